This design comes from an exercise in tuning for small area, a short achievable clock period and few clock cycles on the open sky130 flow, not from production work. Where RTL was checked, it was by simulation tests only, not by an equivalence proof against the original. Order is by start time. A run may have started before the one above it ended, and the first run may already hold edits. Not every run is shown, and edits may drop behaviour that the tests do not exercise. The RTL of runs 5 to 11, 13, 20, 21, 23, 24, 32, 33, 38 to 40, 45 and 46 was laid out without a check of its function.

## flow/config.mk

```make
export PLATFORM = sky130hd
export DESIGN_NAME = LMFE
export DESIGN_NICKNAME = LMFE
export VERILOG_FILES = /design/flow/design.v
export SDC_FILE = /design/flow/constraint.sdc
export NUM_CORES = 4
export LEC_CHECK = 0
export CAP_MARGIN = 20
export CORE_MARGIN = 2
export CORE_UTILIZATION = 40
export SLEW_MARGIN = 20
```

## flow/constraint.sdc

```tcl
create_clock -name core_clock -period 6.0 [get_ports {clk}]
set_input_delay 1.2000 -clock core_clock [delete_from_list [all_inputs] [get_ports {clk}]]
set_output_delay 1.2000 -clock core_clock [all_outputs]
set_load 0.01 [all_outputs]
```

## flow/design.v

```verilog
module LMFE ( clk, reset, Din, in_en, busy, out_valid, Dout, mem_cen, mem_wen, mem_addr, mem_d, mem_q);
input   clk;
input   reset;
input   in_en;
output  busy;
output  out_valid;
input   [7:0]  Din;
output  [7:0]  Dout;
output  mem_cen;
output  mem_wen;
output  [9:0]  mem_addr;
output  [7:0]  mem_d;
input   [7:0]  mem_q;
wire [7:0] med_d_w;
wire med_en_w;
wire med_del_w;
wire newline_w;
control MainCT( .clk(clk), .rst(reset), .data_in(Din), .in_en(in_en), .busy(busy), .med_data(med_d_w), .med_en(med_en_w), .med_del(med_del_w), .cen(mem_cen), .wen(mem_wen), .addr(mem_addr), .memd(mem_d), .memq(mem_q), .out_valid(out_valid), .newline(newline_w));
insert_sort med(.clk(clk), .rst(reset) , .data_valid(med_en_w) , .data_in(med_d_w), .data_out(Dout), .del_valid(med_del_w), .newline(newline_w)); 
endmodule
module insert_sort(clk,rst,data_valid,data_in,data_out,del_valid,newline); 
input clk,rst,data_valid,del_valid,newline;
input [7:0]data_in;
output [7:0] data_out;
reg [7:0] in_r;
reg [6:0] counter_r;
wire [6:0] counter_w;
reg [1:0] state_r,state_w;
reg [7:0] list_r [48:0];
reg [7:0] list_w [48:0];
wire [48:0] pos_w;
integer i,k; 
parameter S_idle=3'd0;
parameter S_load=3'd1;
parameter S_done=3'd2;
parameter S_dele=3'd3;
assign pos_w[0]=(in_r>list_r[0]);
assign pos_w[1]=(in_r>list_r[1]);
assign pos_w[2]=(in_r>list_r[2]);
assign pos_w[3]=(in_r>list_r[3]);
assign pos_w[4]=(in_r>list_r[4]);
assign pos_w[5]=(in_r>list_r[5]);
assign pos_w[6]=(in_r>list_r[6]);
assign pos_w[7]=(in_r>list_r[7]);
assign pos_w[8]=(in_r>list_r[8]);
assign pos_w[9]=(in_r>list_r[9]);
assign pos_w[10]=(in_r>list_r[10]);
assign pos_w[11]=(in_r>list_r[11]);
assign pos_w[12]=(in_r>list_r[12]);
assign pos_w[13]=(in_r>list_r[13]);
assign pos_w[14]=(in_r>list_r[14]);
assign pos_w[15]=(in_r>list_r[15]);
assign pos_w[16]=(in_r>list_r[16]);
assign pos_w[17]=(in_r>list_r[17]);
assign pos_w[18]=(in_r>list_r[18]);
assign pos_w[19]=(in_r>list_r[19]);
assign pos_w[20]=(in_r>list_r[20]);
assign pos_w[21]=(in_r>list_r[21]);
assign pos_w[22]=(in_r>list_r[22]);
assign pos_w[23]=(in_r>list_r[23]);
assign pos_w[24]=(in_r>list_r[24]);
assign pos_w[25]=(in_r>list_r[25]);
assign pos_w[26]=(in_r>list_r[26]);
assign pos_w[27]=(in_r>list_r[27]);
assign pos_w[28]=(in_r>list_r[28]);
assign pos_w[29]=(in_r>list_r[29]);
assign pos_w[30]=(in_r>list_r[30]);
assign pos_w[31]=(in_r>list_r[31]);
assign pos_w[32]=(in_r>list_r[32]);
assign pos_w[33]=(in_r>list_r[33]);
assign pos_w[34]=(in_r>list_r[34]);
assign pos_w[35]=(in_r>list_r[35]);
assign pos_w[36]=(in_r>list_r[36]);
assign pos_w[37]=(in_r>list_r[37]);
assign pos_w[38]=(in_r>list_r[38]);
assign pos_w[39]=(in_r>list_r[39]);
assign pos_w[40]=(in_r>list_r[40]);
assign pos_w[41]=(in_r>list_r[41]);
assign pos_w[42]=(in_r>list_r[42]);
assign pos_w[43]=(in_r>list_r[43]);
assign pos_w[44]=(in_r>list_r[44]);
assign pos_w[45]=(in_r>list_r[45]);
assign pos_w[46]=(in_r>list_r[46]);
assign pos_w[47]=(in_r>list_r[47]);
assign pos_w[48]=(in_r>list_r[48]);
assign counter_w=(state_r==S_load)?counter_r+7'b1:7'b0;
assign data_out=list_r[24];
always@(*)
begin
	case(state_r)
		S_idle:  
		begin
			list_w[0]=list_r[0];
			list_w[1]=list_r[1];
			list_w[2]=list_r[2];
			list_w[3]=list_r[3];
			list_w[4]=list_r[4];
			list_w[5]=list_r[5];
			list_w[6]=list_r[6];
			list_w[7]=list_r[7];
			list_w[8]=list_r[8];
			list_w[9]=list_r[9];
			list_w[10]=list_r[10];
			list_w[11]=list_r[11];
			list_w[12]=list_r[12];
			list_w[13]=list_r[13];
			list_w[14]=list_r[14];
			list_w[15]=list_r[15];
			list_w[16]=list_r[16];
			list_w[17]=list_r[17];
			list_w[18]=list_r[18];
			list_w[19]=list_r[19];
			list_w[20]=list_r[20];
			list_w[21]=list_r[21];
			list_w[22]=list_r[22];
			list_w[23]=list_r[23];
			list_w[24]=list_r[24];
			list_w[25]=list_r[25];
			list_w[26]=list_r[26];
			list_w[27]=list_r[27];
			list_w[28]=list_r[28];
			list_w[29]=list_r[29];
			list_w[30]=list_r[30];
			list_w[31]=list_r[31];
			list_w[32]=list_r[32];
			list_w[33]=list_r[33];
			list_w[34]=list_r[34];
			list_w[35]=list_r[35];
			list_w[36]=list_r[36];
			list_w[37]=list_r[37];
			list_w[38]=list_r[38];
			list_w[39]=list_r[39];
			list_w[40]=list_r[40];
			list_w[41]=list_r[41];
			list_w[42]=list_r[42];
			list_w[43]=list_r[43];	
			list_w[44]=list_r[44];
			list_w[45]=list_r[45];
			list_w[46]=list_r[46];
			list_w[47]=list_r[47];
			list_w[48]=list_r[48];		
		end
		S_load:
		begin
			list_w[0]=((state_r==S_load)&&(pos_w[0]==1'b1))?list_r[0]:in_r;
			list_w[1]=(pos_w[1]==1'b1)?list_r[1]:((pos_w[0]==1'b1)&&(pos_w[1]==1'b0))?in_r:list_r[0];
			list_w[2]=(pos_w[2]==1'b1)?list_r[2]:((pos_w[1]==1'b1)&&(pos_w[2]==1'b0))?in_r:list_r[1];
			list_w[3]=(pos_w[3]==1'b1)?list_r[3]:((pos_w[2]==1'b1)&&(pos_w[3]==1'b0))?in_r:list_r[2];
			list_w[4]=(pos_w[4]==1'b1)?list_r[4]:((pos_w[3]==1'b1)&&(pos_w[4]==1'b0))?in_r:list_r[3];
			list_w[5]=(pos_w[5]==1'b1)?list_r[5]:((pos_w[4]==1'b1)&&(pos_w[5]==1'b0))?in_r:list_r[4];
			list_w[6]=(pos_w[6]==1'b1)?list_r[6]:((pos_w[5]==1'b1)&&(pos_w[6]==1'b0))?in_r:list_r[5];
			list_w[7]=(pos_w[7]==1'b1)?list_r[7]:((pos_w[6]==1'b1)&&(pos_w[7]==1'b0))?in_r:list_r[6];
			list_w[8]=(pos_w[8]==1'b1)?list_r[8]:((pos_w[7]==1'b1)&&(pos_w[8]==1'b0))?in_r:list_r[7];
			list_w[9]=(pos_w[9]==1'b1)?list_r[9]:((pos_w[8]==1'b1)&&(pos_w[9]==1'b0))?in_r:list_r[8];
			list_w[10]=(pos_w[10]==1'b1)?list_r[10]:((pos_w[9]==1'b1)&&(pos_w[10]==1'b0))?in_r:list_r[9];
			list_w[11]=(pos_w[11]==1'b1)?list_r[11]:((pos_w[10]==1'b1)&&(pos_w[11]==1'b0))?in_r:list_r[10];
			list_w[12]=(pos_w[12]==1'b1)?list_r[12]:((pos_w[11]==1'b1)&&(pos_w[12]==1'b0))?in_r:list_r[11];
			list_w[13]=(pos_w[13]==1'b1)?list_r[13]:((pos_w[12]==1'b1)&&(pos_w[13]==1'b0))?in_r:list_r[12];
			list_w[14]=(pos_w[14]==1'b1)?list_r[14]:((pos_w[13]==1'b1)&&(pos_w[14]==1'b0))?in_r:list_r[13];
			list_w[15]=(pos_w[15]==1'b1)?list_r[15]:((pos_w[14]==1'b1)&&(pos_w[15]==1'b0))?in_r:list_r[14];
			list_w[16]=(pos_w[16]==1'b1)?list_r[16]:((pos_w[15]==1'b1)&&(pos_w[16]==1'b0))?in_r:list_r[15];
			list_w[17]=(pos_w[17]==1'b1)?list_r[17]:((pos_w[16]==1'b1)&&(pos_w[17]==1'b0))?in_r:list_r[16];
			list_w[18]=(pos_w[18]==1'b1)?list_r[18]:((pos_w[17]==1'b1)&&(pos_w[18]==1'b0))?in_r:list_r[17];
			list_w[19]=(pos_w[19]==1'b1)?list_r[19]:((pos_w[18]==1'b1)&&(pos_w[19]==1'b0))?in_r:list_r[18];
			list_w[20]=(pos_w[20]==1'b1)?list_r[20]:((pos_w[19]==1'b1)&&(pos_w[20]==1'b0))?in_r:list_r[19];
			list_w[21]=(pos_w[21]==1'b1)?list_r[21]:((pos_w[20]==1'b1)&&(pos_w[21]==1'b0))?in_r:list_r[20];
			list_w[22]=(pos_w[22]==1'b1)?list_r[22]:((pos_w[21]==1'b1)&&(pos_w[22]==1'b0))?in_r:list_r[21];
			list_w[23]=(pos_w[23]==1'b1)?list_r[23]:((pos_w[22]==1'b1)&&(pos_w[23]==1'b0))?in_r:list_r[22];
			list_w[24]=(pos_w[24]==1'b1)?list_r[24]:((pos_w[23]==1'b1)&&(pos_w[24]==1'b0))?in_r:list_r[23];
			list_w[25]=(pos_w[25]==1'b1)?list_r[25]:((pos_w[24]==1'b1)&&(pos_w[25]==1'b0))?in_r:list_r[24];
			list_w[26]=(pos_w[26]==1'b1)?list_r[26]:((pos_w[25]==1'b1)&&(pos_w[26]==1'b0))?in_r:list_r[25];
			list_w[27]=(pos_w[27]==1'b1)?list_r[27]:((pos_w[26]==1'b1)&&(pos_w[27]==1'b0))?in_r:list_r[26];
			list_w[28]=(pos_w[28]==1'b1)?list_r[28]:((pos_w[27]==1'b1)&&(pos_w[28]==1'b0))?in_r:list_r[27];
			list_w[29]=(pos_w[29]==1'b1)?list_r[29]:((pos_w[28]==1'b1)&&(pos_w[29]==1'b0))?in_r:list_r[28];
			list_w[30]=(pos_w[30]==1'b1)?list_r[30]:((pos_w[29]==1'b1)&&(pos_w[30]==1'b0))?in_r:list_r[29];
			list_w[31]=(pos_w[31]==1'b1)?list_r[31]:((pos_w[30]==1'b1)&&(pos_w[31]==1'b0))?in_r:list_r[30];	
			list_w[32]=(pos_w[32]==1'b1)?list_r[32]:((pos_w[31]==1'b1)&&(pos_w[32]==1'b0))?in_r:list_r[31];
			list_w[33]=(pos_w[33]==1'b1)?list_r[33]:((pos_w[32]==1'b1)&&(pos_w[33]==1'b0))?in_r:list_r[32];	
			list_w[34]=(pos_w[34]==1'b1)?list_r[34]:((pos_w[33]==1'b1)&&(pos_w[34]==1'b0))?in_r:list_r[33];
			list_w[35]=(pos_w[35]==1'b1)?list_r[35]:((pos_w[34]==1'b1)&&(pos_w[35]==1'b0))?in_r:list_r[34];	
			list_w[36]=(pos_w[36]==1'b1)?list_r[36]:((pos_w[35]==1'b1)&&(pos_w[36]==1'b0))?in_r:list_r[35];
			list_w[37]=(pos_w[37]==1'b1)?list_r[37]:((pos_w[36]==1'b1)&&(pos_w[37]==1'b0))?in_r:list_r[36];	
			list_w[38]=(pos_w[38]==1'b1)?list_r[38]:((pos_w[37]==1'b1)&&(pos_w[38]==1'b0))?in_r:list_r[37];
			list_w[39]=(pos_w[39]==1'b1)?list_r[39]:((pos_w[38]==1'b1)&&(pos_w[39]==1'b0))?in_r:list_r[38];	
			list_w[40]=(pos_w[40]==1'b1)?list_r[40]:((pos_w[39]==1'b1)&&(pos_w[40]==1'b0))?in_r:list_r[39];
			list_w[41]=(pos_w[41]==1'b1)?list_r[41]:((pos_w[40]==1'b1)&&(pos_w[41]==1'b0))?in_r:list_r[40];	
			list_w[42]=(pos_w[42]==1'b1)?list_r[42]:((pos_w[41]==1'b1)&&(pos_w[42]==1'b0))?in_r:list_r[41];
			list_w[43]=(pos_w[43]==1'b1)?list_r[43]:((pos_w[42]==1'b1)&&(pos_w[43]==1'b0))?in_r:list_r[42];	
			list_w[44]=(pos_w[44]==1'b1)?list_r[44]:((pos_w[43]==1'b1)&&(pos_w[44]==1'b0))?in_r:list_r[43];
			list_w[45]=(pos_w[45]==1'b1)?list_r[45]:((pos_w[44]==1'b1)&&(pos_w[45]==1'b0))?in_r:list_r[44];	
			list_w[46]=(pos_w[46]==1'b1)?list_r[46]:((pos_w[45]==1'b1)&&(pos_w[46]==1'b0))?in_r:list_r[45];
			list_w[47]=(pos_w[47]==1'b1)?list_r[47]:((pos_w[46]==1'b1)&&(pos_w[47]==1'b0))?in_r:list_r[46];				
			list_w[48]=(pos_w[48]==1'b1)?list_r[48]:((pos_w[47]==1'b1)&&(pos_w[48]==1'b0))?in_r:list_r[47];					
		end
		S_done:
		begin
			list_w[0]=list_r[0];
			list_w[1]=list_r[1];
			list_w[2]=list_r[2];
			list_w[3]=list_r[3];
			list_w[4]=list_r[4];
			list_w[5]=list_r[5];
			list_w[6]=list_r[6];
			list_w[7]=list_r[7];
			list_w[8]=list_r[8];
			list_w[9]=list_r[9];
			list_w[10]=list_r[10];
			list_w[11]=list_r[11];
			list_w[12]=list_r[12];
			list_w[13]=list_r[13];
			list_w[14]=list_r[14];
			list_w[15]=list_r[15];
			list_w[16]=list_r[16];
			list_w[17]=list_r[17];
			list_w[18]=list_r[18];
			list_w[19]=list_r[19];
			list_w[20]=list_r[20];
			list_w[21]=list_r[21];
			list_w[22]=list_r[22];
			list_w[23]=list_r[23];
			list_w[24]=list_r[24];
			list_w[25]=list_r[25];
			list_w[26]=list_r[26];
			list_w[27]=list_r[27];
			list_w[28]=list_r[28];
			list_w[29]=list_r[29];
			list_w[30]=list_r[30];
			list_w[31]=list_r[31];
			list_w[32]=list_r[32];
			list_w[33]=list_r[33];
			list_w[34]=list_r[34];
			list_w[35]=list_r[35];
			list_w[36]=list_r[36];
			list_w[37]=list_r[37];
			list_w[38]=list_r[38];
			list_w[39]=list_r[39];
			list_w[40]=list_r[40];
			list_w[41]=list_r[41];
			list_w[42]=list_r[42];
			list_w[43]=list_r[43];	
			list_w[44]=list_r[44];
			list_w[45]=list_r[45];
			list_w[46]=list_r[46];
			list_w[47]=list_r[47];
			list_w[48]=list_r[48];					
		end
		S_dele:
		begin
			list_w[0]=(pos_w[0]==1'b1)?list_r[0]:list_r[1];
			list_w[1]=(pos_w[1]==1'b1)?list_r[1]:list_r[2];
			list_w[2]=(pos_w[2]==1'b1)?list_r[2]:list_r[3];
			list_w[3]=(pos_w[3]==1'b1)?list_r[3]:list_r[4];
			list_w[4]=(pos_w[4]==1'b1)?list_r[4]:list_r[5];
			list_w[5]=(pos_w[5]==1'b1)?list_r[5]:list_r[6];
			list_w[6]=(pos_w[6]==1'b1)?list_r[6]:list_r[7];
			list_w[7]=(pos_w[7]==1'b1)?list_r[7]:list_r[8];
			list_w[8]=(pos_w[8]==1'b1)?list_r[8]:list_r[9];
			list_w[9]=(pos_w[9]==1'b1)?list_r[9]:list_r[10];
			list_w[10]=(pos_w[10]==1'b1)?list_r[10]:list_r[11];
			list_w[11]=(pos_w[11]==1'b1)?list_r[11]:list_r[12];
			list_w[12]=(pos_w[12]==1'b1)?list_r[12]:list_r[13];
			list_w[13]=(pos_w[13]==1'b1)?list_r[13]:list_r[14];
			list_w[14]=(pos_w[14]==1'b1)?list_r[14]:list_r[15];
			list_w[15]=(pos_w[15]==1'b1)?list_r[15]:list_r[16];
			list_w[16]=(pos_w[16]==1'b1)?list_r[16]:list_r[17];
			list_w[17]=(pos_w[17]==1'b1)?list_r[17]:list_r[18];
			list_w[18]=(pos_w[18]==1'b1)?list_r[18]:list_r[19];
			list_w[19]=(pos_w[19]==1'b1)?list_r[19]:list_r[20];
			list_w[20]=(pos_w[20]==1'b1)?list_r[20]:list_r[21];
			list_w[21]=(pos_w[21]==1'b1)?list_r[21]:list_r[22];
			list_w[22]=(pos_w[22]==1'b1)?list_r[22]:list_r[23];
			list_w[23]=(pos_w[23]==1'b1)?list_r[23]:list_r[24];
			list_w[24]=(pos_w[24]==1'b1)?list_r[24]:list_r[25];
			list_w[25]=(pos_w[25]==1'b1)?list_r[25]:list_r[26];
			list_w[26]=(pos_w[26]==1'b1)?list_r[26]:list_r[27];
			list_w[27]=(pos_w[27]==1'b1)?list_r[27]:list_r[28];
			list_w[28]=(pos_w[28]==1'b1)?list_r[28]:list_r[29];
			list_w[29]=(pos_w[29]==1'b1)?list_r[29]:list_r[30];
			list_w[30]=(pos_w[30]==1'b1)?list_r[30]:list_r[31];
			list_w[31]=(pos_w[31]==1'b1)?list_r[31]:list_r[32];
			list_w[32]=(pos_w[32]==1'b1)?list_r[32]:list_r[33];
			list_w[33]=(pos_w[33]==1'b1)?list_r[33]:list_r[34];
			list_w[34]=(pos_w[34]==1'b1)?list_r[34]:list_r[35];
			list_w[35]=(pos_w[35]==1'b1)?list_r[35]:list_r[36];
			list_w[36]=(pos_w[36]==1'b1)?list_r[36]:list_r[37];
			list_w[37]=(pos_w[37]==1'b1)?list_r[37]:list_r[38];
			list_w[38]=(pos_w[38]==1'b1)?list_r[38]:list_r[39];
			list_w[39]=(pos_w[39]==1'b1)?list_r[39]:list_r[40];
			list_w[40]=(pos_w[40]==1'b1)?list_r[40]:list_r[41];
			list_w[41]=(pos_w[41]==1'b1)?list_r[41]:list_r[42];
			list_w[42]=(pos_w[42]==1'b1)?list_r[42]:list_r[43];
			list_w[43]=(pos_w[43]==1'b1)?list_r[43]:list_r[44];
			list_w[44]=(pos_w[44]==1'b1)?list_r[44]:list_r[45];
			list_w[45]=(pos_w[45]==1'b1)?list_r[45]:list_r[46];
			list_w[46]=(pos_w[46]==1'b1)?list_r[46]:list_r[47];
			list_w[47]=(pos_w[47]==1'b1)?list_r[47]:list_r[48];
			list_w[48]=(pos_w[48]==1'b1)?list_r[48]:8'd255;			
		end	
		default:
		begin
			list_w[0]=list_r[0];
			list_w[1]=list_r[1];
			list_w[2]=list_r[2];
			list_w[3]=list_r[3];
			list_w[4]=list_r[4];
			list_w[5]=list_r[5];
			list_w[6]=list_r[6];
			list_w[7]=list_r[7];
			list_w[8]=list_r[8];
			list_w[9]=list_r[9];
			list_w[10]=list_r[10];
			list_w[11]=list_r[11];
			list_w[12]=list_r[12];
			list_w[13]=list_r[13];
			list_w[14]=list_r[14];
			list_w[15]=list_r[15];
			list_w[16]=list_r[16];
			list_w[17]=list_r[17];
			list_w[18]=list_r[18];
			list_w[19]=list_r[19];
			list_w[20]=list_r[20];
			list_w[21]=list_r[21];
			list_w[22]=list_r[22];
			list_w[23]=list_r[23];
			list_w[24]=list_r[24];
			list_w[25]=list_r[25];
			list_w[26]=list_r[26];
			list_w[27]=list_r[27];
			list_w[28]=list_r[28];
			list_w[29]=list_r[29];
			list_w[30]=list_r[30];
			list_w[31]=list_r[31];
			list_w[32]=list_r[32];
			list_w[33]=list_r[33];
			list_w[34]=list_r[34];
			list_w[35]=list_r[35];
			list_w[36]=list_r[36];
			list_w[37]=list_r[37];
			list_w[38]=list_r[38];
			list_w[39]=list_r[39];
			list_w[40]=list_r[40];
			list_w[41]=list_r[41];
			list_w[42]=list_r[42];
			list_w[43]=list_r[43];	
			list_w[44]=list_r[44];
			list_w[45]=list_r[45];
			list_w[46]=list_r[46];
			list_w[47]=list_r[47];
			list_w[48]=list_r[48];
		end
	endcase		
end
always@(*)
begin
	case(state_r)
		S_idle: begin if(data_valid) state_w=S_load; else if(del_valid) state_w=S_dele; else state_w=S_idle; end
		S_load: begin if(data_valid) state_w=S_load; else state_w=S_done; end
		S_dele: begin if(del_valid) state_w=S_dele; else state_w=S_done; end
		S_done: begin if(del_valid) state_w=S_dele; else if(data_valid) state_w=S_load; else state_w=S_idle; end
		default: state_w=state_r;
	endcase
end
always@(posedge clk or posedge rst)
begin
	if(rst)
	begin
		in_r<=7'b0;
		counter_r<=7'b0;
        state_r<=2'b0;	
		list_r[0]<=8'd0;
		list_r[1]<=8'd0;		
		list_r[2]<=8'd0;		
		list_r[3]<=8'd0;		
		list_r[4]<=8'd0;		
		list_r[5]<=8'd0;		
		list_r[6]<=8'd0;		
		list_r[7]<=8'd0;		
		list_r[8]<=8'd0;		
		list_r[9]<=8'd0;		
		list_r[10]<=8'd0;		
		list_r[11]<=8'd0;		
		list_r[12]<=8'd0;		
		list_r[13]<=8'd0;		
		list_r[14]<=8'd0;		
		list_r[15]<=8'd0;		
		list_r[16]<=8'd0;		
		list_r[17]<=8'd0;		
		list_r[18]<=8'd0;		
		list_r[19]<=8'd0;		
		list_r[20]<=8'd0;		
		list_r[21]<=8'd255;		
		list_r[22]<=8'd255;		
		list_r[23]<=8'd255;		
		list_r[24]<=8'd255;		
		list_r[25]<=8'd255;		
		list_r[26]<=8'd255;		
		list_r[27]<=8'd255;		
		list_r[28]<=8'd255;		
		list_r[29]<=8'd255;		
		list_r[30]<=8'd255;		
		list_r[31]<=8'd255;		
		list_r[32]<=8'd255;		
		list_r[33]<=8'd255;		
		list_r[34]<=8'd255;		
		list_r[35]<=8'd255;		
		list_r[36]<=8'd255;		
		list_r[37]<=8'd255;		
		list_r[38]<=8'd255;		
		list_r[39]<=8'd255;		
		list_r[40]<=8'd255;		
		list_r[41]<=8'd255;		
		list_r[42]<=8'd255;		
		list_r[43]<=8'd255;		
		list_r[44]<=8'd255;		
		list_r[45]<=8'd255;		
		list_r[46]<=8'd255;		
		list_r[47]<=8'd255;		
		list_r[48]<=8'd255;		
	end
	else if(newline)
	begin
		in_r<=7'b0;
		counter_r<=7'b0;
        state_r<=2'b0;	
		list_r[0]<=8'd0;
		list_r[1]<=8'd0;		
		list_r[2]<=8'd0;		
		list_r[3]<=8'd0;		
		list_r[4]<=8'd0;		
		list_r[5]<=8'd0;		
		list_r[6]<=8'd0;		
		list_r[7]<=8'd0;		
		list_r[8]<=8'd0;		
		list_r[9]<=8'd0;		
		list_r[10]<=8'd0;		
		list_r[11]<=8'd0;		
		list_r[12]<=8'd0;		
		list_r[13]<=8'd0;		
		list_r[14]<=8'd0;		
		list_r[15]<=8'd0;		
		list_r[16]<=8'd0;		
		list_r[17]<=8'd0;		
		list_r[18]<=8'd0;		
		list_r[19]<=8'd0;		
		list_r[20]<=8'd0;		
		list_r[21]<=8'd255;		
		list_r[22]<=8'd255;		
		list_r[23]<=8'd255;		
		list_r[24]<=8'd255;		
		list_r[25]<=8'd255;		
		list_r[26]<=8'd255;		
		list_r[27]<=8'd255;		
		list_r[28]<=8'd255;		
		list_r[29]<=8'd255;		
		list_r[30]<=8'd255;		
		list_r[31]<=8'd255;		
		list_r[32]<=8'd255;		
		list_r[33]<=8'd255;		
		list_r[34]<=8'd255;		
		list_r[35]<=8'd255;		
		list_r[36]<=8'd255;		
		list_r[37]<=8'd255;		
		list_r[38]<=8'd255;		
		list_r[39]<=8'd255;		
		list_r[40]<=8'd255;		
		list_r[41]<=8'd255;		
		list_r[42]<=8'd255;		
		list_r[43]<=8'd255;		
		list_r[44]<=8'd255;		
		list_r[45]<=8'd255;		
		list_r[46]<=8'd255;		
		list_r[47]<=8'd255;		
		list_r[48]<=8'd255;		
	end	
	else
	begin	
		in_r<=data_in;
		counter_r<=counter_w;
        state_r<=state_w;	
		list_r[0]<=list_w[0];
		list_r[1]<=list_w[1];		
		list_r[2]<=list_w[2];		
		list_r[3]<=list_w[3];		
		list_r[4]<=list_w[4];		
		list_r[5]<=list_w[5];		
		list_r[6]<=list_w[6];		
		list_r[7]<=list_w[7];		
		list_r[8]<=list_w[8];		
		list_r[9]<=list_w[9];		
		list_r[10]<=list_w[10];
		list_r[11]<=list_w[11];
		list_r[12]<=list_w[12];
		list_r[13]<=list_w[13];
		list_r[14]<=list_w[14];
		list_r[15]<=list_w[15];
		list_r[16]<=list_w[16];
		list_r[17]<=list_w[17];
		list_r[18]<=list_w[18];
		list_r[19]<=list_w[19];
		list_r[20]<=list_w[20];
		list_r[21]<=list_w[21];
		list_r[22]<=list_w[22];
		list_r[23]<=list_w[23];
		list_r[24]<=list_w[24];
		list_r[25]<=list_w[25];
		list_r[26]<=list_w[26];
		list_r[27]<=list_w[27];
		list_r[28]<=list_w[28];
		list_r[29]<=list_w[29];
		list_r[30]<=list_w[30];
		list_r[31]<=list_w[31];
		list_r[32]<=list_w[32];
		list_r[33]<=list_w[33];
		list_r[34]<=list_w[34];
		list_r[35]<=list_w[35];
		list_r[36]<=list_w[36];
		list_r[37]<=list_w[37];
		list_r[38]<=list_w[38];
		list_r[39]<=list_w[39];
		list_r[40]<=list_w[40];
		list_r[41]<=list_w[41];
		list_r[42]<=list_w[42];
		list_r[43]<=list_w[43];
		list_r[44]<=list_w[44];
		list_r[45]<=list_w[45];
		list_r[46]<=list_w[46];
		list_r[47]<=list_w[47];
		list_r[48]<=list_w[48];	
	end
end
endmodule
module control ( clk, rst, data_in, in_en, busy, med_data, med_en, med_del, cen, wen, addr, memd, memq, out_valid, newline);
input   clk;
input   rst;
input   in_en;
input   [7:0] data_in;
input   [7:0] memq;
output  [7:0] memd;
output  cen;
output  wen;
output  busy;
output  med_en;
output  med_del;
output  newline;
output  out_valid;
output  [7:0] med_data;
output  [9:0] addr;
parameter S_init=3'd0;
parameter S_prep=3'd1;
parameter S_getw=3'd2;
parameter S_work=3'd3;
parameter S_endl=3'd4;
reg [2:0] state_r,state_w;
reg [6:0] counter_row_r;
wire [6:0] counter_row_w;
reg [6:0] counter_col_r;
wire [6:0] counter_col_w;
reg [6:0] countwin_row_r;
wire [6:0] countwin_row_w;
reg [6:0] countwin_col_r;
wire [6:0] countwin_col_w;
reg wen_r;
reg wen_w;
reg cen_r;
reg cen_w;
reg [9:0] addr_r;
reg [9:0] addr_w;
reg [7:0] work_counter;
reg [5:0] getw_counter;
wire [5:0] getw_counter_w;
reg busy_r;
reg busy_w;
reg out_v_r;
reg out_v_w;
reg med_en_r,med_en_w;
reg med_del_r,med_del_w;
reg [7:0] med_data_r,med_data_w;
integer k;
reg [7:0] data_r;
wire [7:0] data_w;
reg readfin;
wire readfin_w;
wire [6:0] mask_row;
wire [2:0] addr_shift_0;
wire [2:0] addr_shift_1;
wire [2:0] addr_shift_2;
wire [2:0] addr_shift_3;
wire [2:0] addr_shift_4;
wire [2:0] addr_shift_5;
wire [2:0] addr_shift_6;
wire [2:0] addr_shift_7;
assign busy=busy_r;
assign wen=wen_r;
assign cen=cen_r;
assign memd=data_r;
assign med_data=med_data_r;
assign med_del=med_del_r;
assign med_en=med_en_r;
assign counter_col_w=(in_en)?counter_col_r+7'b1:counter_col_r;
assign counter_row_w=(in_en&&counter_col_r==7'd127)?counter_row_r+7'b1:counter_row_r;
assign countwin_col_w=(out_valid)?countwin_col_r+7'b1:countwin_col_r;
assign countwin_row_w=(countwin_col_w==7'd0 && out_valid)?countwin_row_r+7'b1:countwin_row_r;
assign mask_row=(countwin_row_w==7'd0)?7'b000_0_111:(countwin_row_w==7'd1)?7'b000_0_011:(countwin_row_w==7'd2)?7'b000_0_001:(countwin_row_w==7'd125)?7'b100_0_000:(countwin_row_w==7'd126)?7'b110_0_000:(countwin_row_w==7'd127)?7'b111_0_000:7'b0;
assign addr_shift_0=(countwin_row_w[2:0]==3'd5)?(countwin_row_w[5:3]+3'd1):(countwin_row_w[2:0]==3'd6)?(countwin_row_w[5:3]+3'd1):(countwin_row_w[2:0]==3'd7)?(countwin_row_w[5:3]+3'd1):countwin_row_w[5:3];
assign addr_shift_1=(countwin_row_w[2:0]==3'd6)?(countwin_row_w[5:3]+3'd1):(countwin_row_w[2:0]==3'd7)?(countwin_row_w[5:3]+3'd1):countwin_row_w[5:3];
assign addr_shift_2=(countwin_row_w[2:0]==3'd7)?(countwin_row_w[5:3]+3'd1):countwin_row_w[5:3];
assign addr_shift_3=countwin_row_w[5:3];
assign addr_shift_4=countwin_row_w[5:3];
assign addr_shift_5=(countwin_row_w[2:0]==3'd0)?(countwin_row_w[5:3]-3'd1):countwin_row_w[5:3];	
assign addr_shift_6=(countwin_row_w[2:0]==3'd1)?(countwin_row_w[5:3]-3'd1):(countwin_row_w[2:0]==3'd0)?(countwin_row_w[5:3]-3'd1):countwin_row_w[5:3];
assign addr_shift_7=(countwin_row_w[2:0]==3'd2)?(countwin_row_w[5:3]-3'd1):(countwin_row_w[2:0]==3'd1)?(countwin_row_w[5:3]-3'd1):(countwin_row_w[2:0]==3'd0)?(countwin_row_w[5:3]-3'd1):countwin_row_w[5:3];
assign out_valid=(work_counter==8'd34)?1'b1:(getw_counter==5'd19)?1'b1:1'b0;
assign newline=(state_r==S_endl)?1'b1:1'b0;
assign data_w=(in_en)?data_in:data_r;
assign getw_counter_w=(state_r==S_getw)?(getw_counter<19)?getw_counter+5'd1:5'd0:5'd0;
assign readfin_w=(counter_col_r==7'd127 && counter_row_r ==7'd127)?1'b1:readfin;
assign addr=addr_r;
always@(*)
begin
	case(state_r)
	S_endl:
	begin
		busy_w=1'b1;
		cen_w=1'b0;
		wen_w=(readfin==1'b0)?1'b0:1'b1;
		addr_w=(readfin==1'b0)?{counter_row_r[2:0],7'b0}:{countwin_row_r[2:0],countwin_col_r};
		med_en_w=1'd0;
		med_del_w=1'd0;
		med_data_w=8'd255;
	end
	S_prep:
	begin
		busy_w=1'b0;
		cen_w=1'b0;	
		wen_w=1'b0;	
		addr_w={counter_row_r[2:0],counter_col_r};
		med_en_w=1'd0;
		med_del_w=1'd0;
		med_data_w=8'd255;
	end
	S_init:
	begin
		busy_w=1'b0;
		cen_w=1'b0;
		wen_w=1'b0;	
		addr_w=10'd0;
		med_en_w=1'd0;
		med_del_w=1'd0;
		med_data_w=8'd255;		
	end
	S_getw:
	begin
		busy_w=1'b1;		
		cen_w=1'b0;
		wen_w=1'b1;	
		case(getw_counter)
			5'd0: begin addr_w={(countwin_row_r[2:0]-3'd3),countwin_col_r-7'd4}; end
			5'd1: begin addr_w={(countwin_row_r[2:0]-3'd2),countwin_col_r-7'd4}; end
			5'd2: begin addr_w={(countwin_row_r[2:0]-3'd1),countwin_col_r-7'd4}; end		
			5'd3: begin addr_w={(countwin_row_r[2:0]),countwin_col_r-7'd4}; end
			5'd4: begin addr_w={(countwin_row_r[2:0]+3'd1),countwin_col_r-7'd4}; end
			5'd5: begin addr_w={(countwin_row_r[2:0]+3'd2),countwin_col_r-7'd4}; end	
			5'd6: begin addr_w={(countwin_row_r[2:0]+3'd3),countwin_col_r-7'd4}; end
			5'd8: begin addr_w={(countwin_row_r[2:0]-3'd3),countwin_col_r+7'd3}; end
			5'd9: begin addr_w={(countwin_row_r[2:0]-3'd2),countwin_col_r+7'd3}; end
			5'd10: begin addr_w={(countwin_row_r[2:0]-3'd1),countwin_col_r+7'd3}; end
			5'd11: begin addr_w={(countwin_row_r[2:0]),countwin_col_r+7'd3}; end
			5'd12: begin addr_w={(countwin_row_r[2:0]+3'd1),countwin_col_r+7'd3}; end
			5'd13: begin addr_w={(countwin_row_r[2:0]+3'd2),countwin_col_r+7'd3}; end
			5'd14: begin addr_w={(countwin_row_r[2:0]+3'd3),countwin_col_r+7'd3}; end
			default: begin addr_w=addr_r; end
		endcase
		case(getw_counter)	
			5'd1: begin med_data_w=(mask_row[0])?8'd0:(countwin_col_r>3)?memq:8'd0; med_en_w=1'd0; med_del_w=1'd1; end
			5'd2: begin med_data_w=(mask_row[1])?8'd0:(countwin_col_r>3)?memq:8'd0; med_en_w=1'd0; med_del_w=1'd1; end
			5'd3: begin med_data_w=(mask_row[2])?8'd0:(countwin_col_r>3)?memq:8'd0; med_en_w=1'd0; med_del_w=1'd1; end	
			5'd4: begin med_data_w=(mask_row[3])?8'd0:(countwin_col_r>3)?memq:8'd0; med_en_w=1'd0; med_del_w=1'd1; end
			5'd5: begin med_data_w=(mask_row[4])?8'd0:(countwin_col_r>3)?memq:8'd0; med_en_w=1'd0; med_del_w=1'd1; end
			5'd6: begin med_data_w=(mask_row[5])?8'd0:(countwin_col_r>3)?memq:8'd0; med_en_w=1'd0; med_del_w=1'd1; end
			5'd7: begin med_data_w=(mask_row[6])?8'd0:(countwin_col_r>3)?memq:8'd0; med_en_w=1'd0; med_del_w=1'd1; end
			5'd9: begin med_data_w=(mask_row[0])?8'd0:(countwin_col_r<=124)?memq:8'd0; med_en_w=1'd1; med_del_w=1'd0; end
			5'd10: begin med_data_w=(mask_row[1])?8'd0:(countwin_col_r<=124)?memq:8'd0; med_en_w=1'd1; med_del_w=1'd0; end
			5'd11: begin med_data_w=(mask_row[2])?8'd0:(countwin_col_r<=124)?memq:8'd0; med_en_w=1'd1; med_del_w=1'd0; end
			5'd12: begin med_data_w=(mask_row[3])?8'd0:(countwin_col_r<=124)?memq:8'd0; med_en_w=1'd1; med_del_w=1'd0; end
			5'd13: begin med_data_w=(mask_row[4])?8'd0:(countwin_col_r<=124)?memq:8'd0; med_en_w=1'd1; med_del_w=1'd0; end
			5'd14: begin med_data_w=(mask_row[5])?8'd0:(countwin_col_r<=124)?memq:8'd0; med_en_w=1'd1; med_del_w=1'd0; end
			5'd15: begin med_data_w=(mask_row[6])?8'd0:(countwin_col_r<=124)?memq:8'd0; med_en_w=1'd1; med_del_w=1'd0; end	
			default: begin med_data_w=8'd255; med_en_w=1'd0; med_del_w=1'd0; end
		endcase
	end
	S_work:
	begin	
		busy_w=1'b1;	
		cen_w=1'b0;
		wen_w=1'b1;
		med_del_w=1'b0;	
		case(work_counter)
			8'd0: begin addr_w={(countwin_row_r[2:0]-3'd3),countwin_col_r}; end
			8'd1: begin addr_w={(countwin_row_r[2:0]-3'd2),countwin_col_r}; end
			8'd2: begin addr_w={(countwin_row_r[2:0]-3'd1),countwin_col_r}; end		
			8'd3: begin addr_w={(countwin_row_r[2:0]),countwin_col_r}; end
			8'd4: begin addr_w={(countwin_row_r[2:0]+3'd1),countwin_col_r}; end
			8'd5: begin addr_w={(countwin_row_r[2:0]+3'd2),countwin_col_r}; end	
			8'd6: begin addr_w={(countwin_row_r[2:0]+3'd3),countwin_col_r}; end
			8'd8: begin addr_w={(countwin_row_r[2:0]-3'd3),countwin_col_r+7'd1}; end
			8'd9: begin addr_w={(countwin_row_r[2:0]-3'd2),countwin_col_r+7'd1}; end
			8'd10: begin addr_w={(countwin_row_r[2:0]-3'd1),countwin_col_r+7'd1}; end
			8'd11: begin addr_w={(countwin_row_r[2:0]),countwin_col_r+7'd1}; end
			8'd12: begin addr_w={(countwin_row_r[2:0]+3'd1),countwin_col_r+7'd1}; end
			8'd13: begin addr_w={(countwin_row_r[2:0]+3'd2),countwin_col_r+7'd1}; end
			8'd14: begin addr_w={(countwin_row_r[2:0]+3'd3),countwin_col_r+7'd1}; end
			8'd16: begin addr_w={(countwin_row_r[2:0]-3'd3),countwin_col_r+7'd2}; end
			8'd17: begin addr_w={(countwin_row_r[2:0]-3'd2),countwin_col_r+7'd2}; end
			8'd18: begin addr_w={(countwin_row_r[2:0]-3'd1),countwin_col_r+7'd2}; end
			8'd19: begin addr_w={(countwin_row_r[2:0]),countwin_col_r+7'd2}; end
			8'd20: begin addr_w={(countwin_row_r[2:0]+3'd1),countwin_col_r+7'd2}; end
			8'd21: begin addr_w={(countwin_row_r[2:0]+3'd2),countwin_col_r+7'd2}; end
			8'd22: begin addr_w={(countwin_row_r[2:0]+3'd3),countwin_col_r+7'd2}; end	
			8'd24: begin addr_w={(countwin_row_r[2:0]-3'd3),countwin_col_r+7'd3}; end
			8'd25: begin addr_w={(countwin_row_r[2:0]-3'd2),countwin_col_r+7'd3}; end
			8'd26: begin addr_w={(countwin_row_r[2:0]-3'd1),countwin_col_r+7'd3}; end
			8'd27: begin addr_w={(countwin_row_r[2:0]),countwin_col_r+7'd3}; end
			8'd28: begin addr_w={(countwin_row_r[2:0]+3'd1),countwin_col_r+7'd3}; end
			8'd29: begin addr_w={(countwin_row_r[2:0]+3'd2),countwin_col_r+7'd3}; end
			8'd30: begin addr_w={(countwin_row_r[2:0]+3'd3),countwin_col_r+7'd3}; end
			default: begin addr_w=addr_r; end
		endcase
		case(work_counter)	
			8'd1: begin med_data_w=(mask_row[0])?8'd0:memq; med_en_w=1'd1; end
			8'd2: begin med_data_w=(mask_row[1])?8'd0:memq; med_en_w=1'd1; end
			8'd3: begin med_data_w=(mask_row[2])?8'd0:memq; med_en_w=1'd1; end	
			8'd4: begin med_data_w=(mask_row[3])?8'd0:memq; med_en_w=1'd1; end
			8'd5: begin med_data_w=(mask_row[4])?8'd0:memq; med_en_w=1'd1; end
			8'd6: begin med_data_w=(mask_row[5])?8'd0:memq; med_en_w=1'd1; end
			8'd7: begin med_data_w=(mask_row[6])?8'd0:memq; med_en_w=1'd1; end
			8'd9: begin med_data_w=(mask_row[0])?8'd0:memq; med_en_w=1'd1; end
			8'd10: begin med_data_w=(mask_row[1])?8'd0:memq; med_en_w=1'd1; end
			8'd11: begin med_data_w=(mask_row[2])?8'd0:memq; med_en_w=1'd1; end
			8'd12: begin med_data_w=(mask_row[3])?8'd0:memq; med_en_w=1'd1; end
			8'd13: begin med_data_w=(mask_row[4])?8'd0:memq; med_en_w=1'd1; end
			8'd14: begin med_data_w=(mask_row[5])?8'd0:memq; med_en_w=1'd1; end
			8'd15: begin med_data_w=(mask_row[6])?8'd0:memq; med_en_w=1'd1; end	
			8'd17: begin med_data_w=(mask_row[0])?8'd0:memq; med_en_w=1'd1; end
			8'd18: begin med_data_w=(mask_row[1])?8'd0:memq; med_en_w=1'd1; end
			8'd19: begin med_data_w=(mask_row[2])?8'd0:memq; med_en_w=1'd1; end
			8'd20: begin med_data_w=(mask_row[3])?8'd0:memq; med_en_w=1'd1; end
			8'd21: begin med_data_w=(mask_row[4])?8'd0:memq; med_en_w=1'd1; end
			8'd22: begin med_data_w=(mask_row[5])?8'd0:memq; med_en_w=1'd1; end
			8'd23: begin med_data_w=(mask_row[6])?8'd0:memq; med_en_w=1'd1; end	
			8'd25: begin med_data_w=(mask_row[0])?8'd0:memq; med_en_w=1'd1; end
			8'd26: begin med_data_w=(mask_row[1])?8'd0:memq; med_en_w=1'd1; end
			8'd27: begin med_data_w=(mask_row[2])?8'd0:memq; med_en_w=1'd1; end
			8'd28: begin med_data_w=(mask_row[3])?8'd0:memq; med_en_w=1'd1; end
			8'd29: begin med_data_w=(mask_row[4])?8'd0:memq; med_en_w=1'd1; end
			8'd30: begin med_data_w=(mask_row[5])?8'd0:memq; med_en_w=1'd1; end
			8'd31: begin med_data_w=(mask_row[6])?8'd0:memq; med_en_w=1'd1; end
			default: begin med_data_w=8'd255; med_en_w=1'd0; end
		endcase	
	end
	default:
	begin
		busy_w=1'b0;
		cen_w=1'b1;
		wen_w=1'b0;
		addr_w=10'd0;
		med_en_w=1'd0;
		med_del_w=1'd0;
		med_data_w=8'd255;					
	end
	endcase
end
always@(*)
begin
	case(state_r)
		S_init: begin if(in_en) state_w=S_prep; else state_w=S_init; end
		S_prep: begin if(counter_col_r==7'd127 && counter_row_r>7'd3) state_w=S_work; else state_w=S_prep;end
		S_getw: 
		begin 
			if(countwin_col_r==7'd127 && countwin_row_r<7'd127 && getw_counter==5'd19) state_w=S_endl; 
			else if(countwin_col_r==7'd127 && countwin_row_r==7'd127 && getw_counter==5'd19) state_w=S_init; 
			else state_w=S_getw; 
		end
		S_work: begin if(work_counter==8'd33) state_w=S_getw; else state_w=S_work; end
		S_endl: begin if(readfin==1'b0)state_w=S_prep; else state_w=S_work; end
		default:state_w=state_r;
	endcase
end
always@(posedge clk or posedge rst)
begin
	if(rst)
	begin
		readfin<=1'b0;
		state_r<=S_init;
		addr_r<=10'd0;
		out_v_r<=1'b0;
		cen_r<=8'd0;
		wen_r<=8'd0;
		med_en_r<=1'b0;
		med_del_r<=1'b0;
		med_data_r<=8'd0;
		work_counter<=8'd0;
		getw_counter<=5'd0;
		busy_r<=1'b0;
		data_r<=8'd0;
		counter_col_r<=7'b0;
		counter_row_r<=7'b0;
		countwin_col_r<=7'b0;
		countwin_row_r<=7'b0;		
	end
	else
	begin
		readfin<=readfin_w;	
		state_r<=state_w;
		addr_r<=addr_w;
		out_v_r<=1'b0;
		med_data_r<=med_data_w;
		cen_r<=cen_w;
		wen_r<=wen_w;
		med_en_r<=med_en_w;		
		med_del_r<=med_del_w;		
		work_counter<=(state_r==S_work && !in_en)?work_counter+8'd1:8'd0;	
		getw_counter<=getw_counter_w;
		busy_r<=busy_w;
		data_r<=data_w;
		counter_col_r<=counter_col_w;
		counter_row_r<=counter_row_w;		
		countwin_col_r<=countwin_col_w;
		countwin_row_r<=countwin_row_w;	
	end
end
endmodule
```

## flow/run.sh

```bash
#!/bin/bash
# synth_recipe.tcl (not shown) runs the flow's synth.tcl, then flattens the netlist and writes it again
# the make line also repeats each setting of config.mk as NAME=value (left out here)
make -C /OpenROAD-flow-scripts/flow DESIGN_CONFIG=/design/flow/config.mk WORK_HOME=/design/flow/orfs CLKGATE_MAP_FILE= SYNTH_SCRIPT=/design/flow/synth_recipe.tcl finish
```

==> impl_metrics.yaml, run 1 <==
die:
  start_util: 0.404
  ios: 49
  rows: 112
  die-area_um2: 96500
  die_w_um: 311
  coreArea_um2: 93200
  fp.dieH_um: 311
critical_path:
  end_kind: "flip-flop"
  rr_worst_depth: 12
  path_class: "flip-flop to flip-flop"
  r2r_start: "MainCT.work_counter[0]"
  cp.arrival_ps: 4840
  crit_fanout: 11
  r2r_setup_slack_ps: 1660
  cp_data_required_time_ps: 6500
  startpoint_type: "flip-flop"
  timing.rr.end: "MainCT.med_data_r[0]"
detailed_routing:
  vias: 32300
  routedWlPerCell_um: 19.0
  route.detailed.drc: 0
  drt_iter0_markers: 2245
  ant_nets: 0
  routed_via_density: 5.78
  dr.pass1.iters: 5
  routed_wl_mm: 106
timing:
  period_needed_ps: 4340
  clock.fmax_ghz: 0.230
  period_share: 0.724
  worst_slew_pin_slew_ps: 1050
  finalHoldViolCount: 0
  fin_worst_skew_ps: 14.9
  final-setup-viol-count: 0
  slew_headroom: 0.297
  slew_viol_final: 0
  rsz0062_at_grt: "false"
synthesis:
  synth_top_family_by_area: "compound AO/OA/AOI/OAI gates"
  syn_avg_cell_area_um2: 8.64
  synth_ff_type: "dfrtp_1"
  synth_edf_count: 0
  netlist_area_um2: 37600
  synthArstFlopShare: 1.00
  synth-simple-area-share: 0.134
  synthAdderAreaFrac: 0.138
  synth-xor-area-share: 0.0100
  synthCells: 4352
  synthMuxAreaShare: 0.0898
  yosysWarnings: 4
  synth_cell_types: 81
  ys_ff_latch: 479
  ys_seq_area_frac: 0.326
  synth-compound-area-share: 0.239
  synth.net_count: 4786
hold_path:
  hold_depth: 1
  hold_path.class: "flip-flop to flip-flop"
  hp-start: "MainCT.med_data_r[4]"
  hold_end: "med.in_r[4]"
placed_design:
  place_inst: 5475
  io_buffers: 48
  dp_hpwl_mm: 71.1
  gp_congestion: 0.854
finish:
  diodes: 0
  fin_cells: 5583
  area_growth_pct: 9.79
  layout-drive-gt1-share: 0.0970
  layout_common_cells: "ha_1 (415), inv_1 (393), a21oi_1 (390)"
  layout.cells.most_common: "ha_1"
  finish.net_count: 4716
  nFillCells: 9146
clocking:
  cts_root_buf: "clkbuf_16"
  ctsHtreeMaxLevel: 2
  ctsHoldBuffers: 0
  cts_setup_buffers: 0
  clk-insertion-delay-late_ps: 640
  tritoncts: "yes"
  clk_pin_slew_ps: 60
  cts_resized: 0
  cts_made_buffers: 59
  clock_sinks: 479
  clockBufferDepth: 3
global_route:
  grt_pass1_wl_mm: 174
  grt_pass1_vias: 31700
  grt_max_degree: 215
  gr-usage-all-layers: 0.216
  grt-ovfl-total: 0
  grt_antenna_before_repair: 1
flow_run:
  maxCapViolations: 0
run_status:
  run_status: "finished clean"
synthesized netlist by cell type (3+ instances only):
master,instances,area (um^2)
nand4_1,55,344
a221oi_1,7,61.3
o31ai_1,27,203
inv_1,395,1480
nor2_1,382,1430
nand2_1,333,1250
o22ai_1,12,75.1
a22oi_1,8,60.1
o21a_1,76,571
xor2_1,17,149
a31oi_1,59,369
clkbuf_1,202,758
mux2_2,10,113
xnor2_1,26,228
o21ai_1,9,45.0
nand2b_1,28,175
nor4_1,6,37.5
and3_1,11,68.8
nor3_1,18,90.1
o21bai_1,7,52.6
and2_1,27,169
o211ai_1,17,128
dfstp_2,224,5890
a211oi_1,4,30.0
or3_1,8,50.1
a311oi_1,10,87.6
a22o_1,124,1090
o21ai_0,277,1390
buf_1,20,75.1
or2_2,5,31.3
ha_1,415,5190
nand3_1,129,646
a21oi_1,390,1950
nor4b_1,3,26.3
a221o_1,3,30.0
o22a_1,216,1890
a21o_1,44,330
mux2i_1,326,3260
a32o_1,31,310
dfrtp_1,255,6380
nor2b_1,80,500
o31a_1,3,26.3
stage by stage:
stage               cell area (um^2)  hold WS (ps)   util  setup WS (ps)  TNS (ps)
floorplan                      37600           428      -          -1510   -384510
global placement               39300           432  0.422           1840         0
detailed placement             39300           434  0.422           1760         0
CTS                            41300           448  0.443           1630         0
global route                   41300           478  0.443           1310         0
finish                         41300           449  0.443           1660         0
area by class of cell:
type	count	area (um^2)	share of cell area
well taps	1254	1570	0.0380
flip-flops and latches	479	12300	0.298
clock inverters	25	255	0.00618
multi-input cells	3251	23000	0.558
inverters	396	1490	0.0361
clock buffers	83	1700	0.0412
repair buffers	95	958	0.0232
critical path, cell delays in order, from the launching register on:
cell and delay, ps:
dfrtp_1 420, inv_1 110, ha_1 300, or4b_4 520, o2bb2ai_2 480, a31oi_4 250, nor4_4 390, mux2i_1 470
nand4b_1 250, a22oi_1 290, a21oi_1 180, nor4_4 430, nor3_1 100
sequential cells by signal (all words and copies together), names as in the netlist, 8 cells and up:
register             count
med.in_r                 8
med.list_r             392
MainCT.addr_r           10
MainCT.work_counter      8
MainCT.data_r            8
MainCT.med_data_r        8
per-layer routing:
layer	global-route usage	routed length [um]
met5	0	0
met4	0.0520	2380
met3	0.0239	4840
met2	0.347	48200
met1	0.309	50900
worst max path at each step:
stage / from / endpoint / slack, ps
6_report: MainCT.work_counter[0] / MainCT.med_data_r[0] / 1660
5_1_grt: MainCT.work_counter[0] / MainCT.med_data_r[2] / 1310
4_1_cts: MainCT.work_counter[0] / out_valid / 1630
3_5_place_dp: MainCT.work_counter[0] / MainCT.med_data_r[0] / 1760
3_3_place_gp: MainCT.work_counter[0] / MainCT.med_data_r[3] / 1840
2_1_floorplan: reset / MainCT.addr_r[0] / -1510
cells by family after synthesis:
logic type	count (synthesis)
other	1
AND/OR/NAND/NOR	1105
flip-flops	479
multiplexers	336
AO/OA/AOI/OAI	1351
adder cells (fa/ha/maj)	415
buffers and inverters	622
XOR/XNOR	43
Testbench counts, summed over its fixed seeds: cycles 4,153,260.
Power of run 1 is not shown: the default activity estimate is doubtful for this run.
## Run 2: large edit since run 1, in outline
flow/design.v: 831 -> 623 lines; modules unchanged: 0
  LMFE: edited, 20 -> 382 lines, shown in part
  lmfe_pop63: new, 241 lines, not shown
  removed: insert_sort, control
==> module LMFE, changes in run 2, first 63 of 379 lines <==
@@ -11,10 +11,372 @@
 output  [9:0]  mem_addr;
 output  [7:0]  mem_d;
 input   [7:0]  mem_q;
-wire [7:0] med_d_w;
-wire med_en_w;
-wire med_del_w;
-wire newline_w;
-control MainCT( .clk(clk), .rst(reset), .data_in(Din), .in_en(in_en), .busy(busy), .med_data(med_d_w), .med_en(med_en_w), .med_del(med_del_w), .cen(mem_cen), .wen(mem_wen), .addr(mem_addr), .memd(mem_d), .memq(mem_q), .out_valid(out_valid), .newline(newline_w));
-insert_sort med(.clk(clk), .rst(reset) , .data_valid(med_en_w) , .data_in(med_d_w), .data_out(Dout), .del_valid(med_del_w), .newline(newline_w)); 
+localparam S_PRE = 2'd0, S_RUN = 2'd1, S_FIN = 2'd2;
+reg  [1:0]  state;
+reg  [14:0] ldpos;       
+reg  [2:0]  k;           
+reg         busy_r, outv_r, cen_r, wen_r;
+reg  [9:0]  addr_r;
+reg  [7:0]  din_r, dout_r;
+reg  [6:0]  res;
+reg  [4:0]  kreg;
+reg  [62:0] F;
+reg         seldin_r;
+assign busy      = busy_r;
+assign out_valid = outv_r;
+assign Dout      = dout_r;
+assign mem_cen   = cen_r;
+assign mem_wen   = wen_r;
+assign mem_addr  = addr_r;
+assign mem_d     = din_r;
+wire [7:0] row6  = ldpos[14:7];
+wire [6:0] ldcol = ldpos[6:0];
+wire run = (state == S_RUN);
+wire pre = (state == S_PRE);
+wire [8:0] rr = {1'b0, row6} + {6'b0, k} - 9'd7;
+wire rr_ok = ~rr[8] & ~rr[7];
+  reg [7:0] P0;
+  reg [7:0] P1;
+  reg [7:0] P2;
+  reg [7:0] P3;
+  reg [7:0] P4;
+  reg [7:0] P5;
+  reg [7:0] P6;
+  reg [7:0] P7;
+  reg [7:0] P8;
+  reg [7:0] P9;
+  reg [7:0] P10;
+  reg [7:0] P11;
+  reg [7:0] P12;
+  reg [7:0] P13;
+  reg [7:0] P14;
+  reg [7:0] P15;
+  reg [7:0] P16;
+  reg [7:0] P17;
+  reg [7:0] P18;
+  reg [7:0] P19;
+  reg [7:0] P20;
+  reg [7:0] P21;
+  reg [7:0] P22;
+  reg [7:0] P23;
+  reg [7:0] P24;
+  reg [7:0] P25;
+  reg [7:0] P26;
+  reg [7:0] P27;
+  reg [7:0] P28;
==> run 2 against run 1 <==
Compared with the run above:
- still clean on timing, DRC and antenna
- sequential share of layout area up 30 points
- via count down 72%
- highest routed layer unchanged
- global-route usage down 8.7 points
- utilization up 4.5 points
==> impl_metrics.yaml, run 2 <==
run_status:
  run_status: "finished clean"
hold_path:
  hold_depth: 0
  hp-start: "P58[3]"
  hold_end: "P59[3]"
  hold_path.class: "flip-flop to flip-flop"
timing:
  slew_headroom: 0.313
  worst_slew_pin_slew_ps: 1030
  period_needed_ps: 5780
  finalHoldViolCount: 0
  period_share: 0.964
  slew_viol_final: 0
  rsz0062_at_grt: "true"
  clock.fmax_ghz: 0.173
  fin_worst_skew_ps: 19.2
  final-setup-viol-count: 0
detailed_routing:
  dr.pass1.iters: 5
  vias: 9102
  route.detailed.drc: 0
  routed_wl_mm: 28.7
  routed_via_density: 4.52
  drt_iter0_markers: 494
  ant_nets: 0
  routedWlPerCell_um: 14.3
synthesis:
  synth_area_leader_cell: "dfxtp_1"
  synth.net_count: 1394
  synthArstFlopShare: 0.0415
  synth_edf_count: 31
  yosysWarnings: 1
  synth_common_cells: "dfxtp_1 (546), inv_1 (124), nor3_1 (58), fa_1 (57), nor2_1 (46)"
  netlist_area_um2: 17600
  ys_ff_latch: 602
  ys_seq_area_frac: 0.711
  yosysMostFrequentCell: "dfxtp_1"
  synth_ff_type: "dfxtp_1"
  syn_avg_cell_area_um2: 13.6
  synth_top_area_share: 0.622
  synth_area_leaders: "dfxtp_1 (62%), fa_1 (6.5%), edfxtp_1 (5.3%)"
  synthCells: 1291
  synth_cell_types: 58
critical_path:
  r2r_setup_slack_ps: 220
  crit_slowest_cell: "fa_1"
  path_class: "flip-flop to flip-flop"
  r2r_start: "P30[2]"
  cp.arrival_ps: 6240
  rr_worst_depth: 19
  path_cells: "nand2b_1 > fa_1 > inv_1 > fa_1 > fa_1 > inv_1 > fa_1 > fa_1 > inv_1 > fa_1 > inv_1 > fa_2 > nand3b_1 > xnor2_1 > ha_1 > o21a_4 > buf_12 > nor3_1 > o41ai_2"
  end_kind: "flip-flop"
  cpPeakStageDelay_ps: 550
  cp_data_required_time_ps: 6460
  cp_common_cell: "fa_1"
  crit_fanout: 7
  timing.rr.end: "F[21]"
  startpoint_type: "flip-flop"
placed_design:
  gp_congestion: 0.781
  dpl_cell_area_um2: 18800
  io_buffers: 48
  dp_hpwl_mm: 18.3
global_route:
  grt_pass1_vias: 9065
  grt_pass1_wl_mm: 46.0
  grt-ovfl-total: 0
  gr-usage-all-layers: 0.129
  grt_max_degree: 65
  grt_antenna_before_repair: 0
finish:
  area_growth_pct: 19.9
  layout_common_cells: "dfxtp_1 (546), inv_1 (123), clkbuf_16 (62)"
  layout-drive-gt1-share: 0.118
  nFillCells: 3793
  largest_reg_flops: 63
  layout.cells.most_common: "dfxtp_1"
  top_register: "F"
  fin_area_um2: 21100
  reg_top3: "F (63), ldpos (15), addr_r (10)"
  diodes: 0
  finish.net_count: 1486
clocking:
  cts_made_buffers: 55
  clk_pin_slew_ps: 70
  cts_root_buf: "clkbuf_16"
  tritoncts: "yes"
  clockBufferDepth: 3
  ctsHoldBuffers: 0
  ctsHtreeMaxLevel: 2
  clk-insertion-delay-late_ps: 580
  clock_sinks: 602
die:
  die_w_um: 214
  start_util: 0.407
  fp.dieH_um: 214
  die-area_um2: 45600
  ios: 49
  rows: 76
  coreArea_um2: 43200
flow_run:
  maxCapViolations: 0
## run 2: worst max-delay path by stage
stage	start	endpoint	slack, ps	depth (start not counted)
2_1_floorplan	P30[2]	kreg[0]	100	19
3_3_place_gp	P12[4]	F[27]	150	21
3_5_place_dp	P30[2]	F[21]	7	19
4_1_cts	P30[2]	F[21]	20	19
5_1_grt	P30[2]	F[26]	-10	19
6_report	P30[2]	F[21]	220	19
## run 2: cell families after synthesis
logic type,count (synthesis),share of synthesized area
AOI/OAI and AO/OA,164,0.0709
and+or+nand+nor,218,0.0684
muxes,27,0.0160
DFF,602,0.711
xor gates and xnor gates,22,0.0110
adders and majority gates,84,0.0842
buffers and inverters,174,0.0385
## run 2: area by class of cell
class	count	area (um^2)	area share
Multi-Input combinational cell	516	4510	0.214
Tap cell	585	732	0.0347
Clock buffer	73	1620	0.0768
Sequential cell	602	12500	0.593
Timing Repair Buffer	83	891	0.0423
Inverter	125	469	0.0223
Clock inverter	30	359	0.0170
## run 2: worst max-delay path: cells and delay by family, from the launching register on
family,cells,cell delay [ps]
fa+ha+maj,8,3670
compound gates,2,680
simple gates,3,460
buf+inv,5,380
flops,1,320
xor+xnor,1,140
## run 2: metrics by stage
stage                     TNS, ps   util  instances  setup slack, ps  hold slack [ps]
after floorplan                 0      -       1291             97.5              310
after global placement          0  0.436       1899              146              310
after detailed placement        0  0.436       1899             7.33              312
after CTS                       0  0.482       2002             22.1              320
after global routing        -22.9  0.488       2014            -12.2              322
final                           0  0.488       2014              216              318
## run 2: repair_timing
action,in CTS,in global routing
gates cloned,0,5
buffers inserted,0,6
gates resized for setup,1,12
setup endpoints to repair,1,66
pin swaps,0,7
## run 2: routing by layer
layer	track usage	up-vias	wire [um]
met5	0	-	0
met1	0.168	4430	13300
met4	0.0426	0	642
met2	0.209	143	13600
met3	0.0325	51	1190
li1	-	4478	-
Testbench counts for the RTL of run 2, summed over its fixed seeds: cycles 1,577,856.
Power of run 2 is not shown: the default activity estimate is doubtful for this run.
## Run 3: large edit since run 2, in outline
flow/design.v: 623 -> 788 lines; modules unchanged: 0
  LMFE: edited, 382 -> 788 lines, shown in part
  removed: lmfe_pop63
==> module LMFE, changes in run 3, first 72 of 615 lines <==
@@ -18,9 +18,6 @@
 reg         busy_r, outv_r, cen_r, wen_r;
 reg  [9:0]  addr_r;
 reg  [7:0]  din_r, dout_r;
-reg  [6:0]  res;
-reg  [4:0]  kreg;
-reg  [62:0] F;
 reg         seldin_r;
 assign busy      = busy_r;
 assign out_valid = outv_r;
@@ -98,8 +95,17 @@
   reg [7:0] P60;
   reg [7:0] P61;
   reg [7:0] P62;
+  reg [7:0] P63;
+  reg [7:0] P64;
+  reg [7:0] P65;
+  reg [7:0] P66;
+  reg [7:0] P67;
+  reg [7:0] P68;
+  reg [7:0] P69;
+  reg [7:0] P70;
+  reg [7:0] P71;
 wire [7:0] bus = seldin_r ? (in_en ? Din : 8'd0) : (cen_r ? 8'd0 : mem_q);
-wire [2:0] rot = 3'd6 - k;
+wire [2:0] rot = 3'd0 - {ldpos[0], k[2:1]};
 wire [15:0] bus2 = {bus, bus};
 wire [7:0] bus_rot = bus2[rot +: 8];
 always @(posedge clk) begin
@@ -166,75 +172,466 @@
     P60 <= P59;
     P61 <= P60;
     P62 <= P61;
+    P63 <= P62;
+    P64 <= P63;
+    P65 <= P64;
+    P66 <= P65;
+    P67 <= P66;
+    P68 <= P67;
+    P69 <= P68;
+    P70 <= P69;
+    P71 <= P70;
 end
-wire [62:0] bitrd;
-  assign bitrd[0] = P0[0];
-  assign bitrd[1] = P1[7];
-  assign bitrd[2] = P2[6];
-  assign bitrd[3] = P3[5];
-  assign bitrd[4] = P4[4];
-  assign bitrd[5] = P5[3];
-  assign bitrd[6] = P6[2];
-  assign bitrd[7] = P7[1];
-  assign bitrd[8] = P8[0];
-  assign bitrd[9] = P9[7];
-  assign bitrd[10] = P10[6];
-  assign bitrd[11] = P11[5];
-  assign bitrd[12] = P12[4];
-  assign bitrd[13] = P13[3];
-  assign bitrd[14] = P14[2];
-  assign bitrd[15] = P15[1];
-  assign bitrd[16] = P16[0];
-  assign bitrd[17] = P17[7];
-  assign bitrd[18] = P18[6];
-  assign bitrd[19] = P19[5];
-  assign bitrd[20] = P20[4];
-  assign bitrd[21] = P21[3];
-  assign bitrd[22] = P22[2];
-  assign bitrd[23] = P23[1];
-  assign bitrd[24] = P24[0];
-  assign bitrd[25] = P25[7];
-  assign bitrd[26] = P26[6];
-  assign bitrd[27] = P27[5];
==> run 3 against run 2 <==
Compared with the run above:
- still clean on timing, DRC and antenna
- critical path depth down 5
- die area rose by 30%
- synthesized cell count increased by 25%
- non-clock buffer count decreased by 27
- register-to-register slack improved by 1200 ps
- critical path type unchanged
==> impl_metrics.yaml, run 3 <==
timing:
  rsz0062_at_grt: "false"
  period_needed_ps: 4630
  final-setup-viol-count: 0
  period_share: 0.771
  finalHoldViolCount: 0
  slew_viol_final: 0
  clock.fmax_ghz: 0.216
  finalSetupTns_ps: 0
  slew_headroom: 0.308
  worst_slew_pin_slew_ps: 1040
  fin_worst_skew_ps: 21.6
critical_path:
  critPathBufInv: 1
  cp.arrival_ps: 5100
  path_cells: "ha_1 > ha_1 > and4b_4 > inv_1 > ha_1 > or2_2 > a211o_1 > a311oi_2 > and3_1 > nor2_1 > or3_1 > ha_1 > a2111oi_4 > a21oi_2"
  end_kind: "flip-flop"
  cp_common_cell: "ha_1"
  crit_slowest_cell: "dfrtp_1"
  startpoint_type: "flip-flop"
  cp_data_required_time_ps: 6470
  path_class: "flip-flop to flip-flop"
  cp_top_family: "simple AND/OR/NAND/NOR gates"
  crit_fanout: 13
  cpPeakStageDelay_ps: 560
synthesis:
  syn_avg_cell_area_um2: 14.1
  synth_common_cells: "dfxtp_1 (733), mux2i_1 (145), inv_1 (86), xnor2_1 (84), fa_1 (68)"
  synthArstFlopShare: 0.0319
  synth.net_count: 1731
  synth_edf_count: 26
  synth_cell_types: 62
  synth_top_area_share: 0.642
  yosysMostFrequentCell: "dfxtp_1"
  netlist_area_um2: 22900
  synth_area_leader_cell: "dfxtp_1"
  synth_area_leaders: "dfxtp_1 (64%), mux2i_1 (6.3%), fa_1 (6.0%)"
  ys_ff_latch: 784
  ys_seq_area_frac: 0.703
  synth_ff_type: "dfxtp_1"
  synthCells: 1620
  yosysWarnings: 1
finish:
  finish.net_count: 1810
  nFillCells: 4916
  area_growth_pct: 16.7
  top_register: "F1"
  reg_top3: "F1 (71), F2 (69), pr (16)"
  layout-drive-gt1-share: 0.103
  layout_common_cells: "dfxtp_1 (733), mux2i_1 (145), inv_1 (85)"
  diodes: 0
  largest_reg_flops: 71
  layout.cells.most_common: "dfxtp_1"
placed_design:
  dp_hpwl_mm: 25.3
  gp_congestion: 0.829
  io_buffers: 48
global_route:
  grt_antenna_before_repair: 0
  grt_util_met2: 0.216
  grt_pass1_vias: 11700
  gr-usage-all-layers: 0.133
  grt_pass1_wl_mm: 61.9
  grtUsageMet3: 0.0307
  busiest_layer: "met2"
  use_met1: 0.172
  grt-ovfl-total: 0
  grt_max_degree: 46
run_status:
  run_status: "finished clean"
die:
  die_w_um: 243
  start_util: 0.405
  ios: 49
  coreArea_um2: 56500
  die-area_um2: 59100
  fp.dieH_um: 243
  rows: 87
clocking:
  ctsHoldBuffers: 0
  cts_setup_buffers: 0
  tritoncts: "yes"
  clock_sinks: 784
  cts_made_buffers: 72
  clk_pin_slew_ps: 60
  ctsHtreeMaxLevel: 3
  cts_resized: 0
  clk-insertion-delay-late_ps: 600
  clockBufferDepth: 3
  cts_root_buf: "clkbuf_16"
detailed_routing:
  drt_iter0_markers: 374
  routedWlPerCell_um: 15.0
  dr.pass1.iters: 4
  routed_wl_mm: 37.5
  ant_nets: 0
  route.detailed.drc: 0
  vias: 11100
  routed_via_density: 4.42
hold_path:
  hold_path.class: "flip-flop to flip-flop"
flow_run:
  maxCapViolations: 0
==> run 3: cell types whose count changed after synthesis, sizes merged, moves of 39 or more <==
cell and change:
dfxtp +187, mux2i +127, xnor2 +75, nor3 -54, nand2 +48, and2 +43, o41ai -42, a21boi -40
inv -39
==> run 3: worst register-to-register path, cell delays in order, from the launching register on <==
cell	delay, ps
dfrtp_1	560
ha_1	290
ha_1	250
and4b_4	210
inv_1	440
ha_1	370
or2_2	330
a211o_1	290
a311oi_2	350
and3_1	410
nor2_1	80
or3_1	320
ha_1	240
a2111oi_4	320
a21oi_2	50
==> run 3: cell families after synthesis <==
group | after synthesis | share of synthesized area
AO/OA/AOI/OAI | 117 | 0.0378
XOR/XNOR | 93 | 0.0359
adder cells (fa/ha/maj) | 92 | 0.0727
buffers and inverters | 137 | 0.0240
flip-flops | 784 | 0.703
multiplexers | 155 | 0.0725
other | 1 | 0.000164
AND/OR/NAND/NOR | 241 | 0.0536
==> run 3: area by class of cell <==
cell class / instances / area (um^2) / area share
Sequential cell: 784 / 16100 / 0.603
Inverter: 86 / 323 / 0.0121
Clock inverter: 26 / 395 / 0.0148
Tap cell: 756 / 946 / 0.0354
Multi-Input combinational cell: 699 / 6250 / 0.234
Timing Repair Buffer: 56 / 553 / 0.0207
Clock buffer: 102 / 2130 / 0.0798
==> run 3: stage by stage <==
stage	setup WS, ps	std cells	hold slack [ps]	cell area (um^2)	util
floorplan	1670	1620	310	22900	-
global placement	1450	2381	310	24200	0.428
detailed placement	1350	2381	312	24200	0.428
CTS	1340	2509	311	26700	0.472
global route	1070	2509	323	26700	0.472
finish	1370	2509	313	26700	0.472
==> run 3: final timing paths <==
| check | to | cells after the start | slack [ps] | startpoint |
|---|---|---|---|---|
| min reg2reg | P22[2] | 0 | 310 | P21[2] |
| min | P22[2] | 0 | 310 | P21[2] |
| max | M1[4] | 14 | 1370 | k[1] |
| max in group asynchronous | k[0] | 2 | 4520 | reset |
| max reg2reg | M1[4] | 14 | 1370 | k[1] |
| min in group asynchronous | ldpos[0] | 2 | 990 | reset |
==> run 3: per-layer routing <==
metal	part of all wire	up-vias
met4	0.028	0
li1	-	5474
met2	0.47	172
met3	0.038	77
met1	0.47	5368
met5	0	-
Testbench counts for the RTL of run 3, summed over its fixed seeds: cycles 1,577,964.
Power of run 3 is not shown: the default activity estimate is doubtful for this run.
==> run 4, diff against run 3 <==
--- a/flow/config.mk
+++ b/flow/config.mk
@@ -8,4 +8,5 @@
 export CAP_MARGIN = 20
 export CORE_MARGIN = 2
 export CORE_UTILIZATION = 40
+export SETUP_SLACK_MARGIN = 2.5
 export SLEW_MARGIN = 20
==> run 4 against run 3 <==
Compared with the run above:
- clock-buffer cell count is 5 higher
- sequential share of layout area is 3.7 points lower
- flip-flop and latch count stayed put
- die area stayed put
- design area is 6.7% higher
- register-to-register slack better by 910 ps
==> impl_metrics.yaml, run 4 <==
run_status:
  run_status: "finished clean"
timing:
  period_needed_ps: 3720
  rsz0062_at_grt: "true"
  period_share: 0.620
  clock.fmax_ghz: 0.269
  slew_headroom: 0.362
  fin_worst_skew_ps: 21.1
  finalSetupTns_ps: 0
  worst_slew_pin_slew_ps: 954
  slew_viol_final: 0
  finalHoldViolCount: 0
  final-setup-viol-count: 0
global_route:
  grt_max_degree: 68
  grt_pass1_vias: 12000
  grt-ovfl-total: 0
  grt_pass1_wl_mm: 66.5
  grt_antenna_before_repair: 1
  gr-usage-all-layers: 0.146
finish:
  largest_reg_flops: 71
  area_growth_pct: 24.5
  reg_top3: "F1 (71), F2 (69), pr (16)"
  final_util: 0.504
  layout_common_cells: "dfxtp_1 (732), mux2i_1 (142), clkbuf_16 (89)"
  finish.net_count: 1862
  layout.cells.most_common: "dfxtp_1"
  top_register: "F1"
  layout-drive-gt1-share: 0.183
  nFillCells: 4672
  diodes: 0
clocking:
  tritoncts: "yes"
  cts_root_buf: "clkbuf_16"
  cts_made_buffers: 74
  clk-insertion-delay-late_ps: 610
  ctsHtreeMaxLevel: 3
  clk_pin_slew_ps: 60
  clockBufferDepth: 3
  ctsHoldBuffers: 0
  clock_sinks: 784
critical_path:
  critical_path.endpoint: "F1[6]"
  r2r_setup_slack_ps: 2280
  end_kind: "flip-flop"
  crit_fanout: 5
  cp.arrival_ps: 4240
  startpoint_type: "flip-flop"
  path_class: "flip-flop to flip-flop"
  timing.rr.end: "F1[6]"
  rr_worst_depth: 15
  cp_data_required_time_ps: 6520
  startpoint: "pr[11]"
  r2r_start: "pr[11]"
placed_design:
  io_buffers: 48
  dp_hpwl_mm: 24.2
  gp_congestion: 0.819
synthesis:
  synth_common_cells: "dfxtp_1 (733), mux2i_1 (145), inv_1 (86), xnor2_1 (84), fa_1 (68)"
  syn_avg_cell_area_um2: 14.1
  synth_top_area_share: 0.642
  synth.net_count: 1731
  yosysMostFrequentCell: "dfxtp_1"
  synthArstFlopShare: 0.0319
  ys_ff_latch: 784
  netlist_area_um2: 22900
  synthCells: 1620
  synth_area_leaders: "dfxtp_1 (64%), mux2i_1 (6.3%), fa_1 (6.0%)"
  ys_seq_area_frac: 0.703
  synth_edf_count: 26
  synth_ff_type: "dfxtp_1"
  synth_area_leader_cell: "dfxtp_1"
  synth_cell_types: 62
  yosysWarnings: 1
die:
  coreArea_um2: 56500
  die_w_um: 243
  fp.dieH_um: 243
  start_util: 0.405
  ios: 49
  die-area_um2: 59100
  rows: 87
detailed_routing:
  dr.pass1.iters: 5
  vias: 11700
  routed_via_density: 4.55
  route.detailed.drc: 0
  drt_iter0_markers: 617
  routedWlPerCell_um: 17.2
  routed_wl_mm: 44.0
  ant_nets: 0
flow_run:
  maxCapViolations: 0
hold_path:
  hold_path.class: "flip-flop to flip-flop"
run 4: stage by stage:
stage | setup slack [ps] | instances | cell area (um^2) | hold slack (ps)
after floorplan | 2240 | 1620 | 23000 | 310
after global placement | 1640 | 2376 | 24200 | 309
after detailed placement | 1470 | 2376 | 24200 | 312
after CTS | 2300 | 2538 | 27600 | 318
after global routing | 2130 | 2562 | 28500 | 323
final | 2280 | 2562 | 28500 | 316
run 4: cells by family after synthesis:
logic type	Yosys count	synth area share
DFF	784	0.703
and+or+nand+nor	241	0.0536
muxes	155	0.0725
buffers and inverters	137	0.0240
AOI/OAI and AO/OA	117	0.0378
xor gates and xnor gates	93	0.0359
adders and majority gates	92	0.0727
other	1	0.000164
run 4: final cells by class:
| cell class | count | area [um^2] | share of cell area |
|---|---|---|---|
| clock buffer | 107 | 2240 | 0.0788 |
| clock inverter | 24 | 375 | 0.0132 |
| inverter | 86 | 330 | 0.0116 |
| multi-input combinational | 700 | 6940 | 0.244 |
| sequential | 784 | 16100 | 0.565 |
| tap | 756 | 946 | 0.0332 |
| timing repair buffer | 105 | 1540 | 0.0542 |
run 4: timing repair:
item,in CTS,in global routing
gates cloned,15,12
pin swaps,30,117
setup endpoints to repair,91,83
resized for setup,47,91
setup buffers,16,12
run 4: worst min-delay path by stage:
stage / slack [ps] / to / cells after the start / start
floorplan: 310 / M2[0] / 0 / M1[0]
global placement: 310 / P56[5] / 0 / P55[5]
global route: 320 / P26[1] / 0 / P25[1]
detailed placement: 310 / P24[5] / 0 / P23[5]
CTS: 320 / P26[1] / 0 / P25[1]
finish: 320 / P26[1] / 0 / P25[1]
run 4: metal layers:
layer / vias up / track usage / share of wire
met5: - / 0 / 0
met4: 0 / 0.0521 / 0.035
met3: 108 / 0.0345 / 0.049
met2: 226 / 0.233 / 0.46
met1: 5714 / 0.193 / 0.45
li1: 5607 / - / -
run 4: worst max-delay path, stage by stage (launching register included):
cell	delay, ps
dfxtp_2	320
fa_1	520
inv_1	50
fa_1	470
inv_1	50
fa_1	440
ha_1	330
o21ai_2	90
a211oi_4	310
xnor2_4	200
buf_6	180
buf_16	160
buf_12	120
xnor2_4	100
a21oi_2	70
a211oi_2	190
Power of run 4 is not shown: the default activity estimate is doubtful for this run.
--- run 5: outline of the changes from run 4 ---
flow/design.v: 788 -> 782 lines; modules unchanged: 0
  LMFE: edited, 788 -> 782 lines, shown in part
==> module LMFE, changes in run 5, first 51 of 1188 lines <==
@@ -15,10 +15,9 @@
 reg  [1:0]  state;
 reg  [14:0] ldpos;       
 reg  [2:0]  k;           
-reg         busy_r, outv_r, cen_r, wen_r;
+reg         busy_r, outv_r, cen_r, wen_r, seldin_r, accf;
 reg  [9:0]  addr_r;
 reg  [7:0]  din_r, dout_r;
-reg         seldin_r;
 assign busy      = busy_r;
 assign out_valid = outv_r;
 assign Dout      = dout_r;
@@ -30,7 +29,7 @@
 wire [6:0] ldcol = ldpos[6:0];
 wire run = (state == S_RUN);
 wire pre = (state == S_PRE);
-wire [8:0] rr = {1'b0, row6} + {6'b0, k} - 9'd7;
+wire [8:0] rr = {1'b0, row6} + {6'b0, k} - 9'd6;
 wire rr_ok = ~rr[8] & ~rr[7];
   reg [7:0] P0;
   reg [7:0] P1;
@@ -95,19 +94,20 @@
   reg [7:0] P60;
   reg [7:0] P61;
   reg [7:0] P62;
-  reg [7:0] P63;
-  reg [7:0] P64;
-  reg [7:0] P65;
-  reg [7:0] P66;
-  reg [7:0] P67;
-  reg [7:0] P68;
-  reg [7:0] P69;
-  reg [7:0] P70;
-  reg [7:0] P71;
 wire [7:0] bus = seldin_r ? (in_en ? Din : 8'd0) : (cen_r ? 8'd0 : mem_q);
-wire [2:0] rot = 3'd0 - {ldpos[0], k[2:1]};
-wire [15:0] bus2 = {bus, bus};
-wire [7:0] bus_rot = bus2[rot +: 8];
+reg  [7:0] bus_rot;
+always @(*) begin
+  case (k)
+      3'd0: bus_rot = {bus[7], bus[5], bus[4], bus[3], bus[2], bus[1], bus[0], bus[6]};
+      3'd1: bus_rot = {bus[7], bus[1], bus[0], bus[6], bus[5], bus[4], bus[3], bus[2]};
+      3'd2: bus_rot = {bus[7], bus[4], bus[3], bus[2], bus[1], bus[0], bus[6], bus[5]};
+      3'd3: bus_rot = {bus[7], bus[0], bus[6], bus[5], bus[4], bus[3], bus[2], bus[1]};
+      3'd4: bus_rot = {bus[7], bus[3], bus[2], bus[1], bus[0], bus[6], bus[5], bus[4]};
+      3'd5: bus_rot = {bus[7], bus[6], bus[5], bus[4], bus[3], bus[2], bus[1], bus[0]};
+      3'd6: bus_rot = {bus[7], bus[2], bus[1], bus[0], bus[6], bus[5], bus[4], bus[3]};
+    default: bus_rot = bus;
+  endcase
+end
--- a/flow/config.mk
+++ b/flow/config.mk
@@ -8,5 +8,5 @@
 export CAP_MARGIN = 20
 export CORE_MARGIN = 2
 export CORE_UTILIZATION = 40
-export SETUP_SLACK_MARGIN = 2.5
+export SETUP_SLACK_MARGIN = 3.0
 export SLEW_MARGIN = 20
==> run 5 against run 4 <==
Compared with the run above:
- still clean
- largest cell class unchanged
- non-clock buffer count down 16
- sequential share of layout area increased by 0.32 points
- critical path type unchanged
- first-iteration DRC count decreased by 18%
- clock-buffer cell count is 7 lower
- highest routed layer unchanged
==> impl_metrics.yaml, run 5 <==
synthesis:
  synthMuxAreaShare: 0.00939
  synth-compound-area-share: 0.0482
  synth-xor-area-share: 0.0557
  synth_edf_count: 61
  synthAdderAreaFrac: 0.0994
  yosysMostFrequentCell: "dfxtp_1"
  synth_cell_types: 70
  synthCells: 1587
  ys_seq_area_frac: 0.688
  synth_area_leaders: "dfxtp_1 (58%), edfxtp_1 (8.4%), fa_1 (7.0%)"
  synth_area_leader_cell: "dfxtp_1"
  synthArstFlopShare: 0.0350
  netlist_area_um2: 21900
  ys_ff_latch: 714
  synth_ff_type: "dfxtp_1"
  synth_top_area_share: 0.575
  synth_common_cells: "dfxtp_1 (628), inv_1 (120), xor2_1 (93), fa_1 (76), nand2_1 (71)"
  syn_avg_cell_area_um2: 13.8
  yosysWarnings: 1
  synth-simple-area-share: 0.0690
  synth_top_family_by_area: "adder cells"
  synth.net_count: 1734
clocking:
  clk-insertion-delay-late_ps: 610
  ctsHoldBuffers: 0
  cts_made_buffers: 71
  ctsHtreeMaxLevel: 3
  clk_pin_slew_ps: 60
  tritoncts: "yes"
  clockBufferDepth: 3
  clock_sinks: 714
  cts_root_buf: "clkbuf_16"
finish:
  nFillCells: 4604
  area_growth_pct: 21.1
  largest_reg_flops: 61
  layout-drive-gt1-share: 0.148
  reg_top3: "F0 (61), F1 (59)"
  top_register: "F0"
  layout_common_cells: "dfxtp_1 (622), inv_1 (112), xor2_1 (76), clkbuf_16 (76), nand2_1 (70)"
  diodes: 0
  layout.cells.most_common: "dfxtp_1"
  finish.net_count: 1856
  final_util: 0.491
detailed_routing:
  drt_iter0_markers: 503
  routedWlPerCell_um: 15.6
  vias: 11100
  route.detailed.drc: 0
  ant_nets: 0
  routed_wl_mm: 38.5
  dr.pass1.iters: 5
  routed_via_density: 4.53
die:
  ios: 49
  start_util: 0.405
  die_w_um: 238
  fp.dieH_um: 238
  coreArea_um2: 53900
  die-area_um2: 56500
  rows: 85
critical_path:
  startpoint_type: "flip-flop"
  startpoint: "P3[7]"
  r2r_start: "P3[7]"
  end_kind: "flip-flop"
  r2r_setup_slack_ps: 1090
  timing.rr.end: "sreg[4]"
  rr_worst_depth: 15
  path_class: "flip-flop to flip-flop"
  crit_fanout: 2
  cp_data_required_time_ps: 6350
  critical_path.endpoint: "sreg[4]"
  cp.arrival_ps: 5270
hold_path:
  hold_end: "P20[6]"
  hp-start: "P19[6]"
  hold_path.class: "flip-flop to flip-flop"
  hold_depth: 0
placed_design:
  io_buffers: 48
  dp_hpwl_mm: 23.5
  dp_slack_ps: 952
  gp_congestion: 0.790
timing:
  finalSetupTns_ps: 0
  clock.fmax_ghz: 0.203
  rsz0062_at_grt: "true"
  worst_slew_pin_slew_ps: 918
  slew_viol_final: 0
  slew_headroom: 0.384
  finalHoldViolCount: 0
  fin_worst_skew_ps: 21.3
  setup_ws_ps: 1090
  final-setup-viol-count: 0
  period_needed_ps: 4910
  period_share: 0.819
run_status:
  run_status: "finished clean"
global_route:
  grt_max_degree: 58
  grt_antenna_before_repair: 0
  grt_pass1_vias: 11600
  grt_pass1_wl_mm: 61.1
  grt-ovfl-total: 0
  gr-usage-all-layers: 0.138
flow_run:
  maxCapViolations: 0
## run 5: cell types whose count changed after synthesis, moves of 12 or more
cell / change
and2_1: -23
xor2_1: +85
mux2i_1: -138
clkbuf_1: -12
nor2_1: -29
nand2b_1: +13
inv_1: +34
dfxtp_1: -105
ha_1: +28
xnor2_1: -38
edfxtp_1: +35
a31o_2: -29
o22ai_1: +44
nor2b_1: +50
## run 5: through the flow
| stage | area (um^2) | hold slack (ps) | cells |
|---|---|---|---|
| final | 26500 | 310 | 2462 |
| after global routing | 26500 | 315 | 2462 |
| after CTS | 26100 | 308 | 2450 |
| after detailed placement | 23100 | 312 | 2297 |
| after global placement | 23100 | 310 | 2297 |
| after floorplan | 22000 | 310 | 1587 |
## run 5: kinds of logic (layout without fill, tap and decap cells)
kind of cell | count (synthesis) | after routing
AO/OA/AOI/OAI | 151 | 151
XOR/XNOR | 139 | 139
adder cells (fa/ha/maj) | 128 | 128
buffers and inverters | 161 | 340
flip-flops | 714 | 714
multiplexers | 14 | 14
AND/OR/NAND/NOR | 280 | 280
## run 5: repair_timing
| item | 4_1_cts | 5_1_grt |
|---|---|---|
| hold endpoints to repair | 0 | 0 |
| setup buffers | 17 | 10 |
| gates resized for setup | 51 | 40 |
| gates cloned | 6 | 2 |
| pin swaps | 26 | 20 |
| setup endpoints to repair | 75 | 76 |
## run 5: per-layer routing
| metal | GRT usage | vias up | routed length, um | share of wire |
|---|---|---|---|---|
| met5 | 0 | - | 0 | 0 |
| met4 | 0.0494 | 0 | 972 | 0.025 |
| met3 | 0.0327 | 76 | 1540 | 0.040 |
| met2 | 0.228 | 188 | 18600 | 0.48 |
| met1 | 0.178 | 5449 | 17400 | 0.45 |
| li1 | - | 5428 | - | - |
## run 5: critical path, cell delays in order, from the launching register on
cell and delay, ps:
dfxtp_2 330, inv_2 40, fa_1 560, fa_1 420
ha_2 190, fa_2 540, nand2_2 60, fa_1 510
fa_2 450, fa_1 370, inv_1 80, fa_1 450
ha_1 290, a21o_1 160, a21oi_2 130, xnor2_1 70
## run 5: area by class of cell
type,instances,area (um^2),share of cell area
clock buffer,100,2100,0.0793
clock inverter,30,383,0.0145
inverter,121,458,0.0173
multi-input combinational,712,6530,0.247
sequential,714,15000,0.569
tap,696,871,0.0329
timing repair buffer,89,1080,0.0407
Power of run 5 is not shown: the default activity estimate is doubtful for this run.
==> run 6, diff against run 5 <==
--- a/flow/config.mk
+++ b/flow/config.mk
@@ -8,5 +8,5 @@
 export CAP_MARGIN = 20
 export CORE_MARGIN = 2
 export CORE_UTILIZATION = 40
-export SETUP_SLACK_MARGIN = 3.0
+export SETUP_SLACK_MARGIN = 2.5
 export SLEW_MARGIN = 20
==> run 6 against run 5 <==
Compared with the run above:
- die area stayed put
- design area decreased by 0.12%
- critical path depth unchanged
- global-route usage up 0.30 points
- routed wire length about the same
- synthesized cell count unchanged
- flip-flop and latch count did not move
- setup slack improved by 52 ps
- via count down 0.89%
- worst hold slack gained 0.61 ps
- clock skew rose by 1.6 ps
- first-iteration DRC count decreased by 0.40%
- critical path type unchanged
- critical endpoint is now sreg[2]
- highest routed layer unchanged
==> impl_metrics.yaml, run 6 <==
synthesis:
  ys_ff_latch: 714
  netlist_area_um2: 21900
  synthMuxAreaShare: 0.00939
  synthAdderAreaFrac: 0.0994
  synthArstFlopShare: 0.0350
  synth_cell_types: 70
  syn_avg_cell_area_um2: 13.8
  synth-simple-area-share: 0.0690
  synth_common_cells: "dfxtp_1 (628), inv_1 (120), xor2_1 (93), fa_1 (76), nand2_1 (71)"
  synth_top_area_share: 0.575
  synth-compound-area-share: 0.0482
  yosysWarnings: 1
  synth_top_family_by_area: "adder cells"
  synth_ff_type: "dfxtp_1"
  synth_area_leader_cell: "dfxtp_1"
  synth_edf_count: 61
  synth.net_count: 1734
  synth_area_leaders: "dfxtp_1 (58%), edfxtp_1 (8.4%), fa_1 (7.0%)"
  synthCells: 1587
  ys_seq_area_frac: 0.688
  yosysMostFrequentCell: "dfxtp_1"
  synth-xor-area-share: 0.0557
global_route:
  gr-usage-all-layers: 0.141
  grt-ovfl-total: 0
  grt_pass1_wl_mm: 62.1
  grt_antenna_before_repair: 0
  grt_max_degree: 87
  grt_pass1_vias: 11700
critical_path:
  path_class: "flip-flop to flip-flop"
  cp.arrival_ps: 5230
  cp_common_cell: "fa_2"
  critPathBufInv: 4
  r2r_setup_slack_ps: 1140
  cpPeakStageDelay_ps: 550
  crit_fanout: 2
  rr_worst_depth: 15
  cp_top_family: "adder cells"
  crit_slowest_cell: "fa_2"
  cp_data_required_time_ps: 6370
  end_kind: "flip-flop"
  path_cells: "inv_2 > fa_1 > fa_1 > ha_2 > fa_2 > nand2_2 > fa_1 > fa_2 > fa_2 > inv_2 > ha_4 > ha_4 > inv_2 > fa_2 > inv_1"
  r2r_start: "P3[7]"
  timing.rr.end: "sreg[2]"
  startpoint_type: "flip-flop"
clocking:
  clk-insertion-delay-late_ps: 610
  ctsHoldBuffers: 0
  tritoncts: "yes"
  clockBufferDepth: 3
  cts_root_buf: "clkbuf_16"
  clk_pin_slew_ps: 60
  clock_sinks: 714
  cts_made_buffers: 71
  ctsHtreeMaxLevel: 3
timing:
  rsz0062_at_grt: "true"
  final-setup-viol-count: 0
  slew_headroom: 0.298
  worst_slew_pin_slew_ps: 1050
  fin_worst_skew_ps: 22.9
  finalHoldViolCount: 0
  clock.fmax_ghz: 0.206
  slew_viol_final: 0
  period_share: 0.810
  period_needed_ps: 4860
  finalSetupTns_ps: 0
  setup_ws_ps: 1140
detailed_routing:
  dr.pass1.iters: 6
  route.detailed.drc: 0
  vias: 11000
  ant_nets: 0
  routed_via_density: 4.49
  drt_iter0_markers: 501
  routed_wl_mm: 38.5
  routedWlPerCell_um: 15.7
flow_run:
  maxCapViolations: 0
die:
  ios: 49
  coreArea_um2: 53900
  start_util: 0.405
  rows: 85
  fp.dieH_um: 238
  die-area_um2: 56500
  die_w_um: 238
finish:
  fin_cells: 2458
  top_register: "F0"
  diodes: 0
  finish.net_count: 1851
  largest_reg_flops: 61
  layout_common_cells: "dfxtp_1 (624), inv_1 (111), clkbuf_16 (75)"
  area_growth_pct: 20.9
  reg_top3: "F0 (61), F1 (59)"
  layout.cells.most_common: "dfxtp_1"
  layout-drive-gt1-share: 0.146
hold_path:
  hold_depth: 0
  hp-start: "P14[2]"
  hold_path.class: "flip-flop to flip-flop"
  hold_end: "P15[2]"
run_status:
  run_status: "finished clean"
placed_design:
  dp_hpwl_mm: 23.7
  place_inst: 2296
  dp_slack_ps: 935
  io_buffers: 48
  gp_congestion: 0.817
==> run 6: changes by cell type in the layout (fill, tap and decap cells not counted), moves of 3 or more <==
| cell | delta |
|---|---|
| buf_4 | -4 |
| inv_2 | +3 |
| xnor2_1 | -8 |
| xnor2_2 | +8 |
| xor2_1 | -3 |
==> run 6: worst register-to-register path: cells and delay by family, from the launching register on <==
kind	cells	cell delay, ps
flops	1	330
buf+inv	4	150
simple gates	1	60
fa+ha+maj	10	4100
==> run 6: metal layers <==
layer / GRT usage / up-vias / share of wire
li1: - / 5413 / -
met1: 0.172 / 5386 / 0.44
met2: 0.243 / 169 / 0.50
met3: 0.0367 / 74 / 0.040
met4: 0.0473 / 0 / 0.024
met5: 0 / - / 0
==> run 6: how the worst max path moves through the flow <==
stage / startpoint / endpoint / cells past startpoint
floorplan: P3[7] / sreg[4] / 15
global placement: ldpos[0] / sreg[2] / 12
detailed placement: ldpos[0] / sreg[2] / 12
CTS: P3[7] / sreg[2] / 13
global route: ldpos[1] / sreg[4] / 14
finish: P3[7] / sreg[2] / 15
==> run 6: cell families after synthesis <==
| family | after synthesis |
|---|---|
| compound gates | 151 |
| xor+xnor | 139 |
| fa+ha+maj | 128 |
| buf+inv | 161 |
| flops | 714 |
| mux | 14 |
| simple gates | 280 |
==> run 6: final cells by class <==
cell class	count	area (um^2)
inverter	121	454
timing repair buffer	84	1050
clock inverter	32	358
fill	4581	27500
sequential	714	15000
multi-input combinational	712	6580
tap	696	871
clock buffer	99	2080
==> run 6: per-stage QoR <==
| stage | instance area, um^2 | hold slack (ps) | utilization |
|---|---|---|---|
| after global routing | 26400 | 318 | 0.490 |
| after CTS | 26100 | 307 | 0.485 |
| final | 26400 | 310 | 0.490 |
| after global placement | 23100 | 310 | 0.428 |
| after detailed placement | 23100 | 312 | 0.428 |
| after floorplan | 21900 | 310 | - |
==> run 6: repair_timing <==
| item | 4_1_cts | 5_1_grt |
|---|---|---|
| buffers inserted | 16 | 5 |
| cloned | 9 | 1 |
| setup endpoints to repair | 71 | 72 |
| pin swaps | 58 | 33 |
| gates resized for setup | 53 | 40 |
Power of run 6 is not shown: the default activity estimate is doubtful for this run.
==> run 7, diff against run 6 <==
--- a/flow/design.v
+++ b/flow/design.v
@@ -237,25 +237,37 @@
   assign msb[46] = P46[7];
   assign msb[47] = P47[7];
   assign msb[48] = P48[7];
-wire [2:0] cnt6 = {2'b0, ~msb[0]} + {2'b0, ~msb[1]} + {2'b0, ~msb[2]} +
-                  {2'b0, ~msb[3]} + {2'b0, ~msb[4]} + {2'b0, ~msb[5]};
-wire [2:0] cnt7 = cnt6 + {2'b0, ~msb[6]};
+reg  [2:0] ccr;                            
 reg  [2:0] CC0, CC1, CC2, CC3, CC4, CC5;    
-reg  [5:0] sreg;
-reg  [6:0] colact_r;
-reg  [4:0] k0_r;
-wire [5:0] sa = (colact[1] ? {3'b0, CC0} : 6'd0) + (colact[2] ? {3'b0, CC1} : 6'd0) +
-                (colact[3] ? {3'b0, CC2} : 6'd0) + (colact[4] ? {3'b0, CC3} : 6'd0) +
-                (colact[5] ? {3'b0, CC4} : 6'd0) + (colact[6] ? {3'b0, CC5} : 6'd0) +
-                (colact[0] ? {3'b0, cnt6} : 6'd0);
+reg  [5:0] sreg;                           
+reg  [6:0] colact_n, colact_r;            
+reg  [4:0] k0_n, k0_r;
+reg  [2:0] ccsel;
+always @(*) begin
+  case (k)
+    3'd1:    ccsel = colact_n[2] ? CC1 : 3'd0;
+    3'd2:    ccsel = colact_n[3] ? CC2 : 3'd0;
+    3'd3:    ccsel = colact_n[4] ? CC3 : 3'd0;
+    3'd4:    ccsel = colact_n[5] ? CC4 : 3'd0;
+    3'd5:    ccsel = colact_n[6] ? CC5 : 3'd0;
+    3'd6:    ccsel = colact_n[0] ? ccr : 3'd0;
+    default: ccsel = 3'd0;
+  endcase
+end
+wire [5:0] sbase = (k == 3'd1) ? (colact_n[1] ? {3'b0, CC0} : 6'd0) : sreg;
 always @(posedge clk) begin
+  ccr <= ((k == 3'd0) ? 3'd0 : ccr) + {2'b0, ~bus[7]};
+  if (k == 3'd0) begin
+    CC0 <= ccr; CC1 <= CC0; CC2 <= CC1; CC3 <= CC2; CC4 <= CC3; CC5 <= CC4;
+  end
+  sreg <= sbase + {3'b0, ccsel};
   if (k == 3'd0) begin
-    CC0 <= cnt7; CC1 <= CC0; CC2 <= CC1; CC3 <= CC2; CC4 <= CC3; CC5 <= CC4;
+    colact_n <= colact;
+    k0_n     <= k0;
   end
   if (k == 3'd6) begin
-    sreg     <= sa;
-    colact_r <= colact;
-    k0_r     <= k0;
+    colact_r <= colact_n;
+    k0_r     <= k0_n;
   end
 end
 wire [5:0] z7 = sreg + {5'b0, colact_r[0] & ~msb[0]};
@@ -651,58 +663,66 @@
   wire c0_100;
   assign c0_99 = c0_87 ^ c0_70;
   assign c0_100 = c0_87 & c0_70;
-  reg [14:0] pr0;
-  always @(posedge clk) pr0 <= {c0_88, c0_86, c0_100, c0_98, c0_96, c0_99, c0_97, c0_95, c0_94, c0_92, c0_83, c0_93, c0_91, c0_90, c0_89};
+  wire c0_101;
+  wire c0_102;
+  assign c0_101 = c0_90 ^ c0_91 ^ c0_93;
+  assign c0_102 = (c0_90 & c0_91) | (c0_90 & c0_93) | (c0_91 & c0_93);
+  wire c0_103;
+  wire c0_104;
+  assign c0_103 = c0_92 ^ c0_94 ^ c0_95;
+  assign c0_104 = (c0_92 & c0_94) | (c0_92 & c0_95) | (c0_94 & c0_95);
+  wire c0_105;
+  wire c0_106;
+  assign c0_105 = c0_97 ^ c0_99;
+  assign c0_106 = c0_97 & c0_99;
+  wire c0_107;
+  wire c0_108;
+  assign c0_107 = c0_96 ^ c0_98 ^ c0_100;
+  assign c0_108 = (c0_96 & c0_98) | (c0_96 & c0_100) | (c0_98 & c0_100);
+  wire c0_109;
+  wire c0_110;
+  assign c0_109 = c0_86 ^ c0_88;
+  assign c0_110 = c0_86 & c0_88;
+  reg [11:0] pr0;
+  always @(posedge clk) pr0 <= {c0_110, c0_108, c0_109, c0_107, c0_106, c0_104, c0_105, c0_103, c0_102, c0_83, c0_101, c0_89};
   wire cz_1;
   wire cz_2;
-  assign cz_1 = pr0[1] ^ pr0[2] ^ pr0[3];
-  assign cz_2 = (pr0[1] & pr0[2]) | (pr0[1] & pr0[3]) | (pr0[2] & pr0[3]);
+  assign cz_1 = pr0[1] ^ pr0[2] ^ mlast[1];
+  assign cz_2 = (pr0[1] & pr0[2]) | (pr0[1] & mlast[1]) | (pr0[2] & mlast[1]);
   wire cz_3;
   wire cz_4;
-  assign cz_3 = pr0[4] ^ mlast[1];
-  assign cz_4 = pr0[4] & mlast[1];
+  assign cz_3 = pr0[3] ^ pr0[4] ^ pr0[5];
+  assign cz_4 = (pr0[3] & pr0[4]) | (pr0[3] & pr0[5]) | (pr0[4] & pr0[5]);
   wire cz_5;
   wire cz_6;
-  assign cz_5 = pr0[5] ^ pr0[6] ^ pr0[7];
-  assign cz_6 = (pr0[5] & pr0[6]) | (pr0[5] & pr0[7]) | (pr0[6] & pr0[7]);
+  assign cz_5 = pr0[6] ^ pr0[7] ^ pr0[8];
+  assign cz_6 = (pr0[6] & pr0[7]) | (pr0[6] & pr0[8]) | (pr0[7] & pr0[8]);
   wire cz_7;
   wire cz_8;
-  assign cz_7 = pr0[8] ^ pr0[9] ^ mlast[2];
-  assign cz_8 = (pr0[8] & pr0[9]) | (pr0[8] & mlast[2]) | (pr0[9] & mlast[2]);
+  assign cz_7 = pr0[9] ^ mlast[3];
+  assign cz_8 = pr0[9] & mlast[3];
   wire cz_9;
   wire cz_10;
-  assign cz_9 = pr0[10] ^ pr0[11] ^ pr0[12];
-  assign cz_10 = (pr0[10] & pr0[11]) | (pr0[10] & pr0[12]) | (pr0[11] & pr0[12]);
+  assign cz_9 = pr0[10] ^ pr0[11] ^ mlast[4];
+  assign cz_10 = (pr0[10] & pr0[11]) | (pr0[10] & mlast[4]) | (pr0[11] & mlast[4]);
   wire cz_11;
   wire cz_12;
-  assign cz_11 = pr0[13] ^ pr0[14] ^ mlast[3];
-  assign cz_12 = (pr0[13] & pr0[14]) | (pr0[13] & mlast[3]) | (pr0[14] & mlast[3]);
+  assign cz_11 = cz_2 ^ cz_3 ^ mlast[2];
+  assign cz_12 = (cz_2 & cz_3) | (cz_2 & mlast[2]) | (cz_3 & mlast[2]);
   wire cz_13;
   wire cz_14;
-  assign cz_13 = cz_2 ^ cz_4 ^ cz_5;
-  assign cz_14 = (cz_2 & cz_4) | (cz_2 & cz_5) | (cz_4 & cz_5);
+  assign cz_13 = cz_4 ^ cz_5 ^ cz_7;
+  assign cz_14 = (cz_4 & cz_5) | (cz_4 & cz_7) | (cz_5 & cz_7);
   wire cz_15;
   wire cz_16;
   assign cz_15 = cz_6 ^ cz_8 ^ cz_9;
   assign cz_16 = (cz_6 & cz_8) | (cz_6 & cz_9) | (cz_8 & cz_9);
   wire cz_17;
   wire cz_18;
-  assign cz_17 = cz_10 ^ cz_12 ^ mlast[4];
-  assign cz_18 = (cz_10 & cz_12) | (cz_10 & mlast[4]) | (cz_12 & mlast[4]);
-  wire cz_19;
-  wire cz_20;
-  assign cz_19 = cz_14 ^ cz_15 ^ cz_11;
-  assign cz_20 = (cz_14 & cz_15) | (cz_14 & cz_11) | (cz_15 & cz_11);
-  wire cz_21;
-  wire cz_22;
-  assign cz_21 = cz_20 ^ cz_16 ^ cz_17;
-  assign cz_22 = (cz_20 & cz_16) | (cz_20 & cz_17) | (cz_16 & cz_17);
-  wire cz_23;
-  wire cz_24;
-  assign cz_23 = cz_22 ^ cz_18 ^ mlast[5];
-  assign cz_24 = (cz_22 & cz_18) | (cz_22 & mlast[5]) | (cz_18 & mlast[5]);
-  wire [6:0] ya = {cz_24, cz_23, cz_21, cz_19, cz_13, cz_1, pr0[0]};
-  wire [6:0] yb = {1'b0, 1'b0, 1'b0, 1'b0, cz_7, cz_3, mlast[0]};
+  assign cz_17 = cz_16 ^ cz_10 ^ mlast[5];
+  assign cz_18 = (cz_16 & cz_10) | (cz_16 & mlast[5]) | (cz_10 & mlast[5]);
+  wire [6:0] ya = {cz_18, cz_17, cz_14, cz_12, cz_11, cz_1, pr0[0]};
+  wire [6:0] yb = {1'b0, 1'b0, cz_15, cz_13, 1'b0, 1'b0, mlast[0]};
   assign y = ya + yb;
 wire d = ~y[6];
 wire [62:0] Fu = Flast & ~(tapl ^ {63{d}});
--- a/flow/config.mk
+++ b/flow/config.mk
@@ -8,5 +8,5 @@
 export CAP_MARGIN = 20
 export CORE_MARGIN = 2
 export CORE_UTILIZATION = 40
-export SETUP_SLACK_MARGIN = 2.5
+export SETUP_SLACK_MARGIN = 3.0
 export SLEW_MARGIN = 20
==> run 7 against run 6 <==
Compared with the run above:
- still clean on timing, DRC and antenna
- routed wire length is 5.2% higher
- clock skew is 1.7 ps higher
- sequential share of layout area is 0.38 points higher
- die area is 1.2% lower
- critical path type unchanged
- highest routed layer unchanged
==> impl_metrics.yaml, run 7 <==
timing:
  worst_slew_pin_slew_ps: 951
  holdWs_ps: 318
  fin_worst_skew_ps: 24.6
  slew_viol_final: 0
  finalSetupTns_ps: 0
  rsz0062_at_grt: "true"
  period_needed_ps: 3170
  setup_ws_ps: 2830
  period_share: 0.529
  finalHoldViolCount: 0
  final-setup-viol-count: 0
  slew_headroom: 0.362
  clock.fmax_ghz: 0.315
hold_path:
  hold_depth: 0
  hold_end: "P47[3]"
  hp-start: "P46[3]"
  hold_path.class: "flip-flop to flip-flop"
finish:
  layout_common_cells: "dfxtp_1 (614), xor2_1 (97), clkbuf_16 (78)"
  diodes: 0
  layout.cells.most_common: "dfxtp_1"
  fin_area_um2: 26700
  seq_area_um2: 15300
  largest_reg_flops: 61
  layout-drive-gt1-share: 0.182
  top_register: "F0"
  finish.net_count: 1865
  reg_top3: "F0 (61), F1 (59), ldpos (15)"
  nFillCells: 4536
  area_growth_pct: 23.7
  multi_input_area_um2: 6290
clocking:
  clock_sinks: 724
  tritoncts: "yes"
  cts_made_buffers: 70
  clk_pin_slew_ps: 60
  clk-insertion-delay-late_ps: 610
  ctsHoldBuffers: 0
  ctsHtreeMaxLevel: 3
  clockBufferDepth: 3
  cts_root_buf: "clkbuf_16"
synthesis:
  yosysWarnings: 1
  netlist_area_um2: 21600
  synth_edf_count: 65
  synthCells: 1595
  ys_ff_latch: 724
  synth_area_leader_cell: "dfxtp_1"
  synth_top_area_share: 0.588
  synth.net_count: 1724
  syn_avg_cell_area_um2: 13.5
  yosysMostFrequentCell: "dfxtp_1"
  synth_area_leaders: "dfxtp_1 (59%), edfxtp_1 (9.0%), fa_1 (5.6%)"
  synth_common_cells: "dfxtp_1 (634), xor2_1 (119), inv_1 (104), nand3_1 (76), edfxtp_1 (65)"
  ys_seq_area_frac: 0.707
  synth_cell_types: 57
  synth_ff_type: "dfxtp_1"
  synthArstFlopShare: 0.0345
placed_design:
  dp_slack_ps: 2420
  dpl_cell_area_um2: 22900
  gp_congestion: 0.829
  io_buffers: 48
  dp_hpwl_mm: 23.2
detailed_routing:
  route.detailed.drc: 0
  ant_nets: 0
  routedWlPerCell_um: 16.3
  routed_wl_mm: 40.5
  routed_via_density: 4.56
  dr.pass1.iters: 5
  vias: 11300
  drt_iter0_markers: 525
critical_path:
  rr_worst_depth: 9
  end_kind: "flip-flop"
  timing.rr.end: "pr0[1]"
  cp.arrival_ps: 3650
  cp_data_required_time_ps: 6470
  r2r_start: "P27[4]"
  crit_fanout: 2
  path_class: "flip-flop to flip-flop"
  r2r_setup_slack_ps: 2830
  startpoint_type: "flip-flop"
global_route:
  grt_antenna_before_repair: 0
  grt_pass1_wl_mm: 63.2
  gr-usage-all-layers: 0.145
  grt_max_degree: 42
  grt_pass1_vias: 11700
  grt-ovfl-total: 0
die:
  die_w_um: 236
  fp.dieH_um: 236
  coreArea_um2: 53600
  start_util: 0.403
  die-area_um2: 55900
  ios: 49
  rows: 85
run_status:
  run_status: "finished clean"
flow_run:
  maxCapViolations: 0
-- run 7: what timing repair did --
item	CTS	global route
pin swaps	85	76
gates resized for setup	116	86
endpoints found under the setup margin	80	77
buffers inserted	20	16
cloned	15	4
-- run 7: final cells by class --
| cell class | count | area share |
|---|---|---|
| Clock buffer | 106 | 0.0802 |
| Clock inverter | 21 | 0.0107 |
| Inverter | 106 | 0.0158 |
| Multi-Input combinational cell | 727 | 0.235 |
| Sequential cell | 724 | 0.573 |
| Tap cell | 696 | 0.0326 |
| Timing Repair Buffer | 107 | 0.0527 |
-- run 7: logic make-up (layout without fill, tap and decap cells) --
logic type                 Yosys count  in the layout  share of synthesized area
DFF                                724            724                      0.707
and+or+nand+nor                    294            296                     0.0706
buffers and inverters              146            340                     0.0266
xor gates and xnor gates           141            141                     0.0572
adders and majority gates          110            110                     0.0846
muxes                               11             11                    0.00533
AOI/OAI and AO/OA                  169            169                     0.0487
-- run 7: worst max path at each step --
stage,from,end,cells past startpoint
floorplan,F0[42],pr0[1],8
global placement,k[2],sreg[4],13
detailed placement,colact_r[0],M0[3],11
CTS,P32[5],pr0[1],9
global route,pr0[11],F0[52],12
finish,P27[4],pr0[1],9
-- run 7: critical path, stage by stage (launching register included) --
cell and delay (ps):
dfxtp_1 310, nand2b_4 140, fa_1 560, inv_2 50
fa_2 590, inv_2 40, fa_2 520, inv_2 40
fa_2 340, fa_1 460
-- run 7: layer usage --
layer,vias to the layer above,GRT usage,part of all wire
met5,-,0,0
met3,88,0.0318,0.042
met2,251,0.238,0.48
met4,0,0.0541,0.028
met1,5492,0.187,0.45
li1,5499,-,-
-- run 7: through the flow --
step / util / instances
floorplan: - / 1595
global placement: 0.427 / 2305
detailed placement: 0.427 / 2305
CTS: 0.488 / 2467
global route: 0.499 / 2487
finish: 0.499 / 2487
Power of run 7 is not shown: the default activity estimate is doubtful for this run.
==> run 8, diff against run 7 <==
--- a/flow/config.mk
+++ b/flow/config.mk
@@ -8,5 +8,5 @@
 export CAP_MARGIN = 20
 export CORE_MARGIN = 2
 export CORE_UTILIZATION = 40
-export SETUP_SLACK_MARGIN = 3.0
+export SETUP_SLACK_MARGIN = 3.5
 export SLEW_MARGIN = 20
==> run 8 against run 7 <==
Compared with the run above:
- still clean on timing, DRC and antenna
- global-route usage decreased by 0.37 points
- register-to-register slack got worse by 30 ps
- synthesized area unchanged
- die area unchanged
- utilization increased by 0.43 points
- fmax decreased by 0.84%
- design area increased by 0.86%
- setup slack got worse by 27 ps
- critical path depth unchanged
- worst hold slack got worse by 10 ps
- cell count increased by 0.68%
- clock-buffer cell count decreased by 17
==> impl_metrics.yaml, run 8 <==
detailed_routing:
  routed_wl_mm: 38.7
  dr.pass1.iters: 5
  drt_iter0_markers: 698
  routed_via_density: 4.52
  route.detailed.drc: 0
  vias: 11300
  ant_nets: 0
  routedWlPerCell_um: 15.4
timing:
  fin_worst_skew_ps: 22.5
  period_share: 0.533
  finalSetupTns_ps: 0
  clock.fmax_ghz: 0.312
  period_needed_ps: 3200
  slew_viol_final: 0
  rsz0062_at_grt: "true"
  slew_headroom: 0.621
  final-setup-viol-count: 0
  worst_slew_pin_slew_ps: 569
  finalHoldViolCount: 0
global_route:
  grt-ovfl-total: 0
  grt_max_degree: 48
  grt_pass1_vias: 11700
  grt_pass1_wl_mm: 61.8
  gr-usage-all-layers: 0.141
  grt_antenna_before_repair: 0
clocking:
  clk-insertion-delay-late_ps: 600
  clockBufferDepth: 3
  cts_made_buffers: 71
  tritoncts: "yes"
  clk_pin_slew_ps: 60
  cts_root_buf: "clkbuf_16"
  ctsHtreeMaxLevel: 3
  clock_sinks: 724
flow_run:
  maxCapViolations: 0
critical_path:
  cp_common_cell: "fa_2"
  crit_slowest_cell: "fa_2"
  path_cells: "nand2b_4 > fa_1 > inv_2 > fa_2 > inv_2 > fa_2 > inv_2 > fa_2 > fa_2"
  crit_fanout: 2
  cpPeakStageDelay_ps: 580
  cp.arrival_ps: 3740
  path_class: "flip-flop to flip-flop"
  r2r_setup_slack_ps: 2800
  end_kind: "flip-flop"
  startpoint_type: "flip-flop"
  cp_data_required_time_ps: 6540
finish:
  diodes: 0
  layout-drive-gt1-share: 0.199
  nFillCells: 4589
  layout_common_cells: "dfxtp_1 (616), xor2_1 (111), nand3_1 (75)"
  largest_reg_flops: 61
  reg_top3: "F0 (61), F1 (59), ldpos (15)"
  top_register: "F0"
  layout.cells.most_common: "dfxtp_1"
  area_growth_pct: 24.8
  finish.net_count: 1879
synthesis:
  synth_top_area_share: 0.588
  yosysWarnings: 1
  netlist_area_um2: 21600
  synth_cell_types: 57
  synthCells: 1595
  synth_area_leaders: "dfxtp_1 (59%), edfxtp_1 (9.0%), fa_1 (5.6%)"
  synth_ff_type: "dfxtp_1"
  syn_avg_cell_area_um2: 13.5
  yosysMostFrequentCell: "dfxtp_1"
  ys_seq_area_frac: 0.707
  synth_edf_count: 65
  ys_ff_latch: 724
  synth.net_count: 1724
  synthArstFlopShare: 0.0345
  synth_common_cells: "dfxtp_1 (634), xor2_1 (119), inv_1 (104), nand3_1 (76), edfxtp_1 (65)"
  synth_area_leader_cell: "dfxtp_1"
die:
  die-area_um2: 55900
  start_util: 0.403
  coreArea_um2: 53600
  die_w_um: 236
  ios: 49
  rows: 85
  fp.dieH_um: 236
hold_path:
  hold_path.class: "flip-flop to flip-flop"
run_status:
  run_status: "finished clean"
placed_design:
  dp_hpwl_mm: 23.5
  gp_congestion: 0.770
  io_buffers: 48
run 8: cell counts after synthesis:
No cell type changed its count.
run 8: path summary, 6_finish.rpt:
check	start	to	cells after the start
setup reg to reg	P30[6]	pr0[1]	9
min in group asynchronous	reset	outv_r	2
hold reg to reg	P44[0]	P45[0]	0
max in group asynchronous	reset	cen_r	3
setup / recovery	P30[6]	pr0[1]	9
hold / removal	P44[0]	P45[0]	0
run 8: critical path: cells and delay by family (launching register included):
| family | cells | cell delay (ps) |
|---|---|---|
| adders and majority gates | 5 | 2570 |
| buffers and inverters | 3 | 130 |
| DFF | 1 | 330 |
| and+or+nand+nor | 1 | 140 |
run 8: cell families (layout without fill, tap and decap cells):
kind of cell               after synthesis  after routing  synth area share
buffers and inverters                  146            358            0.0266
AOI/OAI and AO/OA                      169            169            0.0487
and+or+nand+nor                        294            294            0.0706
DFF                                    724            724             0.707
adders and majority gates              110            110            0.0846
muxes                                   11             11           0.00533
xor gates and xnor gates               141            142            0.0572
run 8: repair_timing:
action / 4_1_cts / 5_1_grt
setup endpoints to repair: 150 / 101
hold buffers: 0 / 0
setup buffers: 48 / 8
pin swaps: 49 / 34
cloned: 12 / 0
gates resized for setup: 172 / 44
run 8: layout make-up:
type,count,area (um^2),share of cell area
clock inverter,42,591,0.0219
multi-input combinational,726,6350,0.235
inverter,106,428,0.0159
tap,696,871,0.0323
timing repair buffer,121,1430,0.0530
sequential,724,15300,0.568
clock buffer,89,1990,0.0738
run 8: per-stage QoR:
| step | cell area, um^2 | hold slack [ps] | setup slack, ps | util | instances |
|---|---|---|---|---|---|
| 2_1_floorplan | 21900 | 310 | 2980 | - | 1595 |
| 5_1_grt | 27000 | 319 | 2700 | 0.503 | 2504 |
| 4_1_cts | 26700 | 309 | 2800 | 0.498 | 2495 |
| 3_3_place_gp | 23100 | 310 | 2420 | 0.430 | 2304 |
| 6_report | 27000 | 307 | 2800 | 0.503 | 2504 |
| 3_5_place_dp | 23100 | 312 | 2350 | 0.430 | 2304 |
run 8: metal layers:
layer	GRT usage	part of all wire	vias to the layer above
met5	0	0	-
met1	0.182	0.45	5457
met4	0.0526	0.027	0
met2	0.231	0.48	226
met3	0.0330	0.045	85
li1	-	-	5556
Power of run 8 is not shown: the default activity estimate is doubtful for this run.
==> run 9, diff against run 8 <==
--- a/flow/config.mk
+++ b/flow/config.mk
@@ -7,6 +7,7 @@
 export LEC_CHECK = 0
 export CAP_MARGIN = 20
 export CORE_MARGIN = 2
-export CORE_UTILIZATION = 40
-export SETUP_SLACK_MARGIN = 3.5
+export CORE_UTILIZATION = 60
+export CTS_BUF_LIST = sky130_fd_sc_hd__clkbuf_8
+export SETUP_SLACK_MARGIN = 3.0
 export SLEW_MARGIN = 20
==> run 9 against run 8 <==
Compared with the run above:
- sequential share of layout area increased by 1.0 points
- still clean
- critical endpoint is now F0[37]
- clock skew increased by 6.8 ps
- utilization increased by 24 points
- synthesized cell count unchanged
- fmax decreased by 0.83%
- critical path type unchanged
- first-iteration DRC count decreased by 24%
==> impl_metrics.yaml, run 9 <==
finish:
  reg_top3: "F0 (61), F1 (59), ldpos (15)"
  diodes: 0
  layout_common_cells: "dfxtp_1 (616), clkbuf_8 (143), inv_1 (106), xor2_1 (106), nand3_1 (74)"
  area_growth_pct: 22.6
  layout-drive-gt1-share: 0.202
  finish.net_count: 1912
  layout.cells.most_common: "dfxtp_1"
  largest_reg_flops: 61
  final_util: 0.746
  top_register: "F0"
placed_design:
  gp_congestion: 0.833
  dp_hpwl_mm: 22.7
  dp_slack_ps: 2350
  io_buffers: 48
synthesis:
  ys_seq_area_frac: 0.707
  ys_ff_latch: 724
  synth_ff_type: "dfxtp_1"
  yosysWarnings: 1
  synth_common_cells: "dfxtp_1 (634), xor2_1 (119), inv_1 (104), nand3_1 (76), edfxtp_1 (65)"
  synth_edf_count: 65
  synth_area_leader_cell: "dfxtp_1"
  synth.net_count: 1724
  synth_top_area_share: 0.588
  synthCells: 1595
  syn_avg_cell_area_um2: 13.5
  synthArstFlopShare: 0.0345
  synth_cell_types: 57
  synth_area_leaders: "dfxtp_1 (59%), edfxtp_1 (9.0%), fa_1 (5.6%)"
  yosysMostFrequentCell: "dfxtp_1"
  netlist_area_um2: 21600
clocking:
  clk_pin_slew_ps: 60
  clock_sinks: 724
  tritoncts: "yes"
  ctsHtreeMaxLevel: 3
  ctsHoldBuffers: 0
  clk-insertion-delay-late_ps: 670
  cts_root_buf: "clkbuf_8"
  cts_made_buffers: 105
  clockBufferDepth: 3
timing:
  fin_worst_skew_ps: 29.2
  finalHoldViolCount: 0
  finalSetupTns_ps: 0
  final-setup-viol-count: 0
  holdWs_ps: 308
  slew_viol_final: 0
  clock.fmax_ghz: 0.310
  worst_slew_pin_slew_ps: 1090
  period_share: 0.538
  slew_headroom: 0.270
  period_needed_ps: 3230
  rsz0062_at_grt: "true"
  setup_ws_ps: 2770
critical_path:
  r2r_start: "pr0[11]"
  crit_slowest_cell: "fa_1"
  end_kind: "flip-flop"
  timing.rr.end: "F0[37]"
  cp_data_required_time_ps: 6600
  critical_path.endpoint: "F0[37]"
  startpoint: "pr0[11]"
  path_cells: "fa_1 > fa_1 > ha_4 > nand4_1 > a21oi_4 > xnor2_4 > buf_12 > buf_4 > buf_16 > xor2_2 > nand3_1 > o21ai_1"
  path_class: "flip-flop to flip-flop"
  cp.arrival_ps: 3820
  crit_fanout: 7
  cp_common_cell: "fa_1"
  cpPeakStageDelay_ps: 550
  rr_worst_depth: 12
  startpoint_type: "flip-flop"
  r2r_setup_slack_ps: 2770
global_route:
  grt-ovfl-total: 0
  grt_max_degree: 83
  grt_antenna_before_repair: 0
  busiest_layer: "met2"
  grt_util_met2: 0.354
  gr-usage-all-layers: 0.214
  grt_pass1_vias: 12000
  grt_pass1_wl_mm: 62.7
  use_met1: 0.282
  grtUsageMet3: 0.0457
detailed_routing:
  routed_via_density: 4.94
  routedWlPerCell_um: 17.0
  route.detailed.drc: 0
  drt_iter0_markers: 528
  routed_wl_mm: 39.7
  vias: 11500
  ant_nets: 0
  dr.pass1.iters: 6
die:
  die_w_um: 194
  die-area_um2: 37500
  rows: 69
  fp.dieH_um: 194
  start_util: 0.609
  ios: 49
  coreArea_um2: 35500
flow_run:
  maxCapViolations: 0
hold_path:
  hold_path.class: "flip-flop to flip-flop"
run_status:
  run_status: "finished clean"
## run 9: cell counts after synthesis
No cell type changed its count.
## run 9: per-stage QoR
stage | area [um^2] | cells
CTS | 25900 | 2304
detailed placement | 22600 | 2070
floorplan | 21700 | 1595
global placement | 22600 | 2070
global route | 26500 | 2329
finish | 26500 | 2329
## run 9: logic make-up after synthesis
group / share of synthesized area
fa+ha+maj: 0.0846
flops: 0.707
compound gates: 0.0487
xor+xnor: 0.0572
mux: 0.00533
buf+inv: 0.0266
simple gates: 0.0706
## run 9: area by class of cell
class | instances | area [um^2]
clock buffer | 143 | 1970
clock inverter | 49 | 380
fill | 2318 | 9000
inverter | 106 | 415
multi-input combinational | 725 | 6240
sequential | 724 | 15300
tap | 461 | 577
timing repair buffer | 121 | 1590
## run 9: repair_timing
item	4_1_cts	5_1_grt
pin swaps	81	54
cloned	14	2
endpoints found under the setup margin	80	79
buffers inserted	28	23
gates resized for setup	103	96
## run 9: how the worst min path moves through the flow
stage / startpoint / end / slack, ps / cells after the start
finish: P29[4] / P30[4] / 310 / 0
global route: P10[5] / P11[5] / 310 / 0
CTS: P10[5] / P11[5] / 310 / 0
detailed placement: P37[2] / P38[2] / 310 / 0
global placement: P9[1] / P10[1] / 310 / 0
floorplan: M0[0] / M1[0] / 310 / 0
## run 9: layer usage
| layer | vias up | wire length [um] |
|---|---|---|
| li1 | 5621 | - |
| met1 | 5586 | 18200 |
| met2 | 222 | 19300 |
| met3 | 67 | 1480 |
| met4 | 0 | 788 |
| met5 | - | 0 |
## run 9: worst max-delay path: cells and delay by family (launching register included)
kind	cells	cell delay (ps)
adder cells (fa/ha/maj)	3	1330
buffers and inverters	3	470
AO/OA/AOI/OAI	2	400
XOR/XNOR	2	340
flip-flops	1	320
AND/OR/NAND/NOR	2	300
Power of run 9 is not shown: the default activity estimate is doubtful for this run.
==> run 10, diff against run 9 <==
--- a/flow/config.mk
+++ b/flow/config.mk
@@ -8,6 +8,7 @@
 export CAP_MARGIN = 20
 export CORE_MARGIN = 2
 export CORE_UTILIZATION = 60
-export CTS_BUF_LIST = sky130_fd_sc_hd__clkbuf_8
+export CTS_BUF_LIST = sky130_fd_sc_hd__clkbuf_4
+export CTS_CLUSTER_SIZE = 30
 export SETUP_SLACK_MARGIN = 3.0
 export SLEW_MARGIN = 20
==> run 10 against run 9 <==
Compared with the run above:
- still clean on timing, DRC and antenna
- clock-buffer cell count grew 108
- sequential share of layout area up 1.0 points
- clock skew is 35 ps higher
- setup slack improved by 29 ps
- fmax rose by 0.90%
- critical path type unchanged
- largest cell class unchanged
==> impl_metrics.yaml, run 10 <==
run_status:
  run_status: "finished clean"
synthesis:
  synth_area_leaders: "dfxtp_1 (59%), edfxtp_1 (9.0%), fa_1 (5.6%)"
  synthCells: 1595
  yosysMostFrequentCell: "dfxtp_1"
  synth_top_area_share: 0.588
  synth_edf_count: 65
  synth_common_cells: "dfxtp_1 (634), xor2_1 (119), inv_1 (104), nand3_1 (76), edfxtp_1 (65)"
  yosysWarnings: 1
  ys_seq_area_frac: 0.707
  synth_ff_type: "dfxtp_1"
  synth_cell_types: 57
  syn_avg_cell_area_um2: 13.5
  synth_area_leader_cell: "dfxtp_1"
  synth.net_count: 1724
  netlist_area_um2: 21600
  synthArstFlopShare: 0.0345
  ys_ff_latch: 724
detailed_routing:
  drt_iter0_markers: 483
  ant_nets: 0
  route.detailed.drc: 0
  vias: 11800
  routedWlPerCell_um: 16.1
  routed_via_density: 4.89
  routed_wl_mm: 38.8
  dr.pass1.iters: 7
hold_path:
  hp-start: "P10[5]"
  hold_depth: 0
  hold_end: "P11[5]"
  hold_path.class: "flip-flop to flip-flop"
finish:
  reg_top3: "F0 (61), F1 (59), ldpos (15)"
  finish.net_count: 1962
  layout.cells.most_common: "dfxtp_1"
  largest_reg_flops: 61
  area_growth_pct: 20.4
  top_register: "F0"
  nFillCells: 2485
  layout-drive-gt1-share: 0.231
  fin_cells: 2416
  layout_common_cells: "dfxtp_1 (619), clkbuf_4 (252), xor2_1 (105)"
global_route:
  grt-ovfl-total: 0
  gr-usage-all-layers: 0.214
  grt_pass1_wl_mm: 63.3
  grt_antenna_before_repair: 1
  grt_max_degree: 83
  grt_pass1_vias: 12500
critical_path:
  r2r_start: "P31[2]"
  path_class: "flip-flop to flip-flop"
  rr_worst_depth: 9
  timing.rr.end: "pr0[1]"
  crit_fanout: 2
  startpoint: "P31[2]"
  startpoint_type: "flip-flop"
  cp_data_required_time_ps: 6760
  end_kind: "flip-flop"
  r2r_setup_slack_ps: 2800
  cp.arrival_ps: 3950
timing:
  finalSetupTns_ps: 0
  rsz0062_at_grt: "true"
  clock.fmax_ghz: 0.313
  slew_headroom: 0.278
  final-setup-viol-count: 0
  slew_viol_final: 0
  holdWs_ps: 286
  period_share: 0.533
  fin_worst_skew_ps: 64.7
  finalHoldViolCount: 0
  period_needed_ps: 3200
  setup_ws_ps: 2800
  worst_slew_pin_slew_ps: 1080
clocking:
  ctsHoldBuffers: 0
  cts_made_buffers: 169
  clk_pin_slew_ps: 70
  cts_root_buf: "clkbuf_4"
  tritoncts: "yes"
  clk-insertion-delay-late_ps: 840
  clock_sinks: 724
  clockBufferDepth: 3
  ctsHtreeMaxLevel: 4
die:
  die_w_um: 194
  start_util: 0.609
  fp.dieH_um: 194
  ios: 49
  rows: 69
  die-area_um2: 37500
  coreArea_um2: 35500
placed_design:
  dp_hpwl_mm: 22.7
  dp_slack_ps: 2350
  place_inst: 2070
  io_buffers: 48
  gp_congestion: 0.833
flow_run:
  maxCapViolations: 0
[run 10: cell counts after synthesis]
Identical to the previous run, type by type.
[run 10: worst max-delay path by stage]
stage / end / cells past startpoint
2_1_floorplan: pr0[1] / 8
3_3_place_gp: sreg[4] / 13
3_5_place_dp: sreg[5] / 12
4_1_cts: pr0[1] / 9
5_1_grt: F0[36] / 15
6_report: pr0[1] / 9
[run 10: layout make-up]
type | instances | area (um^2) | area share
Clock buffer | 251 | 1880 | 0.0724
Tap cell | 461 | 577 | 0.0222
Timing Repair Buffer | 107 | 1410 | 0.0542
Sequential cell | 724 | 15300 | 0.588
Multi-Input combinational cell | 725 | 6140 | 0.236
Inverter | 106 | 409 | 0.0157
Antenna cell | 1 | 2.50 | 0.0000962
Clock inverter | 41 | 279 | 0.0107
[run 10: cell families after synthesis]
logic type      after synthesis  synth area share
compound gates              169            0.0487
xor+xnor                    141            0.0572
fa+ha+maj                   110            0.0846
buf+inv                     146            0.0266
flops                       724             0.707
mux                          11           0.00533
simple gates                294            0.0706
[run 10: worst max-delay path: stages (launching register included)]
cell      delay [ps]
dfxtp_2          320
nand2b_4         140
fa_1             580
inv_2             50
fa_2             540
inv_2             40
fa_2             350
fa_1             510
inv_2             50
fa_2             570
[run 10: metrics by stage]
stage	area, um^2	util
floorplan	21700	-
global placement	22600	0.637
detailed placement	22600	0.637
CTS	25600	0.722
global route	26000	0.733
finish	26000	0.733
[run 10: layer usage]
layer,wire (um),vias to the layer above,track usage,part of all wire
met5,0,-,0,0
li1,-,5800,-,-
met4,557,0,0.0766,0.014
met1,17700,5709,0.278,0.46
met2,18800,253,0.349,0.49
met3,1720,51,0.0583,0.044
[run 10: timing repair]
| action | in CTS | in global routing |
|---|---|---|
| cloned | 11 | 2 |
| buffers inserted | 26 | 14 |
| pin swaps | 64 | 57 |
| endpoints found under the hold margin | 0 | 0 |
| setup endpoints to repair | 87 | 87 |
| resized for setup | 111 | 70 |
Power of run 10 is not shown: the default activity estimate is doubtful for this run.
## Run 11: large edit since run 10, in outline
flow/design.v: 802 -> 861 lines; modules unchanged: 0
  LMFE: edited, 802 -> 861 lines, shown in part
==> module LMFE, changes in run 11, first 44 of 688 lines <==
@@ -94,17 +94,24 @@
   reg [7:0] P60;
   reg [7:0] P61;
   reg [7:0] P62;
+  reg [7:0] P63;
+  reg [7:0] P64;
+  reg [7:0] P65;
+  reg [7:0] P66;
+  reg [7:0] P67;
+  reg [7:0] P68;
+  reg [7:0] P69;
 wire [7:0] bus = seldin_r ? (in_en ? Din : 8'd0) : (cen_r ? 8'd0 : mem_q);
 reg  [7:0] bus_rot;
 always @(*) begin
   case (k)
       3'd0: bus_rot = {bus[7], bus[5], bus[4], bus[3], bus[2], bus[1], bus[0], bus[6]};
-      3'd1: bus_rot = {bus[7], bus[1], bus[0], bus[6], bus[5], bus[4], bus[3], bus[2]};
-      3'd2: bus_rot = {bus[7], bus[4], bus[3], bus[2], bus[1], bus[0], bus[6], bus[5]};
-      3'd3: bus_rot = {bus[7], bus[0], bus[6], bus[5], bus[4], bus[3], bus[2], bus[1]};
-      3'd4: bus_rot = {bus[7], bus[3], bus[2], bus[1], bus[0], bus[6], bus[5], bus[4]};
-      3'd5: bus_rot = {bus[7], bus[6], bus[5], bus[4], bus[3], bus[2], bus[1], bus[0]};
-      3'd6: bus_rot = {bus[7], bus[2], bus[1], bus[0], bus[6], bus[5], bus[4], bus[3]};
+      3'd1: bus_rot = {bus[7], bus[0], bus[6], bus[5], bus[4], bus[3], bus[2], bus[1]};
+      3'd2: bus_rot = {bus[7], bus[2], bus[1], bus[0], bus[6], bus[5], bus[4], bus[3]};
+      3'd3: bus_rot = {bus[7], bus[4], bus[3], bus[2], bus[1], bus[0], bus[6], bus[5]};
+      3'd4: bus_rot = {bus[7], bus[6], bus[5], bus[4], bus[3], bus[2], bus[1], bus[0]};
+      3'd5: bus_rot = {bus[7], bus[1], bus[0], bus[6], bus[5], bus[4], bus[3], bus[2]};
+      3'd6: bus_rot = {bus[7], bus[3], bus[2], bus[1], bus[0], bus[6], bus[5], bus[4]};
     default: bus_rot = bus;
   endcase
 end
@@ -172,6 +179,13 @@
     P60 <= P59;
     P61 <= P60;
     P62 <= P61;
+    P63 <= P62;
+    P64 <= P63;
+    P65 <= P64;
+    P66 <= P65;
+    P67 <= P66;
+    P68 <= P67;
+    P69 <= P68;
 end
 wire [6:0] fcn = ldcol - 7'd3;      
==> flow/config.mk (replaced) <==
export PLATFORM = sky130hd
export DESIGN_NAME = LMFE
export DESIGN_NICKNAME = LMFE
export VERILOG_FILES = /design/flow/design.v
export SDC_FILE = /design/flow/constraint.sdc
export NUM_CORES = 4
export LEC_CHECK = 0
export CAP_MARGIN = 20
export CORE_MARGIN = 2
export CORE_UTILIZATION = 40
export SETUP_SLACK_MARGIN = 3.5
export SLEW_MARGIN = 20
==> run 11 against run 10 <==
Compared with the run above:
- non-clock buffer count rose by 36
- sequential share of layout area shrank 2.7 points
- cell count is 26% higher
- critical path depth up 3
- via count rose by 29%
- flip-flop and latch count is 154 higher
- still clean on timing, DRC and antenna
- largest cell class unchanged
==> impl_metrics.yaml, run 11 <==
clocking:
  clk_pin_slew_ps: 60
  clock_sinks: 878
  clockBufferDepth: 3
  cts_root_buf: "clkbuf_16"
  ctsHtreeMaxLevel: 3
  cts_made_buffers: 83
  ctsHoldBuffers: 0
  clk-insertion-delay-late_ps: 630
  tritoncts: "yes"
global_route:
  grt_pass1_vias: 15200
  grt_antenna_before_repair: 1
  grt-ovfl-total: 0
  gr-usage-all-layers: 0.160
  grt_max_degree: 74
  grt_pass1_wl_mm: 84.3
synthesis:
  synthCells: 1952
  synth_ff_type: "dfxtp_1"
  ys_ff_latch: 878
  synthAdderAreaFrac: 0.0774
  synth_top_family_by_area: "simple AND/OR/NAND/NOR gates"
  syn_avg_cell_area_um2: 13.5
  synth_top_area_share: 0.599
  ys_seq_area_frac: 0.697
  synth_cell_types: 83
  synth_area_leader_cell: "dfxtp_1"
  synth_edf_count: 65
  synth.net_count: 2093
  netlist_area_um2: 26300
  synthArstFlopShare: 0.0285
  synth-xor-area-share: 0.0150
  synthMuxAreaShare: 0.00204
  synth_common_cells: "dfxtp_1 (788), inv_1 (105), nand3_1 (102), fa_1 (68), edfxtp_1 (65)"
  synth-simple-area-share: 0.110
  yosysWarnings: 1
  synth_area_leaders: "dfxtp_1 (60%), edfxtp_1 (7.4%), fa_1 (5.2%)"
  yosysMostFrequentCell: "dfxtp_1"
  synth-compound-area-share: 0.0626
finish:
  finish.net_count: 2247
  top_register: "F0"
  reg_top3: "F0 (67), F1 (64), F2 (64)"
  layout.cells.most_common: "dfxtp_1"
  layout_common_cells: "dfxtp_1 (787), inv_1 (94), clkbuf_16 (94)"
  largest_reg_flops: 67
  area_growth_pct: 24.2
  layout-drive-gt1-share: 0.200
  nFillCells: 5422
  diodes: 0
detailed_routing:
  routed_via_density: 5.04
  ant_nets: 0
  drt_iter0_markers: 976
  dr.pass1.iters: 5
  routedWlPerCell_um: 19.1
  routed_wl_mm: 58.1
  route.detailed.drc: 0
  vias: 15300
critical_path:
  timing.rr.end: "F0[35]"
  r2r_start: "pr1[9]"
  cp_data_required_time_ps: 6510
  path_class: "flip-flop to flip-flop"
  cp_top_family: "adder cells"
  rr_worst_depth: 12
  cpPeakStageDelay_ps: 550
  crit_slowest_cell: "fa_1"
  crit_fanout: 12
  startpoint_type: "flip-flop"
  r2r_setup_slack_ps: 3310
  cp.depth: 12
  critPathBufInv: 5
  path_cells: "inv_2 > fa_1 > inv_2 > ha_4 > a41o_1 > a21oi_4 > buf_12 > buf_12 > clkbuf_16 > nor3_1 > nand4b_1 > nand3_2"
  cp.arrival_ps: 3190
  end_kind: "flip-flop"
timing:
  slew_headroom: 0.380
  fin_worst_skew_ps: 24.8
  rsz0062_at_grt: "true"
  period_needed_ps: 2690
  slew_viol_final: 0
  clock.fmax_ghz: 0.372
  period_share: 0.448
  finalSetupTns_ps: 0
  worst_slew_pin_slew_ps: 924
  setup_ws_ps: 3310
  final-setup-viol-count: 0
  finalHoldViolCount: 0
hold_path:
  hold_path.class: "flip-flop to flip-flop"
  hp-start: "P63[2]"
  hold_depth: 0
  hold_end: "P64[2]"
die:
  start_util: 0.402
  die-area_um2: 67900
  coreArea_um2: 65500
  ios: 49
  rows: 94
  fp.dieH_um: 261
  die_w_um: 261
run_status:
  run_status: "finished clean"
placed_design:
  dp_hpwl_mm: 29.8
  dp_slack_ps: 2140
  io_buffers: 48
  gp_congestion: 0.840
flow_run:
  maxCapViolations: 0
## run 11: cell count changes in the layout (fill, tap and decap cells not counted), moves of 26 or more
| cell | delta |
|---|---|
| nor3b_1 | +37 |
| nor2_1 | -26 |
| clkbuf_4 | -252 |
| nand3_2 | +45 |
| clkbuf_16 | +92 |
| fa_1 | +31 |
| clkdlybuf4s15_1 | +26 |
| o21ai_1 | -45 |
| o21ai_0 | +33 |
| nor3_1 | +30 |
| dfxtp_1 | +168 |
| xor2_1 | -98 |
| nand4b_1 | +45 |
## run 11: cells by family after synthesis
kind of cell | Yosys count
compound gates | 228
mux | 5
fa+ha+maj | 122
buf+inv | 192
xor+xnor | 45
flops | 878
simple gates | 482
## run 11: layer usage
layer / wire (um) / track usage / vias to the layer above
met3: 3350 / 0.0333 / 153
met1: 24600 / 0.202 / 7536
met4: 2520 / 0.0668 / 0
li1: - / - / 7077
met2: 27600 / 0.268 / 518
met5: 0 / 0 / -
## run 11: cell type report
class                           count  area (um^2)  area share
Clock inverter                     31          343      0.0105
Clock buffer                      118         2430      0.0744
Sequential cell                   878        18400       0.562
Multi-Input combinational cell    893         8240       0.252
Tap cell                          864         1080      0.0331
Timing Repair Buffer              143         1790      0.0548
Inverter                          107          438      0.0134
## run 11: worst max-delay path by stage
| stage | start | endpoint | slack, ps |
|---|---|---|---|
| after detailed placement | k[2] | M0[5] | 2140 |
| after CTS | k0_r[3] | M0[5] | 3350 |
| after floorplan | k0_r[3] | M0[5] | 3470 |
| after global placement | k[2] | M0[5] | 2300 |
| final | pr1[9] | F0[35] | 3310 |
| after global routing | pr1[9] | F0[35] | 3240 |
## run 11: repair_timing
item	4_1_cts	5_1_grt
gates cloned	19	15
hold endpoints to repair	0	0
pin swaps	59	58
endpoints found under the setup margin	127	92
resized for setup	189	140
buffers inserted	44	21
## run 11: stage by stage
step | hold WS [ps] | instances | instance area, um^2 | utilization
after floorplan | 310 | 1952 | 26400 | -
after global placement | 310 | 2786 | 27400 | 0.419
after detailed placement | 312 | 2786 | 27400 | 0.419
after CTS | 304 | 2998 | 31500 | 0.481
after global routing | 320 | 3034 | 32700 | 0.499
final | 311 | 3034 | 32700 | 0.499
Power of run 11 is not shown: the default activity estimate is doubtful for this run.
==> run 12: too many edits to list; what changed since run 11 <==
flow/design.v: 861 -> 802 lines; modules unchanged: 0
  LMFE: edited, 861 -> 802 lines, shown in part
==> module LMFE, changes in run 12, first 44 of 668 lines <==
@@ -94,24 +94,17 @@
   reg [7:0] P60;
   reg [7:0] P61;
   reg [7:0] P62;
-  reg [7:0] P63;
-  reg [7:0] P64;
-  reg [7:0] P65;
-  reg [7:0] P66;
-  reg [7:0] P67;
-  reg [7:0] P68;
-  reg [7:0] P69;
 wire [7:0] bus = seldin_r ? (in_en ? Din : 8'd0) : (cen_r ? 8'd0 : mem_q);
 reg  [7:0] bus_rot;
 always @(*) begin
   case (k)
       3'd0: bus_rot = {bus[7], bus[5], bus[4], bus[3], bus[2], bus[1], bus[0], bus[6]};
-      3'd1: bus_rot = {bus[7], bus[0], bus[6], bus[5], bus[4], bus[3], bus[2], bus[1]};
-      3'd2: bus_rot = {bus[7], bus[2], bus[1], bus[0], bus[6], bus[5], bus[4], bus[3]};
-      3'd3: bus_rot = {bus[7], bus[4], bus[3], bus[2], bus[1], bus[0], bus[6], bus[5]};
-      3'd4: bus_rot = {bus[7], bus[6], bus[5], bus[4], bus[3], bus[2], bus[1], bus[0]};
-      3'd5: bus_rot = {bus[7], bus[1], bus[0], bus[6], bus[5], bus[4], bus[3], bus[2]};
-      3'd6: bus_rot = {bus[7], bus[3], bus[2], bus[1], bus[0], bus[6], bus[5], bus[4]};
+      3'd1: bus_rot = {bus[7], bus[1], bus[0], bus[6], bus[5], bus[4], bus[3], bus[2]};
+      3'd2: bus_rot = {bus[7], bus[4], bus[3], bus[2], bus[1], bus[0], bus[6], bus[5]};
+      3'd3: bus_rot = {bus[7], bus[0], bus[6], bus[5], bus[4], bus[3], bus[2], bus[1]};
+      3'd4: bus_rot = {bus[7], bus[3], bus[2], bus[1], bus[0], bus[6], bus[5], bus[4]};
+      3'd5: bus_rot = {bus[7], bus[6], bus[5], bus[4], bus[3], bus[2], bus[1], bus[0]};
+      3'd6: bus_rot = {bus[7], bus[2], bus[1], bus[0], bus[6], bus[5], bus[4], bus[3]};
     default: bus_rot = bus;
   endcase
 end
@@ -179,13 +172,6 @@
     P60 <= P59;
     P61 <= P60;
     P62 <= P61;
-    P63 <= P62;
-    P64 <= P63;
-    P65 <= P64;
-    P66 <= P65;
-    P67 <= P66;
-    P68 <= P67;
-    P69 <= P68;
 end
 wire [6:0] fcn = ldcol - 7'd3;      
--- a/flow/config.mk
+++ b/flow/config.mk
@@ -8,5 +8,5 @@
 export CAP_MARGIN = 20
 export CORE_MARGIN = 2
 export CORE_UTILIZATION = 40
-export SETUP_SLACK_MARGIN = 3.5
+export SETUP_SLACK_MARGIN = 3.0
 export SLEW_MARGIN = 20
==> run 12 against run 11 <==
Compared with the run above:
- critical path depth shrank 3
- non-clock buffer count decreased by 62
- die area fell by 17%
- largest cell class unchanged
==> impl_metrics.yaml, run 12 <==
synthesis:
  synthCells: 1605
  synth_ff_type: "dfxtp_1"
  synth_area_leader_cell: "dfxtp_1"
  synthArstFlopShare: 0.0345
  ys_seq_area_frac: 0.701
  synth_cell_types: 62
  synth_common_cells: "dfxtp_1 (635), inv_1 (99), o21ai_0 (73), xnor2_1 (69)"
  yosysWarnings: 1
  synth_area_leaders: "dfxtp_1 (58%), edfxtp_1 (9.0%), fa_1 (5.7%)"
  syn_avg_cell_area_um2: 13.6
  synth_edf_count: 65
  netlist_area_um2: 21800
  yosysMostFrequentCell: "dfxtp_1"
  synth_top_area_share: 0.583
  ys_ff_latch: 725
  synth.net_count: 1742
die:
  start_util: 0.405
  ios: 49
  rows: 85
  coreArea_um2: 53800
  die_w_um: 237
  fp.dieH_um: 237
  die-area_um2: 56400
critical_path:
  crit_slowest_cell: "fa_2"
  startpoint_type: "flip-flop"
  cp_top_family: "adder cells"
  cp.arrival_ps: 3610
  critPathBufInv: 3
  path_cells: "nand2b_4 > fa_1 > inv_2 > fa_2 > inv_2 > fa_2 > fa_1 > inv_2 > fa_1"
  path_class: "flip-flop to flip-flop"
  crit_fanout: 2
  end_kind: "flip-flop"
  cp_data_required_time_ps: 6470
  cpPeakStageDelay_ps: 590
timing:
  clock.fmax_ghz: 0.319
  worst_slew_pin_slew_ps: 940
  period_share: 0.523
  setup_ws_ps: 2860
  finalHoldViolCount: 0
  rsz0062_at_grt: "true"
  finalSetupTns_ps: 0
  slew_viol_final: 0
  final-setup-viol-count: 0
  fin_worst_skew_ps: 19.3
  period_needed_ps: 3140
  slew_headroom: 0.370
placed_design:
  dp_hpwl_mm: 24.3
  dp_slack_ps: 2110
  io_buffers: 48
  gp_congestion: 0.841
  place_inst: 2314
clocking:
  clock_sinks: 725
  clk-insertion-delay-late_ps: 600
  tritoncts: "yes"
  clk_pin_slew_ps: 60
  cts_root_buf: "clkbuf_16"
  cts_made_buffers: 68
  ctsHtreeMaxLevel: 3
  clockBufferDepth: 3
finish:
  top_register: "F0"
  layout-drive-gt1-share: 0.147
  multi_input_area_um2: 6330
  area_growth_pct: 20.9
  diodes: 0
  fin_cells: 2468
  seq_area_um2: 15300
  layout_common_cells: "dfxtp_1 (620), inv_1 (81), clkbuf_16 (73)"
  finish.net_count: 1856
  nFillCells: 4663
  layout.cells.most_common: "dfxtp_1"
  reg_top3: "F0 (61), F1 (59), ldpos (15)"
  largest_reg_flops: 61
detailed_routing:
  wl_met3_mm: 1.62
  drt_iter0_markers: 659
  vias: 11200
  top_layer: "met4"
  met1_length_mm: 18.3
  route.detailed.drc: 0
  dr.pass1.iters: 5
  dr_wl_met2_mm: 18.1
  routed_via_density: 4.55
  routed_wl_mm: 39.1
  ant_nets: 0
  routedWlPerCell_um: 15.8
flow_run:
  maxCapViolations: 0
hold_path:
  hold_path.class: "flip-flop to flip-flop"
global_route:
  grt_antenna_before_repair: 0
  grt_pass1_vias: 11800
  gr-usage-all-layers: 0.141
  grt_pass1_wl_mm: 62.3
  grt-ovfl-total: 0
  grt_max_degree: 81
run_status:
  run_status: "finished clean"
[run 12: changes by cell type in the layout (fill, tap and decap cells not counted), sizes merged, moves of 31 or more]
cell,before,now
xor2,7,68
nor3b,41,4
nor3,57,8
dfxtp,788,635
xnor2,38,69
buf,88,32
nand3,102,69
o2111ai,40,0
nand4b,47,1
clkbuf,128,96
[run 12: final timing paths]
| kind | from | end | slack (ps) | cells past startpoint |
|---|---|---|---|---|
| max | P30[6] | pr0[1] | 2860 | 9 |
| min | P56[6] | P57[6] | 320 | 0 |
| max reg2reg | P30[6] | pr0[1] | 2860 | 9 |
| min reg2reg | P56[6] | P57[6] | 320 | 0 |
| max in group asynchronous | reset | k[2] | 4480 | 2 |
| min in group asynchronous | reset | ldpos[11] | 1010 | 2 |
[run 12: worst reg2reg max path, delay by kind of cell (launching register included)]
kind	cells	cell delay (ps)
adder cells (fa/ha/maj)	5	2450
flip-flops	1	320
AND/OR/NAND/NOR	1	140
buffers and inverters	3	130
[run 12: logic make-up (layout without fill, tap and decap cells)]
family                     Yosys count  after routing  synth area share
buffers and inverters              141            308            0.0254
muxes                               12             12           0.00574
DFF                                725            725             0.701
xor gates and xnor gates           137            137            0.0550
and+or+nand+nor                    286            286            0.0702
adders and majority gates          118            118            0.0890
AOI/OAI and AO/OA                  186            186            0.0534
[run 12: per-stage QoR]
step            util  hold slack (ps)  cell area, um^2
2_1_floorplan      -              310            21900
3_3_place_gp   0.429              310            23100
3_5_place_dp   0.430              312            23100
4_1_cts        0.484              308            26100
5_1_grt        0.490              326            26400
6_report       0.490              315            26400
[run 12: timing repair]
item | CTS | global route
resized for setup | 86 | 80
cloned | 9 | 1
endpoints found under the setup margin | 101 | 77
hold endpoints to repair | 0 | 0
pin swaps | 31 | 63
hold buffers | 0 | 0
buffers inserted | 12 | 9
[run 12: cell type report]
type / instances / area share
tap: 696 / 0.0330
sequential: 725 / 0.581
multi-input combinational: 739 / 0.240
timing repair buffer: 81 / 0.0382
clock inverter: 28 / 0.0160
clock buffer: 95 / 0.0754
timing repair inverter: 3 / 0.000664
inverter: 101 / 0.0154
[run 12: routing by layer]
metal,track usage,vias up
li1,-,5514
met1,0.186,5412
met2,0.232,234
met3,0.0302,80
met4,0.0494,0
met5,0,-
Testbench counts for the RTL of run 12, summed over its fixed seeds: cycles 1,381,296.
Power of run 12 is not shown: the default activity estimate is doubtful for this run.
==> run 13, diff against run 12 <==
==> flow/design.v: back to that of run 11 <==
==> run 13 against run 12 <==
Compared with the run above:
- cell count grew 20%
- sequential share of layout area grew 1.7 points
- worst hold slack lost 7.3 ps
- routed wire length grew 27%
- utilization shrank 2.1 points
- flip-flop and latch count grew 153
- clock skew grew 8.6 ps
- setup slack gained 210 ps
- synthesized area grew 21%
- global-route usage grew 0.40 points
- critical endpoint is now mem_cen
- highest routed layer unchanged
==> impl_metrics.yaml, run 13 <==
finish:
  multi_input_area_um2: 7140
  nFillCells: 5685
  largest_reg_flops: 67
  layout-drive-gt1-share: 0.102
  seq_area_um2: 18400
  finish.net_count: 2168
  area_growth_pct: 16.7
  diodes: 0
  top_register: "F0"
  layout.cells.most_common: "dfxtp_1"
  layout_common_cells: "dfxtp_1 (788), inv_1 (102), nand3_1 (102)"
  reg_top3: "F0 (67), F1 (64), F2 (64)"
  fin_area_um2: 30700
hold_path:
  hp-start: "P63[5]"
  hold_depth: 0
  hold_path.class: "flip-flop to flip-flop"
  hold_end: "P64[5]"
synthesis:
  ys_seq_area_frac: 0.697
  yosysMostFrequentCell: "dfxtp_1"
  synth_ff_type: "dfxtp_1"
  synthCells: 1952
  ys_ff_latch: 878
  netlist_area_um2: 26300
  synth_area_leaders: "dfxtp_1 (60%), edfxtp_1 (7.4%), fa_1 (5.2%)"
  synth_area_leader_cell: "dfxtp_1"
  yosysWarnings: 1
  synth_cell_types: 83
  synth_edf_count: 65
  synthArstFlopShare: 0.0285
  synth_top_area_share: 0.599
  syn_avg_cell_area_um2: 13.5
  synth_common_cells: "dfxtp_1 (788), inv_1 (105), nand3_1 (102), fa_1 (68), edfxtp_1 (65)"
  synth.net_count: 2093
critical_path:
  startpoint_type: "flip-flop"
  crit_slowest_cell: "dfstp_2"
  cp_top_family: "flip-flops"
  path_cells: "clkdlybuf4s50_1"
  rr_worst_depth: 11
  crit_fanout: 3
  cpPeakStageDelay_ps: 550
  cp.arrival_ps: 1730
  r2r_setup_slack_ps: 3100
  cp_data_required_time_ps: 4800
  timing.rr.end: "F0[45]"
  critPathBufInv: 1
  path_class: "flip-flop to output port"
  r2r_start: "pr1[9]"
  end_kind: "output port"
global_route:
  grt_max_degree: 96
  gr-usage-all-layers: 0.145
  grt_antenna_before_repair: 1
  grt_pass1_wl_mm: 77.8
  grt-ovfl-total: 0
  grt_pass1_vias: 14500
detailed_routing:
  vias: 14300
  dr.pass1.iters: 5
  routed_wl_mm: 49.7
  routedWlPerCell_um: 16.8
  ant_nets: 0
  drt_iter0_markers: 842
  route.detailed.drc: 0
  routed_via_density: 4.84
flow_run:
  maxCapViolations: 0
timing:
  clock.fmax_ghz: 0.342
  slew_viol_final: 0
  period_needed_ps: 2930
  finalSetupTns_ps: 0
  slew_headroom: 0.256
  final-setup-viol-count: 0
  setup_ws_ps: 3070
  period_share: 0.488
  fin_worst_skew_ps: 27.9
  finalHoldViolCount: 0
  rsz0062_at_grt: "true"
  worst_slew_pin_slew_ps: 1110
clocking:
  ctsHtreeMaxLevel: 3
  ctsHoldBuffers: 0
  clockBufferDepth: 3
  clk_pin_slew_ps: 60
  clock_sinks: 878
  cts_made_buffers: 84
  tritoncts: "yes"
  clk-insertion-delay-late_ps: 640
  cts_root_buf: "clkbuf_16"
die:
  die-area_um2: 67900
  start_util: 0.402
  coreArea_um2: 65500
  ios: 49
  fp.dieH_um: 261
  rows: 94
  die_w_um: 261
run_status:
  run_status: "finished clean"
placed_design:
  io_buffers: 48
  dp_hpwl_mm: 29.7
  gp_congestion: 0.873
  dp_slack_ps: 2190
  dpl_cell_area_um2: 27400
==> run 13: metal layers <==
| layer | vias to the layer above | GRT usage | routed length (um) |
|---|---|---|---|
| li1 | 6872 | - | - |
| met1 | 7035 | 0.191 | 22500 |
| met2 | 343 | 0.240 | 23900 |
| met3 | 70 | 0.0271 | 2350 |
| met4 | 0 | 0.0525 | 998 |
| met5 | - | 0 | 0 |
==> run 13: worst register-to-register path, stage by stage, from the launching register on <==
cell,delay (ps)
dfxtp_1,340
inv_1,60
fa_1,520
inv_1,40
ha_1,370
a41oi_2,200
nor3_4,310
buf_12,170
buf_6,360
o21ai_0,180
nand4b_1,130
nand3_1,80
==> run 13: logic make-up (layout without fill, tap and decap cells) <==
group / after synthesis / after routing / share of synthesized area
AND/OR/NAND/NOR: 482 / 485 / 0.110
buffers and inverters: 192 / 330 / 0.0354
multiplexers: 5 / 5 / 0.00204
adder cells (fa/ha/maj): 122 / 122 / 0.0774
AO/OA/AOI/OAI: 228 / 228 / 0.0626
flip-flops: 878 / 878 / 0.697
XOR/XNOR: 45 / 45 / 0.0150
==> run 13: metrics by stage <==
| step | std cells | hold slack (ps) | utilization |
|---|---|---|---|
| finish | 2957 | 308 | 0.469 |
| global route | 2957 | 324 | 0.469 |
| CTS | 2942 | 302 | 0.465 |
| floorplan | 1952 | 310 | - |
| detailed placement | 2786 | 312 | 0.419 |
| global placement | 2786 | 310 | 0.419 |
==> run 13: what timing repair did <==
item	in CTS	in global routing
buffers inserted	1	9
setup endpoints to repair	88	70
gates cloned	3	6
resized for setup	13	26
pin swaps	3	6
==> run 13: worst max path at each step <==
stage,from,to,slack (ps),cells past startpoint
after floorplan,k0_r[3],M0[5],3350,12
after global placement,k[2],F0[1],2370,8
after detailed placement,k[2],F0[1],2190,8
after CTS,pr1[9],F0[51],2850,9
after global routing,k[2],F0[1],2960,8
final,cen_r,mem_cen,3070,1
==> run 13: cell type report <==
type,count,area share
flip-flops and latches,878,0.598
multi-input cells,885,0.232
clock buffers,113,0.0789
well taps,864,0.0352
repair buffers,71,0.0251
clock inverters,39,0.0172
inverters,107,0.0134
Power of run 13 is not shown: the default activity estimate is doubtful for this run.
==> run 14, diff against run 13 <==
==> flow/design.v: back to that of run 12 <==
--- a/flow/config.mk
+++ b/flow/config.mk
@@ -8,5 +8,5 @@
 export CAP_MARGIN = 20
 export CORE_MARGIN = 2
 export CORE_UTILIZATION = 40
-export SETUP_SLACK_MARGIN = 3.0
+export SETUP_SLACK_MARGIN = 2.7
 export SLEW_MARGIN = 20
==> run 14 against run 13 <==
Compared with the run above:
- register-to-register slack lost 320 ps
- utilization grew 0.60 points
- first-iteration DRC count is 25% lower
- die area shrank 17%
- routed wire length is 27% lower
- worst hold slack improved by 6.9 ps
- setup slack worse by 290 ps
- critical path depth grew 7
- clock skew down 3.9 ps
- non-clock buffer count shrank 17
- critical endpoint is now pr0[1]
- largest cell class unchanged
==> impl_metrics.yaml, run 14 <==
detailed_routing:
  routedWlPerCell_um: 14.9
  routed_wl_mm: 36.4
  routed_via_density: 4.56
  dr.pass1.iters: 5
  drt_iter0_markers: 631
  route.detailed.drc: 0
  ant_nets: 0
  vias: 11100
finish:
  layout-drive-gt1-share: 0.0913
  nFillCells: 4705
  finish.net_count: 1826
  layout_common_cells: "dfxtp_1 (631), inv_1 (92), o21ai_0 (73)"
  fin_area_um2: 25600
  largest_reg_flops: 61
  reg_top3: "F0 (61), F1 (59), ldpos (15)"
  seq_area_um2: 15300
  top_register: "F0"
  diodes: 0
  layout.cells.most_common: "dfxtp_1"
  area_growth_pct: 17.2
  multi_input_area_um2: 6070
global_route:
  grt-ovfl-total: 0
  grt_max_degree: 42
  gr-usage-all-layers: 0.133
  grt_pass1_vias: 11400
  grt_pass1_wl_mm: 59.5
  grt_antenna_before_repair: 0
critical_path:
  r2r_start: "F0[42]"
  rr_worst_depth: 8
  r2r_setup_slack_ps: 2780
  startpoint_type: "flip-flop"
  crit_fanout: 2
  timing.rr.end: "pr0[1]"
  path_class: "flip-flop to flip-flop"
  cp_data_required_time_ps: 6460
  cp.arrival_ps: 3680
  end_kind: "flip-flop"
timing:
  worst_slew_pin_slew_ps: 950
  final-setup-viol-count: 0
  rsz0062_at_grt: "true"
  period_needed_ps: 3220
  finalHoldViolCount: 0
  holdWs_ps: 315
  slew_viol_final: 0
  clock.fmax_ghz: 0.311
  fin_worst_skew_ps: 24.0
  period_share: 0.536
  finalSetupTns_ps: 0
  slew_headroom: 0.367
  setup_ws_ps: 2780
die:
  start_util: 0.405
  fp.dieH_um: 237
  coreArea_um2: 53800
  rows: 85
  die-area_um2: 56400
  ios: 49
  die_w_um: 237
synthesis:
  synthMuxAreaShare: 0.00574
  syn_avg_cell_area_um2: 13.6
  ys_ff_latch: 725
  synthCells: 1605
  synth-simple-area-share: 0.0702
  synth_common_cells: "dfxtp_1 (635), inv_1 (99), o21ai_0 (73), xnor2_1 (69)"
  synth.net_count: 1742
  synth_top_area_share: 0.583
  yosysMostFrequentCell: "dfxtp_1"
  yosysWarnings: 1
  synth_area_leaders: "dfxtp_1 (58%), edfxtp_1 (9.0%), fa_1 (5.7%)"
  synth_edf_count: 65
  ys_seq_area_frac: 0.701
  synth_area_leader_cell: "dfxtp_1"
  synth_ff_type: "dfxtp_1"
  synth_top_family_by_area: "adder cells"
  synthArstFlopShare: 0.0345
  synth-compound-area-share: 0.0534
  synth_cell_types: 62
  synthAdderAreaFrac: 0.0890
  synth-xor-area-share: 0.0550
  netlist_area_um2: 21800
clocking:
  clk_pin_slew_ps: 60
  ctsHtreeMaxLevel: 3
  clock_sinks: 725
  cts_made_buffers: 67
  clockBufferDepth: 3
  tritoncts: "yes"
  cts_root_buf: "clkbuf_16"
  clk-insertion-delay-late_ps: 600
  ctsHoldBuffers: 0
hold_path:
  hold_path.class: "flip-flop to flip-flop"
  hp-start: "P59[1]"
  hold_end: "P60[1]"
  hold_depth: 0
placed_design:
  gp_congestion: 0.843
  dp_slack_ps: 1810
  dp_hpwl_mm: 24.5
  dpl_cell_area_um2: 23100
  io_buffers: 48
flow_run:
  maxCapViolations: 0
run_status:
  run_status: "finished clean"
## run 14: changes by cell type after synthesis, moves of 16 or more
cell / delta
dfxtp_1: -153
xor2_1: +61
nand4b_1: -46
nor3_1: -45
o2111ai_1: -40
nor3b_1: -37
nand3_1: -34
xnor2_1: +31
nand2b_1: -18
buf_6: -17
buf_4: -16
## run 14: routing by layer
metal | part of all wire | vias to the layer above | routed length, um | track usage
met5 | 0 | - | 0 | 0
li1 | - | 5461 | - | -
met2 | 0.46 | 192 | 16900 | 0.214
met1 | 0.48 | 5400 | 17400 | 0.177
met3 | 0.035 | 72 | 1270 | 0.0308
met4 | 0.024 | 0 | 878 | 0.0459
## run 14: worst max-delay path by stage
stage,startpoint,slack (ps),end
2_1_floorplan,P27[4],2850,pr0[1]
3_3_place_gp,k[0],2040,F0[1]
3_5_place_dp,k[0],1810,F0[1]
4_1_cts,pr0[10],2560,M0[0]
5_1_grt,pr0[10],2690,F0[38]
6_report,F0[42],2780,pr0[1]
## run 14: kinds of logic (layout without fill, tap and decap cells)
| logic type | Yosys count | in the layout |
|---|---|---|
| xor gates and xnor gates | 137 | 137 |
| and+or+nand+nor | 286 | 286 |
| buffers and inverters | 141 | 278 |
| muxes | 12 | 12 |
| AOI/OAI and AO/OA | 186 | 186 |
| DFF | 725 | 725 |
| adders and majority gates | 118 | 118 |
## run 14: repair_timing
item                                    in CTS  in global routing
endpoints found under the setup margin      91                 72
cloned                                       1                  0
buffers inserted                             0                  0
hold endpoints to repair                     0                  0
pin swaps                                    2                 10
gates resized for setup                     12                 27
## run 14: through the flow
stage	util	instances
6_report	0.475	2438
4_1_cts	0.474	2438
3_3_place_gp	0.429	2315
5_1_grt	0.475	2438
2_1_floorplan	-	1605
3_5_place_dp	0.429	2315
## run 14: layout make-up
class                           instances  area share
Timing Repair Buffer                   54      0.0217
Timing Repair inverter                  1    0.000196
Clock inverter                         24      0.0135
Sequential cell                       725       0.599
Multi-Input combinational cell        739       0.237
Inverter                              101      0.0152
Tap cell                              696      0.0341
Clock buffer                           98      0.0794
## run 14: worst max-delay path: stages (launching register included)
cell and delay (ps):
dfxtp_2 320, nor2b_2 150, fa_2 560, inv_2 40, fa_1 510, fa_2 620, inv_2 40, fa_2 340
fa_1 490
Testbench counts for the RTL of run 14, summed over its fixed seeds: cycles 1,381,296.
Power of run 14 is not shown: the default activity estimate is doubtful for this run.
==> run 15, diff against run 14 <==
--- a/flow/design.v
+++ b/flow/design.v
@@ -240,8 +240,8 @@
 reg  [2:0] ccr;                            
 reg  [2:0] CC0, CC1, CC2, CC3, CC4, CC5;    
 reg  [5:0] sreg;                           
-reg  [6:0] colact_n, colact_r;            
-reg  [4:0] k0_n, k0_r;
+reg  [6:0] colact_n;                      
+reg  [4:0] k0_n;
 reg  [2:0] ccsel;
 always @(*) begin
   case (k)
@@ -265,67 +265,63 @@
     colact_n <= colact;
     k0_n     <= k0;
   end
-  if (k == 3'd6) begin
-    colact_r <= colact_n;
-    k0_r     <= k0_n;
-  end
 end
-wire e7 = colact_r[0] & ~msb[0];               
+wire e7 = colact_n[0] & ~msb[0];               
 wire [5:0] z7 = sreg + {5'b0, e7};
-wire lt0 = (sreg < {1'b0, k0_r});
-wire lt1 = (sreg < {1'b0, k0_r} - 6'd1);
+wire lt0 = (sreg < {1'b0, k0_n});
+wire lt1 = (sreg < {1'b0, k0_n} - 6'd1);
 wire d7 = e7 ? lt1 : lt0;                       
-wire [5:0] minit = d7 ? (z7 - {1'b0, k0_r}) : (6'd0 - {1'b0, k0_r});
+wire [5:0] minit = d7 ? (z7 - {1'b0, k0_n}) : (6'd0 - {1'b0, k0_n});
 wire [48:0] act;
-  assign act[0] = colact_r[0];
-  assign act[1] = colact_r[0];
-  assign act[2] = colact_r[0];
-  assign act[3] = colact_r[0];
-  assign act[4] = colact_r[0];
-  assign act[5] = colact_r[0];
-  assign act[6] = colact_r[0];
-  assign act[7] = colact_r[1];
-  assign act[8] = colact_r[1];
-  assign act[9] = colact_r[1];
-  assign act[10] = colact_r[1];
-  assign act[11] = colact_r[1];
-  assign act[12] = colact_r[1];
-  assign act[13] = colact_r[1];
-  assign act[14] = colact_r[2];
-  assign act[15] = colact_r[2];
-  assign act[16] = colact_r[2];
-  assign act[17] = colact_r[2];
-  assign act[18] = colact_r[2];
-  assign act[19] = colact_r[2];
-  assign act[20] = colact_r[2];
-  assign act[21] = colact_r[3];
-  assign act[22] = colact_r[3];
-  assign act[23] = colact_r[3];
-  assign act[24] = colact_r[3];
-  assign act[25] = colact_r[3];
-  assign act[26] = colact_r[3];
-  assign act[27] = colact_r[3];
-  assign act[28] = colact_r[4];
-  assign act[29] = colact_r[4];
-  assign act[30] = colact_r[4];
-  assign act[31] = colact_r[4];
-  assign act[32] = colact_r[4];
-  assign act[33] = colact_r[4];
-  assign act[34] = colact_r[4];
-  assign act[35] = colact_r[5];
-  assign act[36] = colact_r[5];
-  assign act[37] = colact_r[5];
-  assign act[38] = colact_r[5];
-  assign act[39] = colact_r[5];
-  assign act[40] = colact_r[5];
-  assign act[41] = colact_r[5];
-  assign act[42] = colact_r[6];
-  assign act[43] = colact_r[6];
-  assign act[44] = colact_r[6];
-  assign act[45] = colact_r[6];
-  assign act[46] = colact_r[6];
-  assign act[47] = colact_r[6];
-  assign act[48] = colact_r[6];
+  assign act[0] = colact_n[0];
+  assign act[1] = colact_n[0];
+  assign act[2] = colact_n[0];
+  assign act[3] = colact_n[0];
+  assign act[4] = colact_n[0];
+  assign act[5] = colact_n[0];
+  assign act[6] = colact_n[0];
+  assign act[7] = colact_n[1];
+  assign act[8] = colact_n[1];
+  assign act[9] = colact_n[1];
+  assign act[10] = colact_n[1];
+  assign act[11] = colact_n[1];
+  assign act[12] = colact_n[1];
+  assign act[13] = colact_n[1];
+  assign act[14] = colact_n[2];
+  assign act[15] = colact_n[2];
+  assign act[16] = colact_n[2];
+  assign act[17] = colact_n[2];
+  assign act[18] = colact_n[2];
+  assign act[19] = colact_n[2];
+  assign act[20] = colact_n[2];
+  assign act[21] = colact_n[3];
+  assign act[22] = colact_n[3];
+  assign act[23] = colact_n[3];
+  assign act[24] = colact_n[3];
+  assign act[25] = colact_n[3];
+  assign act[26] = colact_n[3];
+  assign act[27] = colact_n[3];
+  assign act[28] = colact_n[4];
+  assign act[29] = colact_n[4];
+  assign act[30] = colact_n[4];
+  assign act[31] = colact_n[4];
+  assign act[32] = colact_n[4];
+  assign act[33] = colact_n[4];
+  assign act[34] = colact_n[4];
+  assign act[35] = colact_n[5];
+  assign act[36] = colact_n[5];
+  assign act[37] = colact_n[5];
+  assign act[38] = colact_n[5];
+  assign act[39] = colact_n[5];
+  assign act[40] = colact_n[5];
+  assign act[41] = colact_n[5];
+  assign act[42] = colact_n[6];
+  assign act[43] = colact_n[6];
+  assign act[44] = colact_n[6];
+  assign act[45] = colact_n[6];
+  assign act[46] = colact_n[6];
+  assign act[47] = colact_n[6];
+  assign act[48] = colact_n[6];
 wire [48:0] finit = act & ~(msb ^ {49{d7}});
 wire init = run & (k == 3'd0);
 wire [61:0] tap;
--- a/flow/config.mk
+++ b/flow/config.mk
@@ -8,5 +8,8 @@
 export CAP_MARGIN = 20
 export CORE_MARGIN = 2
 export CORE_UTILIZATION = 40
+export CTS_BUF_LIST = sky130_fd_sc_hd__clkbuf_8
+export CTS_CLUSTER_DIAMETER = 40
+export CTS_CLUSTER_SIZE = 20
 export SETUP_SLACK_MARGIN = 2.7
 export SLEW_MARGIN = 20
==> run 15 against run 14 <==
Compared with the run above:
- synthesized cell count decreased by 0.56%
- worst hold slack about the same
- fmax increased by 0.57%
- sequential share of layout area increased by 0.92 points
- synthesized area decreased by 1.1%
- utilization decreased by 1.4 points
- flip-flop and latch count decreased by 10
- via count about the same
- die area decreased by 1.1%
- critical path depth increased by 3
- non-clock buffer count increased by 7
==> impl_metrics.yaml, run 15 <==
placed_design:
  dp_hpwl_mm: 24.3
  gp_congestion: 0.833
  dpl_cell_area_um2: 22700
  io_buffers: 48
synthesis:
  synth_common_cells: "dfxtp_1 (635), inv_1 (96), nand3_1 (73), xnor2_1 (71), xor2_1 (66)"
  synth.net_count: 1733
  synth_edf_count: 55
  synth_top_family_by_area: "adder cells"
  yosysMostFrequentCell: "dfxtp_1"
  synth-compound-area-share: 0.0515
  synth_area_leaders: "dfxtp_1 (59%), edfxtp_1 (7.7%), fa_1 (5.8%)"
  synth_top_area_share: 0.590
  synth_ff_type: "dfxtp_1"
  synth_area_leader_cell: "dfxtp_1"
  synth-simple-area-share: 0.0732
  netlist_area_um2: 21600
  synthCells: 1596
  ys_ff_latch: 715
  synth-xor-area-share: 0.0557
  synthAdderAreaFrac: 0.0901
  synthArstFlopShare: 0.0350
  synth_cell_types: 67
  synthMuxAreaShare: 0.00528
  syn_avg_cell_area_um2: 13.5
  yosysWarnings: 1
  ys_seq_area_frac: 0.695
clocking:
  ctsHoldBuffers: 0
  clk_pin_slew_ps: 110
  clockBufferDepth: 3
  cts_made_buffers: 74
  cts_root_buf: "clkbuf_8"
  clock_sinks: 715
  ctsHtreeMaxLevel: 3
  clk-insertion-delay-late_ps: 660
  tritoncts: "yes"
timing:
  slew_viol_final: 0
  fin_worst_skew_ps: 50.5
  finalSetupTns_ps: 0
  final-setup-viol-count: 0
  period_share: 0.533
  finalHoldViolCount: 0
  worst_slew_pin_slew_ps: 943
  clock.fmax_ghz: 0.313
  rsz0062_at_grt: "true"
  holdWs_ps: 315
  period_needed_ps: 3200
  slew_headroom: 0.367
critical_path:
  cp.arrival_ps: 3780
  startpoint_type: "flip-flop"
  path_class: "flip-flop to flip-flop"
  cp_top_family: "adder cells"
  cp_common_cell: "fa_1"
  r2r_setup_slack_ps: 2800
  critPathBufInv: 2
  cp_data_required_time_ps: 6580
  crit_slowest_cell: "fa_1"
  crit_fanout: 29
  end_kind: "flip-flop"
  path_cells: "fa_1 > fa_1 > ha_1 > nand4_1 > a21oi_2 > xnor2_2 > buf_4 > buf_12 > xor2_1 > nand3_1 > o21ai_0"
  cpPeakStageDelay_ps: 550
die:
  die-area_um2: 55800
  rows: 85
  ios: 49
  start_util: 0.402
  die_w_um: 236
  fp.dieH_um: 236
  coreArea_um2: 53600
detailed_routing:
  ant_nets: 0
  drt_iter0_markers: 588
  vias: 11100
  routed_wl_mm: 36.5
  routed_via_density: 4.54
  routedWlPerCell_um: 14.9
  dr.pass1.iters: 5
  route.detailed.drc: 0
global_route:
  grt_antenna_before_repair: 0
  grt_max_degree: 66
  grt_pass1_vias: 11500
  grt_pass1_wl_mm: 59.1
  gr-usage-all-layers: 0.133
  grt-ovfl-total: 0
finish:
  largest_reg_flops: 61
  top_register: "F0"
  reg_top3: "F0 (61), F1 (59), ldpos (15)"
  finish.net_count: 1829
  area_growth_pct: 14.5
  fin_area_um2: 24700
  layout-drive-gt1-share: 0.111
  layout_common_cells: "dfxtp_1 (630), inv_1 (96), clkbuf_8 (78)"
  nFillCells: 4870
  layout.cells.most_common: "dfxtp_1"
run_status:
  run_status: "finished clean"
hold_path:
  hold_path.class: "flip-flop to flip-flop"
flow_run:
  maxCapViolations: 0
## run 15: changes by cell type in the layout (fill, tap and decap cells not counted), sizes merged, moves of 5 or more
| cell | delta |
|---|---|
| edfxtp | -10 |
| buf | +6 |
| nor2 | +12 |
| o21ai | -5 |
| clkbuf | -19 |
| inv | +31 |
## run 15: final timing paths
| kind | endpoint | depth (start not counted) | from |
|---|---|---|---|
| setup / recovery | F0[13] | 11 | pr0[10] |
| hold / removal | P38[1] | 0 | P37[1] |
| setup reg to reg | F0[13] | 11 | pr0[10] |
| hold reg to reg | P38[1] | 0 | P37[1] |
| max in group asynchronous | k[1] | 2 | reset |
| min in group asynchronous | ldpos[10] | 2 | reset |
## run 15: stage by stage
step / instances / worst slack, ps / util
floorplan: 1596 / 2850 / -
global placement: 2303 / 2540 / 0.424
detailed placement: 2303 / 2470 / 0.424
CTS: 2442 / 2700 / 0.457
global route: 2450 / 2620 / 0.460
finish: 2451 / 2800 / 0.461
## run 15: final cells by class
class | count | area, um^2 | share of cell area
clock inverter | 60 | 712 | 0.0288
timing repair buffer | 61 | 616 | 0.0249
tap | 696 | 871 | 0.0353
sequential | 715 | 15000 | 0.608
antenna | 1 | 2.50 | 0.000101
inverter | 98 | 372 | 0.0151
clock buffer | 78 | 1070 | 0.0435
multi-input combinational | 742 | 6030 | 0.244
## run 15: layer usage
metal | vias to the layer above | share of wire | GRT usage
li1 | 5478 | - | -
met1 | 5354 | 0.46 | 0.170
met2 | 223 | 0.47 | 0.218
met3 | 71 | 0.051 | 0.0356
met4 | 0 | 0.023 | 0.0447
met5 | - | 0 | 0
## run 15: worst register-to-register path, delay by kind of cell (launching register included)
kind | cells | cell delay, ps
fa+ha+maj | 3 | 1330
buf+inv | 2 | 400
compound gates | 2 | 360
xor+xnor | 2 | 350
flops | 1 | 330
simple gates | 2 | 360
## run 15: kinds of logic after synthesis
| logic type | count (synthesis) |
|---|---|
| buf+inv | 140 |
| flops | 715 |
| compound gates | 177 |
| mux | 11 |
| simple gates | 298 |
| fa+ha+maj | 118 |
| xor+xnor | 137 |
## run 15: repair_timing
action,in CTS,in global routing
gates resized for setup,5,35
gates cloned,1,1
endpoints found under the setup margin,54,74
buffers inserted,0,7
hold endpoints to repair,0,0
pin swaps,3,9
Testbench counts for the RTL of run 15, summed over its fixed seeds: cycles 1,381,296.
Power of run 15 is not shown: the default activity estimate is doubtful for this run.
==> run 16, diff against run 15 <==
--- a/flow/config.mk
+++ b/flow/config.mk
@@ -8,8 +8,8 @@
 export CAP_MARGIN = 20
 export CORE_MARGIN = 2
 export CORE_UTILIZATION = 40
-export CTS_BUF_LIST = sky130_fd_sc_hd__clkbuf_8
-export CTS_CLUSTER_DIAMETER = 40
-export CTS_CLUSTER_SIZE = 20
-export SETUP_SLACK_MARGIN = 2.7
+export CTS_BUF_LIST = sky130_fd_sc_hd__clkbuf_16
+export CTS_CLUSTER_DIAMETER = 60
+export CTS_CLUSTER_SIZE = 30
+export SETUP_SLACK_MARGIN = 2.4
 export SLEW_MARGIN = 20
==> run 16 against run 15 <==
Compared with the run above:
- still clean
- first-iteration DRC count is 12% higher
- utilization is 1.0 points lower
- via count is 3.4% lower
- synthesized area stayed put
- critical path type unchanged
- critical endpoint is now pr0[1]
- highest routed layer unchanged
==> impl_metrics.yaml, run 16 <==
clocking:
  clk-insertion-delay-late_ps: 590
  cts_made_buffers: 38
  clock_sinks: 715
  cts_setup_buffers: 0
  clk_pin_slew_ps: 100
  clockBufferDepth: 3
  tritoncts: "yes"
  ctsHtreeMaxLevel: 2
  cts_root_buf: "clkbuf_16"
critical_path:
  end_kind: "flip-flop"
  cp_common_cell: "fa_1"
  path_class: "flip-flop to flip-flop"
  cp_data_required_time_ps: 6470
  critPathBufInv: 3
  path_cells: "nand2b_1 > fa_1 > inv_1 > fa_1 > inv_1 > fa_1 > fa_1 > inv_1 > fa_1"
  crit_fanout: 2
  r2r_setup_slack_ps: 2660
  cp_top_family: "adder cells"
  cp.arrival_ps: 3810
  startpoint_type: "flip-flop"
  crit_slowest_cell: "fa_1"
  cpPeakStageDelay_ps: 570
synthesis:
  ys_seq_area_frac: 0.695
  synth_cell_types: 67
  synth_edf_count: 55
  syn_avg_cell_area_um2: 13.5
  synth.net_count: 1733
  yosysMostFrequentCell: "dfxtp_1"
  synthCells: 1596
  synth_common_cells: "dfxtp_1 (635), inv_1 (96), nand3_1 (73), xnor2_1 (71), xor2_1 (66)"
  yosysWarnings: 1
  synth_area_leaders: "dfxtp_1 (59%), edfxtp_1 (7.7%), fa_1 (5.8%)"
  synth_ff_type: "dfxtp_1"
  synth_area_leader_cell: "dfxtp_1"
  netlist_area_um2: 21600
  synth_top_area_share: 0.590
  synthArstFlopShare: 0.0350
  ys_ff_latch: 715
timing:
  finalHoldViolCount: 0
  period_needed_ps: 3340
  setup_ws_ps: 2660
  worst_slew_pin_slew_ps: 1030
  rsz0062_at_grt: "true"
  slew_viol_final: 0
  fin_worst_skew_ps: 25.5
  final-setup-viol-count: 0
  finalSetupTns_ps: 0
  clock.fmax_ghz: 0.299
  period_share: 0.557
  holdWs_ps: 313
  slew_headroom: 0.311
global_route:
  grt_antenna_before_repair: 0
  grt_pass1_vias: 11100
  grt_pass1_wl_mm: 57.6
  grt_max_degree: 66
  grt-ovfl-total: 0
  gr-usage-all-layers: 0.129
placed_design:
  dpl_cell_area_um2: 22700
  dp_slack_ps: 2470
  dp_hpwl_mm: 24.3
  gp_congestion: 0.833
  io_buffers: 48
detailed_routing:
  drt_iter0_markers: 658
  routed_via_density: 4.53
  route.detailed.drc: 0
  routedWlPerCell_um: 15.0
  routed_wl_mm: 35.6
  dr.pass1.iters: 7
  vias: 10700
  ant_nets: 0
finish:
  finish.net_count: 1785
  area_growth_pct: 11.9
  layout_common_cells: "dfxtp_1 (635), inv_1 (97), nand3_1 (73)"
  layout.cells.most_common: "dfxtp_1"
  fin_area_um2: 24100
  largest_reg_flops: 61
  layout-drive-gt1-share: 0.0543
  top_register: "F0"
  nFillCells: 4907
  reg_top3: "F0 (61), F1 (59), ldpos (15)"
flow_run:
  maxCapViolations: 0
die:
  start_util: 0.402
  ios: 49
  fp.dieH_um: 236
  die-area_um2: 55800
  rows: 85
  coreArea_um2: 53600
  die_w_um: 236
run_status:
  run_status: "finished clean"
hold_path:
  hold_path.class: "flip-flop to flip-flop"
==> run 16: through the flow <==
stage,std cells,utilization
after detailed placement,2303,0.424
after global routing,2372,0.450
after CTS,2371,0.450
after global placement,2303,0.424
final,2374,0.450
after floorplan,1596,-
==> run 16: worst paths after layout <==
| check | startpoint | end | depth (start not counted) |
|---|---|---|---|
| worst min register to register | P43[5] | P44[5] | 0 |
| worst max-delay path | P27[4] | pr0[1] | 9 |
| worst max register to register | P27[4] | pr0[1] | 9 |
| max in group asynchronous | reset | state[1] | 2 |
| worst min-delay path | P43[5] | P44[5] | 0 |
| min in group asynchronous | reset | k[2] | 2 |
==> run 16: cell type report <==
type	count	area (um^2)	area share
sequential	715	15000	0.621
multi-input combinational	742	5970	0.247
clock buffer	39	976	0.0405
tap	696	871	0.0361
timing repair buffer	53	522	0.0216
clock inverter	29	419	0.0174
inverter	98	369	0.0153
antenna	2	5.00	0.000207
==> run 16: timing repair <==
item	4_1_cts	5_1_grt
endpoints found under the setup margin	0	36
resized for setup	0	2
hold buffers	0	0
==> run 16: per-layer routing <==
layer / wire length, um / vias to the layer above / share of wire / GRT usage
li1: - / 5355 / - / -
met1: 16800 / 5171 / 0.47 / 0.169
met2: 16600 / 167 / 0.47 / 0.213
met3: 1350 / 55 / 0.038 / 0.0238
met4: 856 / 0 / 0.024 / 0.0439
met5: 0 / - / 0 / 0
==> run 16: kinds of logic after synthesis <==
family | count (synthesis) | share of synthesized area
mux | 11 | 0.00528
fa+ha+maj | 118 | 0.0901
xor+xnor | 137 | 0.0557
flops | 715 | 0.695
compound gates | 177 | 0.0515
buf+inv | 140 | 0.0288
simple gates | 298 | 0.0732
==> run 16: worst reg2reg max path: stages (launching register included) <==
cell and delay, ps:
dfxtp_1 320, nand2b_1 170, fa_1 570, inv_1 70, fa_1 540, inv_1 60
fa_1 490, fa_1 520, inv_1 60, fa_1 440
Power of run 16 is not shown: the default activity estimate is doubtful for this run.
==> run 17, diff against run 16 <==
--- a/flow/config.mk
+++ b/flow/config.mk
@@ -9,7 +9,7 @@
 export CORE_MARGIN = 2
 export CORE_UTILIZATION = 40
 export CTS_BUF_LIST = sky130_fd_sc_hd__clkbuf_16
-export CTS_CLUSTER_DIAMETER = 60
-export CTS_CLUSTER_SIZE = 30
-export SETUP_SLACK_MARGIN = 2.4
+export CTS_CLUSTER_DIAMETER = 70
+export CTS_CLUSTER_SIZE = 35
+export SETUP_SLACK_MARGIN = 2.7
 export SLEW_MARGIN = 20
==> run 17 against run 16 <==
Compared with the run above:
- sequential share of layout area decreased by 0.25 points
- non-clock buffer count increased by 9
- critical endpoint is now F0[13]
- setup slack better by 100 ps
- critical path type unchanged
- still clean on timing, DRC and antenna
==> impl_metrics.yaml, run 17 <==
run_status:
  run_status: "finished clean"
detailed_routing:
  routed_wl_mm: 36.3
  drt_iter0_markers: 683
  routedWlPerCell_um: 15.3
  ant_nets: 0
  vias: 10900
  route.detailed.drc: 0
  routed_via_density: 4.57
  dr.pass1.iters: 5
synthesis:
  syn_avg_cell_area_um2: 13.5
  synth_area_leaders: "dfxtp_1 (59%), edfxtp_1 (7.7%), fa_1 (5.8%)"
  synthCells: 1596
  synthArstFlopShare: 0.0350
  netlist_area_um2: 21600
  yosysWarnings: 1
  synth-xor-area-share: 0.0557
  synth_common_cells: "dfxtp_1 (635), inv_1 (96), nand3_1 (73), xnor2_1 (71), xor2_1 (66)"
  synth_top_family_by_area: "adder cells"
  ys_ff_latch: 715
  synth-simple-area-share: 0.0732
  synth.net_count: 1733
  yosysMostFrequentCell: "dfxtp_1"
  synthMuxAreaShare: 0.00528
  synth_area_leader_cell: "dfxtp_1"
  synth_ff_type: "dfxtp_1"
  synth_top_area_share: 0.590
  synth-compound-area-share: 0.0515
  synth_cell_types: 67
  synth_edf_count: 55
  synthAdderAreaFrac: 0.0901
  ys_seq_area_frac: 0.695
die:
  die-area_um2: 55800
  rows: 85
  die_w_um: 236
  ios: 49
  fp.dieH_um: 236
  coreArea_um2: 53600
  start_util: 0.402
critical_path:
  crit_fanout: 15
  cp.arrival_ps: 3740
  timing.rr.end: "F0[13]"
  path_cells: "fa_1 > fa_1 > ha_1 > nand4_1 > a21oi_2 > xnor2_4 > buf_12 > buf_12 > xor2_1 > nand3_1 > o21ai_0"
  critical_path.endpoint: "F0[13]"
  rr_worst_depth: 11
  startpoint: "pr0[10]"
  cp_data_required_time_ps: 6500
  r2r_setup_slack_ps: 2760
  r2r_start: "pr0[10]"
  path_class: "flip-flop to flip-flop"
  crit_slowest_cell: "fa_1"
  end_kind: "flip-flop"
  cpPeakStageDelay_ps: 550
  startpoint_type: "flip-flop"
clocking:
  tritoncts: "yes"
  clk_pin_slew_ps: 110
  ctsHoldBuffers: 0
  clk-insertion-delay-late_ps: 570
  cts_made_buffers: 35
  cts_root_buf: "clkbuf_16"
  ctsHtreeMaxLevel: 2
  clock_sinks: 715
  clockBufferDepth: 3
timing:
  final-setup-viol-count: 0
  finalHoldViolCount: 0
  slew_headroom: 0.364
  worst_slew_pin_slew_ps: 948
  fin_worst_skew_ps: 30.4
  clock.fmax_ghz: 0.308
  period_share: 0.540
  finalSetupTns_ps: 0
  rsz0062_at_grt: "true"
  slew_viol_final: 0
  period_needed_ps: 3240
global_route:
  grt_pass1_vias: 11100
  grt_antenna_before_repair: 0
  grt_pass1_wl_mm: 58.1
  grt-ovfl-total: 0
  grt_max_degree: 66
  gr-usage-all-layers: 0.130
finish:
  area_growth_pct: 12.4
  nFillCells: 4884
  layout_common_cells: "dfxtp_1 (631), inv_1 (94), nand3_1 (73)"
  layout-drive-gt1-share: 0.0673
  top_register: "F0"
  reg_top3: "F0 (61), F1 (59), ldpos (15)"
  largest_reg_flops: 61
  finish.net_count: 1791
  layout.cells.most_common: "dfxtp_1"
placed_design:
  dp_hpwl_mm: 24.3
  gp_congestion: 0.833
  io_buffers: 48
flow_run:
  maxCapViolations: 0
hold_path:
  hold_path.class: "flip-flop to flip-flop"
run 17: cell counts after synthesis:
No cell type changed its count.
run 17: worst min path at each step:
| stage | from | endpoint | cells after the start |
|---|---|---|---|
| 2_1_floorplan | M0[5] | M1[5] | 0 |
| 3_3_place_gp | P18[0] | P19[0] | 0 |
| 3_5_place_dp | P9[4] | P10[4] | 0 |
| 4_1_cts | P43[5] | P44[5] | 0 |
| 5_1_grt | P44[4] | P45[4] | 0 |
| 6_report | P24[5] | P25[5] | 0 |
run 17: cell type report:
type / instances / area (um^2) / share of cell area
flip-flops and latches: 715 / 15000 / 0.619
clock inverters: 24 / 367 / 0.0151
inverters: 98 / 372 / 0.0153
diodes: 1 / 2.50 / 0.000103
repair buffers: 62 / 664 / 0.0274
multi-input cells: 742 / 6030 / 0.249
clock buffers: 37 / 926 / 0.0382
well taps: 696 / 871 / 0.0359
run 17: through the flow:
step	worst slack (ps)	utilization	hold slack, ps	cells	area, um^2
after floorplan	2850	-	310	1596	21600
after global placement	2540	0.424	310	2303	22700
after detailed placement	2470	0.424	312	2303	22700
after CTS	2680	0.448	311	2365	24000
after global routing	2580	0.452	309	2374	24200
final	2760	0.452	312	2375	24200
run 17: layer usage:
| metal | vias up | share of wire | global-route usage |
|---|---|---|---|
| li1 | 5342 | - | - |
| met1 | 5278 | 0.46 | 0.173 |
| met2 | 173 | 0.47 | 0.216 |
| met3 | 60 | 0.038 | 0.0240 |
| met4 | 0 | 0.025 | 0.0395 |
| met5 | - | 0 | 0 |
run 17: logic make-up (layout without fill, tap and decap cells):
family,after synthesis,after routing
DFF,715,715
and+or+nand+nor,298,299
AOI/OAI and AO/OA,177,177
buffers and inverters,140,221
xor gates and xnor gates,137,137
adders and majority gates,118,118
muxes,11,11
other,0,1
run 17: timing repair:
action                                  in CTS  in global routing
setup buffers                                0                  5
resized for setup                            4                 34
gates cloned                                 1                  4
endpoints found under the setup margin      54                 76
pin swaps                                    3                  9
endpoints found under the hold margin        0                  0
run 17: worst max-delay path, delay by kind of cell, from the launching register on:
kind | cells | cell delay [ps]
AOI/OAI and AO/OA | 2 | 440
xor gates and xnor gates | 2 | 340
adders and majority gates | 3 | 1330
buffers and inverters | 2 | 330
DFF | 1 | 340
and+or+nand+nor | 2 | 370
Power of run 17 is not shown: the default activity estimate is doubtful for this run.
==> run 18, diff against run 17 <==
--- a/flow/config.mk
+++ b/flow/config.mk
@@ -9,7 +9,7 @@
 export CORE_MARGIN = 2
 export CORE_UTILIZATION = 40
 export CTS_BUF_LIST = sky130_fd_sc_hd__clkbuf_16
-export CTS_CLUSTER_DIAMETER = 70
-export CTS_CLUSTER_SIZE = 35
-export SETUP_SLACK_MARGIN = 2.7
+export CTS_CLUSTER_DIAMETER = 60
+export CTS_CLUSTER_SIZE = 30
+export SETUP_SLACK_MARGIN = 3.0
 export SLEW_MARGIN = 20
==> run 18 against run 17 <==
Compared with the run above:
- worst hold slack got worse by 12 ps
- sequential share of layout area decreased by 1.5 points
- die area unchanged
- via count increased by 1.2%
- global-route usage increased by 0.28 points
- synthesized area unchanged
- first-iteration DRC count decreased by 24%
- critical path depth decreased by 2
- design area increased by 2.6%
- setup slack improved by 85 ps
- fmax increased by 2.7%
- register-to-register slack improved by 80 ps
- critical path type unchanged
==> impl_metrics.yaml, run 18 <==
run_status:
  run_status: "finished clean"
synthesis:
  syn_avg_cell_area_um2: 13.5
  synth_cell_types: 67
  synth.net_count: 1733
  yosysMostFrequentCell: "dfxtp_1"
  synth_common_cells: "dfxtp_1 (635), inv_1 (96), nand3_1 (73), xnor2_1 (71), xor2_1 (66)"
  synth_area_leaders: "dfxtp_1 (59%), edfxtp_1 (7.7%), fa_1 (5.8%)"
  ys_ff_latch: 715
  synth_area_leader_cell: "dfxtp_1"
  synth_top_area_share: 0.590
  synthArstFlopShare: 0.0350
  synthCells: 1596
  netlist_area_um2: 21600
  ys_seq_area_frac: 0.695
  synth_edf_count: 55
  synth_ff_type: "dfxtp_1"
  yosysWarnings: 1
timing:
  fin_worst_skew_ps: 30.0
  slew_viol_final: 0
  slew_headroom: 0.345
  finalSetupTns_ps: 0
  rsz0062_at_grt: "true"
  final-setup-viol-count: 0
  period_needed_ps: 3160
  worst_slew_pin_slew_ps: 982
  clock.fmax_ghz: 0.317
  period_share: 0.526
  finalHoldViolCount: 0
clocking:
  clk-insertion-delay-late_ps: 580
  cts_root_buf: "clkbuf_16"
  ctsHtreeMaxLevel: 2
  clock_sinks: 715
  clk_pin_slew_ps: 100
  cts_made_buffers: 39
  tritoncts: "yes"
  clockBufferDepth: 3
die:
  fp.dieH_um: 236
  die_w_um: 236
  ios: 49
  rows: 85
  start_util: 0.402
  coreArea_um2: 53600
  die-area_um2: 55800
detailed_routing:
  routed_wl_mm: 36.7
  routed_via_density: 4.58
  dr.pass1.iters: 5
  drt_iter0_markers: 521
  routedWlPerCell_um: 15.3
  vias: 11000
  ant_nets: 0
  route.detailed.drc: 0
critical_path:
  crit_slowest_cell: "fa_1"
  cp_top_family: "adder cells"
  startpoint_type: "flip-flop"
  path_class: "flip-flop to flip-flop"
  cp_common_cell: "fa_1"
  crit_fanout: 2
  cpPeakStageDelay_ps: 560
  cp.arrival_ps: 3620
  path_cells: "nand2b_4 > fa_1 > inv_2 > fa_2 > inv_2 > fa_2 > fa_1 > inv_1 > fa_1"
  critPathBufInv: 3
  cp_data_required_time_ps: 6460
  end_kind: "flip-flop"
finish:
  reg_top3: "F0 (61), F1 (59), ldpos (15)"
  top_register: "F0"
  layout_common_cells: "dfxtp_1 (622), inv_1 (86), nand3_1 (73)"
  layout-drive-gt1-share: 0.120
  multi_input_area_um2: 6310
  diodes: 0
  nFillCells: 4797
  seq_area_um2: 15000
  layout.cells.most_common: "dfxtp_1"
  largest_reg_flops: 61
  area_growth_pct: 15.4
  final_util: 0.464
  finish.net_count: 1813
global_route:
  grt_max_degree: 80
  gr-usage-all-layers: 0.133
  grt_antenna_before_repair: 0
  grt_pass1_vias: 11200
  grt-ovfl-total: 0
  grt_pass1_wl_mm: 59.0
placed_design:
  io_buffers: 48
  gp_congestion: 0.840
  dp_hpwl_mm: 23.6
flow_run:
  maxCapViolations: 0
hold_path:
  hold_path.class: "flip-flop to flip-flop"
run 18: changes by cell type in the layout (fill, tap and decap cells not counted), moves of 10 or more:
cell,delta
dfxtp_2,+10
fa_1,-11
fa_2,+11
o21ai_0,-44
o21ai_1,+42
xor2_1,-18
xor2_2,+18
run 18: cells by family (layout without fill, tap and decap cells):
logic type                 count (synthesis)  in the layout  share of synthesized area
buffers and inverters                    140            245                     0.0288
AOI/OAI and AO/OA                        177            177                     0.0515
and+or+nand+nor                          298            299                     0.0732
muxes                                     11             11                    0.00528
DFF                                      715            715                      0.695
adders and majority gates                118            118                     0.0901
xor gates and xnor gates                 137            137                     0.0557
run 18: final cells by class:
class,count,area share
inverter,98,0.0152
tap,696,0.0350
clock buffer,40,0.0402
multi-input combinational,742,0.254
sequential,715,0.604
timing repair buffer,80,0.0395
clock inverter,27,0.0124
run 18: per-stage QoR:
stage	hold slack [ps]	area (um^2)	std cells	setup WS, ps
2_1_floorplan	310	21600	1596	2970
3_3_place_gp	310	22800	2302	2410
3_5_place_dp	312	22800	2302	2320
4_1_cts	299	24400	2382	2810
5_1_grt	303	24900	2398	2760
6_report	299	24900	2398	2840
run 18: repair_timing:
item                       4_1_cts  5_1_grt
gates resized for setup         50       97
setup endpoints to repair       77       74
cloned                           6        5
buffers inserted                 7       11
hold buffers                     0        0
pin swaps                       30       89
run 18: worst paths after layout:
check | from | slack, ps | cells past startpoint | to
worst min-delay path | P7[6] | 300 | 0 | P8[6]
worst max-delay path | P30[6] | 2840 | 9 | pr0[1]
max in group asynchronous | reset | 4160 | 2 | k[2]
worst max register to register | P30[6] | 2840 | 9 | pr0[1]
min in group asynchronous | reset | 1140 | 2 | ldpos[12]
worst min register to register | P7[6] | 300 | 0 | P8[6]
run 18: routing by layer:
metal  wire length (um)  vias to the layer above  global-route usage
met5                  0                        -                   0
met4                908                        0              0.0428
met3               1310                       53              0.0228
met2              17300                      189               0.222
met1              17200                     5358               0.175
li1                   -                     5380                   -
run 18: worst register-to-register path, stage by stage (launching register included):
cell	delay, ps
dfxtp_2	340
nand2b_4	140
fa_1	560
inv_2	50
fa_2	560
inv_2	40
fa_2	350
fa_1	490
inv_1	60
fa_1	470
Power of run 18 is not shown: the default activity estimate is doubtful for this run.
==> run 19, diff against run 18 <==
--- a/flow/config.mk
+++ b/flow/config.mk
@@ -11,5 +11,5 @@
 export CTS_BUF_LIST = sky130_fd_sc_hd__clkbuf_16
 export CTS_CLUSTER_DIAMETER = 60
 export CTS_CLUSTER_SIZE = 30
-export SETUP_SLACK_MARGIN = 3.0
+export SETUP_SLACK_MARGIN = 2.7
 export SLEW_MARGIN = 20
==> run 19 against run 18 <==
Compared with the run above:
- worst hold slack improved by 14 ps
- global-route usage shrank 0.32 points
- critical path depth shrank 2
- clock skew decreased by 5.2 ps
- flip-flop and latch count stayed put
- still clean on timing, DRC and antenna
- synthesized cell count unchanged
- critical endpoint unchanged
- setup slack got worse by 46 ps
- routed wire length down 3.2%
- first-iteration DRC count rose by 12%
- die area is the same
- clock-buffer cell count fell by 1
==> impl_metrics.yaml, run 19 <==
global_route:
  grt_pass1_wl_mm: 57.9
  grt-ovfl-total: 0
  grt_pass1_vias: 11100
  grt_max_degree: 66
  grt_antenna_before_repair: 0
  gr-usage-all-layers: 0.129
detailed_routing:
  routed_via_density: 4.54
  routedWlPerCell_um: 14.9
  dr.pass1.iters: 4
  routed_wl_mm: 35.5
  vias: 10800
  route.detailed.drc: 0
  ant_nets: 0
  drt_iter0_markers: 582
critical_path:
  crit_slowest_cell: "fa_2"
  cp_data_required_time_ps: 6530
  startpoint_type: "flip-flop"
  path_cells: "nand2b_1 > fa_1 > fa_2 > fa_1 > fa_1 > inv_1 > fa_1"
  cp.arrival_ps: 3730
  crit_fanout: 2
  cp_common_cell: "fa_1"
  cpPeakStageDelay_ps: 610
  end_kind: "flip-flop"
  path_class: "flip-flop to flip-flop"
placed_design:
  dp_hpwl_mm: 24.3
  gp_congestion: 0.833
  io_buffers: 48
finish:
  largest_reg_flops: 61
  layout.cells.most_common: "dfxtp_1"
  reg_top3: "F0 (61), F1 (59), ldpos (15)"
  finish.net_count: 1790
  nFillCells: 4895
  layout_common_cells: "dfxtp_1 (630), inv_1 (95), nand3_1 (73)"
  layout-drive-gt1-share: 0.0696
  top_register: "F0"
  diodes: 0
  area_growth_pct: 12.5
synthesis:
  synth_area_leader_cell: "dfxtp_1"
  synthMuxAreaShare: 0.00528
  synth_common_cells: "dfxtp_1 (635), inv_1 (96), nand3_1 (73), xnor2_1 (71), xor2_1 (66)"
  synth_cell_types: 67
  synth_top_family_by_area: "adder cells"
  syn_avg_cell_area_um2: 13.5
  netlist_area_um2: 21600
  synth-simple-area-share: 0.0732
  synthArstFlopShare: 0.0350
  synth-xor-area-share: 0.0557
  synthAdderAreaFrac: 0.0901
  synth-compound-area-share: 0.0515
  ys_seq_area_frac: 0.695
  ys_ff_latch: 715
  yosysWarnings: 1
  synth_ff_type: "dfxtp_1"
  synth_edf_count: 55
  synth.net_count: 1733
  yosysMostFrequentCell: "dfxtp_1"
  synth_top_area_share: 0.590
  synthCells: 1596
  synth_area_leaders: "dfxtp_1 (59%), edfxtp_1 (7.7%), fa_1 (5.8%)"
die:
  coreArea_um2: 53600
  die-area_um2: 55800
  start_util: 0.402
  rows: 85
  ios: 49
  fp.dieH_um: 236
  die_w_um: 236
timing:
  slew_headroom: 0.366
  period_needed_ps: 3200
  period_share: 0.534
  final-setup-viol-count: 0
  finalHoldViolCount: 0
  worst_slew_pin_slew_ps: 945
  finalSetupTns_ps: 0
  clock.fmax_ghz: 0.312
  rsz0062_at_grt: "true"
  fin_worst_skew_ps: 24.8
  slew_viol_final: 0
clocking:
  cts_made_buffers: 38
  ctsHtreeMaxLevel: 2
  clk_pin_slew_ps: 100
  cts_root_buf: "clkbuf_16"
  clockBufferDepth: 3
  clock_sinks: 715
  clk-insertion-delay-late_ps: 590
  tritoncts: "yes"
hold_path:
  hold_path.class: "flip-flop to flip-flop"
run_status:
  run_status: "finished clean"
flow_run:
  maxCapViolations: 0
[run 19: cell families (layout without fill, tap and decap cells)]
| family | Yosys count | after routing |
|---|---|---|
| XOR/XNOR | 137 | 137 |
| flip-flops | 715 | 715 |
| adder cells (fa/ha/maj) | 118 | 118 |
| buffers and inverters | 140 | 224 |
| multiplexers | 11 | 11 |
| AO/OA/AOI/OAI | 177 | 177 |
| AND/OR/NAND/NOR | 298 | 299 |
[run 19: critical path: cells and delay by family (launching register included)]
family	cells	cell delay, ps
adders and majority gates	5	2600
DFF	1	320
and+or+nand+nor	1	160
buffers and inverters	1	50
[run 19: repair_timing]
item	CTS	global route
gates cloned	1	0
buffers inserted	0	5
hold buffers	0	0
pin swaps	3	5
setup endpoints to repair	54	75
resized for setup	5	30
[run 19: path summary, 6_finish.rpt]
check | end | depth (start not counted) | from | slack [ps]
max | pr0[1] | 7 | P3[2] | 2800
min | P44[5] | 0 | P43[5] | 310
max reg2reg | pr0[1] | 7 | P3[2] | 2800
min reg2reg | P44[5] | 0 | P43[5] | 310
max in group asynchronous | k[0] | 2 | reset | 4500
min in group asynchronous | k[2] | 2 | reset | 1010
[run 19: layout make-up]
| class | count | area [um^2] | area share |
|---|---|---|---|
| sequential | 715 | 15000 | 0.619 |
| multi-input combinational | 742 | 6020 | 0.248 |
| clock buffer | 39 | 976 | 0.0402 |
| tap | 696 | 871 | 0.0359 |
| timing repair buffer | 58 | 584 | 0.0241 |
| clock inverter | 29 | 419 | 0.0173 |
| inverter | 98 | 372 | 0.0153 |
[run 19: metrics by stage]
step	utilization	hold WS [ps]	instance area, um^2	worst slack (ps)	instances
global route	0.452	310	24200	2630	2377
CTS	0.450	312	24100	2670	2372
detailed placement	0.424	312	22700	2470	2303
finish	0.452	314	24200	2800	2377
global placement	0.424	310	22700	2540	2303
floorplan	-	310	21600	2850	1596
[run 19: per-layer routing]
| metal | global-route usage | part of all wire | wire length (um) | vias to the layer above |
|---|---|---|---|---|
| met5 | 0 | 0 | 0 | - |
| met4 | 0.0432 | 0.023 | 822 | 0 |
| met3 | 0.0232 | 0.037 | 1320 | 50 |
| met2 | 0.215 | 0.47 | 16600 | 165 |
| met1 | 0.171 | 0.47 | 16800 | 5207 |
| li1 | - | - | - | 5359 |
Power of run 19 is not shown: the default activity estimate is doubtful for this run.
==> run 20, diff against run 19 <==
--- a/flow/design.v
+++ b/flow/design.v
@@ -691,34 +691,34 @@
   wire c0_114;
   assign c0_113 = c0_103 ^ mfirst[3];
   assign c0_114 = c0_103 & mfirst[3];
-  reg [14:0] pr0;
-  always @(posedge clk) pr0 <= {mfirst[5], mfirst[4], c0_104, c0_114, c0_112, c0_113, c0_111, c0_110, c0_108, c0_109, c0_107, c0_106, c0_83, c0_105, c0_91};
+  wire c0_115;
+  wire c0_116;
+  assign c0_115 = c0_106 ^ c0_107 ^ c0_109;
+  assign c0_116 = (c0_106 & c0_107) | (c0_106 & c0_109) | (c0_107 & c0_109);
+  wire c0_117;
+  wire c0_118;
+  assign c0_117 = c0_108 ^ c0_110 ^ c0_111;
+  assign c0_118 = (c0_108 & c0_110) | (c0_108 & c0_111) | (c0_110 & c0_111);
+  wire c0_119;
+  wire c0_120;
+  assign c0_119 = c0_112 ^ c0_114 ^ c0_104;
+  assign c0_120 = (c0_112 & c0_114) | (c0_112 & c0_104) | (c0_114 & c0_104);
+  reg [11:0] pr0;
+  always @(posedge clk) pr0 <= {mfirst[5], c0_120, mfirst[4], c0_119, c0_118, c0_113, c0_117, c0_116, c0_115, c0_83, c0_105, c0_91};
   wire cz_1;
   wire cz_2;
-  assign cz_1 = pr0[3] ^ pr0[4] ^ pr0[5];
-  assign cz_2 = (pr0[3] & pr0[4]) | (pr0[3] & pr0[5]) | (pr0[4] & pr0[5]);
+  assign cz_1 = pr0[4] ^ pr0[5] ^ pr0[6];
+  assign cz_2 = (pr0[4] & pr0[5]) | (pr0[4] & pr0[6]) | (pr0[5] & pr0[6]);
   wire cz_3;
   wire cz_4;
-  assign cz_3 = pr0[6] ^ pr0[7] ^ pr0[8];
-  assign cz_4 = (pr0[6] & pr0[7]) | (pr0[6] & pr0[8]) | (pr0[7] & pr0[8]);
+  assign cz_3 = pr0[7] ^ pr0[8] ^ pr0[9];
+  assign cz_4 = (pr0[7] & pr0[8]) | (pr0[7] & pr0[9]) | (pr0[8] & pr0[9]);
   wire cz_5;
   wire cz_6;
-  assign cz_5 = pr0[10] ^ pr0[11] ^ pr0[12];
-  assign cz_6 = (pr0[10] & pr0[11]) | (pr0[10] & pr0[12]) | (pr0[11] & pr0[12]);
-  wire cz_7;
-  wire cz_8;
-  assign cz_7 = cz_2 ^ cz_3 ^ pr0[9];
-  assign cz_8 = (cz_2 & cz_3) | (cz_2 & pr0[9]) | (cz_3 & pr0[9]);
-  wire cz_9;
-  wire cz_10;
-  assign cz_9 = cz_4 ^ cz_5 ^ pr0[13];
-  assign cz_10 = (cz_4 & cz_5) | (cz_4 & pr0[13]) | (cz_5 & pr0[13]);
-  wire cz_11;
-  wire cz_12;
-  assign cz_11 = cz_10 ^ cz_6 ^ pr0[14];
-  assign cz_12 = (cz_10 & cz_6) | (cz_10 & pr0[14]) | (cz_6 & pr0[14]);
-  wire [6:0] ya = {cz_12, cz_11, cz_8, cz_7, cz_1, pr0[1], pr0[0]};
-  wire [6:0] yb = {1'b0, 1'b0, cz_9, 1'b0, 1'b0, pr0[2], 1'b0};
+  assign cz_5 = cz_4 ^ pr0[10] ^ pr0[11];
+  assign cz_6 = (cz_4 & pr0[10]) | (cz_4 & pr0[11]) | (pr0[10] & pr0[11]);
+  wire [6:0] ya = {cz_6, cz_5, cz_2, cz_1, pr0[3], pr0[1], pr0[0]};
+  wire [6:0] yb = {1'b0, 1'b0, cz_3, 1'b0, 1'b0, pr0[2], 1'b0};
   assign y = ya + yb;
 wire d = ~y[6];
 wire [62:0] Fu = Flast & ~(tapl ^ {63{d}});
==> run 20 against run 19 <==
Compared with the run above:
- synthesized cell count is 12% higher
- flip-flop and latch count fell by 3
- critical path depth up 2
- still clean on timing, DRC and antenna
- routed wire length grew 18%
- global-route usage grew 1.9 points
- clock-buffer cell count is the same
- fmax fell by 9.7%
- design area rose by 4.3%
- clock skew rose by 3.2 ps
- critical endpoint is now pr0[3]
- synthesized area rose by 4.0%
- highest routed layer unchanged
==> impl_metrics.yaml, run 20 <==
detailed_routing:
  dr_wl_met2_mm: 19.4
  routed_via_density: 4.88
  met1_length_mm: 19.6
  dr.pass1.iters: 6
  top_layer: "met4"
  routedWlPerCell_um: 16.1
  drt_iter0_markers: 785
  routed_wl_mm: 41.8
  ant_nets: 0
  route.detailed.drc: 0
  vias: 12600
  wl_met3_mm: 1.70
run_status:
  run_status: "finished clean"
finish:
  multi_input_area_um2: 6990
  layout-drive-gt1-share: 0.112
  seq_area_um2: 15000
  area_growth_pct: 12.8
  fin_cells: 2590
  final_util: 0.458
  finish.net_count: 1951
  largest_reg_flops: 61
  top_register: "F0"
  reg_top3: "F0 (61), F1 (59), ldpos (15)"
  layout_common_cells: "dfxtp_1 (612), inv_1 (94), nor2_1 (70)"
  nFillCells: 4888
  layout.cells.most_common: "dfxtp_1"
global_route:
  grt_antenna_before_repair: 0
  gr-usage-all-layers: 0.148
  grt-ovfl-total: 0
  grt_pass1_vias: 12900
  grt_pass1_wl_mm: 68.1
  grt_max_degree: 78
timing:
  fin_worst_skew_ps: 28.0
  finalSetupTns_ps: 0
  finalHoldViolCount: 0
  worst_slew_pin_slew_ps: 804
  period_share: 0.591
  period_needed_ps: 3550
  slew_viol_final: 0
  slew_headroom: 0.464
  final-setup-viol-count: 0
  rsz0062_at_grt: "true"
  clock.fmax_ghz: 0.282
synthesis:
  ys_ff_latch: 712
  ys_seq_area_frac: 0.666
  synth_common_cells: "dfxtp_1 (632), inv_1 (111), nor2_1 (70), nand3_1 (69), o21ai_0 (68)"
  synth_edf_count: 55
  synth_cell_types: 72
  syn_avg_cell_area_um2: 12.5
  yosysWarnings: 1
  synthCells: 1787
  netlist_area_um2: 22400
  synthArstFlopShare: 0.0351
  yosysMostFrequentCell: "dfxtp_1"
  synth_ff_type: "dfxtp_1"
  synth_area_leaders: "dfxtp_1 (56%), edfxtp_1 (7.4%), fa_1 (5.5%)"
  synth_area_leader_cell: "dfxtp_1"
  synth.net_count: 1924
  synth_top_area_share: 0.564
flow_run:
  maxCapViolations: 0
clocking:
  cts_root_buf: "clkbuf_16"
  cts_made_buffers: 39
  ctsHtreeMaxLevel: 2
  tritoncts: "yes"
  clockBufferDepth: 3
  clock_sinks: 712
  clk_pin_slew_ps: 110
  cts_setup_buffers: 0
  clk-insertion-delay-late_ps: 590
critical_path:
  crit_slowest_cell: "fa_1"
  cp.arrival_ps: 4020
  path_class: "flip-flop to flip-flop"
  cp_top_family: "adder cells"
  end_kind: "flip-flop"
  cp_data_required_time_ps: 6470
  crit_fanout: 2
  path_cells: "nor2b_2 > fa_2 > fa_2 > fa_1 > inv_2 > fa_2 > fa_2 > inv_1 > fa_1"
  startpoint_type: "flip-flop"
  cp_common_cell: "fa_2"
  cpPeakStageDelay_ps: 570
  critPathBufInv: 2
die:
  fp.dieH_um: 241
  die_w_um: 241
  coreArea_um2: 55200
  die-area_um2: 58000
  ios: 49
  rows: 86
  start_util: 0.406
placed_design:
  place_inst: 2520
  io_buffers: 48
  gp_congestion: 0.869
  dp_hpwl_mm: 27.4
hold_path:
  hold_path.class: "flip-flop to flip-flop"
-- run 20: path summary, 6_finish.rpt --
kind / from / to / slack [ps] / cells after the start
worst min-delay path: P47[6] / P48[6] / 310 / 0
min in group asynchronous: reset / ldpos[3] / 970 / 2
worst max-delay path: F0[22] / pr0[3] / 2450 / 9
worst min register to register: P47[6] / P48[6] / 310 / 0
max in group asynchronous: reset / k[1] / 4630 / 2
worst max register to register: F0[22] / pr0[3] / 2450 / 9
-- run 20: logic make-up (layout without fill, tap and decap cells) --
| group | Yosys count | after routing | share of synthesized area |
|---|---|---|---|
| DFF | 712 | 712 | 0.666 |
| and+or+nand+nor | 438 | 438 | 0.106 |
| AOI/OAI and AO/OA | 280 | 281 | 0.0861 |
| buffers and inverters | 191 | 244 | 0.0359 |
| adders and majority gates | 118 | 118 | 0.0866 |
| xor gates and xnor gates | 40 | 40 | 0.0156 |
| muxes | 8 | 8 | 0.00368 |
| other | 0 | 1 | 0 |
-- run 20: repair_timing --
item | 4_1_cts | 5_1_grt
setup endpoints to repair | 34 | 46
cloned | 0 | 1
hold buffers | 0 | 0
gates resized for setup | 45 | 56
pin swaps | 20 | 21
-- run 20: per-stage QoR --
step	cell area [um^2]	hold WS, ps	worst slack (ps)
after floorplan	22500	310	2560
after global placement	23600	310	2430
after detailed placement	23700	312	2330
after CTS	25100	317	2460
after global routing	25300	325	2380
final	25300	315	2450
-- run 20: layout make-up --
class | instances | area share
Antenna cell | 1 | 0.0000990
Clock buffer | 39 | 0.0386
Clock inverter | 29 | 0.0156
Inverter | 115 | 0.0176
Multi-Input combinational cell | 885 | 0.276
Sequential cell | 712 | 0.592
Tap cell | 748 | 0.0370
Timing Repair Buffer | 61 | 0.0233
-- run 20: routing by layer --
metal	track usage	vias up
li1	-	6161
met1	0.199	6113
met2	0.242	291
met3	0.0261	76
met4	0.0501	0
met5	0	-
-- run 20: worst register-to-register path, delay by kind of cell, from the launching register on --
family	cells	cell delay [ps]
flops	1	340
buf+inv	2	90
simple gates	1	160
fa+ha+maj	6	2840
Power of run 20 is not shown: the default activity estimate is doubtful for this run.
==> run 21, diff against run 20 <==
--- a/flow/design.v
+++ b/flow/design.v
@@ -671,54 +671,54 @@
   wire c0_104;
   assign c0_103 = c0_86 ^ c0_88 ^ c0_90;
   assign c0_104 = (c0_86 & c0_88) | (c0_86 & c0_90) | (c0_88 & c0_90);
-  wire c0_105;
-  wire c0_106;
-  assign c0_105 = c0_92 ^ c0_93 ^ c0_95;
-  assign c0_106 = (c0_92 & c0_93) | (c0_92 & c0_95) | (c0_93 & c0_95);
-  wire c0_107;
-  wire c0_108;
-  assign c0_107 = c0_94 ^ c0_96 ^ c0_97;
-  assign c0_108 = (c0_94 & c0_96) | (c0_94 & c0_97) | (c0_96 & c0_97);
-  wire c0_109;
-  wire c0_110;
-  assign c0_109 = c0_99 ^ c0_101;
-  assign c0_110 = c0_99 & c0_101;
-  wire c0_111;
-  wire c0_112;
-  assign c0_111 = c0_98 ^ c0_100 ^ c0_102;
-  assign c0_112 = (c0_98 & c0_100) | (c0_98 & c0_102) | (c0_100 & c0_102);
-  wire c0_113;
-  wire c0_114;
-  assign c0_113 = c0_103 ^ mfirst[3];
-  assign c0_114 = c0_103 & mfirst[3];
-  wire c0_115;
-  wire c0_116;
-  assign c0_115 = c0_106 ^ c0_107 ^ c0_109;
-  assign c0_116 = (c0_106 & c0_107) | (c0_106 & c0_109) | (c0_107 & c0_109);
-  wire c0_117;
-  wire c0_118;
-  assign c0_117 = c0_108 ^ c0_110 ^ c0_111;
-  assign c0_118 = (c0_108 & c0_110) | (c0_108 & c0_111) | (c0_110 & c0_111);
-  wire c0_119;
-  wire c0_120;
-  assign c0_119 = c0_112 ^ c0_114 ^ c0_104;
-  assign c0_120 = (c0_112 & c0_114) | (c0_112 & c0_104) | (c0_114 & c0_104);
-  reg [11:0] pr0;
-  always @(posedge clk) pr0 <= {mfirst[5], c0_120, mfirst[4], c0_119, c0_118, c0_113, c0_117, c0_116, c0_115, c0_83, c0_105, c0_91};
+  reg [17:0] pr0;
+  always @(posedge clk) pr0 <= {mfirst[5], mfirst[4], c0_104, mfirst[3], c0_103, c0_102, c0_100, c0_98, c0_101, c0_99, c0_97, c0_96, c0_94, c0_83, c0_95, c0_93, c0_92, c0_91};
   wire cz_1;
   wire cz_2;
-  assign cz_1 = pr0[4] ^ pr0[5] ^ pr0[6];
-  assign cz_2 = (pr0[4] & pr0[5]) | (pr0[4] & pr0[6]) | (pr0[5] & pr0[6]);
+  assign cz_1 = pr0[1] ^ pr0[2] ^ pr0[3];
+  assign cz_2 = (pr0[1] & pr0[2]) | (pr0[1] & pr0[3]) | (pr0[2] & pr0[3]);
   wire cz_3;
   wire cz_4;
-  assign cz_3 = pr0[7] ^ pr0[8] ^ pr0[9];
-  assign cz_4 = (pr0[7] & pr0[8]) | (pr0[7] & pr0[9]) | (pr0[8] & pr0[9]);
+  assign cz_3 = pr0[5] ^ pr0[6] ^ pr0[7];
+  assign cz_4 = (pr0[5] & pr0[6]) | (pr0[5] & pr0[7]) | (pr0[6] & pr0[7]);
   wire cz_5;
   wire cz_6;
-  assign cz_5 = cz_4 ^ pr0[10] ^ pr0[11];
-  assign cz_6 = (cz_4 & pr0[10]) | (cz_4 & pr0[11]) | (pr0[10] & pr0[11]);
-  wire [6:0] ya = {cz_6, cz_5, cz_2, cz_1, pr0[3], pr0[1], pr0[0]};
-  wire [6:0] yb = {1'b0, 1'b0, cz_3, 1'b0, 1'b0, pr0[2], 1'b0};
+  assign cz_5 = pr0[8] ^ pr0[9];
+  assign cz_6 = pr0[8] & pr0[9];
+  wire cz_7;
+  wire cz_8;
+  assign cz_7 = pr0[10] ^ pr0[11] ^ pr0[12];
+  assign cz_8 = (pr0[10] & pr0[11]) | (pr0[10] & pr0[12]) | (pr0[11] & pr0[12]);
+  wire cz_9;
+  wire cz_10;
+  assign cz_9 = pr0[13] ^ pr0[14];
+  assign cz_10 = pr0[13] & pr0[14];
+  wire cz_11;
+  wire cz_12;
+  assign cz_11 = cz_2 ^ cz_3 ^ cz_5;
+  assign cz_12 = (cz_2 & cz_3) | (cz_2 & cz_5) | (cz_3 & cz_5);
+  wire cz_13;
+  wire cz_14;
+  assign cz_13 = cz_4 ^ cz_6 ^ cz_7;
+  assign cz_14 = (cz_4 & cz_6) | (cz_4 & cz_7) | (cz_6 & cz_7);
+  wire cz_15;
+  wire cz_16;
+  assign cz_15 = cz_8 ^ cz_10 ^ pr0[15];
+  assign cz_16 = (cz_8 & cz_10) | (cz_8 & pr0[15]) | (cz_10 & pr0[15]);
+  wire cz_17;
+  wire cz_18;
+  assign cz_17 = cz_12 ^ cz_13 ^ cz_9;
+  assign cz_18 = (cz_12 & cz_13) | (cz_12 & cz_9) | (cz_13 & cz_9);
+  wire cz_19;
+  wire cz_20;
+  assign cz_19 = cz_14 ^ cz_15 ^ pr0[16];
+  assign cz_20 = (cz_14 & cz_15) | (cz_14 & pr0[16]) | (cz_15 & pr0[16]);
+  wire cz_21;
+  wire cz_22;
+  assign cz_21 = cz_20 ^ cz_16 ^ pr0[17];
+  assign cz_22 = (cz_20 & cz_16) | (cz_20 & pr0[17]) | (cz_16 & pr0[17]);
+  wire [6:0] ya = {cz_22, cz_21, cz_18, cz_17, cz_11, cz_1, pr0[0]};
+  wire [6:0] yb = {1'b0, 1'b0, cz_19, 1'b0, 1'b0, pr0[4], 1'b0};
   assign y = ya + yb;
 wire d = ~y[6];
 wire [62:0] Fu = Flast & ~(tapl ^ {63{d}});
==> run 21 against run 20 <==
Compared with the run above:
- die area fell by 3.6%
- clock-buffer cell count rose by 2
- still clean on timing, DRC and antenna
- design area fell by 2.5%
- routed wire length fell by 15%
- flip-flop and latch count rose by 5
- non-clock buffer count rose by 8
- global-route usage fell by 1.7 points
==> impl_metrics.yaml, run 21 <==
clocking:
  ctsHtreeMaxLevel: 2
  cts_root_buf: "clkbuf_16"
  clk-insertion-delay-late_ps: 610
  ctsHoldBuffers: 0
  clk_pin_slew_ps: 100
  clockBufferDepth: 3
  tritoncts: "yes"
  cts_made_buffers: 41
  clock_sinks: 717
finish:
  seq_area_um2: 15000
  layout.cells.most_common: "dfxtp_1"
  layout_common_cells: "dfxtp_1 (636), inv_1 (119), xnor2_1 (68)"
  area_growth_pct: 14.2
  multi_input_area_um2: 6020
  nFillCells: 4858
  top_register: "F0"
  finish.net_count: 1816
  final_util: 0.460
  diodes: 0
  largest_reg_flops: 61
  layout-drive-gt1-share: 0.0813
  reg_top3: "F0 (61), F1 (59), pr0 (17)"
timing:
  finalSetupTns_ps: 0
  worst_slew_pin_slew_ps: 866
  setup_ws_ps: 2560
  slew_headroom: 0.423
  final-setup-viol-count: 0
  rsz0062_at_grt: "true"
  period_share: 0.573
  fin_worst_skew_ps: 36.0
  period_needed_ps: 3440
  clock.fmax_ghz: 0.291
  finalHoldViolCount: 0
  slew_viol_final: 0
critical_path:
  startpoint_type: "flip-flop"
  crit_slowest_cell: "fa_2"
  r2r_setup_slack_ps: 2560
  path_class: "flip-flop to flip-flop"
  cpPeakStageDelay_ps: 560
  crit_fanout: 13
  cp_data_required_time_ps: 6450
  path_cells: "fa_2 > inv_2 > fa_2 > inv_2 > fa_1 > ha_4 > nand4b_1 > a21oi_4 > xnor2_4 > buf_6 > buf_12 > inv_1 > a211oi_2 > a21oi_1"
  cp.arrival_ps: 3890
  end_kind: "flip-flop"
  critPathBufInv: 5
  cp_top_family: "adder cells"
global_route:
  grt_antenna_before_repair: 0
  grt_pass1_wl_mm: 58.1
  gr-usage-all-layers: 0.131
  grt-ovfl-total: 0
  grt_max_degree: 70
  grt_pass1_vias: 11000
synthesis:
  synth_cell_types: 73
  synth.net_count: 1740
  synth_common_cells: "dfxtp_1 (637), inv_1 (122), xnor2_1 (68), xor2_1 (68)"
  yosysMostFrequentCell: "dfxtp_1"
  synthCells: 1603
  synth_ff_type: "dfxtp_1"
  synth_area_leader_cell: "dfxtp_1"
  synth_area_leaders: "dfxtp_1 (59%), edfxtp_1 (7.7%), fa_1 (5.7%)"
  ys_seq_area_frac: 0.696
  netlist_area_um2: 21600
  ys_ff_latch: 717
  syn_avg_cell_area_um2: 13.5
  yosysWarnings: 1
  synthArstFlopShare: 0.0349
  synth_top_area_share: 0.591
  synth_edf_count: 55
detailed_routing:
  routed_wl_mm: 35.6
  dr.pass1.iters: 5
  drt_iter0_markers: 509
  routedWlPerCell_um: 14.8
  routed_via_density: 4.48
  ant_nets: 0
  vias: 10800
  route.detailed.drc: 0
run_status:
  run_status: "finished clean"
placed_design:
  dp_slack_ps: 1920
  gp_congestion: 0.849
  io_buffers: 48
  dp_hpwl_mm: 23.6
die:
  die_w_um: 236
  coreArea_um2: 53600
  start_util: 0.403
  rows: 85
  ios: 49
  die-area_um2: 55800
  fp.dieH_um: 236
flow_run:
  maxCapViolations: 0
hold_path:
  hold_path.class: "flip-flop to flip-flop"
==> run 21: final timing paths <==
kind,cells past startpoint,end,startpoint
setup reg to reg,14,M0[0],pr0[10]
setup / recovery,14,M0[0],pr0[10]
hold / removal,0,P2[5],P1[5]
max in group asynchronous,2,k[1],reset
min in group asynchronous,2,ldpos[2],reset
hold reg to reg,0,P2[5],P1[5]
==> run 21: logic make-up (layout without fill, tap and decap cells) <==
group	after synthesis	after routing	synth area share
xor+xnor	137	138	0.0559
fa+ha+maj	118	118	0.0900
flops	717	717	0.696
buf+inv	161	267	0.0317
mux	10	10	0.00475
simple gates	284	284	0.0711
compound gates	176	176	0.0502
==> run 21: repair_timing <==
item                       4_1_cts  5_1_grt
cloned                           6        0
buffers inserted                10        2
resized for setup               34       19
setup endpoints to repair       74       73
pin swaps                       37       18
==> run 21: area by class of cell <==
| class | instances | area share |
|---|---|---|
| clock buffer | 41 | 0.0416 |
| clock inverter | 33 | 0.0182 |
| inverter | 123 | 0.0190 |
| multi-input combinational | 726 | 0.244 |
| sequential | 717 | 0.610 |
| tap | 696 | 0.0353 |
| timing repair buffer | 69 | 0.0321 |
| timing repair inverter | 1 | 0.000203 |
==> run 21: per-layer routing <==
layer	share of wire	vias to the layer above	routed length (um)	GRT usage
li1	-	5371	-	-
met1	0.48	5203	17100	0.178
met2	0.46	148	16500	0.212
met3	0.035	52	1260	0.0264
met4	0.021	0	747	0.0386
met5	0	-	0	0
==> run 21: through the flow <==
step / area [um^2] / hold WS, ps / instances
finish: 24700 / 311 / 2406
global placement: 22800 / 310 / 2314
detailed placement: 22800 / 312 / 2314
CTS: 24600 / 315 / 2404
global route: 24700 / 318 / 2406
floorplan: 21600 / 310 / 1603
Power of run 21 is not shown: the default activity estimate is doubtful for this run.
==> run 22, diff against run 21 <==
==> flow/design.v: back to that of run 15 <==
==> flow/flow/run.sh (new file) <==
#!/bin/bash
# The standard layout (standard.sh, unchanged synthesis script and
# settings from config.mk), except that Yosys does not extract full-adder
# cells: with ADDER_MAP_FILE empty, ORFS's synth.tcl skips extract_fa, so ABC
# maps the adder trees from plain gates (faster than sky130 fa_1 cells).
# Registers are unaffected.
set -euo pipefail
export ADDER_MAP_FILE=
bash standard.sh > standard.log 2>&1
==> flow/standard.sh (new file) <==
#!/bin/bash
# synth_recipe.tcl (not shown) runs the flow's synth.tcl, then flattens the netlist and writes it again
# the make line also repeats each setting of config.mk as NAME=value (left out here)
make -C /OpenROAD-flow-scripts/flow DESIGN_CONFIG=/design/flow/config.mk WORK_HOME=/design/flow/orfs CLKGATE_MAP_FILE= SYNTH_SCRIPT=/design/flow/synth_recipe.tcl "${@:-finish}"
removed: flow/run.sh
==> run 22 against run 21 <==
Compared with the run above:
- utilization is 1.0 points lower
- design area decreased by 2.4%
- synthesized cell count is 1.0% higher
==> impl_metrics.yaml, run 22 <==
synthesis:
  synth-compound-area-share: 0.0655
  yosysWarnings: 1
  synth_cell_types: 65
  synth_top_area_share: 0.590
  synth_common_cells: "dfxtp_1 (635), xnor2_1 (146), xor2_1 (104), nor2b_1 (66), nand2_1 (61)"
  yosysMostFrequentCell: "dfxtp_1"
  synth_area_leaders: "dfxtp_1 (59%), edfxtp_1 (7.7%), xnor2_1 (5.9%)"
  synthArstFlopShare: 0.0350
  synth.net_count: 1638
  synth_ff_type: "dfxtp_1"
  synthMuxAreaShare: 0.00650
  ys_seq_area_frac: 0.696
  ys_ff_latch: 715
  synth-xor-area-share: 0.116
  synthAdderAreaFrac: 0.0247
  synth_area_leader_cell: "dfxtp_1"
  synth_top_family_by_area: "XOR/XNOR gates"
  syn_avg_cell_area_um2: 13.3
  synth-simple-area-share: 0.0727
  synth_edf_count: 55
  netlist_area_um2: 21500
  synthCells: 1619
die:
  coreArea_um2: 53500
  ios: 49
  die_w_um: 236
  die-area_um2: 55700
  rows: 85
  fp.dieH_um: 236
  start_util: 0.403
timing:
  rsz0062_at_grt: "false"
  setup_ws_ps: 2920
  period_needed_ps: 3080
  finalSetupTns_ps: 0
  fin_worst_skew_ps: 34.0
  slew_headroom: 0.320
  worst_slew_pin_slew_ps: 1020
  slew_viol_final: 0
  clock.fmax_ghz: 0.325
  finalHoldViolCount: 0
  period_share: 0.513
  final-setup-viol-count: 0
hold_path:
  hold_depth: 0
  hold_end: "P43[6]"
  hp-start: "P42[6]"
  hold_path.class: "flip-flop to flip-flop"
critical_path:
  cp_common_cell: "mux2i_1"
  end_kind: "flip-flop"
  cp_top_family: "adder cells"
  cpPeakStageDelay_ps: 570
  cp_data_required_time_ps: 6450
  r2r_start: "k0_n[1]"
  timing.rr.end: "M0[2]"
  r2r_setup_slack_ps: 2920
  path_class: "flip-flop to flip-flop"
  critPathBufInv: 1
  crit_fanout: 15
  path_cells: "nand2b_1 > a31oi_1 > maj3_1 > maj3_2 > o211ai_1 > buf_4 > and3_4 > mux2i_1 > xnor2_1 > mux2i_1"
  rr_worst_depth: 10
  startpoint_type: "flip-flop"
  cp.arrival_ps: 3520
  crit_slowest_cell: "edfxtp_1"
placed_design:
  dp_slack_ps: 2430
  gp_congestion: 0.793
  io_buffers: 48
  dp_hpwl_mm: 22.8
finish:
  diodes: 0
  top_register: "F0"
  finish.net_count: 1672
  layout-drive-gt1-share: 0.0553
  layout.cells.most_common: "dfxtp_1"
  area_growth_pct: 11.7
  largest_reg_flops: 61
  reg_top3: "F0 (61), F1 (59), ldpos (15)"
  layout_common_cells: "dfxtp_1 (635), xnor2_1 (146), xor2_1 (104)"
  nFillCells: 4780
detailed_routing:
  dr.pass1.iters: 4
  drt_iter0_markers: 645
  route.detailed.drc: 0
  routed_via_density: 4.64
  vias: 11000
  ant_nets: 0
  routedWlPerCell_um: 14.9
  routed_wl_mm: 35.4
clocking:
  ctsHtreeMaxLevel: 2
  tritoncts: "yes"
  clk-insertion-delay-late_ps: 610
  clock_sinks: 715
  clk_pin_slew_ps: 90
  cts_root_buf: "clkbuf_16"
  ctsHoldBuffers: 0
  cts_made_buffers: 39
  clockBufferDepth: 3
global_route:
  grt_antenna_before_repair: 0
  grt_pass1_wl_mm: 57.3
  grt_pass1_vias: 11000
  grt-ovfl-total: 0
  gr-usage-all-layers: 0.129
  grt_max_degree: 81
run_status:
  run_status: "finished clean"
flow_run:
  maxCapViolations: 0
-- run 22: worst max path at each step --
| stage | from | to | slack, ps | depth (start not counted) |
|---|---|---|---|---|
| 3_3_place_gp | pr0[7] | F0[25] | 2600 | 10 |
| 2_1_floorplan | in_en | ldpos[13] | 3360 | 7 |
| 4_1_cts | pr0[7] | F0[19] | 2820 | 10 |
| 3_5_place_dp | k0_n[1] | M0[2] | 2430 | 9 |
| 5_1_grt | k0_n[1] | F0[20] | 2710 | 9 |
| 6_report | k0_n[1] | M0[2] | 2920 | 10 |
-- run 22: repair_timing --
item / 4_1_cts / 5_1_grt
gates resized for setup: 4 / 3
setup endpoints to repair: 54 / 38
pin swaps: 2 / 0
buffers inserted: 2 / 0
cloned: 2 / 0
-- run 22: metrics by stage --
step	utilization	cell area [um^2]	hold slack, ps	std cells
2_1_floorplan	-	21500	310	1619
3_5_place_dp	0.423	22600	312	2304
3_3_place_gp	0.423	22600	310	2304
4_1_cts	0.450	24100	311	2377
5_1_grt	0.450	24100	319	2377
6_report	0.450	24100	312	2377
-- run 22: cell families after synthesis --
logic type / count (synthesis)
AND/OR/NAND/NOR: 298
flip-flops: 715
XOR/XNOR: 264
AO/OA/AOI/OAI: 192
buffers and inverters: 83
adder cells (fa/ha/maj): 53
multiplexers: 14
-- run 22: layer usage --
metal / track usage / up-vias / routed length [um]
met5: 0 / - / 0
met4: 0.0473 / 0 / 869
met3: 0.0233 / 50 / 1370
met2: 0.216 / 169 / 16800
met1: 0.166 / 5290 / 16400
li1: - / 5513 / -
-- run 22: area by class of cell --
cell class	count	area [um^2]	share of cell area
sequential	715	15000	0.623
multi-input combinational	823	6190	0.257
clock buffer	39	976	0.0405
tap	696	871	0.0362
timing repair buffer	54	533	0.0221
clock inverter	30	427	0.0177
inverter	20	75.1	0.00312
-- run 22: worst register-to-register path, cell delays in order (launching register included) --
cell	delay, ps
edfxtp_1	570
nand2b_1	290
a31oi_1	120
maj3_1	380
maj3_2	310
o211ai_1	170
buf_4	180
and3_4	390
mux2i_1	300
xnor2_1	150
mux2i_1	80
Testbench counts for the RTL of run 22, summed over its fixed seeds: cycles 1,381,296.
Power of run 22 is not shown: the default activity estimate is doubtful for this run.
==> run 23, diff against run 22 <==
--- a/flow/design.v
+++ b/flow/design.v
@@ -255,12 +255,13 @@
   endcase
 end
 wire [5:0] sbase = (k == 3'd1) ? (colact_n[1] ? {3'b0, CC0} : 6'd0) : sreg;
+wire [5:0] snext = sbase + {3'b0, ccsel};
 always @(posedge clk) begin
   ccr <= ((k == 3'd0) ? 3'd0 : ccr) + {2'b0, ~bus[7]};
   if (k == 3'd0) begin
     CC0 <= ccr; CC1 <= CC0; CC2 <= CC1; CC3 <= CC2; CC4 <= CC3; CC5 <= CC4;
   end
-  sreg <= sbase + {3'b0, ccsel};
+  sreg <= snext;
   if (k == 3'd0) begin
     colact_n <= colact;
     k0_n     <= k0;
@@ -268,8 +269,11 @@
 end
 wire e7 = colact_n[0] & ~msb[0];               
 wire [5:0] z7 = sreg + {5'b0, e7};
-wire lt0 = (sreg < {1'b0, k0_n});
-wire lt1 = (sreg < {1'b0, k0_n} - 6'd1);
+reg lt0, lt1;
+always @(posedge clk) begin
+  lt0 <= (snext < {1'b0, k0_n});
+  lt1 <= (snext < {1'b0, k0_n} - 6'd1);
+end
 wire d7 = e7 ? lt1 : lt0;                       
 wire [5:0] minit = d7 ? (z7 - {1'b0, k0_n}) : (6'd0 - {1'b0, k0_n});
 wire [48:0] act;
==> run 23 against run 22 <==
Compared with the run above:
- flip-flop and latch count grew 2
- non-clock buffer count grew 16
- clock skew shrank 2.1 ps
- cell count grew 3.2%
- via count grew 2.9%
- global-route usage grew 0.42 points
- largest cell class unchanged
==> impl_metrics.yaml, run 23 <==
run_status:
  run_status: "finished clean"
synthesis:
  synth_area_leaders: "dfxtp_1 (59%), xnor2_1 (7.8%), edfxtp_1 (7.7%)"
  synth_edf_count: 55
  synth_top_family_by_area: "XOR/XNOR gates"
  synthMuxAreaShare: 0.0118
  synthArstFlopShare: 0.0349
  synth-xor-area-share: 0.115
  synth_common_cells: "dfxtp_1 (637), xnor2_1 (192), nand2_1 (126), nor2_1 (66), nor2b_1 (66)"
  yosysMostFrequentCell: "dfxtp_1"
  netlist_area_um2: 21600
  yosysWarnings: 1
  synth_ff_type: "dfxtp_1"
  synth-simple-area-share: 0.0838
  synth_top_area_share: 0.591
  ys_seq_area_frac: 0.697
  syn_avg_cell_area_um2: 12.9
  synthCells: 1667
  synth-compound-area-share: 0.0553
  synth_area_leader_cell: "dfxtp_1"
  synth.net_count: 1686
  synthAdderAreaFrac: 0.0229
  ys_ff_latch: 717
  synth_cell_types: 74
hold_path:
  hold_path.class: "flip-flop to flip-flop"
timing:
  clock.fmax_ghz: 0.312
  holdWs_ps: 322
  slew_headroom: 0.388
  finalSetupTns_ps: 0
  slew_viol_final: 0
  final-setup-viol-count: 0
  fin_worst_skew_ps: 31.9
  period_needed_ps: 3210
  finalHoldViolCount: 0
  period_share: 0.535
  worst_slew_pin_slew_ps: 912
  rsz0062_at_grt: "false"
finish:
  fin_area_um2: 24400
  top_register: "F0"
  layout-drive-gt1-share: 0.0711
  reg_top3: "F0 (61), F1 (59), ldpos (15)"
  layout_common_cells: "dfxtp_1 (637), xnor2_1 (192), nand2_1 (124)"
  largest_reg_flops: 61
  area_growth_pct: 13.1
  finish.net_count: 1750
  layout.cells.most_common: "dfxtp_1"
global_route:
  grt_pass1_vias: 11300
  gr-usage-all-layers: 0.133
  grt-ovfl-total: 0
  grt_pass1_wl_mm: 59.2
  grt_antenna_before_repair: 1
  grt_max_degree: 80
placed_design:
  dpl_cell_area_um2: 22800
  gp_congestion: 0.805
  io_buffers: 48
  dp_hpwl_mm: 24.0
critical_path:
  path_cells: "and4b_4 > a222oi_1 > buf_4 > nand3_1 > maj3_2 > maj3_2 > xnor2_4 > nand2_2 > a2111oi_4 > o32ai_1"
  crit_fanout: 6
  crit_slowest_cell: "edfxtp_1"
  path_class: "flip-flop to flip-flop"
  cp_common_cell: "maj3_2"
  cpPeakStageDelay_ps: 510
  cp.arrival_ps: 3660
  startpoint_type: "flip-flop"
  end_kind: "flip-flop"
  cp_data_required_time_ps: 6450
clocking:
  clk_pin_slew_ps: 100
  clock_sinks: 717
  cts_root_buf: "clkbuf_16"
  ctsHtreeMaxLevel: 2
  clockBufferDepth: 3
  tritoncts: "yes"
  cts_made_buffers: 38
  clk-insertion-delay-late_ps: 590
die:
  fp.dieH_um: 236
  coreArea_um2: 53600
  start_util: 0.402
  rows: 85
  die-area_um2: 55800
  ios: 49
  die_w_um: 236
detailed_routing:
  vias: 11300
  routed_wl_mm: 36.8
  dr.pass1.iters: 5
  routed_via_density: 4.62
  route.detailed.drc: 0
  drt_iter0_markers: 547
  ant_nets: 0
  routedWlPerCell_um: 15.0
flow_run:
  maxCapViolations: 0
==> run 23: cell types whose count changed in the layout (fill, tap and decap cells not counted), sizes merged, moves of 6 or more <==
cell,before,now
nand2b,15,6
a31o,8,2
nand3,21,15
xor2,104,44
and3,26,18
a21o,13,3
nand2,61,126
a32o,41,1
o22ai,2,54
nor2,56,66
xnor2,147,193
buf,6,21
mux2i,14,22
o21ai,31,42
==> run 23: area by class of cell <==
class	count	area, um^2
diodes	1	2.50
clock buffers	39	976
clock inverters	27	379
fillers	4841	29200
inverters	25	97.6
multi-input cells	878	6350
flip-flops and latches	717	15000
well taps	696	871
repair buffers	70	662
repair inverters	1	5.00
==> run 23: per-layer routing <==
layer	GRT usage	wire length, um
met5	0	0
met4	0.0458	1100
met3	0.0260	1400
met2	0.222	17200
met1	0.172	17100
==> run 23: timing repair <==
action,4_1_cts,5_1_grt
setup endpoints to repair,95,52
buffers inserted,2,16
pin swaps,1,4
gates cloned,4,0
gates resized for setup,10,9
hold buffers,0,0
==> run 23: final timing paths <==
check	cells past startpoint	end	slack (ps)	start
max reg2reg	10	lt1	2790	colact_n[6]
min reg2reg	0	P31[4]	320	P30[4]
min	0	P31[4]	320	P30[4]
max	10	lt1	2790	colact_n[6]
min in group asynchronous	2	ldpos[12]	1020	reset
max in group asynchronous	2	k[1]	4490	reset
==> run 23: cell families after synthesis <==
| family | count (synthesis) |
|---|---|
| adders and majority gates | 49 |
| buffers and inverters | 75 |
| AOI/OAI and AO/OA | 186 |
| xor gates and xnor gates | 254 |
| muxes | 23 |
| and+or+nand+nor | 363 |
| DFF | 717 |
==> run 23: worst max-delay path: cells and delay by family, from the launching register on <==
| family | cells | cell delay, ps |
|---|---|---|
| AO/OA/AOI/OAI | 3 | 830 |
| XOR/XNOR | 1 | 260 |
| adder cells (fa/ha/maj) | 2 | 760 |
| buffers and inverters | 1 | 190 |
| flip-flops | 1 | 510 |
| AND/OR/NAND/NOR | 3 | 550 |
==> run 23: through the flow <==
| stage | utilization | setup slack, ps | instances |
|---|---|---|---|
| 2_1_floorplan | - | 2920 | 1667 |
| 4_1_cts | 0.451 | 2700 | 2437 |
| 3_5_place_dp | 0.425 | 2150 | 2365 |
| 5_1_grt | 0.455 | 2650 | 2453 |
| 6_report | 0.455 | 2790 | 2454 |
| 3_3_place_gp | 0.425 | 2290 | 2365 |
Power of run 23 is not shown: the default activity estimate is doubtful for this run.
==> run 24, diff against run 23 <==
--- a/flow/design.v
+++ b/flow/design.v
@@ -675,54 +675,54 @@
   wire c0_104;
   assign c0_103 = c0_86 ^ c0_88 ^ c0_90;
   assign c0_104 = (c0_86 & c0_88) | (c0_86 & c0_90) | (c0_88 & c0_90);
-  wire c0_105;
-  wire c0_106;
-  assign c0_105 = c0_92 ^ c0_93 ^ c0_95;
-  assign c0_106 = (c0_92 & c0_93) | (c0_92 & c0_95) | (c0_93 & c0_95);
-  wire c0_107;
-  wire c0_108;
-  assign c0_107 = c0_94 ^ c0_96 ^ c0_97;
-  assign c0_108 = (c0_94 & c0_96) | (c0_94 & c0_97) | (c0_96 & c0_97);
-  wire c0_109;
-  wire c0_110;
-  assign c0_109 = c0_99 ^ c0_101;
-  assign c0_110 = c0_99 & c0_101;
-  wire c0_111;
-  wire c0_112;
-  assign c0_111 = c0_98 ^ c0_100 ^ c0_102;
-  assign c0_112 = (c0_98 & c0_100) | (c0_98 & c0_102) | (c0_100 & c0_102);
-  wire c0_113;
-  wire c0_114;
-  assign c0_113 = c0_103 ^ mfirst[3];
-  assign c0_114 = c0_103 & mfirst[3];
-  reg [14:0] pr0;
-  always @(posedge clk) pr0 <= {mfirst[5], mfirst[4], c0_104, c0_114, c0_112, c0_113, c0_111, c0_110, c0_108, c0_109, c0_107, c0_106, c0_83, c0_105, c0_91};
+  reg [17:0] pr0;
+  always @(posedge clk) pr0 <= {mfirst[5], mfirst[4], c0_104, mfirst[3], c0_103, c0_102, c0_100, c0_98, c0_101, c0_99, c0_97, c0_96, c0_94, c0_83, c0_95, c0_93, c0_92, c0_91};
   wire cz_1;
   wire cz_2;
-  assign cz_1 = pr0[3] ^ pr0[4] ^ pr0[5];
-  assign cz_2 = (pr0[3] & pr0[4]) | (pr0[3] & pr0[5]) | (pr0[4] & pr0[5]);
+  assign cz_1 = pr0[1] ^ pr0[2] ^ pr0[3];
+  assign cz_2 = (pr0[1] & pr0[2]) | (pr0[1] & pr0[3]) | (pr0[2] & pr0[3]);
   wire cz_3;
   wire cz_4;
-  assign cz_3 = pr0[6] ^ pr0[7] ^ pr0[8];
-  assign cz_4 = (pr0[6] & pr0[7]) | (pr0[6] & pr0[8]) | (pr0[7] & pr0[8]);
+  assign cz_3 = pr0[5] ^ pr0[6] ^ pr0[7];
+  assign cz_4 = (pr0[5] & pr0[6]) | (pr0[5] & pr0[7]) | (pr0[6] & pr0[7]);
   wire cz_5;
   wire cz_6;
-  assign cz_5 = pr0[10] ^ pr0[11] ^ pr0[12];
-  assign cz_6 = (pr0[10] & pr0[11]) | (pr0[10] & pr0[12]) | (pr0[11] & pr0[12]);
+  assign cz_5 = pr0[8] ^ pr0[9];
+  assign cz_6 = pr0[8] & pr0[9];
   wire cz_7;
   wire cz_8;
-  assign cz_7 = cz_2 ^ cz_3 ^ pr0[9];
-  assign cz_8 = (cz_2 & cz_3) | (cz_2 & pr0[9]) | (cz_3 & pr0[9]);
+  assign cz_7 = pr0[10] ^ pr0[11] ^ pr0[12];
+  assign cz_8 = (pr0[10] & pr0[11]) | (pr0[10] & pr0[12]) | (pr0[11] & pr0[12]);
   wire cz_9;
   wire cz_10;
-  assign cz_9 = cz_4 ^ cz_5 ^ pr0[13];
-  assign cz_10 = (cz_4 & cz_5) | (cz_4 & pr0[13]) | (cz_5 & pr0[13]);
+  assign cz_9 = pr0[13] ^ pr0[14];
+  assign cz_10 = pr0[13] & pr0[14];
   wire cz_11;
   wire cz_12;
-  assign cz_11 = cz_10 ^ cz_6 ^ pr0[14];
-  assign cz_12 = (cz_10 & cz_6) | (cz_10 & pr0[14]) | (cz_6 & pr0[14]);
-  wire [6:0] ya = {cz_12, cz_11, cz_8, cz_7, cz_1, pr0[1], pr0[0]};
-  wire [6:0] yb = {1'b0, 1'b0, cz_9, 1'b0, 1'b0, pr0[2], 1'b0};
+  assign cz_11 = cz_2 ^ cz_3 ^ cz_5;
+  assign cz_12 = (cz_2 & cz_3) | (cz_2 & cz_5) | (cz_3 & cz_5);
+  wire cz_13;
+  wire cz_14;
+  assign cz_13 = cz_4 ^ cz_6 ^ cz_7;
+  assign cz_14 = (cz_4 & cz_6) | (cz_4 & cz_7) | (cz_6 & cz_7);
+  wire cz_15;
+  wire cz_16;
+  assign cz_15 = cz_8 ^ cz_10 ^ pr0[15];
+  assign cz_16 = (cz_8 & cz_10) | (cz_8 & pr0[15]) | (cz_10 & pr0[15]);
+  wire cz_17;
+  wire cz_18;
+  assign cz_17 = cz_12 ^ cz_13 ^ cz_9;
+  assign cz_18 = (cz_12 & cz_13) | (cz_12 & cz_9) | (cz_13 & cz_9);
+  wire cz_19;
+  wire cz_20;
+  assign cz_19 = cz_14 ^ cz_15 ^ pr0[16];
+  assign cz_20 = (cz_14 & cz_15) | (cz_14 & pr0[16]) | (cz_15 & pr0[16]);
+  wire cz_21;
+  wire cz_22;
+  assign cz_21 = cz_20 ^ cz_16 ^ pr0[17];
+  assign cz_22 = (cz_20 & cz_16) | (cz_20 & pr0[17]) | (cz_16 & pr0[17]);
+  wire [6:0] ya = {cz_22, cz_21, cz_18, cz_17, cz_11, cz_1, pr0[0]};
+  wire [6:0] yb = {1'b0, 1'b0, cz_19, 1'b0, 1'b0, pr0[4], 1'b0};
   assign y = ya + yb;
 wire d = ~y[6];
 wire [62:0] Fu = Flast & ~(tapl ^ {63{d}});
==> run 24 against run 23 <==
Compared with the run above:
- critical path type unchanged
- still clean
- cell count grew 0.12%
- critical path depth is 2 higher
- die area rose by 0.29%
- clock skew is 24 ps higher
- first-iteration DRC count up 10%
- highest routed layer unchanged
- design area grew 1.5%
- fmax decreased by 3.0%
- routed wire length rose by 4.3%
- non-clock buffer count grew 13
==> impl_metrics.yaml, run 24 <==
global_route:
  grt_max_degree: 82
  grt_pass1_vias: 11400
  grt-ovfl-total: 0
  grt_antenna_before_repair: 0
  gr-usage-all-layers: 0.134
  grt_pass1_wl_mm: 60.2
timing:
  final-setup-viol-count: 0
  finalSetupTns_ps: 0
  period_share: 0.552
  slew_viol_final: 0
  rsz0062_at_grt: "true"
  finalHoldViolCount: 0
  clock.fmax_ghz: 0.302
  fin_worst_skew_ps: 56.2
  holdWs_ps: 278
  worst_slew_pin_slew_ps: 1030
  period_needed_ps: 3310
  slew_headroom: 0.315
finish:
  seq_area_um2: 15100
  largest_reg_flops: 61
  layout-drive-gt1-share: 0.0789
  finish.net_count: 1753
  nFillCells: 4798
  diodes: 0
  layout_common_cells: "dfxtp_1 (638), xnor2_1 (161), xor2_1 (105)"
  layout.cells.most_common: "dfxtp_1"
  top_register: "F0"
  area_growth_pct: 14.4
  reg_top3: "F0 (61), F1 (59), pr0 (17)"
  fin_area_um2: 24800
  multi_input_area_um2: 6390
  fin_cells: 2457
die:
  start_util: 0.404
  ios: 49
  coreArea_um2: 53600
  die_w_um: 237
  rows: 85
  die-area_um2: 56000
  fp.dieH_um: 237
synthesis:
  ys_ff_latch: 719
  synthArstFlopShare: 0.0348
  synth_cell_types: 70
  synth_ff_type: "dfxtp_1"
  synthCells: 1662
  synth_common_cells: "dfxtp_1 (639), xnor2_1 (162), xor2_1 (108), nor2_1 (73), nor2b_1 (72)"
  syn_avg_cell_area_um2: 13.0
  synth.net_count: 1681
  ys_seq_area_frac: 0.697
  synth_area_leader_cell: "dfxtp_1"
  synth_edf_count: 55
  netlist_area_um2: 21600
  synth_area_leaders: "dfxtp_1 (59%), edfxtp_1 (7.6%), xnor2_1 (6.6%)"
  yosysMostFrequentCell: "dfxtp_1"
  synth_top_area_share: 0.591
  yosysWarnings: 1
detailed_routing:
  vias: 11500
  dr.pass1.iters: 5
  routed_wl_mm: 38.4
  drt_iter0_markers: 604
  ant_nets: 0
  routed_via_density: 4.68
  routedWlPerCell_um: 15.6
  route.detailed.drc: 0
clocking:
  tritoncts: "yes"
  clk_pin_slew_ps: 100
  clk-insertion-delay-late_ps: 590
  cts_made_buffers: 41
  clock_sinks: 719
  ctsHtreeMaxLevel: 2
  clockBufferDepth: 3
  cts_root_buf: "clkbuf_16"
critical_path:
  cpPeakStageDelay_ps: 480
  cp_data_required_time_ps: 6480
  cp_common_cell: "clkbuf_16"
  r2r_start: "pr0[6]"
  path_class: "flip-flop to flip-flop"
  path_cells: "xor3_2 > or4b_4 > o211a_4 > a21o_1 > maj3_2 > nand3_2 > a21oi_1 > nor3_4 > clkbuf_16 > clkbuf_16 > xor2_1 > a32o_1"
  end_kind: "flip-flop"
  crit_fanout: 6
  startpoint: "pr0[6]"
  cp.arrival_ps: 3790
  startpoint_type: "flip-flop"
  crit_slowest_cell: "or4b_4"
run_status:
  run_status: "finished clean"
placed_design:
  dp_hpwl_mm: 24.3
  place_inst: 2359
  dpl_cell_area_um2: 22800
  gp_congestion: 0.792
  io_buffers: 48
hold_path:
  hp-start: "P34[2]"
  hold_path.class: "flip-flop to flip-flop"
flow_run:
  maxCapViolations: 0
## run 24: layout make-up
cell class                 instances  area share
tap                              696      0.0352
sequential                       719       0.609
clock inverter                    28      0.0140
clock buffer                      42      0.0425
multi-input combinational        869       0.258
timing repair buffer              83      0.0378
inverter                          20     0.00308
## run 24: path summary, 6_finish.rpt
path	end	slack, ps	cells after the start
worst max-delay path	F0[36]	2690	12
worst min-delay path	P35[2]	280	0
worst max register to register	F0[36]	2690	12
worst min register to register	P35[2]	280	0
max in group asynchronous	k[1]	4490	2
min in group asynchronous	ldpos[9]	1040	2
## run 24: logic make-up after synthesis
logic type                 synth area share
DFF                                   0.697
and+or+nand+nor                      0.0785
xor gates and xnor gates              0.114
AOI/OAI and AO/OA                    0.0712
buffers and inverters                0.0139
adders and majority gates            0.0200
muxes                               0.00596
## run 24: worst max-delay path: cells and delay by family (launching register included)
kind                       cells  cell delay, ps
and+or+nand+nor                3             950
AOI/OAI and AO/OA              4             670
xor gates and xnor gates       2             480
buffers and inverters          2             420
adders and majority gates      1             350
DFF                            1             330
## run 24: per-stage QoR
step                utilization  setup slack (ps)
global placement          0.426              2220
finish                    0.462              2690
global route              0.462              2590
floorplan                     -              2880
detailed placement        0.426              2170
CTS                       0.454              2630
## run 24: routing by layer
| layer | wire, um | track usage | part of all wire |
|---|---|---|---|
| met5 | 0 | 0 | 0 |
| met4 | 988 | 0.0466 | 0.026 |
| met3 | 1480 | 0.0261 | 0.039 |
| met2 | 18000 | 0.222 | 0.47 |
| met1 | 17900 | 0.175 | 0.47 |
## run 24: timing repair
action	4_1_cts	5_1_grt
resized for setup	12	27
cloned	1	8
buffers inserted	4	15
pin swaps	2	8
setup endpoints to repair	76	65
hold buffers	0	0
Power of run 24 is not shown: the default activity estimate is doubtful for this run.
==> run 25, diff against run 24 <==
--- a/flow/design.v
+++ b/flow/design.v
@@ -256,6 +256,7 @@
 end
 wire [5:0] sbase = (k == 3'd1) ? (colact_n[1] ? {3'b0, CC0} : 6'd0) : sreg;
 wire [5:0] snext = sbase + {3'b0, ccsel};
+wire [5:0] sfin  = sreg + {3'b0, colact_n[0] ? ccr : 3'd0};    
 always @(posedge clk) begin
   ccr <= ((k == 3'd0) ? 3'd0 : ccr) + {2'b0, ~bus[7]};
   if (k == 3'd0) begin
@@ -271,8 +272,8 @@
 wire [5:0] z7 = sreg + {5'b0, e7};
 reg lt0, lt1;
 always @(posedge clk) begin
-  lt0 <= (snext < {1'b0, k0_n});
-  lt1 <= (snext < {1'b0, k0_n} - 6'd1);
+  lt0 <= (sfin < {1'b0, k0_n});
+  lt1 <= (sfin < {1'b0, k0_n} - 6'd1);
 end
 wire d7 = e7 ? lt1 : lt0;                       
 wire [5:0] minit = d7 ? (z7 - {1'b0, k0_n}) : (6'd0 - {1'b0, k0_n});
@@ -675,54 +676,54 @@
   wire c0_104;
   assign c0_103 = c0_86 ^ c0_88 ^ c0_90;
   assign c0_104 = (c0_86 & c0_88) | (c0_86 & c0_90) | (c0_88 & c0_90);
-  reg [17:0] pr0;
-  always @(posedge clk) pr0 <= {mfirst[5], mfirst[4], c0_104, mfirst[3], c0_103, c0_102, c0_100, c0_98, c0_101, c0_99, c0_97, c0_96, c0_94, c0_83, c0_95, c0_93, c0_92, c0_91};
+  wire c0_105;
+  wire c0_106;
+  assign c0_105 = c0_92 ^ c0_93 ^ c0_95;
+  assign c0_106 = (c0_92 & c0_93) | (c0_92 & c0_95) | (c0_93 & c0_95);
+  wire c0_107;
+  wire c0_108;
+  assign c0_107 = c0_94 ^ c0_96 ^ c0_97;
+  assign c0_108 = (c0_94 & c0_96) | (c0_94 & c0_97) | (c0_96 & c0_97);
+  wire c0_109;
+  wire c0_110;
+  assign c0_109 = c0_99 ^ c0_101;
+  assign c0_110 = c0_99 & c0_101;
+  wire c0_111;
+  wire c0_112;
+  assign c0_111 = c0_98 ^ c0_100 ^ c0_102;
+  assign c0_112 = (c0_98 & c0_100) | (c0_98 & c0_102) | (c0_100 & c0_102);
+  wire c0_113;
+  wire c0_114;
+  assign c0_113 = c0_103 ^ mfirst[3];
+  assign c0_114 = c0_103 & mfirst[3];
+  reg [14:0] pr0;
+  always @(posedge clk) pr0 <= {mfirst[5], mfirst[4], c0_104, c0_114, c0_112, c0_113, c0_111, c0_110, c0_108, c0_109, c0_107, c0_106, c0_83, c0_105, c0_91};
   wire cz_1;
   wire cz_2;
-  assign cz_1 = pr0[1] ^ pr0[2] ^ pr0[3];
-  assign cz_2 = (pr0[1] & pr0[2]) | (pr0[1] & pr0[3]) | (pr0[2] & pr0[3]);
+  assign cz_1 = pr0[3] ^ pr0[4] ^ pr0[5];
+  assign cz_2 = (pr0[3] & pr0[4]) | (pr0[3] & pr0[5]) | (pr0[4] & pr0[5]);
   wire cz_3;
   wire cz_4;
-  assign cz_3 = pr0[5] ^ pr0[6] ^ pr0[7];
-  assign cz_4 = (pr0[5] & pr0[6]) | (pr0[5] & pr0[7]) | (pr0[6] & pr0[7]);
+  assign cz_3 = pr0[6] ^ pr0[7] ^ pr0[8];
+  assign cz_4 = (pr0[6] & pr0[7]) | (pr0[6] & pr0[8]) | (pr0[7] & pr0[8]);
   wire cz_5;
   wire cz_6;
-  assign cz_5 = pr0[8] ^ pr0[9];
-  assign cz_6 = pr0[8] & pr0[9];
+  assign cz_5 = pr0[10] ^ pr0[11] ^ pr0[12];
+  assign cz_6 = (pr0[10] & pr0[11]) | (pr0[10] & pr0[12]) | (pr0[11] & pr0[12]);
   wire cz_7;
   wire cz_8;
-  assign cz_7 = pr0[10] ^ pr0[11] ^ pr0[12];
-  assign cz_8 = (pr0[10] & pr0[11]) | (pr0[10] & pr0[12]) | (pr0[11] & pr0[12]);
+  assign cz_7 = cz_2 ^ cz_3 ^ pr0[9];
+  assign cz_8 = (cz_2 & cz_3) | (cz_2 & pr0[9]) | (cz_3 & pr0[9]);
   wire cz_9;
   wire cz_10;
-  assign cz_9 = pr0[13] ^ pr0[14];
-  assign cz_10 = pr0[13] & pr0[14];
+  assign cz_9 = cz_4 ^ cz_5 ^ pr0[13];
+  assign cz_10 = (cz_4 & cz_5) | (cz_4 & pr0[13]) | (cz_5 & pr0[13]);
   wire cz_11;
   wire cz_12;
-  assign cz_11 = cz_2 ^ cz_3 ^ cz_5;
-  assign cz_12 = (cz_2 & cz_3) | (cz_2 & cz_5) | (cz_3 & cz_5);
-  wire cz_13;
-  wire cz_14;
-  assign cz_13 = cz_4 ^ cz_6 ^ cz_7;
-  assign cz_14 = (cz_4 & cz_6) | (cz_4 & cz_7) | (cz_6 & cz_7);
-  wire cz_15;
-  wire cz_16;
-  assign cz_15 = cz_8 ^ cz_10 ^ pr0[15];
-  assign cz_16 = (cz_8 & cz_10) | (cz_8 & pr0[15]) | (cz_10 & pr0[15]);
-  wire cz_17;
-  wire cz_18;
-  assign cz_17 = cz_12 ^ cz_13 ^ cz_9;
-  assign cz_18 = (cz_12 & cz_13) | (cz_12 & cz_9) | (cz_13 & cz_9);
-  wire cz_19;
-  wire cz_20;
-  assign cz_19 = cz_14 ^ cz_15 ^ pr0[16];
-  assign cz_20 = (cz_14 & cz_15) | (cz_14 & pr0[16]) | (cz_15 & pr0[16]);
-  wire cz_21;
-  wire cz_22;
-  assign cz_21 = cz_20 ^ cz_16 ^ pr0[17];
-  assign cz_22 = (cz_20 & cz_16) | (cz_20 & pr0[17]) | (cz_16 & pr0[17]);
-  wire [6:0] ya = {cz_22, cz_21, cz_18, cz_17, cz_11, cz_1, pr0[0]};
-  wire [6:0] yb = {1'b0, 1'b0, cz_19, 1'b0, 1'b0, pr0[4], 1'b0};
+  assign cz_11 = cz_10 ^ cz_6 ^ pr0[14];
+  assign cz_12 = (cz_10 & cz_6) | (cz_10 & pr0[14]) | (cz_6 & pr0[14]);
+  wire [6:0] ya = {cz_12, cz_11, cz_8, cz_7, cz_1, pr0[1], pr0[0]};
+  wire [6:0] yb = {1'b0, 1'b0, cz_9, 1'b0, 1'b0, pr0[2], 1'b0};
   assign y = ya + yb;
 wire d = ~y[6];
 wire [62:0] Fu = Flast & ~(tapl ^ {63{d}});
==> run 25 against run 24 <==
Compared with the run above:
- cell count fell by 1.1%
- die area fell by 0.56%
- design area fell by 2.3%
- critical path type unchanged
- setup slack improved by 160 ps
- via count fell by 2.4%
- largest cell class unchanged
- flip-flop and latch count fell by 2
- routed wire length fell by 4.5%
- first-iteration DRC count fell by 5.0%
- fmax rose by 5.0%
==> impl_metrics.yaml, run 25 <==
clocking:
  tritoncts: "yes"
  clk-insertion-delay-late_ps: 600
  ctsHoldBuffers: 0
  clockBufferDepth: 3
  ctsHtreeMaxLevel: 2
  cts_root_buf: "clkbuf_16"
  clk_pin_slew_ps: 110
  cts_made_buffers: 40
  clock_sinks: 717
die:
  die_w_um: 236
  ios: 49
  fp.dieH_um: 236
  die-area_um2: 55600
  coreArea_um2: 52900
  start_util: 0.407
  rows: 84
synthesis:
  syn_avg_cell_area_um2: 12.9
  synthCells: 1669
  synth_ff_type: "dfxtp_1"
  synthArstFlopShare: 0.0349
  netlist_area_um2: 21500
  ys_ff_latch: 717
  synth_common_cells: "dfxtp_1 (637), xor2_1 (137), xnor2_1 (121), nand2_1 (85), nor2_1 (80)"
  synth_top_area_share: 0.593
  yosysWarnings: 1
  synth_area_leader_cell: "dfxtp_1"
  ys_seq_area_frac: 0.699
  yosysMostFrequentCell: "dfxtp_1"
  synth.net_count: 1688
  synth_edf_count: 55
  synth_cell_types: 66
  synth_area_leaders: "dfxtp_1 (59%), edfxtp_1 (7.7%), xor2_1 (5.6%)"
timing:
  setup_ws_ps: 2850
  finalSetupTns_ps: 0
  worst_slew_pin_slew_ps: 971
  final-setup-viol-count: 0
  clock.fmax_ghz: 0.317
  rsz0062_at_grt: "false"
  finalHoldViolCount: 0
  holdWs_ps: 302
  period_needed_ps: 3150
  slew_viol_final: 0
  fin_worst_skew_ps: 31.7
  period_share: 0.526
  slew_headroom: 0.349
finish:
  diodes: 0
  layout.cells.most_common: "dfxtp_1"
  finish.net_count: 1733
  top_register: "F0"
  layout-drive-gt1-share: 0.0551
  largest_reg_flops: 61
  area_growth_pct: 12.5
  layout_common_cells: "dfxtp_1 (637), xor2_1 (137), xnor2_1 (121)"
  reg_top3: "F0 (61), F1 (59), ldpos (15)"
placed_design:
  io_buffers: 48
  dp_hpwl_mm: 23.8
  gp_congestion: 0.825
  dp_slack_ps: 2430
run_status:
  run_status: "finished clean"
detailed_routing:
  routed_wl_mm: 36.7
  drt_iter0_markers: 574
  dr.pass1.iters: 5
  routedWlPerCell_um: 15.1
  routed_via_density: 4.62
  route.detailed.drc: 0
  ant_nets: 0
  vias: 11200
global_route:
  grt_antenna_before_repair: 0
  grt-ovfl-total: 0
  grt_pass1_wl_mm: 58.1
  gr-usage-all-layers: 0.130
  grt_pass1_vias: 11100
  grt_max_degree: 82
critical_path:
  path_class: "flip-flop to flip-flop"
  crit_fanout: 23
  end_kind: "flip-flop"
  startpoint_type: "flip-flop"
  cp_data_required_time_ps: 6500
  cp.arrival_ps: 3660
flow_run:
  maxCapViolations: 0
hold_path:
  hold_path.class: "flip-flop to flip-flop"
## run 25: kinds of logic after synthesis
kind of cell / after synthesis / share of synthesized area
flip-flops: 717 / 0.699
buffers and inverters: 81 / 0.0154
multiplexers: 13 / 0.00611
XOR/XNOR: 266 / 0.113
AND/OR/NAND/NOR: 356 / 0.0831
AO/OA/AOI/OAI: 186 / 0.0600
adder cells (fa/ha/maj): 50 / 0.0233
## run 25: layout make-up
type | instances | area [um^2]
well taps | 688 | 861
clock inverters | 29 | 383
repair buffers | 58 | 601
flip-flops and latches | 717 | 15000
fillers | 4735 | 28700
multi-input cells | 872 | 6190
clock buffers | 41 | 1030
inverters | 25 | 93.8
## run 25: final timing paths
kind	from	end	slack (ps)	cells after the start
max in group asynchronous	reset	cen_r	4520	3
hold / removal	P25[4]	P26[4]	300	0
hold reg to reg	P25[4]	P26[4]	300	0
setup / recovery	pr0[7]	F0[34]	2850	12
min in group asynchronous	reset	ldpos[3]	930	2
setup reg to reg	pr0[7]	F0[34]	2850	12
## run 25: critical path: stages, from the launching register on
cell and delay [ps]:
dfxtp_1 350, xnor3_1 460, xnor2_2 270, mux2i_1 110, nand2_1 90, a21oi_2 70
maj3_2 340, and3_1 210, nor4_4 390, buf_4 200, buf_12 220, xor2_1 100
a32o_1 260
## run 25: what timing repair did
item | CTS | global route
pin swaps | 0 | 2
gates cloned | 0 | 2
setup buffers | 0 | 3
endpoints found under the setup margin | 49 | 63
gates resized for setup | 4 | 10
## run 25: per-layer routing
metal / track usage / wire, um
met1: 0.171 / 17300
met2: 0.218 / 17200
met3: 0.0227 / 1320
met4: 0.0423 / 831
met5: 0 / 0
## run 25: metrics by stage
step | std cells | utilization | cell area, um^2
3_3_place_gp | 2354 | 0.429 | 22700
3_5_place_dp | 2354 | 0.429 | 22700
6_report | 2430 | 0.458 | 24200
4_1_cts | 2424 | 0.456 | 24100
5_1_grt | 2430 | 0.458 | 24200
2_1_floorplan | 1669 | - | 21500
Testbench counts for the RTL of run 25, summed over its fixed seeds: cycles 1,381,296.
Power of run 25 is not shown: the default activity estimate is doubtful for this run.
==> run 26, diff against run 25 <==
--- a/flow/config.mk
+++ b/flow/config.mk
@@ -11,5 +11,5 @@
 export CTS_BUF_LIST = sky130_fd_sc_hd__clkbuf_16
 export CTS_CLUSTER_DIAMETER = 60
 export CTS_CLUSTER_SIZE = 30
-export SETUP_SLACK_MARGIN = 2.7
+export SETUP_SLACK_MARGIN = 3.7
 export SLEW_MARGIN = 20
==> run 26 against run 25 <==
Compared with the run above:
- still clean
- global-route usage is 0.82 points higher
- synthesized cell count did not move
- register-to-register slack better by 190 ps
- setup slack improved by 190 ps
- non-clock buffer count up 68
- sequential share of layout area fell by 4.2 points
- synthesized area unchanged
- via count up 4.4%
- fmax grew 6.6%
- critical path depth unchanged
==> impl_metrics.yaml, run 26 <==
run_status:
  run_status: "finished clean"
detailed_routing:
  routedWlPerCell_um: 16.1
  drt_iter0_markers: 648
  ant_nets: 0
  route.detailed.drc: 0
  vias: 11700
  routed_wl_mm: 40.0
  dr.pass1.iters: 5
  routed_via_density: 4.70
critical_path:
  cp_top_family: "XOR/XNOR gates"
  cp_data_required_time_ps: 6480
  crit_fanout: 16
  path_class: "flip-flop to flip-flop"
  crit_slowest_cell: "xnor3_1"
  r2r_start: "pr0[8]"
  r2r_setup_slack_ps: 3040
  timing.rr.end: "F0[36]"
  critPathBufInv: 2
  rr_worst_depth: 12
  cp.arrival_ps: 3440
  end_kind: "flip-flop"
  cpPeakStageDelay_ps: 430
  startpoint_type: "flip-flop"
  path_cells: "xnor3_1 > xnor2_2 > mux2i_1 > nand2_1 > a21oi_2 > maj3_2 > nor2_2 > nor4_4 > buf_6 > buf_16 > xor2_1 > a32o_1"
synthesis:
  synthArstFlopShare: 0.0349
  synth_top_area_share: 0.593
  yosysMostFrequentCell: "dfxtp_1"
  synthCells: 1669
  synth_area_leader_cell: "dfxtp_1"
  synth_ff_type: "dfxtp_1"
  ys_seq_area_frac: 0.699
  synth_area_leaders: "dfxtp_1 (59%), edfxtp_1 (7.7%), xor2_1 (5.6%)"
  synth_edf_count: 55
  yosysWarnings: 1
  ys_ff_latch: 717
  synth_common_cells: "dfxtp_1 (637), xor2_1 (137), xnor2_1 (121), nand2_1 (85), nor2_1 (80)"
  syn_avg_cell_area_um2: 12.9
  netlist_area_um2: 21500
  synth_cell_types: 66
  synth.net_count: 1688
finish:
  largest_reg_flops: 61
  diodes: 0
  finish.net_count: 1799
  layout.cells.most_common: "dfxtp_1"
  layout_common_cells: "dfxtp_1 (596), xor2_1 (125), xnor2_1 (80)"
  fin_cells: 2494
  reg_top3: "F0 (61), F1 (59), ldpos (15)"
  area_growth_pct: 21.2
  final_util: 0.493
  top_register: "F0"
  layout-drive-gt1-share: 0.237
placed_design:
  dp_hpwl_mm: 24.7
  place_inst: 2354
  io_buffers: 48
  gp_congestion: 0.818
timing:
  worst_slew_pin_slew_ps: 936
  fin_worst_skew_ps: 22.9
  slew_headroom: 0.372
  finalHoldViolCount: 0
  finalSetupTns_ps: 0
  period_share: 0.493
  period_needed_ps: 2960
  slew_viol_final: 0
  rsz0062_at_grt: "true"
  clock.fmax_ghz: 0.338
  final-setup-viol-count: 0
hold_path:
  hold_path.class: "flip-flop to flip-flop"
  hold_depth: 0
  hold_end: "P7[5]"
  hp-start: "P6[5]"
die:
  coreArea_um2: 52900
  fp.dieH_um: 236
  ios: 49
  die_w_um: 236
  rows: 84
  start_util: 0.407
  die-area_um2: 55600
clocking:
  clock_sinks: 717
  cts_root_buf: "clkbuf_16"
  ctsHtreeMaxLevel: 2
  clk-insertion-delay-late_ps: 590
  clockBufferDepth: 3
  ctsHoldBuffers: 0
  cts_made_buffers: 39
  tritoncts: "yes"
  clk_pin_slew_ps: 100
global_route:
  grt_antenna_before_repair: 0
  grt-ovfl-total: 0
  grt_pass1_vias: 11700
  grt_max_degree: 66
  gr-usage-all-layers: 0.138
  grt_pass1_wl_mm: 61.5
flow_run:
  maxCapViolations: 0
-- run 26: cell counts after synthesis --
Identical to the previous run, type by type.
-- run 26: cell families after synthesis --
kind of cell,Yosys count,synth area share
AOI/OAI and AO/OA,186,0.0600
xor gates and xnor gates,266,0.113
adders and majority gates,50,0.0233
buffers and inverters,81,0.0154
DFF,717,0.699
muxes,13,0.00611
and+or+nand+nor,356,0.0831
-- run 26: repair_timing --
item	in CTS	in global routing
gates cloned	4	4
resized for setup	283	127
hold endpoints to repair	0	0
buffers inserted	44	21
setup endpoints to repair	197	142
pin swaps	64	96
-- run 26: worst max-delay path by stage --
stage,cells after the start,end,from,slack (ps)
4_1_cts,12,F0[44],pr0[8],3040
5_1_grt,12,F0[36],pr0[8],2830
6_report,12,F0[36],pr0[8],3040
2_1_floorplan,12,F0[45],pr0[8],3210
3_3_place_gp,6,F0[24],k[2],2570
3_5_place_dp,6,F0[22],k[2],2480
-- run 26: worst reg2reg max path, cell delays in order, from the launching register on --
cell	delay (ps)
dfxtp_2	340
xnor3_1	430
xnor2_2	230
mux2i_1	210
nand2_1	80
a21oi_2	160
maj3_2	240
nor2_2	60
nor4_4	310
buf_6	240
buf_16	210
xor2_1	90
a32o_1	260
-- run 26: per-layer routing --
metal	wire length, um	up-vias	global-route usage
li1	-	5792	-
met2	19000	191	0.233
met1	18500	5658	0.181
met4	1150	0	0.0492
met5	0	-	0
met3	1380	72	0.0212
-- run 26: final cells by class --
cell class	count	area, um^2
Timing Repair Buffer	126	1210
Tap cell	688	861
Sequential cell	717	15100
Clock inverter	25	404
Multi-Input combinational cell	871	7320
Clock buffer	42	1050
Inverter	25	128
Fill cell	4586	26800
-- run 26: through the flow --
| step | hold slack, ps | cell area [um^2] | setup slack (ps) |
|---|---|---|---|
| floorplan | 310 | 21700 | 3210 |
| global placement | 310 | 22900 | 2570 |
| detailed placement | 312 | 22900 | 2480 |
| CTS | 315 | 25200 | 3040 |
| global route | 319 | 26100 | 2830 |
| finish | 311 | 26100 | 3040 |
Power of run 26 is not shown: the default activity estimate is doubtful for this run.
==> run 27, diff against run 26 <==
--- a/flow/config.mk
+++ b/flow/config.mk
@@ -11,5 +11,5 @@
 export CTS_BUF_LIST = sky130_fd_sc_hd__clkbuf_16
 export CTS_CLUSTER_DIAMETER = 60
 export CTS_CLUSTER_SIZE = 30
-export SETUP_SLACK_MARGIN = 3.7
+export SETUP_SLACK_MARGIN = 3.4
 export SLEW_MARGIN = 20
==> run 27 against run 26 <==
Compared with the run above:
- synthesized area unchanged
- non-clock buffer count decreased by 16
- global-route usage decreased by 0.10 points
- clock-buffer cell count unchanged
- cell count decreased by 0.48%
- design area decreased by 2.9%
- flip-flop and latch count unchanged
- routed wire length decreased by 2.0%
- die area unchanged
- largest cell class unchanged
==> impl_metrics.yaml, run 27 <==
run_status:
  run_status: "finished clean"
die:
  ios: 49
  fp.dieH_um: 236
  coreArea_um2: 52900
  die_w_um: 236
  rows: 84
  start_util: 0.407
  die-area_um2: 55600
critical_path:
  critPathBufInv: 2
  cp.arrival_ps: 3500
  cp_data_required_time_ps: 6490
  cp_top_family: "XOR/XNOR gates"
  startpoint: "pr0[8]"
  r2r_setup_slack_ps: 3000
  timing.rr.end: "F0[17]"
  critical_path.endpoint: "F0[17]"
  path_class: "flip-flop to flip-flop"
  cpPeakStageDelay_ps: 440
  crit_fanout: 12
  rr_worst_depth: 12
  path_cells: "xnor3_1 > xnor2_2 > mux2i_1 > nand2_1 > a21oi_2 > maj3_2 > nor2_4 > nor4_4 > buf_6 > clkbuf_16 > xor2_1 > a32o_1"
  crit_slowest_cell: "xnor3_1"
  r2r_start: "pr0[8]"
  cp.depth: 12
  end_kind: "flip-flop"
  startpoint_type: "flip-flop"
synthesis:
  ys_ff_latch: 717
  yosysMostFrequentCell: "dfxtp_1"
  netlist_area_um2: 21500
  synth_area_leader_cell: "dfxtp_1"
  synth_edf_count: 55
  ys_seq_area_frac: 0.699
  synth.net_count: 1688
  synth_area_leaders: "dfxtp_1 (59%), edfxtp_1 (7.7%), xor2_1 (5.6%)"
  synth_cell_types: 66
  synth_top_area_share: 0.593
  yosysWarnings: 1
  synthCells: 1669
  synth_common_cells: "dfxtp_1 (637), xor2_1 (137), xnor2_1 (121), nand2_1 (85), nor2_1 (80)"
  synthArstFlopShare: 0.0349
  syn_avg_cell_area_um2: 12.9
  synth_ff_type: "dfxtp_1"
clocking:
  cts_made_buffers: 40
  clock_sinks: 717
  clk_pin_slew_ps: 110
  tritoncts: "yes"
  ctsHtreeMaxLevel: 2
  ctsHoldBuffers: 0
  clockBufferDepth: 3
  cts_root_buf: "clkbuf_16"
  clk-insertion-delay-late_ps: 600
timing:
  finalSetupTns_ps: 0
  worst_slew_pin_slew_ps: 971
  rsz0062_at_grt: "true"
  slew_viol_final: 0
  fin_worst_skew_ps: 33.6
  final-setup-viol-count: 0
  clock.fmax_ghz: 0.333
  finalHoldViolCount: 0
  period_share: 0.501
  period_needed_ps: 3000
  slew_headroom: 0.352
flow_run:
  maxCapViolations: 0
finish:
  seq_area_um2: 15100
  largest_reg_flops: 61
  finish.net_count: 1784
  multi_input_area_um2: 6760
  reg_top3: "F0 (61), F1 (59), ldpos (15)"
  layout-drive-gt1-share: 0.154
  area_growth_pct: 17.7
  nFillCells: 4621
  layout.cells.most_common: "dfxtp_1"
  top_register: "F0"
  diodes: 0
  layout_common_cells: "dfxtp_1 (626), xor2_1 (125), xnor2_1 (101)"
detailed_routing:
  dr.pass1.iters: 5
  routed_wl_mm: 39.2
  vias: 11600
  route.detailed.drc: 0
  routed_via_density: 4.66
  ant_nets: 0
  routedWlPerCell_um: 15.8
  drt_iter0_markers: 609
hold_path:
  hold_path.class: "flip-flop to flip-flop"
global_route:
  gr-usage-all-layers: 0.137
  grt-ovfl-total: 0
  grt_pass1_vias: 11400
  grt_max_degree: 82
  grt_antenna_before_repair: 0
  grt_pass1_wl_mm: 61.1
placed_design:
  gp_congestion: 0.851
  io_buffers: 48
  dp_hpwl_mm: 24.5
[run 27: cell counts after synthesis]
Identical to the previous run, type by type.
[run 27: how the worst min path moves through the flow]
stage / startpoint / end / slack, ps / depth (start not counted)
final: P31[1] / P32[1] / 310 / 0
after global routing: P29[2] / P30[2] / 310 / 0
after floorplan: M0[5] / M1[5] / 310 / 0
after detailed placement: P9[1] / P10[1] / 310 / 0
after CTS: M0[5] / M1[5] / 310 / 0
after global placement: P36[2] / P37[2] / 310 / 0
[run 27: cell families after synthesis]
family / after synthesis / share of synthesized area
simple gates: 356 / 0.0831
compound gates: 186 / 0.0600
mux: 13 / 0.00611
fa+ha+maj: 50 / 0.0233
buf+inv: 81 / 0.0154
xor+xnor: 266 / 0.113
flops: 717 / 0.699
[run 27: layout make-up]
type | instances | share of cell area
clock buffers | 42 | 0.0415
clock inverters | 29 | 0.0151
flip-flops and latches | 717 | 0.595
multi-input cells | 871 | 0.267
inverters | 25 | 0.00420
well taps | 688 | 0.0340
repair buffers | 110 | 0.0437
[run 27: repair_timing]
item	in CTS	in global routing
gates resized for setup	109	105
setup buffers	33	18
pin swaps	30	64
gates cloned	4	3
endpoints found under the setup margin	136	89
[run 27: routing by layer]
metal	GRT usage	wire, um	up-vias	share of wire
met5	0	0	-	0
met4	0.0467	810	0	0.021
met3	0.0249	1510	60	0.038
met2	0.228	18600	190	0.48
met1	0.181	18300	5541	0.47
li1	-	-	5769	-
[run 27: through the flow]
step	setup slack [ps]	util	hold slack [ps]	instances	cell area [um^2]
floorplan	3210	-	310	1669	21500
global placement	2430	0.429	310	2353	22700
detailed placement	2330	0.429	312	2353	22700
CTS	3070	0.467	306	2461	24700
global route	2830	0.479	308	2482	25300
finish	3000	0.479	312	2482	25300
Power of run 27 is not shown: the default activity estimate is doubtful for this run.
==> run 28, diff against run 27 <==
--- a/flow/config.mk
+++ b/flow/config.mk
@@ -11,5 +11,5 @@
 export CTS_BUF_LIST = sky130_fd_sc_hd__clkbuf_16
 export CTS_CLUSTER_DIAMETER = 60
 export CTS_CLUSTER_SIZE = 30
-export SETUP_SLACK_MARGIN = 3.4
+export SETUP_SLACK_MARGIN = 3.1
 export SLEW_MARGIN = 20
==> run 28 against run 27 <==
Compared with the run above:
- routed wire length decreased by 3.8%
- clock skew increased by 1.6 ps
- flip-flop and latch count unchanged
- design area decreased by 2.6%
- synthesized area unchanged
- synthesized cell count unchanged
- critical path type unchanged
- cell count decreased by 1.1%
- fmax increased by 2.9%
- sequential share of layout area increased by 1.5 points
- global-route usage decreased by 0.27 points
- via count decreased by 1.4%
==> impl_metrics.yaml, run 28 <==
synthesis:
  synth_area_leaders: "dfxtp_1 (59%), edfxtp_1 (7.7%), xor2_1 (5.6%)"
  synthArstFlopShare: 0.0349
  yosysMostFrequentCell: "dfxtp_1"
  synth_area_leader_cell: "dfxtp_1"
  synth_ff_type: "dfxtp_1"
  synth_edf_count: 55
  synth_common_cells: "dfxtp_1 (637), xor2_1 (137), xnor2_1 (121), nand2_1 (85), nor2_1 (80)"
  synth.net_count: 1688
  synthCells: 1669
  synth_top_area_share: 0.593
  synth_cell_types: 66
  yosysWarnings: 1
  syn_avg_cell_area_um2: 12.9
  ys_seq_area_frac: 0.699
  netlist_area_um2: 21500
  ys_ff_latch: 717
detailed_routing:
  vias: 11400
  met1_length_mm: 17.7
  drt_iter0_markers: 558
  ant_nets: 0
  top_layer: "met4"
  dr.pass1.iters: 4
  route.detailed.drc: 0
  wl_met3_mm: 1.38
  routedWlPerCell_um: 15.4
  routed_via_density: 4.64
  routed_wl_mm: 37.8
  dr_wl_met2_mm: 17.8
critical_path:
  startpoint: "pr0[7]"
  startpoint_type: "flip-flop"
  path_cells: "xnor3_2 > xnor2_4 > mux2i_1 > nand2_1 > a21oi_2 > maj3_2 > and3_4 > nor4_4 > buf_6 > buf_12 > buf_16 > xor2_1 > a32o_1"
  crit_fanout: 6
  cpPeakStageDelay_ps: 470
  cp.arrival_ps: 3470
  end_kind: "flip-flop"
  cp_data_required_time_ps: 6550
  crit_slowest_cell: "xnor3_2"
  path_class: "flip-flop to flip-flop"
  r2r_start: "pr0[7]"
finish:
  largest_reg_flops: 61
  multi_input_area_um2: 6300
  seq_area_um2: 15000
  diodes: 0
  fin_cells: 2455
  fin_area_um2: 24700
  reg_top3: "F0 (61), F1 (59), ldpos (15)"
  nFillCells: 4709
  finish.net_count: 1758
  layout_common_cells: "dfxtp_1 (634), xor2_1 (134), xnor2_1 (118)"
  layout-drive-gt1-share: 0.0826
  layout.cells.most_common: "dfxtp_1"
  area_growth_pct: 14.7
  top_register: "F0"
timing:
  setup_ws_ps: 3080
  final-setup-viol-count: 0
  slew_viol_final: 0
  worst_slew_pin_slew_ps: 955
  finalHoldViolCount: 0
  clock.fmax_ghz: 0.343
  fin_worst_skew_ps: 35.2
  finalSetupTns_ps: 0
  slew_headroom: 0.351
  rsz0062_at_grt: "true"
  period_needed_ps: 2920
  period_share: 0.486
die:
  ios: 49
  rows: 84
  die-area_um2: 55600
  die_w_um: 236
  fp.dieH_um: 236
  coreArea_um2: 52900
  start_util: 0.407
clocking:
  clockBufferDepth: 3
  ctsHtreeMaxLevel: 2
  clk_pin_slew_ps: 110
  ctsHoldBuffers: 0
  clock_sinks: 717
  clk-insertion-delay-late_ps: 600
  cts_made_buffers: 40
  cts_root_buf: "clkbuf_16"
  tritoncts: "yes"
global_route:
  grt_pass1_wl_mm: 59.7
  grt_antenna_before_repair: 0
  grt-ovfl-total: 0
  grt_pass1_vias: 11200
  grt_max_degree: 82
  gr-usage-all-layers: 0.135
placed_design:
  io_buffers: 48
  gp_congestion: 0.825
  dp_slack_ps: 2430
  place_inst: 2354
  dp_hpwl_mm: 23.8
  dpl_cell_area_um2: 22700
run_status:
  run_status: "finished clean"
hold_path:
  hold_path.class: "flip-flop to flip-flop"
  hp-start: "P25[4]"
flow_run:
  maxCapViolations: 0
run 28: cell count changes in the layout (fill, tap and decap cells not counted), moves of 8 or more:
cell             delta
buf_4              -22
clkdlybuf4s50_1    +28
dfxtp_1             +8
dlygate4sd2_1      -27
maj3_1             +14
maj3_2             -14
nor2b_1            +26
nor2b_2            -18
nor2b_4             -8
xnor2_1            +17
xnor2_2            -18
xor2_1              +9
xor2_2              -9
run 28: layer usage:
metal,track usage,vias up
li1,-,5714
met1,0.176,5446
met2,0.227,187
met3,0.0224,54
met4,0.0423,0
met5,0,-
run 28: kinds of logic (layout without fill, tap and decap cells):
| kind of cell | after synthesis | count (layout) | synth area share |
|---|---|---|---|
| multiplexers | 13 | 14 | 0.00611 |
| XOR/XNOR | 266 | 266 | 0.113 |
| adder cells (fa/ha/maj) | 50 | 50 | 0.0233 |
| flip-flops | 717 | 717 | 0.699 |
| buffers and inverters | 81 | 178 | 0.0154 |
| AO/OA/AOI/OAI | 186 | 186 | 0.0600 |
| AND/OR/NAND/NOR | 356 | 356 | 0.0831 |
run 28: critical path, delay by kind of cell, from the launching register on:
kind	cells	cell delay (ps)
xor+xnor	3	810
simple gates	3	560
buf+inv	3	460
fa+ha+maj	1	350
flops	1	340
compound gates	2	240
mux	1	130
run 28: layout make-up:
class | instances | area share
inverter | 25 | 0.00401
clock inverter | 29 | 0.0155
timing repair buffer | 83 | 0.0384
sequential | 717 | 0.610
tap | 688 | 0.0349
multi-input combinational | 872 | 0.256
clock buffer | 41 | 0.0416
run 28: repair_timing:
action / in CTS / in global routing
buffers inserted: 8 / 15
endpoints found under the setup margin: 96 / 74
pin swaps: 7 / 30
cloned: 5 / 2
resized for setup: 30 / 20
run 28: worst paths after layout:
kind / endpoint / slack (ps) / cells after the start
setup reg to reg: F0[30] / 3080 / 13
setup / recovery: F0[30] / 3080 / 13
hold reg to reg: P26[4] / 300 / 0
max in group asynchronous: cen_r / 4520 / 3
hold / removal: P26[4] / 300 / 0
min in group asynchronous: ldpos[3] / 930 / 2
run 28: metrics by stage:
stage	hold WS, ps	util
floorplan	310	-
CTS	308	0.461
detailed placement	312	0.429
finish	301	0.467
global placement	310	0.429
global route	296	0.467
Power of run 28 is not shown: the default activity estimate is doubtful for this run.
==> run 29, diff against run 28 <==
--- a/flow/config.mk
+++ b/flow/config.mk
@@ -5,6 +5,7 @@
 export SDC_FILE = /design/flow/constraint.sdc
 export NUM_CORES = 4
 export LEC_CHECK = 0
+export ABC_CLOCK_PERIOD_IN_PS = 2500
 export CAP_MARGIN = 20
 export CORE_MARGIN = 2
 export CORE_UTILIZATION = 40
==> run 29 against run 28 <==
Compared with the run above:
- still clean
- sequential share of layout area did not move
- synthesized area did not move
- setup slack did not move
- die area did not move
- routed wire length did not move
- highest routed layer unchanged
- critical endpoint unchanged
==> impl_metrics.yaml, run 29 <==
synthesis:
  ys_seq_area_frac: 0.699
  synthCells: 1669
  synth_ff_type: "dfxtp_1"
  synth_common_cells: "dfxtp_1 (637), xor2_1 (137), xnor2_1 (121), nand2_1 (85), nor2_1 (80)"
  netlist_area_um2: 21500
  syn_avg_cell_area_um2: 12.9
  synth.net_count: 1688
  ys_ff_latch: 717
  synth_area_leaders: "dfxtp_1 (59%), edfxtp_1 (7.7%), xor2_1 (5.6%)"
  synth_edf_count: 55
  yosysMostFrequentCell: "dfxtp_1"
  synth_top_area_share: 0.593
  synthArstFlopShare: 0.0349
  synth_area_leader_cell: "dfxtp_1"
  yosysWarnings: 1
  synth_cell_types: 66
critical_path:
  crit_slowest_cell: "xnor3_2"
  path_cells: "xnor3_2 > xnor2_4 > mux2i_1 > nand2_1 > a21oi_2 > maj3_2 > and3_4 > nor4_4 > buf_6 > buf_12 > buf_16 > xor2_1 > a32o_1"
  startpoint_type: "flip-flop"
  path_class: "flip-flop to flip-flop"
  crit_fanout: 6
  cp.arrival_ps: 3470
  cpPeakStageDelay_ps: 470
  end_kind: "flip-flop"
  cp_top_family: "XOR/XNOR gates"
  critPathBufInv: 3
  cp_data_required_time_ps: 6550
die:
  fp.dieH_um: 236
  die_w_um: 236
  die-area_um2: 55600
  ios: 49
  start_util: 0.407
  rows: 84
  coreArea_um2: 52900
finish:
  layout.cells.most_common: "dfxtp_1"
  nFillCells: 4709
  largest_reg_flops: 61
  area_growth_pct: 14.7
  diodes: 0
  finish.net_count: 1758
  layout-drive-gt1-share: 0.0826
  fin_cells: 2455
  layout_common_cells: "dfxtp_1 (634), xor2_1 (134), xnor2_1 (118)"
  top_register: "F0"
  reg_top3: "F0 (61), F1 (59), ldpos (15)"
global_route:
  grt_pass1_vias: 11200
  grt-ovfl-total: 0
  grt_max_degree: 82
  grt_antenna_before_repair: 0
  grt_pass1_wl_mm: 59.7
  gr-usage-all-layers: 0.135
placed_design:
  io_buffers: 48
  dp_slack_ps: 2430
  gp_congestion: 0.825
  place_inst: 2354
  dp_hpwl_mm: 23.8
timing:
  period_share: 0.486
  finalSetupTns_ps: 0
  fin_worst_skew_ps: 35.2
  rsz0062_at_grt: "true"
  final-setup-viol-count: 0
  period_needed_ps: 2920
  clock.fmax_ghz: 0.343
  finalHoldViolCount: 0
  slew_headroom: 0.351
  slew_viol_final: 0
  worst_slew_pin_slew_ps: 955
  setup_ws_ps: 3080
  holdWs_ps: 301
detailed_routing:
  vias: 11400
  dr.pass1.iters: 4
  ant_nets: 0
  routed_wl_mm: 37.8
  route.detailed.drc: 0
  routed_via_density: 4.64
  routedWlPerCell_um: 15.4
  drt_iter0_markers: 558
clocking:
  tritoncts: "yes"
  clock_sinks: 717
  clk-insertion-delay-late_ps: 600
  cts_made_buffers: 40
  clockBufferDepth: 3
  ctsHoldBuffers: 0
  clk_pin_slew_ps: 110
  ctsHtreeMaxLevel: 2
  cts_root_buf: "clkbuf_16"
run_status:
  run_status: "finished clean"
flow_run:
  maxCapViolations: 0
hold_path:
  hold_path.class: "flip-flop to flip-flop"
run 29: metal layers:
metal | part of all wire | vias to the layer above | global-route usage
li1 | - | 5714 | -
met1 | 0.47 | 5446 | 0.176
met2 | 0.47 | 187 | 0.227
met3 | 0.037 | 54 | 0.0224
met4 | 0.021 | 0 | 0.0423
met5 | 0 | - | 0
run 29: what timing repair did:
| item | in CTS | in global routing |
|---|---|---|
| pin swaps | 7 | 30 |
| resized for setup | 30 | 20 |
| setup buffers | 8 | 15 |
| hold endpoints to repair | 0 | 0 |
| endpoints found under the setup margin | 96 | 74 |
| cloned | 5 | 2 |
run 29: cell type report:
class | count | area, um^2 | area share
clock buffers | 41 | 1030 | 0.0416
flip-flops and latches | 717 | 15000 | 0.610
multi-input cells | 872 | 6300 | 0.256
repair buffers | 83 | 948 | 0.0384
inverters | 25 | 98.8 | 0.00401
clock inverters | 29 | 383 | 0.0155
well taps | 688 | 861 | 0.0349
run 29: kinds of logic after synthesis:
logic type / Yosys count / synth area share
AND/OR/NAND/NOR: 356 / 0.0831
XOR/XNOR: 266 / 0.113
adder cells (fa/ha/maj): 50 / 0.0233
flip-flops: 717 / 0.699
AO/OA/AOI/OAI: 186 / 0.0600
multiplexers: 13 / 0.00611
buffers and inverters: 81 / 0.0154
run 29: final timing paths:
path	endpoint	slack, ps	depth (start not counted)	start
max	F0[30]	3080	13	pr0[7]
min	P26[4]	300	0	P25[4]
max reg2reg	F0[30]	3080	13	pr0[7]
min reg2reg	P26[4]	300	0	P25[4]
max in group asynchronous	cen_r	4520	3	reset
min in group asynchronous	ldpos[3]	930	2	reset
run 29: stage by stage:
step	utilization	instance area, um^2
2_1_floorplan	-	21500
3_3_place_gp	0.429	22700
3_5_place_dp	0.429	22700
4_1_cts	0.461	24400
5_1_grt	0.467	24700
6_report	0.467	24700
run 29: worst reg2reg max path, stage by stage, from the launching register on:
cell,delay (ps)
dfxtp_2,340
xnor3_2,480
xnor2_4,170
mux2i_1,130
nand2_1,80
a21oi_2,60
maj3_2,350
and3_4,200
nor4_4,280
buf_6,190
buf_12,140
buf_16,150
xor2_1,170
a32o_1,180
Power of run 29 is not shown: the default activity estimate is doubtful for this run.
==> run 30, diff against run 29 <==
--- a/flow/config.mk
+++ b/flow/config.mk
@@ -5,12 +5,12 @@
 export SDC_FILE = /design/flow/constraint.sdc
 export NUM_CORES = 4
 export LEC_CHECK = 0
-export ABC_CLOCK_PERIOD_IN_PS = 2500
 export CAP_MARGIN = 20
 export CORE_MARGIN = 2
 export CORE_UTILIZATION = 40
 export CTS_BUF_LIST = sky130_fd_sc_hd__clkbuf_16
 export CTS_CLUSTER_DIAMETER = 60
 export CTS_CLUSTER_SIZE = 30
+export PLACE_DENSITY = 0.75
 export SETUP_SLACK_MARGIN = 3.1
 export SLEW_MARGIN = 20
==> run 30 against run 29 <==
Compared with the run above:
- setup slack got worse by 99 ps
- flip-flop and latch count did not move
- design area fell by 1.3%
- non-clock buffer count fell by 9
- register-to-register slack got worse by 99 ps
- first-iteration DRC count rose by 29%
- critical path type unchanged
==> impl_metrics.yaml, run 30 <==
finish:
  layout.cells.most_common: "dfxtp_1"
  reg_top3: "F0 (61), F1 (59), ldpos (15)"
  finish.net_count: 1744
  area_growth_pct: 13.2
  layout-drive-gt1-share: 0.0720
  diodes: 0
  largest_reg_flops: 61
  fin_cells: 2437
  layout_common_cells: "dfxtp_1 (634), xor2_1 (133), xnor2_1 (119)"
  top_register: "F0"
placed_design:
  place_inst: 2355
  gp_congestion: 0.795
  dp_hpwl_mm: 23.5
  io_buffers: 48
clocking:
  clk_pin_slew_ps: 100
  clk-insertion-delay-late_ps: 600
  clockBufferDepth: 3
  clock_sinks: 717
  ctsHtreeMaxLevel: 2
  cts_made_buffers: 36
  cts_root_buf: "clkbuf_16"
  tritoncts: "yes"
  ctsHoldBuffers: 0
die:
  rows: 84
  start_util: 0.407
  die_w_um: 236
  fp.dieH_um: 236
  ios: 49
  coreArea_um2: 52900
  die-area_um2: 55600
synthesis:
  synth_ff_type: "dfxtp_1"
  synth.net_count: 1688
  ys_ff_latch: 717
  synthArstFlopShare: 0.0349
  synth_area_leaders: "dfxtp_1 (59%), edfxtp_1 (7.7%), xor2_1 (5.6%)"
  synth_area_leader_cell: "dfxtp_1"
  yosysMostFrequentCell: "dfxtp_1"
  synth_edf_count: 55
  synth_cell_types: 66
  synth_top_area_share: 0.593
  synthCells: 1669
  synth_common_cells: "dfxtp_1 (637), xor2_1 (137), xnor2_1 (121), nand2_1 (85), nor2_1 (80)"
  netlist_area_um2: 21500
  ys_seq_area_frac: 0.699
  yosysWarnings: 1
  syn_avg_cell_area_um2: 12.9
timing:
  worst_slew_pin_slew_ps: 1010
  fin_worst_skew_ps: 31.7
  final-setup-viol-count: 0
  slew_viol_final: 0
  finalSetupTns_ps: 0
  slew_headroom: 0.330
  period_needed_ps: 3020
  clock.fmax_ghz: 0.332
  holdWs_ps: 300
  finalHoldViolCount: 0
  rsz0062_at_grt: "true"
  period_share: 0.503
critical_path:
  end_kind: "flip-flop"
  startpoint_type: "flip-flop"
  cp.arrival_ps: 3450
  cp_data_required_time_ps: 6430
  crit_fanout: 7
  path_class: "flip-flop to flip-flop"
global_route:
  grt_pass1_wl_mm: 58.2
  grt_antenna_before_repair: 1
  gr-usage-all-layers: 0.129
  grt_pass1_vias: 11400
  grt_max_degree: 82
  grt-ovfl-total: 0
detailed_routing:
  routed_via_density: 4.66
  route.detailed.drc: 0
  routedWlPerCell_um: 15.0
  dr.pass1.iters: 5
  drt_iter0_markers: 720
  routed_wl_mm: 36.6
  ant_nets: 0
  vias: 11400
flow_run:
  maxCapViolations: 0
run_status:
  run_status: "finished clean"
hold_path:
  hold_path.class: "flip-flop to flip-flop"
==> run 30: cell counts after synthesis <==
No cell type changed its count.
==> run 30: cells by family after synthesis <==
group,after synthesis,share of synthesized area
AO/OA/AOI/OAI,186,0.0600
XOR/XNOR,266,0.113
adder cells (fa/ha/maj),50,0.0233
buffers and inverters,81,0.0154
flip-flops,717,0.699
multiplexers,13,0.00611
AND/OR/NAND/NOR,356,0.0831
==> run 30: final cells by class <==
class | count | area (um^2)
Tap cell | 688 | 861
Fill cell | 4644 | 28500
Clock inverter | 26 | 339
Inverter | 25 | 101
Timing Repair Buffer | 74 | 842
Multi-Input combinational cell | 871 | 6260
Sequential cell | 717 | 15000
Clock buffer | 36 | 901
==> run 30: per-stage QoR <==
| step | setup slack [ps] | cell area [um^2] | util |
|---|---|---|---|
| final | 2980 | 24400 | 0.461 |
| after global routing | 2900 | 24400 | 0.461 |
| after CTS | 3020 | 24000 | 0.455 |
| after detailed placement | 2480 | 22700 | 0.429 |
| after global placement | 2550 | 22700 | 0.429 |
| after floorplan | 3100 | 21500 | - |
==> run 30: worst paths after layout <==
check	start	endpoint	slack [ps]	cells after the start
worst max-delay path	pr0[8]	M0[3]	2980	12
worst min-delay path	P53[4]	P54[4]	300	0
worst max register to register	pr0[8]	M0[3]	2980	12
worst min register to register	P53[4]	P54[4]	300	0
max in group asynchronous	reset	k[2]	4210	2
min in group asynchronous	reset	ldpos[10]	1110	2
==> run 30: metal layers <==
layer / part of all wire / track usage
met1: 0.46 / 0.169
met2: 0.47 / 0.213
met3: 0.047 / 0.0238
met4: 0.022 / 0.0454
met5: 0 / 0
==> run 30: repair_timing <==
| item | in CTS | in global routing |
|---|---|---|
| buffers inserted | 7 | 5 |
| gates cloned | 1 | 7 |
| gates resized for setup | 14 | 26 |
| pin swaps | 3 | 18 |
| setup endpoints to repair | 85 | 76 |
==> run 30: worst max-delay path, stage by stage (launching register included) <==
cell and delay (ps):
dfxtp_2 350, xnor3_1 430, xnor2_2 190, mux2i_1 210, nand2_1 110, a21oi_2 200
maj3_2 260, nor2_2 60, nor4_4 320, buf_6 240, buf_12 160, mux2i_2 250
a21oi_1 100
Power of run 30 is not shown: the default activity estimate is doubtful for this run.
==> run 31, diff against run 30 <==
--- a/flow/design.v
+++ b/flow/design.v
@@ -726,21 +726,22 @@
   wire [6:0] yb = {1'b0, 1'b0, cz_9, 1'b0, 1'b0, pr0[2], 1'b0};
   assign y = ya + yb;
 wire d = ~y[6];
-wire [62:0] Fu = Flast & ~(tapl ^ {63{d}});
+wire [62:0] Fu1 = Flast & tapl;
+wire [62:0] Fu0 = Flast & ~tapl;
+wire [62:0] Fi  = {{(63-50){1'b0}}, finit, 1'b0};
 always @(posedge clk) begin
   F1 <= {F0[61:0], 1'b0};
   M1 <= M0;
   R1 <= R0;
+  F0 <= d ? (init ? Fi : {Fu1[61:0], 1'b0}) : (init ? Fi : {Fu0[61:0], 1'b0});
   if (init) begin
-    F0 <= {{(63-50){1'b0}}, finit, 1'b0};
     M0 <= minit;
     R0 <= {6'b0, d7};
-    dout_r <= {Rlast, d};
   end else begin
-    F0 <= {Fu[61:0], 1'b0};
     M0 <= d ? y[5:0] : mlast;
     R0 <= {Rlast[5:0], d};
   end
+  dout_r <= {Rlast, d};    
 end
 always @(posedge clk or posedge reset) begin
   if (reset) begin
--- a/flow/config.mk
+++ b/flow/config.mk
@@ -11,6 +11,5 @@
 export CTS_BUF_LIST = sky130_fd_sc_hd__clkbuf_16
 export CTS_CLUSTER_DIAMETER = 60
 export CTS_CLUSTER_SIZE = 30
-export PLACE_DENSITY = 0.75
 export SETUP_SLACK_MARGIN = 3.1
 export SLEW_MARGIN = 20
==> run 31 against run 30 <==
Compared with the run above:
- via count is 0.34% lower
- synthesized area up 0.33%
- routed wire length about the same
- setup slack improved by 240 ps
- critical path type unchanged
- critical endpoint is now sreg[4]
==> impl_metrics.yaml, run 31 <==
synthesis:
  synth_edf_count: 47
  synth_common_cells: "dfxtp_1 (645), xnor2_1 (195), nand2_1 (118), nor2b_1 (61), maj3_1 (53)"
  synth_ff_type: "dfxtp_1"
  syn_avg_cell_area_um2: 12.9
  synth.net_count: 1696
  synthCells: 1677
  synth_cell_types: 63
  yosysWarnings: 1
  synthArstFlopShare: 0.0349
  ys_seq_area_frac: 0.693
  yosysMostFrequentCell: "dfxtp_1"
  netlist_area_um2: 21600
  synth_area_leader_cell: "dfxtp_1"
  synth_area_leaders: "dfxtp_1 (60%), xnor2_1 (7.9%), edfxtp_1 (6.5%)"
  synth_top_area_share: 0.598
  ys_ff_latch: 717
clocking:
  clock_sinks: 717
  tritoncts: "yes"
  clk-insertion-delay-late_ps: 590
  clk_pin_slew_ps: 100
  ctsHtreeMaxLevel: 2
  cts_setup_buffers: 9
  cts_root_buf: "clkbuf_16"
  ctsHoldBuffers: 0
  cts_made_buffers: 41
  cts_resized: 10
  clockBufferDepth: 3
critical_path:
  path_cells: "nor2b_1 > a21boi_0 > a2111oi_4 > nor2_1 > maj3_1 > maj3_1 > nand2_1 > xor2_1 > nor2_1"
  cp.arrival_ps: 3210
  r2r_setup_slack_ps: 3220
  cp.depth: 9
  r2r_start: "k[1]"
  end_kind: "flip-flop"
  critPathBufInv: 0
  startpoint: "k[1]"
  rr_worst_depth: 9
  crit_slowest_cell: "dfrtp_4"
  path_class: "flip-flop to flip-flop"
  timing.rr.end: "sreg[4]"
  cp_top_family: "adder cells"
  crit_fanout: 12
  critical_path.endpoint: "sreg[4]"
  cp_data_required_time_ps: 6430
  startpoint_type: "flip-flop"
  cpPeakStageDelay_ps: 560
detailed_routing:
  ant_nets: 0
  dr.pass1.iters: 5
  vias: 11300
  routedWlPerCell_um: 14.9
  routed_wl_mm: 36.6
  routed_via_density: 4.60
  route.detailed.drc: 0
  drt_iter0_markers: 502
finish:
  layout.cells.most_common: "dfxtp_1"
  layout_common_cells: "dfxtp_1 (644), xnor2_1 (191), nand2_1 (116)"
  largest_reg_flops: 61
  reg_top3: "F0 (61), F1 (59), ldpos (15)"
  layout-drive-gt1-share: 0.0737
  finish.net_count: 1752
  final_util: 0.457
  top_register: "F0"
  area_growth_pct: 13.6
die:
  die_w_um: 236
  rows: 85
  coreArea_um2: 53600
  start_util: 0.403
  die-area_um2: 55800
  ios: 49
  fp.dieH_um: 236
timing:
  period_share: 0.463
  holdWs_ps: 318
  period_needed_ps: 2780
  worst_slew_pin_slew_ps: 729
  slew_headroom: 0.513
  fin_worst_skew_ps: 28.0
  rsz0062_at_grt: "false"
  slew_viol_final: 0
  finalSetupTns_ps: 0
  clock.fmax_ghz: 0.360
  final-setup-viol-count: 0
  finalHoldViolCount: 0
placed_design:
  io_buffers: 48
  dp_hpwl_mm: 24.4
  gp_congestion: 0.777
run_status:
  run_status: "finished clean"
flow_run:
  maxCapViolations: 0
global_route:
  grt_max_degree: 77
  grt-ovfl-total: 0
  grt_pass1_vias: 11100
  gr-usage-all-layers: 0.131
  grt_pass1_wl_mm: 58.6
  grt_antenna_before_repair: 1
hold_path:
  hold_path.class: "flip-flop to flip-flop"
  hp-start: "P51[1]"
run 31: cell types whose count changed in the layout (fill, tap and decap cells not counted), moves of 10 or more:
cell / previous run / this run
a21o_1: 1 / 14
a22oi_1: 6 / 19
a32o_1: 40 / 1
dfxtp_1: 634 / 644
nand2_1: 84 / 116
nor2_1: 78 / 45
nor2b_1: 67 / 56
o22ai_1: 0 / 48
xnor2_1: 119 / 191
xor2_1: 133 / 49
run 31: per-stage QoR:
stage | worst slack [ps] | std cells | area [um^2]
5_1_grt | 3100 | 2459 | 24500
6_report | 3220 | 2460 | 24500
4_1_cts | 3100 | 2453 | 24400
3_5_place_dp | 2450 | 2371 | 22700
3_3_place_gp | 2490 | 2371 | 22700
2_1_floorplan | 3260 | 1677 | 21600
run 31: kinds of logic (layout without fill, tap and decap cells):
| logic type | Yosys count | after routing | synth area share |
|---|---|---|---|
| and+or+nand+nor | 342 | 342 | 0.0792 |
| other | 0 | 1 | 0 |
| muxes | 11 | 11 | 0.00522 |
| buffers and inverters | 79 | 165 | 0.0164 |
| AOI/OAI and AO/OA | 211 | 211 | 0.0618 |
| DFF | 717 | 717 | 0.693 |
| xor gates and xnor gates | 264 | 264 | 0.120 |
| adders and majority gates | 53 | 53 | 0.0246 |
run 31: worst min path at each step:
stage	to	slack [ps]	cells after the start
3_3_place_gp	P35[3]	310	0
4_1_cts	P23[4]	320	0
3_5_place_dp	P22[1]	310	0
2_1_floorplan	M1[5]	310	0
6_report	P52[1]	320	0
5_1_grt	M1[5]	330	0
run 31: routing by layer:
metal	part of all wire	wire [um]	up-vias	GRT usage
met5	0	0	-	0
met4	0.030	1080	0	0.0508
met3	0.042	1520	74	0.0241
met2	0.48	17500	214	0.223
met1	0.45	16500	5351	0.166
li1	-	-	5688	-
run 31: final cells by class:
class / count / area [um^2]
clock inverter: 30 / 432
tap: 696 / 871
multi-input combinational: 881 / 6400
sequential: 717 / 15000
antenna: 1 / 2.50
fill: 4882 / 29100
inverter: 22 / 82.6
timing repair buffer: 70 / 688
clock buffer: 43 / 1080
run 31: worst reg2reg max path: cells and delay by family, from the launching register on:
kind	cells	cell delay, ps
DFF	1	560
adders and majority gates	2	790
xor gates and xnor gates	1	160
AOI/OAI and AO/OA	2	600
and+or+nand+nor	4	510
Testbench counts for the RTL of run 31, summed over its fixed seeds: cycles 1,381,296.
Power of run 31 is not shown: the default activity estimate is doubtful for this run.
==> run 32, diff against run 31 <==
--- a/flow/design.v
+++ b/flow/design.v
@@ -238,31 +238,43 @@
   assign msb[47] = P47[7];
   assign msb[48] = P48[7];
 reg  [2:0] ccr;                            
-reg  [2:0] CC0, CC1, CC2, CC3, CC4, CC5;    
 reg  [5:0] sreg;                           
 reg  [6:0] colact_n;                      
 reg  [4:0] k0_n;
-reg  [2:0] ccsel;
+reg  [6:0] cmsb;
+integer ci;
+always @(*) begin
+  for (ci = 0; ci < 7; ci = ci + 1) begin
+    case (k)
+      3'd1:    cmsb[ci] = msb[1 + ci];
+      3'd2:    cmsb[ci] = msb[9 + ci];
+      3'd3:    cmsb[ci] = msb[17 + ci];
+      3'd4:    cmsb[ci] = msb[25 + ci];
+      3'd5:    cmsb[ci] = msb[33 + ci];
+      default: cmsb[ci] = msb[41 + ci];
+    endcase
+  end
+end
+wire [2:0] ccol = {2'b0, ~cmsb[0]} + {2'b0, ~cmsb[1]} + {2'b0, ~cmsb[2]} + {2'b0, ~cmsb[3]} +
+                  {2'b0, ~cmsb[4]} + {2'b0, ~cmsb[5]} + {2'b0, ~cmsb[6]};
+reg        cact;
 always @(*) begin
   case (k)
-    3'd1:    ccsel = colact_n[2] ? CC1 : 3'd0;
-    3'd2:    ccsel = colact_n[3] ? CC2 : 3'd0;
-    3'd3:    ccsel = colact_n[4] ? CC3 : 3'd0;
-    3'd4:    ccsel = colact_n[5] ? CC4 : 3'd0;
-    3'd5:    ccsel = colact_n[6] ? CC5 : 3'd0;
-    3'd6:    ccsel = colact_n[0] ? ccr : 3'd0;
-    default: ccsel = 3'd0;
+    3'd1:    cact = colact_n[1];
+    3'd2:    cact = colact_n[2];
+    3'd3:    cact = colact_n[3];
+    3'd4:    cact = colact_n[4];
+    3'd5:    cact = colact_n[5];
+    default: cact = colact_n[6];
   endcase
 end
-wire [5:0] sbase = (k == 3'd1) ? (colact_n[1] ? {3'b0, CC0} : 6'd0) : sreg;
+wire [2:0] ccsel = cact ? ccol : 3'd0;
+wire [5:0] sbase = (k == 3'd1) ? 6'd0 : sreg;
 wire [5:0] snext = sbase + {3'b0, ccsel};
-wire [5:0] sfin  = sreg + {3'b0, colact_n[0] ? ccr : 3'd0};    
+wire [5:0] sfin  = snext + {3'b0, colact_n[0] ? ccr : 3'd0};    
 always @(posedge clk) begin
   ccr <= ((k == 3'd0) ? 3'd0 : ccr) + {2'b0, ~bus[7]};
-  if (k == 3'd0) begin
-    CC0 <= ccr; CC1 <= CC0; CC2 <= CC1; CC3 <= CC2; CC4 <= CC3; CC5 <= CC4;
-  end
-  sreg <= snext;
+  sreg <= (k == 3'd6) ? sfin : snext;
   if (k == 3'd0) begin
     colact_n <= colact;
     k0_n     <= k0;
@@ -799,6 +811,6 @@
   if ((pre || (run && k == 3'd0)) && in_en) din_r <= Din;
   if (run && k == 3'd0) accf <= in_en;
   if (pre || (run && k == 3'd6)) addr_r <= ldpos[9:0];
-  else if (run) addr_r <= {rr[2:0], ldcol};
+  else addr_r <= {rr[2:0], ldcol};
 end
 endmodule
==> run 32 against run 31 <==
Compared with the run above:
- cell count increased by 6.6%
- worst hold slack got worse by 13 ps
- synthesized area increased by 0.14%
- routed wire length increased by 18%
- clock skew increased by 4.0 ps
- sequential share of layout area decreased by 6.1 points
- critical path type unchanged
- critical endpoint is now lt0
- largest cell class unchanged
==> impl_metrics.yaml, run 32 <==
finish:
  multi_input_area_um2: 7900
  area_growth_pct: 20.6
  nFillCells: 4750
  layout_common_cells: "dfxtp_1 (653), xnor2_1 (177), nand2_1 (79)"
  top_register: "F0"
  finish.net_count: 1916
  largest_reg_flops: 61
  layout-drive-gt1-share: 0.159
  final_util: 0.486
  reg_top3: "F0 (61), F1 (59), ldpos (15)"
  fin_cells: 2622
  layout.cells.most_common: "dfxtp_1"
  seq_area_um2: 14300
clocking:
  clock_sinks: 699
  ctsHoldBuffers: 0
  clk-insertion-delay-late_ps: 600
  cts_made_buffers: 40
  clockBufferDepth: 3
  cts_root_buf: "clkbuf_16"
  ctsHtreeMaxLevel: 2
  clk_pin_slew_ps: 110
  tritoncts: "yes"
timing:
  slew_viol_final: 0
  worst_slew_pin_slew_ps: 981
  period_share: 0.759
  final-setup-viol-count: 0
  clock.fmax_ghz: 0.220
  period_needed_ps: 4550
  finalSetupTns_ps: 0
  rsz0062_at_grt: "true"
  fin_worst_skew_ps: 32.0
  slew_headroom: 0.346
  finalHoldViolCount: 0
hold_path:
  hold_depth: 0
  hold_path.class: "flip-flop to flip-flop"
  hp-start: "P0[3]"
  hold_end: "P1[3]"
critical_path:
  rr_worst_depth: 18
  crit_fanout: 7
  end_kind: "flip-flop"
  path_class: "flip-flop to flip-flop"
  timing.rr.end: "lt0"
  cpPeakStageDelay_ps: 530
  r2r_setup_slack_ps: 1450
  cp_top_family: "compound AO/OA/AOI/OAI gates"
  startpoint: "k[2]"
  startpoint_type: "flip-flop"
  critPathBufInv: 2
  r2r_start: "k[2]"
  cp.arrival_ps: 5020
  path_cells: "buf_6 > a22o_1 > a221o_1 > o22a_1 > o211ai_1 > nand2_1 > xnor2_1 > maj3_2 > mux2i_4 > buf_4 > a21oi_2 > nor3_1 > or3_1 > a31oi_2 > xnor2_1 > maj3_2 > o31ai_2 > a21oi_1"
  crit_slowest_cell: "dfrtp_4"
  cp_data_required_time_ps: 6460
detailed_routing:
  drt_iter0_markers: 762
  ant_nets: 0
  route.detailed.drc: 0
  dr.pass1.iters: 5
  routed_via_density: 4.76
  vias: 12500
  routedWlPerCell_um: 16.5
  routed_wl_mm: 43.2
synthesis:
  ys_seq_area_frac: 0.662
  synth_ff_type: "dfxtp_1"
  synth_area_leaders: "dfxtp_1 (61%), xnor2_1 (9.5%), dfrtp_1 (2.7%)"
  yosysMostFrequentCell: "dfxtp_1"
  ys_ff_latch: 699
  synth_area_leader_cell: "dfxtp_1"
  synth_top_area_share: 0.607
  synth_cell_types: 87
  synth_edf_count: 19
  netlist_area_um2: 21600
  synth.net_count: 1808
  synthCells: 1789
  syn_avg_cell_area_um2: 12.1
  yosysWarnings: 1
  synth_common_cells: "dfxtp_1 (655), xnor2_1 (234), o21ai_0 (88), nand2_1 (86), nor2_1 (84)"
  synthArstFlopShare: 0.0358
global_route:
  use_met1: 0.201
  grt_max_degree: 76
  busiest_layer: "met2"
  gr-usage-all-layers: 0.152
  grt_util_met2: 0.255
  grt_antenna_before_repair: 0
  grt_pass1_wl_mm: 67.6
  grtUsageMet3: 0.0238
  grt_pass1_vias: 12400
  grt-ovfl-total: 0
placed_design:
  gp_congestion: 0.844
  dp_hpwl_mm: 28.0
  io_buffers: 48
  place_inst: 2481
die:
  ios: 49
  die-area_um2: 55900
  coreArea_um2: 53600
  start_util: 0.403
  rows: 85
  die_w_um: 236
  fp.dieH_um: 236
flow_run:
  maxCapViolations: 0
run_status:
  run_status: "finished clean"
## run 32: cell count changes in the layout (fill, tap and decap cells not counted), sizes merged, moves of 15 or more
| cell | change |
|---|---|
| buf | +49 |
| o21ai | +43 |
| edfxtp | -28 |
| xnor2 | +43 |
| o22ai | -43 |
| nand3 | +37 |
| nor2 | +42 |
| a22oi | -15 |
| nand2 | -33 |
| a21oi | +16 |
## run 32: worst max path at each step
stage          cells past startpoint  slack (ps)   to
2_1_floorplan                     17        1750  lt0
3_3_place_gp                      16         880  lt1
3_5_place_dp                      16         760  lt1
4_1_cts                           17        1510  lt1
5_1_grt                           16        1250  lt0
6_report                          18        1450  lt0
## run 32: worst reg2reg max path, cell delays in order, from the launching register on
cell and delay, ps:
dfrtp_4 530, buf_6 150, a22o_1 240, a221o_1 390, o22a_1 250, o211ai_1 170
nand2_1 120, xnor2_1 140, maj3_2 370, mux2i_4 270, buf_4 180, a21oi_2 160
nor3_1 80, or3_1 390, a31oi_2 260, xnor2_1 140, maj3_2 330, o31ai_2 180
a21oi_1 100
## run 32: routing by layer
metal,routed length (um),share of wire,vias to the layer above
met5,0,0,-
met4,1190,0.028,0
met3,1560,0.036,76
met2,20500,0.47,190
met1,20000,0.46,6034
li1,-,-,6187
## run 32: layout make-up
class                   count  area share
diodes                      1   0.0000960
clock buffers              41      0.0394
clock inverters            29      0.0178
inverters                  29     0.00461
multi-input cells        1005       0.303
flip-flops and latches    699       0.549
well taps                 696      0.0334
repair buffers            122      0.0521
## run 32: timing repair
action	CTS	global route
resized for setup	90	132
cloned	4	4
pin swaps	38	70
endpoints found under the setup margin	91	82
setup buffers	39	23
## run 32: metrics by stage
step                      worst slack, ps  instance area (um^2)  hold slack [ps]
after global routing                 1250                 26100              300
final                                1450                 26100              305
after floorplan                      1750                 21700              310
after global placement                880                 22800              310
after CTS                            1510                 25100              304
after detailed placement              762                 22800              312
## run 32: logic make-up after synthesis
family	share of synthesized area
AO/OA/AOI/OAI	0.0701
XOR/XNOR	0.119
adder cells (fa/ha/maj)	0.0239
buffers and inverters	0.0161
flip-flops	0.662
multiplexers	0.0131
AND/OR/NAND/NOR	0.0953
Power of run 32 is not shown: the default activity estimate is doubtful for this run.
==> run 33, diff against run 32 <==
--- a/flow/design.v
+++ b/flow/design.v
@@ -246,12 +246,12 @@
 always @(*) begin
   for (ci = 0; ci < 7; ci = ci + 1) begin
     case (k)
-      3'd1:    cmsb[ci] = msb[1 + ci];
-      3'd2:    cmsb[ci] = msb[9 + ci];
-      3'd3:    cmsb[ci] = msb[17 + ci];
-      3'd4:    cmsb[ci] = msb[25 + ci];
-      3'd5:    cmsb[ci] = msb[33 + ci];
-      default: cmsb[ci] = msb[41 + ci];
+      3'd0:    cmsb[ci] = msb[ci];
+      3'd1:    cmsb[ci] = msb[8 + ci];
+      3'd2:    cmsb[ci] = msb[16 + ci];
+      3'd3:    cmsb[ci] = msb[24 + ci];
+      3'd4:    cmsb[ci] = msb[32 + ci];
+      default: cmsb[ci] = msb[40 + ci];
     endcase
   end
 end
@@ -260,17 +260,18 @@
 reg        cact;
 always @(*) begin
   case (k)
-    3'd1:    cact = colact_n[1];
-    3'd2:    cact = colact_n[2];
-    3'd3:    cact = colact_n[3];
-    3'd4:    cact = colact_n[4];
-    3'd5:    cact = colact_n[5];
+    3'd0:    cact = colact[1];
+    3'd1:    cact = colact_n[2];
+    3'd2:    cact = colact_n[3];
+    3'd3:    cact = colact_n[4];
+    3'd4:    cact = colact_n[5];
     default: cact = colact_n[6];
   endcase
 end
-wire [2:0] ccsel = cact ? ccol : 3'd0;
+reg  [2:0] ccreg;
+always @(posedge clk) ccreg <= cact ? ccol : 3'd0;
 wire [5:0] sbase = (k == 3'd1) ? 6'd0 : sreg;
-wire [5:0] snext = sbase + {3'b0, ccsel};
+wire [5:0] snext = sbase + {3'b0, ccreg};
 wire [5:0] sfin  = snext + {3'b0, colact_n[0] ? ccr : 3'd0};    
 always @(posedge clk) begin
   ccr <= ((k == 3'd0) ? 3'd0 : ccr) + {2'b0, ~bus[7]};
==> run 33 against run 32 <==
Compared with the run above:
- cell count down 3.1%
- utilization is 1.8 points lower
- critical path type unchanged
- fmax rose by 58%
- register-to-register slack gained 1700 ps
- largest cell class unchanged
- first-iteration DRC count is 26% lower
- setup slack better by 1700 ps
- routed wire length is 8.4% lower
- design area decreased by 5.1%
- critical endpoint is now ccreg[2]
- die area decreased by 1.0%
- flip-flop and latch count increased by 3
- synthesized area fell by 1.0%
- sequential share of layout area up 3.2 points
==> impl_metrics.yaml, run 33 <==
die:
  die-area_um2: 55300
  coreArea_um2: 52800
  rows: 84
  start_util: 0.405
  ios: 49
  fp.dieH_um: 235
  die_w_um: 235
critical_path:
  r2r_setup_slack_ps: 3120
  crit_slowest_cell: "dfrtp_4"
  cpPeakStageDelay_ps: 520
  startpoint: "k[0]"
  path_cells: "buf_2 > buf_4 > nand3_1 > o21ai_0 > o41a_1 > xor2_2 > xnor2_2 > xor2_1 > maj3_2 > maj3_1 > nor2_1"
  rr_worst_depth: 11
  r2r_start: "k[0]"
  startpoint_type: "flip-flop"
  path_class: "flip-flop to flip-flop"
  critical_path.endpoint: "ccreg[2]"
  cp_data_required_time_ps: 6530
  timing.rr.end: "ccreg[2]"
  crit_fanout: 6
  cp.arrival_ps: 3410
  end_kind: "flip-flop"
detailed_routing:
  routed_via_density: 4.67
  drt_iter0_markers: 567
  dr.pass1.iters: 5
  vias: 11900
  routed_wl_mm: 39.6
  routedWlPerCell_um: 15.6
  ant_nets: 0
  route.detailed.drc: 0
finish:
  fin_cells: 2542
  nFillCells: 4749
  final_util: 0.469
  area_growth_pct: 15.6
  reg_top3: "F0 (61), F1 (59), ldpos (15)"
  largest_reg_flops: 61
  layout_common_cells: "dfxtp_1 (654), xnor2_1 (217), nor2_1 (85)"
  fin_area_um2: 24700
  layout-drive-gt1-share: 0.107
  layout.cells.most_common: "dfxtp_1"
  top_register: "F0"
  finish.net_count: 1841
timing:
  fin_worst_skew_ps: 25.9
  rsz0062_at_grt: "true"
  finalHoldViolCount: 0
  slew_viol_final: 0
  slew_headroom: 0.349
  clock.fmax_ghz: 0.347
  period_share: 0.480
  worst_slew_pin_slew_ps: 976
  final-setup-viol-count: 0
  finalSetupTns_ps: 0
  period_needed_ps: 2880
placed_design:
  dpl_cell_area_um2: 22500
  gp_congestion: 0.825
  place_inst: 2426
  io_buffers: 48
  dp_hpwl_mm: 26.7
clocking:
  cts_made_buffers: 41
  clk-insertion-delay-late_ps: 600
  clock_sinks: 702
  clockBufferDepth: 3
  cts_root_buf: "clkbuf_16"
  clk_pin_slew_ps: 90
  tritoncts: "yes"
  ctsHtreeMaxLevel: 2
hold_path:
  hold_path.class: "flip-flop to flip-flop"
synthesis:
  synth.net_count: 1758
  synthCells: 1739
  synth_area_leaders: "dfxtp_1 (62%), xnor2_1 (9.2%), dfrtp_1 (2.7%)"
  synth_ff_type: "dfxtp_1"
  ys_ff_latch: 702
  yosysWarnings: 1
  ys_seq_area_frac: 0.672
  synth_common_cells: "dfxtp_1 (658), xnor2_1 (224), nand2_1 (87), nor2_1 (86), o21ai_0 (69)"
  synth_area_leader_cell: "dfxtp_1"
  netlist_area_um2: 21400
  synth_edf_count: 19
  synth_cell_types: 86
  synth_top_area_share: 0.616
  yosysMostFrequentCell: "dfxtp_1"
  synthArstFlopShare: 0.0356
  syn_avg_cell_area_um2: 12.3
global_route:
  grt-ovfl-total: 0
  gr-usage-all-layers: 0.140
  grt_pass1_wl_mm: 62.0
  grt_pass1_vias: 11700
  grt_max_degree: 82
  grt_antenna_before_repair: 1
flow_run:
  maxCapViolations: 0
run_status:
  run_status: "finished clean"
## run 33: worst min path at each step
stage / from / to / slack [ps] / depth (start not counted)
2_1_floorplan: M0[5] / M1[5] / 310 / 0
3_3_place_gp: P42[1] / P43[1] / 310 / 0
3_5_place_dp: P10[5] / P11[5] / 310 / 0
4_1_cts: P41[2] / P42[2] / 300 / 0
5_1_grt: P38[0] / P39[0] / 310 / 0
6_report: P41[2] / P42[2] / 320 / 0
## run 33: what timing repair did
action / in CTS / in global routing
hold buffers: 0 / 0
setup buffers: 4 / 31
endpoints found under the setup margin: 102 / 81
cloned: 1 / 5
resized for setup: 23 / 47
pin swaps: 1 / 20
## run 33: final cells by class
class                   instances  area, um^2  share of cell area
multi-input cells             953        6860               0.277
flip-flops and latches        702       14400               0.582
well taps                     688         861              0.0348
inverters                      27         105             0.00425
clock buffers                  42        1050              0.0425
repair buffers                 97        1020              0.0413
clock inverters                32         443              0.0179
diodes                          1        2.50            0.000101
## run 33: critical path: cells and delay by family, from the launching register on
kind | cells | cell delay (ps)
adder cells (fa/ha/maj) | 2 | 690
AO/OA/AOI/OAI | 2 | 560
XOR/XNOR | 3 | 540
flip-flops | 1 | 520
buffers and inverters | 2 | 320
AND/OR/NAND/NOR | 2 | 180
## run 33: logic make-up after synthesis
group | count (synthesis) | synth area share
flops | 702 | 0.672
simple gates | 379 | 0.0896
xor+xnor | 279 | 0.120
buf+inv | 84 | 0.0180
fa+ha+maj | 53 | 0.0251
mux | 13 | 0.00743
compound gates | 229 | 0.0676
## run 33: metrics by stage
stage	worst slack (ps)	hold WS [ps]
after floorplan	3360	310
after global placement	2540	310
after detailed placement	2430	312
after CTS	2960	304
after global routing	3030	308
final	3120	318
## run 33: routing by layer
| layer | global-route usage | share of wire | vias to the layer above |
|---|---|---|---|
| li1 | - | - | 5932 |
| met1 | 0.186 | 0.47 | 5683 |
| met2 | 0.231 | 0.46 | 200 |
| met3 | 0.0261 | 0.041 | 62 |
| met4 | 0.0446 | 0.023 | 0 |
| met5 | 0 | 0 | - |
Power of run 33 is not shown: the default activity estimate is doubtful for this run.
==> run 34, diff against run 33 <==
--- a/flow/design.v
+++ b/flow/design.v
@@ -238,44 +238,31 @@
   assign msb[47] = P47[7];
   assign msb[48] = P48[7];
 reg  [2:0] ccr;                            
+reg  [2:0] CC0, CC1, CC2, CC3, CC4, CC5;    
 reg  [5:0] sreg;                           
 reg  [6:0] colact_n;                      
 reg  [4:0] k0_n;
-reg  [6:0] cmsb;
-integer ci;
-always @(*) begin
-  for (ci = 0; ci < 7; ci = ci + 1) begin
-    case (k)
-      3'd0:    cmsb[ci] = msb[ci];
-      3'd1:    cmsb[ci] = msb[8 + ci];
-      3'd2:    cmsb[ci] = msb[16 + ci];
-      3'd3:    cmsb[ci] = msb[24 + ci];
-      3'd4:    cmsb[ci] = msb[32 + ci];
-      default: cmsb[ci] = msb[40 + ci];
-    endcase
-  end
-end
-wire [2:0] ccol = {2'b0, ~cmsb[0]} + {2'b0, ~cmsb[1]} + {2'b0, ~cmsb[2]} + {2'b0, ~cmsb[3]} +
-                  {2'b0, ~cmsb[4]} + {2'b0, ~cmsb[5]} + {2'b0, ~cmsb[6]};
-reg        cact;
+reg  [2:0] ccsel;
 always @(*) begin
   case (k)
-    3'd0:    cact = colact[1];
-    3'd1:    cact = colact_n[2];
-    3'd2:    cact = colact_n[3];
-    3'd3:    cact = colact_n[4];
-    3'd4:    cact = colact_n[5];
-    default: cact = colact_n[6];
+    3'd1:    ccsel = colact_n[2] ? CC1 : 3'd0;
+    3'd2:    ccsel = colact_n[3] ? CC2 : 3'd0;
+    3'd3:    ccsel = colact_n[4] ? CC3 : 3'd0;
+    3'd4:    ccsel = colact_n[5] ? CC4 : 3'd0;
+    3'd5:    ccsel = colact_n[6] ? CC5 : 3'd0;
+    3'd6:    ccsel = colact_n[0] ? ccr : 3'd0;
+    default: ccsel = 3'd0;
   endcase
 end
-reg  [2:0] ccreg;
-always @(posedge clk) ccreg <= cact ? ccol : 3'd0;
-wire [5:0] sbase = (k == 3'd1) ? 6'd0 : sreg;
-wire [5:0] snext = sbase + {3'b0, ccreg};
-wire [5:0] sfin  = snext + {3'b0, colact_n[0] ? ccr : 3'd0};    
+wire [5:0] sbase = (k == 3'd1) ? (colact_n[1] ? {3'b0, CC0} : 6'd0) : sreg;
+wire [5:0] snext = sbase + {3'b0, ccsel};
+wire [5:0] sfin  = sreg + {3'b0, colact_n[0] ? ccr : 3'd0};    
 always @(posedge clk) begin
   ccr <= ((k == 3'd0) ? 3'd0 : ccr) + {2'b0, ~bus[7]};
-  sreg <= (k == 3'd6) ? sfin : snext;
+  if (k == 3'd0) begin
+    CC0 <= ccr; CC1 <= CC0; CC2 <= CC1; CC3 <= CC2; CC4 <= CC3; CC5 <= CC4;
+  end
+  sreg <= snext;
   if (k == 3'd0) begin
     colact_n <= colact;
     k0_n     <= k0;
@@ -812,6 +799,6 @@
   if ((pre || (run && k == 3'd0)) && in_en) din_r <= Din;
   if (run && k == 3'd0) accf <= in_en;
   if (pre || (run && k == 3'd6)) addr_r <= ldpos[9:0];
-  else addr_r <= {rr[2:0], ldcol};
+  else if (run) addr_r <= {rr[2:0], ldcol};
 end
 endmodule
--- a/flow/config.mk
+++ b/flow/config.mk
@@ -11,5 +11,5 @@
 export CTS_BUF_LIST = sky130_fd_sc_hd__clkbuf_16
 export CTS_CLUSTER_DIAMETER = 60
 export CTS_CLUSTER_SIZE = 30
-export SETUP_SLACK_MARGIN = 3.1
+export SETUP_SLACK_MARGIN = 2.9
 export SLEW_MARGIN = 20
==> run 34 against run 33 <==
Compared with the run above:
- register-to-register slack worse by 30 ps
- clock-buffer cell count grew 1
- die area increased by 0.89%
- clock skew is 2.1 ps lower
- synthesized area increased by 0.90%
- via count is 5.0% lower
- first-iteration DRC count is 20% lower
- critical path type unchanged
- routed wire length is 8.0% lower
- fmax shrank 1.1%
- worst hold slack barely moved
- highest routed layer unchanged
- global-route usage down 0.94 points
- cell count fell by 3.3%
==> impl_metrics.yaml, run 34 <==
finish:
  layout-drive-gt1-share: 0.0614
  finish.net_count: 1749
  layout.cells.most_common: "dfxtp_1"
  reg_top3: "F0 (61), F1 (59), ldpos (15)"
  area_growth_pct: 13.0
  top_register: "F0"
  layout_common_cells: "dfxtp_1 (645), xnor2_1 (195), nand2_1 (118)"
  largest_reg_flops: 61
clocking:
  clockBufferDepth: 3
  ctsHoldBuffers: 0
  ctsHtreeMaxLevel: 2
  cts_setup_buffers: 4
  cts_resized: 7
  cts_root_buf: "clkbuf_16"
  clock_sinks: 717
  tritoncts: "yes"
  clk-insertion-delay-late_ps: 590
  cts_made_buffers: 41
  clk_pin_slew_ps: 100
flow_run:
  maxCapViolations: 0
detailed_routing:
  routed_wl_mm: 36.4
  routed_via_density: 4.59
  vias: 11300
  route.detailed.drc: 0
  ant_nets: 0
  dr.pass1.iters: 5
  routedWlPerCell_um: 14.8
  drt_iter0_markers: 455
timing:
  fin_worst_skew_ps: 23.8
  period_needed_ps: 2910
  finalHoldViolCount: 0
  finalSetupTns_ps: 0
  period_share: 0.485
  worst_slew_pin_slew_ps: 719
  rsz0062_at_grt: "false"
  slew_viol_final: 0
  clock.fmax_ghz: 0.344
  final-setup-viol-count: 0
  slew_headroom: 0.520
synthesis:
  synth-simple-area-share: 0.0792
  synth_area_leaders: "dfxtp_1 (60%), xnor2_1 (7.9%), edfxtp_1 (6.5%)"
  synth_top_family_by_area: "XOR/XNOR gates"
  synthArstFlopShare: 0.0349
  yosysWarnings: 1
  synth_edf_count: 47
  ys_seq_area_frac: 0.693
  syn_avg_cell_area_um2: 12.9
  ys_ff_latch: 717
  yosysMostFrequentCell: "dfxtp_1"
  netlist_area_um2: 21600
  synth-xor-area-share: 0.120
  synth_ff_type: "dfxtp_1"
  synth_cell_types: 63
  synthAdderAreaFrac: 0.0246
  synth_area_leader_cell: "dfxtp_1"
  synth-compound-area-share: 0.0618
  synth.net_count: 1696
  synthMuxAreaShare: 0.00522
  synth_common_cells: "dfxtp_1 (645), xnor2_1 (195), nand2_1 (118), nor2b_1 (61), maj3_1 (53)"
  synthCells: 1677
  synth_top_area_share: 0.598
die:
  fp.dieH_um: 236
  coreArea_um2: 53600
  ios: 49
  start_util: 0.403
  die-area_um2: 55800
  rows: 85
  die_w_um: 236
critical_path:
  cp.arrival_ps: 3350
  startpoint_type: "flip-flop"
  r2r_setup_slack_ps: 3090
  path_class: "flip-flop to flip-flop"
  r2r_start: "k[1]"
  startpoint: "k[1]"
  critical_path.endpoint: "sreg[4]"
  cp_data_required_time_ps: 6430
  rr_worst_depth: 9
  end_kind: "flip-flop"
  timing.rr.end: "sreg[4]"
  crit_fanout: 22
global_route:
  grt-ovfl-total: 0
  grt_antenna_before_repair: 1
  grt_max_degree: 77
  grt_pass1_vias: 11100
  grt_pass1_wl_mm: 58.2
  gr-usage-all-layers: 0.130
run_status:
  run_status: "finished clean"
placed_design:
  gp_congestion: 0.777
  dp_hpwl_mm: 24.4
  io_buffers: 48
hold_path:
  hold_path.class: "flip-flop to flip-flop"
## run 34: cell types whose count changed in the layout (fill, tap and decap cells not counted), moves of 21 or more
cell | previous run | this run
buf_4 | 35 | 14
o22ai_1 | 4 | 48
nor2_1 | 85 | 45
edfxtp_1 | 19 | 47
nand2_1 | 83 | 118
xnor2_1 | 217 | 195
nand3_1 | 58 | 22
## run 34: critical path, stage by stage (launching register included)
cell       delay [ps]
dfrtp_4           610
nor2b_1           210
and3_1            270
a2111oi_4         440
nor2_1            140
maj3_1            390
maj3_1            400
nand2_1           100
xor2_1            160
nor2_1             50
## run 34: through the flow
stage | area (um^2) | hold slack (ps) | worst slack [ps] | cells | utilization
4_1_cts | 24300 | 321 | 2920 | 2448 | 0.453
3_3_place_gp | 22700 | 310 | 2490 | 2371 | 0.424
6_report | 24400 | 317 | 3090 | 2457 | 0.455
3_5_place_dp | 22700 | 312 | 2450 | 2371 | 0.424
2_1_floorplan | 21600 | 310 | 3260 | 1677 | -
5_1_grt | 24400 | 327 | 2910 | 2456 | 0.455
## run 34: routing by layer
metal  up-vias  part of all wire  track usage
met3        71             0.035       0.0236
met2       180              0.47        0.221
met4         0             0.029       0.0501
met1      5349              0.46        0.165
li1       5687                 -            -
met5         -                 0            0
## run 34: cells by family after synthesis
family                   Yosys count
AND/OR/NAND/NOR                  342
XOR/XNOR                         264
flip-flops                       717
adder cells (fa/ha/maj)           53
multiplexers                      11
AO/OA/AOI/OAI                    211
buffers and inverters             79
## run 34: worst min-delay path by stage
| stage | startpoint | end | slack [ps] | cells after the start |
|---|---|---|---|---|
| 5_1_grt | M0[5] | M1[5] | 330 | 0 |
| 3_3_place_gp | P34[3] | P35[3] | 310 | 0 |
| 2_1_floorplan | M0[5] | M1[5] | 310 | 0 |
| 3_5_place_dp | P21[1] | P22[1] | 310 | 0 |
| 6_report | P51[1] | P52[1] | 320 | 0 |
| 4_1_cts | P22[4] | P23[4] | 320 | 0 |
## run 34: cell type report
| class | instances | area [um^2] |
|---|---|---|
| Clock buffer | 43 | 1080 |
| Antenna cell | 1 | 2.50 |
| Multi-Input combinational cell | 881 | 6320 |
| Timing Repair Buffer | 67 | 646 |
| Inverter | 22 | 82.6 |
| Tap cell | 696 | 871 |
| Fill cell | 4894 | 29200 |
| Sequential cell | 717 | 15000 |
| Clock inverter | 30 | 432 |
Testbench counts for the RTL of run 34, summed over its fixed seeds: cycles 1,381,296.
Power of run 34 is not shown: the default activity estimate is doubtful for this run.
==> run 35, diff against run 34 <==
==> flow/flow/run.sh (replaced) <==
#!/bin/bash
# The standard layout (standard.sh, unchanged synthesis script and
# settings from config.mk), with two changes to how cells are chosen:
# - ADDER_MAP_FILE is empty, so ORFS's synth.tcl skips extract_fa and ABC maps
#   the adder trees from plain gates (faster than sky130 fa_1 cells);
# - every input and output port still gets its own buffer, but a buf_4
#   instead of the clkdlybuf4s50_1 delay cell buffer_ports picks by default.
# Registers are unaffected.
set -euo pipefail
export ADDER_MAP_FILE=
export BUFFER_PORTS_ARGS="-buffer_cell sky130_fd_sc_hd__buf_4"
bash standard.sh > standard.log 2>&1
--- a/flow/config.mk
+++ b/flow/config.mk
@@ -11,5 +11,5 @@
 export CTS_BUF_LIST = sky130_fd_sc_hd__clkbuf_16
 export CTS_CLUSTER_DIAMETER = 60
 export CTS_CLUSTER_SIZE = 30
-export SETUP_SLACK_MARGIN = 2.9
+export SETUP_SLACK_MARGIN = 3.3
 export SLEW_MARGIN = 20
==> run 35 against run 34 <==
Compared with the run above:
- flip-flop and latch count unchanged
- fmax up 7.6%
- critical path type unchanged
- first-iteration DRC count up 12%
- worst hold slack worse by 15 ps
- critical endpoint is now M0[4]
- critical path depth up 3
- global-route usage up 0.15 points
- sequential share of layout area down 1.2 points
- routed wire length up 3.0%
- register-to-register slack better by 200 ps
==> impl_metrics.yaml, run 35 <==
run_status:
  run_status: "finished clean"
flow_run:
  maxCapViolations: 0
hold_path:
  hold_depth: 0
  hold_end: "P2[4]"
  hold_path.class: "flip-flop to flip-flop"
  hp-start: "P1[4]"
synthesis:
  synthCells: 1677
  syn_avg_cell_area_um2: 12.9
  synth_ff_type: "dfxtp_1"
  synth_area_leader_cell: "dfxtp_1"
  yosysMostFrequentCell: "dfxtp_1"
  synth_cell_types: 63
  ys_seq_area_frac: 0.693
  synth_top_area_share: 0.598
  yosysWarnings: 1
  ys_ff_latch: 717
  synth.net_count: 1696
  netlist_area_um2: 21600
  synth_area_leaders: "dfxtp_1 (60%), xnor2_1 (7.9%), edfxtp_1 (6.5%)"
  synth_common_cells: "dfxtp_1 (645), xnor2_1 (195), nand2_1 (118), nor2b_1 (61), maj3_1 (53)"
  synthArstFlopShare: 0.0349
  synth_edf_count: 47
detailed_routing:
  vias: 11500
  route.detailed.drc: 0
  routed_via_density: 4.61
  routed_wl_mm: 37.5
  dr.pass1.iters: 4
  ant_nets: 0
  routedWlPerCell_um: 15.1
  drt_iter0_markers: 510
finish:
  reg_top3: "F0 (61), F1 (59), ldpos (15)"
  top_register: "F0"
  diodes: 0
  area_growth_pct: 15.2
  layout.cells.most_common: "dfxtp_1"
  layout-drive-gt1-share: 0.141
  fin_cells: 2487
  largest_reg_flops: 61
  nFillCells: 4854
  fin_area_um2: 24900
  layout_common_cells: "dfxtp_1 (636), xnor2_1 (179), nand2_1 (118)"
  finish.net_count: 1779
critical_path:
  crit_fanout: 8
  cp_data_required_time_ps: 6460
  rr_worst_depth: 12
  timing.rr.end: "M0[4]"
  cp.arrival_ps: 3160
  r2r_start: "pr0[11]"
  path_class: "flip-flop to flip-flop"
  startpoint_type: "flip-flop"
  r2r_setup_slack_ps: 3290
  end_kind: "flip-flop"
clocking:
  tritoncts: "yes"
  clk_pin_slew_ps: 90
  clockBufferDepth: 3
  cts_made_buffers: 40
  clock_sinks: 717
  ctsHtreeMaxLevel: 2
  clk-insertion-delay-late_ps: 610
  ctsHoldBuffers: 0
  cts_root_buf: "clkbuf_16"
timing:
  rsz0062_at_grt: "true"
  period_needed_ps: 2710
  final-setup-viol-count: 0
  finalHoldViolCount: 0
  setup_ws_ps: 3290
  finalSetupTns_ps: 0
  worst_slew_pin_slew_ps: 942
  clock.fmax_ghz: 0.370
  fin_worst_skew_ps: 35.8
  slew_headroom: 0.371
  slew_viol_final: 0
  period_share: 0.451
die:
  start_util: 0.403
  die_w_um: 236
  die-area_um2: 55800
  ios: 49
  fp.dieH_um: 236
  rows: 85
  coreArea_um2: 53600
placed_design:
  gp_congestion: 0.806
  io_buffers: 48
  dp_slack_ps: 2870
  place_inst: 2372
  dpl_cell_area_um2: 22600
  dp_hpwl_mm: 24.0
global_route:
  grt_pass1_vias: 11400
  grt_antenna_before_repair: 0
  grt_pass1_wl_mm: 59.2
  grt_max_degree: 78
  grt-ovfl-total: 0
  gr-usage-all-layers: 0.132
==> run 35: cell counts after synthesis <==
No cell type changed its count.
==> run 35: cell families after synthesis <==
group,synth area share
AND/OR/NAND/NOR,0.0792
AO/OA/AOI/OAI,0.0618
multiplexers,0.00522
buffers and inverters,0.0164
flip-flops,0.693
adder cells (fa/ha/maj),0.0246
XOR/XNOR,0.120
==> run 35: metal layers <==
| metal | GRT usage | wire, um | vias up |
|---|---|---|---|
| met5 | 0 | 0 | - |
| met4 | 0.0499 | 1190 | 0 |
| met3 | 0.0276 | 1370 | 68 |
| met2 | 0.220 | 17800 | 184 |
| met1 | 0.169 | 17200 | 5467 |
| li1 | - | - | 5756 |
==> run 35: layout make-up <==
class	count	area, um^2	share of cell area
repair buffers	97	905	0.0364
clock inverters	33	449	0.0181
clock buffers	40	1000	0.0403
repair inverters	1	5.00	0.000201
well taps	696	871	0.0350
flip-flops and latches	717	15000	0.602
multi-input cells	881	6580	0.265
inverters	22	87.6	0.00352
==> run 35: through the flow <==
step                utilization  hold WS [ps]
floorplan                     -           310
global placement          0.422           310
detailed placement        0.422           312
CTS                       0.456           301
global route              0.464           302
finish                    0.464           302
==> run 35: repair_timing <==
item	4_1_cts	5_1_grt
buffers inserted	19	16
gates cloned	2	5
endpoints found under the setup margin	77	76
resized for setup	51	58
pin swaps	16	25
==> run 35: critical path: stages (launching register included) <==
cell	delay [ps]
dfxtp_2	340
xnor3_2	450
xnor3_1	240
a21oi_1	70
o21ai_1	150
nand2_2	130
and3_4	200
a211oi_4	220
buf_4	170
buf_6	120
buf_12	150
mux2i_4	230
mux2i_1	90
==> run 35: worst max path at each step <==
stage | from | to | slack [ps]
after floorplan | F0[26] | pr0[6] | 3450
after global placement | colact_n[0] | F0[28] | 2970
after detailed placement | colact_n[0] | F0[25] | 2870
after CTS | pr0[12] | M0[1] | 3260
after global routing | F0[50] | pr0[1] | 3190
final | pr0[11] | M0[4] | 3290
Power of run 35 is not shown: the default activity estimate is doubtful for this run.
==> run 36, diff against run 35 <==
--- a/flow/config.mk
+++ b/flow/config.mk
@@ -11,5 +11,5 @@
 export CTS_BUF_LIST = sky130_fd_sc_hd__clkbuf_16
 export CTS_CLUSTER_DIAMETER = 60
 export CTS_CLUSTER_SIZE = 30
-export SETUP_SLACK_MARGIN = 3.3
+export SETUP_SLACK_MARGIN = 3.6
 export SLEW_MARGIN = 20
==> run 36 against run 35 <==
Compared with the run above:
- setup slack better by 61 ps
- die area is the same
- global-route usage grew 1.1 points
- synthesized area did not move
- via count grew 2.8%
- utilization is 2.3 points higher
- flip-flop and latch count unchanged
- critical endpoint is now F0[52]
- largest cell class unchanged
==> impl_metrics.yaml, run 36 <==
die:
  start_util: 0.403
  fp.dieH_um: 236
  die_w_um: 236
  ios: 49
  rows: 85
  die-area_um2: 55800
  coreArea_um2: 53600
flow_run:
  maxCapViolations: 0
timing:
  final-setup-viol-count: 0
  fin_worst_skew_ps: 22.9
  finalHoldViolCount: 0
  worst_slew_pin_slew_ps: 976
  finalSetupTns_ps: 0
  slew_viol_final: 0
  rsz0062_at_grt: "true"
  slew_headroom: 0.349
  period_needed_ps: 2640
  period_share: 0.441
  clock.fmax_ghz: 0.378
finish:
  nFillCells: 4701
  largest_reg_flops: 61
  fin_cells: 2522
  layout_common_cells: "dfxtp_1 (621), xnor2_1 (145), nand2_1 (116)"
  final_util: 0.487
  area_growth_pct: 21.1
  finish.net_count: 1813
  reg_top3: "F0 (61), F1 (59), ldpos (15)"
  layout.cells.most_common: "dfxtp_1"
  layout-drive-gt1-share: 0.230
  top_register: "F0"
  seq_area_um2: 15000
  multi_input_area_um2: 7270
clocking:
  ctsHtreeMaxLevel: 2
  tritoncts: "yes"
  clk_pin_slew_ps: 110
  clockBufferDepth: 3
  clk-insertion-delay-late_ps: 600
  ctsHoldBuffers: 0
  cts_root_buf: "clkbuf_16"
  cts_made_buffers: 40
  clock_sinks: 717
detailed_routing:
  vias: 11800
  drt_iter0_markers: 553
  wl_met3_mm: 1.66
  met1_length_mm: 18.2
  dr_wl_met2_mm: 19.9
  route.detailed.drc: 0
  routedWlPerCell_um: 16.1
  dr.pass1.iters: 5
  top_layer: "met4"
  ant_nets: 0
  routed_wl_mm: 40.7
  routed_via_density: 4.68
global_route:
  grt_antenna_before_repair: 2
  grt_pass1_wl_mm: 62.6
  grt_max_degree: 39
  gr-usage-all-layers: 0.143
  grt-ovfl-total: 0
  grt_pass1_vias: 11700
synthesis:
  ys_seq_area_frac: 0.693
  yosysWarnings: 1
  synthArstFlopShare: 0.0349
  synth_ff_type: "dfxtp_1"
  synth_top_area_share: 0.598
  syn_avg_cell_area_um2: 12.9
  ys_ff_latch: 717
  synth_common_cells: "dfxtp_1 (645), xnor2_1 (195), nand2_1 (118), nor2b_1 (61), maj3_1 (53)"
  yosysMostFrequentCell: "dfxtp_1"
  netlist_area_um2: 21600
  synth.net_count: 1696
  synthCells: 1677
  synth_area_leaders: "dfxtp_1 (60%), xnor2_1 (7.9%), edfxtp_1 (6.5%)"
  synth_cell_types: 63
  synth_edf_count: 47
  synth_area_leader_cell: "dfxtp_1"
critical_path:
  r2r_setup_slack_ps: 3360
  r2r_start: "pr0[12]"
  cp_data_required_time_ps: 6550
  cp.arrival_ps: 3190
  end_kind: "flip-flop"
  critical_path.endpoint: "F0[52]"
  timing.rr.end: "F0[52]"
  startpoint: "pr0[12]"
  rr_worst_depth: 12
  path_class: "flip-flop to flip-flop"
  crit_fanout: 7
  startpoint_type: "flip-flop"
run_status:
  run_status: "finished clean"
placed_design:
  gp_congestion: 0.788
  io_buffers: 48
  dp_hpwl_mm: 24.3
  place_inst: 2371
hold_path:
  hold_path.class: "flip-flop to flip-flop"
## run 36: cell counts after synthesis
No cell type changed its count.
## run 36: worst min path at each step
stage | depth (start not counted) | slack [ps] | to | start
final | 0 | 320 | P28[0] | P27[0]
after global routing | 0 | 320 | P28[0] | P27[0]
after CTS | 0 | 320 | P28[0] | P27[0]
after detailed placement | 0 | 310 | P10[0] | P9[0]
after global placement | 0 | 310 | P39[4] | P38[4]
after floorplan | 0 | 310 | M1[5] | M0[5]
## run 36: metrics by stage
step,hold WS [ps],instance area (um^2),setup WS [ps]
floorplan,310,21700,3580
detailed placement,312,22700,2430
CTS,318,25200,3400
global route,316,26100,3220
global placement,310,22700,2490
finish,315,26100,3360
## run 36: critical path, cell delays in order, from the launching register on
cell and delay (ps):
dfxtp_2 350, xnor3_2 450, xnor3_1 250, a21oi_2 70, o21ai_2 140, nand2_2 100
and3_4 190, a211oi_4 250, buf_12 200, buf_12 120, clkbuf_16 180, xor2_1 140
and3_1 160
## run 36: kinds of logic (layout without fill, tap and decap cells)
logic type,after synthesis,in the layout,synth area share
buffers and inverters,79,227,0.0164
other,0,1,0
xor gates and xnor gates,264,264,0.120
and+or+nand+nor,342,342,0.0792
AOI/OAI and AO/OA,211,211,0.0618
muxes,11,11,0.00522
DFF,717,717,0.693
adders and majority gates,53,53,0.0246
## run 36: cell type report
type | count | area share
clock buffers | 41 | 0.0393
multi-input cells | 881 | 0.278
flip-flops and latches | 717 | 0.574
clock inverters | 32 | 0.0175
well taps | 696 | 0.0333
repair inverters | 1 | 0.000192
repair buffers | 131 | 0.0536
inverters | 22 | 0.00350
diodes | 1 | 0.0000958
## run 36: repair_timing
action,CTS,global route
gates resized for setup,133,136
setup buffers,37,27
endpoints found under the setup margin,119,100
pin swaps,47,113
cloned,10,3
## run 36: routing by layer
layer / vias to the layer above / global-route usage
met5: - / 0
met4: 0 / 0.0407
met3: 60 / 0.0290
met2: 174 / 0.248
met1: 5733 / 0.180
li1: 5834 / -
Power of run 36 is not shown: the default activity estimate is doubtful for this run.
==> run 37, diff against run 36 <==
==> flow/flow/run.sh (replaced) <==
#!/bin/bash
# The standard layout (standard.sh, unchanged synthesis script and
# settings from config.mk), except that Yosys does not extract full-adder
# cells: with ADDER_MAP_FILE empty, ORFS's synth.tcl skips extract_fa, so ABC
# maps the adder trees from plain gates (faster than sky130 fa_1 cells).
# Registers are unaffected.
set -euo pipefail
export ADDER_MAP_FILE=
bash standard.sh > standard.log 2>&1
--- a/flow/config.mk
+++ b/flow/config.mk
@@ -11,5 +11,5 @@
 export CTS_BUF_LIST = sky130_fd_sc_hd__clkbuf_16
 export CTS_CLUSTER_DIAMETER = 60
 export CTS_CLUSTER_SIZE = 30
-export SETUP_SLACK_MARGIN = 3.6
+export SETUP_SLACK_MARGIN = 3.3
 export SLEW_MARGIN = 20
==> run 37 against run 36 <==
Compared with the run above:
- still clean on timing, DRC and antenna
- first-iteration DRC count is 12% lower
- non-clock buffer count fell by 42
- cell count decreased by 1.8%
- worst hold slack got worse by 19 ps
- critical path depth decreased by 11
- routed wire length fell by 5.6%
- largest cell class unchanged
==> impl_metrics.yaml, run 37 <==
run_status:
  run_status: "finished clean"
synthesis:
  syn_avg_cell_area_um2: 12.9
  synth_common_cells: "dfxtp_1 (645), xnor2_1 (195), nand2_1 (118), nor2b_1 (61), maj3_1 (53)"
  yosysMostFrequentCell: "dfxtp_1"
  synth_edf_count: 47
  yosysWarnings: 1
  synth_top_area_share: 0.598
  synth_area_leader_cell: "dfxtp_1"
  ys_ff_latch: 717
  synth_ff_type: "dfxtp_1"
  synthArstFlopShare: 0.0349
  ys_seq_area_frac: 0.693
  synth_area_leaders: "dfxtp_1 (60%), xnor2_1 (7.9%), edfxtp_1 (6.5%)"
  synth_cell_types: 63
  netlist_area_um2: 21600
  synthCells: 1677
  synth.net_count: 1696
placed_design:
  dpl_cell_area_um2: 22800
  io_buffers: 48
  dp_slack_ps: 2720
  dp_hpwl_mm: 23.9
  gp_congestion: 0.784
detailed_routing:
  routed_wl_mm: 38.4
  dr.pass1.iters: 4
  route.detailed.drc: 0
  routed_via_density: 4.62
  routedWlPerCell_um: 15.5
  vias: 11400
  ant_nets: 0
  drt_iter0_markers: 488
clocking:
  clockBufferDepth: 3
  cts_made_buffers: 40
  tritoncts: "yes"
  ctsHtreeMaxLevel: 2
  clk-insertion-delay-late_ps: 600
  ctsHoldBuffers: 0
  cts_root_buf: "clkbuf_16"
  clk_pin_slew_ps: 100
  clock_sinks: 717
finish:
  layout_common_cells: "dfxtp_1 (627), xnor2_1 (181), nand2_1 (118)"
  finish.net_count: 1772
  area_growth_pct: 16.2
  largest_reg_flops: 61
  top_register: "F0"
  layout-drive-gt1-share: 0.126
  multi_input_area_um2: 6630
  layout.cells.most_common: "dfxtp_1"
  nFillCells: 4814
  fin_area_um2: 25100
  diodes: 0
  seq_area_um2: 15000
  reg_top3: "F0 (61), F1 (59), ldpos (15)"
critical_path:
  cp.arrival_ps: 1440
  path_cells: "clkdlybuf4s50_1"
  path_class: "flip-flop to output port"
  rr_worst_depth: 8
  timing.rr.end: "pr0[3]"
  r2r_start: "F0[5]"
  cp.depth: 1
  critical_path.endpoint: "mem_addr[2]"
  crit_fanout: 1
  cpPeakStageDelay_ps: 530
  critPathBufInv: 1
  end_kind: "output port"
  r2r_setup_slack_ps: 3360
  cp_data_required_time_ps: 4800
  crit_slowest_cell: "clkdlybuf4s50_1"
  startpoint_type: "flip-flop"
  startpoint: "addr_r[2]"
  cp_top_family: "buffers and inverters"
die:
  die-area_um2: 55800
  die_w_um: 236
  ios: 49
  coreArea_um2: 53600
  start_util: 0.403
  fp.dieH_um: 236
  rows: 85
timing:
  slew_viol_final: 0
  fin_worst_skew_ps: 33.9
  slew_headroom: 0.420
  final-setup-viol-count: 0
  holdWs_ps: 296
  period_share: 0.440
  finalHoldViolCount: 0
  setup_ws_ps: 3360
  finalSetupTns_ps: 0
  rsz0062_at_grt: "true"
  worst_slew_pin_slew_ps: 854
  clock.fmax_ghz: 0.379
  period_needed_ps: 2640
flow_run:
  maxCapViolations: 0
hold_path:
  hp-start: "P32[1]"
  hold_path.class: "flip-flop to flip-flop"
global_route:
  grt_max_degree: 78
  grt-ovfl-total: 0
  grt_antenna_before_repair: 0
  grt_pass1_wl_mm: 58.2
  gr-usage-all-layers: 0.131
  grt_pass1_vias: 11300
-- run 37: cell counts after synthesis --
Identical to the previous run, type by type.
-- run 37: cell type report --
| type | count | area share |
|---|---|---|
| timing repair buffer | 89 | 0.0410 |
| timing repair inverter | 1 | 0.000200 |
| clock buffer | 43 | 0.0429 |
| inverter | 22 | 0.00349 |
| clock inverter | 27 | 0.0160 |
| tap | 696 | 0.0347 |
| sequential | 717 | 0.597 |
| multi-input combinational | 882 | 0.264 |
-- run 37: metrics by stage --
step,std cells,utilization
finish,2477,0.468
global route,2477,0.468
CTS,2462,0.459
detailed placement,2370,0.424
global placement,2370,0.424
floorplan,1677,-
-- run 37: cell families (layout without fill, tap and decap cells) --
kind of cell	Yosys count	in the layout	synth area share
DFF	717	717	0.693
and+or+nand+nor	342	342	0.0792
xor gates and xnor gates	264	264	0.120
AOI/OAI and AO/OA	211	211	0.0618
buffers and inverters	79	182	0.0164
adders and majority gates	53	53	0.0246
muxes	11	12	0.00522
-- run 37: what timing repair did --
action                     in CTS  in global routing
gates resized for setup        53                 91
pin swaps                      18                 31
buffers inserted               17                  8
setup endpoints to repair      88                 83
gates cloned                    5                  6
-- run 37: worst min-delay path by stage --
| stage | depth (start not counted) | slack, ps | endpoint |
|---|---|---|---|
| global placement | 0 | 310 | P32[5] |
| finish | 0 | 300 | P33[1] |
| floorplan | 0 | 310 | M1[5] |
| global route | 0 | 290 | P35[2] |
| CTS | 0 | 300 | P33[1] |
| detailed placement | 0 | 310 | P11[4] |
-- run 37: metal layers --
| metal | share of wire | vias to the layer above | wire [um] | track usage |
|---|---|---|---|---|
| met5 | 0 | - | 0 | 0 |
| met4 | 0.021 | 0 | 816 | 0.0445 |
| met3 | 0.035 | 57 | 1330 | 0.0236 |
| met2 | 0.49 | 158 | 18800 | 0.227 |
| met1 | 0.46 | 5483 | 17500 | 0.166 |
| li1 | - | 5738 | - | - |
Power of run 37 is not shown: the default activity estimate is doubtful for this run.
--- run 38: outline of the changes from run 37 ---
flow/design.v: 804 -> 863 lines; modules unchanged: 0
  LMFE: edited, 804 -> 863 lines, shown in part
==> module LMFE, changes in run 38, first 39 of 665 lines <==
@@ -94,17 +94,24 @@
   reg [7:0] P60;
   reg [7:0] P61;
   reg [7:0] P62;
+  reg [7:0] P63;
+  reg [7:0] P64;
+  reg [7:0] P65;
+  reg [7:0] P66;
+  reg [7:0] P67;
+  reg [7:0] P68;
+  reg [7:0] P69;
 wire [7:0] bus = seldin_r ? (in_en ? Din : 8'd0) : (cen_r ? 8'd0 : mem_q);
 reg  [7:0] bus_rot;
 always @(*) begin
   case (k)
       3'd0: bus_rot = {bus[7], bus[5], bus[4], bus[3], bus[2], bus[1], bus[0], bus[6]};
-      3'd1: bus_rot = {bus[7], bus[1], bus[0], bus[6], bus[5], bus[4], bus[3], bus[2]};
-      3'd2: bus_rot = {bus[7], bus[4], bus[3], bus[2], bus[1], bus[0], bus[6], bus[5]};
-      3'd3: bus_rot = {bus[7], bus[0], bus[6], bus[5], bus[4], bus[3], bus[2], bus[1]};
-      3'd4: bus_rot = {bus[7], bus[3], bus[2], bus[1], bus[0], bus[6], bus[5], bus[4]};
-      3'd5: bus_rot = {bus[7], bus[6], bus[5], bus[4], bus[3], bus[2], bus[1], bus[0]};
-      3'd6: bus_rot = {bus[7], bus[2], bus[1], bus[0], bus[6], bus[5], bus[4], bus[3]};
+      3'd1: bus_rot = {bus[7], bus[0], bus[6], bus[5], bus[4], bus[3], bus[2], bus[1]};
+      3'd2: bus_rot = {bus[7], bus[2], bus[1], bus[0], bus[6], bus[5], bus[4], bus[3]};
+      3'd3: bus_rot = {bus[7], bus[4], bus[3], bus[2], bus[1], bus[0], bus[6], bus[5]};
+      3'd4: bus_rot = {bus[7], bus[6], bus[5], bus[4], bus[3], bus[2], bus[1], bus[0]};
+      3'd5: bus_rot = {bus[7], bus[1], bus[0], bus[6], bus[5], bus[4], bus[3], bus[2]};
+      3'd6: bus_rot = {bus[7], bus[3], bus[2], bus[1], bus[0], bus[6], bus[5], bus[4]};
     default: bus_rot = bus;
   endcase
 end
@@ -172,6 +179,13 @@
     P60 <= P59;
     P61 <= P60;
     P62 <= P61;
+    P63 <= P62;
+    P64 <= P63;
+    P65 <= P64;
+    P66 <= P65;
==> flow/flow/run.sh (replaced) <==
#!/bin/bash
# The standard layout (standard.sh, unchanged synthesis script and
# settings from config.mk), with two changes to how cells are chosen:
# - ADDER_MAP_FILE is empty, so ORFS's synth.tcl skips extract_fa and ABC maps
#   the adder trees from plain gates (faster than sky130 fa_1 cells);
# - every input and output port still gets its own buffer, but a buf_4
#   instead of the clkdlybuf4s50_1 delay cell buffer_ports picks by default.
# Registers are unaffected.
set -euo pipefail
export ADDER_MAP_FILE=
export BUFFER_PORTS_ARGS="-buffer_cell sky130_fd_sc_hd__buf_4"
bash standard.sh > standard.log 2>&1
--- a/flow/config.mk
+++ b/flow/config.mk
@@ -11,5 +11,5 @@
 export CTS_BUF_LIST = sky130_fd_sc_hd__clkbuf_16
 export CTS_CLUSTER_DIAMETER = 60
 export CTS_CLUSTER_SIZE = 30
-export SETUP_SLACK_MARGIN = 3.3
+export SETUP_SLACK_MARGIN = 3.5
 export SLEW_MARGIN = 20
==> run 38 against run 37 <==
Compared with the run above:
- via count rose by 14%
- cell count rose by 14%
- routed wire length rose by 14%
- synthesized cell count rose by 12%
- register-to-register slack improved by 90 ps
- global-route usage fell by 0.13 points
- highest routed layer unchanged
- clock-buffer cell count rose by 2
- die area rose by 17%
- worst hold slack improved by 21 ps
- sequential share of layout area rose by 2.5 points
- still clean
==> impl_metrics.yaml, run 38 <==
placed_design:
  gp_congestion: 0.775
  dp_hpwl_mm: 27.2
  dp_slack_ps: 2320
  io_buffers: 48
  place_inst: 2712
clocking:
  ctsHoldBuffers: 0
  tritoncts: "yes"
  clk_pin_slew_ps: 100
  clock_sinks: 870
  cts_setup_buffers: 22
  clk-insertion-delay-late_ps: 630
  cts_made_buffers: 45
  cts_root_buf: "clkbuf_16"
  cts_resized: 43
  ctsHtreeMaxLevel: 2
  clockBufferDepth: 3
detailed_routing:
  ant_nets: 0
  routed_wl_mm: 43.7
  vias: 13000
  route.detailed.drc: 0
  drt_iter0_markers: 920
  routed_via_density: 4.60
  routedWlPerCell_um: 15.4
  dr.pass1.iters: 5
critical_path:
  crit_fanout: 7
  end_kind: "flip-flop"
  cp_data_required_time_ps: 6510
  cp.arrival_ps: 3050
  startpoint_type: "flip-flop"
  path_class: "flip-flop to flip-flop"
die:
  die_w_um: 256
  fp.dieH_um: 256
  die-area_um2: 65400
  coreArea_um2: 62900
  start_util: 0.403
  ios: 49
  rows: 92
global_route:
  grt_pass1_vias: 12900
  grt_max_degree: 52
  grt-ovfl-total: 0
  grt_antenna_before_repair: 0
  grt_pass1_wl_mm: 68.7
  gr-usage-all-layers: 0.130
timing:
  worst_slew_pin_slew_ps: 976
  clock.fmax_ghz: 0.393
  fin_worst_skew_ps: 27.0
  finalHoldViolCount: 0
  setup_ws_ps: 3450
  finalSetupTns_ps: 0
  final-setup-viol-count: 0
  rsz0062_at_grt: "true"
  slew_headroom: 0.349
  period_share: 0.424
  period_needed_ps: 2550
  holdWs_ps: 316
  slew_viol_final: 0
finish:
  layout_common_cells: "dfxtp_1 (792), xnor2_1 (206), buf_4 (81)"
  top_register: "F0"
  fin_cells: 2835
  finish.net_count: 1977
  reg_top3: "F0 (67), F1 (64), F2 (64)"
  nFillCells: 5635
  diodes: 0
  layout.cells.most_common: "dfxtp_1"
  area_growth_pct: 14.4
  largest_reg_flops: 67
  layout-drive-gt1-share: 0.135
synthesis:
  netlist_area_um2: 25300
  synth_area_leaders: "dfxtp_1 (63%), xnor2_1 (7.2%), edfxtp_1 (5.6%)"
  syn_avg_cell_area_um2: 13.5
  synth_edf_count: 47
  synth_common_cells: "dfxtp_1 (798), xnor2_1 (209), nor2b_1 (82), nand2_1 (75), nor2_1 (72)"
  synthArstFlopShare: 0.0287
  ys_seq_area_frac: 0.711
  synth_top_area_share: 0.630
  synth_ff_type: "dfxtp_1"
  synth_area_leader_cell: "dfxtp_1"
  synth_cell_types: 74
  yosysWarnings: 1
  ys_ff_latch: 870
  synthCells: 1882
  synth.net_count: 1901
  yosysMostFrequentCell: "dfxtp_1"
run_status:
  run_status: "finished clean"
hold_path:
  hold_path.class: "flip-flop to flip-flop"
flow_run:
  maxCapViolations: 0
==> run 38: cell count changes in the layout (fill, tap and decap cells not counted), sizes merged, moves of 9 or more <==
cell	delta
dfxtp	+153
buf	+57
xnor2	+51
nand2	-44
o22ai	-41
a32o	+38
clkdlybuf4s50	-35
nor2	+27
nor2b	+21
and3	+15
a21o	-13
nand2b	-13
xor2	-11
xor3	-9
==> run 38: per-layer routing <==
layer | vias up | wire length (um) | GRT usage
met5 | - | 0 | 0
met4 | 0 | 877 | 0.0357
met1 | 6291 | 21000 | 0.178
li1 | 6472 | - | -
met3 | 61 | 1610 | 0.0219
met2 | 223 | 20300 | 0.214
==> run 38: final timing paths <==
| check | startpoint | endpoint | slack, ps | cells past startpoint |
|---|---|---|---|---|
| min in group asynchronous | reset | ldpos[9] | 810 | 2 |
| setup / recovery | pr1[8] | F0[16] | 3450 | 9 |
| hold / removal | P62[0] | P63[0] | 320 | 0 |
| max in group asynchronous | reset | k[1] | 4470 | 2 |
| hold reg to reg | P62[0] | P63[0] | 320 | 0 |
| setup reg to reg | pr1[8] | F0[16] | 3450 | 9 |
==> run 38: per-stage QoR <==
stage	utilization	instance area (um^2)
2_1_floorplan	-	25300
3_3_place_gp	0.421	26500
3_5_place_dp	0.421	26500
4_1_cts	0.454	28500
5_1_grt	0.461	29000
6_report	0.461	29000
==> run 38: cell families after synthesis <==
| logic type | count (synthesis) | share of synthesized area |
|---|---|---|
| compound gates | 223 | 0.0635 |
| fa+ha+maj | 57 | 0.0226 |
| xor+xnor | 287 | 0.111 |
| buf+inv | 87 | 0.0159 |
| mux | 12 | 0.00489 |
| flops | 870 | 0.711 |
| simple gates | 346 | 0.0709 |
==> run 38: area by class of cell <==
type / count / area, um^2 / area share
clock buffers: 45 / 1130 / 0.0388
clock inverters: 33 / 556 / 0.0192
well taps: 846 / 1060 / 0.0365
multi-input cells: 926 / 7230 / 0.249
repair buffers: 97 / 910 / 0.0314
flip-flops and latches: 870 / 18000 / 0.622
inverters: 18 / 76.3 / 0.00263
==> run 38: worst max-delay path, stage by stage, from the launching register on <==
cell and delay [ps]:
dfxtp_2 350, xor3_2 480, o211ai_2 160, nand2_2 100, and3_4 210, a221o_4 410, buf_12 160, clkbuf_16 190
xnor2_2 140, a32o_1 210
Power of run 38 is not shown: the default activity estimate is doubtful for this run.
==> run 39: too many edits to list; what changed since run 38 <==
flow/design.v: 863 -> 803 lines; modules unchanged: 0
  LMFE: edited, 863 -> 803 lines, shown in part
==> module LMFE, changes in run 39, first 44 of 667 lines <==
@@ -94,24 +94,17 @@
   reg [7:0] P60;
   reg [7:0] P61;
   reg [7:0] P62;
-  reg [7:0] P63;
-  reg [7:0] P64;
-  reg [7:0] P65;
-  reg [7:0] P66;
-  reg [7:0] P67;
-  reg [7:0] P68;
-  reg [7:0] P69;
 wire [7:0] bus = seldin_r ? (in_en ? Din : 8'd0) : (cen_r ? 8'd0 : mem_q);
 reg  [7:0] bus_rot;
 always @(*) begin
   case (k)
       3'd0: bus_rot = {bus[7], bus[5], bus[4], bus[3], bus[2], bus[1], bus[0], bus[6]};
-      3'd1: bus_rot = {bus[7], bus[0], bus[6], bus[5], bus[4], bus[3], bus[2], bus[1]};
-      3'd2: bus_rot = {bus[7], bus[2], bus[1], bus[0], bus[6], bus[5], bus[4], bus[3]};
-      3'd3: bus_rot = {bus[7], bus[4], bus[3], bus[2], bus[1], bus[0], bus[6], bus[5]};
-      3'd4: bus_rot = {bus[7], bus[6], bus[5], bus[4], bus[3], bus[2], bus[1], bus[0]};
-      3'd5: bus_rot = {bus[7], bus[1], bus[0], bus[6], bus[5], bus[4], bus[3], bus[2]};
-      3'd6: bus_rot = {bus[7], bus[3], bus[2], bus[1], bus[0], bus[6], bus[5], bus[4]};
+      3'd1: bus_rot = {bus[7], bus[1], bus[0], bus[6], bus[5], bus[4], bus[3], bus[2]};
+      3'd2: bus_rot = {bus[7], bus[4], bus[3], bus[2], bus[1], bus[0], bus[6], bus[5]};
+      3'd3: bus_rot = {bus[7], bus[0], bus[6], bus[5], bus[4], bus[3], bus[2], bus[1]};
+      3'd4: bus_rot = {bus[7], bus[3], bus[2], bus[1], bus[0], bus[6], bus[5], bus[4]};
+      3'd5: bus_rot = {bus[7], bus[6], bus[5], bus[4], bus[3], bus[2], bus[1], bus[0]};
+      3'd6: bus_rot = {bus[7], bus[2], bus[1], bus[0], bus[6], bus[5], bus[4], bus[3]};
     default: bus_rot = bus;
   endcase
 end
@@ -179,13 +172,6 @@
     P60 <= P59;
     P61 <= P60;
     P62 <= P61;
-    P63 <= P62;
-    P64 <= P63;
-    P65 <= P64;
-    P66 <= P65;
-    P67 <= P66;
-    P68 <= P67;
-    P69 <= P68;
 end
 wire [6:0] fcn = ldcol - 7'd3;      
==> flow/flow/run.sh (replaced) <==
#!/bin/bash
# The standard layout (standard.sh, unchanged synthesis script and
# settings from config.mk), except that Yosys does not extract full-adder
# cells: with ADDER_MAP_FILE empty, ORFS's synth.tcl skips extract_fa, so ABC
# maps the adder trees from plain gates (faster than sky130 fa_1 cells).
# Registers are unaffected.
set -euo pipefail
export ADDER_MAP_FILE=
bash standard.sh > standard.log 2>&1
--- a/flow/config.mk
+++ b/flow/config.mk
@@ -11,5 +11,5 @@
 export CTS_BUF_LIST = sky130_fd_sc_hd__clkbuf_16
 export CTS_CLUSTER_DIAMETER = 60
 export CTS_CLUSTER_SIZE = 30
-export SETUP_SLACK_MARGIN = 3.5
+export SETUP_SLACK_MARGIN = 3.3
 export SLEW_MARGIN = 20
==> run 39 against run 38 <==
Compared with the run above:
- still clean
- die area is 15% lower
- critical path depth is 3 higher
- setup slack worse by 480 ps
- flip-flop and latch count is 153 lower
- sequential share of layout area is 1.4 points lower
- register-to-register slack worse by 480 ps
- worst hold slack worse by 7.4 ps
- synthesized cell count is 13% lower
==> impl_metrics.yaml, run 39 <==
critical_path:
  path_class: "flip-flop to flip-flop"
  crit_fanout: 10
  cp.arrival_ps: 3500
  end_kind: "flip-flop"
  startpoint_type: "flip-flop"
  cp_data_required_time_ps: 6470
clocking:
  clock_sinks: 717
  ctsHoldBuffers: 0
  clk-insertion-delay-late_ps: 580
  ctsHtreeMaxLevel: 2
  tritoncts: "yes"
  cts_made_buffers: 39
  cts_root_buf: "clkbuf_16"
  clockBufferDepth: 3
  clk_pin_slew_ps: 100
global_route:
  gr-usage-all-layers: 0.130
  grt_max_degree: 80
  grt_pass1_vias: 11100
  grt-ovfl-total: 0
  grt_pass1_wl_mm: 58.0
  grt_antenna_before_repair: 0
synthesis:
  yosysWarnings: 1
  netlist_area_um2: 21400
  synth_area_leaders: "dfxtp_1 (60%), xnor2_1 (7.0%), edfxtp_1 (6.6%)"
  synth_ff_type: "dfxtp_1"
  synthArstFlopShare: 0.0349
  synth_top_area_share: 0.603
  synth_area_leader_cell: "dfxtp_1"
  synthCells: 1645
  synth_common_cells: "dfxtp_1 (645), xnor2_1 (171), xor2_1 (80), nand2_1 (78), nor2_1 (78)"
  ys_ff_latch: 717
  synth_cell_types: 65
  ys_seq_area_frac: 0.698
  syn_avg_cell_area_um2: 13.0
  yosysMostFrequentCell: "dfxtp_1"
  synth.net_count: 1664
  synth_edf_count: 47
timing:
  period_share: 0.505
  final-setup-viol-count: 0
  holdWs_ps: 309
  finalSetupTns_ps: 0
  slew_viol_final: 0
  clock.fmax_ghz: 0.330
  finalHoldViolCount: 0
  rsz0062_at_grt: "true"
  fin_worst_skew_ps: 33.2
  worst_slew_pin_slew_ps: 892
  setup_ws_ps: 2970
  period_needed_ps: 3030
  slew_headroom: 0.401
detailed_routing:
  vias: 11200
  route.detailed.drc: 0
  routedWlPerCell_um: 14.9
  drt_iter0_markers: 455
  routed_wl_mm: 36.1
  routed_via_density: 4.62
  dr.pass1.iters: 5
  ant_nets: 0
finish:
  reg_top3: "F0 (61), F1 (59), ldpos (15)"
  diodes: 0
  top_register: "F0"
  largest_reg_flops: 61
  fin_area_um2: 24600
  layout_common_cells: "dfxtp_1 (640), xnor2_1 (155), xor2_1 (79)"
  final_util: 0.466
  layout-drive-gt1-share: 0.101
  layout.cells.most_common: "dfxtp_1"
  finish.net_count: 1723
  fin_cells: 2418
  area_growth_pct: 14.9
die:
  rows: 84
  ios: 49
  die-area_um2: 55400
  fp.dieH_um: 235
  start_util: 0.406
  coreArea_um2: 52800
  die_w_um: 235
placed_design:
  dp_slack_ps: 2270
  io_buffers: 48
  dp_hpwl_mm: 23.5
  dpl_cell_area_um2: 22600
  place_inst: 2328
  gp_congestion: 0.801
run_status:
  run_status: "finished clean"
hold_path:
  hold_path.class: "flip-flop to flip-flop"
flow_run:
  maxCapViolations: 0
-- run 39: cell count changes after synthesis, moves of 8 or more --
cell | before | now
a22oi_1 | 13 | 2
and3_1 | 32 | 23
buf_2 | 9 | 0
dfxtp_1 | 798 | 645
maj3_1 | 56 | 48
nand2b_1 | 4 | 16
nor2b_1 | 82 | 57
xnor2_1 | 209 | 171
xnor2_2 | 37 | 1
xnor3_1 | 0 | 9
xor2_1 | 39 | 80
-- run 39: cells by family after synthesis --
| kind of cell | count (synthesis) | share of synthesized area |
|---|---|---|
| AO/OA/AOI/OAI | 195 | 0.0648 |
| XOR/XNOR | 264 | 0.116 |
| adder cells (fa/ha/maj) | 48 | 0.0224 |
| buffers and inverters | 83 | 0.0161 |
| flip-flops | 717 | 0.698 |
| multiplexers | 13 | 0.00614 |
| AND/OR/NAND/NOR | 325 | 0.0758 |
-- run 39: path summary, 6_finish.rpt --
| path | from | endpoint | slack, ps | depth (start not counted) |
|---|---|---|---|---|
| setup / recovery | pr0[7] | F0[23] | 2970 | 12 |
| hold / removal | P19[3] | P20[3] | 310 | 0 |
| setup reg to reg | pr0[7] | F0[23] | 2970 | 12 |
| hold reg to reg | P19[3] | P20[3] | 310 | 0 |
| max in group asynchronous | reset | k[1] | 4510 | 2 |
| min in group asynchronous | reset | ldpos[13] | 1000 | 2 |
-- run 39: routing by layer --
layer	track usage	routed length [um]
met3	0.0256	1390
met5	0	0
met4	0.0405	906
met2	0.220	17100
met1	0.169	16700
-- run 39: layout make-up --
type / instances / area, um^2
Clock buffer: 39 / 976
Clock inverter: 28 / 408
Fill cell: 4709 / 28200
Inverter: 24 / 98.8
Multi-Input combinational cell: 846 / 6420
Sequential cell: 717 / 15000
Tap cell: 688 / 861
Timing Repair Buffer: 76 / 862
-- run 39: repair_timing --
action / CTS / global route
buffers inserted: 10 / 8
gates cloned: 3 / 2
pin swaps: 1 / 23
setup endpoints to repair: 84 / 83
resized for setup: 39 / 63
-- run 39: critical path, cell delays in order (launching register included) --
cell,delay [ps]
dfxtp_2,340
xnor3_2,470
xnor2_4,230
and4_1,250
o31ai_2,80
maj3_2,370
nor2_4,140
o21a_1,180
o221ai_4,120
buf_12,180
clkbuf_16,190
xnor2_1,130
a31o_2,240
Power of run 39 is not shown: the default activity estimate is doubtful for this run.
==> run 40, diff against run 39 <==
--- a/flow/config.mk
+++ b/flow/config.mk
@@ -11,5 +11,5 @@
 export CTS_BUF_LIST = sky130_fd_sc_hd__clkbuf_16
 export CTS_CLUSTER_DIAMETER = 60
 export CTS_CLUSTER_SIZE = 30
-export SETUP_SLACK_MARGIN = 3.3
+export SETUP_SLACK_MARGIN = 3.1
 export SLEW_MARGIN = 20
==> run 40 against run 39 <==
Compared with the run above:
- critical path depth stayed put
- clock skew down 9.0 ps
- highest routed layer unchanged
- global-route usage grew 0.53 points
- first-iteration DRC count rose by 29%
- non-clock buffer count increased by 9
- via count is 1.7% higher
- register-to-register slack got worse by 40 ps
- utilization grew 0.33 points
==> impl_metrics.yaml, run 40 <==
placed_design:
  dp_hpwl_mm: 24.1
  io_buffers: 48
  gp_congestion: 0.795
global_route:
  grt-ovfl-total: 0
  grt_pass1_wl_mm: 60.5
  grt_pass1_vias: 11400
  grt_max_degree: 80
  grt_antenna_before_repair: 0
  gr-usage-all-layers: 0.136
finish:
  final_util: 0.470
  finish.net_count: 1733
  largest_reg_flops: 61
  reg_top3: "F0 (61), F1 (59), ldpos (15)"
  layout_common_cells: "dfxtp_1 (642), xnor2_1 (145), xor2_1 (80)"
  layout-drive-gt1-share: 0.101
  diodes: 0
  layout.cells.most_common: "dfxtp_1"
  area_growth_pct: 15.7
  nFillCells: 4745
  top_register: "F0"
die:
  fp.dieH_um: 235
  start_util: 0.406
  ios: 49
  rows: 84
  die_w_um: 235
  coreArea_um2: 52800
  die-area_um2: 55400
detailed_routing:
  routed_via_density: 4.68
  ant_nets: 0
  routedWlPerCell_um: 15.5
  routed_wl_mm: 37.8
  route.detailed.drc: 0
  vias: 11400
  drt_iter0_markers: 589
  dr.pass1.iters: 5
clocking:
  cts_root_buf: "clkbuf_16"
  ctsHtreeMaxLevel: 2
  clk_pin_slew_ps: 100
  tritoncts: "yes"
  clk-insertion-delay-late_ps: 600
  clockBufferDepth: 3
  cts_made_buffers: 40
  clock_sinks: 717
  ctsHoldBuffers: 0
timing:
  worst_slew_pin_slew_ps: 767
  rsz0062_at_grt: "true"
  fin_worst_skew_ps: 24.3
  slew_headroom: 0.487
  clock.fmax_ghz: 0.326
  final-setup-viol-count: 0
  period_needed_ps: 3070
  slew_viol_final: 0
  finalSetupTns_ps: 0
  period_share: 0.512
  finalHoldViolCount: 0
synthesis:
  ys_seq_area_frac: 0.698
  synth_cell_types: 65
  netlist_area_um2: 21400
  synth_edf_count: 47
  ys_ff_latch: 717
  yosysMostFrequentCell: "dfxtp_1"
  synthCells: 1645
  synth_top_area_share: 0.603
  synth_common_cells: "dfxtp_1 (645), xnor2_1 (171), xor2_1 (80), nand2_1 (78), nor2_1 (78)"
  synth_area_leaders: "dfxtp_1 (60%), xnor2_1 (7.0%), edfxtp_1 (6.6%)"
  synth_ff_type: "dfxtp_1"
  synthArstFlopShare: 0.0349
  yosysWarnings: 1
  synth.net_count: 1664
  synth_area_leader_cell: "dfxtp_1"
  syn_avg_cell_area_um2: 13.0
hold_path:
  hold_depth: 0
  hold_end: "P61[1]"
  hold_path.class: "flip-flop to flip-flop"
  hp-start: "P60[1]"
critical_path:
  r2r_start: "pr0[8]"
  critPathBufInv: 2
  timing.rr.end: "F0[7]"
  cpPeakStageDelay_ps: 470
  cp.arrival_ps: 3570
  r2r_setup_slack_ps: 2930
  path_class: "flip-flop to flip-flop"
  crit_slowest_cell: "xnor3_2"
  rr_worst_depth: 12
  startpoint_type: "flip-flop"
  cp_data_required_time_ps: 6500
  end_kind: "flip-flop"
  crit_fanout: 7
  path_cells: "xnor3_2 > xnor2_4 > and4_4 > o31ai_4 > maj3_2 > nor2_4 > o21a_1 > o221ai_4 > buf_12 > clkbuf_16 > xnor2_2 > a32o_1"
  cp_top_family: "XOR/XNOR gates"
run_status:
  run_status: "finished clean"
flow_run:
  maxCapViolations: 0
==> run 40: cell counts after synthesis <==
No cell type changed its count.
==> run 40: per-layer routing <==
layer	track usage	vias to the layer above	share of wire
met5	0	-	0
met4	0.0502	0	0.024
met3	0.0243	64	0.035
met2	0.232	185	0.48
met1	0.172	5477	0.46
li1	-	5636	-
==> run 40: area by class of cell <==
type	count	area, um^2	share of cell area
clock inverters	28	359	0.0145
well taps	688	861	0.0348
inverters	24	98.8	0.00399
clock buffers	42	1050	0.0424
multi-input cells	846	6500	0.263
flip-flops and latches	717	15000	0.604
repair buffers	85	930	0.0375
==> run 40: cell families after synthesis <==
kind of cell,after synthesis,synth area share
DFF,717,0.698
and+or+nand+nor,325,0.0758
xor gates and xnor gates,264,0.116
AOI/OAI and AO/OA,195,0.0648
buffers and inverters,83,0.0161
adders and majority gates,48,0.0224
muxes,13,0.00614
==> run 40: how the worst max path moves through the flow <==
stage	slack, ps	to	depth (start not counted)	start
final	2930	F0[7]	12	pr0[8]
after global routing	2800	F0[7]	12	pr0[8]
after CTS	2940	F0[48]	12	pr0[8]
after detailed placement	2220	F0[44]	9	k[2]
after global placement	2330	F0[48]	9	k[2]
after floorplan	3130	F0[47]	12	pr0[7]
==> run 40: timing repair <==
| action | CTS | global route |
|---|---|---|
| gates cloned | 4 | 3 |
| setup buffers | 7 | 18 |
| endpoints found under the setup margin | 73 | 72 |
| pin swaps | 9 | 31 |
| resized for setup | 32 | 48 |
==> run 40: worst register-to-register path: cells and delay by family, from the launching register on <==
kind	cells	cell delay (ps)
xor+xnor	3	850
flops	1	340
compound gates	4	650
buf+inv	2	380
simple gates	2	400
fa+ha+maj	1	370
==> run 40: stage by stage <==
| stage | setup WS, ps | hold slack [ps] | area [um^2] | instances |
|---|---|---|---|---|
| final | 2930 | 311 | 24800 | 2430 |
| after global routing | 2800 | 320 | 24800 | 2430 |
| after CTS | 2940 | 313 | 24200 | 2408 |
| after detailed placement | 2220 | 312 | 22600 | 2327 |
| after global placement | 2330 | 310 | 22600 | 2327 |
| after floorplan | 3130 | 310 | 21400 | 1645 |
Power of run 40 is not shown: the default activity estimate is doubtful for this run.
==> run 41, diff against run 40 <==
--- a/flow/design.v
+++ b/flow/design.v
@@ -327,6 +327,7 @@
   assign act[46] = colact_n[6];
   assign act[47] = colact_n[6];
   assign act[48] = colact_n[6];
+wire [48:0] finit = act & ~(msb ^ {49{d7}});
 wire init = run & (k == 3'd0);
 wire [61:0] tap;
   assign tap[0] = P0[0];
@@ -725,14 +726,14 @@
   wire [6:0] yb = {1'b0, 1'b0, cz_9, 1'b0, 1'b0, pr0[2], 1'b0};
   assign y = ya + yb;
 wire d = ~y[6];
-wire [62:0] fa = init ? {{(63-50){1'b0}}, act, 1'b0} : {Flast[61:0], 1'b0};
-wire [62:0] fb = init ? {{(63-50){1'b0}}, msb, 1'b0} : {tapl[61:0], 1'b0};
-wire             fc = init ? d7 : d;
+wire [62:0] Fu1 = Flast & tapl;
+wire [62:0] Fu0 = Flast & ~tapl;
+wire [62:0] Fi  = {{(63-50){1'b0}}, finit, 1'b0};
 always @(posedge clk) begin
   F1 <= {F0[61:0], 1'b0};
   M1 <= M0;
   R1 <= R0;
-  F0 <= fa & ~(fb ^ {63{fc}});
+  F0 <= d ? (init ? Fi : {Fu1[61:0], 1'b0}) : (init ? Fi : {Fu0[61:0], 1'b0});
   if (init) begin
     M0 <= minit;
     R0 <= {6'b0, d7};
==> flow/flow/run.sh (replaced) <==
#!/bin/bash
# The standard layout (standard.sh, unchanged synthesis script and
# settings from config.mk), with two changes to how cells are chosen:
# - ADDER_MAP_FILE is empty, so ORFS's synth.tcl skips extract_fa and ABC maps
#   the adder trees from plain gates (faster than sky130 fa_1 cells);
# - every input and output port still gets its own buffer, but a buf_4
#   instead of the clkdlybuf4s50_1 delay cell buffer_ports picks by default.
# Registers are unaffected.
set -euo pipefail
export ADDER_MAP_FILE=
export BUFFER_PORTS_ARGS="-buffer_cell sky130_fd_sc_hd__buf_4"
bash standard.sh > standard.log 2>&1
--- a/flow/config.mk
+++ b/flow/config.mk
@@ -11,5 +11,5 @@
 export CTS_BUF_LIST = sky130_fd_sc_hd__clkbuf_16
 export CTS_CLUSTER_DIAMETER = 60
 export CTS_CLUSTER_SIZE = 30
-export SETUP_SLACK_MARGIN = 3.1
+export SETUP_SLACK_MARGIN = 3.45
 export SLEW_MARGIN = 20
==> run 41 against run 40 <==
Compared with the run above:
- fmax rose by 16%
- utilization increased by 0.36 points
- first-iteration DRC count fell by 0.68%
- synthesized cell count grew 1.9%
- critical path depth unchanged
- die area rose by 0.79%
- routed wire length up 3.5%
- register-to-register slack improved by 430 ps
- clock skew up 6.3 ps
- setup slack better by 430 ps
- design area rose by 2.4%
- sequential share of layout area fell by 1.3 points
- critical path type unchanged
- highest routed layer unchanged
==> impl_metrics.yaml, run 41 <==
detailed_routing:
  wl_met3_mm: 1.28
  route.detailed.drc: 0
  vias: 11600
  top_layer: "met4"
  routedWlPerCell_um: 15.6
  ant_nets: 0
  routed_wl_mm: 39.1
  met1_length_mm: 17.8
  routed_via_density: 4.65
  dr_wl_met2_mm: 19.0
  dr.pass1.iters: 5
  drt_iter0_markers: 585
clocking:
  clk_pin_slew_ps: 100
  clockBufferDepth: 3
  tritoncts: "yes"
  cts_root_buf: "clkbuf_16"
  clock_sinks: 717
  cts_made_buffers: 38
  ctsHtreeMaxLevel: 2
  ctsHoldBuffers: 0
  clk-insertion-delay-late_ps: 600
finish:
  fin_cells: 2499
  layout-drive-gt1-share: 0.190
  nFillCells: 4773
  layout.cells.most_common: "dfxtp_1"
  top_register: "F0"
  diodes: 0
  seq_area_um2: 15000
  multi_input_area_um2: 6880
  area_growth_pct: 17.5
  reg_top3: "F0 (61), F1 (59), ldpos (15)"
  finish.net_count: 1793
  largest_reg_flops: 61
  layout_common_cells: "dfxtp_1 (623), xnor2_1 (165), nand2_1 (117)"
timing:
  slew_viol_final: 0
  period_needed_ps: 2640
  period_share: 0.441
  setup_ws_ps: 3360
  final-setup-viol-count: 0
  finalHoldViolCount: 0
  rsz0062_at_grt: "true"
  fin_worst_skew_ps: 30.6
  clock.fmax_ghz: 0.378
  slew_headroom: 0.389
  finalSetupTns_ps: 0
  worst_slew_pin_slew_ps: 911
die:
  start_util: 0.403
  ios: 49
  die-area_um2: 55800
  rows: 85
  die_w_um: 236
  coreArea_um2: 53600
  fp.dieH_um: 236
synthesis:
  synth_ff_type: "dfxtp_1"
  netlist_area_um2: 21600
  synthArstFlopShare: 0.0349
  synth_cell_types: 63
  synth_area_leaders: "dfxtp_1 (60%), xnor2_1 (7.9%), edfxtp_1 (6.5%)"
  yosysMostFrequentCell: "dfxtp_1"
  synth_edf_count: 47
  yosysWarnings: 1
  synth.net_count: 1696
  synthCells: 1677
  synth_top_area_share: 0.598
  ys_seq_area_frac: 0.693
  ys_ff_latch: 717
  synth_common_cells: "dfxtp_1 (645), xnor2_1 (195), nand2_1 (118), nor2b_1 (61), maj3_1 (53)"
  synth_area_leader_cell: "dfxtp_1"
  syn_avg_cell_area_um2: 12.9
global_route:
  grt_max_degree: 39
  gr-usage-all-layers: 0.139
  grt_pass1_wl_mm: 61.7
  grt_antenna_before_repair: 0
  grt-ovfl-total: 0
  grt_pass1_vias: 11600
critical_path:
  path_cells: "xnor3_2 > xnor3_1 > a21oi_1 > o21ai_1 > nand2_2 > a21oi_4 > a211oi_4 > buf_12 > buf_12 > clkbuf_16 > xnor2_1 > o22ai_1"
  path_class: "flip-flop to flip-flop"
  cpPeakStageDelay_ps: 430
  cp_common_cell: "buf_12"
  startpoint: "pr0[11]"
  r2r_start: "pr0[11]"
  end_kind: "flip-flop"
  crit_fanout: 6
  rr_worst_depth: 12
  startpoint_type: "flip-flop"
  cp.arrival_ps: 3110
  crit_slowest_cell: "xnor3_2"
  cp_data_required_time_ps: 6460
placed_design:
  place_inst: 2370
  io_buffers: 48
  gp_congestion: 0.798
  dp_hpwl_mm: 24.1
  dp_slack_ps: 2310
hold_path:
  hold_depth: 0
  hp-start: "P4[1]"
  hold_path.class: "flip-flop to flip-flop"
run_status:
  run_status: "finished clean"
flow_run:
  maxCapViolations: 0
## run 41: changes by cell type in the layout (fill, tap and decap cells not counted), moves of 19 or more
cell / delta
clkdlybuf4s50_1: -46
dfxtp_1: -19
nor2b_1: -30
a32o_1: -40
o22ai_1: +43
nand2_1: +41
xor2_1: -32
dfxtp_2: +19
buf_4: +72
nor2_1: -32
maj3_2: +19
xnor2_1: +20
## run 41: critical path, delay by kind of cell (launching register included)
kind / cells / cell delay [ps]
compound gates: 5 / 670
simple gates: 1 / 130
xor+xnor: 3 / 910
flops: 1 / 340
buf+inv: 3 / 460
## run 41: kinds of logic (layout without fill, tap and decap cells)
group,Yosys count,count (layout),synth area share
flip-flops,717,717,0.693
AND/OR/NAND/NOR,342,342,0.0792
XOR/XNOR,264,264,0.120
AO/OA/AOI/OAI,211,211,0.0618
buffers and inverters,79,205,0.0164
adder cells (fa/ha/maj),53,53,0.0246
multiplexers,11,11,0.00522
## run 41: routing by layer
| layer | up-vias | global-route usage |
|---|---|---|
| met2 | 168 | 0.241 |
| met4 | 0 | 0.0483 |
| li1 | 5795 | - |
| met5 | - | 0 |
| met3 | 64 | 0.0211 |
| met1 | 5599 | 0.177 |
## run 41: final timing paths
| kind | end | slack [ps] |
|---|---|---|
| worst max-delay path | F0[49] | 3360 |
| max in group asynchronous | k[2] | 4830 |
| worst max register to register | F0[49] | 3360 |
| min in group asynchronous | k[0] | 690 |
| worst min-delay path | P5[1] | 310 |
| worst min register to register | P5[1] | 310 |
## run 41: timing repair
item | CTS | global route
gates resized for setup | 114 | 81
endpoints found under the setup margin | 104 | 82
buffers inserted | 32 | 17
pin swaps | 32 | 50
cloned | 8 | 3
## run 41: layout make-up
type                       instances  share of cell area
clock buffer                      38              0.0375
clock inverter                    31              0.0157
inverter                          22             0.00345
multi-input combinational        881               0.271
sequential                       717               0.591
tap                              696              0.0343
timing repair buffer             113              0.0463
timing repair inverter             1            0.000197
## run 41: per-stage QoR
step / utilization / instance area [um^2] / hold WS, ps
2_1_floorplan: - / 21600 / 310
3_3_place_gp: 0.422 / 22600 / 310
3_5_place_dp: 0.422 / 22600 / 312
4_1_cts: 0.463 / 24800 / 316
5_1_grt: 0.473 / 25400 / 314
6_report: 0.473 / 25400 / 314
Testbench counts for the RTL of run 41, summed over its fixed seeds: cycles 1,381,296.
Power of run 41 is not shown: the default activity estimate is doubtful for this run.
==> run 42, diff against run 41 <==
--- a/flow/config.mk
+++ b/flow/config.mk
@@ -11,5 +11,5 @@
 export CTS_BUF_LIST = sky130_fd_sc_hd__clkbuf_16
 export CTS_CLUSTER_DIAMETER = 60
 export CTS_CLUSTER_SIZE = 30
-export SETUP_SLACK_MARGIN = 3.45
+export SETUP_SLACK_MARGIN = 3.2
 export SLEW_MARGIN = 20
==> run 42 against run 41 <==
Compared with the run above:
- worst hold slack worse by 3.6 ps
- critical path type unchanged
- flip-flop and latch count did not move
- largest cell class unchanged
- global-route usage decreased by 0.49 points
- highest routed layer unchanged
- sequential share of layout area up 2.0 points
- via count down 2.3%
- register-to-register slack got worse by 97 ps
==> impl_metrics.yaml, run 42 <==
run_status:
  run_status: "finished clean"
synthesis:
  synth_top_area_share: 0.598
  netlist_area_um2: 21600
  ys_seq_area_frac: 0.693
  yosysMostFrequentCell: "dfxtp_1"
  synth_cell_types: 63
  yosysWarnings: 1
  synth_area_leader_cell: "dfxtp_1"
  synthArstFlopShare: 0.0349
  synth_edf_count: 47
  synthCells: 1677
  synth_ff_type: "dfxtp_1"
  synth_area_leaders: "dfxtp_1 (60%), xnor2_1 (7.9%), edfxtp_1 (6.5%)"
  synth.net_count: 1696
  syn_avg_cell_area_um2: 12.9
  synth_common_cells: "dfxtp_1 (645), xnor2_1 (195), nand2_1 (118), nor2b_1 (61), maj3_1 (53)"
  ys_ff_latch: 717
detailed_routing:
  dr.pass1.iters: 5
  vias: 11400
  drt_iter0_markers: 527
  routedWlPerCell_um: 15.3
  route.detailed.drc: 0
  routed_via_density: 4.60
  ant_nets: 0
  routed_wl_mm: 37.8
clocking:
  ctsHoldBuffers: 0
  cts_root_buf: "clkbuf_16"
  cts_made_buffers: 39
  clk_pin_slew_ps: 90
  clock_sinks: 717
  clockBufferDepth: 3
  tritoncts: "yes"
  clk-insertion-delay-late_ps: 580
  ctsHtreeMaxLevel: 2
timing:
  period_share: 0.457
  clock.fmax_ghz: 0.365
  worst_slew_pin_slew_ps: 921
  final-setup-viol-count: 0
  finalHoldViolCount: 0
  slew_viol_final: 0
  finalSetupTns_ps: 0
  period_needed_ps: 2740
  rsz0062_at_grt: "true"
  slew_headroom: 0.382
  fin_worst_skew_ps: 26.5
placed_design:
  io_buffers: 48
  dpl_cell_area_um2: 22600
  dp_hpwl_mm: 24.4
  gp_congestion: 0.812
critical_path:
  path_class: "flip-flop to flip-flop"
  end_kind: "flip-flop"
  path_cells: "nor2b_1 > xor3_2 > xor3_2 > maj3_2 > maj3_1 > maj3_1"
  crit_slowest_cell: "xor3_2"
  critPathBufInv: 0
  startpoint_type: "flip-flop"
  crit_fanout: 2
  cp_top_family: "adder cells"
  cp_data_required_time_ps: 6460
  cp.arrival_ps: 3200
  cpPeakStageDelay_ps: 500
global_route:
  gr-usage-all-layers: 0.134
  grt_pass1_wl_mm: 59.7
  grt-ovfl-total: 0
  grt_pass1_vias: 11300
  grt_antenna_before_repair: 1
  grt_max_degree: 43
die:
  fp.dieH_um: 236
  coreArea_um2: 53600
  die-area_um2: 55800
  start_util: 0.403
  rows: 85
  ios: 49
  die_w_um: 236
flow_run:
  maxCapViolations: 0
hold_path:
  hold_path.class: "flip-flop to flip-flop"
finish:
  diodes: 0
  top_register: "F0"
  nFillCells: 4849
  layout.cells.most_common: "dfxtp_1"
  layout-drive-gt1-share: 0.116
  layout_common_cells: "dfxtp_1 (642), xnor2_1 (184), nand2_1 (118)"
  fin_area_um2: 24500
  area_growth_pct: 13.6
  finish.net_count: 1761
  reg_top3: "F0 (61), F1 (59), ldpos (15)"
  largest_reg_flops: 61
run 42: changes by cell type in the layout (fill, tap and decap cells not counted), moves of 5 or more:
cell / before / now
buf_4: 93 / 71
nor2b_1: 26 / 48
dfxtp_1: 623 / 642
dfxtp_2: 22 / 3
xnor2_1: 165 / 184
xnor2_2: 30 / 11
maj3_1: 33 / 48
maj3_2: 20 / 5
nor2b_4: 16 / 3
nor2b_2: 19 / 10
o21ai_0: 41 / 47
buf_16: 5 / 0
run 42: path summary, 6_finish.rpt:
| path | start | endpoint | slack (ps) | cells after the start |
|---|---|---|---|---|
| max in group asynchronous | reset | k[1] | 4800 | 2 |
| worst min-delay path | P21[6] | P22[6] | 310 | 0 |
| worst max-delay path | F0[3] | pr0[6] | 3260 | 6 |
| worst max register to register | F0[3] | pr0[6] | 3260 | 6 |
| min in group asynchronous | reset | ldpos[12] | 710 | 2 |
| worst min register to register | P21[6] | P22[6] | 310 | 0 |
run 42: what timing repair did:
item,CTS,global route
pin swaps,4,11
endpoints found under the setup margin,89,78
gates resized for setup,12,55
gates cloned,1,2
setup buffers,6,16
run 42: metrics by stage:
step	hold WS, ps	setup WS, ps	utilization	std cells
5_1_grt	307	3140	0.457	2467
3_3_place_gp	310	2800	0.422	2372
3_5_place_dp	312	2740	0.422	2372
2_1_floorplan	310	3260	-	1677
4_1_cts	313	3210	0.451	2449
6_report	311	3260	0.457	2467
run 42: final cells by class:
class | instances | area, um^2 | area share
Clock buffer | 41 | 1030 | 0.0419
Multi-Input combinational cell | 882 | 6480 | 0.265
Sequential cell | 717 | 15000 | 0.611
Tap cell | 696 | 871 | 0.0355
Inverter | 22 | 82.6 | 0.00337
Clock inverter | 29 | 400 | 0.0163
Timing Repair Buffer | 80 | 674 | 0.0275
run 42: cell families after synthesis:
kind of cell,count (synthesis),share of synthesized area
compound gates,211,0.0618
flops,717,0.693
simple gates,342,0.0792
mux,11,0.00522
fa+ha+maj,53,0.0246
xor+xnor,264,0.120
buf+inv,79,0.0164
run 42: per-layer routing:
metal / GRT usage / up-vias / wire [um]
met5: 0 / - / 0
met4: 0.0395 / 0 / 768
met3: 0.0262 / 53 / 1500
met2: 0.226 / 181 / 18000
met1: 0.176 / 5399 / 17600
li1: - / 5720 / -
Power of run 42 is not shown: the default activity estimate is doubtful for this run.
==> run 43, diff against run 42 <==
==> flow/flow/run.sh (replaced) <==
#!/bin/bash
# The standard layout (standard.sh, unchanged synthesis script and
# settings from config.mk), except that Yosys does not extract full-adder
# cells: with ADDER_MAP_FILE empty, ORFS's synth.tcl skips extract_fa, so ABC
# maps the adder trees from plain gates (faster than sky130 fa_1 cells).
# Registers are unaffected.
set -euo pipefail
export ADDER_MAP_FILE=
bash standard.sh > standard.log 2>&1
--- a/flow/config.mk
+++ b/flow/config.mk
@@ -7,9 +7,9 @@
 export LEC_CHECK = 0
 export CAP_MARGIN = 20
 export CORE_MARGIN = 2
-export CORE_UTILIZATION = 40
+export CORE_UTILIZATION = 30
 export CTS_BUF_LIST = sky130_fd_sc_hd__clkbuf_16
 export CTS_CLUSTER_DIAMETER = 60
 export CTS_CLUSTER_SIZE = 30
-export SETUP_SLACK_MARGIN = 3.2
+export SETUP_SLACK_MARGIN = 3.3
 export SLEW_MARGIN = 20
==> run 43 against run 42 <==
Compared with the run above:
- flip-flop and latch count is the same
- routed wire length shrank 0.72%
- still clean on timing, DRC and antenna
- die area grew 33%
- fmax grew 2.1%
- non-clock buffer count grew 8
==> impl_metrics.yaml, run 43 <==
timing:
  finalHoldViolCount: 0
  final-setup-viol-count: 0
  worst_slew_pin_slew_ps: 929
  slew_headroom: 0.377
  holdWs_ps: 322
  period_needed_ps: 2680
  fin_worst_skew_ps: 25.9
  rsz0062_at_grt: "true"
  setup_ws_ps: 3320
  clock.fmax_ghz: 0.372
  period_share: 0.447
  finalSetupTns_ps: 0
  slew_viol_final: 0
finish:
  finish.net_count: 1766
  diodes: 0
  top_register: "F0"
  layout-drive-gt1-share: 0.124
  reg_top3: "F0 (61), F1 (59), ldpos (15)"
  largest_reg_flops: 61
  layout_common_cells: "dfxtp_1 (627), xnor2_1 (177), nand2_1 (118)"
  layout.cells.most_common: "dfxtp_1"
  area_growth_pct: 16.6
  fin_area_um2: 25200
detailed_routing:
  routed_wl_mm: 37.5
  routedWlPerCell_um: 13.8
  drt_iter0_markers: 646
  vias: 11500
  route.detailed.drc: 0
  routed_via_density: 4.22
  dr.pass1.iters: 7
  ant_nets: 0
die:
  die-area_um2: 74100
  rows: 98
  fp.dieH_um: 272
  ios: 49
  die_w_um: 272
  start_util: 0.302
  coreArea_um2: 71400
clocking:
  ctsHtreeMaxLevel: 2
  clk-insertion-delay-late_ps: 590
  clk_pin_slew_ps: 110
  tritoncts: "yes"
  cts_made_buffers: 36
  cts_root_buf: "clkbuf_16"
  clockBufferDepth: 3
  clock_sinks: 717
placed_design:
  dp_hpwl_mm: 24.6
  io_buffers: 48
  dp_slack_ps: 2660
  gp_congestion: 0.778
  dpl_cell_area_um2: 23100
synthesis:
  yosysMostFrequentCell: "dfxtp_1"
  synth_area_leaders: "dfxtp_1 (60%), xnor2_1 (7.9%), edfxtp_1 (6.5%)"
  netlist_area_um2: 21600
  synth.net_count: 1696
  syn_avg_cell_area_um2: 12.9
  synth_ff_type: "dfxtp_1"
  synth_cell_types: 63
  ys_seq_area_frac: 0.693
  yosysWarnings: 1
  synth_top_area_share: 0.598
  synth_area_leader_cell: "dfxtp_1"
  synthArstFlopShare: 0.0349
  synth_common_cells: "dfxtp_1 (645), xnor2_1 (195), nand2_1 (118), nor2b_1 (61), maj3_1 (53)"
  synthCells: 1677
  synth_edf_count: 47
  ys_ff_latch: 717
critical_path:
  cp_data_required_time_ps: 6460
  startpoint_type: "flip-flop"
  end_kind: "flip-flop"
  path_class: "flip-flop to flip-flop"
  cp.arrival_ps: 3150
  crit_fanout: 2
flow_run:
  maxCapViolations: 0
global_route:
  grt_antenna_before_repair: 0
  grt_pass1_wl_mm: 59.6
  gr-usage-all-layers: 0.100
  grt_pass1_vias: 11200
  grt_max_degree: 78
  grt-ovfl-total: 0
run_status:
  run_status: "finished clean"
hold_path:
  hold_path.class: "flip-flop to flip-flop"
[run 43: stage by stage]
stage                     utilization  std cells
after global routing            0.353       2722
after detailed placement        0.324       2627
after floorplan                     -       1677
final                           0.353       2722
after global placement          0.323       2626
after CTS                       0.347       2709
[run 43: kinds of logic (layout without fill, tap and decap cells)]
family / after synthesis / in the layout / synth area share
AO/OA/AOI/OAI: 211 / 211 / 0.0618
XOR/XNOR: 264 / 264 / 0.120
adder cells (fa/ha/maj): 53 / 53 / 0.0246
buffers and inverters: 79 / 174 / 0.0164
flip-flops: 717 / 717 / 0.693
multiplexers: 11 / 11 / 0.00522
AND/OR/NAND/NOR: 342 / 342 / 0.0792
[run 43: layer usage]
| metal | routed length [um] | vias up | track usage |
|---|---|---|---|
| met3 | 1380 | 54 | 0.0179 |
| met5 | 0 | - | 0 |
| met4 | 876 | 0 | 0.0343 |
| met2 | 17300 | 198 | 0.161 |
| li1 | - | 5720 | - |
| met1 | 18000 | 5518 | 0.136 |
[run 43: cell type report]
| type | instances | area (um^2) |
|---|---|---|
| flip-flops and latches | 717 | 15000 |
| repair buffers | 88 | 948 |
| well taps | 950 | 1190 |
| inverters | 22 | 87.6 |
| repair inverters | 1 | 5.00 |
| clock inverters | 25 | 317 |
| fillers | 6929 | 46200 |
| clock buffers | 38 | 951 |
| multi-input cells | 881 | 6690 |
[run 43: final timing paths]
| kind | from | slack [ps] | cells after the start | to |
|---|---|---|---|---|
| setup / recovery | F0[50] | 3320 | 8 | pr0[3] |
| hold / removal | P45[1] | 320 | 0 | P46[1] |
| setup reg to reg | F0[50] | 3320 | 8 | pr0[3] |
| hold reg to reg | P45[1] | 320 | 0 | P46[1] |
| max in group asynchronous | reset | 4530 | 2 | k[2] |
| min in group asynchronous | reset | 1000 | 2 | busy_r |
[run 43: worst max-delay path, stage by stage, from the launching register on]
cell     delay, ps
dfxtp_2        350
nor2b_4        180
xnor2_2        140
xnor2_1        160
xor3_2         510
buf_6          140
xor3_2         410
maj3_2         360
maj3_2         310
[run 43: what timing repair did]
item | CTS | global route
gates resized for setup | 94 | 75
setup buffers | 17 | 11
pin swaps | 22 | 31
endpoints found under the setup margin | 100 | 72
hold buffers | 0 | 0
cloned | 2 | 2
Power of run 43 is not shown: the default activity estimate is doubtful for this run.
==> run 44, diff against run 43 <==
--- a/flow/config.mk
+++ b/flow/config.mk
@@ -7,7 +7,7 @@
 export LEC_CHECK = 0
 export CAP_MARGIN = 20
 export CORE_MARGIN = 2
-export CORE_UTILIZATION = 30
+export CORE_UTILIZATION = 55
 export CTS_BUF_LIST = sky130_fd_sc_hd__clkbuf_16
 export CTS_CLUSTER_DIAMETER = 60
 export CTS_CLUSTER_SIZE = 30
==> run 44 against run 43 <==
Compared with the run above:
- via count down 0.70%
- flip-flop and latch count unchanged
- worst hold slack worse by 3.4 ps
- design area down 0.43%
- still clean
- critical path type unchanged
- setup slack better by 8.6 ps
- clock skew down 3.8 ps
- fmax up 0.32%
==> impl_metrics.yaml, run 44 <==
critical_path:
  startpoint_type: "flip-flop"
  cp.arrival_ps: 3130
  path_class: "flip-flop to flip-flop"
  crit_fanout: 3
  cp_data_required_time_ps: 6460
  end_kind: "flip-flop"
clocking:
  clk-insertion-delay-late_ps: 590
  ctsHtreeMaxLevel: 2
  clk_pin_slew_ps: 100
  cts_root_buf: "clkbuf_16"
  cts_made_buffers: 40
  ctsHoldBuffers: 0
  clockBufferDepth: 3
  tritoncts: "yes"
  clock_sinks: 717
synthesis:
  ys_ff_latch: 717
  synth_top_area_share: 0.598
  synthArstFlopShare: 0.0349
  ys_seq_area_frac: 0.693
  synth_cell_types: 63
  netlist_area_um2: 21600
  synth_area_leaders: "dfxtp_1 (60%), xnor2_1 (7.9%), edfxtp_1 (6.5%)"
  synth_common_cells: "dfxtp_1 (645), xnor2_1 (195), nand2_1 (118), nor2b_1 (61), maj3_1 (53)"
  synth_ff_type: "dfxtp_1"
  synthCells: 1677
  yosysMostFrequentCell: "dfxtp_1"
  syn_avg_cell_area_um2: 12.9
  synth.net_count: 1696
  yosysWarnings: 1
  synth_edf_count: 47
  synth_area_leader_cell: "dfxtp_1"
die:
  start_util: 0.558
  ios: 49
  coreArea_um2: 38600
  die_w_um: 202
  fp.dieH_um: 202
  rows: 72
  die-area_um2: 40800
timing:
  rsz0062_at_grt: "true"
  clock.fmax_ghz: 0.374
  period_needed_ps: 2680
  finalSetupTns_ps: 0
  slew_viol_final: 0
  final-setup-viol-count: 0
  finalHoldViolCount: 0
  setup_ws_ps: 3320
  holdWs_ps: 319
  fin_worst_skew_ps: 22.1
  slew_headroom: 0.548
  worst_slew_pin_slew_ps: 674
  period_share: 0.446
global_route:
  gr-usage-all-layers: 0.181
  grt_max_degree: 78
  grt-ovfl-total: 0
  grt_antenna_before_repair: 0
  grt_pass1_wl_mm: 58.4
  grt_pass1_vias: 10800
detailed_routing:
  routedWlPerCell_um: 16.2
  vias: 11400
  routed_wl_mm: 37.6
  drt_iter0_markers: 595
  route.detailed.drc: 0
  ant_nets: 0
  dr.pass1.iters: 5
  routed_via_density: 4.92
finish:
  layout.cells.most_common: "dfxtp_1"
  finish.net_count: 1791
  reg_top3: "F0 (61), F1 (59), ldpos (15)"
  fin_area_um2: 25100
  layout-drive-gt1-share: 0.130
  layout_common_cells: "dfxtp_1 (639), xnor2_1 (176), nand2_1 (118)"
  top_register: "F0"
  area_growth_pct: 16.1
  largest_reg_flops: 61
  nFillCells: 2938
  diodes: 0
placed_design:
  dpl_cell_area_um2: 22500
  io_buffers: 48
  dp_slack_ps: 2350
  gp_congestion: 0.790
  dp_hpwl_mm: 23.2
hold_path:
  hold_path.class: "flip-flop to flip-flop"
run_status:
  run_status: "finished clean"
flow_run:
  maxCapViolations: 0
run 44: cell counts after synthesis:
No cell type changed its count.
run 44: timing repair:
| action | CTS | global route |
|---|---|---|
| buffers inserted | 16 | 28 |
| endpoints found under the setup margin | 108 | 87 |
| resized for setup | 54 | 72 |
| gates cloned | 5 | 6 |
| pin swaps | 13 | 24 |
run 44: layout make-up:
class / count / area, um^2 / share of cell area
clock buffers: 41 / 1030 / 0.0410
clock inverters: 30 / 457 / 0.0182
inverters: 22 / 87.6 / 0.00350
multi-input cells: 881 / 6630 / 0.264
flip-flops and latches: 717 / 15000 / 0.597
well taps: 518 / 648 / 0.0259
repair buffers: 109 / 1240 / 0.0493
repair inverters: 1 / 5.00 / 0.000200
run 44: worst max-delay path, stage by stage (launching register included):
cell      delay, ps
dfxtp_1         350
nand2b_1        150
xor3_2          490
maj3_1          440
maj3_1          450
xnor2_2         180
xnor2_2         150
maj3_1          340
run 44: layer usage:
metal | part of all wire | global-route usage | vias up
li1 | - | - | 5777
met1 | 0.49 | 0.258 | 5449
met2 | 0.45 | 0.282 | 132
met3 | 0.038 | 0.0358 | 51
met4 | 0.022 | 0.0541 | 0
met5 | 0 | 0 | -
run 44: worst paths after layout:
path                       slack, ps  depth (start not counted)   start       end
max in group asynchronous       4700                          3   reset     wen_r
setup reg to reg                3320                          7  P11[5]    pr0[6]
min in group asynchronous        840                          2   reset  state[0]
setup / recovery                3320                          7  P11[5]    pr0[6]
hold reg to reg                  320                          0  P53[6]    P54[6]
hold / removal                   320                          0  P53[6]    P54[6]
run 44: kinds of logic (layout without fill, tap and decap cells):
kind of cell | after synthesis | in the layout | share of synthesized area
AO/OA/AOI/OAI | 211 | 211 | 0.0618
XOR/XNOR | 264 | 264 | 0.120
adder cells (fa/ha/maj) | 53 | 53 | 0.0246
buffers and inverters | 79 | 203 | 0.0164
flip-flops | 717 | 717 | 0.693
multiplexers | 11 | 11 | 0.00522
AND/OR/NAND/NOR | 342 | 342 | 0.0792
run 44: metrics by stage:
step           utilization  std cells
3_5_place_dp         0.582       2192
3_3_place_gp         0.582       2192
6_report             0.648       2319
5_1_grt              0.648       2319
2_1_floorplan            -       1677
4_1_cts              0.632       2284
Power of run 44 is not shown: the default activity estimate is doubtful for this run.
==> run 45, diff against run 44 <==
--- a/flow/design.v
+++ b/flow/design.v
@@ -724,7 +724,54 @@
   assign cz_12 = (cz_10 & cz_6) | (cz_10 & pr0[14]) | (cz_6 & pr0[14]);
   wire [6:0] ya = {cz_12, cz_11, cz_8, cz_7, cz_1, pr0[1], pr0[0]};
   wire [6:0] yb = {1'b0, 1'b0, cz_9, 1'b0, 1'b0, pr0[2], 1'b0};
-  assign y = ya + yb;
+  wire [6:0] kg0 = ya & yb;
+  wire [6:0] kp0 = ya ^ yb;
+  wire [6:0] kg1, kp1;
+  assign kg1[0] = kg0[0];
+  assign kp1[0] = kp0[0];
+  assign kg1[1] = kg0[1] | (kp0[1] & kg0[0]);
+  assign kp1[1] = kp0[1] & kp0[0];
+  assign kg1[2] = kg0[2] | (kp0[2] & kg0[1]);
+  assign kp1[2] = kp0[2] & kp0[1];
+  assign kg1[3] = kg0[3] | (kp0[3] & kg0[2]);
+  assign kp1[3] = kp0[3] & kp0[2];
+  assign kg1[4] = kg0[4] | (kp0[4] & kg0[3]);
+  assign kp1[4] = kp0[4] & kp0[3];
+  assign kg1[5] = kg0[5] | (kp0[5] & kg0[4]);
+  assign kp1[5] = kp0[5] & kp0[4];
+  assign kg1[6] = kg0[6] | (kp0[6] & kg0[5]);
+  assign kp1[6] = kp0[6] & kp0[5];
+  wire [6:0] kg2, kp2;
+  assign kg2[0] = kg1[0];
+  assign kp2[0] = kp1[0];
+  assign kg2[1] = kg1[1];
+  assign kp2[1] = kp1[1];
+  assign kg2[2] = kg1[2] | (kp1[2] & kg1[0]);
+  assign kp2[2] = kp1[2] & kp1[0];
+  assign kg2[3] = kg1[3] | (kp1[3] & kg1[1]);
+  assign kp2[3] = kp1[3] & kp1[1];
+  assign kg2[4] = kg1[4] | (kp1[4] & kg1[2]);
+  assign kp2[4] = kp1[4] & kp1[2];
+  assign kg2[5] = kg1[5] | (kp1[5] & kg1[3]);
+  assign kp2[5] = kp1[5] & kp1[3];
+  assign kg2[6] = kg1[6] | (kp1[6] & kg1[4]);
+  assign kp2[6] = kp1[6] & kp1[4];
+  wire [6:0] kg3, kp3;
+  assign kg3[0] = kg2[0];
+  assign kp3[0] = kp2[0];
+  assign kg3[1] = kg2[1];
+  assign kp3[1] = kp2[1];
+  assign kg3[2] = kg2[2];
+  assign kp3[2] = kp2[2];
+  assign kg3[3] = kg2[3];
+  assign kp3[3] = kp2[3];
+  assign kg3[4] = kg2[4] | (kp2[4] & kg2[0]);
+  assign kp3[4] = kp2[4] & kp2[0];
+  assign kg3[5] = kg2[5] | (kp2[5] & kg2[1]);
+  assign kp3[5] = kp2[5] & kp2[1];
+  assign kg3[6] = kg2[6] | (kp2[6] & kg2[2]);
+  assign kp3[6] = kp2[6] & kp2[2];
+  assign y = kp0 ^ {kg3[5:0], 1'b0};
 wire d = ~y[6];
 wire [62:0] Fu1 = Flast & tapl;
 wire [62:0] Fu0 = Flast & ~tapl;
--- a/flow/config.mk
+++ b/flow/config.mk
@@ -7,7 +7,7 @@
 export LEC_CHECK = 0
 export CAP_MARGIN = 20
 export CORE_MARGIN = 2
-export CORE_UTILIZATION = 55
+export CORE_UTILIZATION = 40
 export CTS_BUF_LIST = sky130_fd_sc_hd__clkbuf_16
 export CTS_CLUSTER_DIAMETER = 60
 export CTS_CLUSTER_SIZE = 30
==> run 45 against run 44 <==
Compared with the run above:
- clock skew up 8.2 ps
- global-route usage down 4.8 points
- clock-buffer cell count unchanged
- worst hold slack worse by 4.1 ps
==> impl_metrics.yaml, run 45 <==
synthesis:
  synth_common_cells: "dfxtp_1 (645), xnor2_1 (200), nand2_1 (117), nor2b_1 (67), maj3_1 (56)"
  synthArstFlopShare: 0.0349
  yosysWarnings: 1
  ys_ff_latch: 717
  synth_top_area_share: 0.602
  synth_area_leaders: "dfxtp_1 (60%), xnor2_1 (8.2%), edfxtp_1 (6.6%)"
  synth_cell_types: 66
  synth_ff_type: "dfxtp_1"
  yosysMostFrequentCell: "dfxtp_1"
  synth.net_count: 1678
  synth_edf_count: 47
  synth_area_leader_cell: "dfxtp_1"
  netlist_area_um2: 21400
  ys_seq_area_frac: 0.698
  synthCells: 1659
  syn_avg_cell_area_um2: 12.9
finish:
  layout-drive-gt1-share: 0.110
  area_growth_pct: 16.1
  layout.cells.most_common: "dfxtp_1"
  fin_area_um2: 24900
  nFillCells: 4705
  largest_reg_flops: 61
  seq_area_um2: 15000
  finish.net_count: 1763
  reg_top3: "F0 (61), F1 (59), ldpos (15)"
  layout_common_cells: "dfxtp_1 (640), xnor2_1 (185), nand2_1 (117)"
  multi_input_area_um2: 6440
  top_register: "F0"
timing:
  slew_headroom: 0.339
  slew_viol_final: 0
  final-setup-viol-count: 0
  holdWs_ps: 315
  fin_worst_skew_ps: 30.3
  clock.fmax_ghz: 0.348
  finalSetupTns_ps: 0
  period_needed_ps: 2880
  finalHoldViolCount: 0
  rsz0062_at_grt: "true"
  worst_slew_pin_slew_ps: 972
  period_share: 0.479
critical_path:
  critPathBufInv: 2
  end_kind: "flip-flop"
  crit_fanout: 9
  crit_slowest_cell: "xnor3_2"
  cp_data_required_time_ps: 6530
  r2r_setup_slack_ps: 3120
  cp_top_family: "XOR/XNOR gates"
  cpPeakStageDelay_ps: 430
  startpoint_type: "flip-flop"
  cp.arrival_ps: 3400
  path_class: "flip-flop to flip-flop"
  path_cells: "xnor3_2 > xnor3_1 > nor2_1 > a221o_1 > and2_4 > and3_4 > nor3_4 > buf_12 > bufbuf_16 > xor2_1 > and3_1"
die:
  coreArea_um2: 52800
  start_util: 0.406
  die-area_um2: 55400
  fp.dieH_um: 235
  die_w_um: 235
  rows: 84
  ios: 49
clocking:
  clockBufferDepth: 3
  clock_sinks: 717
  cts_made_buffers: 39
  tritoncts: "yes"
  cts_root_buf: "clkbuf_16"
  clk-insertion-delay-late_ps: 590
  clk_pin_slew_ps: 110
  ctsHtreeMaxLevel: 2
detailed_routing:
  routed_via_density: 4.60
  route.detailed.drc: 0
  drt_iter0_markers: 512
  ant_nets: 0
  dr.pass1.iters: 5
  routedWlPerCell_um: 15.0
  vias: 11300
  routed_wl_mm: 36.8
run_status:
  run_status: "finished clean"
global_route:
  grt_pass1_wl_mm: 58.8
  grt_max_degree: 78
  grt_antenna_before_repair: 2
  grt-ovfl-total: 0
  gr-usage-all-layers: 0.133
  grt_pass1_vias: 11300
flow_run:
  maxCapViolations: 0
placed_design:
  io_buffers: 48
  gp_congestion: 0.776
  dpl_cell_area_um2: 22600
  dp_hpwl_mm: 23.3
hold_path:
  hold_path.class: "flip-flop to flip-flop"
==> run 45: cell count changes after synthesis, sizes merged, moves of 5 or more <==
cell / change
a21o: -13
a31oi: +6
a22oi: -13
nand2b: -8
nor3: -5
xnor2: +5
nor2b: +6
o21ai: -8
==> run 45: cells by family (layout without fill, tap and decap cells) <==
logic type      Yosys count  count (layout)  share of synthesized area
xor+xnor                265             265                      0.119
compound gates          193             193                     0.0567
buf+inv                  78             188                     0.0158
fa+ha+maj                57              57                     0.0267
simple gates            337             337                     0.0785
other cells               0               1                          0
flops                   717             717                      0.698
mux                      12              13                    0.00560
==> run 45: worst paths after layout <==
| kind | to | startpoint | depth (start not counted) |
|---|---|---|---|
| hold reg to reg | P33[3] | P32[3] | 0 |
| min in group asynchronous | ldpos[9] | reset | 2 |
| setup reg to reg | F0[54] | pr0[12] | 11 |
| max in group asynchronous | k[2] | reset | 2 |
| setup / recovery | F0[54] | pr0[12] | 11 |
| hold / removal | P33[3] | P32[3] | 0 |
==> run 45: area by class of cell <==
class / count / share of cell area
diodes: 1 / 0.000101
clock buffers: 41 / 0.0412
clock inverters: 26 / 0.0143
inverters: 23 / 0.00432
multi-input cells: 865 / 0.259
flip-flops and latches: 717 / 0.602
well taps: 688 / 0.0346
repair buffers: 98 / 0.0451
==> run 45: routing by layer <==
metal / track usage / part of all wire / up-vias
li1: - / - / 5696
met2: 0.228 / 0.47 / 211
met4: 0.0450 / 0.022 / 0
met1: 0.166 / 0.46 / 5331
met5: 0 / 0 / -
met3: 0.0300 / 0.046 / 63
==> run 45: metrics by stage <==
stage               worst slack [ps]  instances  utilization
floorplan                       3330       1659            -
global placement                1980       2347        0.428
detailed placement              1870       2347        0.428
CTS                             3120       2447        0.465
global route                    3000       2459        0.472
finish                          3120       2459        0.472
==> run 45: what timing repair did <==
item	CTS	global route
hold buffers	0	0
setup buffers	25	11
endpoints found under the setup margin	109	94
gates cloned	8	0
gates resized for setup	58	66
pin swaps	16	18
Power of run 45 is not shown: the default activity estimate is doubtful for this run.
==> run 46, diff against run 45 <==
==> flow/flow/run.sh (replaced) <==
#!/bin/bash
# The standard layout (standard.sh, unchanged synthesis script and
# settings from config.mk), with two changes to how cells are chosen:
# - ADDER_MAP_FILE is empty, so ORFS's synth.tcl skips extract_fa and ABC maps
#   the adder trees from plain gates (faster than sky130 fa_1 cells);
# - every input and output port still gets its own buffer, but a buf_4
#   instead of the clkdlybuf4s50_1 delay cell buffer_ports picks by default.
# Registers are unaffected.
set -euo pipefail
export ADDER_MAP_FILE=
export BUFFER_PORTS_ARGS="-buffer_cell sky130_fd_sc_hd__buf_4"
bash standard.sh > standard.log 2>&1
--- a/flow/config.mk
+++ b/flow/config.mk
@@ -11,5 +11,5 @@
 export CTS_BUF_LIST = sky130_fd_sc_hd__clkbuf_16
 export CTS_CLUSTER_DIAMETER = 60
 export CTS_CLUSTER_SIZE = 30
-export SETUP_SLACK_MARGIN = 3.3
+export SETUP_SLACK_MARGIN = 3.4
 export SLEW_MARGIN = 20
==> run 46 against run 45 <==
Compared with the run above:
- still clean
- clock skew fell by 7.2 ps
- sequential share of layout area decreased by 0.24 points
- flip-flop and latch count is the same
- synthesized cell count did not move
- global-route usage increased by 0.11 points
- critical path type unchanged
==> impl_metrics.yaml, run 46 <==
synthesis:
  synthCells: 1659
  synth_top_family_by_area: "XOR/XNOR gates"
  synth-xor-area-share: 0.119
  synthMuxAreaShare: 0.00560
  netlist_area_um2: 21400
  ys_ff_latch: 717
  synth-simple-area-share: 0.0785
  synth_area_leaders: "dfxtp_1 (60%), xnor2_1 (8.2%), edfxtp_1 (6.6%)"
  synth_area_leader_cell: "dfxtp_1"
  synth-compound-area-share: 0.0567
  synth_ff_type: "dfxtp_1"
  synth_common_cells: "dfxtp_1 (645), xnor2_1 (200), nand2_1 (117), nor2b_1 (67), maj3_1 (56)"
  synth_cell_types: 66
  syn_avg_cell_area_um2: 12.9
  yosysMostFrequentCell: "dfxtp_1"
  synth.net_count: 1678
  ys_seq_area_frac: 0.698
  synth_top_area_share: 0.602
  synthAdderAreaFrac: 0.0267
  yosysWarnings: 1
  synthArstFlopShare: 0.0349
  synth_edf_count: 47
critical_path:
  path_class: "flip-flop to flip-flop"
  crit_slowest_cell: "xnor3_2"
  startpoint_type: "flip-flop"
  cp.arrival_ps: 3320
  cp_data_required_time_ps: 6490
  r2r_start: "pr0[12]"
  r2r_setup_slack_ps: 3160
  end_kind: "flip-flop"
  timing.rr.end: "F0[60]"
  cpPeakStageDelay_ps: 450
  path_cells: "xnor3_2 > xnor3_1 > nor2_1 > a221o_1 > and2_4 > nor3_1 > nor3_4 > buf_6 > buf_12 > buf_16 > xor2_1 > and3_1"
  rr_worst_depth: 12
  crit_fanout: 6
detailed_routing:
  routedWlPerCell_um: 15.2
  route.detailed.drc: 0
  routed_via_density: 4.64
  routed_wl_mm: 37.3
  ant_nets: 0
  drt_iter0_markers: 543
  vias: 11400
  dr.pass1.iters: 8
clocking:
  clk-insertion-delay-late_ps: 590
  cts_made_buffers: 39
  clock_sinks: 717
  cts_root_buf: "clkbuf_16"
  clk_pin_slew_ps: 100
  tritoncts: "yes"
  clockBufferDepth: 3
  ctsHtreeMaxLevel: 2
hold_path:
  hold_depth: 0
  hold_end: "P3[2]"
  hold_path.class: "flip-flop to flip-flop"
  hp-start: "P2[2]"
die:
  die_w_um: 235
  rows: 84
  die-area_um2: 55400
  coreArea_um2: 52800
  fp.dieH_um: 235
  start_util: 0.406
  ios: 49
timing:
  period_share: 0.473
  period_needed_ps: 2840
  clock.fmax_ghz: 0.352
  slew_viol_final: 0
  worst_slew_pin_slew_ps: 748
  fin_worst_skew_ps: 23.1
  slew_headroom: 0.499
  rsz0062_at_grt: "true"
  holdWs_ps: 325
  finalHoldViolCount: 0
  finalSetupTns_ps: 0
  final-setup-viol-count: 0
finish:
  layout-drive-gt1-share: 0.176
  layout.cells.most_common: "dfxtp_1"
  finish.net_count: 1767
  diodes: 0
  reg_top3: "F0 (61), F1 (59), ldpos (15)"
  top_register: "F0"
  layout_common_cells: "dfxtp_1 (629), xnor2_1 (160), nand2_1 (115)"
  area_growth_pct: 16.7
  nFillCells: 4690
  largest_reg_flops: 61
global_route:
  grt_pass1_vias: 11400
  grt_pass1_wl_mm: 59.6
  grt-ovfl-total: 0
  grt_max_degree: 77
  grt_antenna_before_repair: 2
  gr-usage-all-layers: 0.134
run_status:
  run_status: "finished clean"
placed_design:
  io_buffers: 48
  dp_hpwl_mm: 23.0
  gp_congestion: 0.802
flow_run:
  maxCapViolations: 0
run 46: cell counts after synthesis:
Identical to the previous run, type by type.
run 46: timing repair:
action,4_1_cts,5_1_grt
buffers inserted,27,14
pin swaps,52,35
gates resized for setup,108,75
endpoints found under the setup margin,107,77
hold buffers,0,0
gates cloned,6,2
run 46: logic make-up after synthesis:
| group | after synthesis |
|---|---|
| and+or+nand+nor | 337 |
| xor gates and xnor gates | 265 |
| adders and majority gates | 57 |
| DFF | 717 |
| AOI/OAI and AO/OA | 193 |
| muxes | 12 |
| buffers and inverters | 78 |
run 46: how the worst max path moves through the flow:
| stage | start | to | slack, ps | cells past startpoint |
|---|---|---|---|---|
| after floorplan | pr0[12] | M0[3] | 3370 | 11 |
| after global placement | k[0] | sreg[5] | 2100 | 9 |
| after detailed placement | k[0] | sreg[5] | 2020 | 9 |
| after CTS | pr0[11] | M0[3] | 3200 | 12 |
| after global routing | pr0[7] | F0[58] | 3040 | 12 |
| final | pr0[12] | F0[60] | 3160 | 12 |
run 46: metal layers:
metal,vias up,share of wire,GRT usage
li1,5704,-,-
met4,0,0.028,0.0508
met3,63,0.046,0.0243
met2,218,0.48,0.229
met5,-,0,0
met1,5453,0.44,0.170
run 46: worst max-delay path, delay by kind of cell, from the launching register on:
family | cells | cell delay, ps
AOI/OAI and AO/OA | 1 | 340
DFF | 1 | 340
xor gates and xnor gates | 3 | 840
and+or+nand+nor | 5 | 800
buffers and inverters | 3 | 440
run 46: cell type report:
type                    count  area (um^2)  share of cell area
clock buffers              39          976              0.0390
clock inverters            29          354              0.0142
inverters                  23          100             0.00400
multi-input cells         864         6710               0.268
flip-flops and latches    717        15000               0.599
well taps                 688          861              0.0344
repair buffers            102         1010              0.0406
repair inverters            1         5.00            0.000200
run 46: per-stage QoR:
step	utilization	instances	setup slack (ps)	area, um^2
floorplan	-	1659	3370	21400
global placement	0.426	2345	2100	22500
detailed placement	0.426	2345	2020	22500
CTS	0.466	2446	3200	24600
global route	0.474	2463	3040	25000
finish	0.474	2463	3160	25000
Power of run 46 is not shown: the default activity estimate is doubtful for this run.
==> run 47, diff against run 46 <==
--- a/flow/design.v
+++ b/flow/design.v
@@ -724,54 +724,7 @@
   assign cz_12 = (cz_10 & cz_6) | (cz_10 & pr0[14]) | (cz_6 & pr0[14]);
   wire [6:0] ya = {cz_12, cz_11, cz_8, cz_7, cz_1, pr0[1], pr0[0]};
   wire [6:0] yb = {1'b0, 1'b0, cz_9, 1'b0, 1'b0, pr0[2], 1'b0};
-  wire [6:0] kg0 = ya & yb;
-  wire [6:0] kp0 = ya ^ yb;
-  wire [6:0] kg1, kp1;
-  assign kg1[0] = kg0[0];
-  assign kp1[0] = kp0[0];
-  assign kg1[1] = kg0[1] | (kp0[1] & kg0[0]);
-  assign kp1[1] = kp0[1] & kp0[0];
-  assign kg1[2] = kg0[2] | (kp0[2] & kg0[1]);
-  assign kp1[2] = kp0[2] & kp0[1];
-  assign kg1[3] = kg0[3] | (kp0[3] & kg0[2]);
-  assign kp1[3] = kp0[3] & kp0[2];
-  assign kg1[4] = kg0[4] | (kp0[4] & kg0[3]);
-  assign kp1[4] = kp0[4] & kp0[3];
-  assign kg1[5] = kg0[5] | (kp0[5] & kg0[4]);
-  assign kp1[5] = kp0[5] & kp0[4];
-  assign kg1[6] = kg0[6] | (kp0[6] & kg0[5]);
-  assign kp1[6] = kp0[6] & kp0[5];
-  wire [6:0] kg2, kp2;
-  assign kg2[0] = kg1[0];
-  assign kp2[0] = kp1[0];
-  assign kg2[1] = kg1[1];
-  assign kp2[1] = kp1[1];
-  assign kg2[2] = kg1[2] | (kp1[2] & kg1[0]);
-  assign kp2[2] = kp1[2] & kp1[0];
-  assign kg2[3] = kg1[3] | (kp1[3] & kg1[1]);
-  assign kp2[3] = kp1[3] & kp1[1];
-  assign kg2[4] = kg1[4] | (kp1[4] & kg1[2]);
-  assign kp2[4] = kp1[4] & kp1[2];
-  assign kg2[5] = kg1[5] | (kp1[5] & kg1[3]);
-  assign kp2[5] = kp1[5] & kp1[3];
-  assign kg2[6] = kg1[6] | (kp1[6] & kg1[4]);
-  assign kp2[6] = kp1[6] & kp1[4];
-  wire [6:0] kg3, kp3;
-  assign kg3[0] = kg2[0];
-  assign kp3[0] = kp2[0];
-  assign kg3[1] = kg2[1];
-  assign kp3[1] = kp2[1];
-  assign kg3[2] = kg2[2];
-  assign kp3[2] = kp2[2];
-  assign kg3[3] = kg2[3];
-  assign kp3[3] = kp2[3];
-  assign kg3[4] = kg2[4] | (kp2[4] & kg2[0]);
-  assign kp3[4] = kp2[4] & kp2[0];
-  assign kg3[5] = kg2[5] | (kp2[5] & kg2[1]);
-  assign kp3[5] = kp2[5] & kp2[1];
-  assign kg3[6] = kg2[6] | (kp2[6] & kg2[2]);
-  assign kp3[6] = kp2[6] & kp2[2];
-  assign y = kp0 ^ {kg3[5:0], 1'b0};
+  assign y = ya + yb;
 wire d = ~y[6];
 wire [62:0] Fu1 = Flast & tapl;
 wire [62:0] Fu0 = Flast & ~tapl;
==> flow/flow/run.sh (replaced) <==
#!/bin/bash
# The standard layout (standard.sh, unchanged synthesis script and
# settings from config.mk), except that Yosys does not extract full-adder
# cells: with ADDER_MAP_FILE empty, ORFS's synth.tcl skips extract_fa, so ABC
# maps the adder trees from plain gates (faster than sky130 fa_1 cells).
# Registers are unaffected.
set -euo pipefail
export ADDER_MAP_FILE=
bash standard.sh > standard.log 2>&1
--- a/flow/config.mk
+++ b/flow/config.mk
@@ -9,7 +9,7 @@
 export CORE_MARGIN = 2
 export CORE_UTILIZATION = 40
 export CTS_BUF_LIST = sky130_fd_sc_hd__clkbuf_16
-export CTS_CLUSTER_DIAMETER = 60
+export CTS_CLUSTER_DIAMETER = 120
 export CTS_CLUSTER_SIZE = 30
-export SETUP_SLACK_MARGIN = 3.4
+export SETUP_SLACK_MARGIN = 3.3
 export SLEW_MARGIN = 20
==> run 47 against run 46 <==
Compared with the run above:
- highest routed layer unchanged
- die area grew 0.67%
- clock skew grew 13 ps
- setup slack gained 160 ps
- still clean on timing, DRC and antenna
==> impl_metrics.yaml, run 47 <==
finish:
  layout.cells.most_common: "dfxtp_1"
  area_growth_pct: 14.5
  finish.net_count: 1773
  top_register: "F0"
  largest_reg_flops: 61
  layout_common_cells: "dfxtp_1 (634), xnor2_1 (161), nand2_1 (117)"
  layout-drive-gt1-share: 0.123
  fin_cells: 2456
  diodes: 0
  reg_top3: "F0 (61), F1 (59), ldpos (15)"
  nFillCells: 4845
global_route:
  gr-usage-all-layers: 0.130
  grt_pass1_vias: 11200
  grt_pass1_wl_mm: 58.2
  grt_max_degree: 78
  grt_antenna_before_repair: 0
  grt-ovfl-total: 0
clocking:
  clk-insertion-delay-late_ps: 610
  cts_made_buffers: 28
  clk_pin_slew_ps: 110
  ctsHtreeMaxLevel: 1
  clockBufferDepth: 3
  clock_sinks: 717
  tritoncts: "yes"
  cts_root_buf: "clkbuf_16"
timing:
  clock.fmax_ghz: 0.373
  rsz0062_at_grt: "true"
  slew_headroom: 0.364
  setup_ws_ps: 3320
  period_share: 0.447
  finalHoldViolCount: 0
  final-setup-viol-count: 0
  worst_slew_pin_slew_ps: 952
  holdWs_ps: 324
  finalSetupTns_ps: 0
  fin_worst_skew_ps: 36.2
  slew_viol_final: 0
  period_needed_ps: 2680
synthesis:
  synth.net_count: 1696
  synth_area_leaders: "dfxtp_1 (60%), xnor2_1 (7.9%), edfxtp_1 (6.5%)"
  syn_avg_cell_area_um2: 12.9
  netlist_area_um2: 21600
  synth_common_cells: "dfxtp_1 (645), xnor2_1 (195), nand2_1 (118), nor2b_1 (61), maj3_1 (53)"
  synth_area_leader_cell: "dfxtp_1"
  ys_seq_area_frac: 0.693
  synthArstFlopShare: 0.0349
  synth_edf_count: 47
  synthCells: 1677
  yosysWarnings: 1
  yosysMostFrequentCell: "dfxtp_1"
  synth_cell_types: 63
  ys_ff_latch: 717
  synth_top_area_share: 0.598
  synth_ff_type: "dfxtp_1"
run_status:
  run_status: "finished clean"
critical_path:
  cp.arrival_ps: 3240
  end_kind: "flip-flop"
  path_cells: "xnor3_2 > xnor3_1 > a21oi_1 > o21ai_1 > nand2_2 > and3_4 > a211oi_4 > buf_6 > buf_4 > clkbuf_16 > xor2_1 > and3_1"
  path_class: "flip-flop to flip-flop"
  r2r_start: "pr0[11]"
  timing.rr.end: "F0[50]"
  startpoint_type: "flip-flop"
  cp_top_family: "XOR/XNOR gates"
  crit_fanout: 7
  critPathBufInv: 3
  r2r_setup_slack_ps: 3320
  rr_worst_depth: 12
  cp_data_required_time_ps: 6560
  crit_slowest_cell: "xnor3_2"
  cpPeakStageDelay_ps: 440
hold_path:
  hold_depth: 0
  hold_end: "P14[5]"
  hold_path.class: "flip-flop to flip-flop"
  hp-start: "P13[5]"
detailed_routing:
  routed_wl_mm: 38.3
  route.detailed.drc: 0
  ant_nets: 0
  routedWlPerCell_um: 15.6
  drt_iter0_markers: 544
  routed_via_density: 4.66
  vias: 11400
  dr.pass1.iters: 4
die:
  ios: 49
  rows: 85
  fp.dieH_um: 236
  die-area_um2: 55800
  start_util: 0.403
  die_w_um: 236
  coreArea_um2: 53600
placed_design:
  dp_hpwl_mm: 23.9
  io_buffers: 48
  dp_slack_ps: 2720
  place_inst: 2370
  gp_congestion: 0.784
flow_run:
  maxCapViolations: 0
[run 47: timing repair]
item                       CTS  global route
hold buffers                 0             0
resized for setup           77           109
setup endpoints to repair  104            74
gates cloned                 5             7
setup buffers               17            21
pin swaps                   19            69
[run 47: area by class of cell]
type                    instances  area, um^2  area share
well taps                     696         871      0.0352
inverters                      22        87.6     0.00354
repair inverters                1        5.00    0.000203
flip-flops and latches        717       15000       0.606
clock inverters                 8        81.3     0.00329
clock buffers                  28         701      0.0284
repair buffers                102        1140      0.0462
multi-input cells             882        6850       0.277
[run 47: kinds of logic (layout without fill, tap and decap cells)]
logic type      after synthesis  count (layout)  share of synthesized area
fa+ha+maj                    53              53                     0.0246
flops                       717             717                      0.693
buf+inv                      79             161                     0.0164
compound gates              211             211                     0.0618
simple gates                342             342                     0.0792
mux                          11              12                    0.00522
xor+xnor                    264             264                      0.120
[run 47: how the worst max path moves through the flow]
stage | start | end | slack [ps] | depth (start not counted)
after global routing | pr0[11] | F0[61] | 3190 | 12
after detailed placement | in_en | P0[2] | 2720 | 8
after global placement | in_en | ldpos[13] | 2750 | 8
final | pr0[11] | F0[50] | 3320 | 12
after CTS | pr0[7] | F0[24] | 3300 | 12
after floorplan | F0[26] | pr0[6] | 3450 | 8
[run 47: worst reg2reg max path, delay by kind of cell (launching register included)]
kind | cells | cell delay (ps)
AOI/OAI and AO/OA | 3 | 470
xor gates and xnor gates | 3 | 830
and+or+nand+nor | 3 | 480
DFF | 1 | 360
buffers and inverters | 3 | 500
[run 47: metal layers]
| metal | global-route usage | wire length, um | vias up |
|---|---|---|---|
| li1 | - | - | 5720 |
| met1 | 0.166 | 17700 | 5527 |
| met2 | 0.232 | 18800 | 144 |
| met3 | 0.0180 | 1170 | 44 |
| met4 | 0.0301 | 670 | 0 |
| met5 | 0 | 0 | - |
[run 47: per-stage QoR]
stage / util / area, um^2
2_1_floorplan: - / 21600
3_3_place_gp: 0.424 / 22800
3_5_place_dp: 0.424 / 22800
4_1_cts: 0.446 / 23900
5_1_grt: 0.461 / 24700
6_report: 0.461 / 24700
Testbench counts for the RTL of run 47, summed over its fixed seeds: cycles 1,381,296.
Power of run 47 is not shown: the default activity estimate is doubtful for this run.
==> run 48, diff against run 47 <==
--- a/flow/config.mk
+++ b/flow/config.mk
@@ -9,7 +9,7 @@
 export CORE_MARGIN = 2
 export CORE_UTILIZATION = 40
 export CTS_BUF_LIST = sky130_fd_sc_hd__clkbuf_16
-export CTS_CLUSTER_DIAMETER = 120
+export CTS_CLUSTER_DIAMETER = 90
 export CTS_CLUSTER_SIZE = 30
 export SETUP_SLACK_MARGIN = 3.3
 export SLEW_MARGIN = 20
==> run 48 against run 47 <==
Compared with the run above:
- still clean
- synthesized area stayed put
- design area is 1.3% lower
- clock-buffer cell count is 2 higher
- setup slack better by 37 ps
- non-clock buffer count is 10 lower
- global-route usage hardly changed
- register-to-register slack better by 40 ps
==> impl_metrics.yaml, run 48 <==
run_status:
  run_status: "finished clean"
clocking:
  clk_pin_slew_ps: 110
  cts_made_buffers: 30
  clockBufferDepth: 3
  tritoncts: "yes"
  cts_root_buf: "clkbuf_16"
  clk-insertion-delay-late_ps: 630
  ctsHtreeMaxLevel: 1
  ctsHoldBuffers: 0
  clock_sinks: 717
critical_path:
  rr_worst_depth: 7
  path_cells: "nor2b_2 > xor3_1 > maj3_2 > xnor2_1 > xnor2_1 > xor3_1 > maj3_2"
  path_class: "flip-flop to flip-flop"
  cpPeakStageDelay_ps: 480
  cp.arrival_ps: 3160
  cp.depth: 7
  critPathBufInv: 0
  end_kind: "flip-flop"
  crit_slowest_cell: "xor3_1"
  crit_fanout: 2
  startpoint_type: "flip-flop"
  cp_top_family: "XOR/XNOR gates"
  cp_data_required_time_ps: 6510
synthesis:
  synth_common_cells: "dfxtp_1 (645), xnor2_1 (195), nand2_1 (118), nor2b_1 (61), maj3_1 (53)"
  synth_top_area_share: 0.598
  synth_area_leaders: "dfxtp_1 (60%), xnor2_1 (7.9%), edfxtp_1 (6.5%)"
  ys_ff_latch: 717
  synthArstFlopShare: 0.0349
  synth_ff_type: "dfxtp_1"
  syn_avg_cell_area_um2: 12.9
  ys_seq_area_frac: 0.693
  synth_edf_count: 47
  synthCells: 1677
  synth_cell_types: 63
  yosysMostFrequentCell: "dfxtp_1"
  synth_area_leader_cell: "dfxtp_1"
  synth.net_count: 1696
  yosysWarnings: 1
  netlist_area_um2: 21600
detailed_routing:
  route.detailed.drc: 0
  dr.pass1.iters: 5
  routed_wl_mm: 37.7
  routed_via_density: 4.64
  ant_nets: 0
  vias: 11400
  drt_iter0_markers: 538
  routedWlPerCell_um: 15.4
timing:
  rsz0062_at_grt: "true"
  finalHoldViolCount: 0
  clock.fmax_ghz: 0.378
  fin_worst_skew_ps: 41.0
  period_share: 0.441
  slew_headroom: 0.420
  period_needed_ps: 2650
  worst_slew_pin_slew_ps: 853
  final-setup-viol-count: 0
  slew_viol_final: 0
  finalSetupTns_ps: 0
finish:
  multi_input_area_um2: 6550
  largest_reg_flops: 61
  nFillCells: 4881
  diodes: 0
  seq_area_um2: 15000
  final_util: 0.455
  fin_area_um2: 24400
  top_register: "F0"
  layout_common_cells: "dfxtp_1 (638), xnor2_1 (186), nand2_1 (117)"
  finish.net_count: 1765
  layout.cells.most_common: "dfxtp_1"
  area_growth_pct: 13.0
  reg_top3: "F0 (61), F1 (59), ldpos (15)"
  layout-drive-gt1-share: 0.0969
die:
  fp.dieH_um: 236
  ios: 49
  coreArea_um2: 53600
  rows: 85
  start_util: 0.403
  die_w_um: 236
  die-area_um2: 55800
global_route:
  grt_max_degree: 78
  grt_pass1_wl_mm: 58.2
  grt_antenna_before_repair: 1
  grt-ovfl-total: 0
  gr-usage-all-layers: 0.130
  grt_pass1_vias: 11200
flow_run:
  maxCapViolations: 0
placed_design:
  dp_hpwl_mm: 23.9
  dpl_cell_area_um2: 22800
  io_buffers: 48
  gp_congestion: 0.784
hold_path:
  hold_path.class: "flip-flop to flip-flop"
  hold_depth: 0
[run 48: cell types whose count changed in the layout (fill, tap and decap cells not counted), moves of 3 or more]
cell,previous run,this run
xnor2_1,161,186
xnor2_2,30,9
nor2b_1,35,44
buf_4,31,23
nor2b_2,21,14
dfxtp_1,634,638
dfxtp_2,11,7
xnor2_4,4,0
o22ai_1,45,48
o22ai_2,3,0
[run 48: final cells by class]
type                       count  area share
sequential                   717       0.614
clock inverter                11     0.00539
timing repair buffer          92      0.0418
timing repair inverter         1    0.000205
multi-input combinational    882       0.269
clock buffer                  30      0.0308
tap                          696      0.0357
inverter                      22     0.00359
[run 48: cells by family (layout without fill, tap and decap cells)]
kind of cell,count (synthesis),in the layout,synth area share
adders and majority gates,53,53,0.0246
AOI/OAI and AO/OA,211,211,0.0618
buffers and inverters,79,156,0.0164
and+or+nand+nor,342,342,0.0792
muxes,11,12,0.00522
DFF,717,717,0.693
xor gates and xnor gates,264,264,0.120
[run 48: worst paths after layout]
| path | start | end | slack (ps) |
|---|---|---|---|
| hold reg to reg | M0[5] | M1[5] | 320 |
| max in group asynchronous | reset | ldpos[14] | 4630 |
| setup / recovery | F0[6] | pr0[3] | 3350 |
| hold / removal | M0[5] | M1[5] | 320 |
| setup reg to reg | F0[6] | pr0[3] | 3350 |
| min in group asynchronous | reset | ldpos[13] | 900 |
[run 48: per-layer routing]
metal	up-vias	share of wire	GRT usage	routed length, um
met5	-	0.00048	0	18
li1	5702	-	-	-
met2	147	0.49	0.231	18600
met4	2	0.020	0.0293	738
met1	5473	0.46	0.164	17200
met3	43	0.031	0.0220	1150
[run 48: per-stage QoR]
| stage | std cells | hold WS (ps) | setup WS (ps) |
|---|---|---|---|
| after floorplan | 1677 | 310 | 3450 |
| after global placement | 2370 | 310 | 2750 |
| after detailed placement | 2370 | 312 | 2720 |
| after CTS | 2429 | 326 | 3240 |
| after global routing | 2451 | 321 | 3220 |
| final | 2451 | 322 | 3350 |
[run 48: timing repair]
action,in CTS,in global routing
gates resized for setup,77,56
setup buffers,14,14
cloned,4,7
endpoints found under the setup margin,106,82
pin swaps,16,15
Power of run 48 is not shown: the default activity estimate is doubtful for this run.
==> run 49, diff against run 48 <==
--- a/flow/config.mk
+++ b/flow/config.mk
@@ -9,7 +9,7 @@
 export CORE_MARGIN = 2
 export CORE_UTILIZATION = 40
 export CTS_BUF_LIST = sky130_fd_sc_hd__clkbuf_16
-export CTS_CLUSTER_DIAMETER = 90
+export CTS_CLUSTER_DIAMETER = 75
 export CTS_CLUSTER_SIZE = 30
 export SETUP_SLACK_MARGIN = 3.3
 export SLEW_MARGIN = 20
==> run 49 against run 48 <==
Compared with the run above:
- die area did not move
- global-route usage rose by 0.21 points
- worst hold slack got worse by 16 ps
- utilization rose by 0.94 points
- via count rose by 0.56%
==> impl_metrics.yaml, run 49 <==
run_status:
  run_status: "finished clean"
die:
  die-area_um2: 55800
  coreArea_um2: 53600
  rows: 85
  ios: 49
  fp.dieH_um: 236
  die_w_um: 236
  start_util: 0.403
detailed_routing:
  dr.pass1.iters: 5
  ant_nets: 0
  drt_iter0_markers: 473
  routedWlPerCell_um: 15.3
  routed_wl_mm: 37.8
  route.detailed.drc: 0
  met1_length_mm: 17.3
  wl_met3_mm: 1.15
  routed_via_density: 4.62
  dr_wl_met2_mm: 18.4
  top_layer: "met4"
  vias: 11400
synthesis:
  netlist_area_um2: 21600
  synth_area_leader_cell: "dfxtp_1"
  synth_edf_count: 47
  ys_ff_latch: 717
  yosysMostFrequentCell: "dfxtp_1"
  synthCells: 1677
  yosysWarnings: 1
  ys_seq_area_frac: 0.693
  synthArstFlopShare: 0.0349
  synth_cell_types: 63
  synth_area_leaders: "dfxtp_1 (60%), xnor2_1 (7.9%), edfxtp_1 (6.5%)"
  syn_avg_cell_area_um2: 12.9
  synth_ff_type: "dfxtp_1"
  synth_top_area_share: 0.598
  synth.net_count: 1696
  synth_common_cells: "dfxtp_1 (645), xnor2_1 (195), nand2_1 (118), nor2b_1 (61), maj3_1 (53)"
clocking:
  clk-insertion-delay-late_ps: 590
  clockBufferDepth: 3
  cts_made_buffers: 35
  tritoncts: "yes"
  cts_root_buf: "clkbuf_16"
  ctsHtreeMaxLevel: 2
  clk_pin_slew_ps: 100
  clock_sinks: 717
timing:
  finalSetupTns_ps: 0
  fin_worst_skew_ps: 37.0
  rsz0062_at_grt: "true"
  clock.fmax_ghz: 0.370
  slew_viol_final: 0
  finalHoldViolCount: 0
  final-setup-viol-count: 0
  period_share: 0.451
  worst_slew_pin_slew_ps: 869
  period_needed_ps: 2700
  slew_headroom: 0.409
critical_path:
  timing.rr.end: "pr0[3]"
  r2r_start: "P29[3]"
  end_kind: "flip-flop"
  crit_fanout: 2
  cp_data_required_time_ps: 6460
  cp.arrival_ps: 3160
  startpoint_type: "flip-flop"
  r2r_setup_slack_ps: 3300
  rr_worst_depth: 8
  path_class: "flip-flop to flip-flop"
hold_path:
  hold_path.class: "flip-flop to flip-flop"
  hold_end: "P27[0]"
  hold_depth: 0
  hp-start: "P26[0]"
placed_design:
  dpl_cell_area_um2: 22800
  gp_congestion: 0.784
  io_buffers: 48
  place_inst: 2370
  dp_hpwl_mm: 23.9
finish:
  fin_area_um2: 24900
  reg_top3: "F0 (61), F1 (59), ldpos (15)"
  finish.net_count: 1775
  top_register: "F0"
  layout.cells.most_common: "dfxtp_1"
  layout-drive-gt1-share: 0.127
  diodes: 0
  area_growth_pct: 15.3
  layout_common_cells: "dfxtp_1 (632), xnor2_1 (176), nand2_1 (117)"
  fin_cells: 2472
  nFillCells: 4852
  largest_reg_flops: 61
global_route:
  grt_pass1_wl_mm: 58.5
  grt_pass1_vias: 11300
  grt-ovfl-total: 0
  grt_max_degree: 78
  gr-usage-all-layers: 0.132
  grt_antenna_before_repair: 0
flow_run:
  maxCapViolations: 0
==> run 49: worst max path at each step <==
stage / depth (start not counted) / startpoint / slack [ps] / to
detailed placement: 8 / in_en / 2720 / P0[2]
CTS: 7 / colact_n[0] / 3140 / M0[0]
floorplan: 8 / F0[26] / 3450 / pr0[6]
global placement: 8 / in_en / 2750 / ldpos[13]
global route: 10 / F0[34] / 3230 / pr0[3]
finish: 8 / P29[3] / 3300 / pr0[3]
==> run 49: per-layer routing <==
metal	global-route usage	vias to the layer above
li1	-	5738
met1	0.165	5485
met2	0.229	148
met3	0.0213	60
met4	0.0483	0
met5	0	-
==> run 49: timing repair <==
action                                  4_1_cts  5_1_grt
gates resized for setup                      63       93
endpoints found under the setup margin       89       85
buffers inserted                             18       17
cloned                                        4        5
pin swaps                                    20       34
hold buffers                                  0        0
==> run 49: final cells by class <==
type	count	area (um^2)	area share
repair buffers	97	1050	0.0423
inverters	22	91.3	0.00367
well taps	696	871	0.0350
repair inverters	1	5.00	0.000201
clock buffers	36	901	0.0362
multi-input cells	882	6720	0.270
flip-flops and latches	717	15000	0.602
clock inverters	21	274	0.0110
==> run 49: logic make-up after synthesis <==
group                    count (synthesis)  share of synthesized area
flip-flops                             717                      0.693
AND/OR/NAND/NOR                        342                     0.0792
XOR/XNOR                               264                      0.120
AO/OA/AOI/OAI                          211                     0.0618
buffers and inverters                   79                     0.0164
adder cells (fa/ha/maj)                 53                     0.0246
multiplexers                            11                    0.00522
==> run 49: worst max-delay path: stages, from the launching register on <==
cell     delay [ps]
dfxtp_1         430
nor2b_4          60
xnor2_1         130
xnor2_1         260
xor3_2          430
buf_4           160
xor3_2          420
maj3_2          360
maj3_2          310
==> run 49: through the flow <==
| stage | setup slack (ps) | hold slack (ps) | util |
|---|---|---|---|
| 5_1_grt | 3230 | 300 | 0.464 |
| 6_report | 3300 | 307 | 0.464 |
| 3_3_place_gp | 2750 | 310 | 0.424 |
| 2_1_floorplan | 3450 | 310 | - |
| 3_5_place_dp | 2720 | 312 | 0.424 |
| 4_1_cts | 3140 | 298 | 0.453 |
Power of run 49 is not shown: the default activity estimate is doubtful for this run.
==> run 50, diff against run 49 <==
--- a/flow/config.mk
+++ b/flow/config.mk
@@ -9,7 +9,7 @@
 export CORE_MARGIN = 2
 export CORE_UTILIZATION = 40
 export CTS_BUF_LIST = sky130_fd_sc_hd__clkbuf_16
-export CTS_CLUSTER_DIAMETER = 75
+export CTS_CLUSTER_DIAMETER = 90
 export CTS_CLUSTER_SIZE = 30
-export SETUP_SLACK_MARGIN = 3.3
+export SETUP_SLACK_MARGIN = 3.4
 export SLEW_MARGIN = 20
==> run 50 against run 49 <==
Compared with the run above:
- global-route usage barely moved
- via count rose by 0.44%
- sequential share of layout area fell by 0.98 points
- still clean
- critical path depth rose by 4
- register-to-register slack improved by 60 ps
==> impl_metrics.yaml, run 50 <==
run_status:
  run_status: "finished clean"
synthesis:
  yosysWarnings: 1
  synth_cell_types: 63
  synth_top_area_share: 0.598
  synth_area_leaders: "dfxtp_1 (60%), xnor2_1 (7.9%), edfxtp_1 (6.5%)"
  synth.net_count: 1696
  synth_ff_type: "dfxtp_1"
  yosysMostFrequentCell: "dfxtp_1"
  synth_area_leader_cell: "dfxtp_1"
  netlist_area_um2: 21600
  ys_ff_latch: 717
  synth_common_cells: "dfxtp_1 (645), xnor2_1 (195), nand2_1 (118), nor2b_1 (61), maj3_1 (53)"
  syn_avg_cell_area_um2: 12.9
  synthArstFlopShare: 0.0349
  ys_seq_area_frac: 0.693
  synthCells: 1677
  synth_edf_count: 47
detailed_routing:
  drt_iter0_markers: 469
  routed_via_density: 4.62
  ant_nets: 0
  route.detailed.drc: 0
  routedWlPerCell_um: 15.4
  dr.pass1.iters: 5
  routed_wl_mm: 38.2
  vias: 11500
global_route:
  grt-ovfl-total: 0
  grt_pass1_wl_mm: 59.0
  grt_pass1_vias: 11400
  grt_max_degree: 78
  grt_antenna_before_repair: 1
  gr-usage-all-layers: 0.132
finish:
  area_growth_pct: 17.3
  layout_common_cells: "dfxtp_1 (628), xnor2_1 (148), nand2_1 (117)"
  reg_top3: "F0 (61), F1 (59), ldpos (15)"
  diodes: 0
  finish.net_count: 1797
  layout-drive-gt1-share: 0.164
  layout.cells.most_common: "dfxtp_1"
  fin_area_um2: 25300
  top_register: "F0"
  largest_reg_flops: 61
  nFillCells: 4789
die:
  fp.dieH_um: 236
  ios: 49
  die_w_um: 236
  rows: 85
  die-area_um2: 55800
  start_util: 0.403
  coreArea_um2: 53600
timing:
  slew_headroom: 0.397
  rsz0062_at_grt: "true"
  period_share: 0.441
  worst_slew_pin_slew_ps: 887
  finalHoldViolCount: 0
  period_needed_ps: 2640
  finalSetupTns_ps: 0
  setup_ws_ps: 3360
  slew_viol_final: 0
  final-setup-viol-count: 0
  fin_worst_skew_ps: 40.5
  clock.fmax_ghz: 0.378
critical_path:
  startpoint: "pr0[12]"
  path_class: "flip-flop to flip-flop"
  startpoint_type: "flip-flop"
  crit_fanout: 7
  cp_data_required_time_ps: 6560
  end_kind: "flip-flop"
  cp.arrival_ps: 3210
  r2r_start: "pr0[12]"
hold_path:
  hold_path.class: "flip-flop to flip-flop"
  hp-start: "P2[2]"
placed_design:
  gp_congestion: 0.784
  io_buffers: 48
  dp_slack_ps: 2720
  dp_hpwl_mm: 23.9
  dpl_cell_area_um2: 22800
clocking:
  ctsHoldBuffers: 0
  cts_root_buf: "clkbuf_16"
  clk-insertion-delay-late_ps: 630
  tritoncts: "yes"
  clockBufferDepth: 3
  ctsHtreeMaxLevel: 1
  clk_pin_slew_ps: 110
  cts_made_buffers: 30
  clock_sinks: 717
flow_run:
  maxCapViolations: 0
## run 50: logic make-up (layout without fill, tap and decap cells)
| logic type | after synthesis | after routing | synth area share |
|---|---|---|---|
| adder cells (fa/ha/maj) | 53 | 53 | 0.0246 |
| AO/OA/AOI/OAI | 211 | 211 | 0.0618 |
| flip-flops | 717 | 717 | 0.693 |
| multiplexers | 11 | 12 | 0.00522 |
| buffers and inverters | 79 | 188 | 0.0164 |
| AND/OR/NAND/NOR | 342 | 342 | 0.0792 |
| XOR/XNOR | 264 | 264 | 0.120 |
## run 50: critical path, cell delays in order, from the launching register on
cell,delay [ps]
dfxtp_2,350
xnor3_2,430
buf_4,170
o21ba_2,200
a21oi_2,130
or2_4,160
a21oi_2,70
a211oi_4,270
buf_12,180
buf_4,120
clkbuf_16,190
xor2_1,150
and3_1,160
## run 50: final timing paths
path                       cells after the start  slack, ps         to
setup reg to reg                              12       3360     F0[53]
hold reg to reg                                0        320      P3[2]
min in group asynchronous                      2        900  ldpos[11]
max in group asynchronous                      3       4630  ldpos[14]
setup / recovery                              12       3360     F0[53]
hold / removal                                 0        320      P3[2]
## run 50: cell type report
class / instances / area, um^2 / area share
sequential: 717 / 15000 / 0.592
clock buffer: 30 / 751 / 0.0297
multi-input combinational: 882 / 7150 / 0.283
inverter: 22 / 91.3 / 0.00361
clock inverter: 11 / 131 / 0.00519
tap: 696 / 871 / 0.0344
timing repair inverter: 1 / 5.00 / 0.000198
timing repair buffer: 124 / 1320 / 0.0523
## run 50: layer usage
metal	part of all wire	wire length (um)	GRT usage	vias up
li1	-	-	-	5784
met1	0.46	17400	0.166	5496
met2	0.49	18700	0.234	151
met3	0.030	1140	0.0219	48
met4	0.024	902	0.0328	2
met5	0.00047	18	0	-
## run 50: repair_timing
action,in CTS,in global routing
gates resized for setup,142,112
buffers inserted,29,31
endpoints found under the setup margin,114,83
pin swaps,33,70
cloned,6,5
## run 50: per-stage QoR
| step | std cells | hold WS (ps) | utilization |
|---|---|---|---|
| after floorplan | 1677 | 310 | - |
| after CTS | 2446 | 326 | 0.454 |
| final | 2483 | 319 | 0.472 |
| after detailed placement | 2370 | 312 | 0.424 |
| after global placement | 2370 | 310 | 0.424 |
| after global routing | 2483 | 322 | 0.472 |
Power of run 50 is not shown: the default activity estimate is doubtful for this run.
==> run 51, diff against run 50 <==
==> flow/flow/run.sh (replaced) <==
#!/bin/bash
# The standard layout (standard.sh, unchanged synthesis script and
# settings from config.mk), with two changes to how cells are chosen:
# - ADDER_MAP_FILE is empty, so ORFS's synth.tcl skips extract_fa and ABC maps
#   the adder trees from plain gates (faster than sky130 fa_1 cells);
# - every input and output port still gets its own buffer, but a buf_4
#   instead of the clkdlybuf4s50_1 delay cell buffer_ports picks by default.
# Registers are unaffected.
set -euo pipefail
export ADDER_MAP_FILE=
export BUFFER_PORTS_ARGS="-buffer_cell sky130_fd_sc_hd__buf_4"
bash standard.sh > standard.log 2>&1
==> run 51 against run 50 <==
Compared with the run above:
- routed wire length about the same
- flip-flop and latch count unchanged
- clock-buffer cell count grew 1
- synthesized cell count unchanged
- cell count decreased by 0.28%
- die area stayed put
- clock skew fell by 18 ps
- sequential share of layout area is 0.059 points lower
- via count hardly changed
- register-to-register slack about the same
- global-route usage fell by 0.071 points
- highest routed layer is now met4
==> impl_metrics.yaml, run 51 <==
hold_path:
  hold_path.class: "flip-flop to flip-flop"
run_status:
  run_status: "finished clean"
clocking:
  clockBufferDepth: 3
  cts_root_buf: "clkbuf_16"
  ctsHoldBuffers: 0
  clock_sinks: 717
  clk_pin_slew_ps: 110
  ctsHtreeMaxLevel: 1
  clk-insertion-delay-late_ps: 620
  tritoncts: "yes"
  cts_made_buffers: 30
timing:
  clock.fmax_ghz: 0.377
  setup_ws_ps: 3340
  finalHoldViolCount: 0
  slew_viol_final: 0
  rsz0062_at_grt: "true"
  fin_worst_skew_ps: 22.3
  worst_slew_pin_slew_ps: 927
  period_needed_ps: 2660
  period_share: 0.443
  holdWs_ps: 321
  final-setup-viol-count: 0
  finalSetupTns_ps: 0
  slew_headroom: 0.381
finish:
  layout-drive-gt1-share: 0.195
  largest_reg_flops: 61
  top_register: "F0"
  multi_input_area_um2: 7140
  layout.cells.most_common: "dfxtp_1"
  nFillCells: 4757
  seq_area_um2: 15000
  finish.net_count: 1789
  area_growth_pct: 17.5
  reg_top3: "F0 (61), F1 (59), ldpos (15)"
  diodes: 0
  layout_common_cells: "dfxtp_1 (616), xnor2_1 (133), nand2_1 (117)"
detailed_routing:
  vias: 11500
  route.detailed.drc: 0
  dr.pass1.iters: 6
  ant_nets: 0
  routedWlPerCell_um: 15.4
  routed_via_density: 4.63
  routed_wl_mm: 38.2
  drt_iter0_markers: 588
synthesis:
  synth_top_family_by_area: "XOR/XNOR gates"
  synthCells: 1677
  synth-xor-area-share: 0.120
  synth-compound-area-share: 0.0618
  netlist_area_um2: 21600
  synth_ff_type: "dfxtp_1"
  synth_cell_types: 63
  synth_area_leader_cell: "dfxtp_1"
  ys_ff_latch: 717
  synthAdderAreaFrac: 0.0246
  synth_area_leaders: "dfxtp_1 (60%), xnor2_1 (7.9%), edfxtp_1 (6.5%)"
  synth.net_count: 1696
  synthArstFlopShare: 0.0349
  synth_edf_count: 47
  synthMuxAreaShare: 0.00522
  ys_seq_area_frac: 0.693
  synth_top_area_share: 0.598
  syn_avg_cell_area_um2: 12.9
  yosysWarnings: 1
  synth_common_cells: "dfxtp_1 (645), xnor2_1 (195), nand2_1 (118), nor2b_1 (61), maj3_1 (53)"
  yosysMostFrequentCell: "dfxtp_1"
  synth-simple-area-share: 0.0792
placed_design:
  dp_slack_ps: 2870
  dp_hpwl_mm: 24.0
  gp_congestion: 0.806
  io_buffers: 48
global_route:
  grt-ovfl-total: 0
  grt_max_degree: 78
  grt_pass1_vias: 11300
  grt_pass1_wl_mm: 59.3
  gr-usage-all-layers: 0.131
  grt_antenna_before_repair: 0
flow_run:
  maxCapViolations: 0
critical_path:
  cp_data_required_time_ps: 6470
  end_kind: "flip-flop"
  crit_fanout: 5
  cp.arrival_ps: 3130
  path_class: "flip-flop to flip-flop"
  startpoint_type: "flip-flop"
die:
  ios: 49
  die_w_um: 236
  coreArea_um2: 53600
  fp.dieH_um: 236
  start_util: 0.403
  rows: 85
  die-area_um2: 55800
-- run 51: cell counts after synthesis --
Identical to the previous run, type by type.
-- run 51: layer usage --
layer	wire, um	vias to the layer above	global-route usage
li1	-	5754	-
met2	18700	174	0.226
met4	946	0	0.0407
met1	17400	5494	0.169
met5	0	-	0
met3	1170	50	0.0191
-- run 51: kinds of logic after synthesis --
logic type	after synthesis
xor gates and xnor gates	264
AOI/OAI and AO/OA	211
buffers and inverters	79
adders and majority gates	53
and+or+nand+nor	342
muxes	11
DFF	717
-- run 51: stage by stage --
stage / instances / utilization / instance area [um^2]
finish: 2476 / 0.473 / 25400
global route: 2476 / 0.473 / 25400
CTS: 2442 / 0.451 / 24200
detailed placement: 2372 / 0.422 / 22600
global placement: 2372 / 0.422 / 22600
floorplan: 1677 / - / 21600
-- run 51: worst max-delay path: stages (launching register included) --
cell and delay [ps]:
dfxtp_2 340, xnor3_2 450, xnor3_1 250, a21oi_1 70
o21ai_1 150, nand2_2 110, and3_4 170, a211oi_4 240
buf_12 180, buf_8 120, buf_12 90, buf_16 130
xnor2_1 120, o22ai_1 100
-- run 51: timing repair --
action / in CTS / in global routing
cloned: 6 / 8
pin swaps: 17 / 99
resized for setup: 74 / 161
buffers inserted: 22 / 26
endpoints found under the setup margin: 81 / 70
-- run 51: cell type report --
| cell class | count | share of cell area |
|---|---|---|
| inverter | 22 | 0.00345 |
| clock buffer | 31 | 0.0306 |
| multi-input combinational | 881 | 0.282 |
| timing repair buffer | 117 | 0.0518 |
| sequential | 717 | 0.591 |
| clock inverter | 11 | 0.00666 |
| tap | 696 | 0.0343 |
| timing repair inverter | 1 | 0.000197 |
-- run 51: worst paths after layout --
check / cells after the start / startpoint / to / slack, ps
worst max-delay path: 13 / pr0[12] / F0[27] / 3340
worst min-delay path: 0 / P4[3] / P5[3] / 320
worst max register to register: 13 / pr0[12] / F0[27] / 3340
worst min register to register: 0 / P4[3] / P5[3] / 320
max in group asynchronous: 2 / reset / k[1] / 4590
min in group asynchronous: 2 / reset / ldpos[13] / 770
Power of run 51 is not shown: the default activity estimate is doubtful for this run.

## static timing again, ports no longer ideal
How much do the figures lean on ideal ports? The routed layouts below were timed once more, with nothing changed but the port constraints. Step 1 (the two cells are an assumption about what drives the block):
set clk [get_ports {clk}]
set_driving_cell -lib_cell sky130_fd_sc_hd__clkbuf_16 $clk
set_driving_cell -lib_cell sky130_fd_sc_hd__buf_2 [delete_from_list [all_inputs] $clk]
Step 2 adds t to the input delays and takes it off the output delays; t is the mean of the earliest and latest rising clock arrival at the registers after step 1. Input paths then give back, and output paths get back, about the clock's delay inside the block. Slacks: no drivers / after step 1 / after step 2; pairs: no drivers / after step 1.
| run | t, ns | setup slack, ns | hold slack, ns | worst setup path at the end | cell pins on the clock port's net |
|---|---|---|---|---|---|
| run 1 | 0.698 | 1.659 / 1.604 / 1.659 | 0.449 / 0.449 / 0.449 | register to register | 1 |
| run 2 | 0.625 | 0.216 / 0.216 / 0.216 | 0.318 / 0.318 / 0.318 | register to register | 1 |
| run 3 | 0.651 | 1.373 / 1.373 / 1.373 | 0.313 / 0.313 / 0.313 | register to register | 1 |
| run 4 | 0.659 | 2.282 / 2.282 / 2.282 | 0.316 / 0.316 / 0.316 | register to register | 1 |
| run 5 | 0.656 | 1.086 / 1.086 / 1.086 | 0.310 / 0.310 / 0.310 | register to register | 1 |
| run 6 | 0.649 | 1.138 / 1.138 / 1.138 | 0.310 / 0.310 / 0.310 | register to register | 1 |
| run 7 | 0.649 | 2.826 / 2.826 / 2.555 | 0.318 / 0.318 / 0.318 | input to register | 1 |
| run 8 | 0.647 | 2.799 / 2.799 / 2.799 | 0.307 / 0.307 / 0.307 | register to register | 1 |
| run 9 | 0.703 | 2.772 / 2.772 / 2.641 | 0.308 / 0.308 / 0.308 | input to register | 1 |
| run 10 | 0.855 | 2.801 / 2.801 / 2.635 | 0.286 / 0.286 / 0.286 | input to register | 1 |
| run 11 | 0.681 | 3.314 / 3.314 / 2.902 | 0.311 / 0.311 / 0.311 | input to register | 1 |
| run 12 | 0.645 | 2.864 / 2.864 / 2.576 | 0.315 / 0.315 / 0.315 | input to register | 1 |
| run 13 | 0.684 | 3.072 / 3.013 / 2.583 | 0.308 / 0.308 / 0.308 | input to register | 1 |
| run 14 | 0.639 | 2.784 / 2.784 / 2.431 | 0.315 / 0.315 / 0.315 | input to register | 1 |
| run 15 | 0.688 | 2.802 / 2.802 / 2.507 | 0.315 / 0.315 / 0.315 | input to register | 1 |
| run 16 | 0.629 | 2.655 / 2.655 / 2.470 | 0.313 / 0.313 / 0.313 | input to register | 1 |
| run 17 | 0.612 | 2.758 / 2.758 / 2.479 | 0.312 / 0.312 / 0.312 | input to register | 1 |
| run 18 | 0.619 | 2.843 / 2.843 / 2.525 | 0.299 / 0.299 / 0.299 | input to register | 1 |
| run 19 | 0.627 | 2.797 / 2.797 / 2.473 | 0.314 / 0.314 / 0.314 | input to register | 1 |
| run 20 | 0.640 | 2.452 / 2.452 / 2.452 | 0.315 / 0.315 / 0.315 | register to register | 1 |
| run 21 | 0.649 | 2.564 / 2.564 / 2.564 | 0.311 / 0.311 / 0.311 | register to register | 1 |
| run 22 | 0.647 | 2.924 / 2.924 / 2.577 | 0.312 / 0.312 / 0.312 | input to register | 1 |
| run 23 | 0.627 | 2.790 / 2.790 / 2.621 | 0.322 / 0.322 / 0.322 | input to register | 1 |
| run 24 | 0.622 | 2.689 / 2.689 / 2.584 | 0.278 / 0.278 / 0.278 | input to register | 1 |
| run 25 | 0.637 | 2.845 / 2.845 / 2.611 | 0.302 / 0.302 / 0.302 | input to register | 1 |
| run 26 | 0.633 | 3.040 / 3.040 / 3.040 | 0.311 / 0.311 / 0.311 | register to register | 1 |
| run 27 | 0.635 | 2.996 / 2.996 / 2.877 | 0.312 / 0.312 / 0.312 | input to register | 1 |
| run 28 | 0.638 | 3.082 / 3.082 / 2.823 | 0.301 / 0.301 / 0.301 | input to register | 1 |
| run 29 | 0.638 | 3.082 / 3.082 / 2.823 | 0.301 / 0.301 / 0.301 | input to register | 1 |
| run 30 | 0.638 | 2.984 / 2.984 / 2.858 | 0.300 / 0.300 / 0.300 | input to register | 1 |
| run 31 | 0.635 | 3.221 / 3.221 / 2.733 | 0.318 / 0.318 / 0.318 | input to register | 1 |
| run 32 | 0.643 | 1.447 / 1.447 / 1.447 | 0.305 / 0.305 / 0.305 | register to register | 1 |
| run 33 | 0.642 | 3.121 / 3.100 / 2.672 | 0.318 / 0.318 / 0.318 | input to register | 1 |
| run 34 | 0.636 | 3.089 / 3.052 / 2.703 | 0.317 / 0.317 / 0.317 | input to register | 1 |
| run 35 | 0.650 | 3.294 / 3.294 / 3.054 | 0.302 / 0.302 / 0.302 | input to register | 1 |
| run 36 | 0.641 | 3.355 / 3.355 / 3.107 | 0.315 / 0.315 / 0.315 | input to register | 1 |
| run 37 | 0.635 | 3.362 / 3.304 / 2.877 | 0.296 / 0.296 / 0.296 | input to register | 1 |
| run 38 | 0.669 | 3.453 / 3.453 / 3.105 | 0.316 / 0.316 / 0.316 | input to register | 1 |
| run 39 | 0.619 | 2.972 / 2.972 / 2.803 | 0.309 / 0.309 / 0.309 | input to register | 1 |
| run 40 | 0.639 | 2.930 / 2.930 / 2.792 | 0.311 / 0.311 / 0.311 | input to register | 1 |
| run 41 | 0.639 | 3.355 / 3.355 / 3.086 | 0.314 / 0.314 / 0.314 | input to register | 1 |
| run 42 | 0.625 | 3.258 / 3.258 / 3.114 | 0.311 / 0.311 / 0.311 | input to register | 1 |
| run 43 | 0.635 | 3.315 / 3.285 / 2.818 | 0.322 / 0.322 / 0.322 | input to register | 1 |
| run 44 | 0.633 | 3.324 / 3.291 / 2.755 | 0.319 / 0.319 / 0.319 | input to register | 1 |
| run 45 | 0.627 | 3.123 / 3.123 / 3.123 | 0.315 / 0.315 / 0.315 | register to register | 1 |
| run 46 | 0.630 | 3.162 / 3.162 / 3.104 | 0.325 / 0.325 / 0.325 | input to register | 1 |
| run 47 | 0.656 | 3.317 / 3.317 / 2.789 | 0.324 / 0.324 / 0.324 | input to register | 1 |
| run 48 | 0.665 | 3.354 / 3.322 / 2.771 | 0.322 / 0.322 / 0.322 | input to register | 1 |
| run 49 | 0.633 | 3.295 / 3.295 / 2.892 | 0.307 / 0.307 / 0.307 | input to register | 1 |
| run 50 | 0.667 | 3.356 / 3.356 / 2.874 | 0.319 / 0.319 / 0.319 | input to register | 1 |
| run 51 | 0.663 | 3.344 / 3.344 / 3.092 | 0.321 / 0.321 / 0.321 | input to register | 1 |
After both steps every run listed still meets setup and hold. The setup slack of run 48, which loses most, moves by -0.032 ns with the drivers and by -0.583 ns with both steps.
